Context: an optimization exercise on an open-source flow, tuned for small area. The choices shown serve that exercise and are no tape-out recipe.
At most, simulation tests tie the RTL to the original design; equivalence was not proved.
The runs stand in the order in which they began. Some may have run side by side, so a run need not build on the results above it, and the first need not be the original design.
Some runs may be left out. An edit can pass the tests and still lose a function that they never use.
Only the layout flow was run in runs 1 to 3, 14 and 15; the RTL was not checked for function there.
No activity file was given, so power comes from the tool's default toggle rates.

[design/flow/design.v]
`timescale 1ns / 1ps
module fir_7_7(
    input clk,
    input rst,
    input [7:0] weight_data,
    input [2:0] weight_idx,
    input weight_valid,
    output weight_ready,
    input [7:0] input_data,
    input input_valid,
    output input_ready,
    output [15:0] output_data,
    input output_ready,
    output output_valid 
    );
    reg i_ready;
    reg w_ready;
    assign input_ready = i_ready;
    assign weight_ready = w_ready;
    wire [15:0] products [6:0];
    wire [15:0] sums [ 5:0];
    reg [7:0] inputs [6:0];
    reg [7:0] weights [6:0];
    reg [15:0] result;
    assign output_data = result;
    reg output_valid_delay;
    reg output_valid_r;
    assign output_valid = output_valid_r;
    always@(posedge clk)
    begin
        if(input_valid & input_ready)
            output_valid_delay <= 1;
        else
            output_valid_delay <= 0;
        output_valid_r <= output_valid_delay;
    end
    always@(posedge clk)
    begin
        if(rst)
        begin
            inputs[0] <= 0;
            inputs[1] <= 0;
            inputs[2] <= 0;
            inputs[3] <= 0;
            inputs[4] <= 0;
            inputs[5] <= 0;
            inputs[6] <= 0;
            weights[0] <= 0;
            weights[1] <= 0;
            weights[2] <= 0;
            weights[3] <= 0;
            weights[4] <= 0;
            weights[5] <= 0;
            weights[6] <= 0;
            result <= 0;
            i_ready <= 0;
            w_ready <= 0;
        end else begin
            i_ready <= 1;
            w_ready <= 1;
            if(weight_ready & weight_valid)begin
                weights[weight_idx] <= weight_data;
            end
            if(input_valid & input_ready)begin
                inputs[0] <= input_data;
                inputs[1] <= inputs[0];
                inputs[2] <= inputs[1];
                inputs[3] <= inputs[2];
                inputs[4] <= inputs[3];
                inputs[5] <= inputs[4];
                inputs[6] <= inputs[5];
            end
            if(output_valid & output_ready)begin
                result <= sums[5];
            end
        end
    end
    multiplier m0(inputs[0], weights[0], products[0]);
    multiplier m1(inputs[1], weights[1], products[1]);
    multiplier m2(inputs[2], weights[2], products[2]);
    multiplier m3(inputs[3], weights[3], products[3]);
    multiplier m4(inputs[4], weights[4], products[4]);
    multiplier m5(inputs[5], weights[5], products[5]);
    multiplier m6(inputs[6], weights[6], products[6]);
    adder a0(products[0], products[1], sums[0]);
    adder a1(products[2], products[3], sums[1]);
    adder a2(products[4], products[5], sums[2]);
    adder a3(products[6], sums[0], sums[3]);
    adder a4(sums[1], sums[2], sums[4]);
    adder a5(sums[3], sums[4], sums[5]);
endmodule
module adder(
    input [15:0] addend1,
    input [15:0] addend2,
    output [15:0] sum
    );
    assign sum = addend1 + addend2;
endmodule
module multiplier(
    input [7:0] weight_data,
    input [7:0] input_data,
    output [15:0] product
    );
    assign product = weight_data * input_data;
endmodule
[design/flow/run.sh]
#!/bin/bash
# synth_recipe.tcl (not shown) runs the flow's synth.tcl, then flattens the netlist and writes it again
# the make line also repeats each setting of config.mk as NAME=value (left out here)
make -C /OpenROAD-flow-scripts/flow DESIGN_CONFIG=/design/flow/config.mk WORK_HOME=/design/flow/orfs CLKGATE_MAP_FILE= SYNTH_SCRIPT=/design/flow/synth_recipe.tcl finish
[design/flow/config.mk]
export PLATFORM = sky130hd
export DESIGN_NAME = fir_7_7
export DESIGN_NICKNAME = fir_7_7
export VERILOG_FILES = /design/flow/design.v
export SDC_FILE = /design/flow/constraint.sdc
export NUM_CORES = 4
export LEC_CHECK = 0
export CAP_MARGIN = 20
export CORE_MARGIN = 2
export CORE_UTILIZATION = 40
export SLEW_MARGIN = 20
[design/flow/constraint.sdc]
create_clock -name core_clock -period 8.0 [get_ports {clk}]
set_input_delay 1.6000 -clock core_clock [delete_from_list [all_inputs] [get_ports {clk}]]
set_output_delay 1.6000 -clock core_clock [all_outputs]
set_load 0.01 [all_outputs]
==> results of run 1 <==
[per-stage QoR]
step / instance area (um2) / total power [mW]
6_report: 21600 / 1.74
5_1_grt: 21600 / 1.80
4_1_cts: 21600 / 1.76
3_5_place_dp: 21000 / 0.923
3_3_place_gp: 21000 / 0.920
2_1_floorplan: 19900 / 0.836
[worst register-to-register path, delay by kind of cell (launching register included)]
| family | cells | cell delay (ns) |
|---|---|---|
| adder cells (fa/ha/maj) | 10 | 5.06 |
| AO/OA/AOI/OAI | 5 | 0.93 |
| flip-flops | 1 | 0.48 |
| multiplexers | 1 | 0.34 |
| AND/OR/NAND/NOR | 1 | 0.23 |
| buffers and inverters | 4 | 0.22 |
[registers in the layout (all words and copies together) (netlist names)]
| signal | flops |
|---|---|
| output_valid_delay | 1 |
| w_ready | 1 |
| output_valid_r | 1 |
| result | 16 |
| weights | 56 |
| inputs | 56 |
[cell type report]
cell class,instances,share of cell area [%]
Inverter,507,8.82
Timing Repair Buffer,59,2.52
Multi-Input combinational cell,1404,67.7
Clock inverter,12,0.597
Tap cell,664,3.85
Clock buffer,20,2.12
Sequential cell,131,14.4
[power breakdown]
group	switching, mW	total [mW]	internal, mW
sequential	0.0301	0.734	0.704
combinational	0.113	0.176	0.0629
clock	0.355	0.831	0.476
[kinds of logic after synthesis]
logic type,count (synthesis)
buffers and inverters,579
AOI/OAI and AO/OA,110
adders and majority gates,584
DFF,131
xor gates and xnor gates,28
muxes,9
and+or+nand+nor,673
[cell usage in the layout, fill, tap and decap left out, types with 17 or more instances in the layout]
cell type        Yosys  routed
ha_1               183     183
dfxtp_1             83      83
nor2_1              50      50
edfxtp_1            48      48
clkdlybuf4s50_1      0      41
xnor2_1             22      22
inv_1              507     506
nand2_1            306     305
clkbuf_16            0      18
fa_1               401     401
and2_1             303     303
a21oi_1             77      77
buf_4                1      17
[worst max path at each step]
stage | cells past startpoint | slack (ns) | end
floorplan | 26 | 0.93 | result[14]
global placement | 24 | 0.67 | result[14]
detailed placement | 24 | 0.61 | result[14]
CTS | 21 | 0.59 | result[14]
global route | 24 | 0.27 | result[14]
finish | 21 | 0.59 | result[14]
[metal layers]
metal | share of wire [%] | GRT usage (%) | vias to the layer above
met1 | 44 | 32.0 | 7027
met5 | 0.022 | 0 | -
met2 | 47 | 38.0 | 396
li1 | - | - | 6189
met3 | 6.4 | 4.14 | 70
met4 | 2.9 | 7.13 | 2
==> results.py, run 1 <==
metrics = {
    "outcome": {
        "outcome": "finished clean",
    },
    "cts": {
        "htreeDepth": 4,
        "clock_latency_ns": 0.50,
        "clock-root-buffer": "clkbuf_16",
        "clk_pin_slew_ns": 0.06,
        "cts_max_path_buffers": 2,
        "cts_made_buffers": 17,
        "postCtsSetupBuffers": 0,
        "clock_sinks": 131,
        "post_cts_resize_count": 0,
        "hold_buffers": 0,
        "cts_tree": "done",
    },
    "route": {
        "wl_per_cell_um": 19.8,
        "route.detailed.drc": 0,
        "drtIter0Drc": 963,
        "avgViaCountPerCell": 4.89,
        "routed_wl_mm": 55.4,
        "ant_nets": 0,
        "vias": 13684,
        "firstDrtPassIters": 5,
    },
    "floorplanning": {
        "pin_count": 43,
        "die_y_um": 227,
        "die_w_um": 227,
        "die-area_um2": 51500,
        "initial_utilization_pct": 40.5,
        "core.rowCount": 81,
        "core_region_area_um2": 49100,
    },
    "global_routing": {
        "grt_first_pass_wirelength_mm": 88.0,
        "grt_pass1_vias": 15012,
        "grt_max_degree": 58,
        "antenna_found_initial": 2,
        "grt_overflow_total": 0,
        "grt_usage_pct": 23.4,
    },
    "synth": {
        "syn_area_per_cell_um2": 9.41,
        "synth_top_area_share_pct": 40.4,
        "netlist_instances": 2114,
        "ys_ff_latch": 131,
        "yosysUniqueCellTypes": 37,
        "synthXorXnorAreaFrac_pct": 1.30,
        "seq_area_frac_synth_pct": 15.6,
        "async_reset_ff_share_pct": 0,
        "syn_area_um2": 19900,
        "synth_most_common_cell": "inv_1",
        "synth-simple-area-share_pct": 16.7,
        "synth-compound-area-share_pct": 3.12,
        "synth_top_area_cell": "fa_1",
        "yosys-top-cells-area": "fa_1, ha_1, inv_1, and2_1, dfxtp_1",
        "synth_edf_count": 48,
        "synth_fa_ha_area_share_pct": 51.9,
        "synth_top_family_by_area": "adder cells",
        "synth_mux_area_share_pct": 0.459,
        "yosysWarnings": 3,
        "synth_commonest_cells": "inv_1, fa_1, nand2_1",
        "ys.flop_type": "dfxtp_1",
    },
    "cells_and_area": {
        "multiInputGateArea_um2": 14600,
        "fin_nets": 2728,
        "final_util_pct": 44.0,
        "final_cells": 2797,
        "num_antenna_cells": 0,
        "drive_above_1_share_pct": 2.63,
        "seq_area_um2": 3100,
        "nFillCells": 4852,
        "area_growth_pct": 8.48,
    },
    "placed_design": {
        "hpwl_mm": 46.4,
        "routabilityCongestion": 0.912,
        "io_buffers": 42,
        "placed_cells": 2765,
        "post-place-ws_ns": 0.613,
    },
    "sta": {
        "finalHoldViolCount": 0,
        "drv_slew": 0,
        "finalSetupTns_ns": 0,
        "rsz0062_at_grt": "no",
        "setup_viol": 0,
        "timing.final.crit_share_pct": 92.6,
        "skew_ns": 0.0189,
        "slew_headroom_pct": 31.7,
        "finalWorstSetupSlack_ns": 0.594,
        "clock.fmax_ghz": 0.135,
        "whs_ns": 0.326,
        "worst_slew_pin_slew_ns": 1.02,
        "period_minus_slack_ns": 7.41,
    },
    "power_and_ir_drop": {
        "vdd_drop_max_mv": 0.136,
        "power_density_nw_per_um2": 80.7,
        "leakagePower_nw": 10.6,
    },
    "setup_path": {
        "r2r_setup_slack_ns": 0.59,
        "crit_chain": "and2_1 -> fa_1 -> inv_1 -> fa_1 -> fa_1 -> fa_1 -> inv_1 -> fa_1 -> fa_1 -> fa_1 -> fa_1 -> inv_1 -> fa_1 -> inv_1 -> ha_1 -> a21o_1 -> a21oi_1 -> o211ai_1 -> a31o_2 -> a21oi_1 -> mux2_2",
        "max_stage_delay_ns": 0.60,
        "worstPathMaxFanout": 8,
        "slowest_stage": "fa_1",
        "timing.rr.end": "result[14]",
        "r2r-start": "weights[0][4]",
        "cp_top_family": "adder cells",
        "start_kind": "flop",
        "cp-end-kind": "flop",
        "critPathKind": "flop to flop",
        "cp_common_cell": "fa_1",
        "reg2regPathDepth": 21,
        "arrival_ns": 7.78,
        "path_buf_inv": 4,
        "cp.required_ns": 8.37,
        "startpoint": "weights[0][4]",
    },
    "hold_path": {
        "min_to": "output_valid_r",
        "hold_path.class": "flop to flop",
        "min_path_cells": 0,
        "hold_start": "output_valid_delay",
    },
    "job": {
        "maxCapViolations": 0,
    },
}
==> run 2, diff against run 1 <==
==> design/flow/design.v (replaced) <==
module fir_7_7(
    input clk,
    input rst,
    input [7:0] weight_data,
    input [2:0] weight_idx,
    input weight_valid,
    output weight_ready,
    input [7:0] input_data,
    input input_valid,
    output input_ready,
    output [15:0] output_data,
    input output_ready,
    output output_valid
    );
    reg rdy;
    reg ov_d, ov_r;
    reg [7:0] x0, x1, x2, x3, x4, x5, x6;
    reg [7:0] w0, w1, w2, w3, w4, w5, w6;
    reg [15:0] result;
    assign input_ready = rdy;
    assign weight_ready = rdy;
    assign output_valid = ov_r;
    assign output_data = result;
    wire acc = input_valid & rdy;
    wire wen = weight_valid & rdy;
    wire [15:0] un;
    always @(posedge clk) begin
        ov_d <= acc;
        ov_r <= ov_d;
    end
    always @(posedge clk) begin
        if (rst) begin
            rdy <= 1'b0;
            x0 <= 8'd0; x1 <= 8'd0; x2 <= 8'd0; x3 <= 8'd0;
            x4 <= 8'd0; x5 <= 8'd0; x6 <= 8'd0;
            w0 <= 8'd0; w1 <= 8'd0; w2 <= 8'd0; w3 <= 8'd0;
            w4 <= 8'd0; w5 <= 8'd0; w6 <= 8'd0;
            result <= 16'd0;
        end else begin
            rdy <= 1'b1;
            if (wen && weight_idx == 3'd0) w0 <= weight_data;
            if (wen && weight_idx == 3'd1) w1 <= weight_data;
            if (wen && weight_idx == 3'd2) w2 <= weight_data;
            if (wen && weight_idx == 3'd3) w3 <= weight_data;
            if (wen && weight_idx == 3'd4) w4 <= weight_data;
            if (wen && weight_idx == 3'd5) w5 <= weight_data;
            if (wen && weight_idx == 3'd6) w6 <= weight_data;
            if (acc) begin
                x0 <= input_data;
                x1 <= x0; x2 <= x1; x3 <= x2;
                x4 <= x3; x5 <= x4; x6 <= x5;
            end
            if (ov_r & output_ready)
                result <= ~un;
        end
    end
  wire pn0_0_0 = ~(x0[0] & w0[0]);
  wire pn0_0_1 = ~(x0[0] & w0[1]);
  wire pn0_0_2 = ~(x0[0] & w0[2]);
  wire pn0_0_3 = ~(x0[0] & w0[3]);
  wire pn0_0_4 = ~(x0[0] & w0[4]);
  wire pn0_0_5 = ~(x0[0] & w0[5]);
  wire pn0_0_6 = ~(x0[0] & w0[6]);
  wire pn0_0_7 = ~(x0[0] & w0[7]);
  wire pn0_1_0 = ~(x0[1] & w0[0]);
  wire pn0_1_1 = ~(x0[1] & w0[1]);
  wire pn0_1_2 = ~(x0[1] & w0[2]);
  wire pn0_1_3 = ~(x0[1] & w0[3]);
  wire pn0_1_4 = ~(x0[1] & w0[4]);
  wire pn0_1_5 = ~(x0[1] & w0[5]);
  wire pn0_1_6 = ~(x0[1] & w0[6]);
  wire pn0_1_7 = ~(x0[1] & w0[7]);
  wire pn0_2_0 = ~(x0[2] & w0[0]);
  wire pn0_2_1 = ~(x0[2] & w0[1]);
  wire pn0_2_2 = ~(x0[2] & w0[2]);
  wire pn0_2_3 = ~(x0[2] & w0[3]);
  wire pn0_2_4 = ~(x0[2] & w0[4]);
  wire pn0_2_5 = ~(x0[2] & w0[5]);
  wire pn0_2_6 = ~(x0[2] & w0[6]);
  wire pn0_2_7 = ~(x0[2] & w0[7]);
  wire pn0_3_0 = ~(x0[3] & w0[0]);
  wire pn0_3_1 = ~(x0[3] & w0[1]);
  wire pn0_3_2 = ~(x0[3] & w0[2]);
  wire pn0_3_3 = ~(x0[3] & w0[3]);
  wire pn0_3_4 = ~(x0[3] & w0[4]);
  wire pn0_3_5 = ~(x0[3] & w0[5]);
  wire pn0_3_6 = ~(x0[3] & w0[6]);
  wire pn0_3_7 = ~(x0[3] & w0[7]);
  wire pn0_4_0 = ~(x0[4] & w0[0]);
  wire pn0_4_1 = ~(x0[4] & w0[1]);
  wire pn0_4_2 = ~(x0[4] & w0[2]);
  wire pn0_4_3 = ~(x0[4] & w0[3]);
  wire pn0_4_4 = ~(x0[4] & w0[4]);
  wire pn0_4_5 = ~(x0[4] & w0[5]);
  wire pn0_4_6 = ~(x0[4] & w0[6]);
  wire pn0_4_7 = ~(x0[4] & w0[7]);
  wire pn0_5_0 = ~(x0[5] & w0[0]);
  wire pn0_5_1 = ~(x0[5] & w0[1]);
  wire pn0_5_2 = ~(x0[5] & w0[2]);
  wire pn0_5_3 = ~(x0[5] & w0[3]);
  wire pn0_5_4 = ~(x0[5] & w0[4]);
  wire pn0_5_5 = ~(x0[5] & w0[5]);
  wire pn0_5_6 = ~(x0[5] & w0[6]);
  wire pn0_5_7 = ~(x0[5] & w0[7]);
  wire pn0_6_0 = ~(x0[6] & w0[0]);
  wire pn0_6_1 = ~(x0[6] & w0[1]);
  wire pn0_6_2 = ~(x0[6] & w0[2]);
  wire pn0_6_3 = ~(x0[6] & w0[3]);
  wire pn0_6_4 = ~(x0[6] & w0[4]);
  wire pn0_6_5 = ~(x0[6] & w0[5]);
  wire pn0_6_6 = ~(x0[6] & w0[6]);
  wire pn0_6_7 = ~(x0[6] & w0[7]);
  wire pn0_7_0 = ~(x0[7] & w0[0]);
  wire pn0_7_1 = ~(x0[7] & w0[1]);
  wire pn0_7_2 = ~(x0[7] & w0[2]);
  wire pn0_7_3 = ~(x0[7] & w0[3]);
  wire pn0_7_4 = ~(x0[7] & w0[4]);
  wire pn0_7_5 = ~(x0[7] & w0[5]);
  wire pn0_7_6 = ~(x0[7] & w0[6]);
  wire pn0_7_7 = ~(x0[7] & w0[7]);
  wire pn1_0_0 = ~(x1[0] & w1[0]);
  wire pn1_0_1 = ~(x1[0] & w1[1]);
  wire pn1_0_2 = ~(x1[0] & w1[2]);
  wire pn1_0_3 = ~(x1[0] & w1[3]);
  wire pn1_0_4 = ~(x1[0] & w1[4]);
  wire pn1_0_5 = ~(x1[0] & w1[5]);
  wire pn1_0_6 = ~(x1[0] & w1[6]);
  wire pn1_0_7 = ~(x1[0] & w1[7]);
  wire pn1_1_0 = ~(x1[1] & w1[0]);
  wire pn1_1_1 = ~(x1[1] & w1[1]);
  wire pn1_1_2 = ~(x1[1] & w1[2]);
  wire pn1_1_3 = ~(x1[1] & w1[3]);
  wire pn1_1_4 = ~(x1[1] & w1[4]);
  wire pn1_1_5 = ~(x1[1] & w1[5]);
  wire pn1_1_6 = ~(x1[1] & w1[6]);
  wire pn1_1_7 = ~(x1[1] & w1[7]);
  wire pn1_2_0 = ~(x1[2] & w1[0]);
  wire pn1_2_1 = ~(x1[2] & w1[1]);
  wire pn1_2_2 = ~(x1[2] & w1[2]);
  wire pn1_2_3 = ~(x1[2] & w1[3]);
  wire pn1_2_4 = ~(x1[2] & w1[4]);
  wire pn1_2_5 = ~(x1[2] & w1[5]);
  wire pn1_2_6 = ~(x1[2] & w1[6]);
  wire pn1_2_7 = ~(x1[2] & w1[7]);
  wire pn1_3_0 = ~(x1[3] & w1[0]);
  wire pn1_3_1 = ~(x1[3] & w1[1]);
  wire pn1_3_2 = ~(x1[3] & w1[2]);
  wire pn1_3_3 = ~(x1[3] & w1[3]);
  wire pn1_3_4 = ~(x1[3] & w1[4]);
  wire pn1_3_5 = ~(x1[3] & w1[5]);
  wire pn1_3_6 = ~(x1[3] & w1[6]);
  wire pn1_3_7 = ~(x1[3] & w1[7]);
  wire pn1_4_0 = ~(x1[4] & w1[0]);
  wire pn1_4_1 = ~(x1[4] & w1[1]);
  wire pn1_4_2 = ~(x1[4] & w1[2]);
  wire pn1_4_3 = ~(x1[4] & w1[3]);
  wire pn1_4_4 = ~(x1[4] & w1[4]);
  wire pn1_4_5 = ~(x1[4] & w1[5]);
  wire pn1_4_6 = ~(x1[4] & w1[6]);
  wire pn1_4_7 = ~(x1[4] & w1[7]);
  wire pn1_5_0 = ~(x1[5] & w1[0]);
  wire pn1_5_1 = ~(x1[5] & w1[1]);
  wire pn1_5_2 = ~(x1[5] & w1[2]);
  wire pn1_5_3 = ~(x1[5] & w1[3]);
  wire pn1_5_4 = ~(x1[5] & w1[4]);
  wire pn1_5_5 = ~(x1[5] & w1[5]);
  wire pn1_5_6 = ~(x1[5] & w1[6]);
  wire pn1_5_7 = ~(x1[5] & w1[7]);
  wire pn1_6_0 = ~(x1[6] & w1[0]);
  wire pn1_6_1 = ~(x1[6] & w1[1]);
  wire pn1_6_2 = ~(x1[6] & w1[2]);
  wire pn1_6_3 = ~(x1[6] & w1[3]);
  wire pn1_6_4 = ~(x1[6] & w1[4]);
  wire pn1_6_5 = ~(x1[6] & w1[5]);
  wire pn1_6_6 = ~(x1[6] & w1[6]);
  wire pn1_6_7 = ~(x1[6] & w1[7]);
  wire pn1_7_0 = ~(x1[7] & w1[0]);
  wire pn1_7_1 = ~(x1[7] & w1[1]);
  wire pn1_7_2 = ~(x1[7] & w1[2]);
  wire pn1_7_3 = ~(x1[7] & w1[3]);
  wire pn1_7_4 = ~(x1[7] & w1[4]);
  wire pn1_7_5 = ~(x1[7] & w1[5]);
  wire pn1_7_6 = ~(x1[7] & w1[6]);
  wire pn1_7_7 = ~(x1[7] & w1[7]);
  wire pn2_0_0 = ~(x2[0] & w2[0]);
  wire pn2_0_1 = ~(x2[0] & w2[1]);
  wire pn2_0_2 = ~(x2[0] & w2[2]);
  wire pn2_0_3 = ~(x2[0] & w2[3]);
  wire pn2_0_4 = ~(x2[0] & w2[4]);
  wire pn2_0_5 = ~(x2[0] & w2[5]);
  wire pn2_0_6 = ~(x2[0] & w2[6]);
  wire pn2_0_7 = ~(x2[0] & w2[7]);
  wire pn2_1_0 = ~(x2[1] & w2[0]);
  wire pn2_1_1 = ~(x2[1] & w2[1]);
  wire pn2_1_2 = ~(x2[1] & w2[2]);
  wire pn2_1_3 = ~(x2[1] & w2[3]);
  wire pn2_1_4 = ~(x2[1] & w2[4]);
  wire pn2_1_5 = ~(x2[1] & w2[5]);
  wire pn2_1_6 = ~(x2[1] & w2[6]);
  wire pn2_1_7 = ~(x2[1] & w2[7]);
  wire pn2_2_0 = ~(x2[2] & w2[0]);
  wire pn2_2_1 = ~(x2[2] & w2[1]);
  wire pn2_2_2 = ~(x2[2] & w2[2]);
  wire pn2_2_3 = ~(x2[2] & w2[3]);
  wire pn2_2_4 = ~(x2[2] & w2[4]);
  wire pn2_2_5 = ~(x2[2] & w2[5]);
  wire pn2_2_6 = ~(x2[2] & w2[6]);
  wire pn2_2_7 = ~(x2[2] & w2[7]);
  wire pn2_3_0 = ~(x2[3] & w2[0]);
  wire pn2_3_1 = ~(x2[3] & w2[1]);
  wire pn2_3_2 = ~(x2[3] & w2[2]);
  wire pn2_3_3 = ~(x2[3] & w2[3]);
  wire pn2_3_4 = ~(x2[3] & w2[4]);
  wire pn2_3_5 = ~(x2[3] & w2[5]);
  wire pn2_3_6 = ~(x2[3] & w2[6]);
  wire pn2_3_7 = ~(x2[3] & w2[7]);
  wire pn2_4_0 = ~(x2[4] & w2[0]);
  wire pn2_4_1 = ~(x2[4] & w2[1]);
  wire pn2_4_2 = ~(x2[4] & w2[2]);
  wire pn2_4_3 = ~(x2[4] & w2[3]);
  wire pn2_4_4 = ~(x2[4] & w2[4]);
  wire pn2_4_5 = ~(x2[4] & w2[5]);
  wire pn2_4_6 = ~(x2[4] & w2[6]);
  wire pn2_4_7 = ~(x2[4] & w2[7]);
  wire pn2_5_0 = ~(x2[5] & w2[0]);
  wire pn2_5_1 = ~(x2[5] & w2[1]);
  wire pn2_5_2 = ~(x2[5] & w2[2]);
  wire pn2_5_3 = ~(x2[5] & w2[3]);
  wire pn2_5_4 = ~(x2[5] & w2[4]);
  wire pn2_5_5 = ~(x2[5] & w2[5]);
  wire pn2_5_6 = ~(x2[5] & w2[6]);
  wire pn2_5_7 = ~(x2[5] & w2[7]);
  wire pn2_6_0 = ~(x2[6] & w2[0]);
  wire pn2_6_1 = ~(x2[6] & w2[1]);
  wire pn2_6_2 = ~(x2[6] & w2[2]);
  wire pn2_6_3 = ~(x2[6] & w2[3]);
  wire pn2_6_4 = ~(x2[6] & w2[4]);
  wire pn2_6_5 = ~(x2[6] & w2[5]);
  wire pn2_6_6 = ~(x2[6] & w2[6]);
  wire pn2_6_7 = ~(x2[6] & w2[7]);
  wire pn2_7_0 = ~(x2[7] & w2[0]);
  wire pn2_7_1 = ~(x2[7] & w2[1]);
  wire pn2_7_2 = ~(x2[7] & w2[2]);
  wire pn2_7_3 = ~(x2[7] & w2[3]);
  wire pn2_7_4 = ~(x2[7] & w2[4]);
  wire pn2_7_5 = ~(x2[7] & w2[5]);
  wire pn2_7_6 = ~(x2[7] & w2[6]);
  wire pn2_7_7 = ~(x2[7] & w2[7]);
  wire pn3_0_0 = ~(x3[0] & w3[0]);
  wire pn3_0_1 = ~(x3[0] & w3[1]);
  wire pn3_0_2 = ~(x3[0] & w3[2]);
  wire pn3_0_3 = ~(x3[0] & w3[3]);
  wire pn3_0_4 = ~(x3[0] & w3[4]);
  wire pn3_0_5 = ~(x3[0] & w3[5]);
  wire pn3_0_6 = ~(x3[0] & w3[6]);
  wire pn3_0_7 = ~(x3[0] & w3[7]);
  wire pn3_1_0 = ~(x3[1] & w3[0]);
  wire pn3_1_1 = ~(x3[1] & w3[1]);
  wire pn3_1_2 = ~(x3[1] & w3[2]);
  wire pn3_1_3 = ~(x3[1] & w3[3]);
  wire pn3_1_4 = ~(x3[1] & w3[4]);
  wire pn3_1_5 = ~(x3[1] & w3[5]);
  wire pn3_1_6 = ~(x3[1] & w3[6]);
  wire pn3_1_7 = ~(x3[1] & w3[7]);
  wire pn3_2_0 = ~(x3[2] & w3[0]);
  wire pn3_2_1 = ~(x3[2] & w3[1]);
  wire pn3_2_2 = ~(x3[2] & w3[2]);
  wire pn3_2_3 = ~(x3[2] & w3[3]);
  wire pn3_2_4 = ~(x3[2] & w3[4]);
  wire pn3_2_5 = ~(x3[2] & w3[5]);
  wire pn3_2_6 = ~(x3[2] & w3[6]);
  wire pn3_2_7 = ~(x3[2] & w3[7]);
  wire pn3_3_0 = ~(x3[3] & w3[0]);
  wire pn3_3_1 = ~(x3[3] & w3[1]);
  wire pn3_3_2 = ~(x3[3] & w3[2]);
  wire pn3_3_3 = ~(x3[3] & w3[3]);
  wire pn3_3_4 = ~(x3[3] & w3[4]);
  wire pn3_3_5 = ~(x3[3] & w3[5]);
  wire pn3_3_6 = ~(x3[3] & w3[6]);
  wire pn3_3_7 = ~(x3[3] & w3[7]);
  wire pn3_4_0 = ~(x3[4] & w3[0]);
  wire pn3_4_1 = ~(x3[4] & w3[1]);
  wire pn3_4_2 = ~(x3[4] & w3[2]);
  wire pn3_4_3 = ~(x3[4] & w3[3]);
  wire pn3_4_4 = ~(x3[4] & w3[4]);
  wire pn3_4_5 = ~(x3[4] & w3[5]);
  wire pn3_4_6 = ~(x3[4] & w3[6]);
  wire pn3_4_7 = ~(x3[4] & w3[7]);
  wire pn3_5_0 = ~(x3[5] & w3[0]);
  wire pn3_5_1 = ~(x3[5] & w3[1]);
  wire pn3_5_2 = ~(x3[5] & w3[2]);
  wire pn3_5_3 = ~(x3[5] & w3[3]);
  wire pn3_5_4 = ~(x3[5] & w3[4]);
  wire pn3_5_5 = ~(x3[5] & w3[5]);
  wire pn3_5_6 = ~(x3[5] & w3[6]);
  wire pn3_5_7 = ~(x3[5] & w3[7]);
  wire pn3_6_0 = ~(x3[6] & w3[0]);
  wire pn3_6_1 = ~(x3[6] & w3[1]);
  wire pn3_6_2 = ~(x3[6] & w3[2]);
  wire pn3_6_3 = ~(x3[6] & w3[3]);
  wire pn3_6_4 = ~(x3[6] & w3[4]);
  wire pn3_6_5 = ~(x3[6] & w3[5]);
  wire pn3_6_6 = ~(x3[6] & w3[6]);
  wire pn3_6_7 = ~(x3[6] & w3[7]);
  wire pn3_7_0 = ~(x3[7] & w3[0]);
  wire pn3_7_1 = ~(x3[7] & w3[1]);
  wire pn3_7_2 = ~(x3[7] & w3[2]);
  wire pn3_7_3 = ~(x3[7] & w3[3]);
  wire pn3_7_4 = ~(x3[7] & w3[4]);
  wire pn3_7_5 = ~(x3[7] & w3[5]);
  wire pn3_7_6 = ~(x3[7] & w3[6]);
  wire pn3_7_7 = ~(x3[7] & w3[7]);
  wire pn4_0_0 = ~(x4[0] & w4[0]);
  wire pn4_0_1 = ~(x4[0] & w4[1]);
  wire pn4_0_2 = ~(x4[0] & w4[2]);
  wire pn4_0_3 = ~(x4[0] & w4[3]);
  wire pn4_0_4 = ~(x4[0] & w4[4]);
  wire pn4_0_5 = ~(x4[0] & w4[5]);
  wire pn4_0_6 = ~(x4[0] & w4[6]);
  wire pn4_0_7 = ~(x4[0] & w4[7]);
  wire pn4_1_0 = ~(x4[1] & w4[0]);
  wire pn4_1_1 = ~(x4[1] & w4[1]);
  wire pn4_1_2 = ~(x4[1] & w4[2]);
  wire pn4_1_3 = ~(x4[1] & w4[3]);
  wire pn4_1_4 = ~(x4[1] & w4[4]);
  wire pn4_1_5 = ~(x4[1] & w4[5]);
  wire pn4_1_6 = ~(x4[1] & w4[6]);
  wire pn4_1_7 = ~(x4[1] & w4[7]);
  wire pn4_2_0 = ~(x4[2] & w4[0]);
  wire pn4_2_1 = ~(x4[2] & w4[1]);
  wire pn4_2_2 = ~(x4[2] & w4[2]);
  wire pn4_2_3 = ~(x4[2] & w4[3]);
  wire pn4_2_4 = ~(x4[2] & w4[4]);
  wire pn4_2_5 = ~(x4[2] & w4[5]);
  wire pn4_2_6 = ~(x4[2] & w4[6]);
  wire pn4_2_7 = ~(x4[2] & w4[7]);
  wire pn4_3_0 = ~(x4[3] & w4[0]);
  wire pn4_3_1 = ~(x4[3] & w4[1]);
  wire pn4_3_2 = ~(x4[3] & w4[2]);
  wire pn4_3_3 = ~(x4[3] & w4[3]);
  wire pn4_3_4 = ~(x4[3] & w4[4]);
  wire pn4_3_5 = ~(x4[3] & w4[5]);
  wire pn4_3_6 = ~(x4[3] & w4[6]);
  wire pn4_3_7 = ~(x4[3] & w4[7]);
  wire pn4_4_0 = ~(x4[4] & w4[0]);
  wire pn4_4_1 = ~(x4[4] & w4[1]);
  wire pn4_4_2 = ~(x4[4] & w4[2]);
  wire pn4_4_3 = ~(x4[4] & w4[3]);
  wire pn4_4_4 = ~(x4[4] & w4[4]);
  wire pn4_4_5 = ~(x4[4] & w4[5]);
  wire pn4_4_6 = ~(x4[4] & w4[6]);
  wire pn4_4_7 = ~(x4[4] & w4[7]);
  wire pn4_5_0 = ~(x4[5] & w4[0]);
  wire pn4_5_1 = ~(x4[5] & w4[1]);
  wire pn4_5_2 = ~(x4[5] & w4[2]);
  wire pn4_5_3 = ~(x4[5] & w4[3]);
  wire pn4_5_4 = ~(x4[5] & w4[4]);
  wire pn4_5_5 = ~(x4[5] & w4[5]);
  wire pn4_5_6 = ~(x4[5] & w4[6]);
  wire pn4_5_7 = ~(x4[5] & w4[7]);
  wire pn4_6_0 = ~(x4[6] & w4[0]);
  wire pn4_6_1 = ~(x4[6] & w4[1]);
  wire pn4_6_2 = ~(x4[6] & w4[2]);
  wire pn4_6_3 = ~(x4[6] & w4[3]);
  wire pn4_6_4 = ~(x4[6] & w4[4]);
  wire pn4_6_5 = ~(x4[6] & w4[5]);
  wire pn4_6_6 = ~(x4[6] & w4[6]);
  wire pn4_6_7 = ~(x4[6] & w4[7]);
  wire pn4_7_0 = ~(x4[7] & w4[0]);
  wire pn4_7_1 = ~(x4[7] & w4[1]);
  wire pn4_7_2 = ~(x4[7] & w4[2]);
  wire pn4_7_3 = ~(x4[7] & w4[3]);
  wire pn4_7_4 = ~(x4[7] & w4[4]);
  wire pn4_7_5 = ~(x4[7] & w4[5]);
  wire pn4_7_6 = ~(x4[7] & w4[6]);
  wire pn4_7_7 = ~(x4[7] & w4[7]);
  wire pn5_0_0 = ~(x5[0] & w5[0]);
  wire pn5_0_1 = ~(x5[0] & w5[1]);
  wire pn5_0_2 = ~(x5[0] & w5[2]);
  wire pn5_0_3 = ~(x5[0] & w5[3]);
  wire pn5_0_4 = ~(x5[0] & w5[4]);
  wire pn5_0_5 = ~(x5[0] & w5[5]);
  wire pn5_0_6 = ~(x5[0] & w5[6]);
  wire pn5_0_7 = ~(x5[0] & w5[7]);
  wire pn5_1_0 = ~(x5[1] & w5[0]);
  wire pn5_1_1 = ~(x5[1] & w5[1]);
  wire pn5_1_2 = ~(x5[1] & w5[2]);
  wire pn5_1_3 = ~(x5[1] & w5[3]);
  wire pn5_1_4 = ~(x5[1] & w5[4]);
  wire pn5_1_5 = ~(x5[1] & w5[5]);
  wire pn5_1_6 = ~(x5[1] & w5[6]);
  wire pn5_1_7 = ~(x5[1] & w5[7]);
  wire pn5_2_0 = ~(x5[2] & w5[0]);
  wire pn5_2_1 = ~(x5[2] & w5[1]);
  wire pn5_2_2 = ~(x5[2] & w5[2]);
  wire pn5_2_3 = ~(x5[2] & w5[3]);
  wire pn5_2_4 = ~(x5[2] & w5[4]);
  wire pn5_2_5 = ~(x5[2] & w5[5]);
  wire pn5_2_6 = ~(x5[2] & w5[6]);
  wire pn5_2_7 = ~(x5[2] & w5[7]);
  wire pn5_3_0 = ~(x5[3] & w5[0]);
  wire pn5_3_1 = ~(x5[3] & w5[1]);
  wire pn5_3_2 = ~(x5[3] & w5[2]);
  wire pn5_3_3 = ~(x5[3] & w5[3]);
  wire pn5_3_4 = ~(x5[3] & w5[4]);
  wire pn5_3_5 = ~(x5[3] & w5[5]);
  wire pn5_3_6 = ~(x5[3] & w5[6]);
  wire pn5_3_7 = ~(x5[3] & w5[7]);
  wire pn5_4_0 = ~(x5[4] & w5[0]);
  wire pn5_4_1 = ~(x5[4] & w5[1]);
  wire pn5_4_2 = ~(x5[4] & w5[2]);
  wire pn5_4_3 = ~(x5[4] & w5[3]);
  wire pn5_4_4 = ~(x5[4] & w5[4]);
  wire pn5_4_5 = ~(x5[4] & w5[5]);
  wire pn5_4_6 = ~(x5[4] & w5[6]);
  wire pn5_4_7 = ~(x5[4] & w5[7]);
  wire pn5_5_0 = ~(x5[5] & w5[0]);
  wire pn5_5_1 = ~(x5[5] & w5[1]);
  wire pn5_5_2 = ~(x5[5] & w5[2]);
  wire pn5_5_3 = ~(x5[5] & w5[3]);
  wire pn5_5_4 = ~(x5[5] & w5[4]);
  wire pn5_5_5 = ~(x5[5] & w5[5]);
  wire pn5_5_6 = ~(x5[5] & w5[6]);
  wire pn5_5_7 = ~(x5[5] & w5[7]);
  wire pn5_6_0 = ~(x5[6] & w5[0]);
  wire pn5_6_1 = ~(x5[6] & w5[1]);
  wire pn5_6_2 = ~(x5[6] & w5[2]);
  wire pn5_6_3 = ~(x5[6] & w5[3]);
  wire pn5_6_4 = ~(x5[6] & w5[4]);
  wire pn5_6_5 = ~(x5[6] & w5[5]);
  wire pn5_6_6 = ~(x5[6] & w5[6]);
  wire pn5_6_7 = ~(x5[6] & w5[7]);
  wire pn5_7_0 = ~(x5[7] & w5[0]);
  wire pn5_7_1 = ~(x5[7] & w5[1]);
  wire pn5_7_2 = ~(x5[7] & w5[2]);
  wire pn5_7_3 = ~(x5[7] & w5[3]);
  wire pn5_7_4 = ~(x5[7] & w5[4]);
  wire pn5_7_5 = ~(x5[7] & w5[5]);
  wire pn5_7_6 = ~(x5[7] & w5[6]);
  wire pn5_7_7 = ~(x5[7] & w5[7]);
  wire pn6_0_0 = ~(x6[0] & w6[0]);
  wire pn6_0_1 = ~(x6[0] & w6[1]);
  wire pn6_0_2 = ~(x6[0] & w6[2]);
  wire pn6_0_3 = ~(x6[0] & w6[3]);
  wire pn6_0_4 = ~(x6[0] & w6[4]);
  wire pn6_0_5 = ~(x6[0] & w6[5]);
  wire pn6_0_6 = ~(x6[0] & w6[6]);
  wire pn6_0_7 = ~(x6[0] & w6[7]);
  wire pn6_1_0 = ~(x6[1] & w6[0]);
  wire pn6_1_1 = ~(x6[1] & w6[1]);
  wire pn6_1_2 = ~(x6[1] & w6[2]);
  wire pn6_1_3 = ~(x6[1] & w6[3]);
  wire pn6_1_4 = ~(x6[1] & w6[4]);
  wire pn6_1_5 = ~(x6[1] & w6[5]);
  wire pn6_1_6 = ~(x6[1] & w6[6]);
  wire pn6_1_7 = ~(x6[1] & w6[7]);
  wire pn6_2_0 = ~(x6[2] & w6[0]);
  wire pn6_2_1 = ~(x6[2] & w6[1]);
  wire pn6_2_2 = ~(x6[2] & w6[2]);
  wire pn6_2_3 = ~(x6[2] & w6[3]);
  wire pn6_2_4 = ~(x6[2] & w6[4]);
  wire pn6_2_5 = ~(x6[2] & w6[5]);
  wire pn6_2_6 = ~(x6[2] & w6[6]);
  wire pn6_2_7 = ~(x6[2] & w6[7]);
  wire pn6_3_0 = ~(x6[3] & w6[0]);
  wire pn6_3_1 = ~(x6[3] & w6[1]);
  wire pn6_3_2 = ~(x6[3] & w6[2]);
  wire pn6_3_3 = ~(x6[3] & w6[3]);
  wire pn6_3_4 = ~(x6[3] & w6[4]);
  wire pn6_3_5 = ~(x6[3] & w6[5]);
  wire pn6_3_6 = ~(x6[3] & w6[6]);
  wire pn6_3_7 = ~(x6[3] & w6[7]);
  wire pn6_4_0 = ~(x6[4] & w6[0]);
  wire pn6_4_1 = ~(x6[4] & w6[1]);
  wire pn6_4_2 = ~(x6[4] & w6[2]);
  wire pn6_4_3 = ~(x6[4] & w6[3]);
  wire pn6_4_4 = ~(x6[4] & w6[4]);
  wire pn6_4_5 = ~(x6[4] & w6[5]);
  wire pn6_4_6 = ~(x6[4] & w6[6]);
  wire pn6_4_7 = ~(x6[4] & w6[7]);
  wire pn6_5_0 = ~(x6[5] & w6[0]);
  wire pn6_5_1 = ~(x6[5] & w6[1]);
  wire pn6_5_2 = ~(x6[5] & w6[2]);
  wire pn6_5_3 = ~(x6[5] & w6[3]);
  wire pn6_5_4 = ~(x6[5] & w6[4]);
  wire pn6_5_5 = ~(x6[5] & w6[5]);
  wire pn6_5_6 = ~(x6[5] & w6[6]);
  wire pn6_5_7 = ~(x6[5] & w6[7]);
  wire pn6_6_0 = ~(x6[6] & w6[0]);
  wire pn6_6_1 = ~(x6[6] & w6[1]);
  wire pn6_6_2 = ~(x6[6] & w6[2]);
  wire pn6_6_3 = ~(x6[6] & w6[3]);
  wire pn6_6_4 = ~(x6[6] & w6[4]);
  wire pn6_6_5 = ~(x6[6] & w6[5]);
  wire pn6_6_6 = ~(x6[6] & w6[6]);
  wire pn6_6_7 = ~(x6[6] & w6[7]);
  wire pn6_7_0 = ~(x6[7] & w6[0]);
  wire pn6_7_1 = ~(x6[7] & w6[1]);
  wire pn6_7_2 = ~(x6[7] & w6[2]);
  wire pn6_7_3 = ~(x6[7] & w6[3]);
  wire pn6_7_4 = ~(x6[7] & w6[4]);
  wire pn6_7_5 = ~(x6[7] & w6[5]);
  wire pn6_7_6 = ~(x6[7] & w6[6]);
  wire pn6_7_7 = ~(x6[7] & w6[7]);
  wire s1, c2;
  fa us1 (pn0_0_0, pn1_0_0, pn2_0_0, s1, c2);
  wire s3, c4;
  fa us3 (pn3_0_0, pn4_0_0, pn5_0_0, s3, c4);
  wire s5, c6;
  fa us5 (pn6_0_0, s1, s3, s5, c6);
  wire s7, c8;
  fa us7 (pn0_0_1, pn0_1_0, pn1_0_1, s7, c8);
  wire s9, c10;
  fa us9 (pn1_1_0, pn2_0_1, pn2_1_0, s9, c10);
  wire s11, c12;
  fa us11 (pn3_0_1, pn3_1_0, pn4_0_1, s11, c12);
  wire s13, c14;
  fa us13 (pn4_1_0, pn5_0_1, pn5_1_0, s13, c14);
  wire s15, c16;
  fa us15 (pn6_0_1, pn6_1_0, c2, s15, c16);
  wire s17, c18;
  fa us17 (c4, s11, s13, s17, c18);
  wire s19, c20;
  fa us19 (s7, s9, c6, s19, c20);
  wire s21, c22;
  fa us21 (s15, s17, s19, s21, c22);
  wire s23, c24;
  fa us23 (pn0_0_2, pn0_1_1, pn0_2_0, s23, c24);
  wire s25, c26;
  fa us25 (pn1_0_2, pn1_1_1, pn1_2_0, s25, c26);
  wire s27, c28;
  fa us27 (pn2_0_2, pn2_1_1, pn2_2_0, s27, c28);
  wire s29, c30;
  fa us29 (pn3_0_2, pn3_1_1, pn3_2_0, s29, c30);
  wire s31, c32;
  fa us31 (pn4_0_2, pn4_1_1, pn4_2_0, s31, c32);
  wire s33, c34;
  fa us33 (pn5_0_2, pn5_1_1, pn5_2_0, s33, c34);
  wire s35, c36;
  fa us35 (pn6_0_2, pn6_1_1, pn6_2_0, s35, c36);
  wire s37, c38;
  fa us37 (c10, c12, c14, s37, c38);
  wire s39, c40;
  fa us39 (c8, s23, s25, s39, c40);
  wire s41, c42;
  fa us41 (s27, s29, s31, s41, c42);
  wire s43, c44;
  fa us43 (s33, s35, c16, s43, c44);
  wire s45, c46;
  fa us45 (c18, s37, s39, s45, c46);
  wire s47, c48;
  fa us47 (s41, c20, s43, s47, c48);
  wire s49, c50;
  fa us49 (s45, c22, s47, s49, c50);
  wire s51, c52;
  fa us51 (pn0_0_3, pn0_1_2, pn0_2_1, s51, c52);
  wire s53, c54;
  fa us53 (pn0_3_0, pn1_0_3, pn1_1_2, s53, c54);
  wire s55, c56;
  fa us55 (pn1_2_1, pn1_3_0, pn2_0_3, s55, c56);
  wire s57, c58;
  fa us57 (pn2_1_2, pn2_2_1, pn2_3_0, s57, c58);
  wire s59, c60;
  fa us59 (pn3_0_3, pn3_1_2, pn3_2_1, s59, c60);
  wire s61, c62;
  fa us61 (pn3_3_0, pn4_0_3, pn4_1_2, s61, c62);
  wire s63, c64;
  fa us63 (pn4_2_1, pn4_3_0, pn5_0_3, s63, c64);
  wire s65, c66;
  fa us65 (pn5_1_2, pn5_2_1, pn5_3_0, s65, c66);
  wire s67, c68;
  fa us67 (pn6_0_3, pn6_1_2, pn6_2_1, s67, c68);
  wire s69, c70;
  fa us69 (pn6_3_0, c24, c26, s69, c70);
  wire s71, c72;
  fa us71 (c28, c30, c32, s71, c72);
  wire s73, c74;
  fa us73 (c34, c36, s51, s73, c74);
  wire s75, c76;
  fa us75 (s53, s55, s57, s75, c76);
  wire s77, c78;
  fa us77 (s59, s61, s63, s77, c78);
  wire s79, c80;
  fa us79 (s65, s67, c38, s79, c80);
  wire s81, c82;
  fa us81 (c40, c42, s69, s81, c82);
  wire s83, c84;
  fa us83 (s71, s73, s75, s83, c84);
  wire s85, c86;
  fa us85 (s77, c44, s79, s85, c86);
  wire s87, c88;
  fa us87 (c46, s81, s83, s87, c88);
  wire s89, c90;
  fa us89 (c48, s85, s87, s89, c90);
  wire s91 = ~(c50 ^ s89);
  wire c92 = c50 | s89;
  wire s93, c94;
  fa us93 (pn0_0_4, pn0_1_3, pn0_2_2, s93, c94);
  wire s95, c96;
  fa us95 (pn0_3_1, pn0_4_0, pn1_0_4, s95, c96);
  wire s97, c98;
  fa us97 (pn1_1_3, pn1_2_2, pn1_3_1, s97, c98);
  wire s99, c100;
  fa us99 (pn1_4_0, pn2_0_4, pn2_1_3, s99, c100);
  wire s101, c102;
  fa us101 (pn2_2_2, pn2_3_1, pn2_4_0, s101, c102);
  wire s103, c104;
  fa us103 (pn3_0_4, pn3_1_3, pn3_2_2, s103, c104);
  wire s105, c106;
  fa us105 (pn3_3_1, pn3_4_0, pn4_0_4, s105, c106);
  wire s107, c108;
  fa us107 (pn4_1_3, pn4_2_2, pn4_3_1, s107, c108);
  wire s109, c110;
  fa us109 (pn4_4_0, pn5_0_4, pn5_1_3, s109, c110);
  wire s111, c112;
  fa us111 (pn5_2_2, pn5_3_1, pn5_4_0, s111, c112);
  wire s113, c114;
  fa us113 (pn6_0_4, pn6_1_3, pn6_2_2, s113, c114);
  wire s115, c116;
  fa us115 (pn6_3_1, pn6_4_0, c52, s115, c116);
  wire s117, c118;
  fa us117 (c54, c56, c58, s117, c118);
  wire s119, c120;
  fa us119 (c60, c62, c64, s119, c120);
  wire s121, c122;
  fa us121 (c66, c68, s101, s121, c122);
  wire s123, c124;
  fa us123 (s103, s105, s107, s123, c124);
  wire s125, c126;
  fa us125 (s109, s111, s113, s125, c126);
  wire s127, c128;
  fa us127 (s93, s95, s97, s127, c128);
  wire s129, c130;
  fa us129 (s99, c70, c72, s129, c130);
  wire s131, c132;
  fa us131 (c74, c76, c78, s131, c132);
  wire s133, c134;
  fa us133 (s115, s117, s119, s133, c134);
  wire s135, c136;
  fa us135 (s121, s123, s125, s135, c136);
  wire s137, c138;
  fa us137 (s127, c80, c82, s137, c138);
  wire s139, c140;
  fa us139 (s129, c84, s131, s139, c140);
  wire s141, c142;
  fa us141 (s133, s135, c86, s141, c142);
  wire s143, c144;
  fa us143 (s137, c88, s139, s143, c144);
  wire s145, c146;
  fa us145 (s141, c90, s143, s145, c146);
  wire s147 = ~(c92 ^ s145);
  wire c148 = c92 | s145;
  wire s149, c150;
  fa us149 (pn0_0_5, pn0_1_4, pn0_2_3, s149, c150);
  wire s151, c152;
  fa us151 (pn0_3_2, pn0_4_1, pn0_5_0, s151, c152);
  wire s153, c154;
  fa us153 (pn1_0_5, pn1_1_4, pn1_2_3, s153, c154);
  wire s155, c156;
  fa us155 (pn1_3_2, pn1_4_1, pn1_5_0, s155, c156);
  wire s157, c158;
  fa us157 (pn2_0_5, pn2_1_4, pn2_2_3, s157, c158);
  wire s159, c160;
  fa us159 (pn2_3_2, pn2_4_1, pn2_5_0, s159, c160);
  wire s161, c162;
  fa us161 (pn3_0_5, pn3_1_4, pn3_2_3, s161, c162);
  wire s163, c164;
  fa us163 (pn3_3_2, pn3_4_1, pn3_5_0, s163, c164);
  wire s165, c166;
  fa us165 (pn4_0_5, pn4_1_4, pn4_2_3, s165, c166);
  wire s167, c168;
  fa us167 (pn4_3_2, pn4_4_1, pn4_5_0, s167, c168);
  wire s169, c170;
  fa us169 (pn5_0_5, pn5_1_4, pn5_2_3, s169, c170);
  wire s171, c172;
  fa us171 (pn5_3_2, pn5_4_1, pn5_5_0, s171, c172);
  wire s173, c174;
  fa us173 (pn6_0_5, pn6_1_4, pn6_2_3, s173, c174);
  wire s175, c176;
  fa us175 (pn6_3_2, pn6_4_1, pn6_5_0, s175, c176);
  wire s177, c178;
  fa us177 (c100, c102, c104, s177, c178);
  wire s179, c180;
  fa us179 (c106, c108, c110, s179, c180);
  wire s181, c182;
  fa us181 (c112, c114, c94, s181, c182);
  wire s183, c184;
  fa us183 (c96, c98, s149, s183, c184);
  wire s185, c186;
  fa us185 (s151, s153, s155, s185, c186);
  wire s187, c188;
  fa us187 (s157, s159, s161, s187, c188);
  wire s189, c190;
  fa us189 (s163, s165, s167, s189, c190);
  wire s191, c192;
  fa us191 (s169, s171, s173, s191, c192);
  wire s193, c194;
  fa us193 (s175, c116, c118, s193, c194);
  wire s195, c196;
  fa us195 (c120, c122, c124, s195, c196);
  wire s197, c198;
  fa us197 (c126, c128, s177, s197, c198);
  wire s199, c200;
  fa us199 (s179, s181, s183, s199, c200);
  wire s201, c202;
  fa us201 (s185, s187, s189, s201, c202);
  wire s203, c204;
  fa us203 (s191, c130, c132, s203, c204);
  wire s205, c206;
  fa us205 (c134, s193, c136, s205, c206);
  wire s207, c208;
  fa us207 (s195, s197, s199, s207, c208);
  wire s209, c210;
  fa us209 (s201, c138, c140, s209, c210);
  wire s211, c212;
  fa us211 (s203, s205, s207, s211, c212);
  wire s213, c214;
  fa us213 (c142, c144, s209, s213, c214);
  wire s215, c216;
  fa us215 (s211, c146, s213, s215, c216);
  wire s217 = ~(c148 ^ s215);
  wire c218 = c148 | s215;
  wire s219, c220;
  fa us219 (pn0_0_6, pn0_1_5, pn0_2_4, s219, c220);
  wire s221, c222;
  fa us221 (pn0_3_3, pn0_4_2, pn0_5_1, s221, c222);
  wire s223, c224;
  fa us223 (pn0_6_0, pn1_0_6, pn1_1_5, s223, c224);
  wire s225, c226;
  fa us225 (pn1_2_4, pn1_3_3, pn1_4_2, s225, c226);
  wire s227, c228;
  fa us227 (pn1_5_1, pn1_6_0, pn2_0_6, s227, c228);
  wire s229, c230;
  fa us229 (pn2_1_5, pn2_2_4, pn2_3_3, s229, c230);
  wire s231, c232;
  fa us231 (pn2_4_2, pn2_5_1, pn2_6_0, s231, c232);
  wire s233, c234;
  fa us233 (pn3_0_6, pn3_1_5, pn3_2_4, s233, c234);
  wire s235, c236;
  fa us235 (pn3_3_3, pn3_4_2, pn3_5_1, s235, c236);
  wire s237, c238;
  fa us237 (pn3_6_0, pn4_0_6, pn4_1_5, s237, c238);
  wire s239, c240;
  fa us239 (pn4_2_4, pn4_3_3, pn4_4_2, s239, c240);
  wire s241, c242;
  fa us241 (pn4_5_1, pn4_6_0, pn5_0_6, s241, c242);
  wire s243, c244;
  fa us243 (pn5_1_5, pn5_2_4, pn5_3_3, s243, c244);
  wire s245, c246;
  fa us245 (pn5_4_2, pn5_5_1, pn5_6_0, s245, c246);
  wire s247, c248;
  fa us247 (pn6_0_6, pn6_1_5, pn6_2_4, s247, c248);
  wire s249, c250;
  fa us249 (pn6_3_3, pn6_4_2, pn6_5_1, s249, c250);
  wire s251, c252;
  fa us251 (pn6_6_0, c150, c152, s251, c252);
  wire s253, c254;
  fa us253 (c154, c156, c158, s253, c254);
  wire s255, c256;
  fa us255 (c160, c162, c164, s255, c256);
  wire s257, c258;
  fa us257 (c166, c168, c170, s257, c258);
  wire s259, c260;
  fa us259 (c172, c174, c176, s259, c260);
  wire s261, c262;
  fa us261 (s219, s221, s223, s261, c262);
  wire s263, c264;
  fa us263 (s225, s227, s229, s263, c264);
  wire s265, c266;
  fa us265 (s231, s233, s235, s265, c266);
  wire s267, c268;
  fa us267 (s237, s239, s241, s267, c268);
  wire s269, c270;
  fa us269 (s243, s245, s247, s269, c270);
  wire s271, c272;
  fa us271 (s249, c178, c180, s271, c272);
  wire s273, c274;
  fa us273 (c182, c184, c186, s273, c274);
  wire s275, c276;
  fa us275 (c188, c190, c192, s275, c276);
  wire s277, c278;
  fa us277 (s251, s253, s255, s277, c278);
  wire s279, c280;
  fa us279 (s257, s259, s261, s279, c280);
  wire s281, c282;
  fa us281 (s263, s265, s267, s281, c282);
  wire s283, c284;
  fa us283 (s269, c194, c196, s283, c284);
  wire s285, c286;
  fa us285 (c198, s271, c200, s285, c286);
  wire s287, c288;
  fa us287 (c202, s273, s275, s287, c288);
  wire s289, c290;
  fa us289 (s277, s279, s281, s289, c290);
  wire s291, c292;
  fa us291 (c204, c206, s283, s291, c292);
  wire s293, c294;
  fa us293 (c208, s285, s287, s293, c294);
  wire s295, c296;
  fa us295 (s289, c210, s291, s295, c296);
  wire s297, c298;
  fa us297 (c212, s293, c214, s297, c298);
  wire s299, c300;
  fa us299 (s295, c216, s297, s299, c300);
  wire s301 = ~(c218 ^ s299);
  wire c302 = c218 | s299;
  wire s303, c304;
  fa us303 (pn0_0_7, pn0_1_6, pn0_2_5, s303, c304);
  wire s305, c306;
  fa us305 (pn0_3_4, pn0_4_3, pn0_5_2, s305, c306);
  wire s307, c308;
  fa us307 (pn0_6_1, pn0_7_0, pn1_0_7, s307, c308);
  wire s309, c310;
  fa us309 (pn1_1_6, pn1_2_5, pn1_3_4, s309, c310);
  wire s311, c312;
  fa us311 (pn1_4_3, pn1_5_2, pn1_6_1, s311, c312);
  wire s313, c314;
  fa us313 (pn1_7_0, pn2_0_7, pn2_1_6, s313, c314);
  wire s315, c316;
  fa us315 (pn2_2_5, pn2_3_4, pn2_4_3, s315, c316);
  wire s317, c318;
  fa us317 (pn2_5_2, pn2_6_1, pn2_7_0, s317, c318);
  wire s319, c320;
  fa us319 (pn3_0_7, pn3_1_6, pn3_2_5, s319, c320);
  wire s321, c322;
  fa us321 (pn3_3_4, pn3_4_3, pn3_5_2, s321, c322);
  wire s323, c324;
  fa us323 (pn3_6_1, pn3_7_0, pn4_0_7, s323, c324);
  wire s325, c326;
  fa us325 (pn4_1_6, pn4_2_5, pn4_3_4, s325, c326);
  wire s327, c328;
  fa us327 (pn4_4_3, pn4_5_2, pn4_6_1, s327, c328);
  wire s329, c330;
  fa us329 (pn4_7_0, pn5_0_7, pn5_1_6, s329, c330);
  wire s331, c332;
  fa us331 (pn5_2_5, pn5_3_4, pn5_4_3, s331, c332);
  wire s333, c334;
  fa us333 (pn5_5_2, pn5_6_1, pn5_7_0, s333, c334);
  wire s335, c336;
  fa us335 (pn6_0_7, pn6_1_6, pn6_2_5, s335, c336);
  wire s337, c338;
  fa us337 (pn6_3_4, pn6_4_3, pn6_5_2, s337, c338);
  wire s339, c340;
  fa us339 (pn6_6_1, pn6_7_0, c220, s339, c340);
  wire s341, c342;
  fa us341 (c222, c224, c226, s341, c342);
  wire s343, c344;
  fa us343 (c228, c230, c232, s343, c344);
  wire s345, c346;
  fa us345 (c234, c236, c238, s345, c346);
  wire s347, c348;
  fa us347 (c240, c242, c244, s347, c348);
  wire s349, c350;
  fa us349 (c246, c248, c250, s349, c350);
  wire s351, c352;
  fa us351 (s303, s305, s307, s351, c352);
  wire s353, c354;
  fa us353 (s309, s311, s313, s353, c354);
  wire s355, c356;
  fa us355 (s315, s317, s319, s355, c356);
  wire s357, c358;
  fa us357 (s321, s323, s325, s357, c358);
  wire s359, c360;
  fa us359 (s327, s329, s331, s359, c360);
  wire s361, c362;
  fa us361 (s333, s335, s337, s361, c362);
  wire s363, c364;
  fa us363 (c252, c254, c256, s363, c364);
  wire s365, c366;
  fa us365 (c258, c260, c262, s365, c366);
  wire s367, c368;
  fa us367 (c264, c266, c268, s367, c368);
  wire s369, c370;
  fa us369 (c270, s339, s341, s369, c370);
  wire s371, c372;
  fa us371 (s343, s345, s347, s371, c372);
  wire s373, c374;
  fa us373 (s349, s351, s353, s373, c374);
  wire s375, c376;
  fa us375 (s355, s357, s359, s375, c376);
  wire s377, c378;
  fa us377 (s361, c272, c274, s377, c378);
  wire s379, c380;
  fa us379 (c276, c278, s363, s379, c380);
  wire s381, c382;
  fa us381 (c280, c282, s365, s381, c382);
  wire s383, c384;
  fa us383 (s367, s369, s371, s383, c384);
  wire s385, c386;
  fa us385 (s373, s375, c284, s385, c386);
  wire s387, c388;
  fa us387 (c286, c288, s377, s387, c388);
  wire s389, c390;
  fa us389 (s379, c290, s381, s389, c390);
  wire s391, c392;
  fa us391 (s383, c292, s385, s391, c392);
  wire s393, c394;
  fa us393 (c294, s387, s389, s393, c394);
  wire s395, c396;
  fa us395 (c296, s391, s393, s395, c396);
  wire s397, c398;
  fa us397 (c298, s395, c300, s397, c398);
  wire s399 = ~(c302 ^ s397);
  wire c400 = c302 | s397;
  wire s401, c402;
  fa us401 (pn0_1_7, pn0_2_6, pn0_3_5, s401, c402);
  wire s403, c404;
  fa us403 (pn0_4_4, pn0_5_3, pn0_6_2, s403, c404);
  wire s405, c406;
  fa us405 (pn0_7_1, pn1_1_7, pn1_2_6, s405, c406);
  wire s407, c408;
  fa us407 (pn1_3_5, pn1_4_4, pn1_5_3, s407, c408);
  wire s409, c410;
  fa us409 (pn1_6_2, pn1_7_1, pn2_1_7, s409, c410);
  wire s411, c412;
  fa us411 (pn2_2_6, pn2_3_5, pn2_4_4, s411, c412);
  wire s413, c414;
  fa us413 (pn2_5_3, pn2_6_2, pn2_7_1, s413, c414);
  wire s415, c416;
  fa us415 (pn3_1_7, pn3_2_6, pn3_3_5, s415, c416);
  wire s417, c418;
  fa us417 (pn3_4_4, pn3_5_3, pn3_6_2, s417, c418);
  wire s419, c420;
  fa us419 (pn3_7_1, pn4_1_7, pn4_2_6, s419, c420);
  wire s421, c422;
  fa us421 (pn4_3_5, pn4_4_4, pn4_5_3, s421, c422);
  wire s423, c424;
  fa us423 (pn4_6_2, pn4_7_1, pn5_1_7, s423, c424);
  wire s425, c426;
  fa us425 (pn5_2_6, pn5_3_5, pn5_4_4, s425, c426);
  wire s427, c428;
  fa us427 (pn5_5_3, pn5_6_2, pn5_7_1, s427, c428);
  wire s429, c430;
  fa us429 (pn6_1_7, pn6_2_6, pn6_3_5, s429, c430);
  wire s431, c432;
  fa us431 (pn6_4_4, pn6_5_3, pn6_6_2, s431, c432);
  wire s433, c434;
  fa us433 (pn6_7_1, c304, c306, s433, c434);
  wire s435, c436;
  fa us435 (c308, c310, c312, s435, c436);
  wire s437, c438;
  fa us437 (c314, c316, c318, s437, c438);
  wire s439, c440;
  fa us439 (c320, c322, c324, s439, c440);
  wire s441, c442;
  fa us441 (c326, c328, c330, s441, c442);
  wire s443, c444;
  fa us443 (c332, c334, c336, s443, c444);
  wire s445, c446;
  fa us445 (c338, s401, s403, s445, c446);
  wire s447, c448;
  fa us447 (s405, s407, s409, s447, c448);
  wire s449, c450;
  fa us449 (s411, s413, s415, s449, c450);
  wire s451, c452;
  fa us451 (s417, s419, s421, s451, c452);
  wire s453, c454;
  fa us453 (s423, s425, s427, s453, c454);
  wire s455, c456;
  fa us455 (s429, s431, c340, s455, c456);
  wire s457, c458;
  fa us457 (c342, c344, c346, s457, c458);
  wire s459, c460;
  fa us459 (c348, c350, c352, s459, c460);
  wire s461, c462;
  fa us461 (c354, c356, c358, s461, c462);
  wire s463, c464;
  fa us463 (c360, c362, s433, s463, c464);
  wire s465, c466;
  fa us465 (s435, s437, s439, s465, c466);
  wire s467, c468;
  fa us467 (s441, s443, s445, s467, c468);
  wire s469, c470;
  fa us469 (s447, s449, s451, s469, c470);
  wire s471, c472;
  fa us471 (s453, c364, c366, s471, c472);
  wire s473, c474;
  fa us473 (c368, c370, c372, s473, c474);
  wire s475, c476;
  fa us475 (s455, s457, c374, s475, c476);
  wire s477, c478;
  fa us477 (c376, s459, s461, s477, c478);
  wire s479, c480;
  fa us479 (s463, s465, s467, s479, c480);
  wire s481, c482;
  fa us481 (s469, c378, c380, s481, c482);
  wire s483, c484;
  fa us483 (c382, c384, s471, s483, c484);
  wire s485, c486;
  fa us485 (s473, s475, s477, s485, c486);
  wire s487, c488;
  fa us487 (s479, c386, c388, s487, c488);
  wire s489, c490;
  fa us489 (s481, c390, s483, s489, c490);
  wire s491, c492;
  fa us491 (s485, c392, s487, s491, c492);
  wire s493, c494;
  fa us493 (c394, s489, s491, s493, c494);
  wire s495, c496;
  fa us495 (c396, s493, c398, s495, c496);
  wire s497 = ~(c400 ^ s495);
  wire c498 = c400 | s495;
  wire s499, c500;
  fa us499 (pn0_2_7, pn0_3_6, pn0_4_5, s499, c500);
  wire s501, c502;
  fa us501 (pn0_5_4, pn0_6_3, pn0_7_2, s501, c502);
  wire s503, c504;
  fa us503 (pn1_2_7, pn1_3_6, pn1_4_5, s503, c504);
  wire s505, c506;
  fa us505 (pn1_5_4, pn1_6_3, pn1_7_2, s505, c506);
  wire s507, c508;
  fa us507 (pn2_2_7, pn2_3_6, pn2_4_5, s507, c508);
  wire s509, c510;
  fa us509 (pn2_5_4, pn2_6_3, pn2_7_2, s509, c510);
  wire s511, c512;
  fa us511 (pn3_2_7, pn3_3_6, pn3_4_5, s511, c512);
  wire s513, c514;
  fa us513 (pn3_5_4, pn3_6_3, pn3_7_2, s513, c514);
  wire s515, c516;
  fa us515 (pn4_2_7, pn4_3_6, pn4_4_5, s515, c516);
  wire s517, c518;
  fa us517 (pn4_5_4, pn4_6_3, pn4_7_2, s517, c518);
  wire s519, c520;
  fa us519 (pn5_2_7, pn5_3_6, pn5_4_5, s519, c520);
  wire s521, c522;
  fa us521 (pn5_5_4, pn5_6_3, pn5_7_2, s521, c522);
  wire s523, c524;
  fa us523 (pn6_2_7, pn6_3_6, pn6_4_5, s523, c524);
  wire s525, c526;
  fa us525 (pn6_5_4, pn6_6_3, pn6_7_2, s525, c526);
  wire s527, c528;
  fa us527 (c402, c404, c406, s527, c528);
  wire s529, c530;
  fa us529 (c408, c410, c412, s529, c530);
  wire s531, c532;
  fa us531 (c414, c416, c418, s531, c532);
  wire s533, c534;
  fa us533 (c420, c422, c424, s533, c534);
  wire s535, c536;
  fa us535 (c426, c428, c430, s535, c536);
  wire s537, c538;
  fa us537 (c432, s499, s501, s537, c538);
  wire s539, c540;
  fa us539 (s503, s505, s507, s539, c540);
  wire s541, c542;
  fa us541 (s509, s511, s513, s541, c542);
  wire s543, c544;
  fa us543 (s515, s517, s519, s543, c544);
  wire s545, c546;
  fa us545 (s521, s523, s525, s545, c546);
  wire s547, c548;
  fa us547 (c434, c436, c438, s547, c548);
  wire s549, c550;
  fa us549 (c440, c442, c444, s549, c550);
  wire s551, c552;
  fa us551 (c446, c448, c450, s551, c552);
  wire s553, c554;
  fa us553 (c452, c454, s527, s553, c554);
  wire s555, c556;
  fa us555 (s529, s531, s533, s555, c556);
  wire s557, c558;
  fa us557 (s535, s537, s539, s557, c558);
  wire s559, c560;
  fa us559 (s541, s543, s545, s559, c560);
  wire s561, c562;
  fa us561 (c456, c458, c460, s561, c562);
  wire s563, c564;
  fa us563 (c462, c464, c466, s563, c564);
  wire s565, c566;
  fa us565 (s547, s549, c468, s565, c566);
  wire s567, c568;
  fa us567 (c470, s551, s553, s567, c568);
  wire s569, c570;
  fa us569 (s555, s557, s559, s569, c570);
  wire s571, c572;
  fa us571 (c472, c474, c476, s571, c572);
  wire s573, c574;
  fa us573 (c478, s561, s563, s573, c574);
  wire s575, c576;
  fa us575 (c480, s565, s567, s575, c576);
  wire s577, c578;
  fa us577 (s569, c482, c484, s577, c578);
  wire s579, c580;
  fa us579 (c486, s571, s573, s579, c580);
  wire s581, c582;
  fa us581 (s575, c488, c490, s581, c582);
  wire s583, c584;
  fa us583 (s577, s579, c492, s583, c584);
  wire s585, c586;
  fa us585 (s581, c494, s583, s585, c586);
  wire s587, c588;
  fa us587 (s585, c496, c498, s587, c588);
  wire s589, c590;
  fa us589 (pn0_3_7, pn0_4_6, pn0_5_5, s589, c590);
  wire s591, c592;
  fa us591 (pn0_6_4, pn0_7_3, pn1_3_7, s591, c592);
  wire s593, c594;
  fa us593 (pn1_4_6, pn1_5_5, pn1_6_4, s593, c594);
  wire s595, c596;
  fa us595 (pn1_7_3, pn2_3_7, pn2_4_6, s595, c596);
  wire s597, c598;
  fa us597 (pn2_5_5, pn2_6_4, pn2_7_3, s597, c598);
  wire s599, c600;
  fa us599 (pn3_3_7, pn3_4_6, pn3_5_5, s599, c600);
  wire s601, c602;
  fa us601 (pn3_6_4, pn3_7_3, pn4_3_7, s601, c602);
  wire s603, c604;
  fa us603 (pn4_4_6, pn4_5_5, pn4_6_4, s603, c604);
  wire s605, c606;
  fa us605 (pn4_7_3, pn5_3_7, pn5_4_6, s605, c606);
  wire s607, c608;
  fa us607 (pn5_5_5, pn5_6_4, pn5_7_3, s607, c608);
  wire s609, c610;
  fa us609 (pn6_3_7, pn6_4_6, pn6_5_5, s609, c610);
  wire s611, c612;
  fa us611 (pn6_6_4, pn6_7_3, c500, s611, c612);
  wire s613, c614;
  fa us613 (c502, c504, c506, s613, c614);
  wire s615, c616;
  fa us615 (c508, c510, c512, s615, c616);
  wire s617, c618;
  fa us617 (c514, c516, c518, s617, c618);
  wire s619, c620;
  fa us619 (c520, c522, c524, s619, c620);
  wire s621, c622;
  fa us621 (c526, s589, s591, s621, c622);
  wire s623, c624;
  fa us623 (s593, s595, s597, s623, c624);
  wire s625, c626;
  fa us625 (s599, s601, s603, s625, c626);
  wire s627, c628;
  fa us627 (s605, s607, s609, s627, c628);
  wire s629, c630;
  fa us629 (c528, c530, c532, s629, c630);
  wire s631, c632;
  fa us631 (c534, c536, c538, s631, c632);
  wire s633, c634;
  fa us633 (c540, c542, c544, s633, c634);
  wire s635, c636;
  fa us635 (c546, s611, s613, s635, c636);
  wire s637, c638;
  fa us637 (s615, s617, s619, s637, c638);
  wire s639, c640;
  fa us639 (s621, s623, s625, s639, c640);
  wire s641, c642;
  fa us641 (s627, c548, c550, s641, c642);
  wire s643, c644;
  fa us643 (c552, c554, c556, s643, c644);
  wire s645, c646;
  fa us645 (s629, c558, c560, s645, c646);
  wire s647, c648;
  fa us647 (s631, s633, s635, s647, c648);
  wire s649, c650;
  fa us649 (s637, s639, c562, s649, c650);
  wire s651, c652;
  fa us651 (c564, s641, c566, s651, c652);
  wire s653, c654;
  fa us653 (c568, s643, c570, s653, c654);
  wire s655, c656;
  fa us655 (s645, s647, c572, s655, c656);
  wire s657, c658;
  fa us657 (c574, s649, c576, s657, c658);
  wire s659, c660;
  fa us659 (s651, s653, c578, s659, c660);
  wire s661, c662;
  fa us661 (s655, c580, s657, s661, c662);
  wire s663, c664;
  fa us663 (c582, s659, s661, s663, c664);
  wire s665, c666;
  fa us665 (c584, s663, c586, s665, c666);
  wire s667 = ~(s665 ^ c588);
  wire c668 = s665 | c588;
  wire s669, c670;
  fa us669 (pn0_4_7, pn0_5_6, pn0_6_5, s669, c670);
  wire s671, c672;
  fa us671 (pn0_7_4, pn1_4_7, pn1_5_6, s671, c672);
  wire s673, c674;
  fa us673 (pn1_6_5, pn1_7_4, pn2_4_7, s673, c674);
  wire s675, c676;
  fa us675 (pn2_5_6, pn2_6_5, pn2_7_4, s675, c676);
  wire s677, c678;
  fa us677 (pn3_4_7, pn3_5_6, pn3_6_5, s677, c678);
  wire s679, c680;
  fa us679 (pn3_7_4, pn4_4_7, pn4_5_6, s679, c680);
  wire s681, c682;
  fa us681 (pn4_6_5, pn4_7_4, pn5_4_7, s681, c682);
  wire s683, c684;
  fa us683 (pn5_5_6, pn5_6_5, pn5_7_4, s683, c684);
  wire s685, c686;
  fa us685 (pn6_4_7, pn6_5_6, pn6_6_5, s685, c686);
  wire s687, c688;
  fa us687 (pn6_7_4, c590, c592, s687, c688);
  wire s689, c690;
  fa us689 (c594, c596, c598, s689, c690);
  wire s691, c692;
  fa us691 (c600, c602, c604, s691, c692);
  wire s693, c694;
  fa us693 (c606, c608, c610, s693, c694);
  wire s695, c696;
  fa us695 (s669, s671, s673, s695, c696);
  wire s697, c698;
  fa us697 (s675, s677, s679, s697, c698);
  wire s699, c700;
  fa us699 (s681, s683, s685, s699, c700);
  wire s701, c702;
  fa us701 (c612, c614, c616, s701, c702);
  wire s703, c704;
  fa us703 (c618, c620, c622, s703, c704);
  wire s705, c706;
  fa us705 (c624, c626, c628, s705, c706);
  wire s707, c708;
  fa us707 (s687, s689, s691, s707, c708);
  wire s709, c710;
  fa us709 (s693, s695, s697, s709, c710);
  wire s711, c712;
  fa us711 (s699, c630, c632, s711, c712);
  wire s713, c714;
  fa us713 (c634, c636, c638, s713, c714);
  wire s715, c716;
  fa us715 (s701, c640, s703, s715, c716);
  wire s717, c718;
  fa us717 (s705, s707, s709, s717, c718);
  wire s719, c720;
  fa us719 (c642, c644, c646, s719, c720);
  wire s721, c722;
  fa us721 (c648, s711, s713, s721, c722);
  wire s723, c724;
  fa us723 (s715, s717, c650, s723, c724);
  wire s725, c726;
  fa us725 (c652, c654, s719, s725, c726);
  wire s727, c728;
  fa us727 (s721, c656, s723, s727, c728);
  wire s729, c730;
  fa us729 (c658, s725, c660, s729, c730);
  wire s731, c732;
  fa us731 (s727, c662, s729, s731, c732);
  wire s733, c734;
  fa us733 (c664, s731, c666, s733, c734);
  wire s735 = ~(s733 ^ c668);
  wire c736 = s733 | c668;
  wire s737, c738;
  fa us737 (pn0_5_7, pn0_6_6, pn0_7_5, s737, c738);
  wire s739, c740;
  fa us739 (pn1_5_7, pn1_6_6, pn1_7_5, s739, c740);
  wire s741, c742;
  fa us741 (pn2_5_7, pn2_6_6, pn2_7_5, s741, c742);
  wire s743, c744;
  fa us743 (pn3_5_7, pn3_6_6, pn3_7_5, s743, c744);
  wire s745, c746;
  fa us745 (pn4_5_7, pn4_6_6, pn4_7_5, s745, c746);
  wire s747, c748;
  fa us747 (pn5_5_7, pn5_6_6, pn5_7_5, s747, c748);
  wire s749, c750;
  fa us749 (pn6_5_7, pn6_6_6, pn6_7_5, s749, c750);
  wire s751, c752;
  fa us751 (c670, c672, c674, s751, c752);
  wire s753, c754;
  fa us753 (c676, c678, c680, s753, c754);
  wire s755, c756;
  fa us755 (c682, c684, c686, s755, c756);
  wire s757, c758;
  fa us757 (s737, s739, s741, s757, c758);
  wire s759, c760;
  fa us759 (s743, s745, s747, s759, c760);
  wire s761, c762;
  fa us761 (s749, c688, c690, s761, c762);
  wire s763, c764;
  fa us763 (c692, c694, c696, s763, c764);
  wire s765, c766;
  fa us765 (c698, c700, s751, s765, c766);
  wire s767, c768;
  fa us767 (s753, s755, s757, s767, c768);
  wire s769, c770;
  fa us769 (s759, c702, c704, s769, c770);
  wire s771, c772;
  fa us771 (c706, c708, s761, s771, c772);
  wire s773, c774;
  fa us773 (c710, s763, s765, s773, c774);
  wire s775, c776;
  fa us775 (s767, c712, c714, s775, c776);
  wire s777, c778;
  fa us777 (c716, s769, s771, s777, c778);
  wire s779, c780;
  fa us779 (c718, s773, c720, s779, c780);
  wire s781, c782;
  fa us781 (c722, s775, s777, s781, c782);
  wire s783, c784;
  fa us783 (c724, c726, s779, s783, c784);
  wire s785, c786;
  fa us785 (s781, c728, s783, s785, c786);
  wire s787, c788;
  fa us787 (c730, s785, c732, s787, c788);
  wire s789, c790;
  fa us789 (s787, c734, c736, s789, c790);
  wire s791, c792;
  fa us791 (pn0_6_7, pn0_7_6, pn1_6_7, s791, c792);
  wire s793, c794;
  fa us793 (pn1_7_6, pn2_6_7, pn2_7_6, s793, c794);
  wire s795, c796;
  fa us795 (pn3_6_7, pn3_7_6, pn4_6_7, s795, c796);
  wire s797, c798;
  fa us797 (pn4_7_6, pn5_6_7, pn5_7_6, s797, c798);
  wire s799, c800;
  fa us799 (pn6_6_7, pn6_7_6, c738, s799, c800);
  wire s801, c802;
  fa us801 (c740, c742, c744, s801, c802);
  wire s803, c804;
  fa us803 (c746, c748, c750, s803, c804);
  wire s805, c806;
  fa us805 (s791, s793, s795, s805, c806);
  wire s807, c808;
  fa us807 (s797, c752, c754, s807, c808);
  wire s809, c810;
  fa us809 (c756, c758, c760, s809, c810);
  wire s811, c812;
  fa us811 (s799, s801, s803, s811, c812);
  wire s813, c814;
  fa us813 (s805, c762, c764, s813, c814);
  wire s815, c816;
  fa us815 (c766, s807, c768, s815, c816);
  wire s817, c818;
  fa us817 (s809, s811, c770, s817, c818);
  wire s819, c820;
  fa us819 (c772, c774, s813, s819, c820);
  wire s821, c822;
  fa us821 (s815, c776, c778, s821, c822);
  wire s823, c824;
  fa us823 (s817, s819, c780, s823, c824);
  wire s825, c826;
  fa us825 (c782, s821, c784, s825, c826);
  wire s827, c828;
  fa us827 (s823, c786, s825, s827, c828);
  wire s829, c830;
  fa us829 (s827, c788, c790, s829, c830);
  wire s831, c832;
  fa us831 (pn0_7_7, pn1_7_7, pn2_7_7, s831, c832);
  wire s833, c834;
  fa us833 (pn3_7_7, pn4_7_7, pn5_7_7, s833, c834);
  wire s835, c836;
  fa us835 (pn6_7_7, c792, c794, s835, c836);
  wire s837, c838;
  fa us837 (c796, c798, s831, s837, c838);
  wire s839, c840;
  fa us839 (s833, c800, c802, s839, c840);
  wire s841, c842;
  fa us841 (c804, c806, s835, s841, c842);
  wire s843, c844;
  fa us843 (s837, c808, c810, s843, c844);
  wire s845, c846;
  fa us845 (c812, s839, s841, s845, c846);
  wire s847, c848;
  fa us847 (c814, c816, s843, s847, c848);
  wire s849, c850;
  fa us849 (s845, c818, c820, s849, c850);
  wire s851, c852;
  fa us851 (s847, c822, s849, s851, c852);
  wire s853, c854;
  fa us853 (c824, s851, c826, s853, c854);
  wire s855, c856;
  fa us855 (c828, s853, c830, s855, c856);
  wire s857 = c832 ^ c834;
  wire s858 = s857 ^ c836;
  wire s859 = c838 ^ s858;
  wire s860 = c840 ^ c842;
  wire s861 = s859 ^ s860;
  wire s862 = c844 ^ c846;
  wire s863 = s861 ^ s862;
  wire s864 = c848 ^ s863;
  wire s865 = s864 ^ c850;
  wire s866 = s865 ^ c852;
  wire s867 = s866 ^ c854;
  wire s868 = s867 ^ c856;
  assign un[0] = s5;
  assign un[1] = s21;
  assign un[2] = s49;
  assign un[3] = s91;
  assign un[4] = s147;
  assign un[5] = s217;
  assign un[6] = s301;
  assign un[7] = s399;
  assign un[8] = s497;
  assign un[9] = s587;
  assign un[10] = s667;
  assign un[11] = s735;
  assign un[12] = s789;
  assign un[13] = s829;
  assign un[14] = s855;
  assign un[15] = s868;
endmodule
module fa(input a, input b, input c, output s, output co);
    assign s = a ^ b ^ c;
    assign co = (a & b) | (a & c) | (b & c);
endmodule
--- a/design/flow/config.mk
+++ b/design/flow/config.mk
@@ -9,3 +9,5 @@
 export CORE_MARGIN = 2
 export CORE_UTILIZATION = 40
 export SLEW_MARGIN = 20
+export SYNTH_HIERARCHICAL = 1
+export SYNTH_MINIMUM_KEEP_SIZE = 0
==> run 2 against run 1 <==
Compared with the run above: register-to-register slack worse by 0.37 ns; setup slack worse by 0.37 ns; clock power up 7.3%; synthesized cell count down 29%; critical path depth up 5; still clean on timing, DRC and antenna; wire length down 11%; largest cell class unchanged; power down 3.9%; critical path type unchanged; worst hold slack better by 0.0029 ns; global-route usage up 3.2 points; cell count down 25%; design area down 18%; via count down 19%.
==> results.py, run 2 <==
metrics = {
    "outcome": {
        "outcome": "finished clean",
    },
    "placed_design": {
        "routabilityCongestion": 0.968,
        "placed_cells": 2060,
        "hpwl_mm": 41.2,
        "io_buffers": 42,
    },
    "synth": {
        "synth_edf_count": 0,
        "synth_commonest_cells": "nand2_1, fa_1, clkbuf_1",
        "ys.flop_type": "dfxtp_1",
        "yosysWarnings": 7,
        "synth_most_common_cell": "nand2_1",
        "netlist_instances": 1509,
        "async_reset_ff_share_pct": 0,
        "ys_ff_latch": 131,
        "seq_area_frac_synth_pct": 17.1,
        "yosysUniqueCellTypes": 24,
        "syn_area_per_cell_um2": 10.1,
        "yosys-top-cells-area": "fa_1, dfxtp_1, nand2_1, mux2i_1, clkbuf_1",
        "synth_top_area_cell": "fa_1",
        "synth_top_area_share_pct": 54.9,
        "syn_area_um2": 15300,
    },
    "route": {
        "drtIter0Drc": 988,
        "avgViaCountPerCell": 5.31,
        "route.detailed.drc": 0,
        "firstDrtPassIters": 5,
        "vias": 11114,
        "routed_wl_mm": 49.1,
        "ant_nets": 0,
        "wl_per_cell_um": 23.5,
    },
    "sta": {
        "skew_ns": 0.0103,
        "finalSetupTns_ns": 0,
        "finalHoldViolCount": 0,
        "setup_viol": 0,
        "whs_ns": 0.329,
        "timing.final.crit_share_pct": 97.2,
        "clock.fmax_ghz": 0.129,
        "period_minus_slack_ns": 7.78,
        "drv_slew": 0,
        "slew_headroom_pct": 38.3,
        "worst_slew_pin_slew_ns": 0.925,
    },
    "cts": {
        "cts_tree": "done",
        "cts_made_buffers": 17,
        "clk_pin_slew_ns": 0.07,
        "clock_latency_ns": 0.45,
        "clock_sinks": 131,
        "hold_buffers": 0,
        "cts_max_path_buffers": 2,
        "clock-root-buffer": "clkbuf_16",
        "htreeDepth": 4,
    },
    "setup_path": {
        "slowest_stage": "fa_1",
        "start_kind": "flop",
        "path_buf_inv": 4,
        "cp.required_ns": 8.31,
        "worstPathMaxFanout": 5,
        "max_stage_delay_ns": 0.62,
        "critPathKind": "flop to flop",
        "cp_common_cell": "fa_2",
        "arrival_ns": 8.09,
        "cp-end-kind": "flop",
        "cp_top_family": "adder cells",
    },
    "cells_and_area": {
        "num_antenna_cells": 0,
        "fin_nets": 2020,
        "drive_above_1_share_pct": 16.1,
        "mostFrequentLayoutCells": "nand2_1, fa_1, buf_4, dfxtp_1, a21oi_1",
        "regMostFlops": "result",
        "final_common_cell": "nand2_1",
        "largest_reg_flops": 16,
        "area_growth_pct": 15.7,
        "final_util_pct": 47.1,
        "final_cells": 2092,
    },
    "global_routing": {
        "grt_first_pass_wirelength_mm": 74.8,
        "grt_pass1_vias": 12204,
        "grt_usage_pct": 26.6,
        "grt_max_degree": 75,
        "antenna_found_initial": 0,
        "grt_overflow_total": 0,
    },
    "power_and_ir_drop": {
        "leakagePower_nw": 3.86,
        "p_total_mw": 1.67,
        "vdd_drop_max_mv": 0.150,
        "power_density_nw_per_um2": 94.4,
    },
    "floorplanning": {
        "core.rowCount": 71,
        "pin_count": 43,
        "initial_utilization_pct": 40.7,
        "core_region_area_um2": 37700,
        "die_w_um": 200,
        "die-area_um2": 39900,
        "die_y_um": 200,
    },
    "job": {
        "maxCapViolations": 0,
    },
    "hold_path": {
        "hold_path.class": "flop to flop",
    },
}
## run 2: kinds of logic (layout without fill, tap and decap cells)
logic type | after synthesis | in the layout | synth area share (%)
muxes | 56 | 56 | 3.66
adders and majority gates | 428 | 428 | 55.6
DFF | 131 | 131 | 17.1
AOI/OAI and AO/OA | 73 | 73 | 2.50
buffers and inverters | 158 | 230 | 3.95
and+or+nand+nor | 654 | 654 | 16.4
xor gates and xnor gates | 9 | 9 | 0.784
## run 2: power by group
| part | internal, mW | total [mW] | switching, mW |
|---|---|---|---|
| registers | 0.661 | 0.671 | 0.00994 |
| logic | 0.0389 | 0.110 | 0.0715 |
| clock network | 0.507 | 0.892 | 0.385 |
## run 2: timing repair
action / in CTS / in global routing
endpoints found under the setup margin: 1 / 1
pin swaps: 6 / 17
buffers inserted: 0 / 0
resized for setup: 24 / 62
## run 2: routing by layer
layer | global-route usage (%) | wire [um] | vias up
met5 | 0 | 0 | -
met4 | 12.1 | 2440 | 0
met3 | 5.87 | 4210 | 101
li1 | - | - | 4672
met2 | 42.8 | 23600 | 566
met1 | 34.4 | 18900 | 5775
## run 2: stage by stage
step,area [um2],setup WS [ns]
2_1_floorplan,15300,0.0316
3_3_place_gp,16900,-0.228
3_5_place_dp,16900,-0.312
4_1_cts,17600,0.00351
5_1_grt,17700,-0.0603
6_report,17700,0.221
## run 2: cell type report
class | instances | area [um2]
fillers | 3571 | 19900
multi-input cells | 1220 | 12200
flip-flops and latches | 131 | 2670
repair buffers | 184 | 1540
well taps | 511 | 639
clock buffers | 17 | 425
clock inverters | 15 | 211
inverters | 14 | 52.6
## run 2: path summary, 6_finish.rpt
kind              slack (ns)  cells past startpoint          to   from
setup / recovery        0.22                     26  result[15]  x1[0]
setup reg to reg        0.22                     26  result[15]  x1[0]
hold / removal          0.33                      0        ov_r   ov_d
hold reg to reg         0.33                      0        ov_r   ov_d
## run 2: per-module statistics from Yosys (local to each module, per instance)
module	cells inside	flops+latches	area (um2)	times used
fa	1	0	20.0	420
fir_7_7	1089	131	6900	1
==> run 3, diff against run 2 <==
--- a/design/flow/config.mk
+++ b/design/flow/config.mk
@@ -8,6 +8,7 @@
 export CAP_MARGIN = 20
 export CORE_MARGIN = 2
 export CORE_UTILIZATION = 40
+export GPL_TIMING_DRIVEN = 0
 export SLEW_MARGIN = 20
 export SYNTH_HIERARCHICAL = 1
 export SYNTH_MINIMUM_KEEP_SIZE = 0
==> run 3 against run 2 <==
Compared with the run above: setup slack worse by 0.041 ns; via count up 1.4%; global-route usage up 0.54 points.
==> results.py, run 3 <==
metrics = {
    "floorplanning": {
        "die_y_um": 200,
        "pin_count": 43,
        "die-area_um2": 39900,
        "die_w_um": 200,
        "initial_utilization_pct": 40.7,
        "core.rowCount": 71,
        "core_region_area_um2": 37700,
    },
    "cells_and_area": {
        "largest_reg_flops": 16,
        "final_common_cell": "nand2_1",
        "final_util_pct": 46.9,
        "final_cells": 2065,
        "nFillCells": 3575,
        "mostFrequentLayoutCells": "nand2_1, fa_1, buf_4, dfxtp_4, a21oi_1",
        "regMostFlops": "result",
        "fin_nets": 1995,
        "num_antenna_cells": 0,
        "area_growth_pct": 15.5,
        "drive_above_1_share_pct": 19.3,
    },
    "placed_design": {
        "io_buffers": 41,
        "routabilityCongestion": 0.914,
        "placed_cells": 2061,
        "hpwl_mm": 40.4,
    },
    "setup_path": {
        "cp_common_cell": "fa_2",
        "slowest_stage": "fa_1",
        "cp.required_ns": 8.31,
        "cp-end-kind": "flop",
        "critPathKind": "flop to flop",
        "arrival_ns": 8.13,
        "max_stage_delay_ns": 0.56,
        "worstPathMaxFanout": 7,
        "start_kind": "flop",
    },
    "synth": {
        "yosysUniqueCellTypes": 24,
        "synth_top_area_cell": "fa_1",
        "synth_top_area_share_pct": 54.9,
        "synth_commonest_cells": "nand2_1, fa_1, clkbuf_1",
        "seq_area_frac_synth_pct": 17.1,
        "syn_area_per_cell_um2": 10.1,
        "ys.flop_type": "dfxtp_1",
        "yosysWarnings": 7,
        "netlist_instances": 1509,
        "synth_most_common_cell": "nand2_1",
        "ys_ff_latch": 131,
        "syn_area_um2": 15300,
        "async_reset_ff_share_pct": 0,
        "yosys-top-cells-area": "fa_1, dfxtp_1, nand2_1, mux2i_1, clkbuf_1",
        "synth_edf_count": 0,
    },
    "sta": {
        "rsz0062_at_grt": "yes",
        "drv_slew": 0,
        "clock.fmax_ghz": 0.128,
        "period_minus_slack_ns": 7.82,
        "finalHoldViolCount": 0,
        "skew_ns": 0.00844,
        "slew_headroom_pct": 29.1,
        "setup_viol": 0,
        "worst_slew_pin_slew_ns": 1.06,
        "timing.final.crit_share_pct": 97.7,
    },
    "cts": {
        "cts_max_path_buffers": 2,
        "clock_latency_ns": 0.45,
        "cts_made_buffers": 17,
        "cts_tree": "done",
        "clk_pin_slew_ns": 0.06,
        "hold_buffers": 0,
        "clock-root-buffer": "clkbuf_16",
        "clock_sinks": 131,
        "htreeDepth": 4,
    },
    "global_routing": {
        "grt_overflow_total": 0,
        "grt_max_degree": 17,
        "grt_first_pass_wirelength_mm": 75.8,
        "grt_pass1_vias": 12033,
        "antenna_found_initial": 0,
        "grt_usage_pct": 27.1,
    },
    "route": {
        "route.top_layer_used": "met4",
        "route.detailed.drc": 0,
        "drtIter0Drc": 1071,
        "wl_met1_mm": 18.9,
        "wl_per_cell_um": 24.5,
        "firstDrtPassIters": 5,
        "met3_length_mm": 4.59,
        "ant_nets": 0,
        "routed_wl_mm": 50.6,
        "vias": 11270,
        "avgViaCountPerCell": 5.46,
        "met2WireLength_mm": 24.4,
    },
    "outcome": {
        "outcome": "finished clean",
    },
    "power_and_ir_drop": {
        "leakagePower_nw": 3.65,
        "vdd_drop_max_mv": 0.156,
        "power_density_nw_per_um2": 82.9,
    },
    "job": {
        "maxCapViolations": 0,
    },
    "hold_path": {
        "hold_path.class": "flop to flop",
    },
}
## run 3: cell count changes in the layout (fill, tap and decap cells not counted), moves of 7 or more
cell / before / now
fa_2: 37 / 60
dfxtp_1: 100 / 32
buf_2: 0 / 9
fa_1: 383 / 360
clkbuf_1: 0 / 29
nand2_1: 578 / 570
buf_4: 129 / 67
nand2_2: 1 / 8
dfxtp_4: 3 / 67
## run 3: worst max-delay path, delay by kind of cell (launching register included)
kind / cells / cell delay, ns
simple gates: 1 / 0.10
compound gates: 1 / 0.08
buf+inv: 4 / 0.22
xor+xnor: 3 / 0.58
fa+ha+maj: 17 / 6.22
flops: 1 / 0.46
## run 3: worst paths after layout
path	depth (start not counted)	slack, ns	from	end
worst max-delay path	26	0.18	w3[1]	result[15]
worst min-delay path	0	0.34	ov_d	ov_r
worst max register to register	26	0.18	w3[1]	result[15]
worst min register to register	0	0.34	ov_d	ov_r
## run 3: cell type report
class	count	area, um2	share of cell area [%]
multi-input cells	1220	12300	69.6
flip-flops and latches	131	2910	16.5
repair buffers	125	1120	6.36
well taps	511	639	3.62
clock buffers	24	472	2.67
plain buffers	34	140	0.793
inverters	14	52.6	0.297
clock inverters	6	32.5	0.184
## run 3: where the power goes
part           internal (mW)  leakage, nW  switching [mW]
Sequential             0.643         1.13          0.0222
Clock                  0.404        0.249           0.297
Combinational         0.0377         2.28          0.0627
Total                   1.08         3.65           0.381
## run 3: repair_timing
action                     CTS  global route
setup endpoints to repair    2             1
pin swaps                   17            58
buffers inserted            40            44
resized for setup          169            93
## run 3: cell families (layout without fill, tap and decap cells)
family | count (synthesis) | after routing | synth area share, %
compound gates | 73 | 73 | 2.50
xor+xnor | 9 | 9 | 0.784
fa+ha+maj | 428 | 428 | 55.6
buf+inv | 158 | 203 | 3.95
flops | 131 | 131 | 17.1
mux | 56 | 56 | 3.66
simple gates | 654 | 654 | 16.4
## run 3: through the flow
stage	hold WS (ns)	power [mW]	setup WS [ns]	setup TNS, ns	instance area [um2]
after global routing	0.352	1.53	-0.0414	-0.0414	17700
final	0.338	1.47	0.180	0	17700
after global placement	0.318	0.788	-0.953	-1.28	16400
after CTS	0.346	1.49	0.00767	0	17100
after detailed placement	0.333	0.790	-0.986	-1.31	16400
after floorplan	0.310	0.733	0.0316	0	15300
## run 3: per-module statistics from Yosys, one instance, submodules excluded
module,copies in the design,cells inside,flops+latches
fa,420,1,0
fir_7_7,1,1089,131
## run 3: layer usage
metal,vias to the layer above,track usage [%]
met5,-,0
met4,0,13.8
met3,113,5.57
met2,616,43.8
met1,5914,34.6
li1,4627,-
## Run 4: large edit since run 3, in outline
design/flow/design.v: 1393 -> 1364 lines; modules unchanged: 1
  fir_7_7: edited, 1389 -> 1360 lines, shown in part
==> module fir_7_7 as of run 4, first 54 of 1360 lines <==
module fir_7_7(
    input clk,
    input rst,
    input [7:0] weight_data,
    input [2:0] weight_idx,
    input weight_valid,
    output weight_ready,
    input [7:0] input_data,
    input input_valid,
    output input_ready,
    output [15:0] output_data,
    input output_ready,
    output output_valid
    );
    reg rdy;
    reg ov_d, ov_r;
    reg [7:0] x0, x1, x2, x3, x4, x5, x6;
    reg [7:0] w0, w1, w2, w3, w4, w5, w6;
    reg [15:0] result;
    assign input_ready = rdy;
    assign weight_ready = rdy;
    assign output_valid = ov_r;
    assign output_data = result;
    wire acc = input_valid & rdy;
    wire wen = weight_valid & rdy;
    wire [15:0] sum;
    always @(posedge clk) begin
        ov_d <= acc;
        ov_r <= ov_d;
    end
    always @(posedge clk) begin
        if (rst) begin
            rdy <= 1'b0;
            x0 <= 8'd0; x1 <= 8'd0; x2 <= 8'd0; x3 <= 8'd0;
            x4 <= 8'd0; x5 <= 8'd0; x6 <= 8'd0;
            w0 <= 8'd0; w1 <= 8'd0; w2 <= 8'd0; w3 <= 8'd0;
            w4 <= 8'd0; w5 <= 8'd0; w6 <= 8'd0;
            result <= 16'd0;
        end else begin
            rdy <= 1'b1;
            if (wen && weight_idx == 3'd0) w0 <= weight_data;
            if (wen && weight_idx == 3'd1) w1 <= weight_data;
            if (wen && weight_idx == 3'd2) w2 <= weight_data;
            if (wen && weight_idx == 3'd3) w3 <= weight_data;
            if (wen && weight_idx == 3'd4) w4 <= weight_data;
            if (wen && weight_idx == 3'd5) w5 <= weight_data;
            if (wen && weight_idx == 3'd6) w6 <= weight_data;
            if (acc) begin
                x0 <= input_data;
                x1 <= x0; x2 <= x1; x3 <= x2;
                x4 <= x3; x5 <= x4; x6 <= x5;
            end
            if (ov_r & output_ready)
                result <= sum;
--- a/design/flow/config.mk
+++ b/design/flow/config.mk
@@ -8,6 +8,7 @@
 export CAP_MARGIN = 20
 export CORE_MARGIN = 2
 export CORE_UTILIZATION = 40
+export CTS_BUF_LIST = sky130_fd_sc_hd__clkbuf_8
 export GPL_TIMING_DRIVEN = 0
 export SLEW_MARGIN = 20
 export SYNTH_HIERARCHICAL = 1
==> run 4 against run 3 <==
Compared with the run above: sequential share of layout area is 0.98 points lower; cell count grew 2.9%; critical path depth shrank 4; non-clock buffer count increased by 25; clock-buffer cell count down 6; die area grew 0.72%; maximum frequency grew 4.0%; register-to-register slack better by 0.30 ns; first-iteration DRC count rose by 3.9%; power is 2.0% lower; critical endpoint is now result[14]; largest cell class unchanged.
==> results.py, run 4 <==
metrics = {
    "sta": {
        "drv_slew": 0,
        "finalSetupTns_ns": 0,
        "setup_viol": 0,
        "clock.fmax_ghz": 0.133,
        "worst_slew_pin_slew_ns": 1.10,
        "finalHoldViolCount": 0,
        "finalWorstSetupSlack_ns": 0.480,
        "rsz0062_at_grt": "no",
        "timing.final.crit_share_pct": 94.0,
        "skew_ns": 0.0189,
        "period_minus_slack_ns": 7.52,
        "slew_headroom_pct": 26.6,
    },
    "synth": {
        "syn_area_per_cell_um2": 10.0,
        "ys.flop_type": "dfxtp_1",
        "yosysUniqueCellTypes": 31,
        "ys_ff_latch": 131,
        "synth_edf_count": 0,
        "yosys-top-cells-area": "fa_1, dfxtp_1, nand2_1, clkbuf_1, mux2i_1",
        "netlist_instances": 1540,
        "seq_area_frac_synth_pct": 17.0,
        "synth_most_common_cell": "nand2_1",
        "syn_area_um2": 15400,
        "yosysWarnings": 7,
        "synth_top_area_cell": "fa_1",
        "synth_top_area_share_pct": 54.1,
        "synth_commonest_cells": "nand2_1, fa_1, clkbuf_1, dfxtp_1, a21oi_1",
        "async_reset_ff_share_pct": 0,
    },
    "setup_path": {
        "cp-end-kind": "flop",
        "cp_top_family": "adder cells",
        "worstPathMaxFanout": 10,
        "worstSetupPathDepth": 22,
        "cp.required_ns": 8.44,
        "cp_common_cell": "fa_1",
        "r2r_setup_slack_ns": 0.48,
        "r2r-start": "x0[0]",
        "max_stage_delay_ns": 0.55,
        "reg2regPathDepth": 22,
        "timing.rr.end": "result[14]",
        "crit_chain": "clkbuf_1 -> nand2_1 -> fa_1 -> fa_1 -> fa_1 -> fa_1 -> fa_1 -> fa_1 -> fa_1 -> fa_1 -> fa_1 -> fa_1 -> fa_1 -> inv_1 -> ha_1 -> inv_1 -> fa_1 -> nor3_1 -> a21o_1 -> a21oi_1 -> xor2_1 -> o31ai_1",
        "arrival_ns": 7.96,
        "slowest_stage": "fa_1",
        "path_buf_inv": 3,
        "critPathKind": "flop to flop",
        "start_kind": "flop",
    },
    "cells_and_area": {
        "final_cells": 2124,
        "regMostFlops": "result",
        "num_antenna_cells": 0,
        "final_common_cell": "nand2_1",
        "nFillCells": 3660,
        "largest_reg_flops": 16,
        "area_growth_pct": 9.64,
        "stdcell_area_um2": 16900,
        "fin_nets": 2051,
        "drive_above_1_share_pct": 2.60,
        "mostFrequentLayoutCells": "nand2_1, fa_1, clkbuf_1, dfxtp_1, a21oi_1",
    },
    "floorplanning": {
        "die_y_um": 200,
        "die-area_um2": 40100,
        "core_region_area_um2": 37800,
        "initial_utilization_pct": 40.8,
        "die_w_um": 200,
        "pin_count": 43,
        "core.rowCount": 71,
    },
    "power_and_ir_drop": {
        "sw_frac_of_total_pct": 27.7,
        "p_switching_mw": 0.397,
        "power_frac_comb_pct": 7.9,
        "vdd_drop_max_mv": 0.107,
        "power_density_nw_per_um2": 85.0,
        "p_int_mw": 1.04,
        "leakagePower_nw": 3.15,
        "power_frac_clock_pct": 45.9,
        "seq_power_share_pct": 46.2,
    },
    "placed_design": {
        "routabilityCongestion": 0.942,
        "io_buffers": 41,
        "hpwl_mm": 41.0,
        "placed_cells": 2092,
        "dpl_cell_area_um2": 16500,
        "post-place-ws_ns": 0.557,
    },
    "global_routing": {
        "grt_max_degree": 17,
        "grt_first_pass_wirelength_mm": 75.4,
        "grt_usage_pct": 25.7,
        "grt_pass1_vias": 12420,
        "antenna_found_initial": 2,
        "grt_overflow_total": 0,
    },
    "cts": {
        "cts_max_path_buffers": 2,
        "cts_made_buffers": 17,
        "htreeDepth": 4,
        "hold_buffers": 0,
        "post_cts_resize_count": 0,
        "clock-root-buffer": "clkbuf_8",
        "cts_tree": "done",
        "postCtsSetupBuffers": 0,
        "clock_sinks": 131,
        "clock_latency_ns": 0.53,
        "clk_pin_slew_ns": 0.08,
    },
    "route": {
        "route.detailed.drc": 0,
        "routed_wl_mm": 49.2,
        "avgViaCountPerCell": 5.38,
        "vias": 11418,
        "wl_per_cell_um": 23.2,
        "drtIter0Drc": 1113,
        "ant_nets": 0,
        "firstDrtPassIters": 6,
    },
    "hold_path": {
        "min_to": "ov_r",
        "hold_path.class": "flop to flop",
        "hold_start": "ov_d",
        "min_path_cells": 0,
    },
    "outcome": {
        "outcome": "finished clean",
    },
    "job": {
        "maxCapViolations": 0,
    },
}
## run 4: cell types whose count changed in the layout (fill, tap and decap cells not counted), sizes merged, moves of 3 or more
cell,previous run,this run
clkbuf,50,149
buf,92,12
a21oi,65,75
nand3,1,11
nand2,579,588
inv,14,22
mux2i,56,48
xnor2,5,13
nor2,68,61
bufinv,0,4
fa,420,417
## run 4: cell type report
cell class | count | area [um2] | area share [%]
clock inverters | 14 | 189 | 1.12
multi-input cells | 1248 | 12200 | 72.1
clock buffers | 18 | 248 | 1.46
plain buffers | 143 | 548 | 3.24
repair buffers | 41 | 410 | 2.43
flip-flops and latches | 131 | 2620 | 15.5
well taps | 511 | 639 | 3.78
inverters | 18 | 67.6 | 0.400
## run 4: logic make-up (layout without fill, tap and decap cells)
kind of cell | count (synthesis) | count (layout) | synth area share, %
fa+ha+maj | 427 | 427 | 54.9
mux | 48 | 48 | 3.11
simple gates | 670 | 670 | 16.9
flops | 131 | 131 | 17.0
buf+inv | 161 | 234 | 3.99
compound gates | 87 | 87 | 3.05
xor+xnor | 16 | 16 | 0.998
## run 4: worst max path at each step
stage / startpoint / end / slack [ns]
after floorplan: x0[0] / result[14] / 1.31
after global placement: x0[0] / result[14] / 0.62
after detailed placement: x0[0] / result[14] / 0.56
after CTS: x0[0] / result[14] / 0.52
after global routing: x1[0] / result[14] / 0.14
final: x0[0] / result[14] / 0.48
## run 4: layer usage
layer	share of wire, %	up-vias	GRT usage [%]
met3	8.2	105	5.37
met1	37	5953	32.1
li1	-	4781	-
met4	4.8	4	11.5
met5	0.053	-	0
met2	49	575	43.2
## run 4: per-module statistics from Yosys, one instance, submodules excluded
module   cells inside  copies in the design  flip-flops and latches  cell area (um2)
fa                  1                   416                       0             20.0
fir_7_7          1124                     1                     131             7100
## run 4: power groups by stage
| stage | clock network (mW) | logic, mW | registers [mW] |
|---|---|---|---|
| finish | 0.660 | 0.114 | 0.663 |
| global route | 0.695 | 0.122 | 0.664 |
| global placement | 0 | 0.111 | 0.678 |
| CTS | 0.664 | 0.113 | 0.663 |
| detailed placement | 0 | 0.112 | 0.679 |
| floorplan | 0 | 0.0547 | 0.679 |
## run 4: stage by stage
stage                     power (mW)  hold WS [ns]  utilization, %
after detailed placement       0.791         0.319            43.5
final                           1.44         0.335            44.7
after CTS                       1.44         0.337            44.7
after global routing            1.48         0.344            44.7
after floorplan                0.734         0.310               -
after global placement         0.789         0.316            43.5
## run 4: worst reg2reg max path, cell delays in order, from the launching register on
cell	delay (ns)
dfxtp_1	0.31
clkbuf_1	0.48
nand2_1	0.20
fa_1	0.55
fa_1	0.41
fa_1	0.44
fa_1	0.43
fa_1	0.48
fa_1	0.41
fa_1	0.40
fa_1	0.47
fa_1	0.41
fa_1	0.39
fa_1	0.48
inv_1	0.08
ha_1	0.18
inv_1	0.06
fa_1	0.39
nor3_1	0.33
a21o_1	0.16
a21oi_1	0.07
xor2_1	0.15
o31ai_1	0.18
==> run 5, diff against run 4 <==
--- a/design/flow/config.mk
+++ b/design/flow/config.mk
@@ -8,7 +8,6 @@
 export CAP_MARGIN = 20
 export CORE_MARGIN = 2
 export CORE_UTILIZATION = 40
-export CTS_BUF_LIST = sky130_fd_sc_hd__clkbuf_8
 export GPL_TIMING_DRIVEN = 0
 export SLEW_MARGIN = 20
 export SYNTH_HIERARCHICAL = 1
==> run 5 against run 4 <==
Compared with the run above: non-clock buffer count did not move; area after synthesis is the same; synthesized cell count unchanged; clock skew is 0.0030 ns lower; utilization increased by 0.52 points; clock power rose by 32%; largest power group is now the clock network.
==> results.py, run 5 <==
metrics = {
    "synth": {
        "syn_area_um2": 15400,
        "syn_area_per_cell_um2": 10.0,
        "synth_top_area_cell": "fa_1",
        "seq_area_frac_synth_pct": 17.0,
        "synth_most_common_cell": "nand2_1",
        "synth_edf_count": 0,
        "yosysWarnings": 7,
        "async_reset_ff_share_pct": 0,
        "ys_ff_latch": 131,
        "netlist_instances": 1540,
        "ys.flop_type": "dfxtp_1",
        "synth_commonest_cells": "nand2_1, fa_1, clkbuf_1, dfxtp_1, a21oi_1",
        "yosys-top-cells-area": "fa_1, dfxtp_1, nand2_1, clkbuf_1, mux2i_1",
        "synth_top_area_share_pct": 54.1,
        "yosysUniqueCellTypes": 31,
    },
    "cts": {
        "clk_pin_slew_ns": 0.07,
        "clock_latency_ns": 0.47,
        "post_cts_resize_count": 0,
        "clock-root-buffer": "clkbuf_16",
        "cts_tree": "done",
        "cts_made_buffers": 17,
        "htreeDepth": 4,
        "hold_buffers": 0,
        "cts_max_path_buffers": 2,
        "clock_sinks": 131,
        "postCtsSetupBuffers": 0,
    },
    "cells_and_area": {
        "seq_area_um2": 2620,
        "nFillCells": 3627,
        "final_cells": 2126,
        "mostFrequentLayoutCells": "nand2_1, fa_1, clkbuf_1, dfxtp_1, a21oi_1",
        "drive_above_1_share_pct": 2.60,
        "largest_reg_flops": 16,
        "area_growth_pct": 10.9,
        "regMostFlops": "result",
        "multiInputGateArea_um2": 12200,
        "final_common_cell": "nand2_1",
        "fin_nets": 2051,
    },
    "placed_design": {
        "placed_cells": 2092,
        "hpwl_mm": 41.0,
        "post-place-ws_ns": 0.557,
        "io_buffers": 41,
        "routabilityCongestion": 0.942,
    },
    "route": {
        "avgViaCountPerCell": 5.38,
        "firstDrtPassIters": 5,
        "routed_wl_mm": 49.4,
        "vias": 11442,
        "ant_nets": 0,
        "drtIter0Drc": 1049,
        "wl_per_cell_um": 23.3,
        "route.detailed.drc": 0,
    },
    "floorplanning": {
        "core_region_area_um2": 37800,
        "initial_utilization_pct": 40.8,
        "core.rowCount": 71,
        "pin_count": 43,
        "die-area_um2": 40100,
        "die_w_um": 200,
        "die_y_um": 200,
    },
    "power_and_ir_drop": {
        "leakagePower_nw": 3.23,
        "p_total_mw": 1.65,
        "vdd_drop_max_mv": 0.140,
        "power_density_nw_per_um2": 96.3,
    },
    "global_routing": {
        "grt_usage_pct": 25.9,
        "grt_first_pass_wirelength_mm": 75.7,
        "grt_overflow_total": 0,
        "grt_pass1_vias": 12419,
        "grt_max_degree": 17,
        "antenna_found_initial": 3,
    },
    "setup_path": {
        "crit_chain": "clkbuf_1 -> nand2_1 -> fa_1 -> fa_1 -> fa_1 -> fa_1 -> fa_1 -> fa_1 -> fa_1 -> fa_1 -> fa_1 -> fa_1 -> fa_1 -> inv_1 -> ha_1 -> inv_1 -> fa_1 -> nor3_1 -> a21o_1 -> a21oi_1 -> xor2_1 -> o31ai_1",
        "cp_top_family": "adder cells",
        "start_kind": "flop",
        "path_buf_inv": 3,
        "cp-end-kind": "flop",
        "max_stage_delay_ns": 0.53,
        "arrival_ns": 7.95,
        "slowest_stage": "clkbuf_1",
        "cp.required_ns": 8.38,
        "critPathKind": "flop to flop",
        "worstPathMaxFanout": 10,
        "cp_common_cell": "fa_1",
    },
    "sta": {
        "timing.final.crit_share_pct": 94.7,
        "finalSetupTns_ns": 0,
        "setup_viol": 0,
        "whs_ns": 0.330,
        "finalHoldViolCount": 0,
        "worst_slew_pin_slew_ns": 1.10,
        "rsz0062_at_grt": "no",
        "finalWorstSetupSlack_ns": 0.425,
        "drv_slew": 0,
        "period_minus_slack_ns": 7.57,
        "skew_ns": 0.0159,
        "clock.fmax_ghz": 0.132,
        "slew_headroom_pct": 26.7,
    },
    "hold_path": {
        "hold_path.class": "flop to flop",
    },
    "outcome": {
        "outcome": "finished clean",
    },
    "job": {
        "maxCapViolations": 0,
    },
}
==> run 5: cell count changes in the layout (fill, tap and decap cells not counted) <==
cell | previous run | this run
clkbuf_1 | 131 | 134
clkbuf_16 | 0 | 17
clkbuf_8 | 18 | 1
diode_2 | 0 | 2
inv_1 | 20 | 17
==> run 5: per-stage QoR <==
| step | utilization (%) | instance area [um2] |
|---|---|---|
| 2_1_floorplan | - | 15400 |
| 3_3_place_gp | 43.5 | 16500 |
| 3_5_place_dp | 43.5 | 16500 |
| 4_1_cts | 45.2 | 17100 |
| 5_1_grt | 45.2 | 17100 |
| 6_report | 45.2 | 17100 |
==> run 5: Yosys stat by module, one instance, submodules excluded <==
module / flops+latches / cells inside / area [um2] / times used
fa: 0 / 1 / 20.0 / 416
fir_7_7: 131 / 1124 / 7100 / 1
==> run 5: worst paths after layout <==
| kind | slack (ns) | from | to | cells after the start |
|---|---|---|---|---|
| setup / recovery | 0.43 | x1[0] | result[14] | 22 |
| hold / removal | 0.33 | ov_d | ov_r | 0 |
| setup reg to reg | 0.43 | x1[0] | result[14] | 22 |
| hold reg to reg | 0.33 | ov_d | ov_r | 0 |
==> run 5: cell type report <==
class                           count  area share, %
Antenna cell                        2         0.0293
Buffer                            143           3.20
Clock buffer                       21           2.63
Clock inverter                     11           1.04
Inverter                           18          0.395
Multi-Input combinational cell   1248           71.2
Sequential cell                   131           15.3
Tap cell                          511           3.74
Timing Repair Buffer               41           2.40
==> run 5: per-layer routing <==
| layer | routed length [um] | GRT usage (%) | share of wire, % | vias up |
|---|---|---|---|---|
| met1 | 18300 | 32.1 | 37 | 5914 |
| met3 | 4220 | 5.40 | 8.5 | 104 |
| li1 | - | - | - | 4790 |
| met4 | 2290 | 11.2 | 4.6 | 2 |
| met2 | 24600 | 43.8 | 50 | 632 |
| met5 | 12 | 0 | 0.024 | - |
==> run 5: report_power, final <==
| part | switching (mW) | internal [mW] |
|---|---|---|
| clock network | 0.337 | 0.532 |
| registers | 0.00284 | 0.661 |
| logic | 0.0814 | 0.0324 |
==> run 5: cell families (layout without fill, tap and decap cells) <==
kind of cell	Yosys count	after routing	share of synthesized area [%]
compound gates	87	87	3.05
flops	131	131	17.0
mux	48	48	3.11
fa+ha+maj	427	427	54.9
simple gates	670	670	16.9
other cells	0	2	0
xor+xnor	16	16	0.998
buf+inv	161	234	3.99
==> run 6, diff against run 5 <==
--- a/design/flow/config.mk
+++ b/design/flow/config.mk
@@ -8,7 +8,8 @@
 export CAP_MARGIN = 20
 export CORE_MARGIN = 2
 export CORE_UTILIZATION = 40
-export GPL_TIMING_DRIVEN = 0
+export CTS_BUF_LIST = sky130_fd_sc_hd__clkbuf_4 sky130_fd_sc_hd__clkbuf_8
+export GPL_TIMING_DRIVEN = 1
 export SLEW_MARGIN = 20
 export SYNTH_HIERARCHICAL = 1
 export SYNTH_MINIMUM_KEEP_SIZE = 0
==> run 6 against run 5 <==
Compared with the run above: cell count fell by 6.3%; utilization fell by 1.6 points; die area did not move; worst hold slack improved by 0.0080 ns; synthesized cell count did not move; combinational power fell by 24%; sequential share of layout area rose by 0.57 points; critical endpoint unchanged.
==> results.py, run 6 <==
metrics = {
    "outcome": {
        "outcome": "finished clean",
    },
    "route": {
        "wl_per_cell_um": 24.4,
        "drtIter0Drc": 1104,
        "ant_nets": 0,
        "avgViaCountPerCell": 5.43,
        "firstDrtPassIters": 6,
        "routed_wl_mm": 48.7,
        "vias": 10829,
        "route.detailed.drc": 0,
    },
    "sta": {
        "skew_ns": 0.0239,
        "timing.final.crit_share_pct": 88.6,
        "finalHoldViolCount": 0,
        "period_minus_slack_ns": 7.09,
        "setup_viol": 0,
        "finalWorstSetupSlack_ns": 0.913,
        "clock.fmax_ghz": 0.141,
        "slew_headroom_pct": 29.7,
        "drv_slew": 0,
        "finalSetupTns_ns": 0,
        "worst_slew_pin_slew_ns": 1.05,
        "rsz0062_at_grt": "no",
    },
    "synth": {
        "synth_edf_count": 0,
        "synth_top_area_cell": "fa_1",
        "synth_most_common_cell": "nand2_1",
        "async_reset_ff_share_pct": 0,
        "synth_top_area_share_pct": 54.1,
        "synth_commonest_cells": "nand2_1, fa_1, clkbuf_1, dfxtp_1, a21oi_1",
        "yosysUniqueCellTypes": 31,
        "ys_ff_latch": 131,
        "syn_area_um2": 15400,
        "netlist_instances": 1540,
        "yosys-top-cells-area": "fa_1, dfxtp_1, nand2_1, clkbuf_1, mux2i_1",
        "seq_area_frac_synth_pct": 17.0,
        "ys.flop_type": "dfxtp_1",
        "syn_area_per_cell_um2": 10.0,
        "yosysWarnings": 7,
    },
    "setup_path": {
        "critPathKind": "flop to flop",
        "cp.required_ns": 8.38,
        "r2r_setup_slack_ns": 0.91,
        "start_kind": "flop",
        "reg2regPathDepth": 21,
        "worstPathMaxFanout": 10,
        "arrival_ns": 7.47,
        "cp-end-kind": "flop",
    },
    "cts": {
        "clock-root-buffer": "clkbuf_8",
        "cts_tree": "done",
        "cts_max_path_buffers": 2,
        "cts_made_buffers": 17,
        "htreeDepth": 4,
        "clock_latency_ns": 0.49,
        "postCtsSetupBuffers": 0,
        "clock_sinks": 131,
        "post_cts_resize_count": 0,
        "hold_buffers": 0,
        "clk_pin_slew_ns": 0.09,
    },
    "power_and_ir_drop": {
        "sw_frac_of_total_pct": 27.2,
        "power_frac_comb_pct": 5.9,
        "p_int_mw": 1.07,
        "vdd_drop_max_mv": 0.0886,
        "leakagePower_nw": 3.04,
        "power_density_nw_per_um2": 89.4,
        "power_frac_clock_pct": 47.7,
        "p_switching_mw": 0.401,
        "seq_power_share_pct": 46.4,
    },
    "hold_path": {
        "min_path_cells": 0,
        "hold_path.class": "flop to flop",
    },
    "global_routing": {
        "grt_usage_pct": 25.7,
        "grt_pass1_vias": 11725,
        "antenna_found_initial": 1,
        "grt_first_pass_wirelength_mm": 75.4,
        "grt_overflow_total": 0,
        "grt_max_degree": 81,
    },
    "placed_design": {
        "post-place-ws_ns": 0.946,
        "io_buffers": 42,
        "hpwl_mm": 39.8,
        "routabilityCongestion": 0.938,
    },
    "floorplanning": {
        "core_region_area_um2": 37800,
        "initial_utilization_pct": 40.8,
        "die_w_um": 200,
        "core.rowCount": 71,
        "pin_count": 43,
        "die-area_um2": 40100,
        "die_y_um": 200,
    },
    "cells_and_area": {
        "mostFrequentLayoutCells": "nand2_1, fa_1, dfxtp_1, a21oi_1, nor2_1",
        "area_growth_pct": 6.91,
        "num_antenna_cells": 0,
        "fin_nets": 1920,
        "final_common_cell": "nand2_1",
        "final_util_pct": 43.6,
        "largest_reg_flops": 16,
        "regMostFlops": "result",
        "drive_above_1_share_pct": 3.58,
    },
    "job": {
        "maxCapViolations": 0,
    },
}
==> run 6: cell counts after synthesis <==
Identical to the previous run, type by type.
==> run 6: cell type report <==
type / count / area, um2
sequential: 131 / 2620
fill: 3663 / 21400
inverter: 18 / 67.6
clock buffer: 18 / 248
timing repair buffer: 53 / 500
tap: 511 / 639
clock inverter: 14 / 224
multi-input combinational: 1248 / 12200
==> run 6: worst max-delay path, cell delays in order (launching register included) <==
cell	delay, ns
dfxtp_1	0.56
nand2_1	0.16
fa_1	0.48
fa_1	0.40
fa_1	0.39
fa_1	0.41
fa_1	0.55
fa_1	0.43
fa_1	0.40
fa_1	0.42
fa_1	0.39
fa_1	0.40
fa_1	0.45
inv_1	0.08
ha_1	0.16
inv_1	0.05
fa_1	0.39
nor3_1	0.33
a21o_1	0.17
a21oi_1	0.07
xor2_1	0.15
o31ai_1	0.19
==> run 6: metal layers <==
layer	global-route usage (%)	vias up	share of wire [%]
li1	-	4510	-
met1	33.6	5645	39
met2	41.7	567	48
met3	5.32	105	8.4
met4	11.1	2	4.7
met5	0	-	0.018
==> run 6: final timing paths <==
| kind | from | to |
|---|---|---|
| setup / recovery | x0[0] | result[14] |
| setup reg to reg | x0[0] | result[14] |
| hold reg to reg | ov_d | ov_r |
| hold / removal | ov_d | ov_r |
==> run 6: stage by stage <==
stage / power (mW) / cell area [um2] / hold slack (ns) / cells
CTS: 1.49 / 16500 / 0.337 / 1993
detailed placement: 0.784 / 16000 / 0.320 / 1961
floorplan: 0.734 / 15400 / 0.310 / 1540
global placement: 0.783 / 16000 / 0.312 / 1961
global route: 1.53 / 16500 / 0.353 / 1993
finish: 1.47 / 16500 / 0.338 / 1993
==> run 6: cell families after synthesis <==
logic type,count (synthesis),synth area share [%]
muxes,48,3.11
and+or+nand+nor,670,16.9
xor gates and xnor gates,16,0.998
buffers and inverters,161,3.99
adders and majority gates,427,54.9
AOI/OAI and AO/OA,87,3.05
DFF,131,17.0
==> run 6: Yosys stat by module, one instance, submodules excluded <==
module   flip-flops and latches  times used  cell area [um2]
fa                            0         416             20.0
fir_7_7                     131           1             7100
==> run 6: power by group through the flow <==
stage / combinational (mW) / sequential, mW / clock (mW)
global placement: 0.0851 / 0.698 / 0
detailed placement: 0.0860 / 0.698 / 0
CTS: 0.0863 / 0.683 / 0.717
finish: 0.0862 / 0.684 / 0.703
floorplan: 0.0547 / 0.679 / 0
global route: 0.0919 / 0.686 / 0.748
==> run 7, diff against run 6 <==
--- a/design/flow/config.mk
+++ b/design/flow/config.mk
@@ -8,7 +8,7 @@
 export CAP_MARGIN = 20
 export CORE_MARGIN = 2
 export CORE_UTILIZATION = 40
-export CTS_BUF_LIST = sky130_fd_sc_hd__clkbuf_4 sky130_fd_sc_hd__clkbuf_8
+export CTS_BUF_LIST = sky130_fd_sc_hd__clkbuf_8
 export GPL_TIMING_DRIVEN = 1
 export SLEW_MARGIN = 20
 export SYNTH_HIERARCHICAL = 1
==> run 7 against run 6 <==
Compared with the run above: still clean on timing, DRC and antenna; utilization stayed put; global-route usage stayed put; via count did not move; register-to-register slack is essentially flat; maximum frequency stayed put; die area unchanged; power unchanged; critical path type unchanged; critical endpoint unchanged; largest cell class unchanged.
==> results.py, run 7 <==
metrics = {
    "hold_path": {
        "hold_path.class": "flop to flop",
        "hold_start": "ov_d",
    },
    "route": {
        "vias": 10829,
        "wl_per_cell_um": 24.4,
        "route.detailed.drc": 0,
        "drtIter0Drc": 1104,
        "routed_wl_mm": 48.7,
        "firstDrtPassIters": 6,
        "avgViaCountPerCell": 5.43,
        "ant_nets": 0,
    },
    "synth": {
        "synth_most_common_cell": "nand2_1",
        "synth_commonest_cells": "nand2_1, fa_1, clkbuf_1, dfxtp_1, a21oi_1",
        "netlist_instances": 1540,
        "yosysWarnings": 7,
        "yosysUniqueCellTypes": 31,
        "ys.flop_type": "dfxtp_1",
        "async_reset_ff_share_pct": 0,
        "syn_area_per_cell_um2": 10.0,
        "synth_top_area_cell": "fa_1",
        "ys_ff_latch": 131,
        "synth_top_area_share_pct": 54.1,
        "syn_area_um2": 15400,
        "seq_area_frac_synth_pct": 17.0,
        "synth_edf_count": 0,
        "yosys-top-cells-area": "fa_1, dfxtp_1, nand2_1, clkbuf_1, mux2i_1",
    },
    "placed_design": {
        "post-place-ws_ns": 0.946,
        "dpl_cell_area_um2": 16000,
        "routabilityCongestion": 0.938,
        "io_buffers": 42,
        "hpwl_mm": 39.8,
    },
    "cts": {
        "clock-root-buffer": "clkbuf_8",
        "post_cts_resize_count": 0,
        "postCtsSetupBuffers": 0,
        "cts_max_path_buffers": 2,
        "clock_latency_ns": 0.49,
        "htreeDepth": 4,
        "clk_pin_slew_ns": 0.09,
        "cts_tree": "done",
        "cts_made_buffers": 17,
        "hold_buffers": 0,
        "clock_sinks": 131,
    },
    "sta": {
        "finalWorstSetupSlack_ns": 0.913,
        "skew_ns": 0.0239,
        "slew_headroom_pct": 29.7,
        "rsz0062_at_grt": "no",
        "timing.final.crit_share_pct": 88.6,
        "worst_slew_pin_slew_ns": 1.05,
        "setup_viol": 0,
        "finalSetupTns_ns": 0,
        "finalHoldViolCount": 0,
        "drv_slew": 0,
        "period_minus_slack_ns": 7.09,
        "clock.fmax_ghz": 0.141,
    },
    "cells_and_area": {
        "stdcell_area_um2": 16500,
        "final_util_pct": 43.6,
        "multiInputGateArea_um2": 12200,
        "largest_reg_flops": 16,
        "num_antenna_cells": 0,
        "drive_above_1_share_pct": 3.58,
        "fin_nets": 1920,
        "nFillCells": 3663,
        "regMostFlops": "result",
        "seq_area_um2": 2620,
        "area_growth_pct": 6.91,
        "final_common_cell": "nand2_1",
        "mostFrequentLayoutCells": "nand2_1, fa_1, dfxtp_1, a21oi_1, nor2_1",
    },
    "setup_path": {
        "r2r-start": "x0[0]",
        "cp_common_cell": "fa_1",
        "worstPathMaxFanout": 10,
        "max_stage_delay_ns": 0.56,
        "cp.required_ns": 8.38,
        "cp_top_family": "adder cells",
        "critPathKind": "flop to flop",
        "path_buf_inv": 2,
        "slowest_stage": "dfxtp_1",
        "crit_chain": "nand2_1 -> fa_1 -> fa_1 -> fa_1 -> fa_1 -> fa_1 -> fa_1 -> fa_1 -> fa_1 -> fa_1 -> fa_1 -> fa_1 -> inv_1 -> ha_1 -> inv_1 -> fa_1 -> nor3_1 -> a21o_1 -> a21oi_1 -> xor2_1 -> o31ai_1",
        "cp-end-kind": "flop",
        "start_kind": "flop",
        "startpoint": "x0[0]",
        "arrival_ns": 7.47,
    },
    "floorplanning": {
        "die-area_um2": 40100,
        "die_w_um": 200,
        "initial_utilization_pct": 40.8,
        "core_region_area_um2": 37800,
        "core.rowCount": 71,
        "pin_count": 43,
        "die_y_um": 200,
    },
    "global_routing": {
        "grt_pass1_vias": 11725,
        "grt_overflow_total": 0,
        "grt_first_pass_wirelength_mm": 75.4,
        "grt_max_degree": 81,
        "grt_usage_pct": 25.7,
        "antenna_found_initial": 1,
    },
    "power_and_ir_drop": {
        "p_total_mw": 1.47,
        "leakagePower_nw": 3.04,
        "vdd_drop_max_mv": 0.0886,
        "power_density_nw_per_um2": 89.4,
    },
    "outcome": {
        "outcome": "finished clean",
    },
    "job": {
        "maxCapViolations": 0,
    },
}
-- run 7: layout make-up --
type / instances / share of cell area [%]
clock inverter: 14 / 1.36
clock buffer: 18 / 1.50
tap: 511 / 3.88
inverter: 18 / 0.410
timing repair buffer: 53 / 3.03
multi-input combinational: 1248 / 73.9
sequential: 131 / 15.9
-- run 7: routing by layer --
metal / vias up / global-route usage [%] / share of wire [%]
met1: 5645 / 33.6 / 39
met3: 105 / 5.32 / 8.4
met4: 2 / 11.1 / 4.7
met5: - / 0 / 0.018
met2: 567 / 41.7 / 48
li1: 4510 / - / -
-- run 7: path summary, 6_finish.rpt --
| kind | slack, ns | cells past startpoint | endpoint |
|---|---|---|---|
| worst max-delay path | 0.91 | 21 | result[14] |
| worst min-delay path | 0.34 | 0 | ov_r |
| worst max register to register | 0.91 | 21 | result[14] |
| worst min register to register | 0.34 | 0 | ov_r |
-- run 7: metrics by stage --
| step | std cells | hold slack, ns |
|---|---|---|
| 2_1_floorplan | 1540 | 0.310 |
| 3_3_place_gp | 1961 | 0.312 |
| 3_5_place_dp | 1961 | 0.320 |
| 4_1_cts | 1993 | 0.337 |
| 5_1_grt | 1993 | 0.353 |
| 6_report | 1993 | 0.338 |
-- run 7: worst register-to-register path: stages, from the launching register on --
cell,delay [ns]
dfxtp_1,0.56
nand2_1,0.16
fa_1,0.48
fa_1,0.40
fa_1,0.39
fa_1,0.41
fa_1,0.55
fa_1,0.43
fa_1,0.40
fa_1,0.42
fa_1,0.39
fa_1,0.40
fa_1,0.45
inv_1,0.08
ha_1,0.16
inv_1,0.05
fa_1,0.39
nor3_1,0.33
a21o_1,0.17
a21oi_1,0.07
xor2_1,0.15
o31ai_1,0.19
-- run 7: power by group --
group          internal (mW)  switching, mW  leakage [nW]
combinational         0.0282         0.0581          1.74
clock                  0.384          0.320         0.234
sequential             0.660         0.0235          1.06
total                   1.07          0.401          3.04
-- run 7: kinds of logic (layout without fill, tap and decap cells) --
family	after synthesis	count (layout)	synth area share [%]
XOR/XNOR	16	16	0.998
multiplexers	48	48	3.11
AND/OR/NAND/NOR	670	670	16.9
flip-flops	131	131	17.0
buffers and inverters	161	103	3.99
AO/OA/AOI/OAI	87	87	3.05
adder cells (fa/ha/maj)	427	427	54.9
-- run 7: Yosys stat by module (local to each module, per instance) --
module   cell area (um2)  copies in the design  flip-flops and latches
fir_7_7             7100                     1                     131
fa                  20.0                   416                       0
==> run 8, diff against run 7 <==
--- a/design/flow/design.v
+++ b/design/flow/design.v
@@ -24,35 +24,40 @@
     wire acc = input_valid & rdy;
     wire wen = weight_valid & rdy;
     wire [15:0] sum;
+    wire x_ld = acc & ~rst;
+    wire x_hd = ~acc & ~rst;
+    wire [6:0] w_sel;
+    assign w_sel[0] = wen & (weight_idx == 3'd0);
+    assign w_sel[1] = wen & (weight_idx == 3'd1);
+    assign w_sel[2] = wen & (weight_idx == 3'd2);
+    assign w_sel[3] = wen & (weight_idx == 3'd3);
+    assign w_sel[4] = wen & (weight_idx == 3'd4);
+    assign w_sel[5] = wen & (weight_idx == 3'd5);
+    assign w_sel[6] = wen & (weight_idx == 3'd6);
+    wire [6:0] w_ld = w_sel & {7{~rst}};
+    wire [6:0] w_hd = ~w_sel & {7{~rst}};
+    wire r_en = ov_r & output_ready;
+    wire r_ld = r_en & ~rst;
+    wire r_hd = ~r_en & ~rst;
     always @(posedge clk) begin
         ov_d <= acc;
         ov_r <= ov_d;
-    end
-    always @(posedge clk) begin
-        if (rst) begin
-            rdy <= 1'b0;
-            x0 <= 8'd0; x1 <= 8'd0; x2 <= 8'd0; x3 <= 8'd0;
-            x4 <= 8'd0; x5 <= 8'd0; x6 <= 8'd0;
-            w0 <= 8'd0; w1 <= 8'd0; w2 <= 8'd0; w3 <= 8'd0;
-            w4 <= 8'd0; w5 <= 8'd0; w6 <= 8'd0;
-            result <= 16'd0;
-        end else begin
-            rdy <= 1'b1;
-            if (wen && weight_idx == 3'd0) w0 <= weight_data;
-            if (wen && weight_idx == 3'd1) w1 <= weight_data;
-            if (wen && weight_idx == 3'd2) w2 <= weight_data;
-            if (wen && weight_idx == 3'd3) w3 <= weight_data;
-            if (wen && weight_idx == 3'd4) w4 <= weight_data;
-            if (wen && weight_idx == 3'd5) w5 <= weight_data;
-            if (wen && weight_idx == 3'd6) w6 <= weight_data;
-            if (acc) begin
-                x0 <= input_data;
-                x1 <= x0; x2 <= x1; x3 <= x2;
-                x4 <= x3; x5 <= x4; x6 <= x5;
-            end
-            if (ov_r & output_ready)
-                result <= sum;
-        end
+        rdy <= ~rst;
+        x0 <= ({8{x_ld}} & input_data) | ({8{x_hd}} & x0);
+        x1 <= ({8{x_ld}} & x0) | ({8{x_hd}} & x1);
+        x2 <= ({8{x_ld}} & x1) | ({8{x_hd}} & x2);
+        x3 <= ({8{x_ld}} & x2) | ({8{x_hd}} & x3);
+        x4 <= ({8{x_ld}} & x3) | ({8{x_hd}} & x4);
+        x5 <= ({8{x_ld}} & x4) | ({8{x_hd}} & x5);
+        x6 <= ({8{x_ld}} & x5) | ({8{x_hd}} & x6);
+        w0 <= ({8{w_ld[0]}} & weight_data) | ({8{w_hd[0]}} & w0);
+        w1 <= ({8{w_ld[1]}} & weight_data) | ({8{w_hd[1]}} & w1);
+        w2 <= ({8{w_ld[2]}} & weight_data) | ({8{w_hd[2]}} & w2);
+        w3 <= ({8{w_ld[3]}} & weight_data) | ({8{w_hd[3]}} & w3);
+        w4 <= ({8{w_ld[4]}} & weight_data) | ({8{w_hd[4]}} & w4);
+        w5 <= ({8{w_ld[5]}} & weight_data) | ({8{w_hd[5]}} & w5);
+        w6 <= ({8{w_ld[6]}} & weight_data) | ({8{w_hd[6]}} & w6);
+        result <= ({16{r_ld}} & sum) | ({16{r_hd}} & result);
     end
     wire pn0_0_0 = ~(x0[0] & w0[0]);
     wire pn0_0_1 = ~(x0[0] & w0[1]);
==> run 8 against run 7 <==
Compared with the run above: still clean; design area shrank 2.8%; sequential share of layout area rose by 0.46 points; wire length down 6.4%; combinational power down 16%; largest cell class unchanged.
==> results.py, run 8 <==
metrics = {
    "synth": {
        "syn_area_um2": 15100,
        "yosysUniqueCellTypes": 31,
        "async_reset_ff_share_pct": 0,
        "yosys-top-cells-area": "fa_1, dfxtp_1, nand2_1, a22o_1, clkbuf_1",
        "ys.flop_type": "dfxtp_1",
        "netlist_instances": 1465,
        "synth_most_common_cell": "nand2_1",
        "synth_top_area_share_pct": 55.2,
        "yosysWarnings": 7,
        "synth_commonest_cells": "nand2_1, fa_1, dfxtp_1",
        "syn_area_per_cell_um2": 10.3,
        "synth_top_area_cell": "fa_1",
        "seq_area_frac_synth_pct": 17.3,
        "synth_edf_count": 0,
        "ys_ff_latch": 131,
    },
    "placed_design": {
        "io_buffers": 42,
        "hpwl_mm": 38.2,
        "routabilityCongestion": 0.918,
    },
    "sta": {
        "timing.final.crit_share_pct": 87.0,
        "drv_slew": 0,
        "finalSetupTns_ns": 0,
        "slew_headroom_pct": 32.7,
        "worst_slew_pin_slew_ns": 1.01,
        "setup_viol": 0,
        "clock.fmax_ghz": 0.144,
        "skew_ns": 0.0119,
        "rsz0062_at_grt": "no",
        "period_minus_slack_ns": 6.96,
        "finalHoldViolCount": 0,
    },
    "cells_and_area": {
        "fin_nets": 1843,
        "seq_area_um2": 2620,
        "final_util_pct": 42.8,
        "area_growth_pct": 5.99,
        "nFillCells": 3520,
        "largest_reg_flops": 16,
        "regMostFlops": "result",
        "num_antenna_cells": 0,
        "final_common_cell": "nand2_1",
        "multiInputGateArea_um2": 11900,
        "drive_above_1_share_pct": 3.14,
        "mostFrequentLayoutCells": "nand2_1, fa_1, dfxtp_1, a21oi_1, a22o_1",
    },
    "job": {
        "maxCapViolations": 0,
    },
    "floorplanning": {
        "die_y_um": 198,
        "core_region_area_um2": 37400,
        "core.rowCount": 71,
        "pin_count": 43,
        "die-area_um2": 39400,
        "initial_utilization_pct": 40.4,
        "die_w_um": 198,
    },
    "setup_path": {
        "cp-end-kind": "flop",
        "worstPathMaxFanout": 10,
        "reg2regPathDepth": 19,
        "r2r_setup_slack_ns": 1.04,
        "timing.rr.end": "result[14]",
        "critPathKind": "flop to flop",
        "arrival_ns": 7.29,
        "r2r-start": "x0[0]",
        "start_kind": "flop",
        "cp.required_ns": 8.33,
    },
    "cts": {
        "clock_sinks": 131,
        "clock-root-buffer": "clkbuf_8",
        "clock_latency_ns": 0.47,
        "postCtsSetupBuffers": 0,
        "htreeDepth": 4,
        "hold_buffers": 0,
        "cts_made_buffers": 17,
        "cts_max_path_buffers": 2,
        "clk_pin_slew_ns": 0.09,
        "cts_tree": "done",
        "post_cts_resize_count": 0,
    },
    "global_routing": {
        "grt_pass1_vias": 11201,
        "antenna_found_initial": 0,
        "grt_first_pass_wirelength_mm": 70.4,
        "grt_usage_pct": 25.1,
        "grt_overflow_total": 0,
        "grt_max_degree": 71,
    },
    "outcome": {
        "outcome": "finished clean",
    },
    "hold_path": {
        "hold_start": "ov_d",
        "hold_path.class": "flop to flop",
        "min_to": "ov_r",
        "min_path_cells": 0,
    },
    "route": {
        "avgViaCountPerCell": 5.52,
        "firstDrtPassIters": 6,
        "drtIter0Drc": 1004,
        "ant_nets": 0,
        "route.detailed.drc": 0,
        "vias": 10559,
        "routed_wl_mm": 45.6,
        "wl_per_cell_um": 23.8,
    },
    "power_and_ir_drop": {
        "leakagePower_nw": 2.89,
        "power_density_nw_per_um2": 81.9,
        "vdd_drop_max_mv": 0.0852,
    },
}
## run 8: cell type report
cell class              count  area share [%]
clock inverters            12           0.679
repair buffers             47            2.83
flip-flops and latches    131            16.4
clock buffers              18            1.55
well taps                 511            3.99
multi-input cells        1178            74.2
inverters                  17           0.398
## run 8: modules after synthesis (local to each module, per instance)
module | area (um2) | times used | flip-flops and latches
fir_7_7 | 6790 | 1 | 131
fa | 20.0 | 416 | 0
## run 8: kinds of logic after synthesis
| group | Yosys count | synth area share [%] |
|---|---|---|
| and+or+nand+nor | 597 | 15.3 |
| buffers and inverters | 156 | 4.03 |
| adders and majority gates | 427 | 56.1 |
| xor gates and xnor gates | 16 | 1.02 |
| DFF | 131 | 17.3 |
| AOI/OAI and AO/OA | 138 | 6.21 |
## run 8: report_power, final
group | switching, mW | leakage (nW) | total [mW] | internal, mW
clock network | 0.308 | 0.175 | 0.559 | 0.251
logic | 0.0494 | 1.66 | 0.0721 | 0.0227
registers | 0.0232 | 1.06 | 0.682 | 0.659
total | 0.380 | 2.89 | 1.31 | 0.932
## run 8: stage by stage
step	setup slack [ns]	instance area (um2)	instances	hold slack (ns)	total power [mW]
floorplan	1.42	15100	1465	0.310	0.725
global placement	1.17	15700	1884	0.311	0.767
detailed placement	1.09	15700	1884	0.326	0.768
CTS	1.05	16000	1914	0.347	1.32
global route	0.701	16000	1914	0.360	1.35
finish	1.04	16000	1914	0.342	1.31
## run 8: how the worst max path moves through the flow
| stage | endpoint | startpoint | slack [ns] |
|---|---|---|---|
| global placement | result[14] | x0[0] | 1.17 |
| CTS | result[15] | x5[2] | 1.05 |
| floorplan | result[14] | x0[0] | 1.42 |
| finish | result[14] | x0[0] | 1.04 |
| global route | result[15] | x5[2] | 0.70 |
| detailed placement | result[15] | x5[2] | 1.09 |
## run 8: metal layers
metal,GRT usage (%),share of wire [%],vias to the layer above
met5,0,0,-
met4,12.9,5.6,0
met3,3.80,8.2,123
met2,41.8,50,588
met1,31.8,37,5503
li1,-,-,4345
## run 8: worst max-delay path, stage by stage (launching register included)
cell and delay [ns]:
dfxtp_1 0.54, nand2_1 0.15, fa_1 0.48, fa_1 0.39, fa_1 0.39, fa_1 0.40, fa_1 0.54, fa_1 0.43
fa_1 0.40, fa_1 0.43, fa_1 0.40, fa_1 0.39, fa_1 0.50, inv_1 0.04, ha_1 0.24, fa_1 0.44
a31o_2 0.22, a21oi_1 0.17, xor2_1 0.16, o21ai_0 0.09
==> run 9, diff against run 8 <==
==> design/flow/flow/run.sh (new file) <==
#!/bin/bash
# Layout flow: the standard ORFS flow (standard.sh: the standard
# synthesis and every ORFS step), with two settings changed:
#  - the port buffers buffer_ports inserts are the smallest buffer, buf_1;
#  - clock tree synthesis is run without dummy load cells.
# The output of the whole run is kept in standard_flow.log; ORFS keeps each
# step's own log under orfs/logs/.
set -euo pipefail
cd "$(dirname "$0")/.."
export BUFFER_PORTS_ARGS="-buffer_cell sky130_fd_sc_hd__buf_1"
export CTS_ARGS="-sink_clustering_enable -repair_clock_nets -buf_list sky130_fd_sc_hd__clkbuf_8 -dont_use_dummy_load -sink_clustering_size 30 -sink_clustering_max_diameter 100"
bash standard.sh finish > standard_flow.log 2>&1
==> design/flow/standard.sh (new file) <==
#!/bin/bash
# synth_recipe.tcl (not shown) runs the flow's synth.tcl, then flattens the netlist and writes it again
# the make line also repeats each setting of config.mk as NAME=value (left out here)
make -C /OpenROAD-flow-scripts/flow DESIGN_CONFIG=/design/flow/config.mk WORK_HOME=/design/flow/orfs CLKGATE_MAP_FILE= SYNTH_SCRIPT=/design/flow/synth_recipe.tcl "${@:-finish}"
removed: design/flow/run.sh
==> run 9 against run 8 <==
Compared with the run above: wire length is 0.71% lower; largest cell class unchanged; maximum frequency is 0.15% lower; area after synthesis stayed put; die area stayed put; worst hold slack worse by 0.017 ns; critical endpoint unchanged; highest routed layer unchanged.
==> results.py, run 9 <==
metrics = {
    "cells_and_area": {
        "largest_reg_flops": 16,
        "drive_above_1_share_pct": 2.30,
        "regMostFlops": "result",
        "final_util_pct": 41.8,
        "fin_nets": 1843,
        "area_growth_pct": 3.50,
        "mostFrequentLayoutCells": "nand2_1, fa_1, dfxtp_1, a21oi_1, a22o_1",
        "num_antenna_cells": 0,
        "final_cells": 1901,
        "final_common_cell": "nand2_1",
    },
    "synth": {
        "synth_mux_area_share_pct": 0,
        "yosys-top-cells-area": "fa_1, dfxtp_1, nand2_1, a22o_1, clkbuf_1",
        "synth_top_family_by_area": "adder cells",
        "synth_most_common_cell": "nand2_1",
        "yosysWarnings": 7,
        "syn_area_per_cell_um2": 10.3,
        "synth_edf_count": 0,
        "synth_top_area_cell": "fa_1",
        "synth_commonest_cells": "nand2_1, fa_1, dfxtp_1",
        "ys.flop_type": "dfxtp_1",
        "synthXorXnorAreaFrac_pct": 1.02,
        "syn_area_um2": 15100,
        "synth-simple-area-share_pct": 15.3,
        "seq_area_frac_synth_pct": 17.3,
        "async_reset_ff_share_pct": 0,
        "ys_ff_latch": 131,
        "yosysUniqueCellTypes": 31,
        "synth_top_area_share_pct": 55.2,
        "synth-compound-area-share_pct": 6.21,
        "synth_fa_ha_area_share_pct": 56.1,
        "netlist_instances": 1465,
    },
    "route": {
        "drtIter0Drc": 873,
        "avgViaCountPerCell": 5.52,
        "route.detailed.drc": 0,
        "vias": 10501,
        "ant_nets": 0,
        "routed_wl_mm": 45.2,
        "wl_per_cell_um": 23.8,
        "firstDrtPassIters": 5,
    },
    "cts": {
        "hold_buffers": 0,
        "clk_pin_slew_ns": 0.09,
        "clock-root-buffer": "clkbuf_8",
        "htreeDepth": 4,
        "post_cts_resize_count": 0,
        "cts_max_path_buffers": 2,
        "clock_latency_ns": 0.48,
        "postCtsSetupBuffers": 0,
        "clock_sinks": 131,
        "cts_made_buffers": 17,
        "cts_tree": "done",
    },
    "sta": {
        "drv_slew": 0,
        "worst_slew_pin_slew_ns": 1.05,
        "timing.final.crit_share_pct": 87.1,
        "rsz0062_at_grt": "no",
        "slew_headroom_pct": 30.1,
        "finalSetupTns_ns": 0,
        "finalWorstSetupSlack_ns": 1.03,
        "finalHoldViolCount": 0,
        "period_minus_slack_ns": 6.97,
        "clock.fmax_ghz": 0.144,
        "setup_viol": 0,
        "skew_ns": 0.0408,
    },
    "setup_path": {
        "critPathKind": "flop to flop",
        "cp.required_ns": 8.31,
        "start_kind": "flop",
        "arrival_ns": 7.28,
        "worstPathMaxFanout": 10,
        "cp-end-kind": "flop",
    },
    "global_routing": {
        "grt_pass1_vias": 11078,
        "grt_usage_pct": 24.9,
        "grt_first_pass_wirelength_mm": 70.4,
        "grt_overflow_total": 0,
        "antenna_found_initial": 0,
        "grt_max_degree": 58,
    },
    "floorplanning": {
        "die_y_um": 198,
        "pin_count": 43,
        "die_w_um": 198,
        "initial_utilization_pct": 40.4,
        "core.rowCount": 71,
        "die-area_um2": 39400,
        "core_region_area_um2": 37400,
    },
    "placed_design": {
        "routabilityCongestion": 0.907,
        "hpwl_mm": 38.2,
        "post-place-ws_ns": 1.08,
        "placed_cells": 1884,
        "io_buffers": 42,
    },
    "power_and_ir_drop": {
        "p_total_mw": 1.19,
        "vdd_drop_max_mv": 0.0859,
        "leakagePower_nw": 2.73,
        "power_density_nw_per_um2": 76.0,
    },
    "hold_path": {
        "hold_path.class": "flop to flop",
    },
    "outcome": {
        "outcome": "finished clean",
    },
    "job": {
        "maxCapViolations": 0,
    },
}
==> run 9: cell counts after synthesis <==
No cell type changed its count.
==> run 9: cells by family (layout without fill, tap and decap cells) <==
logic type,count (synthesis),after routing
simple gates,597,597
fa+ha+maj,427,427
buf+inv,156,81
compound gates,138,138
flops,131,131
xor+xnor,16,16
==> run 9: through the flow <==
step | hold WS, ns | instance area, um2
6_report | 0.325 | 15600
5_1_grt | 0.348 | 15600
4_1_cts | 0.325 | 15600
3_5_place_dp | 0.312 | 15400
3_3_place_gp | 0.312 | 15400
2_1_floorplan | 0.310 | 15100
==> run 9: worst paths after layout <==
path,from,endpoint,slack (ns),cells past startpoint
min,ov_d,ov_r,0.32,0
max reg2reg,x0[0],result[14],1.03,19
max,x0[0],result[14],1.03,19
min reg2reg,ov_d,ov_r,0.32,0
==> run 9: per-module statistics from Yosys (local to each module, per instance) <==
module   copies in the design  area (um2)  cells
fir_7_7                     1        6790   1049
fa                        416        20.0      1
==> run 9: worst max-delay path, cell delays in order, from the launching register on <==
cell     delay, ns
dfxtp_1       0.56
nand2_1       0.16
fa_1          0.49
fa_1          0.41
fa_1          0.39
fa_1          0.51
fa_1          0.43
fa_1          0.41
fa_1          0.43
fa_1          0.43
fa_1          0.40
fa_1          0.39
fa_1          0.49
inv_1         0.04
ha_1          0.23
fa_1          0.43
a31o_2        0.22
a21oi_1       0.16
xor2_1        0.16
o21ai_0       0.09
==> run 9: where the power goes <==
group          total (mW)  internal, mW  switching (mW)
clock network       0.443         0.187           0.256
logic              0.0639        0.0143          0.0496
registers           0.682         0.659          0.0231
==> run 9: area by class of cell <==
cell class / count / area (um2)
tap: 511 / 639
timing repair buffer: 47 / 196
inverter: 17 / 66.3
fill: 3593 / 21800
sequential: 131 / 2620
multi-input combinational: 1178 / 11900
clock buffer: 17 / 234
==> run 9: per-layer routing <==
metal  vias up  wire length (um)  track usage (%)
li1       4326                 -                -
met1      5550             17000             32.8
met2       547             23100             42.3
met3        78              3370             2.87
met4         0              1750             9.69
met5         -                 0                0
==> run 10, diff against run 9 <==
--- a/design/flow/flow/run.sh
+++ b/design/flow/flow/run.sh
@@ -8,5 +8,5 @@
 set -euo pipefail
 cd "$(dirname "$0")/.."
 export BUFFER_PORTS_ARGS="-buffer_cell sky130_fd_sc_hd__buf_1"
-export CTS_ARGS="-sink_clustering_enable -repair_clock_nets -buf_list sky130_fd_sc_hd__clkbuf_8 -dont_use_dummy_load -sink_clustering_size 30 -sink_clustering_max_diameter 100"
+export CTS_ARGS="-sink_clustering_enable -repair_clock_nets -buf_list {sky130_fd_sc_hd__clkbuf_4 sky130_fd_sc_hd__clkbuf_8} -dont_use_dummy_load -sink_clustering_size 12"
 bash standard.sh finish > standard_flow.log 2>&1
==> run 10 against run 9 <==
Compared with the run above: still clean; non-clock buffer count unchanged; wire length unchanged; design area is the same; critical path depth stayed put; area after synthesis unchanged; combinational power hardly changed; cell count is the same; maximum frequency did not move; critical endpoint unchanged; largest power group unchanged.
==> results.py, run 10 <==
metrics = {
    "sta": {
        "rsz0062_at_grt": "no",
        "period_minus_slack_ns": 6.97,
        "finalHoldViolCount": 0,
        "slew_headroom_pct": 30.1,
        "finalSetupTns_ns": 0,
        "finalWorstSetupSlack_ns": 1.03,
        "skew_ns": 0.0408,
        "worst_slew_pin_slew_ns": 1.05,
        "setup_viol": 0,
        "drv_slew": 0,
        "timing.final.crit_share_pct": 87.1,
        "clock.fmax_ghz": 0.144,
    },
    "setup_path": {
        "max_stage_delay_ns": 0.56,
        "r2r_setup_slack_ns": 1.03,
        "timing.rr.end": "result[14]",
        "r2r-start": "x0[0]",
        "critPathKind": "flop to flop",
        "cp_top_family": "adder cells",
        "start_kind": "flop",
        "worstPathMaxFanout": 10,
        "cp_common_cell": "fa_1",
        "slowest_stage": "dfxtp_1",
        "path_buf_inv": 1,
        "crit_chain": "nand2_1 -> fa_1 -> fa_1 -> fa_1 -> fa_1 -> fa_1 -> fa_1 -> fa_1 -> fa_1 -> fa_1 -> fa_1 -> fa_1 -> inv_1 -> ha_1 -> fa_1 -> a31o_2 -> a21oi_1 -> xor2_1 -> o21ai_0",
        "cp-end-kind": "flop",
        "reg2regPathDepth": 19,
        "cp.required_ns": 8.31,
        "arrival_ns": 7.28,
    },
    "floorplanning": {
        "pin_count": 43,
        "die_y_um": 198,
        "die-area_um2": 39400,
        "initial_utilization_pct": 40.4,
        "core_region_area_um2": 37400,
        "core.rowCount": 71,
        "die_w_um": 198,
    },
    "synth": {
        "synth_most_common_cell": "nand2_1",
        "yosysWarnings": 7,
        "synth_edf_count": 0,
        "synth_commonest_cells": "nand2_1, fa_1, dfxtp_1",
        "syn_area_um2": 15100,
        "seq_area_frac_synth_pct": 17.3,
        "synth_top_area_share_pct": 55.2,
        "ys_ff_latch": 131,
        "synth_top_area_cell": "fa_1",
        "yosys-top-cells-area": "fa_1, dfxtp_1, nand2_1, a22o_1, clkbuf_1",
        "yosysUniqueCellTypes": 31,
        "ys.flop_type": "dfxtp_1",
        "syn_area_per_cell_um2": 10.3,
        "netlist_instances": 1465,
        "async_reset_ff_share_pct": 0,
    },
    "route": {
        "firstDrtPassIters": 5,
        "avgViaCountPerCell": 5.52,
        "vias": 10501,
        "ant_nets": 0,
        "route.detailed.drc": 0,
        "routed_wl_mm": 45.2,
        "drtIter0Drc": 873,
        "wl_per_cell_um": 23.8,
    },
    "cells_and_area": {
        "fin_nets": 1843,
        "drive_above_1_share_pct": 2.30,
        "final_common_cell": "nand2_1",
        "num_antenna_cells": 0,
        "nFillCells": 3593,
        "mostFrequentLayoutCells": "nand2_1, fa_1, dfxtp_1, a21oi_1, a22o_1",
        "seq_area_um2": 2620,
        "regMostFlops": "result",
        "area_growth_pct": 3.50,
        "multiInputGateArea_um2": 11900,
        "final_util_pct": 41.8,
        "largest_reg_flops": 16,
    },
    "placed_design": {
        "io_buffers": 42,
        "routabilityCongestion": 0.907,
        "post-place-ws_ns": 1.08,
        "hpwl_mm": 38.2,
    },
    "global_routing": {
        "grt_first_pass_wirelength_mm": 70.4,
        "grt_usage_pct": 24.9,
        "grt_max_degree": 58,
        "grt_pass1_vias": 11078,
        "antenna_found_initial": 0,
        "grt_overflow_total": 0,
    },
    "cts": {
        "htreeDepth": 4,
        "clk_pin_slew_ns": 0.09,
        "clock_sinks": 131,
        "cts_max_path_buffers": 2,
        "cts_made_buffers": 17,
        "hold_buffers": 0,
        "post_cts_resize_count": 0,
        "cts_tree": "done",
        "clock_latency_ns": 0.48,
        "clock-root-buffer": "clkbuf_8",
        "postCtsSetupBuffers": 0,
    },
    "hold_path": {
        "hold_path.class": "flop to flop",
        "min_path_cells": 0,
        "hold_start": "ov_d",
        "min_to": "ov_r",
    },
    "power_and_ir_drop": {
        "power_density_nw_per_um2": 76.0,
        "vdd_drop_max_mv": 0.0859,
        "seq_power_share_pct": 57.4,
        "p_switching_mw": 0.328,
        "p_int_mw": 0.861,
        "power_frac_comb_pct": 5.4,
        "p_total_mw": 1.19,
        "sw_frac_of_total_pct": 27.6,
        "leakagePower_nw": 2.73,
        "power_frac_clock_pct": 37.2,
    },
    "job": {
        "maxCapViolations": 0,
    },
    "outcome": {
        "outcome": "finished clean",
    },
}
==> run 10: cell counts after synthesis <==
No cell type changed its count.
==> run 10: per-module statistics from Yosys, one instance, submodules excluded <==
module | area, um2 | copies in the design
fa | 20.0 | 416
fir_7_7 | 6790 | 1
==> run 10: layout make-up <==
cell class | count | area share (%)
Clock buffer | 17 | 1.50
Multi-Input combinational cell | 1178 | 76.0
Sequential cell | 131 | 16.8
Tap cell | 511 | 4.09
Inverter | 17 | 0.424
Timing Repair Buffer | 47 | 1.26
==> run 10: worst reg2reg max path, cell delays in order, from the launching register on <==
cell and delay (ns):
dfxtp_1 0.56, nand2_1 0.16, fa_1 0.49, fa_1 0.41
fa_1 0.39, fa_1 0.51, fa_1 0.43, fa_1 0.41
fa_1 0.43, fa_1 0.43, fa_1 0.40, fa_1 0.39
fa_1 0.49, inv_1 0.04, ha_1 0.23, fa_1 0.43
a31o_2 0.22, a21oi_1 0.16, xor2_1 0.16, o21ai_0 0.09
==> run 10: power by group through the flow <==
stage                     Clock (mW)  Combinational, mW  Sequential (mW)
after floorplan                    0             0.0489            0.676
after global placement             0             0.0628            0.695
after detailed placement           0             0.0636            0.696
after CTS                      0.455             0.0638            0.680
after global routing           0.481             0.0683            0.683
final                          0.443             0.0639            0.682
==> run 10: how the worst max path moves through the flow <==
stage | startpoint | endpoint | slack, ns | depth (start not counted)
detailed placement | x0[0] | result[14] | 1.08 | 19
floorplan | x0[0] | result[14] | 1.42 | 20
finish | x0[0] | result[14] | 1.03 | 19
CTS | x0[0] | result[14] | 1.04 | 19
global placement | x0[0] | result[14] | 1.16 | 19
global route | x0[0] | result[14] | 0.75 | 19
==> run 10: logic make-up (layout without fill, tap and decap cells) <==
family	after synthesis	after routing	synth area share (%)
AOI/OAI and AO/OA	138	138	6.21
xor gates and xnor gates	16	16	1.02
adders and majority gates	427	427	56.1
buffers and inverters	156	81	4.03
DFF	131	131	17.3
and+or+nand+nor	597	597	15.3
==> run 10: routing by layer <==
layer	GRT usage, %	vias to the layer above	part of all wire (%)
li1	-	4326	-
met1	32.8	5550	38
met5	0	-	0
met4	9.69	0	3.9
met2	42.3	547	51
met3	2.87	78	7.5
==> run 10: metrics by stage <==
| step | instances | instance area (um2) | hold WS, ns |
|---|---|---|---|
| floorplan | 1465 | 15100 | 0.310 |
| global placement | 1884 | 15400 | 0.312 |
| detailed placement | 1884 | 15400 | 0.312 |
| CTS | 1901 | 15600 | 0.325 |
| global route | 1901 | 15600 | 0.348 |
| finish | 1901 | 15600 | 0.325 |
==> run 11, diff against run 10 <==
--- a/design/flow/flow/run.sh
+++ b/design/flow/flow/run.sh
@@ -8,5 +8,5 @@
 set -euo pipefail
 cd "$(dirname "$0")/.."
 export BUFFER_PORTS_ARGS="-buffer_cell sky130_fd_sc_hd__buf_1"
-export CTS_ARGS="-sink_clustering_enable -repair_clock_nets -buf_list {sky130_fd_sc_hd__clkbuf_4 sky130_fd_sc_hd__clkbuf_8} -dont_use_dummy_load -sink_clustering_size 12"
+export CTS_ARGS="-sink_clustering_enable -repair_clock_nets -buf_list sky130_fd_sc_hd__clkbuf_16 -dont_use_dummy_load"
 bash standard.sh finish > standard_flow.log 2>&1
==> run 11 against run 10 <==
Compared with the run above: first-iteration DRC count increased by 4.8%; combinational power is essentially flat; power rose by 17%; cell count unchanged; non-clock buffer count unchanged; sequential share of layout area decreased by 0.20 points; clock-buffer cell count unchanged; design area increased by 1.2%; area after synthesis unchanged; largest cell class unchanged; synthesized cell count unchanged; critical path depth did not move; global-route usage grew 0.065 points.
==> results.py, run 11 <==
metrics = {
    "synth": {
        "syn_area_um2": 15100,
        "ys_ff_latch": 131,
        "synth_edf_count": 0,
        "async_reset_ff_share_pct": 0,
        "yosys-top-cells-area": "fa_1, dfxtp_1, nand2_1, a22o_1, clkbuf_1",
        "yosysWarnings": 7,
        "synth_commonest_cells": "nand2_1, fa_1, dfxtp_1",
        "seq_area_frac_synth_pct": 17.3,
        "synth_top_area_share_pct": 55.2,
        "syn_area_per_cell_um2": 10.3,
        "ys.flop_type": "dfxtp_1",
        "synth_top_area_cell": "fa_1",
        "yosysUniqueCellTypes": 31,
        "netlist_instances": 1465,
        "synth_most_common_cell": "nand2_1",
    },
    "hold_path": {
        "hold_path.class": "flop to flop",
        "min_to": "ov_r",
        "min_path_cells": 0,
        "hold_start": "ov_d",
    },
    "floorplanning": {
        "core_region_area_um2": 37400,
        "die_w_um": 198,
        "die_y_um": 198,
        "initial_utilization_pct": 40.4,
        "die-area_um2": 39400,
        "core.rowCount": 71,
        "pin_count": 43,
    },
    "cells_and_area": {
        "num_antenna_cells": 0,
        "stdcell_area_um2": 15800,
        "fin_nets": 1843,
        "final_common_cell": "nand2_1",
        "area_growth_pct": 4.77,
        "regMostFlops": "result",
        "drive_above_1_share_pct": 2.30,
        "final_util_pct": 42.3,
        "largest_reg_flops": 16,
        "mostFrequentLayoutCells": "nand2_1, fa_1, dfxtp_1, a21oi_1, a22o_1",
    },
    "placed_design": {
        "dpl_cell_area_um2": 15400,
        "hpwl_mm": 38.2,
        "routabilityCongestion": 0.907,
        "post-place-ws_ns": 1.08,
        "io_buffers": 42,
    },
    "sta": {
        "skew_ns": 0.0269,
        "worst_slew_pin_slew_ns": 1.00,
        "period_minus_slack_ns": 6.97,
        "drv_slew": 0,
        "clock.fmax_ghz": 0.144,
        "finalHoldViolCount": 0,
        "slew_headroom_pct": 33.2,
        "finalWorstSetupSlack_ns": 1.03,
        "finalSetupTns_ns": 0,
        "setup_viol": 0,
        "timing.final.crit_share_pct": 87.1,
        "rsz0062_at_grt": "no",
    },
    "route": {
        "drtIter0Drc": 915,
        "route.detailed.drc": 0,
        "wl_per_cell_um": 23.8,
        "firstDrtPassIters": 5,
        "avgViaCountPerCell": 5.50,
        "routed_wl_mm": 45.3,
        "vias": 10450,
        "ant_nets": 0,
    },
    "setup_path": {
        "arrival_ns": 7.25,
        "cp_common_cell": "fa_1",
        "cp-end-kind": "flop",
        "r2r_setup_slack_ns": 1.03,
        "slowest_stage": "dfxtp_1",
        "reg2regPathDepth": 19,
        "r2r-start": "x0[0]",
        "timing.rr.end": "result[14]",
        "max_stage_delay_ns": 0.55,
        "worstPathMaxFanout": 10,
        "cp.required_ns": 8.28,
        "crit_chain": "nand2_1 -> fa_1 -> fa_1 -> fa_1 -> fa_1 -> fa_1 -> fa_1 -> fa_1 -> fa_1 -> fa_1 -> fa_1 -> fa_1 -> inv_1 -> ha_1 -> fa_1 -> a31o_2 -> a21oi_1 -> xor2_1 -> o21ai_0",
        "start_kind": "flop",
        "critPathKind": "flop to flop",
    },
    "cts": {
        "htreeDepth": 4,
        "cts_max_path_buffers": 2,
        "postCtsSetupBuffers": 0,
        "clk_pin_slew_ns": 0.06,
        "cts_tree": "done",
        "clock-root-buffer": "clkbuf_16",
        "clock_latency_ns": 0.45,
        "hold_buffers": 0,
        "post_cts_resize_count": 0,
        "cts_made_buffers": 17,
        "clock_sinks": 131,
    },
    "power_and_ir_drop": {
        "leakagePower_nw": 2.82,
        "vdd_drop_max_mv": 0.115,
        "power_density_nw_per_um2": 88.1,
        "p_total_mw": 1.40,
    },
    "global_routing": {
        "grt_overflow_total": 0,
        "grt_pass1_vias": 11110,
        "grt_max_degree": 58,
        "grt_usage_pct": 25.0,
        "antenna_found_initial": 0,
        "grt_first_pass_wirelength_mm": 70.4,
    },
    "job": {
        "maxCapViolations": 0,
    },
    "outcome": {
        "outcome": "finished clean",
    },
}
## run 11: cell counts after synthesis
Identical to the previous run, type by type.
## run 11: where the power goes
| group | internal [mW] | leakage (nW) | switching, mW | total, mW |
|---|---|---|---|---|
| Combinational | 0.0143 | 1.55 | 0.0499 | 0.0642 |
| Sequential | 0.660 | 1.06 | 0.0231 | 0.683 |
| Clock | 0.367 | 0.209 | 0.281 | 0.649 |
| Total | 1.04 | 2.82 | 0.354 | 1.40 |
## run 11: Yosys stat by module, one instance, submodules excluded
module | flip-flops and latches | cells | times used
fir_7_7 | 131 | 1049 | 1
fa | 0 | 1 | 416
## run 11: through the flow
stage,std cells,hold WS (ns)
2_1_floorplan,1465,0.310
3_3_place_gp,1884,0.312
3_5_place_dp,1884,0.312
4_1_cts,1901,0.322
5_1_grt,1901,0.345
6_report,1901,0.322
## run 11: kinds of logic after synthesis
family	count (synthesis)	synth area share [%]
buffers and inverters	156	4.03
and+or+nand+nor	597	15.3
AOI/OAI and AO/OA	138	6.21
xor gates and xnor gates	16	1.02
DFF	131	17.3
adders and majority gates	427	56.1
## run 11: cell type report
type	count	area, um2
tap	511	639
timing repair buffer	47	196
inverter	17	66.3
clock buffer	17	425
multi-input combinational	1178	11900
fill	3559	21600
sequential	131	2620
## run 11: routing by layer
layer	share of wire, %	track usage [%]	vias up
li1	-	-	4328
met1	38	32.8	5531
met2	51	42.2	504
met3	7.1	3.03	87
met4	4.0	10.1	0
met5	0	0	-
## run 11: critical path: cells and delay by family, from the launching register on
family | cells | cell delay (ns)
xor+xnor | 1 | 0.16
compound gates | 3 | 0.47
flops | 1 | 0.55
fa+ha+maj | 13 | 5.44
simple gates | 1 | 0.16
buf+inv | 1 | 0.04
## run 11: worst max-delay path by stage
stage,from,endpoint,slack (ns),depth (start not counted)
after floorplan,x0[0],result[14],1.42,20
after global placement,x0[0],result[14],1.16,19
after detailed placement,x0[0],result[14],1.08,19
after CTS,x0[0],result[14],1.06,19
after global routing,x0[0],result[14],0.76,19
final,x0[0],result[14],1.03,19
==> run 12, diff against run 11 <==
--- a/design/flow/flow/run.sh
+++ b/design/flow/flow/run.sh
@@ -8,5 +8,5 @@
 set -euo pipefail
 cd "$(dirname "$0")/.."
 export BUFFER_PORTS_ARGS="-buffer_cell sky130_fd_sc_hd__buf_1"
-export CTS_ARGS="-sink_clustering_enable -repair_clock_nets -buf_list sky130_fd_sc_hd__clkbuf_16 -dont_use_dummy_load"
+export CTS_ARGS="-sink_clustering_enable -repair_clock_nets -buf_list sky130_fd_sc_hd__clkbuf_8 -dont_use_dummy_load"
 bash standard.sh finish > standard_flow.log 2>&1
==> run 12 against run 11 <==
Compared with the run above: combinational power about the same; still clean; critical path type unchanged; clock-buffer cell count unchanged; global-route usage down 0.065 points; worst hold slack better by 0.0027 ns; power down 15%; clock skew up 0.014 ns; first-iteration DRC count down 4.6%; area after synthesis unchanged; utilization down 0.51 points; highest routed layer unchanged.
==> results.py, run 12 <==
metrics = {
    "floorplanning": {
        "die_y_um": 198,
        "die-area_um2": 39400,
        "core_region_area_um2": 37400,
        "initial_utilization_pct": 40.4,
        "core.rowCount": 71,
        "die_w_um": 198,
        "pin_count": 43,
    },
    "power_and_ir_drop": {
        "power_frac_clock_pct": 37.2,
        "power_frac_comb_pct": 5.4,
        "p_total_mw": 1.19,
        "sw_frac_of_total_pct": 27.6,
        "vdd_drop_max_mv": 0.0859,
        "power_density_nw_per_um2": 76.0,
        "seq_power_share_pct": 57.4,
        "p_int_mw": 0.861,
        "leakagePower_nw": 2.73,
        "p_switching_mw": 0.328,
    },
    "cells_and_area": {
        "num_antenna_cells": 0,
        "largest_reg_flops": 16,
        "final_common_cell": "nand2_1",
        "regMostFlops": "result",
        "nFillCells": 3593,
        "drive_above_1_share_pct": 2.30,
        "seq_area_um2": 2620,
        "final_cells": 1901,
        "mostFrequentLayoutCells": "nand2_1, fa_1, dfxtp_1, a21oi_1, a22o_1",
        "area_growth_pct": 3.50,
        "multiInputGateArea_um2": 11900,
        "fin_nets": 1843,
        "final_util_pct": 41.8,
    },
    "cts": {
        "clock_sinks": 131,
        "hold_buffers": 0,
        "postCtsSetupBuffers": 0,
        "clk_pin_slew_ns": 0.09,
        "clock-root-buffer": "clkbuf_8",
        "cts_tree": "done",
        "htreeDepth": 4,
        "post_cts_resize_count": 0,
        "cts_max_path_buffers": 2,
        "cts_made_buffers": 17,
        "clock_latency_ns": 0.48,
    },
    "route": {
        "wl_per_cell_um": 23.8,
        "routed_wl_mm": 45.2,
        "firstDrtPassIters": 5,
        "ant_nets": 0,
        "drtIter0Drc": 873,
        "avgViaCountPerCell": 5.52,
        "vias": 10501,
        "route.detailed.drc": 0,
    },
    "sta": {
        "timing.final.crit_share_pct": 87.1,
        "slew_headroom_pct": 30.1,
        "finalSetupTns_ns": 0,
        "period_minus_slack_ns": 6.97,
        "drv_slew": 0,
        "finalHoldViolCount": 0,
        "clock.fmax_ghz": 0.144,
        "worst_slew_pin_slew_ns": 1.05,
        "rsz0062_at_grt": "no",
        "setup_viol": 0,
        "skew_ns": 0.0408,
    },
    "synth": {
        "ys_ff_latch": 131,
        "synth_edf_count": 0,
        "async_reset_ff_share_pct": 0,
        "syn_area_per_cell_um2": 10.3,
        "synth_top_family_by_area": "adder cells",
        "synth_top_area_cell": "fa_1",
        "synth_most_common_cell": "nand2_1",
        "synth_mux_area_share_pct": 0,
        "yosysUniqueCellTypes": 31,
        "synthXorXnorAreaFrac_pct": 1.02,
        "syn_area_um2": 15100,
        "seq_area_frac_synth_pct": 17.3,
        "synth-simple-area-share_pct": 15.3,
        "netlist_instances": 1465,
        "yosysWarnings": 7,
        "synth-compound-area-share_pct": 6.21,
        "synth_fa_ha_area_share_pct": 56.1,
        "synth_top_area_share_pct": 55.2,
        "synth_commonest_cells": "nand2_1, fa_1, dfxtp_1",
        "ys.flop_type": "dfxtp_1",
        "yosys-top-cells-area": "fa_1, dfxtp_1, nand2_1, a22o_1, clkbuf_1",
    },
    "global_routing": {
        "grt_first_pass_wirelength_mm": 70.4,
        "grt_overflow_total": 0,
        "grt_usage_pct": 24.9,
        "antenna_found_initial": 0,
        "grt_max_degree": 58,
        "grt_pass1_vias": 11078,
    },
    "setup_path": {
        "critPathKind": "flop to flop",
        "worstPathMaxFanout": 10,
        "cp.required_ns": 8.31,
        "cp-end-kind": "flop",
        "reg2regPathDepth": 19,
        "arrival_ns": 7.28,
        "startpoint": "x0[0]",
        "r2r_setup_slack_ns": 1.03,
        "r2r-start": "x0[0]",
        "timing.rr.end": "result[14]",
        "start_kind": "flop",
    },
    "placed_design": {
        "routabilityCongestion": 0.907,
        "hpwl_mm": 38.2,
        "placed_cells": 1884,
        "io_buffers": 42,
    },
    "hold_path": {
        "min_to": "ov_r",
        "min_path_cells": 0,
        "hold_start": "ov_d",
        "hold_path.class": "flop to flop",
    },
    "job": {
        "maxCapViolations": 0,
    },
    "outcome": {
        "outcome": "finished clean",
    },
}
## run 12: cell counts after synthesis
No cell type changed its count.
## run 12: worst max-delay path, stage by stage (launching register included)
cell	delay, ns
dfxtp_1	0.56
nand2_1	0.16
fa_1	0.49
fa_1	0.41
fa_1	0.39
fa_1	0.51
fa_1	0.43
fa_1	0.41
fa_1	0.43
fa_1	0.43
fa_1	0.40
fa_1	0.39
fa_1	0.49
inv_1	0.04
ha_1	0.23
fa_1	0.43
a31o_2	0.22
a21oi_1	0.16
xor2_1	0.16
o21ai_0	0.09
## run 12: worst max-delay path by stage
| stage | to | slack [ns] |
|---|---|---|
| after floorplan | result[14] | 1.42 |
| after global placement | result[14] | 1.16 |
| after detailed placement | result[14] | 1.08 |
| final | result[14] | 1.03 |
| after global routing | result[14] | 0.75 |
| after CTS | result[14] | 1.04 |
## run 12: modules after synthesis, one instance, submodules excluded
module   cells  area (um2)  flip-flops and latches  times used
fir_7_7   1049        6790                     131           1
fa           1        20.0                       0         416
## run 12: logic make-up after synthesis
group                    after synthesis
buffers and inverters                156
adder cells (fa/ha/maj)              427
AO/OA/AOI/OAI                        138
XOR/XNOR                              16
flip-flops                           131
AND/OR/NAND/NOR                      597
## run 12: area by class of cell
class | instances | share of cell area (%)
repair buffers | 47 | 1.26
well taps | 511 | 4.09
multi-input cells | 1178 | 76.0
inverters | 17 | 0.424
flip-flops and latches | 131 | 16.8
clock buffers | 17 | 1.50
## run 12: stage by stage
| stage | hold slack [ns] | cell area [um2] | setup WS, ns |
|---|---|---|---|
| global route | 0.348 | 15600 | 0.749 |
| floorplan | 0.310 | 15100 | 1.42 |
| finish | 0.325 | 15600 | 1.03 |
| global placement | 0.312 | 15400 | 1.16 |
| CTS | 0.325 | 15600 | 1.04 |
| detailed placement | 0.312 | 15400 | 1.08 |
## run 12: power groups by stage
stage	combinational [mW]	clock [mW]	sequential, mW
after CTS	0.0638	0.455	0.680
after global placement	0.0628	0	0.695
after global routing	0.0683	0.481	0.683
after detailed placement	0.0636	0	0.696
final	0.0639	0.443	0.682
after floorplan	0.0489	0	0.676
## run 12: routing by layer
metal	GRT usage [%]	vias up	routed length (um)
met5	0	-	0
met4	9.69	0	1750
met3	2.87	78	3370
met2	42.3	547	23100
met1	32.8	5550	17000
li1	-	4326	-
==> run 13, diff against run 12 <==
==> design/flow/design.v (replaced) <==
module fir_7_7(
    input clk,
    input rst,
    input [7:0] weight_data,
    input [2:0] weight_idx,
    input weight_valid,
    output weight_ready,
    input [7:0] input_data,
    input input_valid,
    output input_ready,
    output [15:0] output_data,
    input output_ready,
    output output_valid
    );
    reg rdy;
    reg ov_d, ov_r;
    reg [7:0] x0, x1, x2, x3, x4, x5, x6;
    reg [7:0] w0, w1, w2, w3, w4, w5, w6;
    reg [15:0] result;
    assign input_ready = rdy;
    assign weight_ready = rdy;
    assign output_valid = ov_r;
    assign output_data = result;
    wire acc = input_valid & rdy;
    wire wen = weight_valid & rdy;
    wire [15:0] sum;
    wire x_ld = acc & ~rst;
    wire x_hd = ~acc & ~rst;
    wire [6:0] w_sel;
    assign w_sel[0] = wen & (weight_idx == 3'd0);
    assign w_sel[1] = wen & (weight_idx == 3'd1);
    assign w_sel[2] = wen & (weight_idx == 3'd2);
    assign w_sel[3] = wen & (weight_idx == 3'd3);
    assign w_sel[4] = wen & (weight_idx == 3'd4);
    assign w_sel[5] = wen & (weight_idx == 3'd5);
    assign w_sel[6] = wen & (weight_idx == 3'd6);
    wire [6:0] w_ld = w_sel & {7{~rst}};
    wire [6:0] w_hd = ~w_sel & {7{~rst}};
    wire r_en = ov_r & output_ready;
    wire r_ld = r_en & ~rst;
    wire r_hd = ~r_en & ~rst;
    always @(posedge clk) begin
        ov_d <= acc;
        ov_r <= ov_d;
        rdy <= ~rst;
        x0 <= ({8{x_ld}} & input_data) | ({8{x_hd}} & x0);
        x1 <= ({8{x_ld}} & x0) | ({8{x_hd}} & x1);
        x2 <= ({8{x_ld}} & x1) | ({8{x_hd}} & x2);
        x3 <= ({8{x_ld}} & x2) | ({8{x_hd}} & x3);
        x4 <= ({8{x_ld}} & x3) | ({8{x_hd}} & x4);
        x5 <= ({8{x_ld}} & x4) | ({8{x_hd}} & x5);
        x6 <= ({8{x_ld}} & x5) | ({8{x_hd}} & x6);
        w0 <= ({8{w_ld[0]}} & weight_data) | ({8{w_hd[0]}} & w0);
        w1 <= ({8{w_ld[1]}} & weight_data) | ({8{w_hd[1]}} & w1);
        w2 <= ({8{w_ld[2]}} & weight_data) | ({8{w_hd[2]}} & w2);
        w3 <= ({8{w_ld[3]}} & weight_data) | ({8{w_hd[3]}} & w3);
        w4 <= ({8{w_ld[4]}} & weight_data) | ({8{w_hd[4]}} & w4);
        w5 <= ({8{w_ld[5]}} & weight_data) | ({8{w_hd[5]}} & w5);
        w6 <= ({8{w_ld[6]}} & weight_data) | ({8{w_hd[6]}} & w6);
        result <= ({16{r_ld}} & sum) | ({16{r_hd}} & result);
    end
    wire [8:0] wab0;
    add8 u_add0 (w0, w1, wab0);
    wire sa0_0 = x0[0] & ~x1[0];
    wire sb0_0 = ~x0[0] & x1[0];
    wire sab0_0 = x0[0] & x1[0];
    wire pp0_0_0;
    sel3 u_pp0_0_0 (sa0_0, sb0_0, sab0_0, w0[0], w1[0], wab0[0], pp0_0_0);
    wire pp0_0_1;
    sel3 u_pp0_0_1 (sa0_0, sb0_0, sab0_0, w0[1], w1[1], wab0[1], pp0_0_1);
    wire pp0_0_2;
    sel3 u_pp0_0_2 (sa0_0, sb0_0, sab0_0, w0[2], w1[2], wab0[2], pp0_0_2);
    wire pp0_0_3;
    sel3 u_pp0_0_3 (sa0_0, sb0_0, sab0_0, w0[3], w1[3], wab0[3], pp0_0_3);
    wire pp0_0_4;
    sel3 u_pp0_0_4 (sa0_0, sb0_0, sab0_0, w0[4], w1[4], wab0[4], pp0_0_4);
    wire pp0_0_5;
    sel3 u_pp0_0_5 (sa0_0, sb0_0, sab0_0, w0[5], w1[5], wab0[5], pp0_0_5);
    wire pp0_0_6;
    sel3 u_pp0_0_6 (sa0_0, sb0_0, sab0_0, w0[6], w1[6], wab0[6], pp0_0_6);
    wire pp0_0_7;
    sel3 u_pp0_0_7 (sa0_0, sb0_0, sab0_0, w0[7], w1[7], wab0[7], pp0_0_7);
    wire pp0_0_8 = ~(sab0_0 & wab0[8]);
    wire sa0_1 = x0[1] & ~x1[1];
    wire sb0_1 = ~x0[1] & x1[1];
    wire sab0_1 = x0[1] & x1[1];
    wire pp0_1_0;
    sel3 u_pp0_1_0 (sa0_1, sb0_1, sab0_1, w0[0], w1[0], wab0[0], pp0_1_0);
    wire pp0_1_1;
    sel3 u_pp0_1_1 (sa0_1, sb0_1, sab0_1, w0[1], w1[1], wab0[1], pp0_1_1);
    wire pp0_1_2;
    sel3 u_pp0_1_2 (sa0_1, sb0_1, sab0_1, w0[2], w1[2], wab0[2], pp0_1_2);
    wire pp0_1_3;
    sel3 u_pp0_1_3 (sa0_1, sb0_1, sab0_1, w0[3], w1[3], wab0[3], pp0_1_3);
    wire pp0_1_4;
    sel3 u_pp0_1_4 (sa0_1, sb0_1, sab0_1, w0[4], w1[4], wab0[4], pp0_1_4);
    wire pp0_1_5;
    sel3 u_pp0_1_5 (sa0_1, sb0_1, sab0_1, w0[5], w1[5], wab0[5], pp0_1_5);
    wire pp0_1_6;
    sel3 u_pp0_1_6 (sa0_1, sb0_1, sab0_1, w0[6], w1[6], wab0[6], pp0_1_6);
    wire pp0_1_7;
    sel3 u_pp0_1_7 (sa0_1, sb0_1, sab0_1, w0[7], w1[7], wab0[7], pp0_1_7);
    wire pp0_1_8 = ~(sab0_1 & wab0[8]);
    wire sa0_2 = x0[2] & ~x1[2];
    wire sb0_2 = ~x0[2] & x1[2];
    wire sab0_2 = x0[2] & x1[2];
    wire pp0_2_0;
    sel3 u_pp0_2_0 (sa0_2, sb0_2, sab0_2, w0[0], w1[0], wab0[0], pp0_2_0);
    wire pp0_2_1;
    sel3 u_pp0_2_1 (sa0_2, sb0_2, sab0_2, w0[1], w1[1], wab0[1], pp0_2_1);
    wire pp0_2_2;
    sel3 u_pp0_2_2 (sa0_2, sb0_2, sab0_2, w0[2], w1[2], wab0[2], pp0_2_2);
    wire pp0_2_3;
    sel3 u_pp0_2_3 (sa0_2, sb0_2, sab0_2, w0[3], w1[3], wab0[3], pp0_2_3);
    wire pp0_2_4;
    sel3 u_pp0_2_4 (sa0_2, sb0_2, sab0_2, w0[4], w1[4], wab0[4], pp0_2_4);
    wire pp0_2_5;
    sel3 u_pp0_2_5 (sa0_2, sb0_2, sab0_2, w0[5], w1[5], wab0[5], pp0_2_5);
    wire pp0_2_6;
    sel3 u_pp0_2_6 (sa0_2, sb0_2, sab0_2, w0[6], w1[6], wab0[6], pp0_2_6);
    wire pp0_2_7;
    sel3 u_pp0_2_7 (sa0_2, sb0_2, sab0_2, w0[7], w1[7], wab0[7], pp0_2_7);
    wire pp0_2_8 = ~(sab0_2 & wab0[8]);
    wire sa0_3 = x0[3] & ~x1[3];
    wire sb0_3 = ~x0[3] & x1[3];
    wire sab0_3 = x0[3] & x1[3];
    wire pp0_3_0;
    sel3 u_pp0_3_0 (sa0_3, sb0_3, sab0_3, w0[0], w1[0], wab0[0], pp0_3_0);
    wire pp0_3_1;
    sel3 u_pp0_3_1 (sa0_3, sb0_3, sab0_3, w0[1], w1[1], wab0[1], pp0_3_1);
    wire pp0_3_2;
    sel3 u_pp0_3_2 (sa0_3, sb0_3, sab0_3, w0[2], w1[2], wab0[2], pp0_3_2);
    wire pp0_3_3;
    sel3 u_pp0_3_3 (sa0_3, sb0_3, sab0_3, w0[3], w1[3], wab0[3], pp0_3_3);
    wire pp0_3_4;
    sel3 u_pp0_3_4 (sa0_3, sb0_3, sab0_3, w0[4], w1[4], wab0[4], pp0_3_4);
    wire pp0_3_5;
    sel3 u_pp0_3_5 (sa0_3, sb0_3, sab0_3, w0[5], w1[5], wab0[5], pp0_3_5);
    wire pp0_3_6;
    sel3 u_pp0_3_6 (sa0_3, sb0_3, sab0_3, w0[6], w1[6], wab0[6], pp0_3_6);
    wire pp0_3_7;
    sel3 u_pp0_3_7 (sa0_3, sb0_3, sab0_3, w0[7], w1[7], wab0[7], pp0_3_7);
    wire pp0_3_8 = ~(sab0_3 & wab0[8]);
    wire sa0_4 = x0[4] & ~x1[4];
    wire sb0_4 = ~x0[4] & x1[4];
    wire sab0_4 = x0[4] & x1[4];
    wire pp0_4_0;
    sel3 u_pp0_4_0 (sa0_4, sb0_4, sab0_4, w0[0], w1[0], wab0[0], pp0_4_0);
    wire pp0_4_1;
    sel3 u_pp0_4_1 (sa0_4, sb0_4, sab0_4, w0[1], w1[1], wab0[1], pp0_4_1);
    wire pp0_4_2;
    sel3 u_pp0_4_2 (sa0_4, sb0_4, sab0_4, w0[2], w1[2], wab0[2], pp0_4_2);
    wire pp0_4_3;
    sel3 u_pp0_4_3 (sa0_4, sb0_4, sab0_4, w0[3], w1[3], wab0[3], pp0_4_3);
    wire pp0_4_4;
    sel3 u_pp0_4_4 (sa0_4, sb0_4, sab0_4, w0[4], w1[4], wab0[4], pp0_4_4);
    wire pp0_4_5;
    sel3 u_pp0_4_5 (sa0_4, sb0_4, sab0_4, w0[5], w1[5], wab0[5], pp0_4_5);
    wire pp0_4_6;
    sel3 u_pp0_4_6 (sa0_4, sb0_4, sab0_4, w0[6], w1[6], wab0[6], pp0_4_6);
    wire pp0_4_7;
    sel3 u_pp0_4_7 (sa0_4, sb0_4, sab0_4, w0[7], w1[7], wab0[7], pp0_4_7);
    wire pp0_4_8 = ~(sab0_4 & wab0[8]);
    wire sa0_5 = x0[5] & ~x1[5];
    wire sb0_5 = ~x0[5] & x1[5];
    wire sab0_5 = x0[5] & x1[5];
    wire pp0_5_0;
    sel3 u_pp0_5_0 (sa0_5, sb0_5, sab0_5, w0[0], w1[0], wab0[0], pp0_5_0);
    wire pp0_5_1;
    sel3 u_pp0_5_1 (sa0_5, sb0_5, sab0_5, w0[1], w1[1], wab0[1], pp0_5_1);
    wire pp0_5_2;
    sel3 u_pp0_5_2 (sa0_5, sb0_5, sab0_5, w0[2], w1[2], wab0[2], pp0_5_2);
    wire pp0_5_3;
    sel3 u_pp0_5_3 (sa0_5, sb0_5, sab0_5, w0[3], w1[3], wab0[3], pp0_5_3);
    wire pp0_5_4;
    sel3 u_pp0_5_4 (sa0_5, sb0_5, sab0_5, w0[4], w1[4], wab0[4], pp0_5_4);
    wire pp0_5_5;
    sel3 u_pp0_5_5 (sa0_5, sb0_5, sab0_5, w0[5], w1[5], wab0[5], pp0_5_5);
    wire pp0_5_6;
    sel3 u_pp0_5_6 (sa0_5, sb0_5, sab0_5, w0[6], w1[6], wab0[6], pp0_5_6);
    wire pp0_5_7;
    sel3 u_pp0_5_7 (sa0_5, sb0_5, sab0_5, w0[7], w1[7], wab0[7], pp0_5_7);
    wire pp0_5_8 = ~(sab0_5 & wab0[8]);
    wire sa0_6 = x0[6] & ~x1[6];
    wire sb0_6 = ~x0[6] & x1[6];
    wire sab0_6 = x0[6] & x1[6];
    wire pp0_6_0;
    sel3 u_pp0_6_0 (sa0_6, sb0_6, sab0_6, w0[0], w1[0], wab0[0], pp0_6_0);
    wire pp0_6_1;
    sel3 u_pp0_6_1 (sa0_6, sb0_6, sab0_6, w0[1], w1[1], wab0[1], pp0_6_1);
    wire pp0_6_2;
    sel3 u_pp0_6_2 (sa0_6, sb0_6, sab0_6, w0[2], w1[2], wab0[2], pp0_6_2);
    wire pp0_6_3;
    sel3 u_pp0_6_3 (sa0_6, sb0_6, sab0_6, w0[3], w1[3], wab0[3], pp0_6_3);
    wire pp0_6_4;
    sel3 u_pp0_6_4 (sa0_6, sb0_6, sab0_6, w0[4], w1[4], wab0[4], pp0_6_4);
    wire pp0_6_5;
    sel3 u_pp0_6_5 (sa0_6, sb0_6, sab0_6, w0[5], w1[5], wab0[5], pp0_6_5);
    wire pp0_6_6;
    sel3 u_pp0_6_6 (sa0_6, sb0_6, sab0_6, w0[6], w1[6], wab0[6], pp0_6_6);
    wire pp0_6_7;
    sel3 u_pp0_6_7 (sa0_6, sb0_6, sab0_6, w0[7], w1[7], wab0[7], pp0_6_7);
    wire pp0_6_8 = ~(sab0_6 & wab0[8]);
    wire sa0_7 = x0[7] & ~x1[7];
    wire sb0_7 = ~x0[7] & x1[7];
    wire sab0_7 = x0[7] & x1[7];
    wire pp0_7_0;
    sel3 u_pp0_7_0 (sa0_7, sb0_7, sab0_7, w0[0], w1[0], wab0[0], pp0_7_0);
    wire pp0_7_1;
    sel3 u_pp0_7_1 (sa0_7, sb0_7, sab0_7, w0[1], w1[1], wab0[1], pp0_7_1);
    wire pp0_7_2;
    sel3 u_pp0_7_2 (sa0_7, sb0_7, sab0_7, w0[2], w1[2], wab0[2], pp0_7_2);
    wire pp0_7_3;
    sel3 u_pp0_7_3 (sa0_7, sb0_7, sab0_7, w0[3], w1[3], wab0[3], pp0_7_3);
    wire pp0_7_4;
    sel3 u_pp0_7_4 (sa0_7, sb0_7, sab0_7, w0[4], w1[4], wab0[4], pp0_7_4);
    wire pp0_7_5;
    sel3 u_pp0_7_5 (sa0_7, sb0_7, sab0_7, w0[5], w1[5], wab0[5], pp0_7_5);
    wire pp0_7_6;
    sel3 u_pp0_7_6 (sa0_7, sb0_7, sab0_7, w0[6], w1[6], wab0[6], pp0_7_6);
    wire pp0_7_7;
    sel3 u_pp0_7_7 (sa0_7, sb0_7, sab0_7, w0[7], w1[7], wab0[7], pp0_7_7);
    wire pp0_7_8 = ~(sab0_7 & wab0[8]);
    wire [8:0] wab1;
    add8 u_add1 (w2, w3, wab1);
    wire sa1_0 = x2[0] & ~x3[0];
    wire sb1_0 = ~x2[0] & x3[0];
    wire sab1_0 = x2[0] & x3[0];
    wire pp1_0_0;
    sel3 u_pp1_0_0 (sa1_0, sb1_0, sab1_0, w2[0], w3[0], wab1[0], pp1_0_0);
    wire pp1_0_1;
    sel3 u_pp1_0_1 (sa1_0, sb1_0, sab1_0, w2[1], w3[1], wab1[1], pp1_0_1);
    wire pp1_0_2;
    sel3 u_pp1_0_2 (sa1_0, sb1_0, sab1_0, w2[2], w3[2], wab1[2], pp1_0_2);
    wire pp1_0_3;
    sel3 u_pp1_0_3 (sa1_0, sb1_0, sab1_0, w2[3], w3[3], wab1[3], pp1_0_3);
    wire pp1_0_4;
    sel3 u_pp1_0_4 (sa1_0, sb1_0, sab1_0, w2[4], w3[4], wab1[4], pp1_0_4);
    wire pp1_0_5;
    sel3 u_pp1_0_5 (sa1_0, sb1_0, sab1_0, w2[5], w3[5], wab1[5], pp1_0_5);
    wire pp1_0_6;
    sel3 u_pp1_0_6 (sa1_0, sb1_0, sab1_0, w2[6], w3[6], wab1[6], pp1_0_6);
    wire pp1_0_7;
    sel3 u_pp1_0_7 (sa1_0, sb1_0, sab1_0, w2[7], w3[7], wab1[7], pp1_0_7);
    wire pp1_0_8 = ~(sab1_0 & wab1[8]);
    wire sa1_1 = x2[1] & ~x3[1];
    wire sb1_1 = ~x2[1] & x3[1];
    wire sab1_1 = x2[1] & x3[1];
    wire pp1_1_0;
    sel3 u_pp1_1_0 (sa1_1, sb1_1, sab1_1, w2[0], w3[0], wab1[0], pp1_1_0);
    wire pp1_1_1;
    sel3 u_pp1_1_1 (sa1_1, sb1_1, sab1_1, w2[1], w3[1], wab1[1], pp1_1_1);
    wire pp1_1_2;
    sel3 u_pp1_1_2 (sa1_1, sb1_1, sab1_1, w2[2], w3[2], wab1[2], pp1_1_2);
    wire pp1_1_3;
    sel3 u_pp1_1_3 (sa1_1, sb1_1, sab1_1, w2[3], w3[3], wab1[3], pp1_1_3);
    wire pp1_1_4;
    sel3 u_pp1_1_4 (sa1_1, sb1_1, sab1_1, w2[4], w3[4], wab1[4], pp1_1_4);
    wire pp1_1_5;
    sel3 u_pp1_1_5 (sa1_1, sb1_1, sab1_1, w2[5], w3[5], wab1[5], pp1_1_5);
    wire pp1_1_6;
    sel3 u_pp1_1_6 (sa1_1, sb1_1, sab1_1, w2[6], w3[6], wab1[6], pp1_1_6);
    wire pp1_1_7;
    sel3 u_pp1_1_7 (sa1_1, sb1_1, sab1_1, w2[7], w3[7], wab1[7], pp1_1_7);
    wire pp1_1_8 = ~(sab1_1 & wab1[8]);
    wire sa1_2 = x2[2] & ~x3[2];
    wire sb1_2 = ~x2[2] & x3[2];
    wire sab1_2 = x2[2] & x3[2];
    wire pp1_2_0;
    sel3 u_pp1_2_0 (sa1_2, sb1_2, sab1_2, w2[0], w3[0], wab1[0], pp1_2_0);
    wire pp1_2_1;
    sel3 u_pp1_2_1 (sa1_2, sb1_2, sab1_2, w2[1], w3[1], wab1[1], pp1_2_1);
    wire pp1_2_2;
    sel3 u_pp1_2_2 (sa1_2, sb1_2, sab1_2, w2[2], w3[2], wab1[2], pp1_2_2);
    wire pp1_2_3;
    sel3 u_pp1_2_3 (sa1_2, sb1_2, sab1_2, w2[3], w3[3], wab1[3], pp1_2_3);
    wire pp1_2_4;
    sel3 u_pp1_2_4 (sa1_2, sb1_2, sab1_2, w2[4], w3[4], wab1[4], pp1_2_4);
    wire pp1_2_5;
    sel3 u_pp1_2_5 (sa1_2, sb1_2, sab1_2, w2[5], w3[5], wab1[5], pp1_2_5);
    wire pp1_2_6;
    sel3 u_pp1_2_6 (sa1_2, sb1_2, sab1_2, w2[6], w3[6], wab1[6], pp1_2_6);
    wire pp1_2_7;
    sel3 u_pp1_2_7 (sa1_2, sb1_2, sab1_2, w2[7], w3[7], wab1[7], pp1_2_7);
    wire pp1_2_8 = ~(sab1_2 & wab1[8]);
    wire sa1_3 = x2[3] & ~x3[3];
    wire sb1_3 = ~x2[3] & x3[3];
    wire sab1_3 = x2[3] & x3[3];
    wire pp1_3_0;
    sel3 u_pp1_3_0 (sa1_3, sb1_3, sab1_3, w2[0], w3[0], wab1[0], pp1_3_0);
    wire pp1_3_1;
    sel3 u_pp1_3_1 (sa1_3, sb1_3, sab1_3, w2[1], w3[1], wab1[1], pp1_3_1);
    wire pp1_3_2;
    sel3 u_pp1_3_2 (sa1_3, sb1_3, sab1_3, w2[2], w3[2], wab1[2], pp1_3_2);
    wire pp1_3_3;
    sel3 u_pp1_3_3 (sa1_3, sb1_3, sab1_3, w2[3], w3[3], wab1[3], pp1_3_3);
    wire pp1_3_4;
    sel3 u_pp1_3_4 (sa1_3, sb1_3, sab1_3, w2[4], w3[4], wab1[4], pp1_3_4);
    wire pp1_3_5;
    sel3 u_pp1_3_5 (sa1_3, sb1_3, sab1_3, w2[5], w3[5], wab1[5], pp1_3_5);
    wire pp1_3_6;
    sel3 u_pp1_3_6 (sa1_3, sb1_3, sab1_3, w2[6], w3[6], wab1[6], pp1_3_6);
    wire pp1_3_7;
    sel3 u_pp1_3_7 (sa1_3, sb1_3, sab1_3, w2[7], w3[7], wab1[7], pp1_3_7);
    wire pp1_3_8 = ~(sab1_3 & wab1[8]);
    wire sa1_4 = x2[4] & ~x3[4];
    wire sb1_4 = ~x2[4] & x3[4];
    wire sab1_4 = x2[4] & x3[4];
    wire pp1_4_0;
    sel3 u_pp1_4_0 (sa1_4, sb1_4, sab1_4, w2[0], w3[0], wab1[0], pp1_4_0);
    wire pp1_4_1;
    sel3 u_pp1_4_1 (sa1_4, sb1_4, sab1_4, w2[1], w3[1], wab1[1], pp1_4_1);
    wire pp1_4_2;
    sel3 u_pp1_4_2 (sa1_4, sb1_4, sab1_4, w2[2], w3[2], wab1[2], pp1_4_2);
    wire pp1_4_3;
    sel3 u_pp1_4_3 (sa1_4, sb1_4, sab1_4, w2[3], w3[3], wab1[3], pp1_4_3);
    wire pp1_4_4;
    sel3 u_pp1_4_4 (sa1_4, sb1_4, sab1_4, w2[4], w3[4], wab1[4], pp1_4_4);
    wire pp1_4_5;
    sel3 u_pp1_4_5 (sa1_4, sb1_4, sab1_4, w2[5], w3[5], wab1[5], pp1_4_5);
    wire pp1_4_6;
    sel3 u_pp1_4_6 (sa1_4, sb1_4, sab1_4, w2[6], w3[6], wab1[6], pp1_4_6);
    wire pp1_4_7;
    sel3 u_pp1_4_7 (sa1_4, sb1_4, sab1_4, w2[7], w3[7], wab1[7], pp1_4_7);
    wire pp1_4_8 = ~(sab1_4 & wab1[8]);
    wire sa1_5 = x2[5] & ~x3[5];
    wire sb1_5 = ~x2[5] & x3[5];
    wire sab1_5 = x2[5] & x3[5];
    wire pp1_5_0;
    sel3 u_pp1_5_0 (sa1_5, sb1_5, sab1_5, w2[0], w3[0], wab1[0], pp1_5_0);
    wire pp1_5_1;
    sel3 u_pp1_5_1 (sa1_5, sb1_5, sab1_5, w2[1], w3[1], wab1[1], pp1_5_1);
    wire pp1_5_2;
    sel3 u_pp1_5_2 (sa1_5, sb1_5, sab1_5, w2[2], w3[2], wab1[2], pp1_5_2);
    wire pp1_5_3;
    sel3 u_pp1_5_3 (sa1_5, sb1_5, sab1_5, w2[3], w3[3], wab1[3], pp1_5_3);
    wire pp1_5_4;
    sel3 u_pp1_5_4 (sa1_5, sb1_5, sab1_5, w2[4], w3[4], wab1[4], pp1_5_4);
    wire pp1_5_5;
    sel3 u_pp1_5_5 (sa1_5, sb1_5, sab1_5, w2[5], w3[5], wab1[5], pp1_5_5);
    wire pp1_5_6;
    sel3 u_pp1_5_6 (sa1_5, sb1_5, sab1_5, w2[6], w3[6], wab1[6], pp1_5_6);
    wire pp1_5_7;
    sel3 u_pp1_5_7 (sa1_5, sb1_5, sab1_5, w2[7], w3[7], wab1[7], pp1_5_7);
    wire pp1_5_8 = ~(sab1_5 & wab1[8]);
    wire sa1_6 = x2[6] & ~x3[6];
    wire sb1_6 = ~x2[6] & x3[6];
    wire sab1_6 = x2[6] & x3[6];
    wire pp1_6_0;
    sel3 u_pp1_6_0 (sa1_6, sb1_6, sab1_6, w2[0], w3[0], wab1[0], pp1_6_0);
    wire pp1_6_1;
    sel3 u_pp1_6_1 (sa1_6, sb1_6, sab1_6, w2[1], w3[1], wab1[1], pp1_6_1);
    wire pp1_6_2;
    sel3 u_pp1_6_2 (sa1_6, sb1_6, sab1_6, w2[2], w3[2], wab1[2], pp1_6_2);
    wire pp1_6_3;
    sel3 u_pp1_6_3 (sa1_6, sb1_6, sab1_6, w2[3], w3[3], wab1[3], pp1_6_3);
    wire pp1_6_4;
    sel3 u_pp1_6_4 (sa1_6, sb1_6, sab1_6, w2[4], w3[4], wab1[4], pp1_6_4);
    wire pp1_6_5;
    sel3 u_pp1_6_5 (sa1_6, sb1_6, sab1_6, w2[5], w3[5], wab1[5], pp1_6_5);
    wire pp1_6_6;
    sel3 u_pp1_6_6 (sa1_6, sb1_6, sab1_6, w2[6], w3[6], wab1[6], pp1_6_6);
    wire pp1_6_7;
    sel3 u_pp1_6_7 (sa1_6, sb1_6, sab1_6, w2[7], w3[7], wab1[7], pp1_6_7);
    wire pp1_6_8 = ~(sab1_6 & wab1[8]);
    wire sa1_7 = x2[7] & ~x3[7];
    wire sb1_7 = ~x2[7] & x3[7];
    wire sab1_7 = x2[7] & x3[7];
    wire pp1_7_0;
    sel3 u_pp1_7_0 (sa1_7, sb1_7, sab1_7, w2[0], w3[0], wab1[0], pp1_7_0);
    wire pp1_7_1;
    sel3 u_pp1_7_1 (sa1_7, sb1_7, sab1_7, w2[1], w3[1], wab1[1], pp1_7_1);
    wire pp1_7_2;
    sel3 u_pp1_7_2 (sa1_7, sb1_7, sab1_7, w2[2], w3[2], wab1[2], pp1_7_2);
    wire pp1_7_3;
    sel3 u_pp1_7_3 (sa1_7, sb1_7, sab1_7, w2[3], w3[3], wab1[3], pp1_7_3);
    wire pp1_7_4;
    sel3 u_pp1_7_4 (sa1_7, sb1_7, sab1_7, w2[4], w3[4], wab1[4], pp1_7_4);
    wire pp1_7_5;
    sel3 u_pp1_7_5 (sa1_7, sb1_7, sab1_7, w2[5], w3[5], wab1[5], pp1_7_5);
    wire pp1_7_6;
    sel3 u_pp1_7_6 (sa1_7, sb1_7, sab1_7, w2[6], w3[6], wab1[6], pp1_7_6);
    wire pp1_7_7;
    sel3 u_pp1_7_7 (sa1_7, sb1_7, sab1_7, w2[7], w3[7], wab1[7], pp1_7_7);
    wire pp1_7_8 = ~(sab1_7 & wab1[8]);
    wire [8:0] wab2;
    add8 u_add2 (w4, w5, wab2);
    wire sa2_0 = x4[0] & ~x5[0];
    wire sb2_0 = ~x4[0] & x5[0];
    wire sab2_0 = x4[0] & x5[0];
    wire pp2_0_0;
    sel3 u_pp2_0_0 (sa2_0, sb2_0, sab2_0, w4[0], w5[0], wab2[0], pp2_0_0);
    wire pp2_0_1;
    sel3 u_pp2_0_1 (sa2_0, sb2_0, sab2_0, w4[1], w5[1], wab2[1], pp2_0_1);
    wire pp2_0_2;
    sel3 u_pp2_0_2 (sa2_0, sb2_0, sab2_0, w4[2], w5[2], wab2[2], pp2_0_2);
    wire pp2_0_3;
    sel3 u_pp2_0_3 (sa2_0, sb2_0, sab2_0, w4[3], w5[3], wab2[3], pp2_0_3);
    wire pp2_0_4;
    sel3 u_pp2_0_4 (sa2_0, sb2_0, sab2_0, w4[4], w5[4], wab2[4], pp2_0_4);
    wire pp2_0_5;
    sel3 u_pp2_0_5 (sa2_0, sb2_0, sab2_0, w4[5], w5[5], wab2[5], pp2_0_5);
    wire pp2_0_6;
    sel3 u_pp2_0_6 (sa2_0, sb2_0, sab2_0, w4[6], w5[6], wab2[6], pp2_0_6);
    wire pp2_0_7;
    sel3 u_pp2_0_7 (sa2_0, sb2_0, sab2_0, w4[7], w5[7], wab2[7], pp2_0_7);
    wire pp2_0_8 = ~(sab2_0 & wab2[8]);
    wire sa2_1 = x4[1] & ~x5[1];
    wire sb2_1 = ~x4[1] & x5[1];
    wire sab2_1 = x4[1] & x5[1];
    wire pp2_1_0;
    sel3 u_pp2_1_0 (sa2_1, sb2_1, sab2_1, w4[0], w5[0], wab2[0], pp2_1_0);
    wire pp2_1_1;
    sel3 u_pp2_1_1 (sa2_1, sb2_1, sab2_1, w4[1], w5[1], wab2[1], pp2_1_1);
    wire pp2_1_2;
    sel3 u_pp2_1_2 (sa2_1, sb2_1, sab2_1, w4[2], w5[2], wab2[2], pp2_1_2);
    wire pp2_1_3;
    sel3 u_pp2_1_3 (sa2_1, sb2_1, sab2_1, w4[3], w5[3], wab2[3], pp2_1_3);
    wire pp2_1_4;
    sel3 u_pp2_1_4 (sa2_1, sb2_1, sab2_1, w4[4], w5[4], wab2[4], pp2_1_4);
    wire pp2_1_5;
    sel3 u_pp2_1_5 (sa2_1, sb2_1, sab2_1, w4[5], w5[5], wab2[5], pp2_1_5);
    wire pp2_1_6;
    sel3 u_pp2_1_6 (sa2_1, sb2_1, sab2_1, w4[6], w5[6], wab2[6], pp2_1_6);
    wire pp2_1_7;
    sel3 u_pp2_1_7 (sa2_1, sb2_1, sab2_1, w4[7], w5[7], wab2[7], pp2_1_7);
    wire pp2_1_8 = ~(sab2_1 & wab2[8]);
    wire sa2_2 = x4[2] & ~x5[2];
    wire sb2_2 = ~x4[2] & x5[2];
    wire sab2_2 = x4[2] & x5[2];
    wire pp2_2_0;
    sel3 u_pp2_2_0 (sa2_2, sb2_2, sab2_2, w4[0], w5[0], wab2[0], pp2_2_0);
    wire pp2_2_1;
    sel3 u_pp2_2_1 (sa2_2, sb2_2, sab2_2, w4[1], w5[1], wab2[1], pp2_2_1);
    wire pp2_2_2;
    sel3 u_pp2_2_2 (sa2_2, sb2_2, sab2_2, w4[2], w5[2], wab2[2], pp2_2_2);
    wire pp2_2_3;
    sel3 u_pp2_2_3 (sa2_2, sb2_2, sab2_2, w4[3], w5[3], wab2[3], pp2_2_3);
    wire pp2_2_4;
    sel3 u_pp2_2_4 (sa2_2, sb2_2, sab2_2, w4[4], w5[4], wab2[4], pp2_2_4);
    wire pp2_2_5;
    sel3 u_pp2_2_5 (sa2_2, sb2_2, sab2_2, w4[5], w5[5], wab2[5], pp2_2_5);
    wire pp2_2_6;
    sel3 u_pp2_2_6 (sa2_2, sb2_2, sab2_2, w4[6], w5[6], wab2[6], pp2_2_6);
    wire pp2_2_7;
    sel3 u_pp2_2_7 (sa2_2, sb2_2, sab2_2, w4[7], w5[7], wab2[7], pp2_2_7);
    wire pp2_2_8 = ~(sab2_2 & wab2[8]);
    wire sa2_3 = x4[3] & ~x5[3];
    wire sb2_3 = ~x4[3] & x5[3];
    wire sab2_3 = x4[3] & x5[3];
    wire pp2_3_0;
    sel3 u_pp2_3_0 (sa2_3, sb2_3, sab2_3, w4[0], w5[0], wab2[0], pp2_3_0);
    wire pp2_3_1;
    sel3 u_pp2_3_1 (sa2_3, sb2_3, sab2_3, w4[1], w5[1], wab2[1], pp2_3_1);
    wire pp2_3_2;
    sel3 u_pp2_3_2 (sa2_3, sb2_3, sab2_3, w4[2], w5[2], wab2[2], pp2_3_2);
    wire pp2_3_3;
    sel3 u_pp2_3_3 (sa2_3, sb2_3, sab2_3, w4[3], w5[3], wab2[3], pp2_3_3);
    wire pp2_3_4;
    sel3 u_pp2_3_4 (sa2_3, sb2_3, sab2_3, w4[4], w5[4], wab2[4], pp2_3_4);
    wire pp2_3_5;
    sel3 u_pp2_3_5 (sa2_3, sb2_3, sab2_3, w4[5], w5[5], wab2[5], pp2_3_5);
    wire pp2_3_6;
    sel3 u_pp2_3_6 (sa2_3, sb2_3, sab2_3, w4[6], w5[6], wab2[6], pp2_3_6);
    wire pp2_3_7;
    sel3 u_pp2_3_7 (sa2_3, sb2_3, sab2_3, w4[7], w5[7], wab2[7], pp2_3_7);
    wire pp2_3_8 = ~(sab2_3 & wab2[8]);
    wire sa2_4 = x4[4] & ~x5[4];
    wire sb2_4 = ~x4[4] & x5[4];
    wire sab2_4 = x4[4] & x5[4];
    wire pp2_4_0;
    sel3 u_pp2_4_0 (sa2_4, sb2_4, sab2_4, w4[0], w5[0], wab2[0], pp2_4_0);
    wire pp2_4_1;
    sel3 u_pp2_4_1 (sa2_4, sb2_4, sab2_4, w4[1], w5[1], wab2[1], pp2_4_1);
    wire pp2_4_2;
    sel3 u_pp2_4_2 (sa2_4, sb2_4, sab2_4, w4[2], w5[2], wab2[2], pp2_4_2);
    wire pp2_4_3;
    sel3 u_pp2_4_3 (sa2_4, sb2_4, sab2_4, w4[3], w5[3], wab2[3], pp2_4_3);
    wire pp2_4_4;
    sel3 u_pp2_4_4 (sa2_4, sb2_4, sab2_4, w4[4], w5[4], wab2[4], pp2_4_4);
    wire pp2_4_5;
    sel3 u_pp2_4_5 (sa2_4, sb2_4, sab2_4, w4[5], w5[5], wab2[5], pp2_4_5);
    wire pp2_4_6;
    sel3 u_pp2_4_6 (sa2_4, sb2_4, sab2_4, w4[6], w5[6], wab2[6], pp2_4_6);
    wire pp2_4_7;
    sel3 u_pp2_4_7 (sa2_4, sb2_4, sab2_4, w4[7], w5[7], wab2[7], pp2_4_7);
    wire pp2_4_8 = ~(sab2_4 & wab2[8]);
    wire sa2_5 = x4[5] & ~x5[5];
    wire sb2_5 = ~x4[5] & x5[5];
    wire sab2_5 = x4[5] & x5[5];
    wire pp2_5_0;
    sel3 u_pp2_5_0 (sa2_5, sb2_5, sab2_5, w4[0], w5[0], wab2[0], pp2_5_0);
    wire pp2_5_1;
    sel3 u_pp2_5_1 (sa2_5, sb2_5, sab2_5, w4[1], w5[1], wab2[1], pp2_5_1);
    wire pp2_5_2;
    sel3 u_pp2_5_2 (sa2_5, sb2_5, sab2_5, w4[2], w5[2], wab2[2], pp2_5_2);
    wire pp2_5_3;
    sel3 u_pp2_5_3 (sa2_5, sb2_5, sab2_5, w4[3], w5[3], wab2[3], pp2_5_3);
    wire pp2_5_4;
    sel3 u_pp2_5_4 (sa2_5, sb2_5, sab2_5, w4[4], w5[4], wab2[4], pp2_5_4);
    wire pp2_5_5;
    sel3 u_pp2_5_5 (sa2_5, sb2_5, sab2_5, w4[5], w5[5], wab2[5], pp2_5_5);
    wire pp2_5_6;
    sel3 u_pp2_5_6 (sa2_5, sb2_5, sab2_5, w4[6], w5[6], wab2[6], pp2_5_6);
    wire pp2_5_7;
    sel3 u_pp2_5_7 (sa2_5, sb2_5, sab2_5, w4[7], w5[7], wab2[7], pp2_5_7);
    wire pp2_5_8 = ~(sab2_5 & wab2[8]);
    wire sa2_6 = x4[6] & ~x5[6];
    wire sb2_6 = ~x4[6] & x5[6];
    wire sab2_6 = x4[6] & x5[6];
    wire pp2_6_0;
    sel3 u_pp2_6_0 (sa2_6, sb2_6, sab2_6, w4[0], w5[0], wab2[0], pp2_6_0);
    wire pp2_6_1;
    sel3 u_pp2_6_1 (sa2_6, sb2_6, sab2_6, w4[1], w5[1], wab2[1], pp2_6_1);
    wire pp2_6_2;
    sel3 u_pp2_6_2 (sa2_6, sb2_6, sab2_6, w4[2], w5[2], wab2[2], pp2_6_2);
    wire pp2_6_3;
    sel3 u_pp2_6_3 (sa2_6, sb2_6, sab2_6, w4[3], w5[3], wab2[3], pp2_6_3);
    wire pp2_6_4;
    sel3 u_pp2_6_4 (sa2_6, sb2_6, sab2_6, w4[4], w5[4], wab2[4], pp2_6_4);
    wire pp2_6_5;
    sel3 u_pp2_6_5 (sa2_6, sb2_6, sab2_6, w4[5], w5[5], wab2[5], pp2_6_5);
    wire pp2_6_6;
    sel3 u_pp2_6_6 (sa2_6, sb2_6, sab2_6, w4[6], w5[6], wab2[6], pp2_6_6);
    wire pp2_6_7;
    sel3 u_pp2_6_7 (sa2_6, sb2_6, sab2_6, w4[7], w5[7], wab2[7], pp2_6_7);
    wire pp2_6_8 = ~(sab2_6 & wab2[8]);
    wire sa2_7 = x4[7] & ~x5[7];
    wire sb2_7 = ~x4[7] & x5[7];
    wire sab2_7 = x4[7] & x5[7];
    wire pp2_7_0;
    sel3 u_pp2_7_0 (sa2_7, sb2_7, sab2_7, w4[0], w5[0], wab2[0], pp2_7_0);
    wire pp2_7_1;
    sel3 u_pp2_7_1 (sa2_7, sb2_7, sab2_7, w4[1], w5[1], wab2[1], pp2_7_1);
    wire pp2_7_2;
    sel3 u_pp2_7_2 (sa2_7, sb2_7, sab2_7, w4[2], w5[2], wab2[2], pp2_7_2);
    wire pp2_7_3;
    sel3 u_pp2_7_3 (sa2_7, sb2_7, sab2_7, w4[3], w5[3], wab2[3], pp2_7_3);
    wire pp2_7_4;
    sel3 u_pp2_7_4 (sa2_7, sb2_7, sab2_7, w4[4], w5[4], wab2[4], pp2_7_4);
    wire pp2_7_5;
    sel3 u_pp2_7_5 (sa2_7, sb2_7, sab2_7, w4[5], w5[5], wab2[5], pp2_7_5);
    wire pp2_7_6;
    sel3 u_pp2_7_6 (sa2_7, sb2_7, sab2_7, w4[6], w5[6], wab2[6], pp2_7_6);
    wire pp2_7_7;
    sel3 u_pp2_7_7 (sa2_7, sb2_7, sab2_7, w4[7], w5[7], wab2[7], pp2_7_7);
    wire pp2_7_8 = ~(sab2_7 & wab2[8]);
    wire pn6_0_0 = ~(x6[0] & w6[0]);
    wire pn6_0_1 = ~(x6[0] & w6[1]);
    wire pn6_0_2 = ~(x6[0] & w6[2]);
    wire pn6_0_3 = ~(x6[0] & w6[3]);
    wire pn6_0_4 = ~(x6[0] & w6[4]);
    wire pn6_0_5 = ~(x6[0] & w6[5]);
    wire pn6_0_6 = ~(x6[0] & w6[6]);
    wire pn6_0_7 = ~(x6[0] & w6[7]);
    wire pn6_1_0 = ~(x6[1] & w6[0]);
    wire pn6_1_1 = ~(x6[1] & w6[1]);
    wire pn6_1_2 = ~(x6[1] & w6[2]);
    wire pn6_1_3 = ~(x6[1] & w6[3]);
    wire pn6_1_4 = ~(x6[1] & w6[4]);
    wire pn6_1_5 = ~(x6[1] & w6[5]);
    wire pn6_1_6 = ~(x6[1] & w6[6]);
    wire pn6_1_7 = ~(x6[1] & w6[7]);
    wire pn6_2_0 = ~(x6[2] & w6[0]);
    wire pn6_2_1 = ~(x6[2] & w6[1]);
    wire pn6_2_2 = ~(x6[2] & w6[2]);
    wire pn6_2_3 = ~(x6[2] & w6[3]);
    wire pn6_2_4 = ~(x6[2] & w6[4]);
    wire pn6_2_5 = ~(x6[2] & w6[5]);
    wire pn6_2_6 = ~(x6[2] & w6[6]);
    wire pn6_2_7 = ~(x6[2] & w6[7]);
    wire pn6_3_0 = ~(x6[3] & w6[0]);
    wire pn6_3_1 = ~(x6[3] & w6[1]);
    wire pn6_3_2 = ~(x6[3] & w6[2]);
    wire pn6_3_3 = ~(x6[3] & w6[3]);
    wire pn6_3_4 = ~(x6[3] & w6[4]);
    wire pn6_3_5 = ~(x6[3] & w6[5]);
    wire pn6_3_6 = ~(x6[3] & w6[6]);
    wire pn6_3_7 = ~(x6[3] & w6[7]);
    wire pn6_4_0 = ~(x6[4] & w6[0]);
    wire pn6_4_1 = ~(x6[4] & w6[1]);
    wire pn6_4_2 = ~(x6[4] & w6[2]);
    wire pn6_4_3 = ~(x6[4] & w6[3]);
    wire pn6_4_4 = ~(x6[4] & w6[4]);
    wire pn6_4_5 = ~(x6[4] & w6[5]);
    wire pn6_4_6 = ~(x6[4] & w6[6]);
    wire pn6_4_7 = ~(x6[4] & w6[7]);
    wire pn6_5_0 = ~(x6[5] & w6[0]);
    wire pn6_5_1 = ~(x6[5] & w6[1]);
    wire pn6_5_2 = ~(x6[5] & w6[2]);
    wire pn6_5_3 = ~(x6[5] & w6[3]);
    wire pn6_5_4 = ~(x6[5] & w6[4]);
    wire pn6_5_5 = ~(x6[5] & w6[5]);
    wire pn6_5_6 = ~(x6[5] & w6[6]);
    wire pn6_5_7 = ~(x6[5] & w6[7]);
    wire pn6_6_0 = ~(x6[6] & w6[0]);
    wire pn6_6_1 = ~(x6[6] & w6[1]);
    wire pn6_6_2 = ~(x6[6] & w6[2]);
    wire pn6_6_3 = ~(x6[6] & w6[3]);
    wire pn6_6_4 = ~(x6[6] & w6[4]);
    wire pn6_6_5 = ~(x6[6] & w6[5]);
    wire pn6_6_6 = ~(x6[6] & w6[6]);
    wire pn6_6_7 = ~(x6[6] & w6[7]);
    wire pn6_7_0 = ~(x6[7] & w6[0]);
    wire pn6_7_1 = ~(x6[7] & w6[1]);
    wire pn6_7_2 = ~(x6[7] & w6[2]);
    wire pn6_7_3 = ~(x6[7] & w6[3]);
    wire pn6_7_4 = ~(x6[7] & w6[4]);
    wire pn6_7_5 = ~(x6[7] & w6[5]);
    wire pn6_7_6 = ~(x6[7] & w6[6]);
    wire pn6_7_7 = ~(x6[7] & w6[7]);
    wire s1, c2;
    fa u_s1 (pn6_0_0, pp0_0_0, pp1_0_0, s1, c2);
    wire s3 = ~(pp2_0_0 ^ s1);
    wire c4 = pp2_0_0 | s1;
    wire s5, c6;
    fa u_s5 (pn6_0_1, pn6_1_0, pp0_1_0, s5, c6);
    wire s7, c8;
    fa u_s7 (pp1_1_0, pp2_1_0, pp0_0_1, s7, c8);
    wire s9, c10;
    fa u_s9 (pp1_0_1, pp2_0_1, c2, s9, c10);
    wire s11, c12;
    fa u_s11 (s5, c4, s7, s11, c12);
    wire s13 = ~(s9 ^ s11);
    wire c14 = s9 | s11;
    wire s15, c16;
    fa u_s15 (pn6_0_2, pn6_1_1, pn6_2_0, s15, c16);
    wire s17, c18;
    fa u_s17 (s15, pp0_2_0, pp1_2_0, s17, c18);
    wire s19, c20;
    fa u_s19 (pp2_2_0, c6, pp0_1_1, s19, c20);
    wire s21, c22;
    fa u_s21 (pp1_1_1, pp2_1_1, s17, s21, c22);
    wire s23, c24;
    fa u_s23 (pp0_0_2, pp1_0_2, pp2_0_2, s23, c24);
    wire s25, c26;
    fa u_s25 (c8, c10, s19, s25, c26);
    wire s27, c28;
    fa u_s27 (s21, c12, s23, s27, c28);
    wire s29, c30;
    fa u_s29 (s25, c14, s27, s29, c30);
    wire s31, c32;
    fa u_s31 (pn6_0_3, pn6_1_2, pn6_2_1, s31, c32);
    wire s33, c34;
    fa u_s33 (pn6_3_0, c16, s31, s33, c34);
    wire s35, c36;
    fa u_s35 (pp0_3_0, pp1_3_0, pp2_3_0, s35, c36);
    wire s37, c38;
    fa u_s37 (pp0_2_1, pp1_2_1, pp2_2_1, s37, c38);
    wire s39, c40;
    fa u_s39 (c18, s33, s35, s39, c40);
    wire s41, c42;
    fa u_s41 (pp0_1_2, pp1_1_2, pp2_1_2, s41, c42);
    wire s43, c44;
    fa u_s43 (c20, pp0_0_3, pp1_0_3, s43, c44);
    wire s45, c46;
    fa u_s45 (pp2_0_3, c22, s37, s45, c46);
    wire s47, c48;
    fa u_s47 (s39, c24, s41, s47, c48);
    wire s49, c50;
    fa u_s49 (c26, s43, s45, s49, c50);
    wire s51, c52;
    fa u_s51 (c28, s47, s49, s51, c52);
    wire s53 = ~(c30 ^ s51);
    wire c54 = c30 | s51;
    wire s55, c56;
    fa u_s55 (pn6_0_4, pn6_1_3, pn6_2_2, s55, c56);
    wire s57, c58;
    fa u_s57 (pn6_3_1, pn6_4_0, c32, s57, c58);
    wire s59, c60;
    fa u_s59 (s55, pp0_4_0, pp1_4_0, s59, c60);
    wire s61, c62;
    fa u_s61 (pp2_4_0, s57, c34, s61, c62);
    wire s63, c64;
    fa u_s63 (pp0_3_1, pp1_3_1, pp2_3_1, s63, c64);
    wire s65, c66;
    fa u_s65 (c36, s59, pp0_2_2, s65, c66);
    wire s67, c68;
    fa u_s67 (pp1_2_2, pp2_2_2, c38, s67, c68);
    wire s69, c70;
    fa u_s69 (s61, pp0_0_4, pp0_1_3, s69, c70);
    wire s71, c72;
    fa u_s71 (pp1_0_4, pp1_1_3, pp2_0_4, s71, c72);
    wire s73, c74;
    fa u_s73 (pp2_1_3, c40, s63, s73, c74);
    wire s75, c76;
    fa u_s75 (c42, s65, s67, s75, c76);
    wire s77, c78;
    fa u_s77 (c44, c46, s69, s77, c78);
    wire s79, c80;
    fa u_s79 (s71, s73, c48, s79, c80);
    wire s81, c82;
    fa u_s81 (s75, c50, s77, s81, c82);
    wire s83, c84;
    fa u_s83 (s79, c52, s81, s83, c84);
    wire s85 = ~(c54 ^ s83);
    wire c86 = c54 | s83;
    wire s87, c88;
    fa u_s87 (pn6_0_5, pn6_1_4, pn6_2_3, s87, c88);
    wire s89, c90;
    fa u_s89 (pn6_3_2, pn6_4_1, pn6_5_0, s89, c90);
    wire s91, c92;
    fa u_s91 (c56, s87, s89, s91, c92);
    wire s93, c94;
    fa u_s93 (pp0_5_0, pp1_5_0, pp2_5_0, s93, c94);
    wire s95, c96;
    fa u_s95 (c58, pp0_4_1, pp1_4_1, s95, c96);
    wire s97, c98;
    fa u_s97 (pp2_4_1, c60, s91, s97, c98);
    wire s99, c100;
    fa u_s99 (s93, pp0_3_2, pp1_3_2, s99, c100);
    wire s101, c102;
    fa u_s101 (pp2_3_2, c62, c64, s101, c102);
    wire s103, c104;
    fa u_s103 (pp0_1_4, pp0_2_3, pp1_1_4, s103, c104);
    wire s105, c106;
    fa u_s105 (pp1_2_3, pp2_1_4, pp2_2_3, s105, c106);
    wire s107, c108;
    fa u_s107 (s95, c66, s97, s107, c108);
    wire s109, c110;
    fa u_s109 (pp0_0_5, pp1_0_5, pp2_0_5, s109, c110);
    wire s111, c112;
    fa u_s111 (c68, s99, s101, s111, c112);
    wire s113, c114;
    fa u_s113 (c70, c72, c74, s113, c114);
    wire s115, c116;
    fa u_s115 (s103, s105, s107, s115, c116);
    wire s117, c118;
    fa u_s117 (c76, s109, s111, s117, c118);
    wire s119, c120;
    fa u_s119 (c78, s113, c80, s119, c120);
    wire s121, c122;
    fa u_s121 (s115, s117, c82, s121, c122);
    wire s123, c124;
    fa u_s123 (s119, c84, s121, s123, c124);
    wire s125 = ~(c86 ^ s123);
    wire c126 = c86 | s123;
    wire s127, c128;
    fa u_s127 (pn6_0_6, pn6_1_5, pn6_2_4, s127, c128);
    wire s129, c130;
    fa u_s129 (pn6_3_3, pn6_4_2, pn6_5_1, s129, c130);
    wire s131, c132;
    fa u_s131 (pn6_6_0, c88, c90, s131, c132);
    wire s133, c134;
    fa u_s133 (s127, s129, pp0_6_0, s133, c134);
    wire s135, c136;
    fa u_s135 (pp1_6_0, pp2_6_0, c92, s135, c136);
    wire s137, c138;
    fa u_s137 (pp0_5_1, pp1_5_1, pp2_5_1, s137, c138);
    wire s139, c140;
    fa u_s139 (s131, c94, s133, s139, c140);
    wire s141, c142;
    fa u_s141 (pp0_4_2, pp1_4_2, pp2_4_2, s141, c142);
    wire s143, c144;
    fa u_s143 (c96, s135, pp0_2_4, s143, c144);
    wire s145, c146;
    fa u_s145 (pp0_3_3, pp1_2_4, pp1_3_3, s145, c146);
    wire s147, c148;
    fa u_s147 (pp2_2_4, pp2_3_3, c98, s147, c148);
    wire s149, c150;
    fa u_s149 (s137, s139, c100, s149, c150);
    wire s151, c152;
    fa u_s151 (pp0_0_6, pp0_1_5, pp1_0_6, s151, c152);
    wire s153, c154;
    fa u_s153 (pp1_1_5, pp2_0_6, pp2_1_5, s153, c154);
    wire s155, c156;
    fa u_s155 (c102, s141, c104, s155, c156);
    wire s157, c158;
    fa u_s157 (c106, c108, s143, s157, c158);
    wire s159, c160;
    fa u_s159 (s145, s147, c110, s159, c160);
    wire s161, c162;
    fa u_s161 (s149, c112, s151, s161, c162);
    wire s163, c164;
    fa u_s163 (s153, c114, s155, s163, c164);
    wire s165, c166;
    fa u_s165 (c116, s157, s159, s165, c166);
    wire s167, c168;
    fa u_s167 (c118, s161, c120, s167, c168);
    wire s169, c170;
    fa u_s169 (s163, s165, c122, s169, c170);
    wire s171, c172;
    fa u_s171 (s167, s169, c124, s171, c172);
    wire s173 = ~(c126 ^ s171);
    wire c174 = c126 | s171;
    wire s175, c176;
    fa u_s175 (pn6_0_7, pn6_1_6, pn6_2_5, s175, c176);
    wire s177, c178;
    fa u_s177 (pn6_3_4, pn6_4_3, pn6_5_2, s177, c178);
    wire s179, c180;
    fa u_s179 (pn6_6_1, pn6_7_0, c128, s179, c180);
    wire s181, c182;
    fa u_s181 (c130, s175, s177, s181, c182);
    wire s183, c184;
    fa u_s183 (pp0_7_0, pp1_7_0, pp2_7_0, s183, c184);
    wire s185, c186;
    fa u_s185 (c132, s179, c134, s185, c186);
    wire s187, c188;
    fa u_s187 (pp0_6_1, pp1_6_1, pp2_6_1, s187, c188);
    wire s189, c190;
    fa u_s189 (s181, s183, pp0_5_2, s189, c190);
    wire s191, c192;
    fa u_s191 (pp1_5_2, pp2_5_2, c136, s191, c192);
    wire s193, c194;
    fa u_s193 (c138, s185, pp0_3_4, s193, c194);
    wire s195, c196;
    fa u_s195 (pp0_4_3, pp1_3_4, pp1_4_3, s195, c196);
    wire s197, c198;
    fa u_s197 (pp2_3_4, pp2_4_3, c140, s197, c198);
    wire s199, c200;
    fa u_s199 (s187, c142, pp0_0_7, s199, c200);
    wire s201, c202;
    fa u_s201 (pp0_1_6, pp0_2_5, pp1_0_7, s201, c202);
    wire s203, c204;
    fa u_s203 (pp1_1_6, pp1_2_5, pp2_0_7, s203, c204);
    wire s205, c206;
    fa u_s205 (pp2_1_6, pp2_2_5, s189, s205, c206);
    wire s207, c208;
    fa u_s207 (s191, c144, c146, s207, c208);
    wire s209, c210;
    fa u_s209 (c148, s193, c150, s209, c210);
    wire s211, c212;
    fa u_s211 (s195, s197, c152, s211, c212);
    wire s213, c214;
    fa u_s213 (c154, s199, c156, s213, c214);
    wire s215, c216;
    fa u_s215 (s201, s203, s205, s215, c216);
    wire s217, c218;
    fa u_s217 (c158, s207, c160, s217, c218);
    wire s219, c220;
    fa u_s219 (s209, s211, c162, s219, c220);
    wire s221, c222;
    fa u_s221 (c164, s213, s215, s221, c222);
    wire s223, c224;
    fa u_s223 (c166, s217, s219, s223, c224);
    wire s225, c226;
    fa u_s225 (c168, s221, c170, s225, c226);
    wire s227, c228;
    fa u_s227 (s223, s225, c172, s227, c228);
    wire s229 = ~(c174 ^ s227);
    wire c230 = c174 | s227;
    wire s231, c232;
    fa u_s231 (pn6_1_7, pn6_2_6, pn6_3_5, s231, c232);
    wire s233, c234;
    fa u_s233 (pn6_4_4, pn6_5_3, pn6_6_2, s233, c234);
    wire s235, c236;
    fa u_s235 (pn6_7_1, c176, c178, s235, c236);
    wire s237, c238;
    fa u_s237 (s231, s233, c180, s237, c238);
    wire s239, c240;
    fa u_s239 (c182, pp0_7_1, pp1_7_1, s239, c240);
    wire s241, c242;
    fa u_s241 (pp2_7_1, s235, c184, s241, c242);
    wire s243, c244;
    fa u_s243 (s237, pp0_6_2, pp1_6_2, s243, c244);
    wire s245, c246;
    fa u_s245 (pp2_6_2, c186, c188, s245, c246);
    wire s247, c248;
    fa u_s247 (pp0_4_4, pp0_5_3, pp1_4_4, s247, c248);
    wire s249, c250;
    fa u_s249 (pp1_5_3, pp2_4_4, pp2_5_3, s249, c250);
    wire s251, c252;
    fa u_s251 (s239, s241, c190, s251, c252);
    wire s253, c254;
    fa u_s253 (c192, pp0_0_8, pp0_1_7, s253, c254);
    wire s255, c256;
    fa u_s255 (pp0_2_6, pp0_3_5, pp1_0_8, s255, c256);
    wire s257, c258;
    fa u_s257 (pp1_1_7, pp1_2_6, pp1_3_5, s257, c258);
    wire s259, c260;
    fa u_s259 (pp2_0_8, pp2_1_7, pp2_2_6, s259, c260);
    wire s261, c262;
    fa u_s261 (pp2_3_5, s243, c194, s261, c262);
    wire s263, c264;
    fa u_s263 (c196, c198, s245, s263, c264);
    wire s265, c266;
    fa u_s265 (s247, s249, c200, s265, c266);
    wire s267, c268;
    fa u_s267 (s251, c202, c204, s267, c268);
    wire s269, c270;
    fa u_s269 (c206, c208, s253, s269, c270);
    wire s271, c272;
    fa u_s271 (s255, s257, s259, s271, c272);
    wire s273, c274;
    fa u_s273 (s261, c210, s263, s273, c274);
    wire s275, c276;
    fa u_s275 (c212, s265, c214, s275, c276);
    wire s277, c278;
    fa u_s277 (c216, s267, s269, s277, c278);
    wire s279, c280;
    fa u_s279 (c218, s271, s273, s279, c280);
    wire s281, c282;
    fa u_s281 (c220, s275, c222, s281, c282);
    wire s283, c284;
    fa u_s283 (s277, s279, c224, s283, c284);
    wire s285, c286;
    fa u_s285 (s281, c226, s283, s285, c286);
    wire s287, c288;
    fa u_s287 (c228, s285, c230, s287, c288);
    wire s289, c290;
    fa u_s289 (pn6_2_7, pn6_3_6, pn6_4_5, s289, c290);
    wire s291, c292;
    fa u_s291 (pn6_5_4, pn6_6_3, pn6_7_2, s291, c292);
    wire s293, c294;
    fa u_s293 (c232, c234, s289, s293, c294);
    wire s295, c296;
    fa u_s295 (s291, c236, s293, s295, c296);
    wire s297, c298;
    fa u_s297 (c238, pp0_7_2, pp1_7_2, s297, c298);
    wire s299, c300;
    fa u_s299 (pp2_7_2, c240, c242, s299, c300);
    wire s301, c302;
    fa u_s301 (s295, pp0_5_4, pp0_6_3, s301, c302);
    wire s303, c304;
    fa u_s303 (pp1_5_4, pp1_6_3, pp2_5_4, s303, c304);
    wire s305, c306;
    fa u_s305 (pp2_6_3, c244, pp0_1_8, s305, c306);
    wire s307, c308;
    fa u_s307 (pp0_2_7, pp0_3_6, pp0_4_5, s307, c308);
    wire s309, c310;
    fa u_s309 (pp1_1_8, pp1_2_7, pp1_3_6, s309, c310);
    wire s311, c312;
    fa u_s311 (pp1_4_5, pp2_1_8, pp2_2_7, s311, c312);
    wire s313, c314;
    fa u_s313 (pp2_3_6, pp2_4_5, c246, s313, c314);
    wire s315, c316;
    fa u_s315 (s297, c248, c250, s315, c316);
    wire s317, c318;
    fa u_s317 (c252, s299, s301, s317, c318);
    wire s319, c320;
    fa u_s319 (s303, c254, c256, s319, c320);
    wire s321, c322;
    fa u_s321 (c258, c260, c262, s321, c322);
    wire s323, c324;
    fa u_s323 (s305, s307, s309, s323, c324);
    wire s325, c326;
    fa u_s325 (s311, s313, c264, s325, c326);
    wire s327, c328;
    fa u_s327 (c266, s315, s317, s327, c328);
    wire s329, c330;
    fa u_s329 (c268, c270, c272, s329, c330);
    wire s331, c332;
    fa u_s331 (s319, s321, c274, s331, c332);
    wire s333, c334;
    fa u_s333 (s323, s325, c276, s333, c334);
    wire s335, c336;
    fa u_s335 (s327, c278, s329, s335, c336);
    wire s337, c338;
    fa u_s337 (s331, c280, s333, s337, c338);
    wire s339, c340;
    fa u_s339 (c282, s335, c284, s339, c340);
    wire s341, c342;
    fa u_s341 (s337, s339, c286, s341, c342);
    wire s343, c344;
    fa u_s343 (pn6_3_7, pn6_4_6, pn6_5_5, s343, c344);
    wire s345, c346;
    fa u_s345 (pn6_6_4, pn6_7_3, c290, s345, c346);
    wire s347, c348;
    fa u_s347 (c292, s343, s345, s347, c348);
    wire s349, c350;
    fa u_s349 (c294, s347, c296, s349, c350);
    wire s351, c352;
    fa u_s351 (pp0_6_4, pp0_7_3, pp1_6_4, s351, c352);
    wire s353, c354;
    fa u_s353 (pp1_7_3, pp2_6_4, pp2_7_3, s353, c354);
    wire s355, c356;
    fa u_s355 (c298, pp0_2_8, pp0_3_7, s355, c356);
    wire s357, c358;
    fa u_s357 (pp0_4_6, pp0_5_5, pp1_2_8, s357, c358);
    wire s359, c360;
    fa u_s359 (pp1_3_7, pp1_4_6, pp1_5_5, s359, c360);
    wire s361, c362;
    fa u_s361 (pp2_2_8, pp2_3_7, pp2_4_6, s361, c362);
    wire s363, c364;
    fa u_s363 (pp2_5_5, c300, s349, s363, c364);
    wire s365, c366;
    fa u_s365 (c302, c304, s351, s365, c366);
    wire s367, c368;
    fa u_s367 (s353, c306, c308, s367, c368);
    wire s369, c370;
    fa u_s369 (c310, c312, c314, s369, c370);
    wire s371, c372;
    fa u_s371 (s355, s357, s359, s371, c372);
    wire s373, c374;
    fa u_s373 (s361, c316, s363, s373, c374);
    wire s375, c376;
    fa u_s375 (c318, s365, c320, s375, c376);
    wire s377, c378;
    fa u_s377 (c322, s367, c324, s377, c378);
    wire s379, c380;
    fa u_s379 (c326, s369, s371, s379, c380);
    wire s381, c382;
    fa u_s381 (s373, c328, s375, s381, c382);
    wire s383, c384;
    fa u_s383 (c330, c332, s377, s383, c384);
    wire s385, c386;
    fa u_s385 (s379, c334, s381, s385, c386);
    wire s387, c388;
    fa u_s387 (c336, s383, c338, s387, c388);
    wire s389, c390;
    fa u_s389 (s385, c340, s387, s389, c390);
    wire s391, c392;
    fa u_s391 (pn6_4_7, pn6_5_6, pn6_6_5, s391, c392);
    wire s393, c394;
    fa u_s393 (pn6_7_4, c344, s391, s393, c394);
    wire s395, c396;
    fa u_s395 (c346, s393, c348, s395, c396);
    wire s397, c398;
    fa u_s397 (pp0_7_4, pp1_7_4, pp2_7_4, s397, c398);
    wire s399, c400;
    fa u_s399 (s395, c350, pp0_3_8, s399, c400);
    wire s401, c402;
    fa u_s401 (pp0_4_7, pp0_5_6, pp0_6_5, s401, c402);
    wire s403, c404;
    fa u_s403 (pp1_3_8, pp1_4_7, pp1_5_6, s403, c404);
    wire s405, c406;
    fa u_s405 (pp1_6_5, pp2_3_8, pp2_4_7, s405, c406);
    wire s407, c408;
    fa u_s407 (pp2_5_6, pp2_6_5, c352, s407, c408);
    wire s409, c410;
    fa u_s409 (c354, s397, c356, s409, c410);
    wire s411, c412;
    fa u_s411 (c358, c360, c362, s411, c412);
    wire s413, c414;
    fa u_s413 (c364, s399, s401, s413, c414);
    wire s415, c416;
    fa u_s415 (s403, s405, s407, s415, c416);
    wire s417, c418;
    fa u_s417 (c366, c368, c370, s417, c418);
    wire s419, c420;
    fa u_s419 (s409, c372, s411, s419, c420);
    wire s421, c422;
    fa u_s421 (c374, s413, s415, s421, c422);
    wire s423, c424;
    fa u_s423 (c376, c378, s417, s423, c424);
    wire s425, c426;
    fa u_s425 (c380, s419, c382, s425, c426);
    wire s427, c428;
    fa u_s427 (s421, c384, s423, s427, c428);
    wire s429, c430;
    fa u_s429 (s425, c386, s427, s429, c430);
    wire s431, c432;
    fa u_s431 (c388, s429, c390, s431, c432);
    wire s433, c434;
    fa u_s433 (pn6_5_7, pn6_6_6, pn6_7_5, s433, c434);
    wire s435, c436;
    fa u_s435 (c392, s433, c394, s435, c436);
    wire s437, c438;
    fa u_s437 (s435, c396, pp0_4_8, s437, c438);
    wire s439, c440;
    fa u_s439 (pp0_5_7, pp0_6_6, pp0_7_5, s439, c440);
    wire s441, c442;
    fa u_s441 (pp1_4_8, pp1_5_7, pp1_6_6, s441, c442);
    wire s443, c444;
    fa u_s443 (pp1_7_5, pp2_4_8, pp2_5_7, s443, c444);
    wire s445, c446;
    fa u_s445 (pp2_6_6, pp2_7_5, c398, s445, c446);
    wire s447, c448;
    fa u_s447 (c400, c402, c404, s447, c448);
    wire s449, c450;
    fa u_s449 (c406, s437, c408, s449, c450);
    wire s451, c452;
    fa u_s451 (s439, s441, s443, s451, c452);
    wire s453, c454;
    fa u_s453 (s445, c410, c412, s453, c454);
    wire s455, c456;
    fa u_s455 (c414, c416, s447, s455, c456);
    wire s457, c458;
    fa u_s457 (s449, s451, c418, s457, c458);
    wire s459, c460;
    fa u_s459 (s453, c420, c422, s459, c460);
    wire s461, c462;
    fa u_s461 (s455, s457, c424, s461, c462);
    wire s463, c464;
    fa u_s463 (s459, c426, c428, s463, c464);
    wire s465, c466;
    fa u_s465 (s461, s463, c430, s465, c466);
    wire s467, c468;
    fa u_s467 (pn6_6_7, pn6_7_6, c434, s467, c468);
    wire s469, c470;
    fa u_s469 (s467, c436, pp0_5_8, s469, c470);
    wire s471, c472;
    fa u_s471 (pp0_6_7, pp0_7_6, pp1_5_8, s471, c472);
    wire s473, c474;
    fa u_s473 (pp1_6_7, pp1_7_6, pp2_5_8, s473, c474);
    wire s475, c476;
    fa u_s475 (pp2_6_7, pp2_7_6, c438, s475, c476);
    wire s477, c478;
    fa u_s477 (c440, c442, c444, s477, c478);
    wire s479, c480;
    fa u_s479 (s469, c446, s471, s479, c480);
    wire s481, c482;
    fa u_s481 (s473, s475, c448, s481, c482);
    wire s483, c484;
    fa u_s483 (c450, c452, s477, s483, c484);
    wire s485, c486;
    fa u_s485 (s479, c454, s481, s485, c486);
    wire s487, c488;
    fa u_s487 (c456, c458, s483, s487, c488);
    wire s489, c490;
    fa u_s489 (s485, c460, c462, s489, c490);
    wire s491, c492;
    fa u_s491 (s487, s489, c464, s491, c492);
    wire s493, c494;
    fa u_s493 (pn6_7_7, c468, pp0_6_8, s493, c494);
    wire s495, c496;
    fa u_s495 (pp0_7_7, pp1_6_8, pp1_7_7, s495, c496);
    wire s497, c498;
    fa u_s497 (pp2_6_8, pp2_7_7, c470, s497, c498);
    wire s499, c500;
    fa u_s499 (c472, c474, s493, s499, c500);
    wire s501, c502;
    fa u_s501 (s495, c476, s497, s501, c502);
    wire s503, c504;
    fa u_s503 (c478, c480, s499, s503, c504);
    wire s505, c506;
    fa u_s505 (c482, s501, c484, s505, c506);
    wire s507, c508;
    fa u_s507 (s503, c486, s505, s507, c508);
    wire s509, c510;
    fa u_s509 (c488, s507, c490, s509, c510);
    assign sum[0] = ~s3;
    assign sum[1] = ~s13;
    assign sum[2] = ~s29;
    assign sum[3] = ~s53;
    assign sum[4] = ~s85;
    assign sum[5] = ~s125;
    assign sum[6] = ~s173;
    assign sum[7] = ~s229;
    wire [7:0] hi_a = {1'b0, ~s509, ~s491, ~s465, ~s431, ~s389, ~s341, ~s287};
    wire [7:0] hi_b = {1'b0, ~c492, ~c466, ~c432, 1'b0, ~c342, ~c288, 1'b0};
    wire [7:0] hi = hi_a + hi_b;
    assign sum[14:8] = hi[6:0];
    assign sum[15] = hi[7] ^ ~pp0_7_8 ^ ~pp1_7_8 ^ ~pp2_7_8 ^ ~c494 ^ ~c496 ^ ~c498 ^ ~c500 ^ ~c502 ^ ~c504 ^ ~c506 ^ ~c508 ^ ~c510;
endmodule
module fa(input a, input b, input c, output s, output co);
    assign s = a ^ b ^ c;
    assign co = (a & b) | (a & c) | (b & c);
endmodule
module sel3(input sa, input sb, input sab, input a, input b, input ab, output y);
    assign y = ~((sa & a) | (sb & b) | (sab & ab));
endmodule
module add8(input [7:0] a, input [7:0] b, output [8:0] s);
    wire [7:0] g = a & b;
    wire [7:0] p = a ^ b;
    wire g10 = g[1] | (p[1] & g[0]);
    wire g32 = g[3] | (p[3] & g[2]);
    wire p32 = p[3] & p[2];
    wire g54 = g[5] | (p[5] & g[4]);
    wire p54 = p[5] & p[4];
    wire g76 = g[7] | (p[7] & g[6]);
    wire p76 = p[7] & p[6];
    wire g20 = g[2] | (p[2] & g10);
    wire g30 = g32 | (p32 & g10);
    wire g64 = g[6] | (p[6] & g54);
    wire p64 = p[6] & p54;
    wire g74 = g76 | (p76 & g54);
    wire p74 = p76 & p54;
    wire g40 = g[4] | (p[4] & g30);
    wire g50 = g54 | (p54 & g30);
    wire g60 = g64 | (p64 & g30);
    wire g70 = g74 | (p74 & g30);
    assign s = {g70, p[7] ^ g60, p[6] ^ g50, p[5] ^ g40, p[4] ^ g30,
                p[3] ^ g20, p[2] ^ g10, p[1] ^ g[0], p[0]};
endmodule
==> run 13 against run 12 <==
Compared with the run above: die area down 10%; via count up 16%; global-route usage up 6.5 points; area after synthesis down 11%; power up 2.4%; clock skew down 0.0084 ns; register-to-register slack worse by 0.69 ns; critical path type unchanged; critical endpoint is now result[15]; first-iteration DRC count rose to 3.4 times the previous value.
==> results.py, run 13 <==
metrics = {
    "job": {
        "maxCapViolations": 0,
    },
    "global_routing": {
        "grt_max_degree": 57,
        "grt_pass1_vias": 12269,
        "grt_overflow_total": 0,
        "antenna_found_initial": 0,
        "grt_first_pass_wirelength_mm": 80.6,
        "grt_usage_pct": 31.4,
    },
    "cts": {
        "cts_max_path_buffers": 2,
        "postCtsSetupBuffers": 0,
        "clock_sinks": 131,
        "clock_latency_ns": 0.50,
        "hold_buffers": 0,
        "clock-root-buffer": "clkbuf_8",
        "post_cts_resize_count": 0,
        "cts_made_buffers": 17,
        "htreeDepth": 4,
        "cts_tree": "done",
        "clk_pin_slew_ns": 0.06,
    },
    "route": {
        "vias": 12210,
        "ant_nets": 0,
        "drtIter0Drc": 2962,
        "wl_per_cell_um": 30.4,
        "routed_wl_mm": 54.9,
        "firstDrtPassIters": 17,
        "route.detailed.drc": 0,
        "avgViaCountPerCell": 6.77,
    },
    "synth": {
        "synth_edf_count": 0,
        "syn_area_per_cell_um2": 10.9,
        "ys.flop_type": "dfxtp_1",
        "ys_ff_latch": 131,
        "synth_top_area_cell": "fa_1",
        "async_reset_ff_share_pct": 0,
        "syn_area_um2": 13500,
        "synth_top_area_share_pct": 38.2,
        "seq_area_frac_synth_pct": 19.4,
        "synth_commonest_cells": "fa_1, nand2_1, a222oi_1",
        "yosysUniqueCellTypes": 44,
        "yosysWarnings": 7,
        "synth_most_common_cell": "fa_1",
        "yosys-top-cells-area": "fa_1, dfxtp_1, a222oi_1, nand2_1, a22o_1",
        "netlist_instances": 1237,
    },
    "cells_and_area": {
        "final_cells": 1803,
        "stdcell_area_um2": 15100,
        "regMostFlops": "result",
        "final_common_cell": "fa_1",
        "largest_reg_flops": 16,
        "final_util_pct": 45.1,
        "mostFrequentLayoutCells": "fa_1, nand2_1, a222oi_1, dfxtp_1, buf_4",
        "fin_nets": 1672,
        "drive_above_1_share_pct": 11.3,
        "area_growth_pct": 11.5,
        "num_antenna_cells": 0,
    },
    "floorplanning": {
        "initial_utilization_pct": 40.4,
        "pin_count": 43,
        "core_region_area_um2": 33400,
        "die_w_um": 188,
        "die_y_um": 188,
        "core.rowCount": 67,
        "die-area_um2": 35300,
    },
    "setup_path": {
        "cp-end-kind": "flop",
        "critPathKind": "flop to flop",
        "arrival_ns": 8.07,
        "r2r_setup_slack_ns": 0.34,
        "start_kind": "flop",
        "worstPathMaxFanout": 3,
        "cp.required_ns": 8.41,
    },
    "sta": {
        "finalSetupTns_ns": 0,
        "worst_slew_pin_slew_ns": 0.993,
        "whs_ns": 0.326,
        "period_minus_slack_ns": 7.66,
        "finalHoldViolCount": 0,
        "setup_viol": 0,
        "drv_slew": 0,
        "finalWorstSetupSlack_ns": 0.338,
        "rsz0062_at_grt": "no",
        "slew_headroom_pct": 33.8,
        "timing.final.crit_share_pct": 95.8,
        "clock.fmax_ghz": 0.131,
        "skew_ns": 0.0324,
    },
    "power_and_ir_drop": {
        "power_density_nw_per_um2": 80.8,
        "leakagePower_nw": 3.99,
        "p_total_mw": 1.22,
        "vdd_drop_max_mv": 0.0980,
    },
    "placed_design": {
        "placed_cells": 1786,
        "io_buffers": 42,
        "dpl_cell_area_um2": 14800,
        "post-place-ws_ns": 0.303,
        "hpwl_mm": 44.0,
        "routabilityCongestion": 1.02,
    },
    "outcome": {
        "outcome": "finished clean",
    },
    "hold_path": {
        "hold_path.class": "flop to flop",
    },
}
==> run 13: cell count changes in the layout (fill, tap and decap cells not counted), moves of 4 or more <==
cell | before | now
buf_4 | 5 | 108
inv_1 | 16 | 38
ha_1 | 10 | 32
nand2b_1 | 0 | 5
nand3_1 | 1 | 5
fa_1 | 417 | 257
a22o_1 | 63 | 56
a222oi_1 | 0 | 192
nor2b_1 | 1 | 49
and2_1 | 0 | 26
a21oi_1 | 63 | 78
a21o_1 | 0 | 10
nand2_1 | 572 | 226
==> run 13: final cells by class <==
| class | instances | area, um2 |
|---|---|---|
| clock buffer | 17 | 234 |
| sequential | 131 | 2620 |
| tap | 448 | 561 |
| multi-input combinational | 1017 | 10500 |
| inverter | 40 | 150 |
| timing repair buffer | 150 | 972 |
| fill | 3185 | 18400 |
==> run 13: Yosys stat by module, one instance, submodules excluded <==
module	flops+latches	area [um2]
add8	0	308
fa	0	20.0
fir_7_7	131	5710
sel3	0	10.0
==> run 13: worst max-delay path, cell delays in order (launching register included) <==
cell,delay [ns]
dfxtp_1,0.31
ha_2,0.18
fa_1,0.41
a21o_1,0.18
a21o_1,0.20
fa_2,0.48
a222oi_1,0.57
fa_1,0.54
fa_1,0.52
fa_1,0.43
fa_1,0.40
fa_1,0.42
fa_1,0.39
fa_1,0.49
inv_1,0.04
ha_1,0.18
inv_1,0.07
fa_1,0.16
inv_1,0.04
ha_1,0.21
fa_1,0.40
and3b_1,0.21
a221oi_2,0.26
xnor2_1,0.17
xnor2_1,0.14
nand2_1,0.08
a21oi_2,0.13
==> run 13: power breakdown <==
| group | total, mW | internal [mW] | switching [mW] |
|---|---|---|---|
| registers | 0.670 | 0.660 | 0.0106 |
| logic | 0.113 | 0.0279 | 0.0848 |
| clock network | 0.435 | 0.186 | 0.249 |
| total | 1.22 | 0.874 | 0.344 |
==> run 13: routing by layer <==
layer	GRT usage (%)	vias up	share of wire, %
li1	-	4968	-
met5	0	-	0
met2	48.6	936	44
met3	8.85	200	12
met4	15.6	0	6.3
met1	40.4	6106	38
==> run 13: cell families after synthesis <==
logic type | Yosys count | synth area share [%]
AOI/OAI and AO/OA | 362 | 23.0
xor gates and xnor gates | 21 | 1.56
and+or+nand+nor | 343 | 12.1
buffers and inverters | 89 | 2.75
adders and majority gates | 291 | 41.3
DFF | 131 | 19.4
==> run 13: worst paths after layout <==
kind | from | endpoint | cells after the start
setup / recovery | w0[0] | result[15] | 26
hold / removal | ov_d | ov_r | 0
setup reg to reg | w0[0] | result[15] | 26
hold reg to reg | ov_d | ov_r | 0
==> run 14, diff against run 13 <==
--- a/design/flow/design.v
+++ b/design/flow/design.v
@@ -636,7 +636,7 @@
     wire s25, c26;
     fa u_s25 (c8, c10, s19, s25, c26);
     wire s27, c28;
-    fa u_s27 (s21, c12, s23, s27, c28);
+    fa u_s27 (s21, s23, c12, s27, c28);
     wire s29, c30;
     fa u_s29 (s25, c14, s27, s29, c30);
     wire s31, c32;
@@ -678,17 +678,17 @@
     wire s67, c68;
     fa u_s67 (pp1_2_2, pp2_2_2, c38, s67, c68);
     wire s69, c70;
-    fa u_s69 (s61, pp0_0_4, pp0_1_3, s69, c70);
+    fa u_s69 (pp0_1_3, pp1_1_3, pp2_1_3, s69, c70);
     wire s71, c72;
-    fa u_s71 (pp1_0_4, pp1_1_3, pp2_0_4, s71, c72);
+    fa u_s71 (s61, c40, s63, s71, c72);
     wire s73, c74;
-    fa u_s73 (pp2_1_3, c40, s63, s73, c74);
+    fa u_s73 (c42, pp0_0_4, pp1_0_4, s73, c74);
     wire s75, c76;
-    fa u_s75 (c42, s65, s67, s75, c76);
+    fa u_s75 (pp2_0_4, s65, c44, s75, c76);
     wire s77, c78;
-    fa u_s77 (c44, c46, s69, s77, c78);
+    fa u_s77 (s67, c46, s69, s77, c78);
     wire s79, c80;
-    fa u_s79 (s71, s73, c48, s79, c80);
+    fa u_s79 (s71, c48, s73, s79, c80);
     wire s81, c82;
     fa u_s81 (s75, c50, s77, s81, c82);
     wire s83, c84;
@@ -712,25 +712,25 @@
     wire s101, c102;
     fa u_s101 (pp2_3_2, c62, c64, s101, c102);
     wire s103, c104;
-    fa u_s103 (pp0_1_4, pp0_2_3, pp1_1_4, s103, c104);
+    fa u_s103 (pp0_2_3, pp1_2_3, pp2_2_3, s103, c104);
     wire s105, c106;
-    fa u_s105 (pp1_2_3, pp2_1_4, pp2_2_3, s105, c106);
+    fa u_s105 (s95, c66, s97, s105, c106);
     wire s107, c108;
-    fa u_s107 (s95, c66, s97, s107, c108);
+    fa u_s107 (pp0_1_4, pp1_1_4, pp2_1_4, s107, c108);
     wire s109, c110;
-    fa u_s109 (pp0_0_5, pp1_0_5, pp2_0_5, s109, c110);
+    fa u_s109 (c68, s99, c70, s109, c110);
     wire s111, c112;
-    fa u_s111 (c68, s99, s101, s111, c112);
+    fa u_s111 (s101, pp0_0_5, pp1_0_5, s111, c112);
     wire s113, c114;
-    fa u_s113 (c70, c72, c74, s113, c114);
+    fa u_s113 (pp2_0_5, c72, s103, s113, c114);
     wire s115, c116;
-    fa u_s115 (s103, s105, s107, s115, c116);
+    fa u_s115 (c74, s105, c76, s115, c116);
     wire s117, c118;
-    fa u_s117 (c76, s109, s111, s117, c118);
+    fa u_s117 (s107, c78, s109, s117, c118);
     wire s119, c120;
-    fa u_s119 (c78, s113, c80, s119, c120);
+    fa u_s119 (s111, s113, c80, s119, c120);
     wire s121, c122;
-    fa u_s121 (s115, s117, c82, s121, c122);
+    fa u_s121 (s115, c82, s117, s121, c122);
     wire s123, c124;
     fa u_s123 (s119, c84, s121, s123, c124);
     wire s125 = ~(c86 ^ s123);
@@ -752,35 +752,35 @@
     wire s141, c142;
     fa u_s141 (pp0_4_2, pp1_4_2, pp2_4_2, s141, c142);
     wire s143, c144;
-    fa u_s143 (c96, s135, pp0_2_4, s143, c144);
+    fa u_s143 (c96, pp0_3_3, pp1_3_3, s143, c144);
     wire s145, c146;
-    fa u_s145 (pp0_3_3, pp1_2_4, pp1_3_3, s145, c146);
+    fa u_s145 (pp2_3_3, s135, c98, s145, c146);
     wire s147, c148;
-    fa u_s147 (pp2_2_4, pp2_3_3, c98, s147, c148);
+    fa u_s147 (s137, s139, c100, s147, c148);
     wire s149, c150;
-    fa u_s149 (s137, s139, c100, s149, c150);
+    fa u_s149 (pp0_2_4, pp1_2_4, pp2_2_4, s149, c150);
     wire s151, c152;
-    fa u_s151 (pp0_0_6, pp0_1_5, pp1_0_6, s151, c152);
+    fa u_s151 (c102, s141, c104, s151, c152);
     wire s153, c154;
-    fa u_s153 (pp1_1_5, pp2_0_6, pp2_1_5, s153, c154);
+    fa u_s153 (pp0_1_5, pp1_1_5, pp2_1_5, s153, c154);
     wire s155, c156;
-    fa u_s155 (c102, s141, c104, s155, c156);
+    fa u_s155 (c106, s143, s145, s155, c156);
     wire s157, c158;
-    fa u_s157 (c106, c108, s143, s157, c158);
+    fa u_s157 (c108, pp0_0_6, pp1_0_6, s157, c158);
     wire s159, c160;
-    fa u_s159 (s145, s147, c110, s159, c160);
+    fa u_s159 (pp2_0_6, s147, c110, s159, c160);
     wire s161, c162;
-    fa u_s161 (s149, c112, s151, s161, c162);
+    fa u_s161 (s149, c112, c114, s161, c162);
     wire s163, c164;
-    fa u_s163 (s153, c114, s155, s163, c164);
+    fa u_s163 (s151, s153, c116, s163, c164);
     wire s165, c166;
-    fa u_s165 (c116, s157, s159, s165, c166);
+    fa u_s165 (s155, s157, s159, s165, c166);
     wire s167, c168;
     fa u_s167 (c118, s161, c120, s167, c168);
     wire s169, c170;
     fa u_s169 (s163, s165, c122, s169, c170);
     wire s171, c172;
-    fa u_s171 (s167, s169, c124, s171, c172);
+    fa u_s171 (s167, c124, s169, s171, c172);
     wire s173 = ~(c126 ^ s171);
     wire c174 = c126 | s171;
     wire s175, c176;
@@ -802,39 +802,39 @@
     wire s191, c192;
     fa u_s191 (pp1_5_2, pp2_5_2, c136, s191, c192);
     wire s193, c194;
-    fa u_s193 (c138, s185, pp0_3_4, s193, c194);
+    fa u_s193 (c138, pp0_4_3, pp1_4_3, s193, c194);
     wire s195, c196;
-    fa u_s195 (pp0_4_3, pp1_3_4, pp1_4_3, s195, c196);
+    fa u_s195 (pp2_4_3, s185, c140, s195, c196);
     wire s197, c198;
-    fa u_s197 (pp2_3_4, pp2_4_3, c140, s197, c198);
+    fa u_s197 (s187, c142, pp0_3_4, s197, c198);
     wire s199, c200;
-    fa u_s199 (s187, c142, pp0_0_7, s199, c200);
+    fa u_s199 (pp1_3_4, pp2_3_4, s189, s199, c200);
     wire s201, c202;
-    fa u_s201 (pp0_1_6, pp0_2_5, pp1_0_7, s201, c202);
+    fa u_s201 (s191, c144, c146, s201, c202);
     wire s203, c204;
-    fa u_s203 (pp1_1_6, pp1_2_5, pp2_0_7, s203, c204);
+    fa u_s203 (pp0_2_5, pp1_2_5, pp2_2_5, s203, c204);
     wire s205, c206;
-    fa u_s205 (pp2_1_6, pp2_2_5, s189, s205, c206);
+    fa u_s205 (s193, s195, c148, s205, c206);
     wire s207, c208;
-    fa u_s207 (s191, c144, c146, s207, c208);
+    fa u_s207 (c150, pp0_1_6, pp1_1_6, s207, c208);
     wire s209, c210;
-    fa u_s209 (c148, s193, c150, s209, c210);
+    fa u_s209 (pp2_1_6, c152, s197, s209, c210);
     wire s211, c212;
-    fa u_s211 (s195, s197, c152, s211, c212);
+    fa u_s211 (s199, c154, pp0_0_7, s211, c212);
     wire s213, c214;
-    fa u_s213 (c154, s199, c156, s213, c214);
+    fa u_s213 (pp1_0_7, pp2_0_7, c156, s213, c214);
     wire s215, c216;
-    fa u_s215 (s201, s203, s205, s215, c216);
+    fa u_s215 (s201, s203, c158, s215, c216);
     wire s217, c218;
-    fa u_s217 (c158, s207, c160, s217, c218);
+    fa u_s217 (s205, c160, s207, s217, c218);
     wire s219, c220;
-    fa u_s219 (s209, s211, c162, s219, c220);
+    fa u_s219 (c162, s209, s211, s219, c220);
     wire s221, c222;
-    fa u_s221 (c164, s213, s215, s221, c222);
+    fa u_s221 (s213, c164, s215, s221, c222);
     wire s223, c224;
-    fa u_s223 (c166, s217, s219, s223, c224);
+    fa u_s223 (c166, s217, c168, s223, c224);
     wire s225, c226;
-    fa u_s225 (c168, s221, c170, s225, c226);
+    fa u_s225 (s219, s221, c170, s225, c226);
     wire s227, c228;
     fa u_s227 (s223, s225, c172, s227, c228);
     wire s229 = ~(c174 ^ s227);
@@ -852,47 +852,47 @@
     wire s241, c242;
     fa u_s241 (pp2_7_1, s235, c184, s241, c242);
     wire s243, c244;
-    fa u_s243 (s237, pp0_6_2, pp1_6_2, s243, c244);
+    fa u_s243 (pp0_6_2, pp1_6_2, pp2_6_2, s243, c244);
     wire s245, c246;
-    fa u_s245 (pp2_6_2, c186, c188, s245, c246);
+    fa u_s245 (s237, c186, c188, s245, c246);
     wire s247, c248;
-    fa u_s247 (pp0_4_4, pp0_5_3, pp1_4_4, s247, c248);
+    fa u_s247 (pp0_5_3, pp1_5_3, pp2_5_3, s247, c248);
     wire s249, c250;
-    fa u_s249 (pp1_5_3, pp2_4_4, pp2_5_3, s249, c250);
+    fa u_s249 (s239, s241, c190, s249, c250);
     wire s251, c252;
-    fa u_s251 (s239, s241, c190, s251, c252);
+    fa u_s251 (pp0_4_4, pp1_4_4, pp2_4_4, s251, c252);
     wire s253, c254;
-    fa u_s253 (c192, pp0_0_8, pp0_1_7, s253, c254);
+    fa u_s253 (c192, s243, c194, s253, c254);
     wire s255, c256;
-    fa u_s255 (pp0_2_6, pp0_3_5, pp1_0_8, s255, c256);
+    fa u_s255 (c196, pp0_3_5, pp1_3_5, s255, c256);
     wire s257, c258;
-    fa u_s257 (pp1_1_7, pp1_2_6, pp1_3_5, s257, c258);
+    fa u_s257 (pp2_3_5, s245, s247, s257, c258);
     wire s259, c260;
-    fa u_s259 (pp2_0_8, pp2_1_7, pp2_2_6, s259, c260);
+    fa u_s259 (c198, pp0_2_6, pp1_2_6, s259, c260);
     wire s261, c262;
-    fa u_s261 (pp2_3_5, s243, c194, s261, c262);
+    fa u_s261 (pp2_2_6, c200, s249, s261, c262);
     wire s263, c264;
-    fa u_s263 (c196, c198, s245, s263, c264);
+    fa u_s263 (s251, c202, c204, s263, c264);
     wire s265, c266;
-    fa u_s265 (s247, s249, c200, s265, c266);
+    fa u_s265 (pp0_1_7, pp1_1_7, pp2_1_7, s265, c266);
     wire s267, c268;
-    fa u_s267 (s251, c202, c204, s267, c268);
+    fa u_s267 (s253, c206, s255, s267, c268);
     wire s269, c270;
-    fa u_s269 (c206, c208, s253, s269, c270);
+    fa u_s269 (c208, s257, pp0_0_8, s269, c270);
     wire s271, c272;
-    fa u_s271 (s255, s257, s259, s271, c272);
+    fa u_s271 (pp1_0_8, pp2_0_8, c210, s271, c272);
     wire s273, c274;
-    fa u_s273 (s261, c210, s263, s273, c274);
+    fa u_s273 (s259, s261, c212, s273, c274);
     wire s275, c276;
-    fa u_s275 (c212, s265, c214, s275, c276);
+    fa u_s275 (c214, s263, c216, s275, c276);
     wire s277, c278;
-    fa u_s277 (c216, s267, s269, s277, c278);
+    fa u_s277 (s265, s267, c218, s277, c278);
     wire s279, c280;
-    fa u_s279 (c218, s271, s273, s279, c280);
+    fa u_s279 (s269, s271, c220, s279, c280);
     wire s281, c282;
-    fa u_s281 (c220, s275, c222, s281, c282);
+    fa u_s281 (s273, c222, s275, s281, c282);
     wire s283, c284;
-    fa u_s283 (s277, s279, c224, s283, c284);
+    fa u_s283 (s277, c224, s279, s283, c284);
     wire s285, c286;
     fa u_s285 (s281, c226, s283, s285, c286);
     wire s287, c288;
@@ -910,45 +910,45 @@
     wire s299, c300;
     fa u_s299 (pp2_7_2, c240, c242, s299, c300);
     wire s301, c302;
-    fa u_s301 (s295, pp0_5_4, pp0_6_3, s301, c302);
+    fa u_s301 (pp0_6_3, pp1_6_3, pp2_6_3, s301, c302);
     wire s303, c304;
-    fa u_s303 (pp1_5_4, pp1_6_3, pp2_5_4, s303, c304);
+    fa u_s303 (s295, c244, pp0_5_4, s303, c304);
     wire s305, c306;
-    fa u_s305 (pp2_6_3, c244, pp0_1_8, s305, c306);
+    fa u_s305 (pp1_5_4, pp2_5_4, c246, s305, c306);
     wire s307, c308;
-    fa u_s307 (pp0_2_7, pp0_3_6, pp0_4_5, s307, c308);
+    fa u_s307 (s297, c248, pp0_4_5, s307, c308);
     wire s309, c310;
-    fa u_s309 (pp1_1_8, pp1_2_7, pp1_3_6, s309, c310);
+    fa u_s309 (pp1_4_5, pp2_4_5, c250, s309, c310);
     wire s311, c312;
-    fa u_s311 (pp1_4_5, pp2_1_8, pp2_2_7, s311, c312);
+    fa u_s311 (s299, s301, c252, s311, c312);
     wire s313, c314;
-    fa u_s313 (pp2_3_6, pp2_4_5, c246, s313, c314);
+    fa u_s313 (pp0_3_6, pp1_3_6, pp2_3_6, s313, c314);
     wire s315, c316;
-    fa u_s315 (s297, c248, c250, s315, c316);
+    fa u_s315 (c254, s303, s305, s315, c316);
     wire s317, c318;
-    fa u_s317 (c252, s299, s301, s317, c318);
+    fa u_s317 (c256, pp0_2_7, pp1_2_7, s317, c318);
     wire s319, c320;
-    fa u_s319 (s303, c254, c256, s319, c320);
+    fa u_s319 (pp2_2_7, c258, s307, s319, c320);
     wire s321, c322;
-    fa u_s321 (c258, c260, c262, s321, c322);
+    fa u_s321 (s309, c260, c262, s321, c322);
     wire s323, c324;
-    fa u_s323 (s305, s307, s309, s323, c324);
+    fa u_s323 (pp0_1_8, pp1_1_8, pp2_1_8, s323, c324);
     wire s325, c326;
     fa u_s325 (s311, s313, c264, s325, c326);
     wire s327, c328;
-    fa u_s327 (c266, s315, s317, s327, c328);
+    fa u_s327 (c266, s315, c268, s327, c328);
     wire s329, c330;
-    fa u_s329 (c268, c270, c272, s329, c330);
+    fa u_s329 (s317, c270, s319, s329, c330);
     wire s331, c332;
-    fa u_s331 (s319, s321, c274, s331, c332);
+    fa u_s331 (c272, s321, c274, s331, c332);
     wire s333, c334;
     fa u_s333 (s323, s325, c276, s333, c334);
     wire s335, c336;
     fa u_s335 (s327, c278, s329, s335, c336);
     wire s337, c338;
-    fa u_s337 (s331, c280, s333, s337, c338);
+    fa u_s337 (c280, s331, c282, s337, c338);
     wire s339, c340;
-    fa u_s339 (c282, s335, c284, s339, c340);
+    fa u_s339 (s333, s335, c284, s339, c340);
     wire s341, c342;
     fa u_s341 (s337, s339, c286, s341, c342);
     wire s343, c344;
@@ -960,39 +960,39 @@
     wire s349, c350;
     fa u_s349 (c294, s347, c296, s349, c350);
     wire s351, c352;
-    fa u_s351 (pp0_6_4, pp0_7_3, pp1_6_4, s351, c352);
+    fa u_s351 (pp0_7_3, pp1_7_3, pp2_7_3, s351, c352);
     wire s353, c354;
-    fa u_s353 (pp1_7_3, pp2_6_4, pp2_7_3, s353, c354);
+    fa u_s353 (c298, pp0_6_4, pp1_6_4, s353, c354);
     wire s355, c356;
-    fa u_s355 (c298, pp0_2_8, pp0_3_7, s355, c356);
+    fa u_s355 (pp2_6_4, c300, c302, s355, c356);
     wire s357, c358;
-    fa u_s357 (pp0_4_6, pp0_5_5, pp1_2_8, s357, c358);
+    fa u_s357 (pp0_5_5, pp1_5_5, pp2_5_5, s357, c358);
     wire s359, c360;
-    fa u_s359 (pp1_3_7, pp1_4_6, pp1_5_5, s359, c360);
+    fa u_s359 (s349, s351, c304, s359, c360);
     wire s361, c362;
-    fa u_s361 (pp2_2_8, pp2_3_7, pp2_4_6, s361, c362);
+    fa u_s361 (pp0_4_6, pp1_4_6, pp2_4_6, s361, c362);
     wire s363, c364;
-    fa u_s363 (pp2_5_5, c300, s349, s363, c364);
+    fa u_s363 (c306, s353, c308, s363, c364);
     wire s365, c366;
-    fa u_s365 (c302, c304, s351, s365, c366);
+    fa u_s365 (pp0_3_7, pp1_3_7, pp2_3_7, s365, c366);
     wire s367, c368;
-    fa u_s367 (s353, c306, c308, s367, c368);
+    fa u_s367 (c310, s355, c312, s367, c368);
     wire s369, c370;
-    fa u_s369 (c310, c312, c314, s369, c370);
+    fa u_s369 (s357, c314, pp0_2_8, s369, c370);
     wire s371, c372;
-    fa u_s371 (s355, s357, s359, s371, c372);
+    fa u_s371 (pp1_2_8, pp2_2_8, s359, s371, c372);
     wire s373, c374;
-    fa u_s373 (s361, c316, s363, s373, c374);
+    fa u_s373 (c316, s361, c318, s373, c374);
     wire s375, c376;
-    fa u_s375 (c318, s365, c320, s375, c376);
+    fa u_s375 (c320, s363, s365, s375, c376);
     wire s377, c378;
-    fa u_s377 (c322, s367, c324, s377, c378);
+    fa u_s377 (c322, c324, s367, s377, c378);
     wire s379, c380;
     fa u_s379 (c326, s369, s371, s379, c380);
     wire s381, c382;
-    fa u_s381 (s373, c328, s375, s381, c382);
+    fa u_s381 (c328, s373, c330, s381, c382);
     wire s383, c384;
-    fa u_s383 (c330, c332, s377, s383, c384);
+    fa u_s383 (s375, c332, s377, s383, c384);
     wire s385, c386;
     fa u_s385 (s379, c334, s381, s385, c386);
     wire s387, c388;
@@ -1008,35 +1008,35 @@
     wire s397, c398;
     fa u_s397 (pp0_7_4, pp1_7_4, pp2_7_4, s397, c398);
     wire s399, c400;
-    fa u_s399 (s395, c350, pp0_3_8, s399, c400);
+    fa u_s399 (s395, c350, c352, s399, c400);
     wire s401, c402;
-    fa u_s401 (pp0_4_7, pp0_5_6, pp0_6_5, s401, c402);
+    fa u_s401 (pp0_6_5, pp1_6_5, pp2_6_5, s401, c402);
     wire s403, c404;
-    fa u_s403 (pp1_3_8, pp1_4_7, pp1_5_6, s403, c404);
+    fa u_s403 (c354, pp0_5_6, pp1_5_6, s403, c404);
     wire s405, c406;
-    fa u_s405 (pp1_6_5, pp2_3_8, pp2_4_7, s405, c406);
+    fa u_s405 (pp2_5_6, s397, c356, s405, c406);
     wire s407, c408;
-    fa u_s407 (pp2_5_6, pp2_6_5, c352, s407, c408);
+    fa u_s407 (c358, pp0_4_7, pp1_4_7, s407, c408);
     wire s409, c410;
-    fa u_s409 (c354, s397, c356, s409, c410);
+    fa u_s409 (pp2_4_7, s399, c360, s409, c410);
     wire s411, c412;
-    fa u_s411 (c358, c360, c362, s411, c412);
+    fa u_s411 (s401, c362, pp0_3_8, s411, c412);
     wire s413, c414;
-    fa u_s413 (c364, s399, s401, s413, c414);
+    fa u_s413 (pp1_3_8, pp2_3_8, c364, s413, c414);
     wire s415, c416;
-    fa u_s415 (s403, s405, s407, s415, c416);
+    fa u_s415 (s403, c366, s405, s415, c416);
     wire s417, c418;
-    fa u_s417 (c366, c368, c370, s417, c418);
+    fa u_s417 (c368, s407, s409, s417, c418);
     wire s419, c420;
-    fa u_s419 (s409, c372, s411, s419, c420);
+    fa u_s419 (c370, c372, c374, s419, c420);
     wire s421, c422;
-    fa u_s421 (c374, s413, s415, s421, c422);
+    fa u_s421 (s411, s413, c376, s421, c422);
     wire s423, c424;
-    fa u_s423 (c376, c378, s417, s423, c424);
+    fa u_s423 (s415, c378, s417, s423, c424);
     wire s425, c426;
-    fa u_s425 (c380, s419, c382, s425, c426);
+    fa u_s425 (c380, s419, s421, s425, c426);
     wire s427, c428;
-    fa u_s427 (s421, c384, s423, s427, c428);
+    fa u_s427 (c382, c384, s423, s427, c428);
     wire s429, c430;
     fa u_s429 (s425, c386, s427, s429, c430);
     wire s431, c432;
@@ -1046,73 +1046,73 @@
     wire s435, c436;
     fa u_s435 (c392, s433, c394, s435, c436);
     wire s437, c438;
-    fa u_s437 (s435, c396, pp0_4_8, s437, c438);
+    fa u_s437 (s435, c396, pp0_7_5, s437, c438);
     wire s439, c440;
-    fa u_s439 (pp0_5_7, pp0_6_6, pp0_7_5, s439, c440);
+    fa u_s439 (pp1_7_5, pp2_7_5, c398, s439, c440);
     wire s441, c442;
-    fa u_s441 (pp1_4_8, pp1_5_7, pp1_6_6, s441, c442);
+    fa u_s441 (pp0_6_6, pp1_6_6, pp2_6_6, s441, c442);
     wire s443, c444;
-    fa u_s443 (pp1_7_5, pp2_4_8, pp2_5_7, s443, c444);
+    fa u_s443 (c400, c402, pp0_5_7, s443, c444);
     wire s445, c446;
-    fa u_s445 (pp2_6_6, pp2_7_5, c398, s445, c446);
+    fa u_s445 (pp1_5_7, pp2_5_7, s437, s445, c446);
     wire s447, c448;
-    fa u_s447 (c400, c402, c404, s447, c448);
+    fa u_s447 (c404, s439, pp0_4_8, s447, c448);
     wire s449, c450;
-    fa u_s449 (c406, s437, c408, s449, c450);
+    fa u_s449 (pp1_4_8, pp2_4_8, c406, s449, c450);
     wire s451, c452;
-    fa u_s451 (s439, s441, s443, s451, c452);
+    fa u_s451 (s441, c408, c410, s451, c452);
     wire s453, c454;
-    fa u_s453 (s445, c410, c412, s453, c454);
+    fa u_s453 (s443, s445, c412, s453, c454);
     wire s455, c456;
-    fa u_s455 (c414, c416, s447, s455, c456);
+    fa u_s455 (c414, s447, s449, s455, c456);
     wire s457, c458;
-    fa u_s457 (s449, s451, c418, s457, c458);
+    fa u_s457 (c416, c418, s451, s457, c458);
     wire s459, c460;
-    fa u_s459 (s453, c420, c422, s459, c460);
+    fa u_s459 (c420, s453, c422, s459, c460);
     wire s461, c462;
-    fa u_s461 (s455, s457, c424, s461, c462);
+    fa u_s461 (s455, c424, s457, s461, c462);
     wire s463, c464;
-    fa u_s463 (s459, c426, c428, s463, c464);
+    fa u_s463 (c426, s459, c428, s463, c464);
     wire s465, c466;
     fa u_s465 (s461, s463, c430, s465, c466);
     wire s467, c468;
     fa u_s467 (pn6_6_7, pn6_7_6, c434, s467, c468);
     wire s469, c470;
-    fa u_s469 (s467, c436, pp0_5_8, s469, c470);
+    fa u_s469 (s467, c436, pp0_7_6, s469, c470);
     wire s471, c472;
-    fa u_s471 (pp0_6_7, pp0_7_6, pp1_5_8, s471, c472);
+    fa u_s471 (pp1_7_6, pp2_7_6, c438, s471, c472);
     wire s473, c474;
-    fa u_s473 (pp1_6_7, pp1_7_6, pp2_5_8, s473, c474);
+    fa u_s473 (pp0_6_7, pp1_6_7, pp2_6_7, s473, c474);
     wire s475, c476;
-    fa u_s475 (pp2_6_7, pp2_7_6, c438, s475, c476);
+    fa u_s475 (c440, c442, pp0_5_8, s475, c476);
     wire s477, c478;
-    fa u_s477 (c440, c442, c444, s477, c478);
+    fa u_s477 (pp1_5_8, pp2_5_8, s469, s477, c478);
     wire s479, c480;
-    fa u_s479 (s469, c446, s471, s479, c480);
+    fa u_s479 (s471, c444, c446, s479, c480);
     wire s481, c482;
-    fa u_s481 (s473, s475, c448, s481, c482);
+    fa u_s481 (s473, c448, c450, s481, c482);
     wire s483, c484;
-    fa u_s483 (c450, c452, s477, s483, c484);
+    fa u_s483 (s475, s477, c452, s483, c484);
     wire s485, c486;
     fa u_s485 (s479, c454, s481, s485, c486);
     wire s487, c488;
-    fa u_s487 (c456, c458, s483, s487, c488);
+    fa u_s487 (c456, s483, c458, s487, c488);
     wire s489, c490;
     fa u_s489 (s485, c460, c462, s489, c490);
     wire s491, c492;
     fa u_s491 (s487, s489, c464, s491, c492);
     wire s493, c494;
-    fa u_s493 (pn6_7_7, c468, pp0_6_8, s493, c494);
+    fa u_s493 (pn6_7_7, c468, pp0_7_7, s493, c494);
     wire s495, c496;
-    fa u_s495 (pp0_7_7, pp1_6_8, pp1_7_7, s495, c496);
+    fa u_s495 (pp1_7_7, pp2_7_7, c470, s495, c496);
     wire s497, c498;
-    fa u_s497 (pp2_6_8, pp2_7_7, c470, s497, c498);
+    fa u_s497 (pp0_6_8, pp1_6_8, pp2_6_8, s497, c498);
     wire s499, c500;
     fa u_s499 (c472, c474, s493, s499, c500);
     wire s501, c502;
-    fa u_s501 (s495, c476, s497, s501, c502);
+    fa u_s501 (s495, c476, c478, s501, c502);
     wire s503, c504;
-    fa u_s503 (c478, c480, s499, s503, c504);
+    fa u_s503 (s497, c480, s499, s503, c504);
     wire s505, c506;
     fa u_s505 (c482, s501, c484, s505, c506);
     wire s507, c508;
@@ -1143,23 +1143,12 @@
 module add8(input [7:0] a, input [7:0] b, output [8:0] s);
     wire [7:0] g = a & b;
     wire [7:0] p = a ^ b;
-    wire g10 = g[1] | (p[1] & g[0]);
-    wire g32 = g[3] | (p[3] & g[2]);
-    wire p32 = p[3] & p[2];
-    wire g54 = g[5] | (p[5] & g[4]);
-    wire p54 = p[5] & p[4];
-    wire g76 = g[7] | (p[7] & g[6]);
-    wire p76 = p[7] & p[6];
-    wire g20 = g[2] | (p[2] & g10);
-    wire g30 = g32 | (p32 & g10);
-    wire g64 = g[6] | (p[6] & g54);
-    wire p64 = p[6] & p54;
-    wire g74 = g76 | (p76 & g54);
-    wire p74 = p76 & p54;
-    wire g40 = g[4] | (p[4] & g30);
-    wire g50 = g54 | (p54 & g30);
-    wire g60 = g64 | (p64 & g30);
-    wire g70 = g74 | (p74 & g30);
-    assign s = {g70, p[7] ^ g60, p[6] ^ g50, p[5] ^ g40, p[4] ^ g30,
-                p[3] ^ g20, p[2] ^ g10, p[1] ^ g[0], p[0]};
+    wire [8:0] c;
+    assign c[0] = 1'b0;
+    assign c[1] = g[0];
+    genvar i;
+    generate for (i = 1; i < 8; i = i + 1) begin : rc
+        assign c[i + 1] = g[i] | (p[i] & c[i]);
+    end endgenerate
+    assign s = {c[8], p ^ c[7:0]};
 endmodule
==> run 14 against run 13 <==
Compared with the run above: register-to-register slack worse by 0.20 ns; utilization rose by 1.6 points; critical path depth did not move; sequential power is essentially flat; non-clock buffer count rose by 37; worst hold slack about the same; global-route usage grew 2.0 points; design area up 0.16%; largest cell class unchanged.
==> results.py, run 14 <==
metrics = {
    "synth": {
        "yosysUniqueCellTypes": 36,
        "yosys-top-cells-area": "fa_1, dfxtp_1, a222oi_1, nand2_1, a22o_1",
        "synth_top_area_cell": "fa_1",
        "synth_top_area_share_pct": 41.2,
        "netlist_instances": 1177,
        "seq_area_frac_synth_pct": 20.0,
        "syn_area_per_cell_um2": 11.1,
        "syn_area_um2": 13100,
        "yosysWarnings": 7,
        "synth_edf_count": 0,
        "synth_commonest_cells": "fa_1, nand2_1, a222oi_1",
        "ys_ff_latch": 131,
        "ys.flop_type": "dfxtp_1",
        "async_reset_ff_share_pct": 0,
        "synth_most_common_cell": "fa_1",
    },
    "setup_path": {
        "cp_top_family": "adder cells",
        "slowest_stage": "fa_2",
        "path_buf_inv": 3,
        "cp.required_ns": 8.41,
        "arrival_ns": 8.27,
        "critPathKind": "flop to flop",
        "r2r_setup_slack_ns": 0.14,
        "start_kind": "flop",
        "worstPathMaxFanout": 3,
        "cp_common_cell": "fa_2",
        "cp-end-kind": "flop",
        "max_stage_delay_ns": 0.57,
    },
    "floorplanning": {
        "initial_utilization_pct": 40.5,
        "core_region_area_um2": 32400,
        "core.rowCount": 66,
        "die-area_um2": 34200,
        "die_y_um": 185,
        "pin_count": 43,
        "die_w_um": 185,
    },
    "global_routing": {
        "antenna_found_initial": 0,
        "grt_overflow_total": 0,
        "grt_first_pass_wirelength_mm": 80.9,
        "grt_max_degree": 73,
        "grt_usage_pct": 33.4,
        "grt_pass1_vias": 12204,
    },
    "route": {
        "firstDrtPassIters": 15,
        "wl_per_cell_um": 31.3,
        "routed_wl_mm": 55.7,
        "ant_nets": 0,
        "route.detailed.drc": 0,
        "drtIter0Drc": 2746,
        "vias": 11991,
        "avgViaCountPerCell": 6.75,
    },
    "placed_design": {
        "hpwl_mm": 43.7,
        "placed_cells": 1757,
        "io_buffers": 42,
        "routabilityCongestion": 1.08,
    },
    "power_and_ir_drop": {
        "power_density_nw_per_um2": 81.0,
        "leakagePower_nw": 3.88,
        "vdd_drop_max_mv": 0.0933,
    },
    "cells_and_area": {
        "nFillCells": 3094,
        "largest_reg_flops": 16,
        "final_cells": 1777,
        "regMostFlops": "result",
        "drive_above_1_share_pct": 17.2,
        "mostFrequentLayoutCells": "fa_1, nand2_1, a222oi_1, buf_4, dfxtp_1",
        "num_antenna_cells": 0,
        "fin_nets": 1646,
        "final_common_cell": "fa_1",
        "area_growth_pct": 15.1,
    },
    "job": {
        "maxCapViolations": 0,
    },
    "outcome": {
        "outcome": "finished clean",
    },
    "sta": {
        "whs_ns": 0.326,
        "worst_slew_pin_slew_ns": 1.18,
        "skew_ns": 0.0353,
        "finalSetupTns_ns": 0,
        "finalHoldViolCount": 0,
        "timing.final.crit_share_pct": 98.2,
        "rsz0062_at_grt": "yes",
        "slew_headroom_pct": 21.1,
        "period_minus_slack_ns": 7.86,
        "clock.fmax_ghz": 0.127,
        "drv_slew": 0,
        "setup_viol": 0,
    },
    "cts": {
        "htreeDepth": 4,
        "clock-root-buffer": "clkbuf_8",
        "cts_tree": "done",
        "cts_made_buffers": 17,
        "cts_max_path_buffers": 2,
        "clock_sinks": 131,
        "clock_latency_ns": 0.51,
        "clk_pin_slew_ns": 0.06,
    },
    "hold_path": {
        "hold_path.class": "flop to flop",
    },
}
[run 14: final timing paths]
kind | startpoint | end | cells after the start
setup / recovery | w2[0] | result[15] | 26
hold / removal | ov_d | ov_r | 0
setup reg to reg | w2[0] | result[15] | 26
hold reg to reg | ov_d | ov_r | 0
[run 14: layout make-up]
cell class                      count  area (um2)  share of cell area [%]
Multi-Input combinational cell    960       10300                    68.1
Inverter                           40         150                   0.995
Sequential cell                   131        2620                    17.4
Clock buffer                       17         234                    1.55
Timing Repair Buffer              187        1250                    8.28
Tap cell                          442         553                    3.66
[run 14: cell families (layout without fill, tap and decap cells)]
logic type	after synthesis	after routing	synth area share (%)
compound gates	332	332	21.8
simple gates	331	331	11.8
fa+ha+maj	285	285	42.7
flops	131	131	20.0
buf+inv	86	244	2.66
xor+xnor	12	12	1.01
[run 14: repair_timing]
action | in CTS | in global routing
endpoints found under the setup margin | 4 | 4
pin swaps | 21 | 43
hold buffers | 0 | 0
gates cloned | 0 | 0
setup buffers | 2 | 1
gates resized for setup | 27 | 26
[run 14: power by group]
group	internal [mW]	switching (mW)	total [mW]
logic	0.0301	0.0800	0.110
registers	0.659	0.0138	0.673
clock network	0.186	0.253	0.440
[run 14: Yosys stat by module, one instance, submodules excluded]
module	times used	flip-flops and latches
add8	3	0
fa	248	0
fir_7_7	1	131
sel3	192	0
[run 14: per-stage QoR]
step | worst slack, ns | utilization (%) | power (mW) | instance area, um2
2_1_floorplan | 0.197 | - | 0.736 | 13100
3_3_place_gp | -0.0907 | 45.4 | 0.790 | 14700
3_5_place_dp | -0.155 | 45.4 | 0.791 | 14700
4_1_cts | 0.0109 | 46.4 | 1.23 | 15000
5_1_grt | -0.0741 | 46.6 | 1.26 | 15100
6_report | 0.142 | 46.6 | 1.22 | 15100
[run 14: per-layer routing]
layer	GRT usage, %	up-vias	wire length [um]
met5	0	-	0
met4	19.4	0	3940
met3	11.5	256	7170
met2	50.7	962	24100
met1	41.4	5985	20500
li1	-	4788	-
==> run 15, diff against run 14 <==
--- a/design/flow/design.v
+++ b/design/flow/design.v
@@ -39,6 +39,13 @@
     wire r_en = ov_r & output_ready;
     wire r_ld = r_en & ~rst;
     wire r_hd = ~r_en & ~rst;
+    wire [7:0] wn0 = ({8{w_ld[0]}} & weight_data) | ({8{w_hd[0]}} & w0);
+    wire [7:0] wn1 = ({8{w_ld[1]}} & weight_data) | ({8{w_hd[1]}} & w1);
+    wire [7:0] wn2 = ({8{w_ld[2]}} & weight_data) | ({8{w_hd[2]}} & w2);
+    wire [7:0] wn3 = ({8{w_ld[3]}} & weight_data) | ({8{w_hd[3]}} & w3);
+    wire [7:0] wn4 = ({8{w_ld[4]}} & weight_data) | ({8{w_hd[4]}} & w4);
+    wire [7:0] wn5 = ({8{w_ld[5]}} & weight_data) | ({8{w_hd[5]}} & w5);
+    wire [7:0] wn6 = ({8{w_ld[6]}} & weight_data) | ({8{w_hd[6]}} & w6);
     always @(posedge clk) begin
         ov_d <= acc;
         ov_r <= ov_d;
@@ -50,17 +57,19 @@
         x4 <= ({8{x_ld}} & x3) | ({8{x_hd}} & x4);
         x5 <= ({8{x_ld}} & x4) | ({8{x_hd}} & x5);
         x6 <= ({8{x_ld}} & x5) | ({8{x_hd}} & x6);
-        w0 <= ({8{w_ld[0]}} & weight_data) | ({8{w_hd[0]}} & w0);
-        w1 <= ({8{w_ld[1]}} & weight_data) | ({8{w_hd[1]}} & w1);
-        w2 <= ({8{w_ld[2]}} & weight_data) | ({8{w_hd[2]}} & w2);
-        w3 <= ({8{w_ld[3]}} & weight_data) | ({8{w_hd[3]}} & w3);
-        w4 <= ({8{w_ld[4]}} & weight_data) | ({8{w_hd[4]}} & w4);
-        w5 <= ({8{w_ld[5]}} & weight_data) | ({8{w_hd[5]}} & w5);
-        w6 <= ({8{w_ld[6]}} & weight_data) | ({8{w_hd[6]}} & w6);
+        w0 <= wn0;
+        w1 <= wn1;
+        w2 <= wn2;
+        w3 <= wn3;
+        w4 <= wn4;
+        w5 <= wn5;
+        w6 <= wn6;
         result <= ({16{r_ld}} & sum) | ({16{r_hd}} & result);
     end
-    wire [8:0] wab0;
-    add8 u_add0 (w0, w1, wab0);
+    wire [8:0] wabn0;
+    add8 u_add0 (wn0, wn1, wabn0);
+    reg [8:0] wab0;
+    always @(posedge clk) wab0 <= wabn0;
     wire sa0_0 = x0[0] & ~x1[0];
     wire sb0_0 = ~x0[0] & x1[0];
     wire sab0_0 = x0[0] & x1[0];
@@ -221,8 +230,10 @@
     wire pp0_7_7;
     sel3 u_pp0_7_7 (sa0_7, sb0_7, sab0_7, w0[7], w1[7], wab0[7], pp0_7_7);
     wire pp0_7_8 = ~(sab0_7 & wab0[8]);
-    wire [8:0] wab1;
-    add8 u_add1 (w2, w3, wab1);
+    wire [8:0] wabn1;
+    add8 u_add1 (wn2, wn3, wabn1);
+    reg [8:0] wab1;
+    always @(posedge clk) wab1 <= wabn1;
     wire sa1_0 = x2[0] & ~x3[0];
     wire sb1_0 = ~x2[0] & x3[0];
     wire sab1_0 = x2[0] & x3[0];
@@ -383,8 +394,10 @@
     wire pp1_7_7;
     sel3 u_pp1_7_7 (sa1_7, sb1_7, sab1_7, w2[7], w3[7], wab1[7], pp1_7_7);
     wire pp1_7_8 = ~(sab1_7 & wab1[8]);
-    wire [8:0] wab2;
-    add8 u_add2 (w4, w5, wab2);
+    wire [8:0] wabn2;
+    add8 u_add2 (wn4, wn5, wabn2);
+    reg [8:0] wab2;
+    always @(posedge clk) wab2 <= wabn2;
     wire sa2_0 = x4[0] & ~x5[0];
     wire sb2_0 = ~x4[0] & x5[0];
     wire sab2_0 = x4[0] & x5[0];
@@ -614,29 +627,29 @@
     wire s3 = ~(pp2_0_0 ^ s1);
     wire c4 = pp2_0_0 | s1;
     wire s5, c6;
-    fa u_s5 (pn6_0_1, pn6_1_0, pp0_1_0, s5, c6);
+    fa u_s5 (pn6_0_1, pn6_1_0, pp0_0_1, s5, c6);
     wire s7, c8;
-    fa u_s7 (pp1_1_0, pp2_1_0, pp0_0_1, s7, c8);
+    fa u_s7 (pp0_1_0, pp1_0_1, pp1_1_0, s7, c8);
     wire s9, c10;
-    fa u_s9 (pp1_0_1, pp2_0_1, c2, s9, c10);
+    fa u_s9 (pp2_0_1, pp2_1_0, c2, s9, c10);
     wire s11, c12;
-    fa u_s11 (s5, c4, s7, s11, c12);
+    fa u_s11 (s5, s7, c4, s11, c12);
     wire s13 = ~(s9 ^ s11);
     wire c14 = s9 | s11;
     wire s15, c16;
     fa u_s15 (pn6_0_2, pn6_1_1, pn6_2_0, s15, c16);
     wire s17, c18;
-    fa u_s17 (s15, pp0_2_0, pp1_2_0, s17, c18);
+    fa u_s17 (s15, pp0_0_2, pp0_1_1, s17, c18);
     wire s19, c20;
-    fa u_s19 (pp2_2_0, c6, pp0_1_1, s19, c20);
+    fa u_s19 (pp0_2_0, pp1_0_2, pp1_1_1, s19, c20);
     wire s21, c22;
-    fa u_s21 (pp1_1_1, pp2_1_1, s17, s21, c22);
+    fa u_s21 (pp1_2_0, pp2_0_2, pp2_1_1, s21, c22);
     wire s23, c24;
-    fa u_s23 (pp0_0_2, pp1_0_2, pp2_0_2, s23, c24);
+    fa u_s23 (pp2_2_0, c6, c8, s23, c24);
     wire s25, c26;
-    fa u_s25 (c8, c10, s19, s25, c26);
+    fa u_s25 (s17, s19, s21, s25, c26);
     wire s27, c28;
-    fa u_s27 (s21, s23, c12, s27, c28);
+    fa u_s27 (c10, s23, c12, s27, c28);
     wire s29, c30;
     fa u_s29 (s25, c14, s27, s29, c30);
     wire s31, c32;
@@ -644,23 +657,23 @@
     wire s33, c34;
     fa u_s33 (pn6_3_0, c16, s31, s33, c34);
     wire s35, c36;
-    fa u_s35 (pp0_3_0, pp1_3_0, pp2_3_0, s35, c36);
+    fa u_s35 (pp0_0_3, pp0_1_2, pp0_2_1, s35, c36);
     wire s37, c38;
-    fa u_s37 (pp0_2_1, pp1_2_1, pp2_2_1, s37, c38);
+    fa u_s37 (pp0_3_0, pp1_0_3, pp1_1_2, s37, c38);
     wire s39, c40;
-    fa u_s39 (c18, s33, s35, s39, c40);
+    fa u_s39 (pp1_2_1, pp1_3_0, pp2_0_3, s39, c40);
     wire s41, c42;
-    fa u_s41 (pp0_1_2, pp1_1_2, pp2_1_2, s41, c42);
+    fa u_s41 (pp2_1_2, pp2_2_1, pp2_3_0, s41, c42);
     wire s43, c44;
-    fa u_s43 (c20, pp0_0_3, pp1_0_3, s43, c44);
+    fa u_s43 (s33, c18, c20, s43, c44);
     wire s45, c46;
-    fa u_s45 (pp2_0_3, c22, s37, s45, c46);
+    fa u_s45 (c22, s35, s37, s45, c46);
     wire s47, c48;
-    fa u_s47 (s39, c24, s41, s47, c48);
+    fa u_s47 (s39, s41, c24, s47, c48);
     wire s49, c50;
     fa u_s49 (c26, s43, s45, s49, c50);
     wire s51, c52;
-    fa u_s51 (c28, s47, s49, s51, c52);
+    fa u_s51 (s47, c28, s49, s51, c52);
     wire s53 = ~(c30 ^ s51);
     wire c54 = c30 | s51;
     wire s55, c56;
@@ -668,29 +681,29 @@
     wire s57, c58;
     fa u_s57 (pn6_3_1, pn6_4_0, c32, s57, c58);
     wire s59, c60;
-    fa u_s59 (s55, pp0_4_0, pp1_4_0, s59, c60);
+    fa u_s59 (s55, pp0_0_4, pp0_1_3, s59, c60);
     wire s61, c62;
-    fa u_s61 (pp2_4_0, s57, c34, s61, c62);
+    fa u_s61 (pp0_2_2, pp0_3_1, pp0_4_0, s61, c62);
     wire s63, c64;
-    fa u_s63 (pp0_3_1, pp1_3_1, pp2_3_1, s63, c64);
+    fa u_s63 (pp1_0_4, pp1_1_3, pp1_2_2, s63, c64);
     wire s65, c66;
-    fa u_s65 (c36, s59, pp0_2_2, s65, c66);
+    fa u_s65 (pp1_3_1, pp1_4_0, pp2_0_4, s65, c66);
     wire s67, c68;
-    fa u_s67 (pp1_2_2, pp2_2_2, c38, s67, c68);
+    fa u_s67 (pp2_1_3, pp2_2_2, pp2_3_1, s67, c68);
     wire s69, c70;
-    fa u_s69 (pp0_1_3, pp1_1_3, pp2_1_3, s69, c70);
+    fa u_s69 (pp2_4_0, s57, c34, s69, c70);
     wire s71, c72;
-    fa u_s71 (s61, c40, s63, s71, c72);
+    fa u_s71 (c36, c38, c40, s71, c72);
     wire s73, c74;
-    fa u_s73 (c42, pp0_0_4, pp1_0_4, s73, c74);
+    fa u_s73 (c42, s59, s61, s73, c74);
     wire s75, c76;
-    fa u_s75 (pp2_0_4, s65, c44, s75, c76);
+    fa u_s75 (s63, s65, s67, s75, c76);
     wire s77, c78;
-    fa u_s77 (s67, c46, s69, s77, c78);
+    fa u_s77 (s69, c44, c46, s77, c78);
     wire s79, c80;
     fa u_s79 (s71, c48, s73, s79, c80);
     wire s81, c82;
-    fa u_s81 (s75, c50, s77, s81, c82);
+    fa u_s81 (s75, s77, c50, s81, c82);
     wire s83, c84;
     fa u_s83 (s79, c52, s81, s83, c84);
     wire s85 = ~(c54 ^ s83);
@@ -702,37 +715,37 @@
     wire s91, c92;
     fa u_s91 (c56, s87, s89, s91, c92);
     wire s93, c94;
-    fa u_s93 (pp0_5_0, pp1_5_0, pp2_5_0, s93, c94);
+    fa u_s93 (pp0_0_5, pp0_1_4, pp0_2_3, s93, c94);
     wire s95, c96;
-    fa u_s95 (c58, pp0_4_1, pp1_4_1, s95, c96);
+    fa u_s95 (pp0_3_2, pp0_4_1, pp0_5_0, s95, c96);
     wire s97, c98;
-    fa u_s97 (pp2_4_1, c60, s91, s97, c98);
+    fa u_s97 (pp1_0_5, pp1_1_4, pp1_2_3, s97, c98);
     wire s99, c100;
-    fa u_s99 (s93, pp0_3_2, pp1_3_2, s99, c100);
+    fa u_s99 (pp1_3_2, pp1_4_1, pp1_5_0, s99, c100);
     wire s101, c102;
-    fa u_s101 (pp2_3_2, c62, c64, s101, c102);
+    fa u_s101 (pp2_0_5, pp2_1_4, pp2_2_3, s101, c102);
     wire s103, c104;
-    fa u_s103 (pp0_2_3, pp1_2_3, pp2_2_3, s103, c104);
+    fa u_s103 (pp2_3_2, pp2_4_1, pp2_5_0, s103, c104);
     wire s105, c106;
-    fa u_s105 (s95, c66, s97, s105, c106);
+    fa u_s105 (c58, s91, c60, s105, c106);
     wire s107, c108;
-    fa u_s107 (pp0_1_4, pp1_1_4, pp2_1_4, s107, c108);
+    fa u_s107 (c62, c64, c66, s107, c108);
     wire s109, c110;
-    fa u_s109 (c68, s99, c70, s109, c110);
+    fa u_s109 (c68, c70, s101, s109, c110);
     wire s111, c112;
-    fa u_s111 (s101, pp0_0_5, pp1_0_5, s111, c112);
+    fa u_s111 (s103, s93, s95, s111, c112);
     wire s113, c114;
-    fa u_s113 (pp2_0_5, c72, s103, s113, c114);
+    fa u_s113 (s97, s99, c72, s113, c114);
     wire s115, c116;
-    fa u_s115 (c74, s105, c76, s115, c116);
+    fa u_s115 (s105, c74, c76, s115, c116);
     wire s117, c118;
-    fa u_s117 (s107, c78, s109, s117, c118);
+    fa u_s117 (s107, s109, s111, s117, c118);
     wire s119, c120;
-    fa u_s119 (s111, s113, c80, s119, c120);
+    fa u_s119 (s113, c78, c80, s119, c120);
     wire s121, c122;
-    fa u_s121 (s115, c82, s117, s121, c122);
+    fa u_s121 (s115, s117, c82, s121, c122);
     wire s123, c124;
-    fa u_s123 (s119, c84, s121, s123, c124);
+    fa u_s123 (s119, s121, c84, s123, c124);
     wire s125 = ~(c86 ^ s123);
     wire c126 = c86 | s123;
     wire s127, c128;
@@ -742,45 +755,45 @@
     wire s131, c132;
     fa u_s131 (pn6_6_0, c88, c90, s131, c132);
     wire s133, c134;
-    fa u_s133 (s127, s129, pp0_6_0, s133, c134);
+    fa u_s133 (s127, s129, pp0_0_6, s133, c134);
     wire s135, c136;
-    fa u_s135 (pp1_6_0, pp2_6_0, c92, s135, c136);
+    fa u_s135 (pp0_1_5, pp0_2_4, pp0_3_3, s135, c136);
     wire s137, c138;
-    fa u_s137 (pp0_5_1, pp1_5_1, pp2_5_1, s137, c138);
+    fa u_s137 (pp0_4_2, pp0_5_1, pp0_6_0, s137, c138);
     wire s139, c140;
-    fa u_s139 (s131, c94, s133, s139, c140);
+    fa u_s139 (pp1_0_6, pp1_1_5, pp1_2_4, s139, c140);
     wire s141, c142;
-    fa u_s141 (pp0_4_2, pp1_4_2, pp2_4_2, s141, c142);
+    fa u_s141 (pp1_3_3, pp1_4_2, pp1_5_1, s141, c142);
     wire s143, c144;
-    fa u_s143 (c96, pp0_3_3, pp1_3_3, s143, c144);
+    fa u_s143 (pp1_6_0, pp2_0_6, pp2_1_5, s143, c144);
     wire s145, c146;
-    fa u_s145 (pp2_3_3, s135, c98, s145, c146);
+    fa u_s145 (pp2_2_4, pp2_3_3, pp2_4_2, s145, c146);
     wire s147, c148;
-    fa u_s147 (s137, s139, c100, s147, c148);
+    fa u_s147 (pp2_5_1, pp2_6_0, c92, s147, c148);
     wire s149, c150;
-    fa u_s149 (pp0_2_4, pp1_2_4, pp2_2_4, s149, c150);
+    fa u_s149 (s131, c100, c102, s149, c150);
     wire s151, c152;
-    fa u_s151 (c102, s141, c104, s151, c152);
+    fa u_s151 (c104, c94, c96, s151, c152);
     wire s153, c154;
-    fa u_s153 (pp0_1_5, pp1_1_5, pp2_1_5, s153, c154);
+    fa u_s153 (c98, s133, s135, s153, c154);
     wire s155, c156;
-    fa u_s155 (c106, s143, s145, s155, c156);
+    fa u_s155 (s137, s139, s141, s155, c156);
     wire s157, c158;
-    fa u_s157 (c108, pp0_0_6, pp1_0_6, s157, c158);
+    fa u_s157 (s143, s145, s147, s157, c158);
     wire s159, c160;
-    fa u_s159 (pp2_0_6, s147, c110, s159, c160);
+    fa u_s159 (c106, c108, c110, s159, c160);
     wire s161, c162;
-    fa u_s161 (s149, c112, c114, s161, c162);
+    fa u_s161 (c112, s149, s151, s161, c162);
     wire s163, c164;
-    fa u_s163 (s151, s153, c116, s163, c164);
+    fa u_s163 (s153, s155, s157, s163, c164);
     wire s165, c166;
-    fa u_s165 (s155, s157, s159, s165, c166);
+    fa u_s165 (c114, c116, s159, s165, c166);
     wire s167, c168;
-    fa u_s167 (c118, s161, c120, s167, c168);
+    fa u_s167 (c118, s161, s163, s167, c168);
     wire s169, c170;
-    fa u_s169 (s163, s165, c122, s169, c170);
+    fa u_s169 (c120, s165, s167, s169, c170);
     wire s171, c172;
-    fa u_s171 (s167, c124, s169, s171, c172);
+    fa u_s171 (c122, s169, c124, s171, c172);
     wire s173 = ~(c126 ^ s171);
     wire c174 = c126 | s171;
     wire s175, c176;
@@ -792,51 +805,51 @@
     wire s181, c182;
     fa u_s181 (c130, s175, s177, s181, c182);
     wire s183, c184;
-    fa u_s183 (pp0_7_0, pp1_7_0, pp2_7_0, s183, c184);
+    fa u_s183 (pp0_0_7, pp0_1_6, pp0_2_5, s183, c184);
     wire s185, c186;
-    fa u_s185 (c132, s179, c134, s185, c186);
+    fa u_s185 (pp0_3_4, pp0_4_3, pp0_5_2, s185, c186);
     wire s187, c188;
-    fa u_s187 (pp0_6_1, pp1_6_1, pp2_6_1, s187, c188);
+    fa u_s187 (pp0_6_1, pp0_7_0, pp1_0_7, s187, c188);
     wire s189, c190;
-    fa u_s189 (s181, s183, pp0_5_2, s189, c190);
+    fa u_s189 (pp1_1_6, pp1_2_5, pp1_3_4, s189, c190);
     wire s191, c192;
-    fa u_s191 (pp1_5_2, pp2_5_2, c136, s191, c192);
+    fa u_s191 (pp1_4_3, pp1_5_2, pp1_6_1, s191, c192);
     wire s193, c194;
-    fa u_s193 (c138, pp0_4_3, pp1_4_3, s193, c194);
+    fa u_s193 (pp1_7_0, pp2_0_7, pp2_1_6, s193, c194);
     wire s195, c196;
-    fa u_s195 (pp2_4_3, s185, c140, s195, c196);
+    fa u_s195 (pp2_2_5, pp2_3_4, pp2_4_3, s195, c196);
     wire s197, c198;
-    fa u_s197 (s187, c142, pp0_3_4, s197, c198);
+    fa u_s197 (pp2_5_2, pp2_6_1, pp2_7_0, s197, c198);
     wire s199, c200;
-    fa u_s199 (pp1_3_4, pp2_3_4, s189, s199, c200);
+    fa u_s199 (c132, s179, c134, s199, c200);
     wire s201, c202;
-    fa u_s201 (s191, c144, c146, s201, c202);
+    fa u_s201 (s181, c136, c138, s201, c202);
     wire s203, c204;
-    fa u_s203 (pp0_2_5, pp1_2_5, pp2_2_5, s203, c204);
+    fa u_s203 (c140, c142, c144, s203, c204);
     wire s205, c206;
-    fa u_s205 (s193, s195, c148, s205, c206);
+    fa u_s205 (c146, s183, s185, s205, c206);
     wire s207, c208;
-    fa u_s207 (c150, pp0_1_6, pp1_1_6, s207, c208);
+    fa u_s207 (s187, s189, s191, s207, c208);
     wire s209, c210;
-    fa u_s209 (pp2_1_6, c152, s197, s209, c210);
+    fa u_s209 (s193, s195, s197, s209, c210);
     wire s211, c212;
-    fa u_s211 (s199, c154, pp0_0_7, s211, c212);
+    fa u_s211 (c148, s199, c150, s211, c212);
     wire s213, c214;
-    fa u_s213 (pp1_0_7, pp2_0_7, c156, s213, c214);
+    fa u_s213 (c152, c154, c156, s213, c214);
     wire s215, c216;
     fa u_s215 (s201, s203, c158, s215, c216);
     wire s217, c218;
-    fa u_s217 (s205, c160, s207, s217, c218);
+    fa u_s217 (s205, s207, s209, s217, c218);
     wire s219, c220;
-    fa u_s219 (c162, s209, s211, s219, c220);
+    fa u_s219 (c160, s211, c162, s219, c220);
     wire s221, c222;
     fa u_s221 (s213, c164, s215, s221, c222);
     wire s223, c224;
-    fa u_s223 (c166, s217, c168, s223, c224);
+    fa u_s223 (s217, c166, s219, s223, c224);
     wire s225, c226;
-    fa u_s225 (s219, s221, c170, s225, c226);
+    fa u_s225 (c168, s221, s223, s225, c226);
     wire s227, c228;
-    fa u_s227 (s223, s225, c172, s227, c228);
+    fa u_s227 (c170, s225, c172, s227, c228);
     wire s229 = ~(c174 ^ s227);
     wire c230 = c174 | s227;
     wire s231, c232;
@@ -846,57 +859,57 @@
     wire s235, c236;
     fa u_s235 (pn6_7_1, c176, c178, s235, c236);
     wire s237, c238;
-    fa u_s237 (s231, s233, c180, s237, c238);
+    fa u_s237 (s231, s233, pp0_0_8, s237, c238);
     wire s239, c240;
-    fa u_s239 (c182, pp0_7_1, pp1_7_1, s239, c240);
+    fa u_s239 (pp0_1_7, pp0_2_6, pp0_3_5, s239, c240);
     wire s241, c242;
-    fa u_s241 (pp2_7_1, s235, c184, s241, c242);
+    fa u_s241 (pp0_4_4, pp0_5_3, pp0_6_2, s241, c242);
     wire s243, c244;
-    fa u_s243 (pp0_6_2, pp1_6_2, pp2_6_2, s243, c244);
+    fa u_s243 (pp0_7_1, pp1_0_8, pp1_1_7, s243, c244);
     wire s245, c246;
-    fa u_s245 (s237, c186, c188, s245, c246);
+    fa u_s245 (pp1_2_6, pp1_3_5, pp1_4_4, s245, c246);
     wire s247, c248;
-    fa u_s247 (pp0_5_3, pp1_5_3, pp2_5_3, s247, c248);
+    fa u_s247 (pp1_5_3, pp1_6_2, pp1_7_1, s247, c248);
     wire s249, c250;
-    fa u_s249 (s239, s241, c190, s249, c250);
+    fa u_s249 (pp2_0_8, pp2_1_7, pp2_2_6, s249, c250);
     wire s251, c252;
-    fa u_s251 (pp0_4_4, pp1_4_4, pp2_4_4, s251, c252);
+    fa u_s251 (pp2_3_5, pp2_4_4, pp2_5_3, s251, c252);
     wire s253, c254;
-    fa u_s253 (c192, s243, c194, s253, c254);
+    fa u_s253 (pp2_6_2, pp2_7_1, c180, s253, c254);
     wire s255, c256;
-    fa u_s255 (c196, pp0_3_5, pp1_3_5, s255, c256);
+    fa u_s255 (c182, s235, c184, s255, c256);
     wire s257, c258;
-    fa u_s257 (pp2_3_5, s245, s247, s257, c258);
+    fa u_s257 (c186, c188, c190, s257, c258);
     wire s259, c260;
-    fa u_s259 (c198, pp0_2_6, pp1_2_6, s259, c260);
+    fa u_s259 (c192, c194, c196, s259, c260);
     wire s261, c262;
-    fa u_s261 (pp2_2_6, c200, s249, s261, c262);
+    fa u_s261 (c198, s237, s239, s261, c262);
     wire s263, c264;
-    fa u_s263 (s251, c202, c204, s263, c264);
+    fa u_s263 (s241, s243, s245, s263, c264);
     wire s265, c266;
-    fa u_s265 (pp0_1_7, pp1_1_7, pp2_1_7, s265, c266);
+    fa u_s265 (s247, s249, s251, s265, c266);
     wire s267, c268;
-    fa u_s267 (s253, c206, s255, s267, c268);
+    fa u_s267 (s253, c200, c202, s267, c268);
     wire s269, c270;
-    fa u_s269 (c208, s257, pp0_0_8, s269, c270);
+    fa u_s269 (c204, s255, c206, s269, c270);
     wire s271, c272;
-    fa u_s271 (pp1_0_8, pp2_0_8, c210, s271, c272);
+    fa u_s271 (c208, c210, s257, s271, c272);
     wire s273, c274;
-    fa u_s273 (s259, s261, c212, s273, c274);
+    fa u_s273 (s259, s261, s263, s273, c274);
     wire s275, c276;
-    fa u_s275 (c214, s263, c216, s275, c276);
+    fa u_s275 (s265, c212, s267, s275, c276);
     wire s277, c278;
-    fa u_s277 (s265, s267, c218, s277, c278);
+    fa u_s277 (c214, c216, s269, s277, c278);
     wire s279, c280;
-    fa u_s279 (s269, s271, c220, s279, c280);
+    fa u_s279 (c218, s271, s273, s279, c280);
     wire s281, c282;
-    fa u_s281 (s273, c222, s275, s281, c282);
+    fa u_s281 (c220, s275, c222, s281, c282);
     wire s283, c284;
-    fa u_s283 (s277, c224, s279, s283, c284);
+    fa u_s283 (s277, s279, c224, s283, c284);
     wire s285, c286;
     fa u_s285 (s281, c226, s283, s285, c286);
     wire s287, c288;
-    fa u_s287 (c228, s285, c230, s287, c288);
+    fa u_s287 (s285, c228, c230, s287, c288);
     wire s289, c290;
     fa u_s289 (pn6_2_7, pn6_3_6, pn6_4_5, s289, c290);
     wire s291, c292;
@@ -904,139 +917,139 @@
     wire s293, c294;
     fa u_s293 (c232, c234, s289, s293, c294);
     wire s295, c296;
-    fa u_s295 (s291, c236, s293, s295, c296);
+    fa u_s295 (s291, pp0_1_8, pp0_2_7, s295, c296);
     wire s297, c298;
-    fa u_s297 (c238, pp0_7_2, pp1_7_2, s297, c298);
+    fa u_s297 (pp0_3_6, pp0_4_5, pp0_5_4, s297, c298);
     wire s299, c300;
-    fa u_s299 (pp2_7_2, c240, c242, s299, c300);
+    fa u_s299 (pp0_6_3, pp0_7_2, pp1_1_8, s299, c300);
     wire s301, c302;
-    fa u_s301 (pp0_6_3, pp1_6_3, pp2_6_3, s301, c302);
+    fa u_s301 (pp1_2_7, pp1_3_6, pp1_4_5, s301, c302);
     wire s303, c304;
-    fa u_s303 (s295, c244, pp0_5_4, s303, c304);
+    fa u_s303 (pp1_5_4, pp1_6_3, pp1_7_2, s303, c304);
     wire s305, c306;
-    fa u_s305 (pp1_5_4, pp2_5_4, c246, s305, c306);
+    fa u_s305 (pp2_1_8, pp2_2_7, pp2_3_6, s305, c306);
     wire s307, c308;
-    fa u_s307 (s297, c248, pp0_4_5, s307, c308);
+    fa u_s307 (pp2_4_5, pp2_5_4, pp2_6_3, s307, c308);
     wire s309, c310;
-    fa u_s309 (pp1_4_5, pp2_4_5, c250, s309, c310);
+    fa u_s309 (pp2_7_2, c236, s293, s309, c310);
     wire s311, c312;
-    fa u_s311 (s299, s301, c252, s311, c312);
+    fa u_s311 (c238, c240, c242, s311, c312);
     wire s313, c314;
-    fa u_s313 (pp0_3_6, pp1_3_6, pp2_3_6, s313, c314);
+    fa u_s313 (c244, c246, c248, s313, c314);
     wire s315, c316;
-    fa u_s315 (c254, s303, s305, s315, c316);
+    fa u_s315 (c250, c252, c254, s315, c316);
     wire s317, c318;
-    fa u_s317 (c256, pp0_2_7, pp1_2_7, s317, c318);
+    fa u_s317 (s295, s297, s299, s317, c318);
     wire s319, c320;
-    fa u_s319 (pp2_2_7, c258, s307, s319, c320);
+    fa u_s319 (s301, s303, s305, s319, c320);
     wire s321, c322;
-    fa u_s321 (s309, c260, c262, s321, c322);
+    fa u_s321 (s307, s309, c256, s321, c322);
     wire s323, c324;
-    fa u_s323 (pp0_1_8, pp1_1_8, pp2_1_8, s323, c324);
+    fa u_s323 (c258, c260, c262, s323, c324);
     wire s325, c326;
-    fa u_s325 (s311, s313, c264, s325, c326);
+    fa u_s325 (c264, c266, s311, s325, c326);
     wire s327, c328;
-    fa u_s327 (c266, s315, c268, s327, c328);
+    fa u_s327 (s313, s315, s317, s327, c328);
     wire s329, c330;
-    fa u_s329 (s317, c270, s319, s329, c330);
+    fa u_s329 (s319, c268, s321, s329, c330);
     wire s331, c332;
-    fa u_s331 (c272, s321, c274, s331, c332);
+    fa u_s331 (c270, c272, s323, s331, c332);
     wire s333, c334;
-    fa u_s333 (s323, s325, c276, s333, c334);
+    fa u_s333 (c274, s325, s327, s333, c334);
     wire s335, c336;
-    fa u_s335 (s327, c278, s329, s335, c336);
+    fa u_s335 (c276, s329, c278, s335, c336);
     wire s337, c338;
-    fa u_s337 (c280, s331, c282, s337, c338);
+    fa u_s337 (c280, s331, s333, s337, c338);
     wire s339, c340;
-    fa u_s339 (s333, s335, c284, s339, c340);
+    fa u_s339 (c282, s335, s337, s339, c340);
     wire s341, c342;
-    fa u_s341 (s337, s339, c286, s341, c342);
+    fa u_s341 (c284, s339, c286, s341, c342);
     wire s343, c344;
     fa u_s343 (pn6_3_7, pn6_4_6, pn6_5_5, s343, c344);
     wire s345, c346;
     fa u_s345 (pn6_6_4, pn6_7_3, c290, s345, c346);
     wire s347, c348;
-    fa u_s347 (c292, s343, s345, s347, c348);
+    fa u_s347 (c292, s343, pp0_2_8, s347, c348);
     wire s349, c350;
-    fa u_s349 (c294, s347, c296, s349, c350);
+    fa u_s349 (pp0_3_7, pp0_4_6, pp0_5_5, s349, c350);
     wire s351, c352;
-    fa u_s351 (pp0_7_3, pp1_7_3, pp2_7_3, s351, c352);
+    fa u_s351 (pp0_6_4, pp0_7_3, pp1_2_8, s351, c352);
     wire s353, c354;
-    fa u_s353 (c298, pp0_6_4, pp1_6_4, s353, c354);
+    fa u_s353 (pp1_3_7, pp1_4_6, pp1_5_5, s353, c354);
     wire s355, c356;
-    fa u_s355 (pp2_6_4, c300, c302, s355, c356);
+    fa u_s355 (pp1_6_4, pp1_7_3, pp2_2_8, s355, c356);
     wire s357, c358;
-    fa u_s357 (pp0_5_5, pp1_5_5, pp2_5_5, s357, c358);
+    fa u_s357 (pp2_3_7, pp2_4_6, pp2_5_5, s357, c358);
     wire s359, c360;
-    fa u_s359 (s349, s351, c304, s359, c360);
+    fa u_s359 (pp2_6_4, pp2_7_3, s345, s359, c360);
     wire s361, c362;
-    fa u_s361 (pp0_4_6, pp1_4_6, pp2_4_6, s361, c362);
+    fa u_s361 (c294, c296, c298, s361, c362);
     wire s363, c364;
-    fa u_s363 (c306, s353, c308, s363, c364);
+    fa u_s363 (c300, c302, c304, s363, c364);
     wire s365, c366;
-    fa u_s365 (pp0_3_7, pp1_3_7, pp2_3_7, s365, c366);
+    fa u_s365 (c306, c308, s347, s365, c366);
     wire s367, c368;
-    fa u_s367 (c310, s355, c312, s367, c368);
+    fa u_s367 (s349, s351, s353, s367, c368);
     wire s369, c370;
-    fa u_s369 (s357, c314, pp0_2_8, s369, c370);
+    fa u_s369 (s355, s357, s359, s369, c370);
     wire s371, c372;
-    fa u_s371 (pp1_2_8, pp2_2_8, s359, s371, c372);
+    fa u_s371 (c310, c312, c314, s371, c372);
     wire s373, c374;
-    fa u_s373 (c316, s361, c318, s373, c374);
+    fa u_s373 (c316, c318, c320, s373, c374);
     wire s375, c376;
-    fa u_s375 (c320, s363, s365, s375, c376);
+    fa u_s375 (s361, s363, s365, s375, c376);
     wire s377, c378;
-    fa u_s377 (c322, c324, s367, s377, c378);
+    fa u_s377 (c322, s367, s369, s377, c378);
     wire s379, c380;
-    fa u_s379 (c326, s369, s371, s379, c380);
+    fa u_s379 (c324, c326, s371, s379, c380);
     wire s381, c382;
-    fa u_s381 (c328, s373, c330, s381, c382);
+    fa u_s381 (c328, s373, s375, s381, c382);
     wire s383, c384;
-    fa u_s383 (s375, c332, s377, s383, c384);
+    fa u_s383 (c330, s377, c332, s383, c384);
     wire s385, c386;
-    fa u_s385 (s379, c334, s381, s385, c386);
+    fa u_s385 (c334, s379, s381, s385, c386);
     wire s387, c388;
     fa u_s387 (c336, s383, c338, s387, c388);
     wire s389, c390;
-    fa u_s389 (s385, c340, s387, s389, c390);
+    fa u_s389 (s385, s387, c340, s389, c390);
     wire s391, c392;
     fa u_s391 (pn6_4_7, pn6_5_6, pn6_6_5, s391, c392);
     wire s393, c394;
     fa u_s393 (pn6_7_4, c344, s391, s393, c394);
     wire s395, c396;
-    fa u_s395 (c346, s393, c348, s395, c396);
+    fa u_s395 (pp0_3_8, pp0_4_7, pp0_5_6, s395, c396);
     wire s397, c398;
-    fa u_s397 (pp0_7_4, pp1_7_4, pp2_7_4, s397, c398);
+    fa u_s397 (pp0_6_5, pp0_7_4, pp1_3_8, s397, c398);
     wire s399, c400;
-    fa u_s399 (s395, c350, c352, s399, c400);
+    fa u_s399 (pp1_4_7, pp1_5_6, pp1_6_5, s399, c400);
     wire s401, c402;
-    fa u_s401 (pp0_6_5, pp1_6_5, pp2_6_5, s401, c402);
+    fa u_s401 (pp1_7_4, pp2_3_8, pp2_4_7, s401, c402);
     wire s403, c404;
-    fa u_s403 (c354, pp0_5_6, pp1_5_6, s403, c404);
+    fa u_s403 (pp2_5_6, pp2_6_5, pp2_7_4, s403, c404);
     wire s405, c406;
-    fa u_s405 (pp2_5_6, s397, c356, s405, c406);
+    fa u_s405 (c346, s393, c348, s405, c406);
     wire s407, c408;
-    fa u_s407 (c358, pp0_4_7, pp1_4_7, s407, c408);
+    fa u_s407 (c350, c352, c354, s407, c408);
     wire s409, c410;
-    fa u_s409 (pp2_4_7, s399, c360, s409, c410);
+    fa u_s409 (c356, c358, c360, s409, c410);
     wire s411, c412;
-    fa u_s411 (s401, c362, pp0_3_8, s411, c412);
+    fa u_s411 (s395, s397, s399, s411, c412);
     wire s413, c414;
-    fa u_s413 (pp1_3_8, pp2_3_8, c364, s413, c414);
+    fa u_s413 (s401, s403, c362, s413, c414);
     wire s415, c416;
-    fa u_s415 (s403, c366, s405, s415, c416);
+    fa u_s415 (c364, c366, s405, s415, c416);
     wire s417, c418;
-    fa u_s417 (c368, s407, s409, s417, c418);
+    fa u_s417 (c368, c370, s407, s417, c418);
     wire s419, c420;
-    fa u_s419 (c370, c372, c374, s419, c420);
+    fa u_s419 (s409, s411, c372, s419, c420);
     wire s421, c422;
-    fa u_s421 (s411, s413, c376, s421, c422);
+    fa u_s421 (s413, c374, c376, s421, c422);
     wire s423, c424;
     fa u_s423 (s415, c378, s417, s423, c424);
     wire s425, c426;
-    fa u_s425 (c380, s419, s421, s425, c426);
+    fa u_s425 (s419, c380, c382, s425, c426);
     wire s427, c428;
-    fa u_s427 (c382, c384, s423, s427, c428);
+    fa u_s427 (s421, s423, c384, s427, c428);
     wire s429, c430;
     fa u_s429 (s425, c386, s427, s429, c430);
     wire s431, c432;
@@ -1044,75 +1057,75 @@
     wire s433, c434;
     fa u_s433 (pn6_5_7, pn6_6_6, pn6_7_5, s433, c434);
     wire s435, c436;
-    fa u_s435 (c392, s433, c394, s435, c436);
+    fa u_s435 (c392, s433, pp0_4_8, s435, c436);
     wire s437, c438;
-    fa u_s437 (s435, c396, pp0_7_5, s437, c438);
+    fa u_s437 (pp0_5_7, pp0_6_6, pp0_7_5, s437, c438);
     wire s439, c440;
-    fa u_s439 (pp1_7_5, pp2_7_5, c398, s439, c440);
+    fa u_s439 (pp1_4_8, pp1_5_7, pp1_6_6, s439, c440);
     wire s441, c442;
-    fa u_s441 (pp0_6_6, pp1_6_6, pp2_6_6, s441, c442);
+    fa u_s441 (pp1_7_5, pp2_4_8, pp2_5_7, s441, c442);
     wire s443, c444;
-    fa u_s443 (c400, c402, pp0_5_7, s443, c444);
+    fa u_s443 (pp2_6_6, pp2_7_5, c394, s443, c444);
     wire s445, c446;
-    fa u_s445 (pp1_5_7, pp2_5_7, s437, s445, c446);
+    fa u_s445 (c396, c398, c400, s445, c446);
     wire s447, c448;
-    fa u_s447 (c404, s439, pp0_4_8, s447, c448);
+    fa u_s447 (c402, c404, s435, s447, c448);
     wire s449, c450;
-    fa u_s449 (pp1_4_8, pp2_4_8, c406, s449, c450);
+    fa u_s449 (s437, s439, s441, s449, c450);
     wire s451, c452;
-    fa u_s451 (s441, c408, c410, s451, c452);
+    fa u_s451 (s443, c406, c408, s451, c452);
     wire s453, c454;
-    fa u_s453 (s443, s445, c412, s453, c454);
+    fa u_s453 (c410, c412, s445, s453, c454);
     wire s455, c456;
-    fa u_s455 (c414, s447, s449, s455, c456);
+    fa u_s455 (s447, s449, c414, s455, c456);
     wire s457, c458;
-    fa u_s457 (c416, c418, s451, s457, c458);
+    fa u_s457 (c416, s451, c418, s457, c458);
     wire s459, c460;
-    fa u_s459 (c420, s453, c422, s459, c460);
+    fa u_s459 (s453, c420, s455, s459, c460);
     wire s461, c462;
-    fa u_s461 (s455, c424, s457, s461, c462);
+    fa u_s461 (c422, s457, c424, s461, c462);
     wire s463, c464;
-    fa u_s463 (c426, s459, c428, s463, c464);
+    fa u_s463 (s459, c426, s461, s463, c464);
     wire s465, c466;
-    fa u_s465 (s461, s463, c430, s465, c466);
+    fa u_s465 (c428, s463, c430, s465, c466);
     wire s467, c468;
     fa u_s467 (pn6_6_7, pn6_7_6, c434, s467, c468);
     wire s469, c470;
-    fa u_s469 (s467, c436, pp0_7_6, s469, c470);
+    fa u_s469 (pp0_5_8, pp0_6_7, pp0_7_6, s469, c470);
     wire s471, c472;
-    fa u_s471 (pp1_7_6, pp2_7_6, c438, s471, c472);
+    fa u_s471 (pp1_5_8, pp1_6_7, pp1_7_6, s471, c472);
     wire s473, c474;
-    fa u_s473 (pp0_6_7, pp1_6_7, pp2_6_7, s473, c474);
+    fa u_s473 (pp2_5_8, pp2_6_7, pp2_7_6, s473, c474);
     wire s475, c476;
-    fa u_s475 (c440, c442, pp0_5_8, s475, c476);
+    fa u_s475 (s467, c436, c438, s475, c476);
     wire s477, c478;
-    fa u_s477 (pp1_5_8, pp2_5_8, s469, s477, c478);
+    fa u_s477 (c440, c442, c444, s477, c478);
     wire s479, c480;
-    fa u_s479 (s471, c444, c446, s479, c480);
+    fa u_s479 (s469, s471, s473, s479, c480);
     wire s481, c482;
-    fa u_s481 (s473, c448, c450, s481, c482);
+    fa u_s481 (c446, c448, s475, s481, c482);
     wire s483, c484;
-    fa u_s483 (s475, s477, c452, s483, c484);
+    fa u_s483 (c450, s477, s479, s483, c484);
     wire s485, c486;
-    fa u_s485 (s479, c454, s481, s485, c486);
+    fa u_s485 (c452, c454, s481, s485, c486);
     wire s487, c488;
     fa u_s487 (c456, s483, c458, s487, c488);
     wire s489, c490;
-    fa u_s489 (s485, c460, c462, s489, c490);
+    fa u_s489 (s485, c460, s487, s489, c490);
     wire s491, c492;
-    fa u_s491 (s487, s489, c464, s491, c492);
+    fa u_s491 (c462, s489, c464, s491, c492);
     wire s493, c494;
-    fa u_s493 (pn6_7_7, c468, pp0_7_7, s493, c494);
+    fa u_s493 (pn6_7_7, pp0_6_8, pp0_7_7, s493, c494);
     wire s495, c496;
-    fa u_s495 (pp1_7_7, pp2_7_7, c470, s495, c496);
+    fa u_s495 (pp1_6_8, pp1_7_7, pp2_6_8, s495, c496);
     wire s497, c498;
-    fa u_s497 (pp0_6_8, pp1_6_8, pp2_6_8, s497, c498);
+    fa u_s497 (pp2_7_7, c468, c470, s497, c498);
     wire s499, c500;
     fa u_s499 (c472, c474, s493, s499, c500);
     wire s501, c502;
-    fa u_s501 (s495, c476, c478, s501, c502);
+    fa u_s501 (s495, c476, s497, s501, c502);
     wire s503, c504;
-    fa u_s503 (s497, c480, s499, s503, c504);
+    fa u_s503 (c478, c480, s499, s503, c504);
     wire s505, c506;
     fa u_s505 (c482, s501, c484, s505, c506);
     wire s507, c508;
==> design/flow/flow/run.sh (replaced) <==
#!/bin/bash
# Layout flow: the standard ORFS flow (standard.sh: the standard
# synthesis and every ORFS step), with these settings changed:
#  - the buffers Yosys/ABC inserted are removed at floorplan
#    (REMOVE_ABC_BUFFERS; global placement is not timing driven, so it
#    would not remove them itself), and timing is then repaired by the
#    usual repair steps after placement, CTS and global routing;
#  - the port buffers buffer_ports inserts are the smallest buffer, buf_1;
#  - clock tree synthesis uses clkbuf_8 and no dummy load cells.
# The output of the whole run is kept in standard_flow.log; ORFS keeps each
# step's own log under orfs/logs/.
set -euo pipefail
cd "$(dirname "$0")/.."
export REMOVE_ABC_BUFFERS=1
export BUFFER_PORTS_ARGS="-buffer_cell sky130_fd_sc_hd__buf_1"
export CTS_ARGS="-sink_clustering_enable -repair_clock_nets -buf_list sky130_fd_sc_hd__clkbuf_8 -dont_use_dummy_load"
bash standard.sh finish > standard_flow.log 2>&1
--- a/design/flow/config.mk
+++ b/design/flow/config.mk
@@ -6,10 +6,12 @@
 export NUM_CORES = 4
 export LEC_CHECK = 0
 export CAP_MARGIN = 20
+export CELL_PAD_IN_SITES_DETAIL_PLACEMENT = 1
+export CELL_PAD_IN_SITES_GLOBAL_PLACEMENT = 1
 export CORE_MARGIN = 2
 export CORE_UTILIZATION = 40
 export CTS_BUF_LIST = sky130_fd_sc_hd__clkbuf_8
-export GPL_TIMING_DRIVEN = 1
+export GPL_TIMING_DRIVEN = 0
 export SLEW_MARGIN = 20
 export SYNTH_HIERARCHICAL = 1
 export SYNTH_MINIMUM_KEEP_SIZE = 0
==> run 15 against run 14 <==
Compared with the run above: highest routed layer unchanged; flip-flop and latch count up 27; register-to-register slack improved by 0.57 ns; non-clock buffer count shrank 142; worst hold slack better by 0.0055 ns; still clean; combinational power is 26% lower.
==> results.py, run 15 <==
metrics = {
    "cts": {
        "hold_buffers": 0,
        "postCtsSetupBuffers": 0,
        "cts_max_path_buffers": 2,
        "cts_made_buffers": 17,
        "clock-root-buffer": "clkbuf_8",
        "clock_sinks": 158,
        "post_cts_resize_count": 0,
        "clk_pin_slew_ns": 0.07,
        "htreeDepth": 4,
        "clock_latency_ns": 0.51,
        "cts_tree": "done",
    },
    "placed_design": {
        "hpwl_mm": 39.4,
        "placed_cells": 1651,
        "post-place-ws_ns": 0.677,
        "io_buffers": 42,
        "routabilityCongestion": 0.914,
        "dpl_cell_area_um2": 14200,
    },
    "sta": {
        "finalWorstSetupSlack_ns": 0.712,
        "worst_slew_pin_slew_ns": 0.923,
        "slew_headroom_pct": 38.5,
        "skew_ns": 0.0313,
        "period_minus_slack_ns": 7.29,
        "rsz0062_at_grt": "no",
        "finalHoldViolCount": 0,
        "setup_viol": 0,
        "drv_slew": 0,
        "timing.final.crit_share_pct": 91.1,
        "clock.fmax_ghz": 0.137,
    },
    "setup_path": {
        "start_kind": "flop",
        "cp_common_cell": "fa_1",
        "max_stage_delay_ns": 0.59,
        "path_buf_inv": 5,
        "cp.required_ns": 8.42,
        "r2r_setup_slack_ns": 0.71,
        "reg2regPathDepth": 26,
        "critPathKind": "flop to flop",
        "arrival_ns": 7.71,
        "worstPathMaxFanout": 8,
        "cp_top_family": "adder cells",
        "slowest_stage": "nor2b_1",
        "worstSetupPathDepth": 26,
        "cp-end-kind": "flop",
    },
    "synth": {
        "yosysWarnings": 7,
        "synth_commonest_cells": "fa_1, nand2_1, a222oi_1",
        "netlist_instances": 1204,
        "ys.flop_type": "dfxtp_1",
        "syn_area_per_cell_um2": 11.3,
        "yosys-top-cells-area": "fa_1, dfxtp_1, a222oi_1, nand2_1, a22o_1",
        "synth_top_area_cell": "fa_1",
        "async_reset_ff_share_pct": 0,
        "yosysUniqueCellTypes": 36,
        "syn_area_um2": 13700,
        "seq_area_frac_synth_pct": 23.2,
        "synth_most_common_cell": "fa_1",
        "synth_top_area_share_pct": 39.6,
        "synth_edf_count": 0,
        "ys_ff_latch": 158,
    },
    "power_and_ir_drop": {
        "leakagePower_nw": 3.39,
        "vdd_drop_max_mv": 0.105,
        "power_density_nw_per_um2": 95.7,
    },
    "cells_and_area": {
        "area_growth_pct": 6.04,
        "nFillCells": 3639,
        "regMostFlops": "result",
        "drive_above_1_share_pct": 3.03,
        "final_cells": 1668,
        "fin_nets": 1531,
        "stdcell_area_um2": 14500,
        "mostFrequentLayoutCells": "fa_1, nand2_1, a222oi_1, dfxtp_1, a21oi_1",
        "final_common_cell": "fa_1",
        "num_antenna_cells": 0,
        "largest_reg_flops": 16,
        "seq_area_um2": 3160,
        "multiInputGateArea_um2": 10100,
    },
    "hold_path": {
        "min_path_cells": 0,
        "hold_path.class": "flop to flop",
    },
    "floorplanning": {
        "initial_utilization_pct": 40.7,
        "core_region_area_um2": 33500,
        "core.rowCount": 67,
        "die-area_um2": 35600,
        "die_y_um": 189,
        "die_w_um": 189,
        "pin_count": 43,
    },
    "global_routing": {
        "grt_usage_pct": 28.3,
        "grt_max_degree": 58,
        "antenna_found_initial": 0,
        "grt_overflow_total": 0,
        "grt_pass1_vias": 11727,
        "grt_first_pass_wirelength_mm": 74.3,
    },
    "job": {
        "maxCapViolations": 0,
    },
    "route": {
        "route.top_layer_used": "met4",
        "firstDrtPassIters": 14,
        "wl_per_cell_um": 28.9,
        "vias": 11123,
        "ant_nets": 0,
        "avgViaCountPerCell": 6.67,
        "met2WireLength_mm": 21.9,
        "drtIter0Drc": 2252,
        "route.detailed.drc": 0,
        "met3_length_mm": 4.13,
        "routed_wl_mm": 48.3,
        "wl_met1_mm": 19.0,
    },
    "outcome": {
        "outcome": "finished clean",
    },
}
-- run 15: changes by cell type after synthesis --
cell     change
dfxtp_1     +27
-- run 15: final timing paths --
check / startpoint / to
max: x0[0] / result[15]
min: ov_d / ov_r
max reg2reg: x0[0] / result[15]
min reg2reg: ov_d / ov_r
-- run 15: routing by layer --
metal  up-vias  track usage, %
li1       4585               -
met1      5757            37.1
met2       667            43.8
met3       114            5.46
met4         0            16.9
met5         -               0
-- run 15: where the power goes --
part           switching [mW]  internal, mW
clock                   0.294         0.188
combinational          0.0621        0.0197
sequential             0.0262         0.797
-- run 15: kinds of logic (layout without fill, tap and decap cells) --
group | after synthesis | after routing | share of synthesized area [%]
xor+xnor | 12 | 12 | 0.972
simple gates | 331 | 331 | 11.4
compound gates | 332 | 332 | 21.0
fa+ha+maj | 285 | 285 | 41.0
flops | 158 | 158 | 23.2
buf+inv | 86 | 102 | 2.56
-- run 15: worst reg2reg max path: stages (launching register included) --
cell	delay (ns)
dfxtp_1	0.41
nor2b_1	0.59
a222oi_1	0.33
fa_1	0.54
inv_1	0.07
ha_1	0.16
inv_1	0.06
fa_1	0.38
fa_1	0.40
fa_1	0.42
fa_1	0.41
fa_1	0.40
fa_1	0.41
fa_1	0.49
inv_1	0.04
ha_1	0.18
inv_1	0.06
fa_1	0.15
inv_1	0.04
ha_1	0.21
fa_1	0.40
and3b_1	0.22
a221oi_2	0.27
xnor2_1	0.12
xnor2_1	0.24
nand2_1	0.10
a21oi_2	0.13
-- run 15: per-module statistics from Yosys, one instance, submodules excluded --
module | cell area, um2 | cells inside | flip-flops and latches
fir_7_7 | 6250 | 725 | 158
fa | 20.0 | 1 | 0
add8 | 171 | 13 | 0
sel3 | 10.0 | 1 | 0
-- run 15: final cells by class --
class,count,area share (%)
multi-input combinational,960,70.1
sequential,158,21.9
tap,448,3.87
clock buffer,17,1.62
timing repair buffer,45,1.51
inverter,40,1.05
-- run 15: metrics by stage --
step	setup TNS, ns	util [%]	power [mW]	hold slack [ns]
after global routing	0	43.2	1.44	0.346
after floorplan	0	-	0.864	0.310
after detailed placement	0	42.5	0.921	0.321
after CTS	0	43.2	1.40	0.338
after global placement	-17.15	42.3	0.916	0.314
final	0	43.2	1.39	0.332
==> run 16, diff against run 15 <==
==> design/flow/design.v: back to that of run 13 <==
--- a/design/flow/config.mk
+++ b/design/flow/config.mk
@@ -6,8 +6,6 @@
 export NUM_CORES = 4
 export LEC_CHECK = 0
 export CAP_MARGIN = 20
-export CELL_PAD_IN_SITES_DETAIL_PLACEMENT = 1
-export CELL_PAD_IN_SITES_GLOBAL_PLACEMENT = 1
 export CORE_MARGIN = 2
 export CORE_UTILIZATION = 40
 export CTS_BUF_LIST = sky130_fd_sc_hd__clkbuf_8
==> run 16 against run 15 <==
Compared with the run above: clock skew increased by 0.0095 ns; setup slack got worse by 0.52 ns; critical path depth down 5; area after synthesis down 0.96%; utilization rose by 0.11 points; largest power group unchanged.
==> results.py, run 16 <==
metrics = {
    "hold_path": {
        "hold_path.class": "flop to flop",
        "hold_start": "ov_d",
    },
    "route": {
        "drtIter0Drc": 2576,
        "wl_per_cell_um": 29.9,
        "route.detailed.drc": 0,
        "routed_wl_mm": 51.0,
        "ant_nets": 0,
        "vias": 11487,
        "firstDrtPassIters": 12,
        "avgViaCountPerCell": 6.74,
    },
    "synth": {
        "syn_area_per_cell_um2": 10.9,
        "synth_most_common_cell": "fa_1",
        "yosysWarnings": 7,
        "synth_top_area_share_pct": 38.2,
        "synth_top_area_cell": "fa_1",
        "netlist_instances": 1237,
        "async_reset_ff_share_pct": 0,
        "synth_commonest_cells": "fa_1, nand2_1, a222oi_1",
        "ys.flop_type": "dfxtp_1",
        "syn_area_um2": 13500,
        "ys_ff_latch": 131,
        "seq_area_frac_synth_pct": 19.4,
        "yosys-top-cells-area": "fa_1, dfxtp_1, a222oi_1, nand2_1, a22o_1",
        "yosysUniqueCellTypes": 44,
        "synth_edf_count": 0,
    },
    "cts": {
        "clock_sinks": 131,
        "htreeDepth": 4,
        "clk_pin_slew_ns": 0.07,
        "clock-root-buffer": "clkbuf_8",
        "cts_tree": "done",
        "clock_latency_ns": 0.50,
        "cts_max_path_buffers": 2,
        "hold_buffers": 0,
        "cts_made_buffers": 17,
    },
    "outcome": {
        "outcome": "finished clean",
    },
    "cells_and_area": {
        "regMostFlops": "result",
        "mostFrequentLayoutCells": "fa_1, nand2_1, a222oi_1, dfxtp_1, a21oi_1",
        "area_growth_pct": 7.08,
        "fin_nets": 1574,
        "final_util_pct": 43.3,
        "final_common_cell": "fa_1",
        "largest_reg_flops": 16,
        "stdcell_area_um2": 14500,
        "drive_above_1_share_pct": 6.92,
        "num_antenna_cells": 0,
    },
    "floorplanning": {
        "die_y_um": 188,
        "initial_utilization_pct": 40.4,
        "core_region_area_um2": 33400,
        "pin_count": 43,
        "die_w_um": 188,
        "die-area_um2": 35300,
        "core.rowCount": 67,
    },
    "job": {
        "maxCapViolations": 0,
    },
    "sta": {
        "finalHoldViolCount": 0,
        "clock.fmax_ghz": 0.128,
        "period_minus_slack_ns": 7.81,
        "finalSetupTns_ns": 0,
        "skew_ns": 0.0408,
        "timing.final.crit_share_pct": 97.7,
        "slew_headroom_pct": 32.4,
        "rsz0062_at_grt": "no",
        "drv_slew": 0,
        "setup_viol": 0,
        "worst_slew_pin_slew_ns": 1.01,
    },
    "power_and_ir_drop": {
        "vdd_drop_max_mv": 0.100,
        "power_density_nw_per_um2": 83.3,
        "leakagePower_nw": 3.50,
    },
    "global_routing": {
        "grt_pass1_vias": 11802,
        "grt_overflow_total": 0,
        "antenna_found_initial": 0,
        "grt_usage_pct": 29.2,
        "grt_max_degree": 58,
        "grt_first_pass_wirelength_mm": 75.9,
    },
    "setup_path": {
        "worstPathMaxFanout": 10,
        "cp_common_cell": "fa_1",
        "cp_top_family": "adder cells",
        "startpoint": "w3[5]",
        "r2r-start": "w3[5]",
        "cp.required_ns": 8.40,
        "cp-end-kind": "flop",
        "slowest_stage": "xor2_1",
        "critPathKind": "flop to flop",
        "crit_chain": "ha_1 -> a21oi_1 -> o21ai_0 -> xor2_1 -> a222oi_1 -> fa_1 -> fa_1 -> fa_1 -> fa_1 -> fa_1 -> fa_1 -> fa_1 -> inv_1 -> ha_1 -> fa_2 -> and3b_1 -> a221oi_2 -> xnor2_1 -> xnor2_1 -> nand2_1 -> a21oi_2",
        "path_buf_inv": 1,
        "start_kind": "flop",
        "arrival_ns": 8.21,
        "max_stage_delay_ns": 0.83,
    },
    "placed_design": {
        "hpwl_mm": 39.2,
        "dpl_cell_area_um2": 14100,
        "routabilityCongestion": 0.967,
        "io_buffers": 42,
    },
}
run 16: changes by cell type in the layout (fill, tap and decap cells not counted), moves of 4 or more:
cell | before | now
xor2_2 | 0 | 4
buf_4 | 0 | 8
fa_2 | 0 | 10
dfxtp_4 | 0 | 6
dfxtp_2 | 0 | 10
dfxtp_1 | 158 | 115
ha_1 | 15 | 33
fa_1 | 270 | 248
a21o_1 | 1 | 10
run 16: logic make-up (layout without fill, tap and decap cells):
kind of cell | after synthesis | in the layout | share of synthesized area (%)
AO/OA/AOI/OAI | 362 | 362 | 23.0
AND/OR/NAND/NOR | 343 | 343 | 12.1
adder cells (fa/ha/maj) | 291 | 291 | 41.3
flip-flops | 131 | 131 | 19.4
buffers and inverters | 89 | 109 | 2.75
XOR/XNOR | 21 | 21 | 1.56
run 16: through the flow:
stage	setup WS (ns)	cells	power [mW]	hold slack, ns
final	0.188	1705	1.21	0.327
after global routing	0.00235	1705	1.25	0.335
after floorplan	0.706	1188	0.729	0.310
after CTS	0.00505	1697	1.22	0.331
after detailed placement	-0.241	1680	0.785	0.314
after global placement	-0.267	1678	0.782	0.311
run 16: worst paths after layout:
kind                                   end  slack, ns  depth (start not counted)
worst min register to register        ov_r       0.33                          0
worst max register to register  result[15]       0.19                         21
worst max-delay path            result[15]       0.19                         21
worst min-delay path                  ov_r       0.33                          0
run 16: cell type report:
class | count | area [um2]
clock buffer | 17 | 234
timing repair buffer | 52 | 259
inverter | 40 | 155
multi-input combinational | 1017 | 10600
tap | 448 | 561
sequential | 131 | 2660
fill | 3190 | 19000
run 16: what timing repair did:
item | 4_1_cts | 5_1_grt
setup endpoints to repair | 2 | 2
buffers inserted | 0 | 8
pin swaps | 3 | 13
resized for setup | 15 | 25
run 16: where the power goes:
group          switching [mW]  total [mW]  internal, mW
sequential             0.0213       0.679         0.658
clock                   0.245       0.431         0.186
combinational          0.0723      0.0959        0.0236
run 16: per-layer routing:
layer / GRT usage, % / up-vias / share of wire [%]
li1: - / 4765 / -
met1: 37.6 / 5775 / 37
met2: 45.1 / 796 / 46
met3: 7.07 / 151 / 11
met4: 16.8 / 0 / 6.1
met5: 0 / - / 0
run 16: modules after synthesis (local to each module, per instance):
module	copies in the design	flip-flops and latches	cells	cell area (um2)
fir_7_7	1	131	698	5710
fa	248	0	1	20.0
add8	3	0	33	308
sel3	192	0	1	10.0
==> run 17, diff against run 16 <==
--- a/design/flow/design.v
+++ b/design/flow/design.v
@@ -39,6 +39,13 @@
     wire r_en = ov_r & output_ready;
     wire r_ld = r_en & ~rst;
     wire r_hd = ~r_en & ~rst;
+    wire [7:0] wn0 = ({8{w_ld[0]}} & weight_data) | ({8{w_hd[0]}} & w0);
+    wire [7:0] wn1 = ({8{w_ld[1]}} & weight_data) | ({8{w_hd[1]}} & w1);
+    wire [7:0] wn2 = ({8{w_ld[2]}} & weight_data) | ({8{w_hd[2]}} & w2);
+    wire [7:0] wn3 = ({8{w_ld[3]}} & weight_data) | ({8{w_hd[3]}} & w3);
+    wire [7:0] wn4 = ({8{w_ld[4]}} & weight_data) | ({8{w_hd[4]}} & w4);
+    wire [7:0] wn5 = ({8{w_ld[5]}} & weight_data) | ({8{w_hd[5]}} & w5);
+    wire [7:0] wn6 = ({8{w_ld[6]}} & weight_data) | ({8{w_hd[6]}} & w6);
     always @(posedge clk) begin
         ov_d <= acc;
         ov_r <= ov_d;
@@ -50,17 +57,19 @@
         x4 <= ({8{x_ld}} & x3) | ({8{x_hd}} & x4);
         x5 <= ({8{x_ld}} & x4) | ({8{x_hd}} & x5);
         x6 <= ({8{x_ld}} & x5) | ({8{x_hd}} & x6);
-        w0 <= ({8{w_ld[0]}} & weight_data) | ({8{w_hd[0]}} & w0);
-        w1 <= ({8{w_ld[1]}} & weight_data) | ({8{w_hd[1]}} & w1);
-        w2 <= ({8{w_ld[2]}} & weight_data) | ({8{w_hd[2]}} & w2);
-        w3 <= ({8{w_ld[3]}} & weight_data) | ({8{w_hd[3]}} & w3);
-        w4 <= ({8{w_ld[4]}} & weight_data) | ({8{w_hd[4]}} & w4);
-        w5 <= ({8{w_ld[5]}} & weight_data) | ({8{w_hd[5]}} & w5);
-        w6 <= ({8{w_ld[6]}} & weight_data) | ({8{w_hd[6]}} & w6);
+        w0 <= wn0;
+        w1 <= wn1;
+        w2 <= wn2;
+        w3 <= wn3;
+        w4 <= wn4;
+        w5 <= wn5;
+        w6 <= wn6;
         result <= ({16{r_ld}} & sum) | ({16{r_hd}} & result);
     end
-    wire [8:0] wab0;
-    add8 u_add0 (w0, w1, wab0);
+    wire [8:0] wabn0;
+    add8 u_add0 (wn0, wn1, wabn0);
+    reg [8:0] wab0;
+    always @(posedge clk) wab0 <= wabn0;
     wire sa0_0 = x0[0] & ~x1[0];
     wire sb0_0 = ~x0[0] & x1[0];
     wire sab0_0 = x0[0] & x1[0];
@@ -221,8 +230,10 @@
     wire pp0_7_7;
     sel3 u_pp0_7_7 (sa0_7, sb0_7, sab0_7, w0[7], w1[7], wab0[7], pp0_7_7);
     wire pp0_7_8 = ~(sab0_7 & wab0[8]);
-    wire [8:0] wab1;
-    add8 u_add1 (w2, w3, wab1);
+    wire [8:0] wabn1;
+    add8 u_add1 (wn2, wn3, wabn1);
+    reg [8:0] wab1;
+    always @(posedge clk) wab1 <= wabn1;
     wire sa1_0 = x2[0] & ~x3[0];
     wire sb1_0 = ~x2[0] & x3[0];
     wire sab1_0 = x2[0] & x3[0];
@@ -383,8 +394,10 @@
     wire pp1_7_7;
     sel3 u_pp1_7_7 (sa1_7, sb1_7, sab1_7, w2[7], w3[7], wab1[7], pp1_7_7);
     wire pp1_7_8 = ~(sab1_7 & wab1[8]);
-    wire [8:0] wab2;
-    add8 u_add2 (w4, w5, wab2);
+    wire [8:0] wabn2;
+    add8 u_add2 (wn4, wn5, wabn2);
+    reg [8:0] wab2;
+    always @(posedge clk) wab2 <= wabn2;
     wire sa2_0 = x4[0] & ~x5[0];
     wire sb2_0 = ~x4[0] & x5[0];
     wire sab2_0 = x4[0] & x5[0];
@@ -611,32 +624,34 @@
     wire pn6_7_7 = ~(x6[7] & w6[7]);
     wire s1, c2;
     fa u_s1 (pn6_0_0, pp0_0_0, pp1_0_0, s1, c2);
-    wire s3 = ~(pp2_0_0 ^ s1);
-    wire c4 = pp2_0_0 | s1;
+    wire s3, c4;
+    xnor2m u_s3 (pp2_0_0, s1, s3);
+    or2m u_c4 (pp2_0_0, s1, c4);
     wire s5, c6;
-    fa u_s5 (pn6_0_1, pn6_1_0, pp0_1_0, s5, c6);
+    fa u_s5 (pn6_0_1, pn6_1_0, pp0_0_1, s5, c6);
     wire s7, c8;
-    fa u_s7 (pp1_1_0, pp2_1_0, pp0_0_1, s7, c8);
+    fa u_s7 (pp0_1_0, pp1_0_1, pp1_1_0, s7, c8);
     wire s9, c10;
-    fa u_s9 (pp1_0_1, pp2_0_1, c2, s9, c10);
+    fa u_s9 (pp2_0_1, pp2_1_0, c2, s9, c10);
     wire s11, c12;
-    fa u_s11 (s5, c4, s7, s11, c12);
-    wire s13 = ~(s9 ^ s11);
-    wire c14 = s9 | s11;
+    fa u_s11 (s5, s7, c4, s11, c12);
+    wire s13, c14;
+    xnor2m u_s13 (s9, s11, s13);
+    or2m u_c14 (s9, s11, c14);
     wire s15, c16;
     fa u_s15 (pn6_0_2, pn6_1_1, pn6_2_0, s15, c16);
     wire s17, c18;
-    fa u_s17 (s15, pp0_2_0, pp1_2_0, s17, c18);
+    fa u_s17 (s15, pp0_0_2, pp0_1_1, s17, c18);
     wire s19, c20;
-    fa u_s19 (pp2_2_0, c6, pp0_1_1, s19, c20);
+    fa u_s19 (pp0_2_0, pp1_0_2, pp1_1_1, s19, c20);
     wire s21, c22;
-    fa u_s21 (pp1_1_1, pp2_1_1, s17, s21, c22);
+    fa u_s21 (pp1_2_0, pp2_0_2, pp2_1_1, s21, c22);
     wire s23, c24;
-    fa u_s23 (pp0_0_2, pp1_0_2, pp2_0_2, s23, c24);
+    fa u_s23 (pp2_2_0, c6, c8, s23, c24);
     wire s25, c26;
-    fa u_s25 (c8, c10, s19, s25, c26);
+    fa u_s25 (s17, s19, s21, s25, c26);
     wire s27, c28;
-    fa u_s27 (s21, c12, s23, s27, c28);
+    fa u_s27 (c10, s23, c12, s27, c28);
     wire s29, c30;
     fa u_s29 (s25, c14, s27, s29, c30);
     wire s31, c32;
@@ -644,57 +659,59 @@
     wire s33, c34;
     fa u_s33 (pn6_3_0, c16, s31, s33, c34);
     wire s35, c36;
-    fa u_s35 (pp0_3_0, pp1_3_0, pp2_3_0, s35, c36);
+    fa u_s35 (pp0_0_3, pp0_1_2, pp0_2_1, s35, c36);
     wire s37, c38;
-    fa u_s37 (pp0_2_1, pp1_2_1, pp2_2_1, s37, c38);
+    fa u_s37 (pp0_3_0, pp1_0_3, pp1_1_2, s37, c38);
     wire s39, c40;
-    fa u_s39 (c18, s33, s35, s39, c40);
+    fa u_s39 (pp1_2_1, pp1_3_0, pp2_0_3, s39, c40);
     wire s41, c42;
-    fa u_s41 (pp0_1_2, pp1_1_2, pp2_1_2, s41, c42);
+    fa u_s41 (pp2_1_2, pp2_2_1, pp2_3_0, s41, c42);
     wire s43, c44;
-    fa u_s43 (c20, pp0_0_3, pp1_0_3, s43, c44);
+    fa u_s43 (s33, c18, c20, s43, c44);
     wire s45, c46;
-    fa u_s45 (pp2_0_3, c22, s37, s45, c46);
+    fa u_s45 (c22, s35, s37, s45, c46);
     wire s47, c48;
-    fa u_s47 (s39, c24, s41, s47, c48);
+    fa u_s47 (s39, s41, c24, s47, c48);
     wire s49, c50;
     fa u_s49 (c26, s43, s45, s49, c50);
     wire s51, c52;
-    fa u_s51 (c28, s47, s49, s51, c52);
-    wire s53 = ~(c30 ^ s51);
-    wire c54 = c30 | s51;
+    fa u_s51 (s47, c28, s49, s51, c52);
+    wire s53, c54;
+    xnor2m u_s53 (c30, s51, s53);
+    or2m u_c54 (c30, s51, c54);
     wire s55, c56;
     fa u_s55 (pn6_0_4, pn6_1_3, pn6_2_2, s55, c56);
     wire s57, c58;
     fa u_s57 (pn6_3_1, pn6_4_0, c32, s57, c58);
     wire s59, c60;
-    fa u_s59 (s55, pp0_4_0, pp1_4_0, s59, c60);
+    fa u_s59 (s55, pp0_0_4, pp0_1_3, s59, c60);
     wire s61, c62;
-    fa u_s61 (pp2_4_0, s57, c34, s61, c62);
+    fa u_s61 (pp0_2_2, pp0_3_1, pp0_4_0, s61, c62);
     wire s63, c64;
-    fa u_s63 (pp0_3_1, pp1_3_1, pp2_3_1, s63, c64);
+    fa u_s63 (pp1_0_4, pp1_1_3, pp1_2_2, s63, c64);
     wire s65, c66;
-    fa u_s65 (c36, s59, pp0_2_2, s65, c66);
+    fa u_s65 (pp1_3_1, pp1_4_0, pp2_0_4, s65, c66);
     wire s67, c68;
-    fa u_s67 (pp1_2_2, pp2_2_2, c38, s67, c68);
+    fa u_s67 (pp2_1_3, pp2_2_2, pp2_3_1, s67, c68);
     wire s69, c70;
-    fa u_s69 (s61, pp0_0_4, pp0_1_3, s69, c70);
+    fa u_s69 (pp2_4_0, s57, c34, s69, c70);
     wire s71, c72;
-    fa u_s71 (pp1_0_4, pp1_1_3, pp2_0_4, s71, c72);
+    fa u_s71 (c36, c38, c40, s71, c72);
     wire s73, c74;
-    fa u_s73 (pp2_1_3, c40, s63, s73, c74);
+    fa u_s73 (c42, s59, s61, s73, c74);
     wire s75, c76;
-    fa u_s75 (c42, s65, s67, s75, c76);
+    fa u_s75 (s63, s65, s67, s75, c76);
     wire s77, c78;
-    fa u_s77 (c44, c46, s69, s77, c78);
+    fa u_s77 (s69, c44, c46, s77, c78);
     wire s79, c80;
-    fa u_s79 (s71, s73, c48, s79, c80);
+    fa u_s79 (s71, c48, s73, s79, c80);
     wire s81, c82;
-    fa u_s81 (s75, c50, s77, s81, c82);
+    fa u_s81 (s75, s77, c50, s81, c82);
     wire s83, c84;
     fa u_s83 (s79, c52, s81, s83, c84);
-    wire s85 = ~(c54 ^ s83);
-    wire c86 = c54 | s83;
+    wire s85, c86;
+    xnor2m u_s85 (c54, s83, s85);
+    or2m u_c86 (c54, s83, c86);
     wire s87, c88;
     fa u_s87 (pn6_0_5, pn6_1_4, pn6_2_3, s87, c88);
     wire s89, c90;
@@ -702,39 +719,40 @@
     wire s91, c92;
     fa u_s91 (c56, s87, s89, s91, c92);
     wire s93, c94;
-    fa u_s93 (pp0_5_0, pp1_5_0, pp2_5_0, s93, c94);
+    fa u_s93 (pp0_0_5, pp0_1_4, pp0_2_3, s93, c94);
     wire s95, c96;
-    fa u_s95 (c58, pp0_4_1, pp1_4_1, s95, c96);
+    fa u_s95 (pp0_3_2, pp0_4_1, pp0_5_0, s95, c96);
     wire s97, c98;
-    fa u_s97 (pp2_4_1, c60, s91, s97, c98);
+    fa u_s97 (pp1_0_5, pp1_1_4, pp1_2_3, s97, c98);
     wire s99, c100;
-    fa u_s99 (s93, pp0_3_2, pp1_3_2, s99, c100);
+    fa u_s99 (pp1_3_2, pp1_4_1, pp1_5_0, s99, c100);
     wire s101, c102;
-    fa u_s101 (pp2_3_2, c62, c64, s101, c102);
+    fa u_s101 (pp2_0_5, pp2_1_4, pp2_2_3, s101, c102);
     wire s103, c104;
-    fa u_s103 (pp0_1_4, pp0_2_3, pp1_1_4, s103, c104);
+    fa u_s103 (pp2_3_2, pp2_4_1, pp2_5_0, s103, c104);
     wire s105, c106;
-    fa u_s105 (pp1_2_3, pp2_1_4, pp2_2_3, s105, c106);
+    fa u_s105 (c58, s91, c60, s105, c106);
     wire s107, c108;
-    fa u_s107 (s95, c66, s97, s107, c108);
+    fa u_s107 (c62, c64, c66, s107, c108);
     wire s109, c110;
-    fa u_s109 (pp0_0_5, pp1_0_5, pp2_0_5, s109, c110);
+    fa u_s109 (c68, c70, s101, s109, c110);
     wire s111, c112;
-    fa u_s111 (c68, s99, s101, s111, c112);
+    fa u_s111 (s103, s93, s95, s111, c112);
     wire s113, c114;
-    fa u_s113 (c70, c72, c74, s113, c114);
+    fa u_s113 (s97, s99, c72, s113, c114);
     wire s115, c116;
-    fa u_s115 (s103, s105, s107, s115, c116);
+    fa u_s115 (s105, c74, c76, s115, c116);
     wire s117, c118;
-    fa u_s117 (c76, s109, s111, s117, c118);
+    fa u_s117 (s107, s109, s111, s117, c118);
     wire s119, c120;
-    fa u_s119 (c78, s113, c80, s119, c120);
+    fa u_s119 (s113, c78, c80, s119, c120);
     wire s121, c122;
     fa u_s121 (s115, s117, c82, s121, c122);
     wire s123, c124;
-    fa u_s123 (s119, c84, s121, s123, c124);
-    wire s125 = ~(c86 ^ s123);
-    wire c126 = c86 | s123;
+    fa u_s123 (s119, s121, c84, s123, c124);
+    wire s125, c126;
+    xnor2m u_s125 (c86, s123, s125);
+    or2m u_c126 (c86, s123, c126);
     wire s127, c128;
     fa u_s127 (pn6_0_6, pn6_1_5, pn6_2_4, s127, c128);
     wire s129, c130;
@@ -742,47 +760,48 @@
     wire s131, c132;
     fa u_s131 (pn6_6_0, c88, c90, s131, c132);
     wire s133, c134;
-    fa u_s133 (s127, s129, pp0_6_0, s133, c134);
+    fa u_s133 (s127, s129, pp0_0_6, s133, c134);
     wire s135, c136;
-    fa u_s135 (pp1_6_0, pp2_6_0, c92, s135, c136);
+    fa u_s135 (pp0_1_5, pp0_2_4, pp0_3_3, s135, c136);
     wire s137, c138;
-    fa u_s137 (pp0_5_1, pp1_5_1, pp2_5_1, s137, c138);
+    fa u_s137 (pp0_4_2, pp0_5_1, pp0_6_0, s137, c138);
     wire s139, c140;
-    fa u_s139 (s131, c94, s133, s139, c140);
+    fa u_s139 (pp1_0_6, pp1_1_5, pp1_2_4, s139, c140);
     wire s141, c142;
-    fa u_s141 (pp0_4_2, pp1_4_2, pp2_4_2, s141, c142);
+    fa u_s141 (pp1_3_3, pp1_4_2, pp1_5_1, s141, c142);
     wire s143, c144;
-    fa u_s143 (c96, s135, pp0_2_4, s143, c144);
+    fa u_s143 (pp1_6_0, pp2_0_6, pp2_1_5, s143, c144);
     wire s145, c146;
-    fa u_s145 (pp0_3_3, pp1_2_4, pp1_3_3, s145, c146);
+    fa u_s145 (pp2_2_4, pp2_3_3, pp2_4_2, s145, c146);
     wire s147, c148;
-    fa u_s147 (pp2_2_4, pp2_3_3, c98, s147, c148);
+    fa u_s147 (pp2_5_1, pp2_6_0, c92, s147, c148);
     wire s149, c150;
-    fa u_s149 (s137, s139, c100, s149, c150);
+    fa u_s149 (s131, c100, c102, s149, c150);
     wire s151, c152;
-    fa u_s151 (pp0_0_6, pp0_1_5, pp1_0_6, s151, c152);
+    fa u_s151 (c104, c94, c96, s151, c152);
     wire s153, c154;
-    fa u_s153 (pp1_1_5, pp2_0_6, pp2_1_5, s153, c154);
+    fa u_s153 (c98, s133, s135, s153, c154);
     wire s155, c156;
-    fa u_s155 (c102, s141, c104, s155, c156);
+    fa u_s155 (s137, s139, s141, s155, c156);
     wire s157, c158;
-    fa u_s157 (c106, c108, s143, s157, c158);
+    fa u_s157 (s143, s145, s147, s157, c158);
     wire s159, c160;
-    fa u_s159 (s145, s147, c110, s159, c160);
+    fa u_s159 (c106, c108, c110, s159, c160);
     wire s161, c162;
-    fa u_s161 (s149, c112, s151, s161, c162);
+    fa u_s161 (c112, s149, s151, s161, c162);
     wire s163, c164;
-    fa u_s163 (s153, c114, s155, s163, c164);
+    fa u_s163 (s153, s155, s157, s163, c164);
     wire s165, c166;
-    fa u_s165 (c116, s157, s159, s165, c166);
+    fa u_s165 (c114, c116, s159, s165, c166);
     wire s167, c168;
-    fa u_s167 (c118, s161, c120, s167, c168);
+    fa u_s167 (c118, s161, s163, s167, c168);
     wire s169, c170;
-    fa u_s169 (s163, s165, c122, s169, c170);
+    fa u_s169 (c120, s165, s167, s169, c170);
     wire s171, c172;
-    fa u_s171 (s167, s169, c124, s171, c172);
-    wire s173 = ~(c126 ^ s171);
-    wire c174 = c126 | s171;
+    fa u_s171 (c122, s169, c124, s171, c172);
+    wire s173, c174;
+    xnor2m u_s173 (c126, s171, s173);
+    or2m u_c174 (c126, s171, c174);
     wire s175, c176;
     fa u_s175 (pn6_0_7, pn6_1_6, pn6_2_5, s175, c176);
     wire s177, c178;
@@ -792,53 +811,54 @@
     wire s181, c182;
     fa u_s181 (c130, s175, s177, s181, c182);
     wire s183, c184;
-    fa u_s183 (pp0_7_0, pp1_7_0, pp2_7_0, s183, c184);
+    fa u_s183 (pp0_0_7, pp0_1_6, pp0_2_5, s183, c184);
     wire s185, c186;
-    fa u_s185 (c132, s179, c134, s185, c186);
+    fa u_s185 (pp0_3_4, pp0_4_3, pp0_5_2, s185, c186);
     wire s187, c188;
-    fa u_s187 (pp0_6_1, pp1_6_1, pp2_6_1, s187, c188);
+    fa u_s187 (pp0_6_1, pp0_7_0, pp1_0_7, s187, c188);
     wire s189, c190;
-    fa u_s189 (s181, s183, pp0_5_2, s189, c190);
+    fa u_s189 (pp1_1_6, pp1_2_5, pp1_3_4, s189, c190);
     wire s191, c192;
-    fa u_s191 (pp1_5_2, pp2_5_2, c136, s191, c192);
+    fa u_s191 (pp1_4_3, pp1_5_2, pp1_6_1, s191, c192);
     wire s193, c194;
-    fa u_s193 (c138, s185, pp0_3_4, s193, c194);
+    fa u_s193 (pp1_7_0, pp2_0_7, pp2_1_6, s193, c194);
     wire s195, c196;
-    fa u_s195 (pp0_4_3, pp1_3_4, pp1_4_3, s195, c196);
+    fa u_s195 (pp2_2_5, pp2_3_4, pp2_4_3, s195, c196);
     wire s197, c198;
-    fa u_s197 (pp2_3_4, pp2_4_3, c140, s197, c198);
+    fa u_s197 (pp2_5_2, pp2_6_1, pp2_7_0, s197, c198);
     wire s199, c200;
-    fa u_s199 (s187, c142, pp0_0_7, s199, c200);
+    fa u_s199 (c132, s179, c134, s199, c200);
     wire s201, c202;
-    fa u_s201 (pp0_1_6, pp0_2_5, pp1_0_7, s201, c202);
+    fa u_s201 (s181, c136, c138, s201, c202);
     wire s203, c204;
-    fa u_s203 (pp1_1_6, pp1_2_5, pp2_0_7, s203, c204);
+    fa u_s203 (c140, c142, c144, s203, c204);
     wire s205, c206;
-    fa u_s205 (pp2_1_6, pp2_2_5, s189, s205, c206);
+    fa u_s205 (c146, s183, s185, s205, c206);
     wire s207, c208;
-    fa u_s207 (s191, c144, c146, s207, c208);
+    fa u_s207 (s187, s189, s191, s207, c208);
     wire s209, c210;
-    fa u_s209 (c148, s193, c150, s209, c210);
+    fa u_s209 (s193, s195, s197, s209, c210);
     wire s211, c212;
-    fa u_s211 (s195, s197, c152, s211, c212);
+    fa u_s211 (c148, s199, c150, s211, c212);
     wire s213, c214;
-    fa u_s213 (c154, s199, c156, s213, c214);
+    fa u_s213 (c152, c154, c156, s213, c214);
     wire s215, c216;
-    fa u_s215 (s201, s203, s205, s215, c216);
+    fa u_s215 (s201, s203, c158, s215, c216);
     wire s217, c218;
-    fa u_s217 (c158, s207, c160, s217, c218);
+    fa u_s217 (s205, s207, s209, s217, c218);
     wire s219, c220;
-    fa u_s219 (s209, s211, c162, s219, c220);
+    fa u_s219 (c160, s211, c162, s219, c220);
     wire s221, c222;
-    fa u_s221 (c164, s213, s215, s221, c222);
+    fa u_s221 (s213, c164, s215, s221, c222);
     wire s223, c224;
-    fa u_s223 (c166, s217, s219, s223, c224);
+    fa u_s223 (s217, c166, s219, s223, c224);
     wire s225, c226;
-    fa u_s225 (c168, s221, c170, s225, c226);
+    fa u_s225 (c168, s221, s223, s225, c226);
     wire s227, c228;
-    fa u_s227 (s223, s225, c172, s227, c228);
-    wire s229 = ~(c174 ^ s227);
-    wire c230 = c174 | s227;
+    fa u_s227 (c170, s225, c172, s227, c228);
+    wire s229, c230;
+    xnor2m u_s229 (c174, s227, s229);
+    or2m u_c230 (c174, s227, c230);
     wire s231, c232;
     fa u_s231 (pn6_1_7, pn6_2_6, pn6_3_5, s231, c232);
     wire s233, c234;
@@ -846,47 +866,47 @@
     wire s235, c236;
     fa u_s235 (pn6_7_1, c176, c178, s235, c236);
     wire s237, c238;
-    fa u_s237 (s231, s233, c180, s237, c238);
+    fa u_s237 (s231, s233, pp0_0_8, s237, c238);
     wire s239, c240;
-    fa u_s239 (c182, pp0_7_1, pp1_7_1, s239, c240);
+    fa u_s239 (pp0_1_7, pp0_2_6, pp0_3_5, s239, c240);
     wire s241, c242;
-    fa u_s241 (pp2_7_1, s235, c184, s241, c242);
+    fa u_s241 (pp0_4_4, pp0_5_3, pp0_6_2, s241, c242);
     wire s243, c244;
-    fa u_s243 (s237, pp0_6_2, pp1_6_2, s243, c244);
+    fa u_s243 (pp0_7_1, pp1_0_8, pp1_1_7, s243, c244);
     wire s245, c246;
-    fa u_s245 (pp2_6_2, c186, c188, s245, c246);
+    fa u_s245 (pp1_2_6, pp1_3_5, pp1_4_4, s245, c246);
     wire s247, c248;
-    fa u_s247 (pp0_4_4, pp0_5_3, pp1_4_4, s247, c248);
+    fa u_s247 (pp1_5_3, pp1_6_2, pp1_7_1, s247, c248);
     wire s249, c250;
-    fa u_s249 (pp1_5_3, pp2_4_4, pp2_5_3, s249, c250);
+    fa u_s249 (pp2_0_8, pp2_1_7, pp2_2_6, s249, c250);
     wire s251, c252;
-    fa u_s251 (s239, s241, c190, s251, c252);
+    fa u_s251 (pp2_3_5, pp2_4_4, pp2_5_3, s251, c252);
     wire s253, c254;
-    fa u_s253 (c192, pp0_0_8, pp0_1_7, s253, c254);
+    fa u_s253 (pp2_6_2, pp2_7_1, c180, s253, c254);
     wire s255, c256;
-    fa u_s255 (pp0_2_6, pp0_3_5, pp1_0_8, s255, c256);
+    fa u_s255 (c182, s235, c184, s255, c256);
     wire s257, c258;
-    fa u_s257 (pp1_1_7, pp1_2_6, pp1_3_5, s257, c258);
+    fa u_s257 (c186, c188, c190, s257, c258);
     wire s259, c260;
-    fa u_s259 (pp2_0_8, pp2_1_7, pp2_2_6, s259, c260);
+    fa u_s259 (c192, c194, c196, s259, c260);
     wire s261, c262;
-    fa u_s261 (pp2_3_5, s243, c194, s261, c262);
+    fa u_s261 (c198, s237, s239, s261, c262);
     wire s263, c264;
-    fa u_s263 (c196, c198, s245, s263, c264);
+    fa u_s263 (s241, s243, s245, s263, c264);
     wire s265, c266;
-    fa u_s265 (s247, s249, c200, s265, c266);
+    fa u_s265 (s247, s249, s251, s265, c266);
     wire s267, c268;
-    fa u_s267 (s251, c202, c204, s267, c268);
+    fa u_s267 (s253, c200, c202, s267, c268);
     wire s269, c270;
-    fa u_s269 (c206, c208, s253, s269, c270);
+    fa u_s269 (c204, s255, c206, s269, c270);
     wire s271, c272;
-    fa u_s271 (s255, s257, s259, s271, c272);
+    fa u_s271 (c208, c210, s257, s271, c272);
     wire s273, c274;
-    fa u_s273 (s261, c210, s263, s273, c274);
+    fa u_s273 (s259, s261, s263, s273, c274);
     wire s275, c276;
-    fa u_s275 (c212, s265, c214, s275, c276);
+    fa u_s275 (s265, c212, s267, s275, c276);
     wire s277, c278;
-    fa u_s277 (c216, s267, s269, s277, c278);
+    fa u_s277 (c214, c216, s269, s277, c278);
     wire s279, c280;
     fa u_s279 (c218, s271, s273, s279, c280);
     wire s281, c282;
@@ -896,7 +916,7 @@
     wire s285, c286;
     fa u_s285 (s281, c226, s283, s285, c286);
     wire s287, c288;
-    fa u_s287 (c228, s285, c230, s287, c288);
+    fa u_s287 (s285, c228, c230, s287, c288);
     wire s289, c290;
     fa u_s289 (pn6_2_7, pn6_3_6, pn6_4_5, s289, c290);
     wire s291, c292;
@@ -904,139 +924,139 @@
     wire s293, c294;
     fa u_s293 (c232, c234, s289, s293, c294);
     wire s295, c296;
-    fa u_s295 (s291, c236, s293, s295, c296);
+    fa u_s295 (s291, pp0_1_8, pp0_2_7, s295, c296);
     wire s297, c298;
-    fa u_s297 (c238, pp0_7_2, pp1_7_2, s297, c298);
+    fa u_s297 (pp0_3_6, pp0_4_5, pp0_5_4, s297, c298);
     wire s299, c300;
-    fa u_s299 (pp2_7_2, c240, c242, s299, c300);
+    fa u_s299 (pp0_6_3, pp0_7_2, pp1_1_8, s299, c300);
     wire s301, c302;
-    fa u_s301 (s295, pp0_5_4, pp0_6_3, s301, c302);
+    fa u_s301 (pp1_2_7, pp1_3_6, pp1_4_5, s301, c302);
     wire s303, c304;
-    fa u_s303 (pp1_5_4, pp1_6_3, pp2_5_4, s303, c304);
+    fa u_s303 (pp1_5_4, pp1_6_3, pp1_7_2, s303, c304);
     wire s305, c306;
-    fa u_s305 (pp2_6_3, c244, pp0_1_8, s305, c306);
+    fa u_s305 (pp2_1_8, pp2_2_7, pp2_3_6, s305, c306);
     wire s307, c308;
-    fa u_s307 (pp0_2_7, pp0_3_6, pp0_4_5, s307, c308);
+    fa u_s307 (pp2_4_5, pp2_5_4, pp2_6_3, s307, c308);
     wire s309, c310;
-    fa u_s309 (pp1_1_8, pp1_2_7, pp1_3_6, s309, c310);
+    fa u_s309 (pp2_7_2, c236, s293, s309, c310);
     wire s311, c312;
-    fa u_s311 (pp1_4_5, pp2_1_8, pp2_2_7, s311, c312);
+    fa u_s311 (c238, c240, c242, s311, c312);
     wire s313, c314;
-    fa u_s313 (pp2_3_6, pp2_4_5, c246, s313, c314);
+    fa u_s313 (c244, c246, c248, s313, c314);
     wire s315, c316;
-    fa u_s315 (s297, c248, c250, s315, c316);
+    fa u_s315 (c250, c252, c254, s315, c316);
     wire s317, c318;
-    fa u_s317 (c252, s299, s301, s317, c318);
+    fa u_s317 (s295, s297, s299, s317, c318);
     wire s319, c320;
-    fa u_s319 (s303, c254, c256, s319, c320);
+    fa u_s319 (s301, s303, s305, s319, c320);
     wire s321, c322;
-    fa u_s321 (c258, c260, c262, s321, c322);
+    fa u_s321 (s307, s309, c256, s321, c322);
     wire s323, c324;
-    fa u_s323 (s305, s307, s309, s323, c324);
+    fa u_s323 (c258, c260, c262, s323, c324);
     wire s325, c326;
-    fa u_s325 (s311, s313, c264, s325, c326);
+    fa u_s325 (c264, c266, s311, s325, c326);
     wire s327, c328;
-    fa u_s327 (c266, s315, s317, s327, c328);
+    fa u_s327 (s313, s315, s317, s327, c328);
     wire s329, c330;
-    fa u_s329 (c268, c270, c272, s329, c330);
+    fa u_s329 (s319, c268, s321, s329, c330);
     wire s331, c332;
-    fa u_s331 (s319, s321, c274, s331, c332);
+    fa u_s331 (c270, c272, s323, s331, c332);
     wire s333, c334;
-    fa u_s333 (s323, s325, c276, s333, c334);
+    fa u_s333 (c274, s325, s327, s333, c334);
     wire s335, c336;
-    fa u_s335 (s327, c278, s329, s335, c336);
+    fa u_s335 (c276, s329, c278, s335, c336);
     wire s337, c338;
-    fa u_s337 (s331, c280, s333, s337, c338);
+    fa u_s337 (c280, s331, s333, s337, c338);
     wire s339, c340;
-    fa u_s339 (c282, s335, c284, s339, c340);
+    fa u_s339 (c282, s335, s337, s339, c340);
     wire s341, c342;
-    fa u_s341 (s337, s339, c286, s341, c342);
+    fa u_s341 (c284, s339, c286, s341, c342);
     wire s343, c344;
     fa u_s343 (pn6_3_7, pn6_4_6, pn6_5_5, s343, c344);
     wire s345, c346;
     fa u_s345 (pn6_6_4, pn6_7_3, c290, s345, c346);
     wire s347, c348;
-    fa u_s347 (c292, s343, s345, s347, c348);
+    fa u_s347 (c292, s343, pp0_2_8, s347, c348);
     wire s349, c350;
-    fa u_s349 (c294, s347, c296, s349, c350);
+    fa u_s349 (pp0_3_7, pp0_4_6, pp0_5_5, s349, c350);
     wire s351, c352;
-    fa u_s351 (pp0_6_4, pp0_7_3, pp1_6_4, s351, c352);
+    fa u_s351 (pp0_6_4, pp0_7_3, pp1_2_8, s351, c352);
     wire s353, c354;
-    fa u_s353 (pp1_7_3, pp2_6_4, pp2_7_3, s353, c354);
+    fa u_s353 (pp1_3_7, pp1_4_6, pp1_5_5, s353, c354);
     wire s355, c356;
-    fa u_s355 (c298, pp0_2_8, pp0_3_7, s355, c356);
+    fa u_s355 (pp1_6_4, pp1_7_3, pp2_2_8, s355, c356);
     wire s357, c358;
-    fa u_s357 (pp0_4_6, pp0_5_5, pp1_2_8, s357, c358);
+    fa u_s357 (pp2_3_7, pp2_4_6, pp2_5_5, s357, c358);
     wire s359, c360;
-    fa u_s359 (pp1_3_7, pp1_4_6, pp1_5_5, s359, c360);
+    fa u_s359 (pp2_6_4, pp2_7_3, s345, s359, c360);
     wire s361, c362;
-    fa u_s361 (pp2_2_8, pp2_3_7, pp2_4_6, s361, c362);
+    fa u_s361 (c294, c296, c298, s361, c362);
     wire s363, c364;
-    fa u_s363 (pp2_5_5, c300, s349, s363, c364);
+    fa u_s363 (c300, c302, c304, s363, c364);
     wire s365, c366;
-    fa u_s365 (c302, c304, s351, s365, c366);
+    fa u_s365 (c306, c308, s347, s365, c366);
     wire s367, c368;
-    fa u_s367 (s353, c306, c308, s367, c368);
+    fa u_s367 (s349, s351, s353, s367, c368);
     wire s369, c370;
-    fa u_s369 (c310, c312, c314, s369, c370);
+    fa u_s369 (s355, s357, s359, s369, c370);
     wire s371, c372;
-    fa u_s371 (s355, s357, s359, s371, c372);
+    fa u_s371 (c310, c312, c314, s371, c372);
     wire s373, c374;
-    fa u_s373 (s361, c316, s363, s373, c374);
+    fa u_s373 (c316, c318, c320, s373, c374);
     wire s375, c376;
-    fa u_s375 (c318, s365, c320, s375, c376);
+    fa u_s375 (s361, s363, s365, s375, c376);
     wire s377, c378;
-    fa u_s377 (c322, s367, c324, s377, c378);
+    fa u_s377 (c322, s367, s369, s377, c378);
     wire s379, c380;
-    fa u_s379 (c326, s369, s371, s379, c380);
+    fa u_s379 (c324, c326, s371, s379, c380);
     wire s381, c382;
-    fa u_s381 (s373, c328, s375, s381, c382);
+    fa u_s381 (c328, s373, s375, s381, c382);
     wire s383, c384;
-    fa u_s383 (c330, c332, s377, s383, c384);
+    fa u_s383 (c330, s377, c332, s383, c384);
     wire s385, c386;
-    fa u_s385 (s379, c334, s381, s385, c386);
+    fa u_s385 (c334, s379, s381, s385, c386);
     wire s387, c388;
     fa u_s387 (c336, s383, c338, s387, c388);
     wire s389, c390;
-    fa u_s389 (s385, c340, s387, s389, c390);
+    fa u_s389 (s385, s387, c340, s389, c390);
     wire s391, c392;
     fa u_s391 (pn6_4_7, pn6_5_6, pn6_6_5, s391, c392);
     wire s393, c394;
     fa u_s393 (pn6_7_4, c344, s391, s393, c394);
     wire s395, c396;
-    fa u_s395 (c346, s393, c348, s395, c396);
+    fa u_s395 (pp0_3_8, pp0_4_7, pp0_5_6, s395, c396);
     wire s397, c398;
-    fa u_s397 (pp0_7_4, pp1_7_4, pp2_7_4, s397, c398);
+    fa u_s397 (pp0_6_5, pp0_7_4, pp1_3_8, s397, c398);
     wire s399, c400;
-    fa u_s399 (s395, c350, pp0_3_8, s399, c400);
+    fa u_s399 (pp1_4_7, pp1_5_6, pp1_6_5, s399, c400);
     wire s401, c402;
-    fa u_s401 (pp0_4_7, pp0_5_6, pp0_6_5, s401, c402);
+    fa u_s401 (pp1_7_4, pp2_3_8, pp2_4_7, s401, c402);
     wire s403, c404;
-    fa u_s403 (pp1_3_8, pp1_4_7, pp1_5_6, s403, c404);
+    fa u_s403 (pp2_5_6, pp2_6_5, pp2_7_4, s403, c404);
     wire s405, c406;
-    fa u_s405 (pp1_6_5, pp2_3_8, pp2_4_7, s405, c406);
+    fa u_s405 (c346, s393, c348, s405, c406);
     wire s407, c408;
-    fa u_s407 (pp2_5_6, pp2_6_5, c352, s407, c408);
+    fa u_s407 (c350, c352, c354, s407, c408);
     wire s409, c410;
-    fa u_s409 (c354, s397, c356, s409, c410);
+    fa u_s409 (c356, c358, c360, s409, c410);
     wire s411, c412;
-    fa u_s411 (c358, c360, c362, s411, c412);
+    fa u_s411 (s395, s397, s399, s411, c412);
     wire s413, c414;
-    fa u_s413 (c364, s399, s401, s413, c414);
+    fa u_s413 (s401, s403, c362, s413, c414);
     wire s415, c416;
-    fa u_s415 (s403, s405, s407, s415, c416);
+    fa u_s415 (c364, c366, s405, s415, c416);
     wire s417, c418;
-    fa u_s417 (c366, c368, c370, s417, c418);
+    fa u_s417 (c368, c370, s407, s417, c418);
     wire s419, c420;
-    fa u_s419 (s409, c372, s411, s419, c420);
+    fa u_s419 (s409, s411, c372, s419, c420);
     wire s421, c422;
-    fa u_s421 (c374, s413, s415, s421, c422);
+    fa u_s421 (s413, c374, c376, s421, c422);
     wire s423, c424;
-    fa u_s423 (c376, c378, s417, s423, c424);
+    fa u_s423 (s415, c378, s417, s423, c424);
     wire s425, c426;
-    fa u_s425 (c380, s419, c382, s425, c426);
+    fa u_s425 (s419, c380, c382, s425, c426);
     wire s427, c428;
-    fa u_s427 (s421, c384, s423, s427, c428);
+    fa u_s427 (s421, s423, c384, s427, c428);
     wire s429, c430;
     fa u_s429 (s425, c386, s427, s429, c430);
     wire s431, c432;
@@ -1044,69 +1064,69 @@
     wire s433, c434;
     fa u_s433 (pn6_5_7, pn6_6_6, pn6_7_5, s433, c434);
     wire s435, c436;
-    fa u_s435 (c392, s433, c394, s435, c436);
+    fa u_s435 (c392, s433, pp0_4_8, s435, c436);
     wire s437, c438;
-    fa u_s437 (s435, c396, pp0_4_8, s437, c438);
+    fa u_s437 (pp0_5_7, pp0_6_6, pp0_7_5, s437, c438);
     wire s439, c440;
-    fa u_s439 (pp0_5_7, pp0_6_6, pp0_7_5, s439, c440);
+    fa u_s439 (pp1_4_8, pp1_5_7, pp1_6_6, s439, c440);
     wire s441, c442;
-    fa u_s441 (pp1_4_8, pp1_5_7, pp1_6_6, s441, c442);
+    fa u_s441 (pp1_7_5, pp2_4_8, pp2_5_7, s441, c442);
     wire s443, c444;
-    fa u_s443 (pp1_7_5, pp2_4_8, pp2_5_7, s443, c444);
+    fa u_s443 (pp2_6_6, pp2_7_5, c394, s443, c444);
     wire s445, c446;
-    fa u_s445 (pp2_6_6, pp2_7_5, c398, s445, c446);
+    fa u_s445 (c396, c398, c400, s445, c446);
     wire s447, c448;
-    fa u_s447 (c400, c402, c404, s447, c448);
+    fa u_s447 (c402, c404, s435, s447, c448);
     wire s449, c450;
-    fa u_s449 (c406, s437, c408, s449, c450);
+    fa u_s449 (s437, s439, s441, s449, c450);
     wire s451, c452;
-    fa u_s451 (s439, s441, s443, s451, c452);
+    fa u_s451 (s443, c406, c408, s451, c452);
     wire s453, c454;
-    fa u_s453 (s445, c410, c412, s453, c454);
+    fa u_s453 (c410, c412, s445, s453, c454);
     wire s455, c456;
-    fa u_s455 (c414, c416, s447, s455, c456);
+    fa u_s455 (s447, s449, c414, s455, c456);
     wire s457, c458;
-    fa u_s457 (s449, s451, c418, s457, c458);
+    fa u_s457 (c416, s451, c418, s457, c458);
     wire s459, c460;
-    fa u_s459 (s453, c420, c422, s459, c460);
+    fa u_s459 (s453, c420, s455, s459, c460);
     wire s461, c462;
-    fa u_s461 (s455, s457, c424, s461, c462);
+    fa u_s461 (c422, s457, c424, s461, c462);
     wire s463, c464;
-    fa u_s463 (s459, c426, c428, s463, c464);
+    fa u_s463 (s459, c426, s461, s463, c464);
     wire s465, c466;
-    fa u_s465 (s461, s463, c430, s465, c466);
+    fa u_s465 (c428, s463, c430, s465, c466);
     wire s467, c468;
     fa u_s467 (pn6_6_7, pn6_7_6, c434, s467, c468);
     wire s469, c470;
-    fa u_s469 (s467, c436, pp0_5_8, s469, c470);
+    fa u_s469 (pp0_5_8, pp0_6_7, pp0_7_6, s469, c470);
     wire s471, c472;
-    fa u_s471 (pp0_6_7, pp0_7_6, pp1_5_8, s471, c472);
+    fa u_s471 (pp1_5_8, pp1_6_7, pp1_7_6, s471, c472);
     wire s473, c474;
-    fa u_s473 (pp1_6_7, pp1_7_6, pp2_5_8, s473, c474);
+    fa u_s473 (pp2_5_8, pp2_6_7, pp2_7_6, s473, c474);
     wire s475, c476;
-    fa u_s475 (pp2_6_7, pp2_7_6, c438, s475, c476);
+    fa u_s475 (s467, c436, c438, s475, c476);
     wire s477, c478;
     fa u_s477 (c440, c442, c444, s477, c478);
     wire s479, c480;
-    fa u_s479 (s469, c446, s471, s479, c480);
+    fa u_s479 (s469, s471, s473, s479, c480);
     wire s481, c482;
-    fa u_s481 (s473, s475, c448, s481, c482);
+    fa u_s481 (c446, c448, s475, s481, c482);
     wire s483, c484;
-    fa u_s483 (c450, c452, s477, s483, c484);
+    fa u_s483 (c450, s477, s479, s483, c484);
     wire s485, c486;
-    fa u_s485 (s479, c454, s481, s485, c486);
+    fa u_s485 (c452, c454, s481, s485, c486);
     wire s487, c488;
-    fa u_s487 (c456, c458, s483, s487, c488);
+    fa u_s487 (c456, s483, c458, s487, c488);
     wire s489, c490;
-    fa u_s489 (s485, c460, c462, s489, c490);
+    fa u_s489 (s485, c460, s487, s489, c490);
     wire s491, c492;
-    fa u_s491 (s487, s489, c464, s491, c492);
+    fa u_s491 (c462, s489, c464, s491, c492);
     wire s493, c494;
-    fa u_s493 (pn6_7_7, c468, pp0_6_8, s493, c494);
+    fa u_s493 (pn6_7_7, pp0_6_8, pp0_7_7, s493, c494);
     wire s495, c496;
-    fa u_s495 (pp0_7_7, pp1_6_8, pp1_7_7, s495, c496);
+    fa u_s495 (pp1_6_8, pp1_7_7, pp2_6_8, s495, c496);
     wire s497, c498;
-    fa u_s497 (pp2_6_8, pp2_7_7, c470, s497, c498);
+    fa u_s497 (pp2_7_7, c468, c470, s497, c498);
     wire s499, c500;
     fa u_s499 (c472, c474, s493, s499, c500);
     wire s501, c502;
@@ -1137,29 +1157,22 @@
     assign s = a ^ b ^ c;
     assign co = (a & b) | (a & c) | (b & c);
 endmodule
+module xnor2m(input a, input b, output y);
+    assign y = ~(a ^ b);
+endmodule
+module or2m(input a, input b, output y);
+    assign y = a | b;
+endmodule
 module sel3(input sa, input sb, input sab, input a, input b, input ab, output y);
     assign y = ~((sa & a) | (sb & b) | (sab & ab));
 endmodule
 module add8(input [7:0] a, input [7:0] b, output [8:0] s);
-    wire [7:0] g = a & b;
-    wire [7:0] p = a ^ b;
-    wire g10 = g[1] | (p[1] & g[0]);
-    wire g32 = g[3] | (p[3] & g[2]);
-    wire p32 = p[3] & p[2];
-    wire g54 = g[5] | (p[5] & g[4]);
-    wire p54 = p[5] & p[4];
-    wire g76 = g[7] | (p[7] & g[6]);
-    wire p76 = p[7] & p[6];
-    wire g20 = g[2] | (p[2] & g10);
-    wire g30 = g32 | (p32 & g10);
-    wire g64 = g[6] | (p[6] & g54);
-    wire p64 = p[6] & p54;
-    wire g74 = g76 | (p76 & g54);
-    wire p74 = p76 & p54;
-    wire g40 = g[4] | (p[4] & g30);
-    wire g50 = g54 | (p54 & g30);
-    wire g60 = g64 | (p64 & g30);
-    wire g70 = g74 | (p74 & g30);
-    assign s = {g70, p[7] ^ g60, p[6] ^ g50, p[5] ^ g40, p[4] ^ g30,
-                p[3] ^ g20, p[2] ^ g10, p[1] ^ g[0], p[0]};
+    wire [7:1] c;
+    assign s[0] = a[0] ^ b[0];
+    assign c[1] = a[0] & b[0];
+    genvar i;
+    generate for (i = 1; i < 7; i = i + 1) begin : rc
+        fa u_fa (a[i], b[i], c[i], s[i], c[i + 1]);
+    end endgenerate
+    fa u_fa7 (a[7], b[7], c[7], s[7], s[8]);
 endmodule
--- a/design/flow/config.mk
+++ b/design/flow/config.mk
@@ -6,6 +6,8 @@
 export NUM_CORES = 4
 export LEC_CHECK = 0
 export CAP_MARGIN = 20
+export CELL_PAD_IN_SITES_DETAIL_PLACEMENT = 1
+export CELL_PAD_IN_SITES_GLOBAL_PLACEMENT = 1
 export CORE_MARGIN = 2
 export CORE_UTILIZATION = 40
 export CTS_BUF_LIST = sky130_fd_sc_hd__clkbuf_8
==> run 17 against run 16 <==
Compared with the run above: still clean; via count is 4.6% lower; register-to-register slack better by 0.56 ns; clock skew grew 0.0064 ns; clock-buffer cell count unchanged; power rose by 14%; maximum frequency increased by 7.7%; critical path type unchanged; critical endpoint unchanged.
==> results.py, run 17 <==
metrics = {
    "global_routing": {
        "grt_first_pass_wirelength_mm": 74.7,
        "grt_max_degree": 58,
        "grt_usage_pct": 28.3,
        "grt_overflow_total": 0,
        "grt_pass1_vias": 11684,
        "antenna_found_initial": 0,
    },
    "placed_design": {
        "dpl_cell_area_um2": 14100,
        "hpwl_mm": 39.2,
        "routabilityCongestion": 0.946,
        "io_buffers": 42,
    },
    "sta": {
        "drv_slew": 0,
        "skew_ns": 0.0472,
        "finalHoldViolCount": 0,
        "slew_headroom_pct": 32.7,
        "setup_viol": 0,
        "worst_slew_pin_slew_ns": 1.00,
        "timing.final.crit_share_pct": 90.7,
        "period_minus_slack_ns": 7.25,
        "whs_ns": 0.330,
        "rsz0062_at_grt": "no",
        "clock.fmax_ghz": 0.138,
    },
    "floorplanning": {
        "initial_utilization_pct": 40.5,
        "core_region_area_um2": 33400,
        "die_w_um": 188,
        "pin_count": 43,
        "core.rowCount": 67,
        "die-area_um2": 35300,
        "die_y_um": 188,
    },
    "setup_path": {
        "path_buf_inv": 1,
        "startpoint": "w6[5]",
        "worstPathMaxFanout": 9,
        "r2r-start": "w6[5]",
        "critPathKind": "flop to flop",
        "cp_top_family": "adder cells",
        "cp-end-kind": "flop",
        "max_stage_delay_ns": 0.56,
        "slowest_stage": "dfxtp_1",
        "crit_chain": "nand2_1 -> fa_1 -> fa_1 -> fa_1 -> fa_1 -> fa_1 -> fa_1 -> fa_1 -> fa_1 -> fa_1 -> or2_1 -> fa_1 -> inv_1 -> ha_1 -> fa_1 -> and3b_1 -> a221oi_2 -> xnor2_1 -> xnor2_1 -> nand3_1 -> a21oi_2",
        "arrival_ns": 7.67,
        "start_kind": "flop",
        "cp_common_cell": "fa_1",
        "cp.required_ns": 8.42,
    },
    "synth": {
        "yosys-top-cells-area": "fa_1, dfxtp_1, a222oi_1, nand2_1, a22o_1",
        "seq_area_frac_synth_pct": 23.4,
        "netlist_instances": 1182,
        "syn_area_per_cell_um2": 11.4,
        "synth_top_area_cell": "fa_1",
        "ys_ff_latch": 158,
        "yosysUniqueCellTypes": 35,
        "async_reset_ff_share_pct": 0,
        "synth_top_area_share_pct": 40.0,
        "synth_most_common_cell": "fa_1",
        "synth_commonest_cells": "fa_1, nand2_1, a222oi_1",
        "yosysWarnings": 7,
        "syn_area_um2": 13500,
        "synth_edf_count": 0,
        "ys.flop_type": "dfxtp_1",
    },
    "cells_and_area": {
        "drive_above_1_share_pct": 2.75,
        "fin_nets": 1503,
        "regMostFlops": "result",
        "stdcell_area_um2": 14400,
        "num_antenna_cells": 0,
        "final_common_cell": "fa_1",
        "area_growth_pct": 6.18,
        "mostFrequentLayoutCells": "fa_1, nand2_1, a222oi_1, dfxtp_1, a21oi_1",
        "largest_reg_flops": 16,
    },
    "cts": {
        "htreeDepth": 4,
        "clock_sinks": 158,
        "post_cts_resize_count": 0,
        "cts_tree": "done",
        "cts_max_path_buffers": 2,
        "hold_buffers": 0,
        "clock-root-buffer": "clkbuf_8",
        "clock_latency_ns": 0.52,
        "cts_made_buffers": 17,
        "postCtsSetupBuffers": 0,
        "clk_pin_slew_ns": 0.08,
    },
    "route": {
        "avgViaCountPerCell": 6.65,
        "wl_per_cell_um": 29.1,
        "drtIter0Drc": 2565,
        "ant_nets": 0,
        "firstDrtPassIters": 14,
        "route.detailed.drc": 0,
        "routed_wl_mm": 48.0,
        "vias": 10957,
    },
    "job": {
        "maxCapViolations": 0,
    },
    "hold_path": {
        "hold_start": "ov_d",
        "hold_path.class": "flop to flop",
    },
    "outcome": {
        "outcome": "finished clean",
    },
    "power_and_ir_drop": {
        "vdd_drop_max_mv": 0.101,
        "leakagePower_nw": 3.20,
        "power_density_nw_per_um2": 95.5,
    },
}
run 17: cell count changes in the layout (fill, tap and decap cells not counted), sizes merged, moves of 4 or more:
cell and delta:
ha -25, buf -7, or3 -4, fa +12, dfxtp +27, nand2 -21, a21o -9, or2 +7
o21ai -4, nor2 +19, xor2 -4, inv -26
run 17: path summary, 6_finish.rpt:
path	cells after the start	endpoint	slack [ns]
max	21	result[15]	0.75
max reg2reg	21	result[15]	0.75
min reg2reg	0	ov_r	0.33
min	0	ov_r	0.33
run 17: stage by stage:
stage          TNS [ns]  std cells  utilization (%)  worst slack, ns  power [mW]
6_report              0       1647             43.0            0.748        1.37
5_1_grt               0       1647             43.0            0.404        1.43
4_1_cts               0       1647             43.0            0.700        1.39
3_5_place_dp          0       1630             42.3            0.738       0.919
3_3_place_gp     -15.46       1627             42.1            -1.55       0.913
2_1_floorplan         0       1137                -             1.45       0.863
run 17: modules after synthesis, one instance, submodules excluded:
module	times used	area, um2	cells inside	flops+latches
or2m	7	6.26	1	0
xnor2m	7	8.76	1	0
sel3	192	10.0	1	0
fa	269	20.0	1	0
fir_7_7	1	6070	704	158
add8	3	12.5	1	0
run 17: kinds of logic (layout without fill, tap and decap cells):
logic type               Yosys count  count (layout)  synth area share, %
AND/OR/NAND/NOR                  337             337                 11.5
buffers and inverters             57              74                 1.72
XOR/XNOR                          20              20                 1.50
flip-flops                       158             158                 23.4
AO/OA/AOI/OAI                    332             332                 21.1
adder cells (fa/ha/maj)          278             278                 40.7
run 17: report_power, final:
group / switching, mW / total, mW / internal (mW)
logic: 0.0596 / 0.0787 / 0.0191
clock network: 0.281 / 0.468 / 0.187
registers: 0.0268 / 0.823 / 0.797
total: 0.368 / 1.37 / 1.00
run 17: layout make-up:
class | instances | area [um2]
Fill cell | 3665 | 19000
Multi-Input combinational cell | 967 | 10100
Sequential cell | 158 | 3160
Tap cell | 448 | 561
Clock buffer | 17 | 234
Timing Repair Buffer | 45 | 219
Inverter | 12 | 47.5
run 17: per-layer routing:
| layer | GRT usage [%] | part of all wire, % |
|---|---|---|
| met1 | 38.2 | 40 |
| met2 | 46.4 | 48 |
| met3 | 4.14 | 8.4 |
| met4 | 10.8 | 3.7 |
| met5 | 0 | 0 |
==> run 18, diff against run 17 <==
--- a/design/flow/design.v
+++ b/design/flow/design.v
@@ -66,10 +66,11 @@
         w6 <= wn6;
         result <= ({16{r_ld}} & sum) | ({16{r_hd}} & result);
     end
-    wire [8:0] wabn0;
-    add8 u_add0 (wn0, wn1, wabn0);
-    reg [8:0] wab0;
-    always @(posedge clk) wab0 <= wabn0;
+    wire [8:1] wabn0;
+    add8h u_add0 (wn0, wn1, wabn0);
+    reg [8:1] wabr0;
+    always @(posedge clk) wabr0 <= wabn0;
+    wire [8:0] wab0 = {wabr0, w0[0] ^ w1[0]};
     wire sa0_0 = x0[0] & ~x1[0];
     wire sb0_0 = ~x0[0] & x1[0];
     wire sab0_0 = x0[0] & x1[0];
@@ -230,10 +231,11 @@
     wire pp0_7_7;
     sel3 u_pp0_7_7 (sa0_7, sb0_7, sab0_7, w0[7], w1[7], wab0[7], pp0_7_7);
     wire pp0_7_8 = ~(sab0_7 & wab0[8]);
-    wire [8:0] wabn1;
-    add8 u_add1 (wn2, wn3, wabn1);
-    reg [8:0] wab1;
-    always @(posedge clk) wab1 <= wabn1;
+    wire [8:1] wabn1;
+    add8h u_add1 (wn2, wn3, wabn1);
+    reg [8:1] wabr1;
+    always @(posedge clk) wabr1 <= wabn1;
+    wire [8:0] wab1 = {wabr1, w2[0] ^ w3[0]};
     wire sa1_0 = x2[0] & ~x3[0];
     wire sb1_0 = ~x2[0] & x3[0];
     wire sab1_0 = x2[0] & x3[0];
@@ -394,10 +396,11 @@
     wire pp1_7_7;
     sel3 u_pp1_7_7 (sa1_7, sb1_7, sab1_7, w2[7], w3[7], wab1[7], pp1_7_7);
     wire pp1_7_8 = ~(sab1_7 & wab1[8]);
-    wire [8:0] wabn2;
-    add8 u_add2 (wn4, wn5, wabn2);
-    reg [8:0] wab2;
-    always @(posedge clk) wab2 <= wabn2;
+    wire [8:1] wabn2;
+    add8h u_add2 (wn4, wn5, wabn2);
+    reg [8:1] wabr2;
+    always @(posedge clk) wabr2 <= wabn2;
+    wire [8:0] wab2 = {wabr2, w4[0] ^ w5[0]};
     wire sa2_0 = x4[0] & ~x5[0];
     wire sb2_0 = ~x4[0] & x5[0];
     wire sab2_0 = x4[0] & x5[0];
@@ -1166,6 +1169,15 @@
 module sel3(input sa, input sb, input sab, input a, input b, input ab, output y);
     assign y = ~((sa & a) | (sb & b) | (sab & ab));
 endmodule
+module add8h(input [7:0] a, input [7:0] b, output [8:1] s);
+    wire [7:1] c;
+    assign c[1] = a[0] & b[0];
+    genvar i;
+    generate for (i = 1; i < 7; i = i + 1) begin : rc
+        fa u_fa (a[i], b[i], c[i], s[i], c[i + 1]);
+    end endgenerate
+    fa u_fa7 (a[7], b[7], c[7], s[7], s[8]);
+endmodule
 module add8(input [7:0] a, input [7:0] b, output [8:0] s);
     wire [7:1] c;
     assign s[0] = a[0] ^ b[0];
==> run 18 against run 17 <==
Compared with the run above: still clean; register-to-register slack lost 0.29 ns; setup slack lost 0.29 ns; clock-buffer cell count is the same; first-iteration DRC count shrank 12%; combinational power grew 0.5%; power shrank 1.7%; non-clock buffer count is the same; maximum frequency shrank 3.8%; die area shrank 0.38%; critical path type unchanged; critical endpoint unchanged; largest power group unchanged.
==> results.py, run 18 <==
metrics = {
    "power_and_ir_drop": {
        "p_total_mw": 1.35,
        "power_density_nw_per_um2": 94.2,
        "vdd_drop_max_mv": 0.0955,
        "leakagePower_nw": 3.18,
    },
    "cts": {
        "post_cts_resize_count": 0,
        "clk_pin_slew_ns": 0.07,
        "hold_buffers": 0,
        "clock_latency_ns": 0.51,
        "postCtsSetupBuffers": 0,
        "clock-root-buffer": "clkbuf_8",
        "cts_tree": "done",
        "cts_max_path_buffers": 2,
        "cts_made_buffers": 17,
        "clock_sinks": 155,
        "htreeDepth": 4,
    },
    "hold_path": {
        "min_to": "ov_r",
        "hold_path.class": "flop to flop",
        "min_path_cells": 0,
        "hold_start": "ov_d",
    },
    "job": {
        "maxCapViolations": 0,
    },
    "sta": {
        "period_minus_slack_ns": 7.54,
        "finalHoldViolCount": 0,
        "finalSetupTns_ns": 0,
        "skew_ns": 0.0435,
        "clock.fmax_ghz": 0.133,
        "setup_viol": 0,
        "worst_slew_pin_slew_ns": 0.944,
        "drv_slew": 0,
        "rsz0062_at_grt": "no",
        "slew_headroom_pct": 36.6,
        "timing.final.crit_share_pct": 94.3,
    },
    "synth": {
        "async_reset_ff_share_pct": 0,
        "synth_most_common_cell": "fa_1",
        "yosys-top-cells-area": "fa_1, dfxtp_1, a222oi_1, nand2_1, a22o_1",
        "ys.flop_type": "dfxtp_1",
        "syn_area_per_cell_um2": 11.4,
        "synth_top_area_share_pct": 40.1,
        "synth_commonest_cells": "fa_1, nand2_1, a222oi_1",
        "synth_edf_count": 0,
        "syn_area_um2": 13500,
        "yosysWarnings": 7,
        "ys_ff_latch": 155,
        "synth_top_area_cell": "fa_1",
        "seq_area_frac_synth_pct": 23.0,
        "yosysUniqueCellTypes": 35,
        "netlist_instances": 1182,
    },
    "cells_and_area": {
        "final_util_pct": 42.9,
        "fin_nets": 1500,
        "area_growth_pct": 6.21,
        "regMostFlops": "result",
        "stdcell_area_um2": 14300,
        "num_antenna_cells": 0,
        "largest_reg_flops": 16,
        "drive_above_1_share_pct": 2.75,
        "mostFrequentLayoutCells": "fa_1, nand2_1, a222oi_1, dfxtp_1, a21oi_1",
        "final_common_cell": "fa_1",
    },
    "global_routing": {
        "grt_pass1_vias": 11563,
        "antenna_found_initial": 0,
        "grt_max_degree": 58,
        "grt_usage_pct": 28.2,
        "grt_overflow_total": 0,
        "grt_first_pass_wirelength_mm": 73.6,
    },
    "floorplanning": {
        "core.rowCount": 67,
        "pin_count": 43,
        "die_w_um": 187,
        "initial_utilization_pct": 40.4,
        "core_region_area_um2": 33400,
        "die_y_um": 187,
        "die-area_um2": 35100,
    },
    "route": {
        "wl_per_cell_um": 28.9,
        "routed_wl_mm": 47.6,
        "drtIter0Drc": 2270,
        "vias": 10920,
        "ant_nets": 0,
        "avgViaCountPerCell": 6.63,
        "firstDrtPassIters": 13,
        "route.detailed.drc": 0,
    },
    "placed_design": {
        "routabilityCongestion": 0.889,
        "io_buffers": 42,
        "dpl_cell_area_um2": 14100,
        "hpwl_mm": 39.0,
    },
    "setup_path": {
        "timing.rr.end": "result[15]",
        "start_kind": "flop",
        "cp-end-kind": "flop",
        "cp.required_ns": 8.41,
        "reg2regPathDepth": 22,
        "critPathKind": "flop to flop",
        "r2r-start": "w3[0]",
        "worstPathMaxFanout": 10,
        "arrival_ns": 7.95,
        "r2r_setup_slack_ns": 0.46,
    },
    "outcome": {
        "outcome": "finished clean",
    },
}
[run 18: changes by cell type in the layout (fill, tap and decap cells not counted)]
cell     previous run  this run
and2_1             25        28
dfxtp_1           158       155
ha_1                8         5
xor2_1              3         6
[run 18: Yosys stat by module, one instance, submodules excluded]
| module | times used | cells |
|---|---|---|
| or2m | 7 | 1 |
| fa | 269 | 1 |
| add8h | 3 | 1 |
| sel3 | 192 | 1 |
| xnor2m | 7 | 1 |
| fir_7_7 | 1 | 704 |
[run 18: cell families (layout without fill, tap and decap cells)]
kind of cell | count (synthesis) | in the layout | share of synthesized area (%)
AND/OR/NAND/NOR | 340 | 340 | 11.7
AO/OA/AOI/OAI | 332 | 332 | 21.2
adder cells (fa/ha/maj) | 275 | 275 | 40.6
flip-flops | 155 | 155 | 23.0
buffers and inverters | 57 | 74 | 1.73
XOR/XNOR | 23 | 23 | 1.70
[run 18: routing by layer]
layer | vias up | GRT usage (%) | wire, um
met5 | - | 0 | 0
met3 | 74 | 4.60 | 3760
met1 | 5659 | 37.6 | 19200
li1 | 4544 | - | -
met4 | 0 | 12.1 | 2160
met2 | 643 | 45.7 | 22500
[run 18: cell type report]
| type | instances | area (um2) |
|---|---|---|
| inverters | 12 | 47.5 |
| multi-input cells | 970 | 10100 |
| well taps | 448 | 561 |
| clock buffers | 17 | 234 |
| flip-flops and latches | 155 | 3100 |
| fillers | 3696 | 19100 |
| repair buffers | 45 | 219 |
[run 18: stage by stage]
| stage | std cells | hold slack (ns) | worst slack (ns) |
|---|---|---|---|
| 6_report | 1647 | 0.329 | 0.457 |
| 5_1_grt | 1647 | 0.338 | 0.186 |
| 4_1_cts | 1647 | 0.332 | 0.590 |
| 3_5_place_dp | 1630 | 0.314 | 0.649 |
| 3_3_place_gp | 1627 | 0.312 | -1.38 |
| 2_1_floorplan | 1137 | 0.310 | 1.45 |
[run 18: where the power goes]
| group | switching [mW] | internal [mW] | total, mW | leakage [nW] |
|---|---|---|---|---|
| Combinational | 0.0601 | 0.0191 | 0.0791 | 1.80 |
| Sequential | 0.0253 | 0.781 | 0.807 | 1.25 |
| Clock | 0.274 | 0.187 | 0.461 | 0.122 |
| Total | 0.359 | 0.988 | 1.35 | 3.18 |
[run 18: critical path: stages (launching register included)]
cell and delay (ns):
dfxtp_1 0.63, xor2_1 0.73, a222oi_1 0.31, fa_1 0.53, or2_1 0.25, fa_1 0.38
fa_1 0.40, fa_1 0.42, fa_1 0.43, fa_1 0.40, fa_1 0.40, fa_1 0.52
or2_1 0.12, fa_1 0.16, inv_1 0.04, ha_1 0.22, fa_1 0.40, and3b_1 0.23
a221oi_2 0.27, xnor2_1 0.13, xnor2_1 0.25, nand3_1 0.14, a21oi_2 0.12
[run 18: worst max path at each step]
stage	endpoint	from	slack, ns
after floorplan	result[15]	w6[5]	1.45
after global placement	wabr1[7]	rst	-1.38
after detailed placement	result[15]	w2[0]	0.65
after CTS	result[15]	w1[0]	0.59
after global routing	result[15]	w2[0]	0.19
final	result[15]	w3[0]	0.46

-- port drivers added, routing unchanged --
The results above use ideal ports. As a check the final layouts listed here were re-extracted and re-timed, cells and wires unchanged. Step 1: set_driving_cell puts a clkbuf_16 on clk and a buf_2 on each other input, an assumption about the parent block. Step 2 times the ports against the registers' clock, not the clock port: input delays grow and output delays shrink by t, the midpoint of the rising clock arrivals with the driver on. a / b / c = ideal ports / drivers / drivers and shift; a / b = the first two.
run	shift t [ns]	setup WS [ns]	clock arrival spread, ns	worst register clock-pin slew, ns
run 1	0.539	0.594 / 0.594 / 0.594	0.019 / 0.018	0.07 / 0.07
run 2	0.496	0.221 / 0.221 / 0.221	0.013 / 0.013	0.08 / 0.08
run 3	0.498	0.180 / 0.180 / 0.180	0.009 / 0.009	0.06 / 0.06
run 4	0.567	0.480 / 0.480 / 0.480	0.020 / 0.020	0.10 / 0.10
run 5	0.516	0.425 / 0.425 / 0.425	0.016 / 0.016	0.07 / 0.07
run 6	0.528	0.913 / 0.913 / 0.913	0.024 / 0.024	0.10 / 0.10
run 7	0.528	0.913 / 0.913 / 0.913	0.024 / 0.024	0.10 / 0.10
run 8	0.514	1.043 / 1.043 / 1.043	0.012 / 0.012	0.09 / 0.09
run 9	0.512	1.033 / 1.033 / 1.033	0.042 / 0.041	0.10 / 0.10
run 10	0.512	1.033 / 1.033 / 1.033	0.042 / 0.041	0.10 / 0.10
run 11	0.485	1.033 / 1.033 / 1.033	0.027 / 0.028	0.07 / 0.07
run 12	0.512	1.033 / 1.033 / 1.033	0.042 / 0.041	0.10 / 0.10
run 13	0.532	0.338 / 0.338 / 0.338	0.036 / 0.035	0.09 / 0.09
run 14	0.542	0.142 / 0.142 / 0.142	0.035 / 0.036	0.09 / 0.09
run 15	0.540	0.712 / 0.712 / 0.712	0.032 / 0.031	0.10 / 0.10
run 16	0.528	0.188 / 0.188 / 0.188	0.041 / 0.041	0.09 / 0.09
run 17	0.547	0.748 / 0.748 / 0.748	0.047 / 0.047	0.11 / 0.11
run 18	0.539	0.457 / 0.457 / 0.457	0.045 / 0.046	0.11 / 0.11
After both steps setup and hold are still met in every run listed.
